Context: an optimization exercise on an open-source flow, tuned for small area, a short achievable clock period and few clock cycles per item. The choices shown serve that exercise and are no tape-out recipe. Where RTL was checked, it was by simulation tests only, not by an equivalence proof against the original. Runs are listed by start time; runs that overlapped did not see each other's results, and the first one shown may already differ from the original design. Not every run is shown, and edits may drop behaviour that the tests do not exercise. No functional check of the RTL was part of runs 6 to 10, 12, 26 and 27.

--- design/flow/run.sh ---
#!/bin/bash
# synth_recipe.tcl (not shown) runs the flow's synth.tcl, then flattens the netlist and writes it again
# the make line also repeats each setting of config.mk as NAME=value (left out here)
make -C /OpenROAD-flow-scripts/flow DESIGN_CONFIG=/design/flow/config.mk WORK_HOME=/design/flow/orfs CLKGATE_MAP_FILE= SYNTH_SCRIPT=/design/flow/synth_recipe.tcl finish
--- design/flow/constraint.sdc ---
create_clock -name core_clock -period 5.0 [get_ports {clk}]
set_input_delay 1.0000 -clock core_clock [delete_from_list [all_inputs] [get_ports {clk}]]
set_output_delay 1.0000 -clock core_clock [all_outputs]
set_load 0.01 [all_outputs]
--- design/flow/design.v ---
module Fib
(
  input  clk,
  input  reset,
  input signed [32-1 : 0] fib_n,
  output signed [64-1 : 0] fib_return,
  output  fib_busy,
  input  fib_req
);
  wire  clk_sig;
  wire  reset_sig;
  wire signed [32-1 : 0] fib_n_sig;
  reg signed [64-1 : 0] fib_return_sig;
  reg  fib_busy_sig;
  wire  fib_req_sig;
  reg signed [32-1 : 0] fib_n_0000;
  wire signed [32-1 : 0] fib_n_local = 0;
  reg signed [64-1 : 0] fib_cur_0001;
  reg signed [64-1 : 0] fib_next_0005;
  reg signed [32-1 : 0] fib_i_0009;
  reg  binary_expr_00012;
  reg signed [32-1 : 0] unary_expr_00015;
  reg signed [64-1 : 0] fib_tmp_0016;
  reg signed [64-1 : 0] binary_expr_00017;
  wire  fib_req_flag;
  wire  fib_req_local = 1'b0;
  wire  tmp_0001;
  localparam fib_method_IDLE = 32'd0;
  localparam fib_method_S_0000 = 32'd1;
  localparam fib_method_S_0001 = 32'd2;
  localparam fib_method_S_0002 = 32'd3;
  localparam fib_method_S_0005 = 32'd4;
  localparam fib_method_S_0006 = 32'd5;
  localparam fib_method_S_0007 = 32'd6;
  localparam fib_method_S_0008 = 32'd7;
  localparam fib_method_S_0009 = 32'd8;
  localparam fib_method_S_0010 = 32'd9;
  localparam fib_method_S_0011 = 32'd10;
  localparam fib_method_S_0012 = 32'd11;
  localparam fib_method_S_0014 = 32'd12;
  localparam fib_method_S_0015 = 32'd13;
  localparam fib_method_S_0016 = 32'd14;
  localparam fib_method_S_0017 = 32'd15;
  reg [31:0] fib_method;
  reg signed [32-1 : 0] fib_method_delay;
  reg  fib_req_flag_d;
  wire  fib_req_flag_edge;
  wire  tmp_0002;
  wire  tmp_0003;
  wire  tmp_0004;
  wire  tmp_0005;
  wire  tmp_0006;
  wire  tmp_0007;
  wire  tmp_0008;
  wire  tmp_0009;
  wire  tmp_0010;
  wire  tmp_0011;
  wire signed [32-1 : 0] tmp_0012;
  wire  tmp_0013;
  wire signed [32-1 : 0] tmp_0014;
  wire signed [64-1 : 0] tmp_0015;
  assign clk_sig = clk;
  assign reset_sig = reset;
  assign fib_n_sig = fib_n;
  assign fib_return = fib_return_sig;
  always @(posedge clk) begin
    if(reset == 1'b1) begin
      fib_return_sig <= 0;
    end else begin
      if (fib_method == fib_method_S_0016) begin
        fib_return_sig <= fib_cur_0001;
      end
    end
  end
  assign fib_busy = fib_busy_sig;
  always @(posedge clk) begin
    if(reset == 1'b1) begin
      fib_busy_sig <= 1'b1;
    end else begin
      if (fib_method == fib_method_S_0000) begin
        fib_busy_sig <= 1'b0;
      end else if (fib_method == fib_method_S_0001) begin
        fib_busy_sig <= tmp_0005;
      end
    end
  end
  assign fib_req_sig = fib_req;
  assign tmp_0001 = fib_req_local | fib_req_sig;
  assign tmp_0002 = ~fib_req_flag_d;
  assign tmp_0003 = fib_req_flag & tmp_0002;
  assign tmp_0004 = fib_req_flag | fib_req_flag_d;
  assign tmp_0005 = fib_req_flag | fib_req_flag_d;
  assign tmp_0006 = binary_expr_00012 == 1'b1 ? 1'b1 : 1'b0;
  assign tmp_0007 = binary_expr_00012 == 1'b0 ? 1'b1 : 1'b0;
  assign tmp_0008 = fib_method != fib_method_S_0000 ? 1'b1 : 1'b0;
  assign tmp_0009 = fib_method != fib_method_S_0001 ? 1'b1 : 1'b0;
  assign tmp_0010 = tmp_0009 & fib_req_flag_edge;
  assign tmp_0011 = tmp_0008 & tmp_0010;
  assign tmp_0012 = fib_req_sig == 1'b1 ? fib_n_sig : fib_n_local;
  assign tmp_0013 = fib_i_0009 < fib_n_0000 ? 1'b1 : 1'b0;
  assign tmp_0014 = fib_i_0009 + 32'sh00000001;
  assign tmp_0015 = fib_next_0005 + fib_tmp_0016;
  always @(posedge clk) begin
    if(reset == 1'b1) begin
      fib_method <= fib_method_IDLE;
      fib_method_delay <= 32'h0;
    end else begin
      case (fib_method)
        fib_method_IDLE : begin
          fib_method <= fib_method_S_0000;
        end
        fib_method_S_0000 : begin
          fib_method <= fib_method_S_0001;
        end
        fib_method_S_0001 : begin
          if (tmp_0004 == 1'b1) begin
            fib_method <= fib_method_S_0002;
          end
        end
        fib_method_S_0002 : begin
          fib_method <= fib_method_S_0005;
        end
        fib_method_S_0005 : begin
          fib_method <= fib_method_S_0006;
        end
        fib_method_S_0006 : begin
          if (tmp_0006 == 1'b1) begin
            fib_method <= fib_method_S_0011;
          end else if (tmp_0007 == 1'b1) begin
            fib_method <= fib_method_S_0007;
          end
        end
        fib_method_S_0007 : begin
          fib_method <= fib_method_S_0016;
        end
        fib_method_S_0008 : begin
          fib_method <= fib_method_S_0009;
        end
        fib_method_S_0009 : begin
          fib_method <= fib_method_S_0010;
        end
        fib_method_S_0010 : begin
          fib_method <= fib_method_S_0005;
        end
        fib_method_S_0011 : begin
          fib_method <= fib_method_S_0012;
        end
        fib_method_S_0012 : begin
          fib_method <= fib_method_S_0014;
        end
        fib_method_S_0014 : begin
          fib_method <= fib_method_S_0015;
        end
        fib_method_S_0015 : begin
          fib_method <= fib_method_S_0008;
        end
        fib_method_S_0016 : begin
          fib_method <= fib_method_S_0000;
        end
        fib_method_S_0017 : begin
          fib_method <= fib_method_S_0000;
        end
      endcase
      fib_req_flag_d <= fib_req_flag;
      if(tmp_0008 & tmp_0010 == 1'b1) begin
        fib_method <= fib_method_S_0001;
      end
    end
  end
  always @(posedge clk) begin
    if(reset == 1'b1) begin
      fib_n_0000 <= 0;
    end else begin
      if (fib_method == fib_method_S_0001) begin
        fib_n_0000 <= tmp_0012;
      end
    end
  end
  always @(posedge clk) begin
    if(reset == 1'b1) begin
      fib_cur_0001 <= 64'sh0000000000000000;
    end else begin
      if (fib_method == fib_method_S_0002) begin
        fib_cur_0001 <= 64'sh0000000000000000;
      end else if (fib_method == fib_method_S_0012) begin
        fib_cur_0001 <= fib_next_0005;
      end
    end
  end
  always @(posedge clk) begin
    if(reset == 1'b1) begin
      fib_next_0005 <= 64'sh0000000000000001;
    end else begin
      if (fib_method == fib_method_S_0002) begin
        fib_next_0005 <= 64'sh0000000000000001;
      end else if (fib_method == fib_method_S_0014) begin
        fib_next_0005 <= binary_expr_00017;
      end
    end
  end
  always @(posedge clk) begin
    if(reset == 1'b1) begin
      fib_i_0009 <= 32'sh00000000;
    end else begin
      if (fib_method == fib_method_S_0002) begin
        fib_i_0009 <= 32'sh00000000;
      end else if (fib_method == fib_method_S_0009) begin
        fib_i_0009 <= unary_expr_00015;
      end
    end
  end
  always @(posedge clk) begin
    if(reset == 1'b1) begin
      binary_expr_00012 <= 1'b0;
    end else begin
      if (fib_method == fib_method_S_0005) begin
        binary_expr_00012 <= tmp_0013;
      end
    end
  end
  always @(posedge clk) begin
    if(reset == 1'b1) begin
      unary_expr_00015 <= 0;
    end else begin
      if (fib_method == fib_method_S_0008) begin
        unary_expr_00015 <= tmp_0014;
      end
    end
  end
  always @(posedge clk) begin
    if(reset == 1'b1) begin
      fib_tmp_0016 <= 0;
    end else begin
      if (fib_method == fib_method_S_0011) begin
        fib_tmp_0016 <= fib_cur_0001;
      end
    end
  end
  always @(posedge clk) begin
    if(reset == 1'b1) begin
      binary_expr_00017 <= 0;
    end else begin
      if (fib_method == fib_method_S_0012) begin
        binary_expr_00017 <= tmp_0015;
      end
    end
  end
  assign fib_req_flag = tmp_0001;
  assign fib_req_flag_edge = tmp_0003;
endmodule
--- design/flow/config.mk ---
export PLATFORM = sky130hd
export DESIGN_NAME = Fib
export DESIGN_NICKNAME = Fib
export VERILOG_FILES = /design/flow/design.v
export SDC_FILE = /design/flow/constraint.sdc
export NUM_CORES = 4
export LEC_CHECK = 0
export CAP_MARGIN = 20
export CORE_MARGIN = 2
export CORE_UTILIZATION = 40
export SLEW_MARGIN = 20
==> summary.md, run 1 <==
| Metric | Value |
|---|---|
| Total CTS buffers | 48 |
| Number of global-route vias before repair | 16600 |
| Worst EP arrival | 3.85 ns |
| CTS clk-pin slew, worst paths | 0.06 ns |
| Clk buf depth | 3 |
| Post-route clock skew | 0.0158 ns |
| Post-Synthesis Cells | 2530 |
| Fin nets | 2682 |
| Commonest cells after routing, fill and taps aside | nand2_1 (759), a21oi_1 (451), dfxtp_1 (422) |
| YS warnings | 1 |
| Clock Sink Count | 423 |
| Boundary Pins | 100 |
| FF-to-FF End | binary_expr_00017[58] |
| RSZ-0062 raised after global routing | false |
| Total die area | 0.0505 mm^2 |
| Gpl congestion | 0.851 |
| Hold WC Path Type | reg2reg |
| DRT iter0 DRCs | 1058 |
| Routed wire per std cell | 15.9 um |
| Vias/cell | 5.34 |
| Min-delay src | unary_expr_00015[4] |
| Pin count of the biggest net entering global routing | 107 |
| Period utilisation layout | 0.678 |
| CTS tree | done |
| DRT antenna net count | 0 |
| Post-CTS Setup Bufs | 0 |
| Worst Setup End Kind | register |
| Final Max Slew Viols | 0 |
| Worst slew pin tran | 1.05 ns |
| Dpl cells | 3115 |
| Root buffer cell | clkbuf_16 |
| Initial antenna violation count | 1 |
| # setup viols final | 0 |
| Row cnt | 80 |
| Hold Buf Count CTS | 0 |
| RR Startpoint | fib_next_0005[0] |
| Clock latency on the worst-skew pair | 0.58 ns |
| #FFs+latches synth | 423 |
| Reg2reg setup slack | 1.61 ns |
| First-pass GRT wire length | 85.5 mm |
| Die height | 225 um |
| Filler cell count | 4761 |
| First-pass DRT Iterations | 5 |
| Final non-filler cell total | 3203 |
| Data required time of the critical path | 5.46 ns |
| Crit path largest cell delay | 0.41 ns |
| Max Clock Freq | 0.295 GHz |
| R2r worst-path depth | 12 |
| Wirelength, routed | 50.9 mm |
| Die X | 225 um |
| Crit path launch type | register |
| Fraction of registers with async set/reset | 0 |
| CORE AREA | 0.0479 mm^2 |
| Layout cells sized above 1 | 0.0529 |
| Hold WS | 0.449 ns |
| Status | timing/DRC/antenna clean |
| Mean Syn Cell Area | 7.70 um^2 |
| Synthesized net count | 2661 |
| Setup total negative slack | 0 ns |
| CP cell instances | ha_1 -> fa_1 -> a21oi_1 -> nand4b_1 -> a211oi_1 -> nor2_1 -> o211ai_2 -> o21ai_2 -> o2111ai_4 -> a31o_2 -> or2_1 -> a32o_1 |
| Maximum Capacitance Violations | 0 |
| Via count | 17100 |
| Commonest non-fill, non-tap cell in the layout | nand2_1 |
| Starting Density | 0.406 |
| Number of flops mapped to enable cells by yosys | 1 |
| CP Launch Point | fib_next_0005[0] |
| Final hold vios | 0 |
| Post-cts resize count | 0 |
| Fin crit period | 3.39 ns |
| Global route overflow | 0 |
| HPWL Detailed | 33.4 mm |
| CP Capture Point | binary_expr_00017[58] |
| Antenna cell count | 0 |
| Dominant synthesized flop cell | dfxtp_1 |
| Critical path fanouts, max | 5 |
| Setup CP Type | reg2reg |
| Crit-path slowest cell | fa_1 |
| Slew margin rel. | 0.297 |
| Post-route DRC | 0 |
| Post-synthesis cell type count | 76 |
| Port bufs | 99 |
| Synthesized cell area | 0.0195 mm^2 |
| Layout area overhead | 16.3% |
| Gr usage total | 0.203 |
| H-Tree Depth | 2 |
| Post-synthesis sequential area ratio | 0.435 |
## layer usage
layer,track usage,wire length (um),vias up
met4,0.0602,1170,2
met3,0.0283,2370,84
met2,0.340,23500,374
met1,0.273,23900,8015
li1,-,-,8626
met5,0,8,-
## cell type report
type / instances / area [um^2] / area share
inverter: 55 / 206 / 0.00911
timing repair buffer: 121 / 1180 / 0.0521
clock inverter: 20 / 304 / 0.0134
clock buffer: 67 / 1430 / 0.0633
tap: 615 / 769 / 0.0340
sequential: 423 / 8480 / 0.374
multi-input combinational: 1902 / 10300 / 0.454
## cells by family (layout without fill, tap and decap cells)
kind of cell / count (synthesis) / after routing / synth area share
AOI/OAI and AO/OA: 670 / 670 / 0.200
xor gates and xnor gates: 85 / 85 / 0.0382
and+or+nand+nor: 1049 / 1049 / 0.222
muxes: 2 / 2 / 0.00103
buffers and inverters: 205 / 263 / 0.0416
adders and majority gates: 96 / 96 / 0.0621
DFF: 423 / 423 / 0.435
## metrics by stage
step	instance area, um^2	setup slack [ns]	util
2_1_floorplan	19500	2.12	-
3_3_place_gp	20900	1.48	0.435
3_5_place_dp	20900	1.43	0.435
4_1_cts	22600	1.63	0.472
5_1_grt	22700	1.43	0.472
6_report	22700	1.61	0.472
## registers in the layout, indices dropped and copies added (netlist names)
register and cells:
fib_n_0000 32, fib_next_0005 64, fib_return_sig 64, fib_i_0009 32
unary_expr_00015 32, fib_busy_sig 1, binary_expr_00017 64, fib_method 4
fib_req_flag_d 1, binary_expr_00012 1, fib_tmp_0016 64, fib_cur_0001 64
## critical path: cells and delay by family, from the launching register on
kind / cells / cell delay [ns]
flip-flops: 1 / 0.33
adder cells (fa/ha/maj): 2 / 0.65
AND/OR/NAND/NOR: 3 / 0.62
AO/OA/AOI/OAI: 7 / 1.66
## synth_stat cells, types with 3 or more instances
master    instances  share of area
a21o_1           40          0.015
buf_4             5         0.0019
a31oi_1           4         0.0013
a311oi_1          4         0.0018
o21bai_1         13         0.0050
nand2b_1         11         0.0035
and4_1            4         0.0018
a211oi_1         38          0.015
nand4b_1          3         0.0013
or3_1             7         0.0022
a21boi_0          3         0.0012
buf_1             4        0.00077
o21ai_0          58          0.015
clkbuf_1        131          0.025
inv_1            54          0.010
o31ai_1           3         0.0012
nand2_1         763           0.15
o211ai_1          6         0.0023
dfxtp_1         422           0.43
nor2_1          101          0.019
xor2_1           34          0.015
nor4_1            5         0.0016
nor3_1           20         0.0051
and2_1            4         0.0013
a22o_1           13         0.0058
nor2b_1          12         0.0039
a21oi_1         451           0.12
nand3_1          67          0.017
a221oi_1          3         0.0013
nand4_1          25         0.0080
xnor2_1          51          0.023
buf_2             8         0.0021
o21a_1            3         0.0012
a211o_1           5         0.0022
and3_1           13         0.0042
ha_1             95          0.061
## worst min path at each step
stage,endpoint,slack [ns],depth (start not counted)
floorplan,fib_next_0005[62],0.43,2
global placement,fib_i_0009[6],0.44,2
detailed placement,fib_i_0009[4],0.44,2
CTS,fib_next_0005[15],0.45,2
global route,binary_expr_00017[15],0.46,2
finish,fib_i_0009[4],0.45,2
Testbench counts, summed over its fixed seeds: cycles 446,377, requests 1,024.
Power of run 1 is not shown: the default activity estimate is doubtful for this run.
==> run 2: changes to the inputs <==
==> design/flow/design.v (replaced) <==
module Fib
(
  input  clk,
  input  reset,
  input signed [32-1 : 0] fib_n,
  output signed [64-1 : 0] fib_return,
  output  fib_busy,
  input  fib_req
);
  function [63:0] rom(input [6:0] a);
    case (a)
      7'd0: rom = 64'h0000000000000000;
      7'd1: rom = 64'h0000000000000001;
      7'd2: rom = 64'h0000000000000001;
      7'd3: rom = 64'h0000000000000002;
      7'd4: rom = 64'h0000000000000003;
      7'd5: rom = 64'h0000000000000005;
      7'd6: rom = 64'h0000000000000008;
      7'd7: rom = 64'h000000000000000d;
      7'd8: rom = 64'h0000000000000015;
      7'd9: rom = 64'h0000000000000022;
      7'd10: rom = 64'h0000000000000037;
      7'd11: rom = 64'h0000000000000059;
      7'd12: rom = 64'h0000000000000090;
      7'd13: rom = 64'h00000000000000e9;
      7'd14: rom = 64'h0000000000000179;
      7'd15: rom = 64'h0000000000000262;
      7'd16: rom = 64'h00000000000003db;
      7'd17: rom = 64'h000000000000063d;
      7'd18: rom = 64'h0000000000000a18;
      7'd19: rom = 64'h0000000000001055;
      7'd20: rom = 64'h0000000000001a6d;
      7'd21: rom = 64'h0000000000002ac2;
      7'd22: rom = 64'h000000000000452f;
      7'd23: rom = 64'h0000000000006ff1;
      7'd24: rom = 64'h000000000000b520;
      7'd25: rom = 64'h0000000000012511;
      7'd26: rom = 64'h000000000001da31;
      7'd27: rom = 64'h000000000002ff42;
      7'd28: rom = 64'h000000000004d973;
      7'd29: rom = 64'h000000000007d8b5;
      7'd30: rom = 64'h00000000000cb228;
      7'd31: rom = 64'h0000000000148add;
      7'd32: rom = 64'h0000000000213d05;
      7'd33: rom = 64'h000000000035c7e2;
      7'd34: rom = 64'h00000000005704e7;
      7'd35: rom = 64'h00000000008cccc9;
      7'd36: rom = 64'h0000000000e3d1b0;
      7'd37: rom = 64'h0000000001709e79;
      7'd38: rom = 64'h0000000002547029;
      7'd39: rom = 64'h0000000003c50ea2;
      7'd40: rom = 64'h0000000006197ecb;
      7'd41: rom = 64'h0000000009de8d6d;
      7'd42: rom = 64'h000000000ff80c38;
      7'd43: rom = 64'h0000000019d699a5;
      7'd44: rom = 64'h0000000029cea5dd;
      7'd45: rom = 64'h0000000043a53f82;
      7'd46: rom = 64'h000000006d73e55f;
      7'd47: rom = 64'h00000000b11924e1;
      7'd48: rom = 64'h000000011e8d0a40;
      7'd49: rom = 64'h00000001cfa62f21;
      7'd50: rom = 64'h00000002ee333961;
      7'd51: rom = 64'h00000004bdd96882;
      7'd52: rom = 64'h00000007ac0ca1e3;
      7'd53: rom = 64'h0000000c69e60a65;
      7'd54: rom = 64'h0000001415f2ac48;
      7'd55: rom = 64'h000000207fd8b6ad;
      7'd56: rom = 64'h0000003495cb62f5;
      7'd57: rom = 64'h0000005515a419a2;
      7'd58: rom = 64'h00000089ab6f7c97;
      7'd59: rom = 64'h000000dec1139639;
      7'd60: rom = 64'h000001686c8312d0;
      7'd61: rom = 64'h000002472d96a909;
      7'd62: rom = 64'h000003af9a19bbd9;
      7'd63: rom = 64'h000005f6c7b064e2;
      7'd64: rom = 64'h000009a661ca20bb;
      7'd65: rom = 64'h00000f9d297a859d;
      7'd66: rom = 64'h000019438b44a658;
      7'd67: rom = 64'h000028e0b4bf2bf5;
      7'd68: rom = 64'h000042244003d24d;
      7'd69: rom = 64'h00006b04f4c2fe42;
      7'd70: rom = 64'h0000ad2934c6d08f;
      7'd71: rom = 64'h0001182e2989ced1;
      7'd72: rom = 64'h0001c5575e509f60;
      7'd73: rom = 64'h0002dd8587da6e31;
      7'd74: rom = 64'h0004a2dce62b0d91;
      7'd75: rom = 64'h000780626e057bc2;
      7'd76: rom = 64'h000c233f54308953;
      7'd77: rom = 64'h0013a3a1c2360515;
      7'd78: rom = 64'h001fc6e116668e68;
      7'd79: rom = 64'h00336a82d89c937d;
      7'd80: rom = 64'h00533163ef0321e5;
      7'd81: rom = 64'h00869be6c79fb562;
      7'd82: rom = 64'h00d9cd4ab6a2d747;
      7'd83: rom = 64'h016069317e428ca9;
      7'd84: rom = 64'h023a367c34e563f0;
      7'd85: rom = 64'h039a9fadb327f099;
      7'd86: rom = 64'h05d4d629e80d5489;
      7'd87: rom = 64'h096f75d79b354522;
      7'd88: rom = 64'h0f444c01834299ab;
      7'd89: rom = 64'h18b3c1d91e77decd;
      7'd90: rom = 64'h27f80ddaa1ba7878;
      7'd91: rom = 64'h40abcfb3c0325745;
      7'd92: rom = 64'h68a3dd8e61eccfbd;
      7'd93: rom = 64'ha94fad42221f2702;
      default: rom = 64'h0;
    endcase
  endfunction
  reg  [63:0] cur, nxt;
  reg  [31:0] cnt;
  reg         busy;
  reg  [2:0]  ph;        
  reg  [1:0]  st;        
  reg         c;         
  reg         b;         
  wire neg  = fib_n[31];
  wire big  = ~neg & ((|fib_n[30:7]) | (fib_n[6:0] >= 7'd94));
  wire [63:0] tab = neg ? 64'h0 : rom(fib_n[6:0]);
  wire first = (ph == 3'd0);
  wire last  = (ph == 3'd7);
  wire [8:0] sum = nxt[7:0] + cur[7:0] + (c & ~first);
  wire [7:0] nin = st[1] ? sum[7:0] : {7'd0, st[0] & first};
  wire       bin = first ? st != 2'd0 : b;
  wire [4:0] dec = {1'b0, cnt[3:0]} - bin;
  wire       under = dec[4];
  always @(posedge clk) begin
    if (busy) begin
      cur <= {nxt[7:0], cur[63:8]};
    end else if (fib_req) begin
      cur <= tab;
    end
    nxt <= {nin, nxt[63:8]};
    if (busy)
      cnt <= {dec[3:0], cnt[31:4]};
    else
      cnt <= fib_n;
    c <= sum[8];
    b <= under;
  end
  always @(posedge clk) begin
    if (reset) begin
      busy <= 1'b0;
      ph <= 3'd0;
      st <= 2'd0;
    end else if (busy) begin
      ph <= ph + 3'd1;
      if (last) begin
        if (st != 2'd2) st <= st + 2'd1;
        if (st == 2'd2 && under) busy <= 1'b0;
      end
    end else if (fib_req & big) begin
      busy <= 1'b1;
      ph <= 3'd0;
      st <= 2'd0;
    end
  end
  assign fib_return = cur;
  assign fib_busy = busy;
endmodule
==> run 2 against run 1 <==
  * The run now fails in synthesis (1_2_yosys)
==> summary.md, run 2 <==
| Metric | Value |
|---|---|
| Err | ERROR: TCL interpreter returned an error: Source files actually used in the design: |
| Status | stopped before the end (was timing/DRC/antenna clean) |
| YS warnings | 1 (unchanged) |
| Exit stage | synthesis (1_2_yosys) |
Testbench counts for the RTL of run 2, summed over its fixed seeds: cycles 1,024, requests 1,024.
==> run 3: changes to the inputs <==
--- a/design/flow/config.mk
+++ b/design/flow/config.mk
@@ -6,6 +6,8 @@
 export NUM_CORES = 4
 export LEC_CHECK = 0
+export ABC_AREA = 1
 export CAP_MARGIN = 20
 export CORE_MARGIN = 2
 export CORE_UTILIZATION = 40
 export SLEW_MARGIN = 20
+export SYNTH_MEMORY_MAX_BITS = 16384
==> run 3 against run 2 <==
  * Now clean on timing, DRC and antenna
==> summary.md, run 3 <==
| Metric | Value |
|---|---|
| Hold Buf Count CTS | 0 |
| Min-delay src | nxt[45] |
| Setup CP Type | in2reg |
| Gr usage total | 0.384 |
| Starting Density | 0.406 |
| Crit path launch type | primary input |
| Data required time of the critical path | 5.17 ns |
| CTS tree | done |
| Synth top cells by count | nand2_1 (424), nand3_1 (136), dfxtp_1 (104) |
| Port bufs | 99 |
| First-pass DRT Iterations | 7 |
| Mean Syn Cell Area | 7.18 um^2 |
| Pin count of the biggest net entering global routing | 69 |
| HPWL Detailed | 35.3 mm |
| Commonest cells after routing, fill and taps aside | nand2_1 (423), nand3_1 (136), dfxtp_1 (103) |
| Max Clock Freq | 0.258 GHz |
| Critical path fanouts, max | 12 |
| Maximum Capacitance Violations | 0 |
| Post-synthesis sequential area ratio | 0.421 |
| DRT antenna net count | 0 |
| Top post-synthesis cells by area | dfxtp_1 (22%), edfxtp_1 (20%), nand2_1 (17%) |
| H-Tree Depth | 4 |
| RR Startpoint | busy |
| Total CTS buffers | 17 |
| Fin crit period | 3.88 ns |
| Post-synthesis cell type count | 43 |
| Routed wire per std cell | 27.4 um |
| Clock Sink Count | 168 |
| Setup total negative slack | 0 ns |
| Worst slew pin tran | 0.961 ns |
| Wirelength, routed | 47.7 mm |
| Via count | 10500 |
| # setup viols final | 0 |
| Post-route DRC | 0 |
| Total die area | 0.0250 mm^2 |
| Clk buf depth | 2 |
| Fin util | 0.486 |
| Initial antenna violation count | 1 |
| R2r worst-path depth | 3 |
| FF-to-FF End | cur[35] |
| CORE AREA | 0.0234 mm^2 |
| Dominant synthesized flop cell | dfxtp_1 |
| Die X | 158 um |
| Commonest non-fill, non-tap cell in the layout | nand2_1 |
| Post-route clock skew | 0.0200 ns |
| Worst EP arrival | 4.05 ns |
| Post-Synthesis Cells | 1323 |
| Number of global-route vias before repair | 9905 |
| Area of the multi-input gates | 0.00480 mm^2 |
| Fraction of registers with async set/reset | 0 |
| Status | timing/DRC/antenna clean (was stopped before the end) |
| #FFs+latches synth | 168 |
| Hold endpoint | nxt[37] |
| Post-cts resize count | 0 |
| Layout area overhead | 19.6% |
| Filler cell count | 2405 |
| Gpl congestion | 1.22 |
| Final Max Slew Viols | 0 |
| Slew margin rel. | 0.358 |
| Layout cells sized above 1 | 0.0874 |
| YS warnings | 1 (unchanged) |
| Number of flops mapped to enable cells by yosys | 64 |
| Hold depth | 0 |
| DRT iter0 DRCs | 1707 |
| Reg area | 0.00401 mm^2 |
| Boundary Pins | 100 |
| First-pass GRT wire length | 67.8 mm |
| RSZ-0062 raised after global routing | false |
| Clock latency on the worst-skew pair | 0.44 ns |
| Area leader, netlist | dfxtp_1 |
| Fin nets | 1475 |
| Largest regs | cur x64, nxt x64, cnt x32 |
| Most instantiated library cell after synthesis | nand2_1 |
| Synthesized cell area | 0.00950 mm^2 |
| Yosys top cell area share | 0.219 |
| Row cnt | 56 |
| Post-CTS Setup Bufs | 0 |
| Die height | 158 um |
| Synthesized net count | 1392 |
| Vias/cell | 6.05 |
| Period utilisation layout | 0.775 |
| Global route overflow | 0 |
| Root buffer cell | clkbuf_16 |
| Worst Setup End Kind | register |
| Reg2reg setup slack | 2.18 ns |
| Final hold vios | 0 |
| Hold WC Path Type | reg2reg |
| CTS clk-pin slew, worst paths | 0.08 ns |
==> run 3: worst max path at each step <==
stage              from      end  depth (start not counted)
2_1_floorplan   fib_req   cur[0]                          2
3_3_place_gp   fib_n[0]  cur[18]                         12
3_5_place_dp   fib_n[0]  cur[18]                         12
4_1_cts        fib_n[0]  cur[18]                         12
5_1_grt        fib_n[0]  cur[33]                         12
6_report       fib_n[0]  cur[33]                         12
==> run 3: worst max-delay path, stage by stage <==
cell and delay [ns]:
clkdlybuf4s50_1 0.45, buf_4 0.18, inv_1 0.20, ha_1 0.45, nor2_1 0.54, inv_2 0.18, nand2_1 0.33, nand2_1 0.13
a31oi_1 0.25, o21ai_1 0.12, nand2_1 0.12, nand2_1 0.07
==> run 3: area by class of cell <==
class,instances,area share
well taps,319,0.0351
inverters,108,0.0357
multi-input cells,986,0.422
clock inverters,14,0.0132
clock buffers,18,0.0378
flip-flops and latches,168,0.353
diodes,1,0.000220
repair buffers,125,0.103
==> run 3: cell families after synthesis <==
group | after synthesis | synth area share
xor+xnor | 1 | 0.000922
simple gates | 710 | 0.315
buf+inv | 169 | 0.0748
fa+ha+maj | 34 | 0.0463
flops | 168 | 0.421
compound gates | 241 | 0.142
==> run 3: through the flow <==
stage | setup WS [ns] | hold WS, ns | instances | instance area [um^2]
after CTS | 1.38 | 0.309 | 1738 | 11400
after detailed placement | 0.916 | 0.312 | 1706 | 10800
after floorplan | 2.18 | 0.310 | 1323 | 9500
final | 1.12 | 0.313 | 1739 | 11400
after global routing | 1.17 | 0.311 | 1738 | 11400
after global placement | 0.860 | 0.310 | 1706 | 10800
==> run 3: routing by layer <==
metal,vias up,share of wire,track usage
li1,4591,-,-
met1,4831,0.37,0.468
met2,859,0.42,0.575
met3,242,0.13,0.128
met4,0,0.083,0.263
met5,-,0,0
Power of run 3 is not shown: the default activity estimate is doubtful for this run.
==> run 4: changes to the inputs <==
--- a/design/flow/config.mk
+++ b/design/flow/config.mk
@@ -6,8 +6,10 @@
 export NUM_CORES = 4
 export LEC_CHECK = 0
-export ABC_AREA = 1
+export ABC_AREA = 0
+export ABC_CLOCK_PERIOD_IN_PS = 2500
 export CAP_MARGIN = 20
 export CORE_MARGIN = 2
 export CORE_UTILIZATION = 40
+export SETUP_SLACK_MARGIN = 2.5
 export SLEW_MARGIN = 20
 export SYNTH_MEMORY_MAX_BITS = 16384
==> run 4 against run 3 <==
  * Final area rose by 20%
  * Cell count fell by 8.1%
  * Clock skew fell by 0.0033 ns
  * Largest cell class unchanged
  * Highest routed layer is now met5
==> summary.md, run 4 <==
| Metric | Value |
|---|---|
| Vias/cell | 6.83 (was 6.05) |
| First-pass DRT Iterations | 7 (unchanged) |
| Final hold vios | 0 (unchanged) |
| Critical path fanouts, max | 44 (was 12) |
| Max Clock Freq | 0.362 GHz (was 0.258 GHz) |
| Wirelength, routed | 52.2 mm (was 47.7 mm) |
| Clock Sink Count | 168 (unchanged) |
| HPWL Detailed | 33.9 mm (was 35.3 mm) |
| Global route overflow | 0 (unchanged) |
| Via count | 10900 (was 10500) |
| Number of global-route vias before repair | 10300 (was 9905) |
| Status | timing/DRC/antenna clean (unchanged) |
| #FFs+latches synth | 168 (unchanged) |
| CTS clk-pin slew, worst paths | 0.08 ns (about the same) |
| Top post-synthesis cells by area | dfxtp_1 (21%), edfxtp_1 (19%), o21ai_0 (4.7%) (was dfxtp_1 (22%), edfxtp_1 (20%), nand2_1 (17%)) |
| Mean Syn Cell Area | 8.78 um^2 (was 7.18 um^2) |
| DRT antenna net count | 0 (unchanged) |
| Layout cells sized above 1 | 0.271 (was 0.0874) |
| H-Tree Depth | 4 (unchanged) |
| Post-route setup slack | 2.24 ns (was 1.12 ns) |
| Initial antenna violation count | 1 (unchanged) |
| Layout area overhead | 37.4% (was 19.6%) |
| Clk buf depth | 2 (unchanged) |
| Data required time of the critical path | 5.26 ns (was 5.17 ns) |
| Commonest non-fill, non-tap cell in the layout | dfxtp_1 (was nand2_1) |
| Worst Setup End Kind | register (unchanged) |
| Dominant synthesized flop cell | dfxtp_1 (unchanged) |
| Post-synthesis sequential area ratio | 0.404 (was 0.421) |
| Period utilisation layout | 0.552 (was 0.775) |
| Final Max Slew Viols | 0 (unchanged) |
| Die X | 161 um (was 158 um) |
| Post-Place Cell Area | 0.0114 mm^2 (was 0.0108 mm^2) |
| Post-route clock skew | 0.0167 ns (was 0.0200 ns) |
| Pin count of the biggest net entering global routing | 88 (was 69) |
| Row cnt | 57 (was 56) |
| Synth top cells by count | dfxtp_1 (104), o21ai_0 (94), nand2_1 (93) (was nand2_1 (424), nand3_1 (136), dfxtp_1 (104)) |
| Hold WC Path Type | reg2reg (unchanged) |
| Cell area after layout | 0.0136 mm^2 (was 0.0114 mm^2) |
| Gr usage total | 0.392 (was 0.384) |
| Hold WS | 0.326 ns (was 0.313 ns) |
| Gpl congestion | 1.13 (was 1.22) |
| First-pass GRT wire length | 73.4 mm (was 67.8 mm) |
| Post-route DRC | 0 (unchanged) |
| Total die area | 0.0261 mm^2 (was 0.0250 mm^2) |
| YS warnings | 1 (unchanged) |
| Root buffer cell | clkbuf_16 (unchanged) |
| Clock latency on the worst-skew pair | 0.45 ns (was 0.44 ns) |
| CTS tree | done (unchanged) |
| Worst EP arrival | 3.02 ns (was 4.05 ns) |
| Routed wire per std cell | 32.7 um (was 27.4 um) |
| Synthesized cell area | 0.00992 mm^2 (was 0.00950 mm^2) |
| Number of flops mapped to enable cells by yosys | 64 (unchanged) |
| Maximum Capacitance Violations | 0 (unchanged) |
| Boundary Pins | 100 (unchanged) |
| Area leader, netlist | dfxtp_1 (unchanged) |
| Fin crit period | 2.76 ns (was 3.88 ns) |
| Setup total negative slack | 0 ns (unchanged) |
| Slew margin rel. | 0.389 (was 0.358) |
| # setup viols final | 0 (unchanged) |
| Port bufs | 99 (unchanged) |
| Post-Synthesis Cells | 1129 (was 1323) |
| Die height | 161 um (was 158 um) |
| Largest regs | cur x64, nxt x64, cnt x32 (unchanged) |
| Setup CP Type | in2reg (unchanged) |
| Crit path launch type | primary input (unchanged) |
| Fin nets | 1331 (was 1475) |
| Fraction of registers with async set/reset | 0 (unchanged) |
| Pre-CTS setup slack | 0.733 ns (was 0.916 ns) |
| RSZ-0062 raised after global routing | true (was false) |
| Total CTS buffers | 17 (unchanged) |
| Antenna cell count | 0 (was 1) |
| Most instantiated library cell after synthesis | dfxtp_1 (was nand2_1) |
| Synthesized net count | 1198 (was 1392) |
| Yosys top cell area share | 0.210 (was 0.219) |
| Commonest cells after routing, fill and taps aside | dfxtp_1 (101), clkdlybuf4s50_1 (90), nand2_1 (87) (was nand2_1 (423), nand3_1 (136), dfxtp_1 (103)) |
| Worst slew pin tran | 0.916 ns (was 0.961 ns) |
| CORE AREA | 0.0243 mm^2 (was 0.0234 mm^2) |
| Post-synthesis cell type count | 75 (was 43) |
| DRT iter0 DRCs | 2110 (was 1707) |
| Starting Density | 0.408 (was 0.406) |
## run 4: path summary, 6_finish.rpt
kind / cells after the start / slack [ns] / endpoint / start
setup / recovery: 6 / 2.24 / cur[3] / fib_n[4]
hold / removal: 0 / 0.33 / nxt[33] / nxt[41]
setup reg to reg: 11 / 2.64 / c / ph[0]
hold reg to reg: 0 / 0.33 / nxt[33] / nxt[41]
## run 4: layer usage
layer | up-vias | share of wire | GRT usage
met5 | - | 0.00023 | 0
met4 | 2 | 0.081 | 0.267
met3 | 258 | 0.13 | 0.128
met2 | 941 | 0.41 | 0.562
met1 | 5187 | 0.38 | 0.498
li1 | 4527 | - | -
## run 4: final cells by class
type                       count  area, um^2
inverter                      26         124
fill                        2196       10700
clock inverter                15         209
multi-input combinational    828        6160
sequential                   168        4010
tap                          324         405
timing repair buffer         221        2290
clock buffer                  17         425
## run 4: stage by stage
stage	instances	utilization
2_1_floorplan	1129	-
3_3_place_gp	1491	0.469
3_5_place_dp	1491	0.469
4_1_cts	1577	0.539
5_1_grt	1599	0.560
6_report	1599	0.560
## run 4: repair_timing
action / in CTS / in global routing
setup endpoints to repair: 76 / 61
pin swaps: 33 / 38
gates cloned: 4 / 1
hold buffers: 0 / 0
setup buffers: 50 / 21
resized for setup: 146 / 86
## run 4: cell families (layout without fill, tap and decap cells)
family,after synthesis,in the layout,share of synthesized area
multiplexers,37,37,0.0428
buffers and inverters,133,279,0.0568
XOR/XNOR,6,6,0.00530
AND/OR/NAND/NOR,357,357,0.180
flip-flops,168,168,0.404
adder cells (fa/ha/maj),34,34,0.0444
AO/OA/AOI/OAI,394,394,0.267
## run 4: worst max-delay path: stages
cell and delay [ns]:
buf_6 0.35, buf_4 0.34, and3b_1 0.48, a221oi_1 0.14, o211ai_1 0.36, a22o_1 0.32
Power of run 4 is not shown: the default activity estimate is doubtful for this run.
==> run 5: changes to the inputs <==
--- a/design/flow/config.mk
+++ b/design/flow/config.mk
@@ -6,6 +6,5 @@
 export NUM_CORES = 4
 export LEC_CHECK = 0
-export ABC_AREA = 0
-export ABC_CLOCK_PERIOD_IN_PS = 2500
+export ABC_AREA = 1
 export CAP_MARGIN = 20
 export CORE_MARGIN = 2
==> run 5 against run 4 <==
  * Still clean on timing, DRC and antenna
  * Global-route usage rose by 2.7 points
  * Wire length barely moved
  * Register-to-register slack got worse by 0.06 ns
  * Core utilization down 1.1 points
  * Hold slack got worse by 0.017 ns
  * Sequential cell count unchanged
==> summary.md, run 5 <==
| Metric | Value |
|---|---|
| Global route overflow | 0 (unchanged) |
| Clock latency on the worst-skew pair | 0.45 ns (about the same) |
| Post-Place Cell Area | 0.0108 mm^2 (was 0.0114 mm^2) |
| Period utilisation layout | 0.521 (was 0.552) |
| # setup viols final | 0 (unchanged) |
| Gr usage total | 0.419 (was 0.392) |
| CTS clk-pin slew, worst paths | 0.09 ns (was 0.08 ns) |
| R2r worst-path depth | 16 (was 11) |
| Slew margin rel. | 0.511 (was 0.389) |
| Vias/cell | 6.22 (was 6.83) |
| Most instantiated library cell after synthesis | nand2_1 (was dfxtp_1) |
| Final Max Slew Viols | 0 (unchanged) |
| Area leader, netlist | dfxtp_1 (unchanged) |
| Hold WS | 0.309 ns (was 0.326 ns) |
| Hold depth | 0 (unchanged) |
| Pin count of the biggest net entering global routing | 69 (was 88) |
| Maximum Capacitance Violations | 0 (unchanged) |
| Worst Setup End Kind | register (unchanged) |
| CORE AREA | 0.0234 mm^2 (was 0.0243 mm^2) |
| Hold Buf Count CTS | 0 (unchanged) |
| Commonest cells after routing, fill and taps aside | nand2_1 (371), nand3_1 (117), dfxtp_1 (101) (was dfxtp_1 (101), clkdlybuf4s50_1 (90), nand2_1 (87)) |
| Post-synthesis sequential area ratio | 0.421 (was 0.404) |
| Dominant synthesized flop cell | dfxtp_1 (unchanged) |
| Post-route DRC | 0 (unchanged) |
| First-pass GRT wire length | 73.8 mm (was 73.4 mm) |
| Reg area | 0.00401 mm^2 (unchanged) |
| Gpl congestion | 1.17 (was 1.13) |
| Crit path launch type | primary input (unchanged) |
| First-pass DRT Iterations | 6 (was 7) |
| Routed wire per std cell | 29.1 um (was 32.7 um) |
| Max Clock Freq | 0.384 GHz (was 0.362 GHz) |
| Largest regs | cur x64, nxt x64, cnt x32 (unchanged) |
| Layout cells sized above 1 | 0.220 (was 0.271) |
| DRT antenna net count | 0 (unchanged) |
| Pre-CTS setup slack | 0.677 ns (was 0.733 ns) |
| DRT iter0 DRCs | 1844 (was 2110) |
| Setup CP Type | in2reg (unchanged) |
| Root buffer cell | clkbuf_16 (unchanged) |
| Number of flops mapped to enable cells by yosys | 64 (unchanged) |
| CTS tree | done (unchanged) |
| Synth top cells by count | nand2_1 (424), nand3_1 (136), dfxtp_1 (104) (was dfxtp_1 (104), o21ai_0 (94), nand2_1 (93)) |
| Area of the multi-input gates | 0.00557 mm^2 (was 0.00616 mm^2) |
| Fraction of registers with async set/reset | 0 (unchanged) |
| Die X | 158 um (was 161 um) |
| Total die area | 0.0250 mm^2 (was 0.0261 mm^2) |
| Via count | 11200 (was 10900) |
| Commonest non-fill, non-tap cell in the layout | nand2_1 (was dfxtp_1) |
| Die height | 158 um (was 161 um) |
| Post-route setup slack | 2.39 ns (was 2.24 ns) |
| Initial antenna violation count | 1 (unchanged) |
| Post-route clock skew | 0.0206 ns (was 0.0167 ns) |
| HPWL Detailed | 37.2 mm (was 33.9 mm) |
| RSZ-0062 raised after global routing | true (unchanged) |
| Clock Sink Count | 168 (unchanged) |
| Filler cell count | 2261 (was 2196) |
| Hold WC Path Type | reg2reg (unchanged) |
| Wirelength, routed | 52.2 mm (about the same) |
| YS warnings | 1 (unchanged) |
| Post-Synthesis Cells | 1323 (was 1129) |
| Worst EP arrival | 2.86 ns (was 3.02 ns) |
| Row cnt | 56 (was 57) |
| Number of global-route vias before repair | 10700 (was 10300) |
| Setup total negative slack | 0 ns (unchanged) |
| Port bufs | 99 (unchanged) |
| Data required time of the critical path | 5.25 ns (was 5.26 ns) |
| Yosys top cell area share | 0.219 (was 0.210) |
| Fin nets | 1533 (was 1331) |
| Boundary Pins | 100 (unchanged) |
| Layout area overhead | 35.3% (was 37.4%) |
| Total CTS buffers | 17 (unchanged) |
| Top post-synthesis cells by area | dfxtp_1 (22%), edfxtp_1 (20%), nand2_1 (17%) (was dfxtp_1 (21%), edfxtp_1 (19%), o21ai_0 (4.7%)) |
| Mean Syn Cell Area | 7.18 um^2 (was 8.78 um^2) |
| Worst slew pin tran | 0.734 ns (was 0.916 ns) |
| Clk buf depth | 2 (unchanged) |
| Final hold vios | 0 (unchanged) |
| Synthesized cell area | 0.00950 mm^2 (was 0.00992 mm^2) |
| Status | timing/DRC/antenna clean (unchanged) |
| Fin crit period | 2.61 ns (was 2.76 ns) |
| Cell area after layout | 0.0129 mm^2 (was 0.0136 mm^2) |
| Synthesized net count | 1392 (was 1198) |
| Critical path fanouts, max | 25 (was 44) |
| Starting Density | 0.406 (was 0.408) |
| #FFs+latches synth | 168 (unchanged) |
| Post-synthesis cell type count | 43 (was 75) |
| H-Tree Depth | 4 (unchanged) |
-- run 5: changes by cell type after synthesis, moves of 27 or more --
cell	delta
o21ai_0	-40
inv_2	+36
o21ai_1	+61
nand3_1	+97
clkbuf_1	-33
nor2b_1	-31
nand2_1	+331
nand2b_1	-32
inv_1	+47
nor2_1	+34
nor3_1	-27
-- run 5: layout make-up --
cell class,count,share of cell area
Antenna cell,1,0.000195
Clock buffer,17,0.0331
Sequential cell,168,0.312
Inverter,108,0.0369
Timing Repair inverter,2,0.00107
Clock inverter,15,0.0137
Timing Repair Buffer,181,0.139
Tap cell,319,0.0310
Multi-Input combinational cell,986,0.433
-- run 5: metrics by stage --
stage / utilization / instances
final: 0.550 / 1797
after global routing: 0.550 / 1796
after CTS: 0.531 / 1774
after detailed placement: 0.462 / 1708
after global placement: 0.462 / 1708
after floorplan: - / 1323
-- run 5: critical path, cell delays in order --
cell	delay (ns)
clkdlybuf4s15_2	0.25
buf_8	0.17
inv_16	0.13
ha_1	0.26
nor2_2	0.27
nor2_1	0.16
o21ai_0	0.20
nand2_1	0.13
o21ai_2	0.27
-- run 5: repair_timing --
| action | in CTS | in global routing |
|---|---|---|
| buffers inserted | 31 | 21 |
| gates cloned | 3 | 1 |
| pin swaps | 27 | 24 |
| setup endpoints to repair | 121 | 89 |
| resized for setup | 200 | 72 |
-- run 5: final timing paths --
path         slack (ns)  endpoint     start
max                2.39   cur[46]  fib_n[2]
min                0.31    nxt[2]   nxt[10]
max reg2reg        2.58   nxt[62]     ph[0]
min reg2reg        0.31    nxt[2]   nxt[10]
-- run 5: cells by family (layout without fill, tap and decap cells) --
logic type | Yosys count | after routing | share of synthesized area
other | 0 | 1 | 0
AND/OR/NAND/NOR | 710 | 710 | 0.315
AO/OA/AOI/OAI | 241 | 241 | 0.142
adder cells (fa/ha/maj) | 34 | 34 | 0.0463
buffers and inverters | 169 | 323 | 0.0748
XOR/XNOR | 1 | 1 | 0.000922
flip-flops | 168 | 168 | 0.421
-- run 5: metal layers --
layer	GRT usage	routed length, um	up-vias
met1	0.506	19200	5240
met4	0.294	4720	2
li1	-	-	4704
met2	0.635	22000	946
met3	0.128	6280	286
met5	0	17	-
Power of run 5 is not shown: the default activity estimate is doubtful for this run.
==> run 6: changes to the inputs <==
--- a/design/flow/design.v
+++ b/design/flow/design.v
@@ -119,8 +119,7 @@
   wire first = (ph == 3'd0);
   wire last  = (ph == 3'd7);
-  wire [8:0] sum = nxt[7:0] + cur[7:0] + (c & ~first);
+  wire [8:0] sum = nxt[7:0] + cur[7:0] + c;
   wire [7:0] nin = st[1] ? sum[7:0] : {7'd0, st[0] & first};
-  wire       bin = first ? st != 2'd0 : b;
-  wire [4:0] dec = {1'b0, cnt[3:0]} - bin;
+  wire [4:0] dec = {1'b0, cnt[3:0]} - b;
   wire       under = dec[4];
   always @(posedge clk) begin
@@ -135,6 +134,6 @@
     else
       cnt <= fib_n;
-    c <= sum[8];
-    b <= under;
+    c <= sum[8] & ~last;
+    b <= busy & (last | under);
   end
   always @(posedge clk) begin
==> design/flow/flow/run.sh (new file) <==
#!/bin/bash
set -euo pipefail
export BUFFER_PORTS_ARGS="-buffer_cell sky130_fd_sc_hd__buf_1"
bash standard.sh > standard_flow.log 2>&1
==> design/flow/standard.sh (new file) <==
#!/bin/bash
# synth_recipe.tcl (not shown) runs the flow's synth.tcl, then flattens the netlist and writes it again
# the make line also repeats each setting of config.mk as NAME=value (left out here)
make -C /OpenROAD-flow-scripts/flow DESIGN_CONFIG=/design/flow/config.mk WORK_HOME=/design/flow/orfs CLKGATE_MAP_FILE= SYNTH_SCRIPT=/design/flow/synth_recipe.tcl "${@:-finish}"
removed: design/flow/run.sh
==> run 6 against run 5 <==
  * Still clean on timing, DRC and antenna
  * Register-to-register slack improved by 0.14 ns
  * Hold slack improved by 0.014 ns
  * Synthesized cell count decreased by 0.15%
  * Die area about the same
  * Sequential cell count unchanged
  * Cell count decreased by 1.8%
  * First-iteration DRC count decreased by 12%
  * Sequential share of layout area increased by 3.4 points
  * Critical path depth increased by 2
  * Via count decreased by 5.4%
  * Largest cell class unchanged
==> summary.md, run 6 <==
| Metric | Value |
|---|---|
| Status | timing/DRC/antenna clean (unchanged) |
| Filler cell count | 2400 (was 2261) |
| Boundary Pins | 100 (unchanged) |
| Worst slew pin tran | 0.938 ns (was 0.734 ns) |
| # setup viols final | 0 (unchanged) |
| First-pass GRT wire length | 69.9 mm (was 73.8 mm) |
| Commonest cells after routing, fill and taps aside | nand2_1 (401), nand3_1 (126), dfxtp_1 (103) (was nand2_1 (371), nand3_1 (117), dfxtp_1 (101)) |
| Die X | 158 um (about the same) |
| Post-Place Cell Area | 0.0103 mm^2 (was 0.0108 mm^2) |
| Post-Synthesis Cells | 1321 (was 1323) |
| Crit path launch type | primary input (unchanged) |
| Number of flops mapped to enable cells by yosys | 64 (unchanged) |
| Port bufs | 99 (unchanged) |
| Dpl cells | 1713 (was 1708) |
| RSZ-0062 raised after global routing | true (unchanged) |
| Critical path fanouts, max | 12 (was 25) |
| Final non-filler cell total | 1764 (was 1797) |
| FF-to-FF End | nxt[62] (unchanged) |
| Routed wire per std cell | 28.4 um (was 29.1 um) |
| Fin nets | 1499 (was 1533) |
| Maximum Capacitance Violations | 0 (unchanged) |
| Setup CP Type | in2reg (unchanged) |
| Row cnt | 56 (unchanged) |
| Starting Density | 0.406 (about the same) |
| Min-delay src | nxt[48] (was nxt[10]) |
| Pin count of the biggest net entering global routing | 72 (was 69) |
| Reg2reg setup slack | 2.72 ns (was 2.58 ns) |
| Final Max Slew Viols | 0 (unchanged) |
| Clock Sink Count | 168 (unchanged) |
| Synthesized cell area | 0.00951 mm^2 (was 0.00950 mm^2) |
| Hold WS | 0.323 ns (was 0.309 ns) |
| Post-route clock skew | 0.0195 ns (was 0.0206 ns) |
| Setup total negative slack | 0 ns (unchanged) |
| Max Clock Freq | 0.388 GHz (was 0.384 GHz) |
| Total die area | 0.0250 mm^2 (about the same) |
| Top post-synthesis cells by area | dfxtp_1 (22%), edfxtp_1 (20%), nand2_1 (17%) (unchanged) |
| First-pass DRT Iterations | 8 (was 6) |
| Layout area overhead | 21.9% (was 35.3%) |
| Total CTS buffers | 17 (unchanged) |
| H-Tree Depth | 4 (unchanged) |
| Layout cells sized above 1 | 0.162 (was 0.220) |
| Via count | 10600 (was 11200) |
| Largest regs | cur x64, nxt x64, cnt x32 (unchanged) |
| Gr usage total | 0.401 (was 0.419) |
| Mean Syn Cell Area | 7.20 um^2 (was 7.18 um^2) |
| Synth top cells by count | nand2_1 (433), nand3_1 (130), nor2_1 (107) (was nand2_1 (424), nand3_1 (136), dfxtp_1 (104)) |
| Fin crit period | 2.58 ns (was 2.61 ns) |
| Global route overflow | 0 (unchanged) |
| Clk buf depth | 2 (unchanged) |
| Yosys top cell area share | 0.219 (about the same) |
| DRT iter0 DRCs | 1626 (was 1844) |
| CP Launch Point | fib_n[0] (was fib_n[2]) |
| CP Capture Point | cur[34] (was cur[46]) |
| YS warnings | 1 (unchanged) |
| Commonest non-fill, non-tap cell in the layout | nand2_1 (unchanged) |
| Cell area after layout | 0.0116 mm^2 (was 0.0129 mm^2) |
| Period utilisation layout | 0.515 (was 0.521) |
| Data required time of the critical path | 5.19 ns (was 5.25 ns) |
| HPWL Detailed | 36.7 mm (was 37.2 mm) |
| Post-synthesis sequential area ratio | 0.421 (about the same) |
| Final hold vios | 0 (unchanged) |
| RR Startpoint | cur[0] (was ph[0]) |
| Antenna cell count | 0 (was 1) |
| DRT antenna net count | 0 (unchanged) |
| Clock latency on the worst-skew pair | 0.44 ns (was 0.45 ns) |
| R2r worst-path depth | 11 (was 16) |
| Root buffer cell | clkbuf_16 (unchanged) |
| Gpl congestion | 1.12 (was 1.17) |
| Area leader, netlist | dfxtp_1 (unchanged) |
| Hold WC Path Type | reg2reg (unchanged) |
| CTS clk-pin slew, worst paths | 0.08 ns (was 0.09 ns) |
| Die height | 158 um (about the same) |
| Post-route DRC | 0 (unchanged) |
| Most instantiated library cell after synthesis | nand2_1 (unchanged) |
| Post-synthesis cell type count | 46 (was 43) |
| #FFs+latches synth | 168 (unchanged) |
| Dominant synthesized flop cell | dfxtp_1 (unchanged) |
| Number of global-route vias before repair | 9914 (was 10700) |
| CTS tree | done (unchanged) |
| Synthesized net count | 1388 (was 1392) |
| Fraction of registers with async set/reset | 0 (unchanged) |
| Initial antenna violation count | 2 (was 1) |
| Slew margin rel. | 0.375 (was 0.511) |
| Worst Setup End Kind | register (unchanged) |
| Vias/cell | 5.99 (was 6.22) |
| Wirelength, routed | 50.0 mm (was 52.2 mm) |
| Worst EP arrival | 2.77 ns (was 2.86 ns) |
| CORE AREA | 0.0234 mm^2 (unchanged) |
-- run 6: cell types whose count changed after synthesis, sizes merged, moves of 8 or more --
cell	delta
nor2	+14
o21ai	-9
nand2	+9
a21oi	-8
a31oi	-8
-- run 6: stage by stage --
step	util	setup WS (ns)
after floorplan	-	2.50
after global placement	0.439	1.02
after detailed placement	0.439	0.960
after CTS	0.480	2.41
after global routing	0.495	2.41
final	0.495	2.42
-- run 6: cell families after synthesis --
| group | after synthesis | synth area share |
|---|---|---|
| and+or+nand+nor | 730 | 0.323 |
| AOI/OAI and AO/OA | 226 | 0.136 |
| DFF | 168 | 0.421 |
| buffers and inverters | 164 | 0.0751 |
| adders and majority gates | 32 | 0.0437 |
| xor gates and xnor gates | 1 | 0.000921 |
-- run 6: metal layers --
layer | global-route usage | vias to the layer above | share of wire
met5 | 0 | - | 0
met4 | 0.263 | 0 | 0.083
met3 | 0.111 | 246 | 0.11
met2 | 0.619 | 799 | 0.43
met1 | 0.491 | 4905 | 0.38
li1 | - | 4622 | -
-- run 6: repair_timing --
| action | 4_1_cts | 5_1_grt |
|---|---|---|
| endpoints found under the hold margin | 0 | 0 |
| hold buffers | 0 | 0 |
| gates cloned | 1 | 0 |
| endpoints found under the setup margin | 67 | 42 |
| setup buffers | 3 | 15 |
| gates resized for setup | 77 | 74 |
| pin swaps | 2 | 18 |
-- run 6: worst min-delay path by stage --
| stage | to | slack, ns | cells after the start |
|---|---|---|---|
| floorplan | nxt[0] | 0.31 | 0 |
| global placement | nxt[44] | 0.31 | 0 |
| detailed placement | nxt[30] | 0.31 | 0 |
| CTS | nxt[8] | 0.32 | 0 |
| global route | nxt[18] | 0.33 | 0 |
| finish | nxt[40] | 0.32 | 0 |
-- run 6: worst max-delay path, stage by stage --
cell	delay, ns
buf_12	0.13
clkinvlp_4	0.12
buf_8	0.15
ha_4	0.18
nor2_4	0.08
inv_4	0.11
nand2_2	0.08
o211ai_1	0.31
o211ai_1	0.35
nand2_1	0.17
nand2_1	0.07
-- run 6: area by class of cell --
type | instances | area, um^2 | share of cell area
Clock inverter | 15 | 211 | 0.0182
Timing Repair Buffer | 154 | 908 | 0.0784
Tap cell | 319 | 399 | 0.0344
Inverter | 102 | 427 | 0.0368
Multi-Input combinational cell | 989 | 5210 | 0.450
Sequential cell | 168 | 4010 | 0.346
Clock buffer | 17 | 425 | 0.0367
Power of run 6 is not shown: the default activity estimate is doubtful for this run.
==> run 7: changes to the inputs <==
==> design/flow/flow/run.sh (replaced) <==
#!/bin/bash
set -euo pipefail
export BUFFER_PORTS_ARGS="-buffer_cell sky130_fd_sc_hd__buf_2"
bash standard.sh > standard_flow.log 2>&1
==> run 7 against run 6 <==
  * Still clean
  * Worst setup slack improved by 0.031 ns
  * Global-route usage shrank 2.5 points
  * Sequential share of layout area decreased by 0.17 points
  * Cell count decreased by 0.85%
  * Non-clock buffer count down 15
  * Synthesized cell count unchanged
  * Clock skew increased by 0.012 ns
  * Die area unchanged
  * Via count is 0.76% lower
  * Core utilization grew 0.25 points
  * Maximum frequency rose by 1.2%
  * Highest routed layer is now met5
==> summary.md, run 7 <==
| Metric | Value |
|---|---|
| Status | timing/DRC/antenna clean (unchanged) |
| CTS clk-pin slew, worst paths | 0.08 ns (about the same) |
| Port bufs | 99 (unchanged) |
| Commonest non-fill, non-tap cell in the layout | nand2_1 (unchanged) |
| # setup viols final | 0 (unchanged) |
| Synth top cells by count | nand2_1 (433), nand3_1 (130), nor2_1 (107) (unchanged) |
| Via count | 10500 (was 10600) |
| Yosys top cell area share | 0.219 (unchanged) |
| DRT iter0 DRCs | 1514 (was 1626) |
| Clock latency on the worst-skew pair | 0.45 ns (was 0.44 ns) |
| Row cnt | 56 (unchanged) |
| Pin count of the biggest net entering global routing | 66 (was 72) |
| Post-route clock skew | 0.0311 ns (was 0.0195 ns) |
| First-pass GRT wire length | 66.7 mm (was 69.9 mm) |
| RSZ-0062 raised after global routing | true (unchanged) |
| Total die area | 0.0250 mm^2 (unchanged) |
| Hold Buf Count CTS | 0 (unchanged) |
| Post-route DRC | 0 (unchanged) |
| Die height | 158 um (unchanged) |
| Final Max Slew Viols | 0 (unchanged) |
| Maximum Capacitance Violations | 0 (unchanged) |
| Layout cells sized above 1 | 0.221 (was 0.162) |
| Starting Density | 0.406 (unchanged) |
| YS warnings | 1 (unchanged) |
| Setup total negative slack | 0 ns (unchanged) |
| Layout area overhead | 22.5% (was 21.9%) |
| WL met1 | 18.2 mm (was 18.9 mm) |
| Fin crit period | 2.54 ns (was 2.58 ns) |
| Post-synthesis cell type count | 46 (unchanged) |
| Root buffer cell | clkbuf_16 (unchanged) |
| Crit path launch type | primary input (unchanged) |
| Initial antenna violation count | 1 (was 2) |
| Area leader, netlist | dfxtp_1 (unchanged) |
| DR WL met2 | 19.6 mm (was 21.5 mm) |
| Dominant synthesized flop cell | dfxtp_1 (unchanged) |
| CORE AREA | 0.0234 mm^2 (unchanged) |
| Global route overflow | 0 (unchanged) |
| Top post-synthesis cells by area | dfxtp_1 (22%), edfxtp_1 (20%), nand2_1 (17%) (unchanged) |
| Fin nets | 1484 (was 1499) |
| Boundary Pins | 100 (unchanged) |
| Gr usage total | 0.376 (was 0.401) |
| Vias/cell | 6.00 (was 5.99) |
| Number of global-route vias before repair | 9723 (was 9914) |
| Post-synthesis sequential area ratio | 0.421 (unchanged) |
| HPWL Detailed | 34.6 mm (was 36.7 mm) |
| Setup CP Type | in2reg (unchanged) |
| Synthesized cell area | 0.00951 mm^2 (unchanged) |
| First-pass DRT Iterations | 6 (was 8) |
| Post-Synthesis Cells | 1321 (unchanged) |
| Max Clock Freq | 0.393 GHz (was 0.388 GHz) |
| Most instantiated library cell after synthesis | nand2_1 (unchanged) |
| Data required time of the critical path | 5.18 ns (was 5.19 ns) |
| Die X | 158 um (unchanged) |
| DRT antenna net count | 0 (unchanged) |
| Final hold vios | 0 (unchanged) |
| Gpl congestion | 1.14 (was 1.12) |
| Top layer in use | met5 (was met4) |
| Met3 wire length | 5.23 mm (was 5.54 mm) |
| Largest regs | cur x64, nxt x64, cnt x32 (unchanged) |
| Wirelength, routed | 47.3 mm (was 50.0 mm) |
| Worst Setup End Kind | register (unchanged) |
| Total CTS buffers | 17 (unchanged) |
| Slew margin rel. | 0.435 (was 0.375) |
| Antenna cell count | 0 (unchanged) |
| Clock Sink Count | 168 (unchanged) |
| Hold WC Path Type | reg2reg (unchanged) |
| Routed wire per std cell | 27.1 um (was 28.4 um) |
| Worst EP arrival | 2.72 ns (was 2.77 ns) |
| Synthesized net count | 1388 (unchanged) |
| H-Tree Depth | 4 (unchanged) |
| Fraction of registers with async set/reset | 0 (unchanged) |
| Clk buf depth | 2 (unchanged) |
| #FFs+latches synth | 168 (unchanged) |
| CTS tree | done (unchanged) |
| Critical path fanouts, max | 27 (was 12) |
| Worst slew pin tran | 0.846 ns (was 0.938 ns) |
| Commonest cells after routing, fill and taps aside | nand2_1 (396), nand3_1 (126), dfxtp_1 (103) (was nand2_1 (401), nand3_1 (126), dfxtp_1 (103)) |
| Period utilisation layout | 0.509 (was 0.515) |
| Number of flops mapped to enable cells by yosys | 64 (unchanged) |
| Mean Syn Cell Area | 7.20 um^2 (unchanged) |
## run 7: worst max-delay path, stage by stage
cell and delay [ns]:
buf_2 0.15, buf_6 0.30, buf_16 0.24, nand2_2 0.13
inv_1 0.13, nand2_1 0.20, nand3_1 0.18, nand2_1 0.06
o21ai_1 0.20, nand2_1 0.10
## run 7: kinds of logic after synthesis
family,after synthesis,synth area share
AO/OA/AOI/OAI,226,0.136
XOR/XNOR,1,0.000921
adder cells (fa/ha/maj),32,0.0437
buffers and inverters,164,0.0751
flip-flops,168,0.421
AND/OR/NAND/NOR,730,0.323
## run 7: repair_timing
item,CTS,global route
endpoints found under the setup margin,64,35
resized for setup,81,74
setup buffers,7,14
cloned,0,2
pin swaps,4,12
## run 7: cell type report
class | count | area, um^2
clock buffer | 17 | 425
tap | 319 | 399
clock inverter | 15 | 214
timing repair buffer | 139 | 956
fill | 2427 | 11800
inverter | 102 | 418
sequential | 168 | 4010
multi-input combinational | 989 | 5230
## run 7: layer usage
layer	GRT usage	up-vias
li1	-	4602
met1	0.483	4843
met3	0.0898	241
met5	0	-
met2	0.559	804
met4	0.254	2
## run 7: worst paths after layout
kind | from | end | slack, ns | depth (start not counted)
hold / removal | nxt[37] | nxt[29] | 0.32 | 0
setup reg to reg | busy | cur[54] | 2.61 | 5
hold reg to reg | nxt[37] | nxt[29] | 0.32 | 0
setup / recovery | fib_n[3] | cur[23] | 2.46 | 10
## run 7: through the flow
stage	utilization	hold WS, ns	cell area, um^2	setup slack, ns	cells
finish	0.498	0.325	11600	2.46	1749
global route	0.498	0.327	11600	2.48	1749
CTS	0.479	0.322	11200	2.47	1733
detailed placement	0.439	0.312	10300	1.36	1694
global placement	0.439	0.310	10300	1.36	1694
floorplan	-	0.310	9530	2.50	1321
Power of run 7 is not shown: the default activity estimate is doubtful for this run.
==> run 8: changes to the inputs <==
==> design/flow/design.v (replaced) <==
module Fib
(
  input  clk,
  input  reset,
  input signed [32-1 : 0] fib_n,
  output signed [64-1 : 0] fib_return,
  output  fib_busy,
  input  fib_req
);
  function [63:0] rom(input [6:0] a);
    reg [5:0] h; reg [15:0] l; integer k;
    begin
      for (k = 0; k < 6; k = k + 1) h[k] = (a[6:4] == k);
      for (k = 0; k < 16; k = k + 1) l[k] = (a[3:0] == k);
      rom[0] = (h[0] & |(l & 16'h6db6)) | (h[1] & |(l & 16'hb6db)) | (h[2] & |(l & 16'hdb6d)) | (h[3] & |(l & 16'h6db6)) | (h[4] & |(l & 16'hb6db)) | (h[5] & |(l & 16'h1b6d));
      rom[1] = (h[0] & |(l & 16'h8618)) | (h[1] & |(l & 16'h1861)) | (h[2] & |(l & 16'h6186)) | (h[3] & |(l & 16'h8618)) | (h[4] & |(l & 16'h1861)) | (h[5] & |(l & 16'h2186));
      rom[2] = (h[0] & |(l & 16'h5a0)) | (h[1] & |(l & 16'ha05a)) | (h[2] & |(l & 16'h5a05)) | (h[3] & |(l & 16'h5a0)) | (h[4] & |(l & 16'ha05a)) | (h[5] & |(l & 16'h1a05));
      rom[3] = (h[0] & |(l & 16'h68c0)) | (h[1] & |(l & 16'hc057)) | (h[2] & |(l & 16'h5768)) | (h[3] & |(l & 16'h68c0)) | (h[4] & |(l & 16'hc057)) | (h[5] & |(l & 16'h1768));
      rom[4] = (h[0] & |(l & 16'h5d00)) | (h[1] & |(l & 16'hb68f)) | (h[2] & |(l & 16'h5430)) | (h[3] & |(l & 16'h5d00)) | (h[4] & |(l & 16'hb68f)) | (h[5] & |(l & 16'h1430));
      rom[5] = (h[0] & |(l & 16'he600)) | (h[1] & |(l & 16'h75d2)) | (h[2] & |(l & 16'h8ef6)) | (h[3] & |(l & 16'h8bb6)) | (h[4] & |(l & 16'hc309)) | (h[5] & |(l & 16'h159b));
      rom[6] = (h[0] & |(l & 16'he800)) | (h[1] & |(l & 16'h98b9)) | (h[2] & |(l & 16'hd32e)) | (h[3] & |(l & 16'hd175)) | (h[4] & |(l & 16'hd9bc)) | (h[5] & |(l & 16'he17));
      rom[7] = (h[0] & |(l & 16'h3000)) | (h[1] & |(l & 16'ha0a1)) | (h[2] & |(l & 16'hb99e)) | (h[3] & |(l & 16'hd798)) | (h[4] & |(l & 16'hccb)) | (h[5] & |(l & 16'h1379));
      rom[8] = (h[0] & |(l & 16'h4000)) | (h[1] & |(l & 16'h1bc1)) | (h[2] & |(l & 16'h7a13)) | (h[3] & |(l & 16'h6216)) | (h[4] & |(l & 16'hbd0a)) | (h[5] & |(l & 16'h3997));
      rom[9] = (h[0] & |(l & 16'h8000)) | (h[1] & |(l & 16'hccb7)) | (h[2] & |(l & 16'h21a2)) | (h[3] & |(l & 16'h59a3)) | (h[4] & |(l & 16'hcbbc)) | (h[5] & |(l & 16'h3a14));
      rom[10] = (h[1] & |(l & 16'hbc2)) | (h[2] & |(l & 16'hf7af)) | (h[3] & |(l & 16'h8cc2)) | (h[4] & |(l & 16'h67a6)) | (h[5] & |(l & 16'h3ace));
      rom[11] = (h[1] & |(l & 16'hbcb4)) | (h[2] & |(l & 16'h2fa9)) | (h[3] & |(l & 16'h666f)) | (h[4] & |(l & 16'h5fa8)) | (h[5] & |(l & 16'h1708));
      rom[12] = (h[1] & |(l & 16'h7d18)) | (h[2] & |(l & 16'h2971)) | (h[3] & |(l & 16'h5e84)) | (h[4] & |(l & 16'h8970)) | (h[5] & |(l & 16'hf66));
      rom[13] = (h[1] & |(l & 16'h4ba0)) | (h[2] & |(l & 16'hf141)) | (h[3] & |(l & 16'he5de)) | (h[4] & |(l & 16'ha2d)) | (h[5] & |(l & 16'h2433));
      rom[14] = (h[1] & |(l & 16'h3cc0)) | (h[2] & |(l & 16'h415a)) | (h[3] & |(l & 16'h8508)) | (h[4] & |(l & 16'haf0)) | (h[5] & |(l & 16'h1ef4));
      rom[15] = (h[1] & |(l & 16'hfd00)) | (h[2] & |(l & 16'h5a3a)) | (h[3] & |(l & 16'h68d0)) | (h[4] & |(l & 16'hd1f6)) | (h[5] & |(l & 16'h132e));
      rom[16] = (h[1] & |(l & 16'h2600)) | (h[2] & |(l & 16'he197)) | (h[3] & |(l & 16'h5d0d)) | (h[4] & |(l & 16'hc98)) | (h[5] & |(l & 16'h22f3));
      rom[17] = (h[1] & |(l & 16'h2800)) | (h[2] & |(l & 16'h5a14)) | (h[3] & |(l & 16'h3d66)) | (h[4] & |(l & 16'h667b)) | (h[5] & |(l & 16'h2f2f));
      rom[18] = (h[1] & |(l & 16'hf000)) | (h[2] & |(l & 16'h3ace)) | (h[3] & |(l & 16'h2633)) | (h[4] & |(l & 16'he84c)) | (h[5] & |(l & 16'h32f2));
      rom[19] = (h[1] & |(l & 16'h4000)) | (h[2] & |(l & 16'h9708)) | (h[3] & |(l & 16'h4599)) | (h[4] & |(l & 16'h868b)) | (h[5] & |(l & 16'h3442));
      rom[20] = (h[1] & |(l & 16'h8000)) | (h[2] & |(l & 16'hcf66)) | (h[3] & |(l & 16'he8cc)) | (h[4] & |(l & 16'hb30a)) | (h[5] & |(l & 16'h2e82));
      rom[21] = (h[2] & |(l & 16'h6433)) | (h[3] & |(l & 16'h8666)) | (h[4] & |(l & 16'h740a)) | (h[5] & |(l & 16'h1eb4));
      rom[22] = (h[2] & |(l & 16'h5ef4)) | (h[3] & |(l & 16'h5e8)) | (h[4] & |(l & 16'h4367)) | (h[5] & |(l & 16'h1318));
      rom[23] = (h[2] & |(l & 16'h3e98)) | (h[3] & |(l & 16'hb3eb)) | (h[4] & |(l & 16'h82e9)) | (h[5] & |(l & 16'h1416));
      rom[24] = (h[2] & |(l & 16'hfea0)) | (h[3] & |(l & 16'hafea)) | (h[4] & |(l & 16'h287)) | (h[5] & |(l & 16'h15a3));
      rom[25] = (h[2] & |(l & 16'h25c0)) | (h[3] & |(l & 16'hc487)) | (h[4] & |(l & 16'h6f04)) | (h[5] & |(l & 16'h23af));
      rom[26] = (h[2] & |(l & 16'h4500)) | (h[3] & |(l & 16'hb3df)) | (h[4] & |(l & 16'h5f68)) | (h[5] & |(l & 16'h21f));
      rom[27] = (h[2] & |(l & 16'h5e00)) | (h[3] & |(l & 16'h74bf)) | (h[4] & |(l & 16'h8986)) | (h[5] & |(l & 16'h2c9));
      rom[28] = (h[2] & |(l & 16'h8800)) | (h[3] & |(l & 16'h43c9)) | (h[4] & |(l & 16'hd168)) | (h[5] & |(l & 16'h2bc));
      rom[29] = (h[2] & |(l & 16'hd000)) | (h[3] & |(l & 16'h34bc)) | (h[4] & |(l & 16'hceb)) | (h[5] & |(l & 16'h347d));
      rom[30] = (h[2] & |(l & 16'h6000)) | (h[3] & |(l & 16'h98a6)) | (h[4] & |(l & 16'hbd31)) | (h[5] & |(l & 16'h184b));
      rom[31] = (h[2] & |(l & 16'h8000)) | (h[3] & |(l & 16'hcd1e)) | (h[4] & |(l & 16'ha62c)) | (h[5] & |(l & 16'hde7));
      rom[32] = (h[3] & |(l & 16'h6613)) | (h[4] & |(l & 16'h7346)) | (h[5] & |(l & 16'hbe9));
      rom[33] = (h[3] & |(l & 16'he814)) | (h[4] & |(l & 16'h9985)) | (h[5] & |(l & 16'h3c87));
      rom[34] = (h[3] & |(l & 16'heb78)) | (h[4] & |(l & 16'h17b3)) | (h[5] & |(l & 16'h10b2));
      rom[35] = (h[3] & |(l & 16'h5c20)) | (h[4] & |(l & 16'h14c2)) | (h[5] & |(l & 16'h1674));
      rom[36] = (h[3] & |(l & 16'h8b40)) | (h[4] & |(l & 16'h1502)) | (h[5] & |(l & 16'he98));
      rom[37] = (h[3] & |(l & 16'hd180)) | (h[4] & |(l & 16'h78d9)) | (h[5] & |(l & 16'h87b));
      rom[38] = (h[3] & |(l & 16'hba00)) | (h[4] & |(l & 16'h4d0c)) | (h[5] & |(l & 16'h2697));
      rom[39] = (h[3] & |(l & 16'hcc00)) | (h[4] & |(l & 16'he60b)) | (h[5] & |(l & 16'h1ea2));
      rom[40] = (h[3] & |(l & 16'hd000)) | (h[4] & |(l & 16'h3367)) | (h[5] & |(l & 16'h3eaf));
      rom[41] = (h[3] & |(l & 16'h6000)) | (h[4] & |(l & 16'hf432)) | (h[5] & |(l & 16'h872));
      rom[42] = (h[3] & |(l & 16'h8000)) | (h[4] & |(l & 16'h4342)) | (h[5] & |(l & 16'h3df4));
      rom[43] = (h[4] & |(l & 16'h82ef)) | (h[5] & |(l & 16'h3d2e));
      rom[44] = (h[4] & |(l & 16'h284)) | (h[5] & |(l & 16'h10f3));
      rom[45] = (h[4] & |(l & 16'hb468)) | (h[5] & |(l & 16'h2099));
      rom[46] = (h[4] & |(l & 16'hc330)) | (h[5] & |(l & 16'h1bcc));
      rom[47] = (h[4] & |(l & 16'h6f40)) | (h[5] & |(l & 16'h3a66));
      rom[48] = (h[4] & |(l & 16'he980)) | (h[5] & |(l & 16'h3a85));
      rom[49] = (h[4] & |(l & 16'hea00)) | (h[5] & |(l & 16'h3ab3));
      rom[50] = (h[4] & |(l & 16'h5c00)) | (h[5] & |(l & 16'h21c2));
      rom[51] = (h[4] & |(l & 16'h5000)) | (h[5] & |(l & 16'h2cb4));
      rom[52] = (h[4] & |(l & 16'he000)) | (h[5] & |(l & 16'h675));
      rom[53] = (h[4] & |(l & 16'h8000)) | (h[5] & |(l & 16'h1e98));
      rom[54] = (h[5] & |(l & 16'h25cd));
      rom[55] = (h[5] & |(l & 16'h1e66));
      rom[56] = (h[5] & |(l & 16'h25e8));
      rom[57] = (h[5] & |(l & 16'h530));
      rom[58] = (h[5] & |(l & 16'h540));
      rom[59] = (h[5] & |(l & 16'h3380));
      rom[60] = (h[5] & |(l & 16'h200));
      rom[61] = (h[5] & |(l & 16'h3400));
      rom[62] = (h[5] & |(l & 16'h1800));
      rom[63] = (h[5] & |(l & 16'h2000));
    end
  endfunction
  reg  [63:0] cur, nxt;
  reg  [31:0] cnt;
  reg         busy;
  reg  [2:0]  ph;        
  reg  [1:0]  st;        
  reg         c;         
  reg         b;         
  wire neg  = fib_n[31];
  wire big  = ~neg & ((|fib_n[30:7]) | (fib_n[6:0] >= 7'd94));
  wire [63:0] tab = neg ? 64'h0 : rom(fib_n[6:0]);
  wire first = (ph == 3'd0);
  wire last  = (ph == 3'd7);
  wire [8:0] sum = nxt[7:0] + cur[7:0] + c;
  wire [7:0] nin = st[1] ? sum[7:0] : {7'd0, st[0] & first};
  wire [4:0] dec = {1'b0, cnt[3:0]} - b;
  wire       under = dec[4];
  always @(posedge clk) begin
    if (busy) begin
      cur <= {nxt[7:0], cur[63:8]};
    end else if (fib_req) begin
      cur <= tab;
    end
    nxt <= {nin, nxt[63:8]};
    if (busy)
      cnt <= {dec[3:0], cnt[31:4]};
    else
      cnt <= fib_n;
    c <= sum[8] & ~last;
    b <= busy & (last | under);
  end
  always @(posedge clk) begin
    if (reset) begin
      busy <= 1'b0;
      ph <= 3'd0;
      st <= 2'd0;
    end else if (busy) begin
      ph <= ph + 3'd1;
      if (last) begin
        if (st != 2'd2) st <= st + 2'd1;
        if (st == 2'd2 && under) busy <= 1'b0;
      end
    end else if (fib_req & big) begin
      busy <= 1'b1;
      ph <= 3'd0;
      st <= 2'd0;
    end
  end
  assign fib_return = cur;
  assign fib_busy = busy;
endmodule
==> design/flow/flow/run.sh (replaced) <==
#!/bin/bash
set -euo pipefail
export BUFFER_PORTS_ARGS="-buffer_cell sky130_fd_sc_hd__buf_1"
bash standard.sh > standard_flow.log 2>&1
--- a/design/flow/config.mk
+++ b/design/flow/config.mk
@@ -10,5 +10,5 @@
 export CORE_MARGIN = 2
 export CORE_UTILIZATION = 40
+export CTS_BUF_LIST = sky130_fd_sc_hd__clkbuf_8
 export SETUP_SLACK_MARGIN = 2.5
 export SLEW_MARGIN = 20
-export SYNTH_MEMORY_MAX_BITS = 16384
==> run 8 against run 7 <==
  * First-iteration DRC count rose by 5.5%
  * Non-clock buffer count is 2 higher
  * Register-to-register slack improved by 0.17 ns
  * Sequential share of layout area grew 4.4 points
==> summary.md, run 8 <==
| Metric | Value |
|---|---|
| Most instantiated library cell after synthesis | nand2_1 (unchanged) |
| Gr usage total | 0.407 (was 0.376) |
| H-Tree Depth | 4 (unchanged) |
| First-pass DRT Iterations | 7 (was 6) |
| Hold endpoint | nxt[54] (was nxt[29]) |
| YS warnings | 1 (unchanged) |
| Critical path fanouts, max | 11 (was 27) |
| Period utilisation layout | 0.536 (was 0.509) |
| Area leader, netlist | dfxtp_1 (unchanged) |
| DRT iter0 DRCs | 1598 (was 1514) |
| Clock latency on the worst-skew pair | 0.48 ns (was 0.45 ns) |
| Status | timing/DRC/antenna clean (unchanged) |
| Post-synthesis cell type count | 41 (was 46) |
| Layout cells sized above 1 | 0.149 (was 0.221) |
| Initial antenna violation count | 1 (unchanged) |
| Slew margin rel. | 0.344 (was 0.435) |
| Reg area | 0.00401 mm^2 (unchanged) |
| Worst path bufs/invs | 3 (was 4) |
| DRT antenna net count | 0 (unchanged) |
| #FFs+latches synth | 168 (unchanged) |
| Die X | 151 um (was 158 um) |
| Max Clock Freq | 0.373 GHz (was 0.393 GHz) |
| Final Max Slew Viols | 0 (unchanged) |
| Min-delay src | nxt[62] (was nxt[37]) |
| Number of flops mapped to enable cells by yosys | 64 (unchanged) |
| Synthesized cell area | 0.00862 mm^2 (was 0.00951 mm^2) |
| Clk buf depth | 2 (unchanged) |
| R2r worst-path depth | 6 (was 5) |
| Top post-synthesis cells by area | dfxtp_1 (24%), edfxtp_1 (22%), nand2_1 (17%) (was dfxtp_1 (22%), edfxtp_1 (20%), nand2_1 (17%)) |
| Largest regs | cur x64, nxt x64, cnt x32 (unchanged) |
| Number of global-route vias before repair | 9366 (was 9723) |
| Crit-path slowest cell | nand4_1 (was buf_6) |
| CORE AREA | 0.0211 mm^2 (was 0.0234 mm^2) |
| Synthesized net count | 1231 (was 1388) |
| Clock Sink Count | 168 (unchanged) |
| Commonest cells after routing, fill and taps aside | nand2_1 (367), dfxtp_1 (103), o21ai_0 (95) (was nand2_1 (396), nand3_1 (126), dfxtp_1 (103)) |
| Starting Density | 0.409 (was 0.406) |
| Worst slew pin tran | 0.983 ns (was 0.846 ns) |
| Post-route clock skew | 0.0226 ns (was 0.0311 ns) |
| Root buffer cell | clkbuf_8 (was clkbuf_16) |
| Global route overflow | 0 (unchanged) |
| # setup viols final | 0 (unchanged) |
| Vias/cell | 6.18 (was 6.00) |
| Via count | 9832 (was 10500) |
| Filler cell count | 2142 (was 2427) |
| Post-synthesis sequential area ratio | 0.464 (was 0.421) |
| First-pass GRT wire length | 64.8 mm (was 66.7 mm) |
| Setup CP Type | in2reg (unchanged) |
| Crit path largest cell delay | 0.32 ns (was 0.30 ns) |
| Antenna cell count | 0 (unchanged) |
| Fin nets | 1353 (was 1484) |
| Die height | 151 um (was 158 um) |
| RR Startpoint | busy (unchanged) |
| Pin count of the biggest net entering global routing | 65 (was 66) |
| FF-to-FF End | cur[34] (was cur[54]) |
| Final hold vios | 0 (unchanged) |
| HPWL Detailed | 33.7 mm (was 34.6 mm) |
| Area of the multi-input gates | 0.00442 mm^2 (was 0.00523 mm^2) |
| Commonest non-fill, non-tap cell in the layout | nand2_1 (unchanged) |
| Reg2reg setup slack | 2.78 ns (was 2.61 ns) |
| Fin crit period | 2.68 ns (was 2.54 ns) |
| Total CTS buffers | 17 (unchanged) |
| Setup total negative slack | 0 ns (unchanged) |
| Hold depth | 0 (unchanged) |
| Crit path launch type | primary input (unchanged) |
| CTS tree | done (unchanged) |
| RSZ-0062 raised after global routing | true (unchanged) |
| Data required time of the critical path | 5.14 ns (was 5.18 ns) |
| Layout area overhead | 19.7% (was 22.5%) |
| Post-synthesis compound-gate area fraction | 0.144 (was 0.136) |
| Worst Setup End Kind | register (unchanged) |
| Synth Area in Adders | 0.0235 (was 0.0437) |
| Area share of and/or/nand/nor cells after synthesis | 0.309 (was 0.323) |
| Fraction of registers with async set/reset | 0 (unchanged) |
| Largest family of logic cells by synthesized area | simple AND/OR/NAND/NOR gates (unchanged) |
| Post-route DRC | 0 (unchanged) |
| Maximum Capacitance Violations | 0 (unchanged) |
| Yosys top cell area share | 0.241 (was 0.219) |
| Mean Syn Cell Area | 7.30 um^2 (was 7.20 um^2) |
| Total die area | 0.0228 mm^2 (was 0.0250 mm^2) |
| CP cell instances | buf_4 -> inv_2 -> nor2_2 -> nand2_2 -> nand2_1 -> nor2_1 -> inv_1 -> o211ai_1 -> nand4_1 (was buf_2 -> buf_6 -> buf_16 -> nand2_2 -> inv_1 -> nand2_1 -> nand3_1 -> nand2_1 -> o21ai_1 -> nand2_1) |
| Synth top cells by count | nand2_1 (395), o21ai_0 (106), dfxtp_1 (104) (was nand2_1 (433), nand3_1 (130), nor2_1 (107)) |
| CTS clk-pin slew, worst paths | 0.11 ns (was 0.08 ns) |
| Routed wire per std cell | 29.0 um (was 27.1 um) |
| Synth Area in XOR/XNOR | 0.00102 (was 0.000921) |
| Boundary Pins | 100 (unchanged) |
| Post-Synthesis Cells | 1181 (was 1321) |
| Dominant synthesized flop cell | dfxtp_1 (unchanged) |
| Wirelength, routed | 46.1 mm (was 47.3 mm) |
| Row cnt | 53 (was 56) |
| Port bufs | 99 (unchanged) |
| Delay-heaviest family, CP | simple AND/OR/NAND/NOR gates (was buffers and inverters) |
| Mux contribution to synthesized area | 0 (unchanged) |
| Worst EP arrival | 2.83 ns (was 2.72 ns) |
| Gpl congestion | 1.19 (was 1.14) |
| Hold WC Path Type | reg2reg (unchanged) |
-- run 8: cell count changes after synthesis, sizes merged, moves of 8 or more --
cell and delta:
o211ai -12, nand4 +12, o31ai -9, ha -17, clkbuf +8, inv -16, nand3 -46, o21ai +36
nor2 -17, nand2 -38, buf -29, a21oi -8
-- run 8: worst max-delay path by stage --
stage	from	endpoint	slack, ns	cells after the start
5_1_grt	fib_n[0]	cur[32]	2.37	9
4_1_cts	fib_n[2]	cur[18]	2.47	10
3_3_place_gp	fib_n[2]	cur[28]	0.79	12
6_report	fib_n[0]	cur[32]	2.32	9
3_5_place_dp	fib_n[2]	cur[18]	0.92	10
2_1_floorplan	fib_n[2]	cur[8]	2.59	11
-- run 8: stage by stage --
stage,cell area (um^2),cells,hold WS [ns],setup WS (ns),util
finish,10300,1591,0.327,2.32,0.489
global route,10300,1591,0.328,2.37,0.489
CTS,10000,1579,0.324,2.47,0.476
detailed placement,9330,1535,0.313,0.921,0.442
global placement,9330,1535,0.311,0.795,0.442
floorplan,8630,1181,0.310,2.59,-
-- run 8: per-layer routing --
metal	GRT usage	share of wire
met2	0.606	0.42
met3	0.127	0.12
met1	0.502	0.37
met5	0	0
met4	0.280	0.092
-- run 8: cell families (layout without fill, tap and decap cells) --
group / count (synthesis) / after routing
xor+xnor: 1 / 1
compound gates: 231 / 231
buf+inv: 127 / 260
flops: 168 / 168
fa+ha+maj: 15 / 15
simple gates: 639 / 641
-- run 8: area by class of cell --
type / instances / area share
Multi-Input combinational cell: 888 / 0.428
Sequential cell: 168 / 0.388
Timing Repair Buffer: 141 / 0.0739
Inverter: 86 / 0.0341
Tap cell: 275 / 0.0333
Clock buffer: 18 / 0.0240
Clock inverter: 14 / 0.0172
Timing Repair inverter: 1 / 0.000727
-- run 8: what timing repair did --
action	CTS	global route
buffers inserted	10	11
hold buffers	0	0
gates resized for setup	70	53
endpoints found under the setup margin	132	46
cloned	2	1
pin swaps	1	9
-- run 8: worst register-to-register path, delay by kind of cell, from the launching register on --
family	cells	cell delay [ns]
DFF	1	0.40
and+or+nand+nor	2	0.34
buffers and inverters	3	0.84
AOI/OAI and AO/OA	1	0.41
Power of run 8 is not shown: the default activity estimate is doubtful for this run.
==> run 9: changes to the inputs <==
==> design/flow/flow/run.sh (replaced) <==
#!/bin/bash
set -euo pipefail
export BUFFER_PORTS_ARGS="-buffer_cell sky130_fd_sc_hd__buf_1"
export CTS_ARGS="-sink_clustering_enable -repair_clock_nets -buf_list sky130_fd_sc_hd__clkbuf_8 -dont_use_dummy_load"
bash standard.sh > standard_flow.log 2>&1
--- a/design/flow/config.mk
+++ b/design/flow/config.mk
@@ -10,5 +10,4 @@
 export CORE_MARGIN = 2
 export CORE_UTILIZATION = 40
-export CTS_BUF_LIST = sky130_fd_sc_hd__clkbuf_8
 export SETUP_SLACK_MARGIN = 2.5
 export SLEW_MARGIN = 20
==> run 9 against run 8 <==
  * Synthesized cell count unchanged
  * Register-to-register slack worse by 0.03 ns
  * Hold slack worse by 0.027 ns
  * Final area down 1.2%
  * First-iteration DRC count down 7.3%
  * Global-route usage down 0.35 points
  * Maximum frequency up 2.2%
==> summary.md, run 9 <==
| Metric | Value |
|---|---|
| Worst Setup End Kind | register (unchanged) |
| Largest regs | cur x64, nxt x64, cnt x32 (unchanged) |
| Hold WC Path Type | reg2reg (unchanged) |
| Boundary Pins | 100 (unchanged) |
| Synthesized cell area | 0.00862 mm^2 (unchanged) |
| Routed wire per std cell | 29.2 um (was 29.0 um) |
| Worst slew pin tran | 0.962 ns (was 0.983 ns) |
| Post-route clock skew | 0.0371 ns (was 0.0226 ns) |
| Period utilisation layout | 0.525 (was 0.536) |
| Post-synthesis cell type count | 41 (unchanged) |
| Worst EP arrival | 2.72 ns (was 2.83 ns) |
| # setup viols final | 0 (unchanged) |
| Initial antenna violation count | 0 (was 1) |
| Filler cell count | 2172 (was 2142) |
| Clk buf depth | 2 (unchanged) |
| Yosys top cell area share | 0.241 (unchanged) |
| Post-synthesis sequential area ratio | 0.464 (unchanged) |
| Post-Place Cell Area | 0.00933 mm^2 (unchanged) |
| Die height | 151 um (unchanged) |
| Reg area | 0.00401 mm^2 (unchanged) |
| Die X | 151 um (unchanged) |
| Area share of and/or/nand/nor cells after synthesis | 0.309 (unchanged) |
| Root buffer cell | clkbuf_8 (unchanged) |
| Total CTS buffers | 17 (unchanged) |
| CORE AREA | 0.0211 mm^2 (unchanged) |
| Clock Sink Count | 168 (unchanged) |
| Layout cells sized above 1 | 0.141 (was 0.149) |
| First-pass DRT Iterations | 6 (was 7) |
| Gr usage total | 0.403 (was 0.407) |
| Setup total negative slack | 0 ns (unchanged) |
| Dominant synthesized flop cell | dfxtp_1 (unchanged) |
| Wirelength, routed | 46.0 mm (was 46.1 mm) |
| Top post-synthesis cells by area | dfxtp_1 (24%), edfxtp_1 (22%), nand2_1 (17%) (unchanged) |
| Mean Syn Cell Area | 7.30 um^2 (unchanged) |
| Setup CP Type | in2reg (unchanged) |
| Pin count of the biggest net entering global routing | 65 (unchanged) |
| Global route overflow | 0 (unchanged) |
| HPWL Detailed | 33.7 mm (unchanged) |
| Via count | 9940 (was 9832) |
| Data required time of the critical path | 5.10 ns (was 5.14 ns) |
| Mux contribution to synthesized area | 0 (unchanged) |
| Max Clock Freq | 0.381 GHz (was 0.373 GHz) |
| H-Tree Depth | 4 (unchanged) |
| FF-to-FF End | cur[33] (was cur[34]) |
| Post-route DRC | 0 (unchanged) |
| Fin nets | 1351 (was 1353) |
| YS warnings | 1 (unchanged) |
| Final hold vios | 0 (unchanged) |
| Synth Area in Adders | 0.0235 (unchanged) |
| Fin crit period | 2.62 ns (was 2.68 ns) |
| Total die area | 0.0228 mm^2 (unchanged) |
| Clock latency on the worst-skew pair | 0.46 ns (was 0.48 ns) |
| #FFs+latches synth | 168 (unchanged) |
| Largest family of logic cells by synthesized area | simple AND/OR/NAND/NOR gates (unchanged) |
| Most instantiated library cell after synthesis | nand2_1 (unchanged) |
| Gpl congestion | 1.19 (unchanged) |
| Synth top cells by count | nand2_1 (395), o21ai_0 (106), dfxtp_1 (104) (unchanged) |
| DRT iter0 DRCs | 1482 (was 1598) |
| First-pass GRT wire length | 64.2 mm (was 64.8 mm) |
| R2r worst-path depth | 3 (was 6) |
| Number of global-route vias before repair | 9375 (was 9366) |
| CP Capture Point | cur[32] (unchanged) |
| Area of the multi-input gates | 0.00448 mm^2 (was 0.00442 mm^2) |
| Number of flops mapped to enable cells by yosys | 64 (unchanged) |
| Fraction of registers with async set/reset | 0 (unchanged) |
| CP Launch Point | fib_n[3] (was fib_n[0]) |
| Post-Synthesis Cells | 1181 (unchanged) |
| CTS tree | done (unchanged) |
| RR Startpoint | busy (unchanged) |
| Vias/cell | 6.31 (was 6.18) |
| Starting Density | 0.409 (unchanged) |
| Crit path launch type | primary input (unchanged) |
| Final Max Slew Viols | 0 (unchanged) |
| Commonest cells after routing, fill and taps aside | nand2_1 (370), dfxtp_1 (103), o21ai_0 (94) (was nand2_1 (367), dfxtp_1 (103), o21ai_0 (95)) |
| Area leader, netlist | dfxtp_1 (unchanged) |
| Slew margin rel. | 0.358 (was 0.344) |
| Status | timing/DRC/antenna clean (unchanged) |
| Commonest non-fill, non-tap cell in the layout | nand2_1 (unchanged) |
| Synthesized net count | 1231 (unchanged) |
| RSZ-0062 raised after global routing | true (unchanged) |
| Reg2reg setup slack | 2.75 ns (was 2.78 ns) |
| Cell area after layout | 0.0102 mm^2 (was 0.0103 mm^2) |
| Synth Area in XOR/XNOR | 0.00102 (unchanged) |
| Post-synthesis compound-gate area fraction | 0.144 (unchanged) |
| Port bufs | 99 (unchanged) |
| Maximum Capacitance Violations | 0 (unchanged) |
| Layout area overhead | 18.2% (was 19.7%) |
| CTS clk-pin slew, worst paths | 0.10 ns (was 0.11 ns) |
| Row cnt | 53 (unchanged) |
| Critical path fanouts, max | 13 (was 11) |
| DRT antenna net count | 0 (unchanged) |
==> run 9: kinds of logic after synthesis <==
logic type      count (synthesis)
buf+inv                       127
xor+xnor                        1
compound gates                231
simple gates                  639
flops                         168
fa+ha+maj                      15
==> run 9: worst min-delay path by stage <==
| stage | start | end | cells past startpoint |
|---|---|---|---|
| 2_1_floorplan | nxt[8] | nxt[0] | 0 |
| 3_3_place_gp | nxt[60] | nxt[52] | 0 |
| 3_5_place_dp | nxt[29] | nxt[21] | 0 |
| 4_1_cts | nxt[62] | nxt[54] | 0 |
| 5_1_grt | nxt[62] | nxt[54] | 0 |
| 6_report | nxt[45] | nxt[37] | 0 |
==> run 9: per-stage QoR <==
stage | worst slack [ns] | utilization | cells | hold WS (ns)
2_1_floorplan | 2.59 | - | 1181 | 0.310
3_3_place_gp | 0.795 | 0.442 | 1535 | 0.311
3_5_place_dp | 0.921 | 0.442 | 1535 | 0.313
4_1_cts | 2.46 | 0.470 | 1566 | 0.300
5_1_grt | 2.39 | 0.483 | 1574 | 0.304
6_report | 2.38 | 0.484 | 1575 | 0.299
==> run 9: area by class of cell <==
type / count / area share
diodes: 1 / 0.000245
clock buffers: 17 / 0.0229
inverters: 86 / 0.0358
multi-input cells: 887 / 0.439
flip-flops and latches: 168 / 0.393
well taps: 275 / 0.0337
repair buffers: 140 / 0.0742
repair inverters: 1 / 0.000736
==> run 9: worst max-delay path, stage by stage <==
cell	delay, ns
buf_6	0.15
inv_6	0.14
nor2_4	0.09
clkbuf_2	0.16
nand2_4	0.16
nand2_1	0.14
nor2_2	0.14
inv_1	0.07
o211ai_1	0.32
nand4_1	0.32
==> run 9: per-layer routing <==
| metal | up-vias | wire, um | GRT usage |
|---|---|---|---|
| met3 | 252 | 5570 | 0.128 |
| met4 | 0 | 4120 | 0.297 |
| met1 | 4680 | 17100 | 0.495 |
| met2 | 822 | 19300 | 0.593 |
| li1 | 4186 | - | - |
| met5 | - | 0 | 0 |
==> run 9: timing repair <==
action,CTS,global route
hold buffers,0,0
cloned,2,0
hold endpoints to repair,0,0
buffers inserted,12,8
endpoints found under the setup margin,131,47
gates resized for setup,81,65
pin swaps,1,13
Power of run 9 is not shown: the default activity estimate is doubtful for this run.
==> run 10: changes to the inputs <==
--- a/design/flow/config.mk
+++ b/design/flow/config.mk
@@ -10,4 +10,4 @@
 export CORE_MARGIN = 2
 export CORE_UTILIZATION = 40
-export SETUP_SLACK_MARGIN = 2.5
+export SETUP_SLACK_MARGIN = 3.0
 export SLEW_MARGIN = 20
==> run 10 against run 9 <==
  * Critical endpoint is now cur[5]
  * Core utilization grew 15 points
  * Still clean
  * Worst setup slack better by 0.23 ns
  * Sequential share of layout area shrank 9.3 points
  * Via count up 9.9%
==> summary.md, run 10 <==
| Metric | Value |
|---|---|
| Commonest non-fill, non-tap cell in the layout | nand2_1 (unchanged) |
| Setup total negative slack | 0 ns (unchanged) |
| Wirelength, routed | 51.6 mm (was 46.0 mm) |
| Cell area after layout | 0.0134 mm^2 (was 0.0102 mm^2) |
| Fin crit period | 2.40 ns (was 2.62 ns) |
| CTS tree | done (unchanged) |
| Post-synthesis cell type count | 41 (unchanged) |
| Hold WC Path Type | reg2reg (unchanged) |
| Clk buf depth | 2 (unchanged) |
| Antenna cell count | 0 (was 1) |
| Synthesized cell area | 0.00862 mm^2 (unchanged) |
| CP cell instances | buf_2 -> inv_1 -> nand2_2 -> inv_1 -> nand2_1 -> nand3_1 -> nor2_1 -> nand3_1 -> o21ai_2 -> nand2_1 (was buf_6 -> inv_6 -> nor2_4 -> clkbuf_2 -> nand2_4 -> nand2_1 -> nor2_2 -> inv_1 -> o211ai_1 -> nand4_1) |
| First-pass DRT Iterations | 9 (was 6) |
| Hold WS | 0.286 ns (was 0.299 ns) |
| Final hold vios | 0 (unchanged) |
| DRT antenna net count | 0 (unchanged) |
| Post-Synthesis Cells | 1181 (unchanged) |
| Die height | 151 um (unchanged) |
| Area leader, netlist | dfxtp_1 (unchanged) |
| R2r worst-path depth | 11 (was 3) |
| Synthesized net count | 1231 (unchanged) |
| Boundary Pins | 100 (unchanged) |
| Critical path fanouts, max | 6 (was 13) |
| Initial antenna violation count | 0 (unchanged) |
| CTS clk-pin slew, worst paths | 0.12 ns (was 0.10 ns) |
| Dominant synthesized flop cell | dfxtp_1 (unchanged) |
| Dpl cells | 1529 (was 1535) |
| Met3 wire length | 6.71 mm (was 5.57 mm) |
| Synth top cells by count | nand2_1 (395), o21ai_0 (106), dfxtp_1 (104) (unchanged) |
| Pin count of the biggest net entering global routing | 65 (unchanged) |
| Commonest cells after routing, fill and taps aside | nand2_1 (306), buf_4 (147), dfxtp_1 (103) (was nand2_1 (370), dfxtp_1 (103), o21ai_0 (94)) |
| Top post-synthesis cells by area | dfxtp_1 (24%), edfxtp_1 (22%), nand2_1 (17%) (unchanged) |
| Global route overflow | 0 (unchanged) |
| CORE AREA | 0.0211 mm^2 (unchanged) |
| First-pass GRT wire length | 70.7 mm (was 64.2 mm) |
| Via count | 10900 (was 9940) |
| Port bufs | 99 (unchanged) |
| Post-route DRC | 0 (unchanged) |
| Yosys top cell area share | 0.241 (unchanged) |
| Fraction of registers with async set/reset | 0 (unchanged) |
| Routed wire per std cell | 29.8 um (was 29.2 um) |
| Slew margin rel. | 0.551 (was 0.358) |
| Data required time of the critical path | 5.24 ns (was 5.10 ns) |
| Post-synthesis sequential area ratio | 0.464 (unchanged) |
| Clock Sink Count | 168 (unchanged) |
| Worst slew pin tran | 0.673 ns (was 0.962 ns) |
| DR WL met2 | 21.3 mm (was 19.3 mm) |
| Vias/cell | 6.30 (was 6.31) |
| Largest regs | cur x64, nxt x64, cnt x32 (unchanged) |
| Status | timing/DRC/antenna clean (unchanged) |
| Crit path launch type | primary input (unchanged) |
| YS warnings | 1 (unchanged) |
| Post-Place Cell Area | 0.00960 mm^2 (was 0.00933 mm^2) |
| Row cnt | 53 (unchanged) |
| Max Clock Freq | 0.417 GHz (was 0.381 GHz) |
| Total die area | 0.0228 mm^2 (unchanged) |
| Root buffer cell | clkbuf_8 (unchanged) |
| Post-route clock skew | 0.0497 ns (was 0.0371 ns) |
| Number of global-route vias before repair | 10100 (was 9375) |
| Number of flops mapped to enable cells by yosys | 64 (unchanged) |
| Fin nets | 1511 (was 1351) |
| Total CTS buffers | 17 (unchanged) |
| DRT iter0 DRCs | 1502 (was 1482) |
| Most instantiated library cell after synthesis | nand2_1 (unchanged) |
| Setup CP Type | in2reg (unchanged) |
| H-Tree Depth | 4 (unchanged) |
| Crit path largest cell delay | 0.24 ns (was 0.32 ns) |
| Die X | 151 um (unchanged) |
| Delay-heaviest family, CP | simple AND/OR/NAND/NOR gates (unchanged) |
| Hold depth | 0 (unchanged) |
| Crit-path slowest cell | nand2_2 (was o211ai_1) |
| Layout area overhead | 55.1% (was 18.2%) |
| Worst Setup End Kind | register (unchanged) |
| Final Max Slew Viols | 0 (unchanged) |
| Gr usage total | 0.444 (was 0.403) |
| Gpl congestion | 1.14 (was 1.19) |
| #FFs+latches synth | 168 (unchanged) |
| Final non-filler cell total | 1734 (was 1575) |
| # setup viols final | 0 (unchanged) |
| Worst path bufs/invs | 3 (was 4) |
| Maximum Capacitance Violations | 0 (unchanged) |
| Layout cells sized above 1 | 0.395 (was 0.141) |
| Period utilisation layout | 0.480 (was 0.525) |
| Clock latency on the worst-skew pair | 0.47 ns (was 0.46 ns) |
| Levels on crit path | 10 (unchanged) |
| HPWL Detailed | 34.0 mm (was 33.7 mm) |
| Starting Density | 0.409 (unchanged) |
| WL met1 | 18.5 mm (was 17.1 mm) |
| Top layer in use | met4 (unchanged) |
| Worst EP arrival | 2.63 ns (was 2.72 ns) |
| Mean Syn Cell Area | 7.30 um^2 (unchanged) |
| RSZ-0062 raised after global routing | true (unchanged) |
run 10: cell count changes in the layout (fill, tap and decap cells not counted), sizes merged:
cell,previous run,this run
buf,137,248
clkbuf,20,64
bufbuf,0,2
clkinvlp,7,5
inv,78,80
nand2,407,409
clkinv,2,3
diode,1,0
run 10: cell families (layout without fill, tap and decap cells):
kind of cell	count (synthesis)	after routing	synth area share
simple gates	639	642	0.309
compound gates	231	231	0.144
flops	168	168	0.464
buf+inv	127	402	0.0580
fa+ha+maj	15	15	0.0235
xor+xnor	1	1	0.00102
run 10: layout make-up:
class / count / area (um^2)
Tap cell: 275 / 344
Sequential cell: 168 / 4010
Timing Repair Buffer: 297 / 2500
Fill cell: 1774 / 7710
Timing Repair inverter: 2 / 16.3
Clock buffer: 17 / 234
Multi-Input combinational cell: 889 / 5800
Inverter: 86 / 477
run 10: worst paths after layout:
kind,endpoint,from,slack (ns)
max,cur[5],fib_n[6],2.60
min,nxt[31],nxt[39],0.29
max reg2reg,nxt[62],cur[0],3.06
min reg2reg,nxt[31],nxt[39],0.29
run 10: worst reg2reg max path: cells and delay by family, from the launching register on:
family          cells  cell delay (ns)
fa+ha+maj           2             0.74
buf+inv             2             0.15
compound gates      3             0.26
flops               1             0.37
simple gates        4             0.30
run 10: through the flow:
| stage | util | setup WS [ns] |
|---|---|---|
| global placement | 0.455 | 1.13 |
| CTS | 0.587 | 2.73 |
| detailed placement | 0.455 | 1.17 |
| finish | 0.634 | 2.60 |
| floorplan | - | 2.75 |
| global route | 0.634 | 2.61 |
run 10: repair_timing:
item,in CTS,in global routing
resized for setup,357,167
pin swaps,70,65
hold buffers,0,0
setup endpoints to repair,177,193
setup buffers,131,50
cloned,7,0
run 10: layer usage:
layer | up-vias | global-route usage
met5 | - | 0
met4 | 0 | 0.314
met3 | 328 | 0.135
met2 | 990 | 0.668
met1 | 5069 | 0.541
li1 | 4536 | -
Power of run 10 is not shown: the default activity estimate is doubtful for this run.
==> run 11: changes to the inputs <==
==> design/flow/design.v (replaced) <==
module Fib
(
  input  clk,
  input  reset,
  input signed [32-1 : 0] fib_n,
  output signed [64-1 : 0] fib_return,
  output  fib_busy,
  input  fib_req
);
  wire [63:0] romv;
  wire r0866;
  wire r0867;
  wire r0868;
  wire r0869;
  wire r0870;
  wire r0871;
  wire r0872;
  wire r0873;
  wire r0874;
  wire r0875;
  wire r0876;
  wire r0877;
  wire r0878;
  wire r0879;
  wire r0880;
  wire r0881;
  wire r0882;
  wire r0883;
  wire r0884;
  wire r0885;
  wire r0886;
  wire r0887;
  wire r0888;
  wire r0889;
  wire r0890;
  wire r0891;
  wire r0892;
  wire r0893;
  wire r0894;
  wire r0895;
  wire r0896;
  wire r0897;
  wire r0898;
  wire r0899;
  wire r0900;
  wire r0901;
  wire r0902;
  wire r0903;
  wire r0904;
  wire r0905;
  wire r0906;
  wire r0907;
  wire r0908;
  wire r0909;
  wire r0910;
  wire r0911;
  wire r0912;
  wire r0913;
  wire r0914;
  wire r0915;
  wire r0916;
  wire r0917;
  wire r0918;
  wire r0919;
  wire r0920;
  wire r0921;
  wire r0922;
  wire r0923;
  wire r0924;
  wire r0925;
  wire r0926;
  wire r0927;
  wire r0928;
  wire r0929;
  wire r0930;
  wire r0931;
  wire r0932;
  wire r0933;
  wire r0934;
  wire r0935;
  wire r0936;
  wire r0937;
  wire r0938;
  wire r0939;
  wire r0940;
  wire r0941;
  wire r0942;
  wire r0943;
  wire r0944;
  wire r0945;
  wire r0946;
  wire r0947;
  wire r0948;
  wire r0949;
  wire r0950;
  wire r0951;
  wire r0952;
  wire r0953;
  wire r0954;
  wire r0955;
  wire r0956;
  wire r0957;
  wire r0958;
  wire r0959;
  wire r0960;
  wire r0961;
  wire r0962;
  wire r0963;
  wire r0964;
  wire r0965;
  wire r0966;
  wire r0967;
  wire r0968;
  wire r0969;
  wire r0970;
  wire r0971;
  wire r0972;
  wire r0973;
  wire r0974;
  wire r0975;
  wire r0976;
  wire r0977;
  wire r0978;
  wire r0979;
  wire r0980;
  wire r0981;
  wire r0982;
  wire r0983;
  wire r0984;
  wire r0985;
  wire r0986;
  wire r0987;
  wire r0988;
  wire r0989;
  wire r0990;
  wire r0991;
  wire r0992;
  wire r0993;
  wire r0994;
  wire r0995;
  wire r0996;
  wire r0997;
  wire r0998;
  wire r0999;
  wire r1000;
  wire r1001;
  wire r1002;
  wire r1003;
  wire r1004;
  wire r1005;
  wire r1006;
  wire r1007;
  wire r1008;
  wire r1009;
  wire r1010;
  wire r1011;
  wire r1012;
  wire r1013;
  wire r1014;
  wire r1015;
  wire r1016;
  wire r1017;
  wire r1018;
  wire r1019;
  wire r1020;
  wire r1021;
  wire r1022;
  wire r1023;
  wire r1024;
  wire r1025;
  wire r1026;
  wire r1027;
  wire r1028;
  wire r1029;
  wire r1030;
  wire r1031;
  wire r1032;
  wire r1033;
  wire r1034;
  wire r1035;
  wire r1036;
  wire r1037;
  wire r1038;
  wire r1039;
  wire r1040;
  wire r1041;
  wire r1042;
  wire r1043;
  wire r1044;
  wire r1045;
  wire r1046;
  wire r1047;
  wire r1048;
  wire r1049;
  wire r1050;
  wire r1051;
  wire r1052;
  wire r1053;
  wire r1054;
  wire r1055;
  wire r1056;
  wire r1057;
  wire r1058;
  wire r1059;
  wire r1060;
  wire r1061;
  wire r1062;
  wire r1063;
  wire r1064;
  wire r1065;
  wire r1066;
  wire r1067;
  wire r1068;
  wire r1069;
  wire r1070;
  wire r1071;
  wire r1072;
  wire r1073;
  wire r1074;
  wire r1075;
  wire r1076;
  wire r1077;
  wire r1078;
  wire r1079;
  wire r1080;
  wire r1081;
  wire r1082;
  wire r1083;
  wire r1084;
  wire r1085;
  wire r1086;
  wire r1087;
  wire r1088;
  wire r1089;
  wire r1090;
  wire r1091;
  wire r1092;
  wire r1093;
  wire r1094;
  wire r1095;
  wire r1096;
  wire r1097;
  wire r1098;
  wire r1099;
  wire r1100;
  wire r1101;
  wire r1102;
  wire r1103;
  wire r1104;
  wire r1105;
  wire r1106;
  wire r1107;
  wire r1108;
  wire r1109;
  wire r1110;
  wire r1111;
  wire r1112;
  wire r1113;
  wire r1114;
  wire r1115;
  wire r1116;
  wire r1117;
  wire r1118;
  wire r1119;
  wire r1120;
  wire r1121;
  wire r1122;
  wire r1123;
  wire r1124;
  wire r1125;
  wire r1126;
  wire r1127;
  wire r1128;
  wire r1129;
  wire r1130;
  wire r1131;
  wire r1132;
  wire r1133;
  wire r1134;
  wire r1135;
  wire r1136;
  wire r1137;
  wire r1138;
  wire r1139;
  wire r1140;
  wire r1141;
  wire r1142;
  wire r1143;
  wire r1144;
  wire r1145;
  wire r1146;
  wire r1147;
  wire r1148;
  wire r1149;
  wire r1150;
  wire r1151;
  wire r1152;
  wire r1153;
  wire r1154;
  wire r1155;
  wire r1156;
  wire r1157;
  wire r1158;
  wire r1159;
  wire r1160;
  wire r1161;
  wire r1162;
  wire r1163;
  wire r1164;
  wire r1165;
  wire r1166;
  wire r1167;
  wire r1168;
  wire r1169;
  wire r1170;
  wire r1171;
  wire r1172;
  wire r1173;
  wire r1174;
  wire r1175;
  wire r1176;
  wire r1177;
  wire r1178;
  wire r1179;
  wire r1180;
  wire r1181;
  wire r1182;
  wire r1183;
  wire r1184;
  wire r1185;
  wire r1186;
  wire r1187;
  wire r1188;
  wire r1189;
  wire r1190;
  wire r1191;
  wire r1192;
  wire r1193;
  wire r1194;
  wire r1195;
  wire r1196;
  wire r1197;
  wire r1198;
  wire r1199;
  wire r1200;
  wire r1201;
  wire r1202;
  wire r1203;
  wire r1204;
  wire r1205;
  wire r1206;
  wire r1207;
  wire r1208;
  wire r1209;
  wire r1210;
  wire r1211;
  wire r1212;
  wire r1213;
  wire r1214;
  wire r1215;
  wire r1216;
  wire r1217;
  wire r1218;
  wire r1219;
  wire r1220;
  wire r1221;
  wire r1222;
  wire r1223;
  wire r1224;
  wire r1225;
  wire r1226;
  wire r1227;
  wire r1228;
  wire r1229;
  wire r1230;
  wire r1231;
  wire r1232;
  wire r1233;
  wire r1234;
  wire r1235;
  wire r1236;
  wire r1237;
  wire r1238;
  wire r1239;
  wire r1240;
  wire r1241;
  wire r1242;
  wire r1243;
  wire r1244;
  wire r1245;
  wire r1246;
  wire r1247;
  wire r1248;
  wire r1249;
  wire r1250;
  wire r1251;
  wire r1252;
  wire r1253;
  wire r1254;
  wire r1255;
  wire r1256;
  wire r1257;
  wire r1258;
  wire r1259;
  wire r1260;
  wire r1261;
  wire r1262;
  wire r1263;
  wire r1264;
  wire r1265;
  wire r1266;
  wire r1267;
  wire r1268;
  wire r1269;
  wire r1270;
  wire r1271;
  wire r1272;
  wire r1273;
  wire r1274;
  wire r1275;
  wire r1276;
  wire r1277;
  wire r1278;
  wire r1279;
  wire r1280;
  wire r1281;
  wire r1282;
  wire r1283;
  wire r1284;
  wire r1285;
  wire r1286;
  wire r1287;
  wire r1288;
  wire r1289;
  wire r1290;
  wire r1291;
  wire r1292;
  wire r1293;
  wire r1294;
  wire r1295;
  wire r1296;
  wire r1297;
  wire r1298;
  wire r1299;
  wire r1300;
  wire r1301;
  wire r1302;
  wire r1303;
  wire r1304;
  wire r1305;
  wire r1306;
  wire r1307;
  wire r1308;
  wire r1309;
  wire r1310;
  wire r1311;
  wire r1312;
  wire r1313;
  wire r1314;
  wire r1315;
  wire r1316;
  wire r1317;
  wire r1318;
  wire r1319;
  wire r1320;
  wire r1321;
  wire r1322;
  wire r1323;
  wire r1324;
  wire r1325;
  wire r1326;
  wire r1327;
  wire r1328;
  wire r1329;
  wire r1330;
  wire r1331;
  wire r1332;
  wire r1333;
  wire r1334;
  wire r1335;
  wire r1336;
  wire r1337;
  wire r1338;
  wire r1339;
  wire r1340;
  wire r1341;
  wire r1342;
  wire r1343;
  wire r1344;
  wire r1345;
  wire r1346;
  wire r1347;
  wire r1348;
  wire r1349;
  wire r1350;
  wire r1351;
  wire r1352;
  wire r1353;
  wire r1354;
  wire r1355;
  wire r1356;
  wire r1357;
  wire r1358;
  wire r1359;
  wire r1360;
  wire r1361;
  wire r1362;
  wire r1363;
  wire r1364;
  wire r1365;
  wire r1366;
  wire r1367;
  wire r1368;
  wire r1369;
  wire r1370;
  wire r1371;
  wire r1372;
  wire r1373;
  wire r1374;
  wire r1375;
  wire r1376;
  wire r1377;
  wire r1378;
  wire r1379;
  wire r1380;
  wire r1381;
  wire r1382;
  wire r1383;
  wire r1384;
  wire r1385;
  wire r1386;
  wire r1387;
  wire r1388;
  wire r1389;
  wire r1390;
  assign r1299 = (~r0864);
  assign r1300 = (~r0865&~r0863&~r1299);
  assign r1301 = (~r1300);
  assign r1302 = (~r0859);
  assign r1303 = (~r0860&~r1302);
  assign r1304 = (~r0862);
  assign r1305 = (~r0861);
  assign r1306 = (~r1304&~r1305);
  assign r1307 = (~r1306);
  assign r1308 = (~r1303&~r1307);
  assign r1309 = (~r1308);
  assign r1310 = (~r1301&~r1309);
  assign r1311 = (~r0860&~r1307);
  assign r1312 = (~r0860);
  assign r1313 = (~r0859&~r1312);
  assign r1314 = (~r1313);
  assign r1315 = (~r0861&~r1304);
  assign r1316 = (~r1315);
  assign r1317 = (~r1314&~r1316);
  assign r1318 = (~r1311&~r1317);
  assign r1319 = (~r0862&~r0861);
  assign r1320 = (~r1319);
  assign r1321 = (~r1302&~r1312);
  assign r1322 = (~r1321);
  assign r1323 = (~r1320&~r1322);
  assign r1324 = (~r1323);
  assign r1325 = (~r0862&~r1305);
  assign r1326 = (~r0859&~r1320);
  assign r0866 = (~r1322&~r1326) | (~r1325&~r1326);
  assign r0867 = (~r0865);
  assign r0868 = (~r0863);
  assign r0869 = (~r0864&~r0867&~r0868);
  assign r0870 = (~r0869);
  assign r0871 = (~r1318&~r0870) | (~r1324&~r0870) | (~r0866&~r0870);
  assign r0872 = (~r0862&~r1312);
  assign r0873 = (~r0872);
  assign r0874 = (~r1302&~r1305);
  assign r0875 = (~r0874);
  assign r0876 = (~r0873&~r0875);
  assign r0877 = (~r0876);
  assign r0878 = (~r1312&~r1320);
  assign r0879 = (~r1325);
  assign r0880 = (~r0860&~r0879);
  assign r0881 = (~r0878&~r0880);
  assign r0882 = (~r0865&~r0868&~r1299);
  assign r0883 = (~r0882);
  assign r0884 = (~r1318&~r0883) | (~r0877&~r0883) | (~r0881&~r0883);
  assign r0885 = (~r0879&~r1314);
  assign r0886 = (~r1323&~r0885);
  assign r0887 = (~r1312&~r1316);
  assign r0888 = (~r0887);
  assign r0889 = (~r0860&~r1320);
  assign r0890 = (~r1302&~r0879);
  assign r0891 = (~r0889&~r0890);
  assign r0892 = (~r0863&~r0864&~r0867);
  assign r0893 = (~r0892);
  assign r0894 = (~r0886&~r0893) | (~r0888&~r0893) | (~r0891&~r0893);
  assign r1348 = (r1310) | (r0871) | (r0884) | (r0894);
  assign r0895 = (~r0859&~r0860);
  assign r0896 = (~r0895&~r1321);
  assign r0897 = (~r0896);
  assign r0898 = (~r1316&~r0897);
  assign r0899 = (~r0898);
  assign r0900 = (~r0895);
  assign r0901 = (~r0900&~r1307);
  assign r0902 = (~r0901);
  assign r0903 = (~r0899) | (~r0902);
  assign r0904 = (~r0879&~r0897);
  assign r0905 = (~r0900&~r0879);
  assign r0906 = (~r0905);
  assign r0907 = (~r1313) | (~r1319);
  assign r0908 = (~r0906) | (~r0907);
  assign r0909 = (~r0904&~r0908);
  assign r0910 = (~r0909);
  assign r0911 = (~r0903&~r0910) | (~r0869);
  assign r0912 = (~r0885);
  assign r0913 = (~r1303);
  assign r0914 = (~r1320&~r0913);
  assign r0915 = (~r0914);
  assign r0916 = (~r0912) | (~r0915);
  assign r0917 = (~r0916);
  assign r0918 = (~r0876&~r1317);
  assign r0919 = (~r0917) | (~r0918);
  assign r0920 = (~r0901&~r0919) | (~r0892);
  assign r0921 = (~r0879&~r0913);
  assign r0922 = (~r0859&~r1307);
  assign r0923 = (~r0887&~r0922);
  assign r0924 = (~r0923);
  assign r0925 = (~r0921&~r0924) | (~r0882);
  assign r1355 = (~r0911) | (~r0920) | (~r0925);
  assign r0926 = (~r1302&~r1316);
  assign r0927 = (~r0926&~r1311);
  assign r0928 = (~r0859&~r1316);
  assign r0929 = (~r1314&~r1307);
  assign r0930 = (~r0928&~r0929);
  assign r0931 = (~r0861&~r1302);
  assign r0932 = (~r0931);
  assign r0933 = (~r1312&~r1304);
  assign r0934 = (~r0933);
  assign r0935 = (~r0932&~r0934);
  assign r0936 = (~r0935);
  assign r0937 = (~r0930) | (~r0936);
  assign r0938 = (~r0878&~r0937) | (~r0892);
  assign r0939 = (~r1322&~r1307);
  assign r0940 = (~r0939) | (~r0882);
  assign r0941 = (~r1303) | (~r1305);
  assign r0942 = (~r0918) | (~r0941);
  assign r0943 = (~r0889&~r0908);
  assign r0944 = (~r0913&~r1307);
  assign r0945 = (~r0944);
  assign r0946 = (~r0943) | (~r0945);
  assign r0947 = (~r0942&~r0946) | (~r0869);
  assign r1358 = (~r0883&~r0927) | (~r0938) | (~r0940) | (~r0947);
  assign r0948 = (~r0900&~r1316);
  assign r0949 = (~r0948&~r0885);
  assign r0950 = (~r0949);
  assign r0951 = (~r1323&~r0921);
  assign r0952 = (~r0951);
  assign r0953 = (~r0950&~r0952);
  assign r0954 = (~r0953);
  assign r0955 = (~r1308&~r0954) | (~r0892);
  assign r0956 = (~r1304&~r1322);
  assign r0957 = (~r1316&~r0913);
  assign r0958 = (~r0957);
  assign r0959 = (~r0958) | (~r0877);
  assign r0960 = (~r0959);
  assign r0961 = (~r0960&~r0870) | (~r0881&~r0870);
  assign r0962 = (~r1300&~r0961) | (~r0956&~r0961);
  assign r0963 = (~r1320&~r0896);
  assign r0964 = (~r1312&~r0879);
  assign r0965 = (~r0964&~r0957);
  assign r0966 = (~r0965);
  assign r0967 = (~r0929&~r0963&~r0948&~r0966) | (~r0882);
  assign r1347 = (~r0955) | (~r0962) | (~r0967);
  assign r0968 = (~r0939);
  assign r0969 = (~r0926);
  assign r0970 = (~r0968) | (~r0949) | (~r0969);
  assign r0971 = (~r0963&~r0966) | (~r0869);
  assign r0972 = (~r0895&~r1316);
  assign r0973 = (~r0972&~r0922);
  assign r0974 = (~r0973);
  assign r0975 = (~r1322) | (~r1319);
  assign r0976 = (~r0895&~r0975);
  assign r0977 = (~r0948&~r0876);
  assign r0978 = (~r0977);
  assign r0979 = (~r0976&~r0978);
  assign r0980 = (~r0956);
  assign r0981 = (~r0979) | (~r0980);
  assign r0982 = (~r1300&~r0981) | (~r1300&~r0892) | (~r0974&~r0981) | (~r0974&~r0892);
  assign r1346 = (~r0883&~r0970) | (~r0971) | (~r0982);
  assign r0983 = (~r0905&~r0957);
  assign r0984 = (~r0983);
  assign r0985 = (~r1319&~r0984) | (~r0869);
  assign r0986 = (~r0874&~r0934);
  assign r0987 = (~r0921&~r0986);
  assign r0988 = (~r0987) | (~r0882);
  assign r0989 = (~r0974&~r0954) | (~r0892);
  assign r1345 = (~r1301&~r0930) | (~r0985) | (~r0988) | (~r0989);
  assign r0990 = (~r0887&~r0876);
  assign r0991 = (~r0990);
  assign r0992 = (~r1307&~r0901&~r0991) | (~r1303&~r0901&~r0991);
  assign r0993 = (~r0899) | (~r0945);
  assign r0994 = (~r0887&~r1311);
  assign r0995 = (~r0994);
  assign r0996 = (~r0995&~r0978&~r0910);
  assign r0997 = (~r0993&~r0996) | (~r0892);
  assign r1359 = (~r0934&~r0883) | (~r0870&~r0992) | (~r0997);
  assign r0998 = (~r0877) | (~r0975);
  assign r0999 = (~r0932&~r0998) | (~r0933&~r0998);
  assign r1000 = (~r0859&~r0879);
  assign r1001 = (~r1312&~r1307);
  assign r1002 = (~r1000&~r1001);
  assign r1003 = (~r0923) | (~r1002) | (~r0869);
  assign r1004 = (~r0928&~r0964);
  assign r1005 = (~r1004);
  assign r1006 = (~r0944&~r1005) | (~r1300);
  assign r1007 = (~r1316) | (~r0907);
  assign r1008 = (~r1307&~r0897);
  assign r1009 = (~r1008);
  assign r1010 = (~r1009) | (~r0936);
  assign r1011 = (~r1007&~r1010) | (~r0892);
  assign r1344 = (~r0883&~r0999) | (~r1003) | (~r1006) | (~r1011);
  assign r1012 = (~r1321&~r1307);
  assign r1013 = (~r1000&~r0935);
  assign r1014 = (~r1013) | (~r0877);
  assign r1015 = (~r0963&~r1012&~r1014);
  assign r1016 = (~r0914&~r0905);
  assign r1017 = (~r0879&~r0897) | (~r1016);
  assign r1018 = (~r0935&~r1017) | (~r0869);
  assign r1019 = (~r1308&~r0978) | (~r0882);
  assign r1020 = (~r0889&~r1323&~r0885);
  assign r1021 = (~r0870&~r1020);
  assign r1022 = (~r1021);
  assign r1357 = (~r0893&~r1015) | (~r1018) | (~r1019) | (~r1022);
  assign r1023 = (~r0928);
  assign r1024 = (~r0902) | (~r1023);
  assign r1025 = (~r0890&~r0889&~r1024);
  assign r1026 = (~r0957&~r0998) | (~r0892);
  assign r1027 = (~r0859&~r1005) | (~r0882);
  assign r1028 = (~r0890);
  assign r1029 = (~r1028) | (~r0934);
  assign r1030 = (~r0927);
  assign r1031 = (~r1029&~r1030) | (~r1300);
  assign r1343 = (~r0870&~r1025) | (~r1026) | (~r1027) | (~r1031);
  assign r1032 = (~r0859&~r0994);
  assign r1033 = (~r0905&~r0976&~r1032);
  assign r1034 = (~r0963);
  assign r1035 = (~r0968) | (~r1034);
  assign r1036 = (~r0904&~r0959&~r1035) | (~r0892);
  assign r1037 = (~r0860&~r1316);
  assign r1038 = (~r1037);
  assign r1039 = (~r1302&~r1320);
  assign r1040 = (~r1039);
  assign r1041 = (~r1314) | (~r1306);
  assign r1042 = (~r1038) | (~r1040) | (~r1041);
  assign r1043 = (~r0886) | (~r0891);
  assign r1044 = (~r1042&~r1043) | (~r0882);
  assign r1045 = (~r0905&~r1323);
  assign r1046 = (~r1045);
  assign r1047 = (~r0991&~r1046);
  assign r1048 = (~r1047);
  assign r1049 = (~r1030&~r1048) | (~r1300);
  assign r1342 = (~r0870&~r1033) | (~r1036) | (~r1044) | (~r1049);
  assign r1050 = (~r0948);
  assign r1051 = (~r1002) | (~r0869) | (~r1050);
  assign r1052 = (~r0879&~r0913) | (~r0975);
  assign r1053 = (~r1311&~r0957);
  assign r1054 = (~r1053) | (~r0949);
  assign r1055 = (~r1052&~r1054) | (~r0892);
  assign r1361 = (~r1309&~r0883) | (~r1051) | (~r1055);
  assign r1056 = (~r0909) | (~r0958) | (~r0990);
  assign r1057 = (~r0922&~r1056) | (~r1300);
  assign r1058 = (~r0860&~r1304&~r0874);
  assign r1059 = (~r1058&~r1046) | (~r0869);
  assign r1060 = (~r1313) | (~r0861);
  assign r1061 = (~r1038) | (~r1060);
  assign r1062 = (~r1052&~r1061) | (~r0892);
  assign r1063 = (~r1005&~r0952) | (~r0882);
  assign r1341 = (~r1057) | (~r1059) | (~r1062) | (~r1063);
  assign r1064 = (~r0908);
  assign r1065 = (~r1064) | (~r1028);
  assign r1066 = (~r0901&~r0972&~r1065) | (~r0869);
  assign r1067 = (~r1317&~r0944);
  assign r1068 = (~r1312) | (~r1304);
  assign r1069 = (~r1067) | (~r1068);
  assign r1070 = (~r0929&~r1069) | (~r1300);
  assign r1071 = (~r0862&~r0897);
  assign r1072 = (~r1071);
  assign r1073 = (~r1072) | (~r0899) | (~r0968);
  assign r1074 = (~r0929);
  assign r1075 = (~r1318&~r0893) | (~r1074&~r0893) | (~r1040&~r0893);
  assign r1076 = (~r1073&~r1075) | (~r0882&~r1075);
  assign r1340 = (~r1066) | (~r1070) | (~r1076);
  assign r1077 = (~r0862&~r0896);
  assign r1078 = (~r0936) | (~r0945);
  assign r1079 = (~r1078&~r0942) | (~r0869);
  assign r1080 = (~r0865&~r0864&~r0868);
  assign r1081 = (~r0895&~r1307);
  assign r1082 = (~r1081&~r0935);
  assign r1083 = (~r1082&~r0883) | (~r0873&~r0883);
  assign r1084 = (~r0892&~r0939&~r1083) | (~r0892&~r1080&~r1083) | (~r1042&~r0939&~r1083) | (~r1042&~r1080&~r1083);
  assign r1339 = (~r1311&~r1301&~r1077) | (~r1079) | (~r1084);
  assign r1085 = (~r1326&~r0926);
  assign r1086 = (~r1085);
  assign r1087 = (~r1038) | (~r0873) | (~r0892);
  assign r1362 = (~r1086&~r1087) | (~r0883&~r1009) | (~r1018);
  assign r1088 = (~r0957&~r1048) | (~r0869);
  assign r1089 = (~r0970) | (~r0882);
  assign r1090 = (~r0914&~r1024) | (~r0892);
  assign r1356 = (~r1088) | (~r1089) | (~r1090);
  assign r1091 = (~r1082);
  assign r1092 = (~r0984&~r1091&~r0954) | (~r0882);
  assign r1093 = (~r1016) | (~r0902) | (~r1028);
  assign r1094 = (~r1093) | (~r0869);
  assign r1095 = (~r0860&~r0874) | (~r1028) | (~r1023);
  assign r1096 = (~r1095) | (~r0892);
  assign r1354 = (~r1092) | (~r1094) | (~r1096);
  assign r1097 = (~r1307&~r0896);
  assign r1098 = (~r1038&~r1303) | (~r1040&~r1303);
  assign r1099 = (r0898) | (r1098);
  assign r1100 = (~r1097&~r1099) | (~r1300);
  assign r1101 = (~r1035&~r0942) | (~r0892);
  assign r1102 = (~r1080);
  assign r1103 = (~r1307&~r1102);
  assign r1104 = (~r1077);
  assign r1105 = (~r0930&~r0883) | (~r1104&~r0883);
  assign r1106 = (~r1313&~r1105) | (~r1103&~r1105);
  assign r1107 = (~r0917) | (~r1318);
  assign r1108 = (~r1107) | (~r0869);
  assign r1337 = (~r1100) | (~r1101) | (~r1106) | (~r1108);
  assign r1109 = (~r0914&~r1061);
  assign r1363 = (~r0870&~r0996) | (~r0893&~r1109) | (~r0940);
  assign r1110 = (~r0872&~r0931&~r1311);
  assign r1111 = (~r1068);
  assign r1112 = (~r1111&~r0993) | (~r0882);
  assign r1113 = (~r0893&~r1095);
  assign r1114 = (~r1103&~r1113);
  assign r1115 = (~r1311);
  assign r1116 = (~r0960) | (~r1115);
  assign r1117 = (~r1017&~r1116) | (~r0869);
  assign r1336 = (~r1301&~r1110) | (~r1112) | (~r1114) | (~r1117);
  assign r1118 = (~r0922&~r0926&~r0908);
  assign r1119 = (~r0994) | (~r1023);
  assign r1120 = (~r1071&~r1119) | (~r0882);
  assign r1121 = (~r0913&~r0870) | (~r0861&~r0870);
  assign r1122 = (~r1078&~r1121) | (~r1080&~r1121);
  assign r1123 = (~r1326&~r0978);
  assign r1124 = (~r0936) | (~r0902);
  assign r1125 = (~r1124);
  assign r1126 = (~r1123) | (~r0968) | (~r1125);
  assign r1127 = (~r0889);
  assign r1128 = (~r1126) | (~r1127) | (~r1045);
  assign r1129 = (~r1128) | (~r0892);
  assign r1335 = (~r1301&~r1118) | (~r1120) | (~r1122) | (~r1129);
  assign r1130 = (~r0976&~r1119&~r0952) | (~r0869);
  assign r1364 = (~r1130) | (~r1036) | (~r1026);
  assign r1131 = (~r1326&~r0924&~r1098);
  assign r1386 = (~r0870&~r0945);
  assign r1132 = (~r1080&~r1386) | (~r0993);
  assign r1133 = (~r0965&~r0870) | (~r1068&~r0870);
  assign r1134 = (~r1048&~r1133) | (~r0892&~r1133);
  assign r1135 = (~r0943);
  assign r1136 = (~r0978&~r1081&~r1135) | (~r1300);
  assign r1334 = (~r0883&~r1131) | (~r1132) | (~r1134) | (~r1136);
  assign r1137 = (~r1320&~r0900);
  assign r1138 = (~r1137&~r0885);
  assign r1139 = (~r0958) | (~r0877) | (~r0907);
  assign r1140 = (~r1139) | (~r0892);
  assign r1365 = (~r0870&~r1138) | (~r1140) | (~r1094);
  assign r1141 = (~r0931&~r0880&~r0922);
  assign r1142 = (~r1008&~r1014) | (~r0882);
  assign r1143 = (~r0941) | (~r0862) | (~r1080);
  assign r1144 = (~r0976);
  assign r1145 = (r1058) | (~r1144) | (~r0951);
  assign r1146 = (~r1325&~r0976);
  assign r1147 = (~r1001);
  assign r1148 = (~r1304&~r0900);
  assign r1149 = (~r1148);
  assign r1150 = (~r1146&~r0893) | (~r1147&~r0893) | (~r1149&~r0893);
  assign r1151 = (~r0869&~r1150) | (~r1145&~r1150);
  assign r1333 = (~r1301&~r1141) | (~r1142) | (~r1143) | (~r1151);
  assign r1152 = (~r0939&~r1317&~r1098);
  assign r1153 = (~r0964&~r0995) | (~r1080);
  assign r1154 = (~r1039&~r1000);
  assign r1155 = (~r1074) | (~r1154) | (~r1050);
  assign r1156 = (~r0969&~r0893) | (~r0879&~r0893);
  assign r1157 = (~r1155&~r1156) | (~r1300&~r1156);
  assign r1158 = (~r0901&~r1056) | (~r0869);
  assign r1332 = (~r0883&~r1152) | (~r1153) | (~r1157) | (~r1158);
  assign r1159 = (~r0886) | (~r1041);
  assign r1160 = (~r1317&~r0921&~r1159);
  assign r1161 = (~r0944&~r1077) | (~r0869);
  assign r1366 = (~r0893&~r1160) | (~r1161);
  assign r1162 = (~r0951&~r0893) | (~r1085&~r0893);
  assign r1163 = (~r1138&~r1301) | (~r1307&~r1301) | (~r1149&~r1301);
  assign r1164 = (~r0890&~r1037);
  assign r1165 = (~r1164&~r1102) | (~r0936&~r1102) | (~r1074&~r1102);
  assign r1166 = (~r1162&~r1163&~r1165);
  assign r1167 = (~r1325&~r0895&~r0926);
  assign r1168 = (~r1016) | (~r1004);
  assign r1169 = (~r1167&~r1168) | (~r0882);
  assign r1170 = (~r1069) | (~r0869);
  assign r1331 = (~r1166) | (~r1169) | (~r1170);
  assign r1171 = (~r0880&~r1037&~r1001);
  assign r1172 = (~r0872&~r1037&~r1124);
  assign r1367 = (~r0870&~r1172) | (~r0893&~r1171);
  assign r1173 = (~r1126) | (~r0892);
  assign r1174 = (~r0908&~r1091) | (~r0882);
  assign r1175 = (~r0998&~r0995) | (~r0869);
  assign r1353 = (~r1173) | (~r1174) | (~r1175);
  assign r1176 = (~r0880&~r0956);
  assign r1177 = (~r0949&~r0893) | (~r1176&~r0893);
  assign r1178 = (~r0973&~r0883) | (~r0877&~r0883) | (~r0907&~r0883);
  assign r1179 = (~r0935&~r1012);
  assign r1180 = (~r1179&~r1102) | (~r1045&~r1102) | (~r1023&~r1102);
  assign r1181 = (~r0897&~r0880) | (~r1315&~r0880);
  assign r1182 = (~r1181&~r1301) | (~r0945&~r1301) | (~r1138&~r1301);
  assign r1183 = (~r1177&~r1178&~r1180&~r1182);
  assign r1330 = (~r0870&~r1306&~r1077) | (~r1183);
  assign r1184 = (~r1071&~r1030) | (~r0869);
  assign r1185 = (~r0945) | (~r0888);
  assign r1186 = (~r1061&~r1185) | (~r0892);
  assign r1368 = (~r1184) | (~r1186);
  assign r1187 = (~r1164);
  assign r1188 = (~r0963&~r1185&~r1187);
  assign r1189 = (~r0897&~r0883) | (~r1320&~r0883);
  assign r1190 = (~r1109&~r1189) | (~r1034&~r1189) | (~r1080&~r1189);
  assign r1191 = (~r0901&~r1099) | (~r0869);
  assign r1192 = (~r0926&~r0978);
  assign r1193 = (~r1192);
  assign r1194 = (~r0924&~r0952&~r1193) | (~r0892);
  assign r1329 = (~r1301&~r1188) | (~r1190) | (~r1191) | (~r1194);
  assign r1195 = (~r0976&~r1008);
  assign r1196 = (~r1195);
  assign r1197 = (~r0928&~r1187&~r1196);
  assign r1198 = (~r0956&~r0919) | (~r0882);
  assign r1199 = (~r0916&~r0978);
  assign r1200 = (~r1199) | (~r0969);
  assign r1201 = (~r1200) | (~r1080);
  assign r1202 = (~r0870&~r1110);
  assign r1203 = (~r1300&~r1202) | (~r1013&~r1202);
  assign r1328 = (~r0893&~r1197) | (~r1198) | (~r1201) | (~r1203);
  assign r1204 = (~r1086&~r1116) | (~r0869);
  assign r1205 = (~r0978&~r1091) | (~r0892);
  assign r1369 = (~r1204) | (~r1205);
  assign r1206 = (~r0922);
  assign r1207 = (~r0897) | (~r1315);
  assign r1208 = (~r1206&~r0883) | (~r0891&~r0883) | (~r1207&~r0883);
  assign r1209 = (~r1064&~r0870) | (~r0927&~r0870);
  assign r1210 = (~r0865&~r0863&~r0864);
  assign r1211 = (~r1210);
  assign r1212 = (~r1316&~r0978) | (~r1303&~r0978);
  assign r1213 = (~r1301&~r1212) | (~r0968&~r1211);
  assign r1214 = (~r1208&~r1209&~r1213);
  assign r1215 = (~r1192) | (~r1147) | (~r0881);
  assign r1216 = (~r1215) | (~r0892);
  assign r1217 = (~r1029&~r1135) | (~r1080);
  assign r1390 = (~r1214) | (~r1216) | (~r1217);
  assign r1218 = (~r1023&~r0876&~r0935) | (~r1312&~r0876&~r0935);
  assign r1219 = (~r0926&~r1081) | (~r0892);
  assign r1370 = (~r0870&~r1218) | (~r1219);
  assign r1220 = (~r1302&~r1307);
  assign r1221 = (~r1125) | (~r1023);
  assign r1222 = (~r1039&~r1220&~r1221);
  assign r1223 = (~r1124&~r0978);
  assign r1224 = (~r1223);
  assign r1225 = (~r0946&~r1224) | (~r0869);
  assign r1226 = (~r0984&~r1196) | (~r0882);
  assign r1227 = (~r1179) | (~r0983) | (~r1127);
  assign r1228 = (~r0880&~r1102&~r1167);
  assign r1229 = (~r0929&~r1227&~r1228) | (~r0929&~r1300&~r1228) | (~r1210&~r1227&~r1228) | (~r1210&~r1300&~r1228);
  assign r1389 = (~r0893&~r1222) | (~r1225) | (~r1226) | (~r1229);
  assign r1230 = (~r0924&~r1386) | (~r0892&~r1386);
  assign r1372 = (~r0870&~r1199) | (~r1230);
  assign r1231 = (~r1144) | (~r1045);
  assign r1232 = (~r1220&~r1231&~r1224);
  assign r1233 = (~r0949) | (~r0902) | (~r0958);
  assign r1234 = (~r0880&~r0963&~r1233) | (~r0869);
  assign r1235 = (~r1020) | (~r0990);
  assign r1236 = (~r0874&~r1137) | (~r1080);
  assign r1237 = (~r1211&~r1115) | (~r1236);
  assign r1238 = (~r1235&~r1237) | (~r0892&~r1237);
  assign r1239 = (~r0899) | (~r0968) | (~r1045);
  assign r1240 = (~r0922&~r0978&~r1239) | (~r0882);
  assign r1388 = (~r1301&~r1232) | (~r1234) | (~r1238) | (~r1240);
  assign r1241 = (~r1185&~r1065) | (~r0869);
  assign r1373 = (~r1206&~r0893) | (~r1241);
  assign r1242 = (~r1147) | (~r0866) | (~r1149);
  assign r1243 = (~r0972);
  assign r1244 = (~r0943&~r0870) | (~r1243&~r0870);
  assign r1245 = (~r0882&~r1091&~r1244) | (~r0882&~r1210&~r1244) | (~r1242&~r1091&~r1244) | (~r1242&~r1210&~r1244);
  assign r1246 = (~r1001&~r1145) | (~r1300);
  assign r1247 = (~r1223) | (~r1147) | (~r0881);
  assign r1248 = (~r0876&~r0935&~r1097);
  assign r1249 = (~r0880);
  assign r1250 = (~r1248&~r1102) | (~r1249&~r1102) | (~r1034&~r1102);
  assign r1251 = (~r1247&~r1250) | (~r0892&~r1250);
  assign r1387 = (~r1245) | (~r1246) | (~r1251);
  assign r1252 = (~r1317&~r0889&~r1008&~r0984);
  assign r1253 = (~r0904&~r0963&~r1193);
  assign r1254 = (~r1233&~r1196) | (~r0892);
  assign r1352 = (~r0870&~r1253) | (~r0883&~r1252) | (~r1254);
  assign r1255 = (~r1081);
  assign r1256 = (~r0899) | (~r0866);
  assign r1257 = (~r1256) | (~r0869);
  assign r1374 = (~r0893&~r1255) | (~r1257);
  assign r1258 = (~r1192) | (~r1144) | (~r1176);
  assign r1259 = (~r1034&~r0893) | (~r1147&~r0893) | (~r1038&~r0893);
  assign r1260 = (~r0899&~r1211) | (~r1255&~r1211);
  assign r1261 = (~r1146&~r1301) | (~r1243&~r1301) | (~r0980&~r1301);
  assign r1262 = (~r1258&~r1259&~r1260&~r1261) | (~r0882&~r1259&~r1260&~r1261);
  assign r1263 = (~r1012&~r1168) | (~r1080);
  assign r1264 = (~r0889&~r0978&~r1046&~r1032) | (~r0869);
  assign r1382 = (~r1262) | (~r1263) | (~r1264);
  assign r1265 = (~r0870&~r0902);
  assign r1266 = (~r0892&~r1265) | (~r0939&~r1265);
  assign r1375 = (~r1088) | (~r1266);
  assign r1267 = (~r0883) | (~r1211);
  assign r1268 = (~r0929&~r1221) | (~r1267);
  assign r1269 = (~r1300&~r0869);
  assign r1270 = (~r1269);
  assign r1271 = (~r0880&~r1032) | (~r1270);
  assign r1272 = (~r0929) | (~r1300);
  assign r1273 = (~r0893) | (~r1102);
  assign r1274 = (~r1181) | (~r1060) | (~r1273);
  assign r1371 = (~r1268) | (~r1271) | (~r1272) | (~r1274);
  assign r1376 = (~r1123&~r0870) | (~r0886&~r0870) | (~r1067&~r0870);
  assign r1377 = (~r1072&~r0870) | (~r0902&~r0870) | (~r1243&~r0870);
  assign r1275 = (~r0903&~r0954) | (~r1270);
  assign r1276 = (~r0943) | (~r1002);
  assign r1277 = (~r1276) | (~r1273);
  assign r1278 = (~r0964&~r1010) | (~r1267);
  assign r1360 = (~r1275) | (~r1272) | (~r1277) | (~r1278);
  assign r1378 = (~r0951&~r0870) | (~r1004&~r0870) | (~r0945&~r0870);
  assign r1379 = (~r1249&~r0870) | (~r1023&~r0870);
  assign r1279 = (~r0901&~r1086) | (~r1270);
  assign r1280 = (~r1039&~r1000&~r1220) | (~r1273);
  assign r1281 = (~r0890&~r0928) | (~r1267);
  assign r1349 = (~r1279) | (~r1272) | (~r1280) | (~r1281);
  assign r1380 = (~r0912&~r0870) | (~r1023&~r0870);
  assign r1385 = (~r0870&~r1125);
  assign r1282 = (~r1300&~r1385) | (~r1008&~r1385);
  assign r1283 = (~r0890&~r0901&~r0956&~r0976) | (~r0882);
  assign r1284 = (~r0873) | (~r0941) | (~r1060) | (~r0892);
  assign r1350 = (~r1282) | (~r1022) | (~r1283) | (~r1284);
  assign r1381 = (~r1053&~r0870) | (~r0977&~r0870);
  assign r1285 = (~r0979) | (~r0945);
  assign r1286 = (~r1285) | (~r1270);
  assign r1287 = (~r0904&~r1137&~r1124) | (~r1273);
  assign r1288 = (~r1239) | (~r1267);
  assign r1338 = (~r1286) | (~r1287) | (~r1272) | (~r1288);
  assign r1289 = (~r0935&~r1052&~r1005);
  assign r1290 = (~r0889&~r0893);
  assign r1291 = (~r0977) | (~r1013) | (~r1206) | (~r1290);
  assign r1292 = (~r0939) | (~r0867) | (~r0864);
  assign r1293 = (~r0937&~r1231) | (~r0882);
  assign r1351 = (~r0870&~r1289) | (~r1291) | (~r1292) | (~r1293);
  assign r1383 = (~r0870&~r0958);
  assign r1384 = (~r0870&~r1318);
  assign r1294 = (~r0953&~r1269) | (~r1085&~r1269);
  assign r1295 = (~r1310&~r1265&~r1294);
  assign r1296 = (~r0880&~r0986&~r1285) | (~r1267);
  assign r1297 = (~r1007&~r0921&~r0986);
  assign r1298 = (~r0898&~r1297) | (~r1273);
  assign r1327 = (~r1295) | (~r1296) | (~r1298);
  assign r0865 = fib_n[6];
  assign r0863 = fib_n[4];
  assign r0864 = fib_n[5];
  assign r0859 = fib_n[0];
  assign r0860 = fib_n[1];
  assign r0862 = fib_n[3];
  assign r0861 = fib_n[2];
  assign romv[29] = r1348;
  assign romv[35] = r1355;
  assign romv[38] = r1358;
  assign romv[28] = r1347;
  assign romv[27] = r1346;
  assign romv[26] = r1345;
  assign romv[39] = r1359;
  assign romv[25] = r1344;
  assign romv[37] = r1357;
  assign romv[24] = r1343;
  assign romv[23] = r1342;
  assign romv[40] = r1361;
  assign romv[22] = r1341;
  assign romv[21] = r1340;
  assign romv[20] = r1339;
  assign romv[41] = r1362;
  assign romv[36] = r1356;
  assign romv[34] = r1354;
  assign romv[19] = r1337;
  assign romv[42] = r1363;
  assign romv[18] = r1336;
  assign romv[17] = r1335;
  assign romv[43] = r1364;
  assign romv[16] = r1334;
  assign romv[44] = r1365;
  assign romv[15] = r1333;
  assign romv[14] = r1332;
  assign romv[45] = r1366;
  assign romv[13] = r1331;
  assign romv[46] = r1367;
  assign romv[33] = r1353;
  assign romv[12] = r1330;
  assign romv[47] = r1368;
  assign romv[11] = r1329;
  assign romv[10] = r1328;
  assign romv[48] = r1369;
  assign romv[9] = r1390;
  assign romv[49] = r1370;
  assign romv[8] = r1389;
  assign romv[50] = r1372;
  assign romv[7] = r1388;
  assign romv[51] = r1373;
  assign romv[6] = r1387;
  assign romv[32] = r1352;
  assign romv[52] = r1374;
  assign romv[5] = r1382;
  assign romv[53] = r1375;
  assign romv[4] = r1371;
  assign romv[54] = r1376;
  assign romv[55] = r1377;
  assign romv[3] = r1360;
  assign romv[56] = r1378;
  assign romv[57] = r1379;
  assign romv[2] = r1349;
  assign romv[58] = r1380;
  assign romv[30] = r1350;
  assign romv[59] = r1381;
  assign romv[1] = r1338;
  assign romv[31] = r1351;
  assign romv[60] = r1383;
  assign romv[61] = r1384;
  assign romv[0] = r1327;
  assign romv[62] = r1385;
  assign romv[63] = r1386;
  reg  [63:0] cur, nxt;
  reg  [31:0] cnt;
  reg         busy;
  reg  [2:0]  ph;        
  reg  [1:0]  st;        
  reg         c;         
  reg         b;         
  wire neg  = fib_n[31];
  wire big  = ~neg & ((|fib_n[30:7]) | (fib_n[6:0] >= 7'd94));
  wire [63:0] tab = neg ? 64'h0 : romv;
  wire first = (ph == 3'd0);
  wire last  = (ph == 3'd7);
  wire [8:0] sum = nxt[7:0] + cur[7:0] + c;
  wire [7:0] nin = st[1] ? sum[7:0] : {7'd0, st[0] & first};
  wire [4:0] dec = {1'b0, cnt[3:0]} - b;
  wire       under = dec[4];
  always @(posedge clk) begin
    if (busy) begin
      cur <= {nxt[7:0], cur[63:8]};
    end else if (fib_req) begin
      cur <= tab;
    end
    nxt <= {nin, nxt[63:8]};
    if (busy)
      cnt <= {dec[3:0], cnt[31:4]};
    else
      cnt <= fib_n;
    c <= sum[8] & ~last;
    b <= busy & (last | under);
  end
  always @(posedge clk) begin
    if (reset) begin
      busy <= 1'b0;
      ph <= 3'd0;
      st <= 2'd0;
    end else if (busy) begin
      ph <= ph + 3'd1;
      if (last) begin
        if (st != 2'd2) st <= st + 2'd1;
        if (st == 2'd2 && under) busy <= 1'b0;
      end
    end else if (fib_req & big) begin
      busy <= 1'b1;
      ph <= 3'd0;
      st <= 2'd0;
    end
  end
  assign fib_return = cur;
  assign fib_busy = busy;
endmodule
--- a/design/flow/config.mk
+++ b/design/flow/config.mk
@@ -10,4 +10,4 @@
 export CORE_MARGIN = 2
 export CORE_UTILIZATION = 40
-export SETUP_SLACK_MARGIN = 3.0
+export SETUP_SLACK_MARGIN = 2.5
 export SLEW_MARGIN = 20
==> run 11 against run 10 <==
  * Core utilization is 15 points lower
  * Largest cell class unchanged
  * First-iteration DRC count fell by 11%
  * Maximum frequency fell by 7.8%
  * Critical endpoint is now cur[18]
  * Final area decreased by 25%
  * Worst setup slack got worse by 0.20 ns
  * Still clean
  * Synthesized cell count down 2.8%
  * Via count is 14% lower
  * Non-clock buffer count is 158 lower
  * Area after synthesis decreased by 1.1%
  * Wire length is 18% lower
  * Register-to-register slack lost 0.25 ns
  * Clock-buffer cell count is the same
==> summary.md, run 11 <==
| Metric | Value |
|---|---|
| Via count | 9345 (was 10900) |
| CP cell instances | buf_4 -> inv_4 -> nor2_8 -> nand2_2 -> o211ai_1 -> or2_2 -> nand4_1 -> nand2_1 -> nand2_1 (was buf_2 -> inv_1 -> nand2_2 -> inv_1 -> nand2_1 -> nand3_1 -> nor2_1 -> nand3_1 -> o21ai_2 -> nand2_1) |
| Row cnt | 53 (unchanged) |
| Pre-CTS setup slack | 0.871 ns (was 1.17 ns) |
| Commonest non-fill, non-tap cell in the layout | nand2_1 (unchanged) |
| Synthesized net count | 1202 (was 1231) |
| Filler cell count | 2135 (was 1774) |
| First-pass DRT Iterations | 6 (was 9) |
| YS warnings | 8 (was 1) |
| Number of global-route vias before repair | 8749 (was 10100) |
| Largest regs | cur x64, nxt x64, cnt x32 (unchanged) |
| HPWL Detailed | 31.8 mm (was 34.0 mm) |
| Hold Buf Count CTS | 0 (unchanged) |
| Initial antenna violation count | 1 (was 0) |
| Layout cells sized above 1 | 0.133 (was 0.395) |
| Commonest cells after routing, fill and taps aside | nand2_1 (354), o21ai_0 (106), dfxtp_1 (103) (was nand2_1 (306), buf_4 (147), dfxtp_1 (103)) |
| Setup CP Type | in2reg (unchanged) |
| R2r worst-path depth | 8 (was 11) |
| Status | timing/DRC/antenna clean (unchanged) |
| Total die area | 0.0225 mm^2 (was 0.0228 mm^2) |
| Synthesized cell area | 0.00853 mm^2 (was 0.00862 mm^2) |
| Setup total negative slack | 0 ns (unchanged) |
| Number of flops mapped to enable cells by yosys | 64 (unchanged) |
| Worst Setup End Kind | register (unchanged) |
| Reg area | 0.00401 mm^2 (unchanged) |
| Yosys top cell area share | 0.244 (was 0.241) |
| Area of the multi-input gates | 0.00437 mm^2 (was 0.00580 mm^2) |
| Clk buf depth | 2 (unchanged) |
| Synth top cells by count | nand2_1 (378), o21ai_0 (118), dfxtp_1 (104) (was nand2_1 (395), o21ai_0 (106), dfxtp_1 (104)) |
| Crit path top cell by count | nand2_1 |
| Routed wire per std cell | 27.5 um (was 29.8 um) |
| Final Max Slew Viols | 0 (unchanged) |
| Gr usage total | 0.379 (was 0.444) |
| Crit-path slowest cell | o211ai_1 (was nand2_2) |
| Worst slew pin tran | 0.873 ns (was 0.673 ns) |
| Top post-synthesis cells by area | dfxtp_1 (24%), edfxtp_1 (23%), nand2_1 (17%) (was dfxtp_1 (24%), edfxtp_1 (22%), nand2_1 (17%)) |
| Clock latency on the worst-skew pair | 0.46 ns (was 0.47 ns) |
| Crit path launch type | primary input (unchanged) |
| CTS clk-pin slew, worst paths | 0.11 ns (was 0.12 ns) |
| Data required time of the critical path | 5.19 ns (was 5.24 ns) |
| Post-synthesis cell type count | 45 (was 41) |
| Worst EP arrival | 2.79 ns (was 2.63 ns) |
| Crit path largest cell delay | 0.26 ns (was 0.24 ns) |
| RSZ-0062 raised after global routing | true (unchanged) |
| Fin nets | 1321 (was 1511) |
| Hold endpoint | nxt[28] (was nxt[31]) |
| DRT antenna net count | 0 (unchanged) |
| Mean Syn Cell Area | 7.43 um^2 (was 7.30 um^2) |
| CTS tree | done (unchanged) |
| Total CTS buffers | 17 (unchanged) |
| Dominant synthesized flop cell | dfxtp_1 (unchanged) |
| Min-delay src | nxt[36] (was nxt[39]) |
| Slew margin rel. | 0.418 (was 0.551) |
| Most instantiated library cell after synthesis | nand2_1 (unchanged) |
| Global route overflow | 0 (unchanged) |
| # setup viols final | 0 (unchanged) |
| Post-route setup slack | 2.40 ns (was 2.60 ns) |
| #FFs+latches synth | 168 (unchanged) |
| CORE AREA | 0.0210 mm^2 (was 0.0211 mm^2) |
| H-Tree Depth | 4 (unchanged) |
| Root buffer cell | clkbuf_8 (unchanged) |
| Reg2reg setup slack | 2.81 ns (was 3.06 ns) |
| Post-synthesis sequential area ratio | 0.469 (was 0.464) |
| Layout area overhead | 18.2% (was 55.1%) |
| Period utilisation layout | 0.520 (was 0.480) |
| Vias/cell | 6.07 (was 6.30) |
| Hold depth | 0 (unchanged) |
| First-pass GRT wire length | 60.3 mm (was 70.7 mm) |
| Final hold vios | 0 (unchanged) |
| Maximum Capacitance Violations | 0 (unchanged) |
| Post-route DRC | 0 (unchanged) |
| Wirelength, routed | 42.3 mm (was 51.6 mm) |
| Post-route clock skew | 0.0379 ns (was 0.0497 ns) |
| DRT iter0 DRCs | 1333 (was 1502) |
| Die X | 150 um (was 151 um) |
| Port bufs | 99 (unchanged) |
| Area leader, netlist | dfxtp_1 (unchanged) |
| Starting Density | 0.407 (was 0.409) |
| Pin count of the biggest net entering global routing | 59 (was 65) |
| Clock Sink Count | 168 (unchanged) |
| RR Startpoint | busy (was cur[0]) |
| FF-to-FF End | cur[30] (was nxt[62]) |
| Post-Synthesis Cells | 1148 (was 1181) |
| Gpl congestion | 1.18 (was 1.14) |
| Critical path fanouts, max | 15 (was 6) |
| Hold WC Path Type | reg2reg (unchanged) |
| Max Clock Freq | 0.384 GHz (was 0.417 GHz) |
| Antenna cell count | 0 (unchanged) |
| Die height | 150 um (was 151 um) |
| Fraction of registers with async set/reset | 0 (unchanged) |
| Fin crit period | 2.60 ns (was 2.40 ns) |
| Boundary Pins | 100 (unchanged) |
run 11: worst max-delay path: cells and delay by family:
family,cells,cell delay [ns]
simple gates,6,1.15
buf+inv,2,0.37
compound gates,1,0.26
run 11: per-layer routing:
layer	vias to the layer above	GRT usage	share of wire
li1	4065	-	-
met1	4439	0.492	0.39
met2	665	0.585	0.44
met3	176	0.0848	0.098
met4	0	0.209	0.071
met5	-	0	0
run 11: cell type report:
type | count | area share
multi-input combinational | 849 | 0.433
sequential | 168 | 0.397
timing repair buffer | 139 | 0.0739
inverter | 92 | 0.0381
tap | 275 | 0.0341
clock buffer | 17 | 0.0232
run 11: kinds of logic after synthesis:
| logic type | count (synthesis) | share of synthesized area |
|---|---|---|
| buffers and inverters | 131 | 0.0607 |
| adders and majority gates | 19 | 0.0296 |
| DFF | 168 | 0.469 |
| xor gates and xnor gates | 1 | 0.00103 |
| AOI/OAI and AO/OA | 212 | 0.138 |
| and+or+nand+nor | 617 | 0.302 |
run 11: metrics by stage:
| stage | utilization | cell area, um^2 | cells | hold slack [ns] |
|---|---|---|---|---|
| after global placement | 0.441 | 9240 | 1499 | 0.311 |
| after CTS | 0.470 | 9840 | 1530 | 0.301 |
| after global routing | 0.481 | 10100 | 1540 | 0.298 |
| final | 0.481 | 10100 | 1540 | 0.301 |
| after detailed placement | 0.441 | 9240 | 1499 | 0.312 |
| after floorplan | - | 8580 | 1148 | 0.310 |
run 11: worst max path at each step:
| stage | startpoint | end | slack [ns] | cells past startpoint |
|---|---|---|---|---|
| 2_1_floorplan | fib_n[0] | cur[31] | 2.50 | 14 |
| 3_3_place_gp | fib_n[2] | cur[27] | 0.72 | 10 |
| 3_5_place_dp | fib_n[2] | cur[27] | 0.87 | 10 |
| 4_1_cts | fib_n[1] | cur[14] | 2.46 | 13 |
| 5_1_grt | fib_n[3] | cur[18] | 2.45 | 9 |
| 6_report | fib_n[3] | cur[18] | 2.40 | 9 |
run 11: what timing repair did:
action                                  CTS  global route
endpoints found under the setup margin   67            42
gates resized for setup                  84            43
endpoints found under the hold margin     0             0
pin swaps                                 5             7
gates cloned                              0             0
buffers inserted                         14            10
Testbench counts for the RTL of run 11, summed over its fixed seeds: cycles 1,024, requests 1,024.
Power of run 11 is not shown: the default activity estimate is doubtful for this run.
==> run 12: changes to the inputs <==
--- a/design/flow/design.v
+++ b/design/flow/design.v
@@ -1137,7 +1137,6 @@
   reg         c;         
   reg         b;         
-  wire neg  = fib_n[31];
-  wire big  = ~neg & ((|fib_n[30:7]) | (fib_n[6:0] >= 7'd94));
-  wire [63:0] tab = neg ? 64'h0 : romv;
+  wire big  = fib_n[31] | (|fib_n[30:7]) | (fib_n[6:0] >= 7'd94);
+  wire [63:0] tab = romv;
   wire first = (ph == 3'd0);
   wire last  = (ph == 3'd7);
@@ -1169,5 +1168,5 @@
       if (last) begin
         if (st != 2'd2) st <= st + 2'd1;
-        if (st == 2'd2 && under) busy <= 1'b0;
+        if ((st == 2'd2 && under) || (st == 2'd1 && cnt[3])) busy <= 1'b0;
       end
     end else if (fib_req & big) begin
==> run 12 against run 11 <==
  * Critical path depth down 1
  * Core utilization up 1.4 points
  * Maximum frequency down 0.37%
  * Sequential cell count unchanged
  * Largest cell class unchanged
  * Register-to-register slack worse by 0.17 ns
==> summary.md, run 12 <==
| Metric | Value |
|---|---|
| Commonest cells after routing, fill and taps aside | nand2_1 (282), nor2_1 (146), o21ai_0 (123) (was nand2_1 (354), o21ai_0 (106), dfxtp_1 (103)) |
| Fin nets | 1383 (was 1321) |
| # setup viols final | 0 (unchanged) |
| Most instantiated library cell after synthesis | nand2_1 (unchanged) |
| Number of flops mapped to enable cells by yosys | 64 (unchanged) |
| Fin util | 0.495 (was 0.481) |
| CORE AREA | 0.0211 mm^2 (was 0.0210 mm^2) |
| Total die area | 0.0228 mm^2 (was 0.0225 mm^2) |
| Gr usage total | 0.384 (was 0.379) |
| Fin crit period | 2.61 ns (was 2.60 ns) |
| Setup CP Type | in2reg (unchanged) |
| CTS tree | done (unchanged) |
| Post-Synthesis Cells | 1190 (was 1148) |
| Global route overflow | 0 (unchanged) |
| Synthesized cell area | 0.00863 mm^2 (was 0.00853 mm^2) |
| Worst EP arrival | 2.90 ns (was 2.79 ns) |
| Layout cells sized above 1 | 0.150 (was 0.133) |
| Worst Setup End Kind | register (unchanged) |
| Final hold vios | 0 (unchanged) |
| Gpl congestion | 1.09 (was 1.18) |
| Delay-heaviest family, CP | compound AO/OA/AOI/OAI gates (was simple AND/OR/NAND/NOR gates) |
| Mean Syn Cell Area | 7.25 um^2 (was 7.43 um^2) |
| Pin count of the biggest net entering global routing | 87 (was 59) |
| CP cell instances | buf_4 -> nor2_4 -> nand2_1 -> o21ai_1 -> o21ai_0 -> nand2_1 -> nor2_1 -> a21oi_1 (was buf_4 -> inv_4 -> nor2_8 -> nand2_2 -> o211ai_1 -> or2_2 -> nand4_1 -> nand2_1 -> nand2_1) |
| Synthesized net count | 1245 (was 1202) |
| Hold WC Path Type | reg2reg (unchanged) |
| Synth top cells by count | nand2_1 (312), nor2_1 (168), o21ai_0 (141) (was nand2_1 (378), o21ai_0 (118), dfxtp_1 (104)) |
| Max Clock Freq | 0.383 GHz (was 0.384 GHz) |
| Total CTS buffers | 17 (unchanged) |
| Hold Buf Count CTS | 0 (unchanged) |
| Die X | 151 um (was 150 um) |
| Boundary Pins | 100 (unchanged) |
| RSZ-0062 raised after global routing | true (unchanged) |
| Clk buf depth | 2 (unchanged) |
| Post-route DRC | 0 (unchanged) |
| Post-synthesis cell type count | 37 (was 45) |
| First-pass DRT Iterations | 6 (unchanged) |
| Area leader, netlist | dfxtp_1 (unchanged) |
| Root buffer cell | clkbuf_8 (unchanged) |
| Routed wire per std cell | 27.2 um (was 27.5 um) |
| Crit path top cell by count | nand2_1 (unchanged) |
| Largest regs | cur x64, nxt x64, cnt x32 (unchanged) |
| Top post-synthesis cells by area | dfxtp_1 (24%), edfxtp_1 (22%), nand2_1 (14%) (was dfxtp_1 (24%), edfxtp_1 (23%), nand2_1 (17%)) |
| Crit path largest cell delay | 0.48 ns (was 0.26 ns) |
| Setup total negative slack | 0 ns (unchanged) |
| Maximum Capacitance Violations | 0 (unchanged) |
| HPWL Detailed | 32.1 mm (was 31.8 mm) |
| Commonest non-fill, non-tap cell in the layout | nand2_1 (unchanged) |
| Port bufs | 99 (unchanged) |
| #FFs+latches synth | 168 (unchanged) |
| Yosys top cell area share | 0.241 (was 0.244) |
| First-pass GRT wire length | 61.2 mm (was 60.3 mm) |
| Data required time of the critical path | 5.29 ns (was 5.19 ns) |
| Post-route clock skew | 0.0428 ns (was 0.0379 ns) |
| Clock Sink Count | 168 (unchanged) |
| Period utilisation layout | 0.522 (was 0.520) |
| YS warnings | 8 (unchanged) |
| Row cnt | 53 (unchanged) |
| CTS clk-pin slew, worst paths | 0.12 ns (was 0.11 ns) |
| Antenna cell count | 0 (unchanged) |
| Status | timing/DRC/antenna clean (unchanged) |
| Number of global-route vias before repair | 8927 (was 8749) |
| Fraction of registers with async set/reset | 0 (unchanged) |
| Post-route setup slack | 2.39 ns (was 2.40 ns) |
| Crit path launch type | primary input (unchanged) |
| Slew margin rel. | 0.394 (was 0.418) |
| Vias/cell | 5.88 (was 6.07) |
| Worst path bufs/invs | 1 (was 2) |
| Worst slew pin tran | 0.909 ns (was 0.873 ns) |
| Initial antenna violation count | 0 (was 1) |
| Dominant synthesized flop cell | dfxtp_1 (unchanged) |
| Critical path fanouts, max | 14 (was 15) |
| Final Max Slew Viols | 0 (unchanged) |
| H-Tree Depth | 4 (unchanged) |
| Crit-path slowest cell | o21ai_1 (was o211ai_1) |
| Layout area overhead | 21.1% (was 18.2%) |
| Wirelength, routed | 43.5 mm (was 42.3 mm) |
| Starting Density | 0.409 (was 0.407) |
| DRT antenna net count | 0 (unchanged) |
| Clock latency on the worst-skew pair | 0.48 ns (was 0.46 ns) |
| Die height | 151 um (was 150 um) |
| Pre-CTS setup slack | 1.12 ns (was 0.871 ns) |
| Post-synthesis sequential area ratio | 0.464 (was 0.469) |
| DRT iter0 DRCs | 1426 (was 1333) |
| Via count | 9419 (was 9345) |
[run 12: worst register-to-register path, cell delays in order (launching register included)]
cell and delay, ns:
dfxtp_2 0.38, inv_2 0.41, buf_4 0.43, o21ai_0 0.17, inv_1 0.21, nand2_1 0.12
nor2_2 0.13, nand3_1 0.09, nor2_2 0.12, nor2_1 0.04
[run 12: logic make-up after synthesis]
kind of cell / share of synthesized area
compound gates: 0.140
xor+xnor: 0.00203
fa+ha+maj: 0.0307
buf+inv: 0.0722
flops: 0.464
simple gates: 0.291
[run 12: cell type report]
class	count	area (um^2)
inverters	120	508
repair inverters	1	7.51
repair buffers	159	896
fillers	2217	10600
multi-input cells	861	4450
well taps	275	344
clock buffers	17	234
flip-flops and latches	168	4010
[run 12: final timing paths]
kind	start	endpoint	slack, ns	cells past startpoint
worst max-delay path	fib_n[3]	cur[6]	2.39	8
worst max register to register	busy	cur[5]	2.64	9
worst min-delay path	nxt[59]	nxt[51]	0.28	0
worst min register to register	nxt[59]	nxt[51]	0.28	0
[run 12: layer usage]
metal | global-route usage | vias to the layer above | part of all wire
met3 | 0.0982 | 191 | 0.11
met4 | 0.247 | 0 | 0.084
met1 | 0.493 | 4346 | 0.39
li1 | - | 4176 | -
met5 | 0 | - | 0
met2 | 0.574 | 706 | 0.42
[run 12: through the flow]
step           hold WS (ns)  cells  area, um^2
6_report              0.282   1601       10400
3_5_place_dp          0.312   1540        9330
2_1_floorplan         0.310   1190        8660
4_1_cts               0.287   1576       10100
3_3_place_gp          0.310   1540        9330
5_1_grt               0.289   1601       10400
[run 12: what timing repair did]
item	CTS	global route
pin swaps	6	11
resized for setup	101	59
buffers inserted	18	25
endpoints found under the setup margin	69	50
gates cloned	1	0
Power of run 12 is not shown: the default activity estimate is doubtful for this run.
==> run 13: changes to the inputs <==
--- a/design/flow/design.v
+++ b/design/flow/design.v
@@ -1137,6 +1137,7 @@
   reg         c;         
   reg         b;         
-  wire big  = fib_n[31] | (|fib_n[30:7]) | (fib_n[6:0] >= 7'd94);
-  wire [63:0] tab = romv;
+  wire neg  = fib_n[31];
+  wire big  = ~neg & ((|fib_n[30:7]) | (fib_n[6:0] >= 7'd94));
+  wire [63:0] tab = neg ? 64'h0 : romv;
   wire first = (ph == 3'd0);
   wire last  = (ph == 3'd7);
@@ -1168,5 +1169,5 @@
       if (last) begin
         if (st != 2'd2) st <= st + 2'd1;
-        if ((st == 2'd2 && under) || (st == 2'd1 && cnt[3])) busy <= 1'b0;
+        if (st == 2'd2 && under) busy <= 1'b0;
       end
     end else if (fib_req & big) begin
--- a/design/flow/config.mk
+++ b/design/flow/config.mk
@@ -10,4 +10,4 @@
 export CORE_MARGIN = 2
 export CORE_UTILIZATION = 40
-export SETUP_SLACK_MARGIN = 2.5
+export SETUP_SLACK_MARGIN = 2.6
 export SLEW_MARGIN = 20
==> run 13 against run 12 <==
  * Still clean
  * Sequential share of layout area about the same
  * Synthesized cell count down 3.5%
  * Cell count down 2.7%
  * Global-route usage up 2.1 points
  * Sequential cell count unchanged
  * Hold slack better by 0.023 ns
  * Critical path type unchanged
  * Critical endpoint is now cur[15]
==> summary.md, run 13 <==
| Metric | Value |
|---|---|
| Post-synthesis sequential area ratio | 0.469 (was 0.464) |
| Die X | 150 um (was 151 um) |
| Starting Density | 0.407 (was 0.409) |
| Top post-synthesis cells by area | dfxtp_1 (24%), edfxtp_1 (23%), nand2_1 (17%) (was dfxtp_1 (24%), edfxtp_1 (22%), nand2_1 (14%)) |
| Via count | 9741 (was 9419) |
| Synthesized net count | 1202 (was 1245) |
| Commonest cells after routing, fill and taps aside | nand2_1 (345), dfxtp_1 (103), o21ai_0 (98) (was nand2_1 (282), nor2_1 (146), o21ai_0 (123)) |
| Synthesized cell area | 0.00853 mm^2 (was 0.00863 mm^2) |
| RSZ-0062 raised after global routing | true (unchanged) |
| Wirelength, routed | 46.1 mm (was 43.5 mm) |
| Setup CP Type | in2reg (unchanged) |
| Hold Buf Count CTS | 0 (unchanged) |
| Setup total negative slack | 0 ns (unchanged) |
| Period utilisation layout | 0.512 (was 0.522) |
| Initial antenna violation count | 1 (was 0) |
| Total CTS buffers | 17 (unchanged) |
| Layout area overhead | 22.6% (was 21.1%) |
| Final non-filler cell total | 1557 (was 1601) |
| Crit path launch type | primary input (unchanged) |
| Dominant synthesized flop cell | dfxtp_1 (unchanged) |
| Clock Sink Count | 168 (unchanged) |
| CORE AREA | 0.0210 mm^2 (was 0.0211 mm^2) |
| Port bufs | 99 (unchanged) |
| Cell area after layout | 0.0105 mm^2 (was 0.0104 mm^2) |
| Area leader, netlist | dfxtp_1 (unchanged) |
| #FFs+latches synth | 168 (unchanged) |
| Post-Synthesis Cells | 1148 (was 1190) |
| CTS clk-pin slew, worst paths | 0.11 ns (was 0.12 ns) |
| Delay-heaviest family, CP | buffers and inverters (was compound AO/OA/AOI/OAI gates) |
| Routed wire per std cell | 29.6 um (was 27.2 um) |
| CP cell instances | buf_8 -> inv_8 -> ha_4 -> buf_4 -> nand2_4 -> inv_1 -> o21ai_0 -> nand3_1 -> o21ai_1 -> buf_4 -> nand2_1 (was buf_4 -> nor2_4 -> nand2_1 -> o21ai_1 -> o21ai_0 -> nand2_1 -> nor2_1 -> a21oi_1) |
| Filler cell count | 2091 (was 2217) |
| H-Tree Depth | 4 (unchanged) |
| Worst Setup End Kind | register (unchanged) |
| Post-Place Cell Area | 0.00928 mm^2 (was 0.00933 mm^2) |
| Critical path fanouts, max | 11 (was 14) |
| Number of global-route vias before repair | 9144 (was 8927) |
| Dpl cells | 1498 (was 1540) |
| Clk buf depth | 2 (unchanged) |
| Gr usage total | 0.405 (was 0.384) |
| Area of the multi-input gates | 0.00457 mm^2 (was 0.00445 mm^2) |
| First-pass GRT wire length | 63.5 mm (was 61.2 mm) |
| Levels on crit path | 11 (was 8) |
| R2r worst-path depth | 11 (was 9) |
| Gpl congestion | 1.18 (was 1.09) |
| Data required time of the critical path | 5.20 ns (was 5.29 ns) |
| Post-route clock skew | 0.0442 ns (was 0.0428 ns) |
| Mean Syn Cell Area | 7.43 um^2 (was 7.25 um^2) |
| Worst path bufs/invs | 5 (was 1) |
| First-pass DRT Iterations | 8 (was 6) |
| Vias/cell | 6.26 (was 5.88) |
| Fin crit period | 2.56 ns (was 2.61 ns) |
| # setup viols final | 0 (unchanged) |
| Most instantiated library cell after synthesis | nand2_1 (unchanged) |
| Worst EP arrival | 2.76 ns (was 2.90 ns) |
| Yosys top cell area share | 0.244 (was 0.241) |
| Crit path top cell by count | buf_4 (was nand2_1) |
| Final Max Slew Viols | 0 (unchanged) |
| Final hold vios | 0 (unchanged) |
| Pin count of the biggest net entering global routing | 39 (was 87) |
| HPWL Detailed | 33.8 mm (was 32.1 mm) |
| Synth top cells by count | nand2_1 (378), o21ai_0 (118), dfxtp_1 (104) (was nand2_1 (312), nor2_1 (168), o21ai_0 (141)) |
| Fraction of registers with async set/reset | 0 (unchanged) |
| Commonest non-fill, non-tap cell in the layout | nand2_1 (unchanged) |
| Post-route DRC | 0 (unchanged) |
| CP Capture Point | cur[15] (was cur[6]) |
| FF-to-FF End | nxt[62] (was cur[5]) |
| Largest regs | cur x64, nxt x64, cnt x32 (unchanged) |
| Number of flops mapped to enable cells by yosys | 64 (unchanged) |
| Crit-path slowest cell | ha_4 (was o21ai_1) |
| Die height | 150 um (was 151 um) |
| Post-synthesis cell type count | 45 (was 37) |
| Crit path largest cell delay | 0.29 ns (was 0.48 ns) |
| Slew margin rel. | 0.486 (was 0.394) |
| CP Launch Point | fib_n[1] (was fib_n[3]) |
| YS warnings | 8 (unchanged) |
| Root buffer cell | clkbuf_8 (unchanged) |
| Max Clock Freq | 0.390 GHz (was 0.383 GHz) |
| CTS tree | done (unchanged) |
| Worst slew pin tran | 0.766 ns (was 0.909 ns) |
| Layout cells sized above 1 | 0.166 (was 0.150) |
| Total die area | 0.0225 mm^2 (was 0.0228 mm^2) |
| Hold WS | 0.305 ns (was 0.282 ns) |
| Fin nets | 1337 (was 1383) |
| Boundary Pins | 100 (unchanged) |
| Hold WC Path Type | reg2reg (unchanged) |
| Clock latency on the worst-skew pair | 0.45 ns (was 0.48 ns) |
| Maximum Capacitance Violations | 0 (unchanged) |
| RR Startpoint | cur[0] (was busy) |
| DRT antenna net count | 0 (unchanged) |
| Global route overflow | 0 (unchanged) |
| DRT iter0 DRCs | 1195 (was 1426) |
| Reg2reg setup slack | 2.85 ns (was 2.64 ns) |
| Reg area | 0.00401 mm^2 (about the same) |
| Status | timing/DRC/antenna clean (unchanged) |
| Row cnt | 53 (unchanged) |
run 13: changes by cell type after synthesis, moves of 8 or more:
cell / change
inv_1: -31
nand2_1: +66
a31oi_1: -12
nor2_1: -74
nand2_2: +8
nor3_1: +8
o31ai_1: +8
o21ai_0: -23
run 13: cell families after synthesis:
kind of cell	after synthesis	share of synthesized area
adder cells (fa/ha/maj)	19	0.0296
AND/OR/NAND/NOR	617	0.302
AO/OA/AOI/OAI	212	0.138
flip-flops	168	0.469
buffers and inverters	131	0.0607
XOR/XNOR	1	0.00103
run 13: area by class of cell:
class                   count  area share
well taps                 275      0.0329
multi-input cells         850       0.437
inverters                  92      0.0377
repair buffers            153      0.0862
flip-flops and latches    168       0.383
repair inverters            1    0.000718
clock buffers              17      0.0224
diodes                      1    0.000239
run 13: how the worst min path moves through the flow:
stage / depth (start not counted) / start / to
floorplan: 0 / nxt[8] / nxt[0]
global placement: 0 / nxt[43] / nxt[35]
detailed placement: 0 / nxt[53] / nxt[45]
CTS: 0 / nxt[43] / nxt[35]
global route: 0 / nxt[43] / nxt[35]
finish: 0 / nxt[43] / nxt[35]
run 13: through the flow:
step | worst slack [ns] | util
final | 2.44 | 0.499
after CTS | 2.50 | 0.479
after global placement | 0.828 | 0.443
after floorplan | 2.60 | -
after global routing | 2.48 | 0.499
after detailed placement | 0.948 | 0.443
run 13: worst register-to-register path, delay by kind of cell, from the launching register on:
kind | cells | cell delay (ns)
simple gates | 4 | 0.37
buf+inv | 2 | 0.17
flops | 1 | 0.37
compound gates | 3 | 0.32
fa+ha+maj | 2 | 0.84
run 13: layer usage:
layer	wire length (um)	global-route usage	vias to the layer above
met5	11	0	-
met4	4130	0.284	2
met3	4910	0.102	243
met2	19800	0.624	776
met1	17200	0.496	4608
li1	-	-	4112
run 13: repair_timing:
| action | CTS | global route |
|---|---|---|
| endpoints found under the setup margin | 69 | 75 |
| pin swaps | 5 | 12 |
| gates resized for setup | 112 | 78 |
| buffers inserted | 16 | 22 |
| cloned | 2 | 1 |
Testbench counts for the RTL of run 13, summed over its fixed seeds: cycles 1,024, requests 1,024.
Power of run 13 is not shown: the default activity estimate is doubtful for this run.
==> run 14: changes to the inputs <==
--- a/design/flow/config.mk
+++ b/design/flow/config.mk
@@ -10,4 +10,5 @@
 export CORE_MARGIN = 2
 export CORE_UTILIZATION = 40
-export SETUP_SLACK_MARGIN = 2.6
+export PLACE_DENSITY = 0.75
+export SETUP_SLACK_MARGIN = 2.5
 export SLEW_MARGIN = 20
==> run 14 against run 13 <==
  * Synthesized cell count did not move
  * Area after synthesis did not move
  * Hold slack got worse by 0.0040 ns
  * Non-clock buffer count fell by 7
  * Worst setup slack improved by 0.0023 ns
  * Sequential share of layout area rose by 0.52 points
  * Wire length fell by 1.7%
  * Register-to-register slack got worse by 0.02 ns
  * Cell count fell by 0.58%
  * Die area did not move
  * Global-route usage barely moved
  * Clock-buffer cell count did not move
  * Critical path type unchanged
  * Highest routed layer is now met4
==> summary.md, run 14 <==
| Metric | Value |
|---|---|
| Commonest cells after routing, fill and taps aside | nand2_1 (341), dfxtp_1 (103), o21ai_0 (101) (was nand2_1 (345), dfxtp_1 (103), o21ai_0 (98)) |
| Layout cells sized above 1 | 0.152 (was 0.166) |
| Routed wire per std cell | 29.3 um (was 29.6 um) |
| Row cnt | 53 (unchanged) |
| H-Tree Depth | 4 (unchanged) |
| Slew margin rel. | 0.319 (was 0.486) |
| Port bufs | 99 (unchanged) |
| Global route overflow | 0 (unchanged) |
| Worst slew pin tran | 1.02 ns (was 0.766 ns) |
| YS warnings | 8 (unchanged) |
| Yosys top cell area share | 0.244 (unchanged) |
| Reg2reg setup slack | 2.83 ns (was 2.85 ns) |
| M3 GR Usage | 0.127 (was 0.102) |
| Total CTS buffers | 17 (unchanged) |
| Min-delay src | nxt[25] (was nxt[43]) |
| Data required time of the critical path | 5.18 ns (was 5.20 ns) |
| Status | timing/DRC/antenna clean (unchanged) |
| Worst Setup End Kind | register (unchanged) |
| Final Max Slew Viols | 0 (unchanged) |
| Period utilisation layout | 0.512 (about the same) |
| FF-to-FF End | cur[41] (was nxt[62]) |
| Fin nets | 1329 (was 1337) |
| Hold WC Path Type | reg2reg (unchanged) |
| Fin crit period | 2.56 ns (about the same) |
| Post-route DRC | 0 (unchanged) |
| Root buffer cell | clkbuf_8 (unchanged) |
| DRT iter0 DRCs | 1462 (was 1195) |
| Clock Sink Count | 168 (unchanged) |
| Clk buf depth | 2 (unchanged) |
| Max Clock Freq | 0.391 GHz (was 0.390 GHz) |
| Most instantiated library cell after synthesis | nand2_1 (unchanged) |
| Gr usage total | 0.406 (was 0.405) |
| Synthesized cell area | 0.00853 mm^2 (unchanged) |
| Vias/cell | 6.16 (was 6.26) |
| Hold depth | 0 (unchanged) |
| First-pass DRT Iterations | 6 (was 8) |
| Number of flops mapped to enable cells by yosys | 64 (unchanged) |
| Post-route clock skew | 0.0631 ns (was 0.0442 ns) |
| DRT antenna net count | 0 (unchanged) |
| Post-Synthesis Cells | 1148 (unchanged) |
| Boundary Pins | 100 (unchanged) |
| CTS clk-pin slew, worst paths | 0.09 ns (was 0.11 ns) |
| Worst EP arrival | 2.74 ns (was 2.76 ns) |
| Pin count of the biggest net entering global routing | 44 (was 39) |
| Area leader, netlist | dfxtp_1 (unchanged) |
| Commonest non-fill, non-tap cell in the layout | nand2_1 (unchanged) |
| Number of global-route vias before repair | 9350 (was 9144) |
| Met1 GRT Util | 0.487 (was 0.496) |
| Maximum Capacitance Violations | 0 (unchanged) |
| CORE AREA | 0.0210 mm^2 (unchanged) |
| R2r worst-path depth | 7 (was 11) |
| Top post-synthesis cells by area | dfxtp_1 (24%), edfxtp_1 (23%), nand2_1 (17%) (unchanged) |
| Die X | 150 um (unchanged) |
| HPWL Detailed | 33.5 mm (was 33.8 mm) |
| #FFs+latches synth | 168 (unchanged) |
| Antenna cell count | 0 (was 1) |
| Gpl congestion | 1.17 (was 1.18) |
| Final hold vios | 0 (unchanged) |
| Total die area | 0.0225 mm^2 (unchanged) |
| Hold endpoint | nxt[17] (was nxt[35]) |
| Layout area overhead | 21.0% (was 22.6%) |
| Post-synthesis cell type count | 45 (unchanged) |
| RSZ-0062 raised after global routing | true (unchanged) |
| Post-synthesis sequential area ratio | 0.469 (unchanged) |
| Hold Buf Count CTS | 0 (unchanged) |
| Mean Syn Cell Area | 7.43 um^2 (unchanged) |
| Initial antenna violation count | 0 (was 1) |
| RR Startpoint | busy (was cur[0]) |
| Die height | 150 um (unchanged) |
| Setup CP Type | in2reg (unchanged) |
| Largest regs | cur x64, nxt x64, cnt x32 (unchanged) |
| CTS tree | done (unchanged) |
| Synthesized net count | 1202 (unchanged) |
| Clock latency on the worst-skew pair | 0.48 ns (was 0.45 ns) |
| Wirelength, routed | 45.3 mm (was 46.1 mm) |
| Fraction of registers with async set/reset | 0 (unchanged) |
| Setup total negative slack | 0 ns (unchanged) |
| Synth top cells by count | nand2_1 (378), o21ai_0 (118), dfxtp_1 (104) (unchanged) |
| GR Util met2 | 0.617 (was 0.624) |
| GRT busiest layer | met2 (unchanged) |
| Starting Density | 0.407 (unchanged) |
| Via count | 9543 (was 9741) |
| # setup viols final | 0 (unchanged) |
| Critical path fanouts, max | 9 (was 11) |
| First-pass GRT wire length | 63.7 mm (was 63.5 mm) |
| Crit path launch type | primary input (unchanged) |
| Dominant synthesized flop cell | dfxtp_1 (unchanged) |
[run 14: kinds of logic (layout without fill, tap and decap cells)]
group,count (synthesis),after routing,share of synthesized area
AND/OR/NAND/NOR,617,617,0.302
adder cells (fa/ha/maj),19,19,0.0296
flip-flops,168,168,0.469
XOR/XNOR,1,1,0.00103
AO/OA/AOI/OAI,212,212,0.138
buffers and inverters,131,256,0.0607
[run 14: how the worst max path moves through the flow]
stage | start | to | slack [ns]
6_report | fib_n[0] | cur[54] | 2.44
5_1_grt | fib_n[0] | cur[7] | 2.45
4_1_cts | fib_n[0] | cur[31] | 2.42
3_5_place_dp | fib_n[2] | cur[27] | 0.91
3_3_place_gp | fib_n[2] | cur[9] | 0.78
2_1_floorplan | fib_n[0] | cur[31] | 2.50
[run 14: area by class of cell]
type                    instances  area (um^2)
flip-flops and latches        168         4010
inverters                      92          390
repair buffers                146          867
well taps                     275          344
fillers                      2149        10600
clock buffers                  17          234
multi-input cells             849         4470
repair inverters                1         7.51
[run 14: metal layers]
metal / wire (um) / vias up
met5: 0 / -
met4: 4190 / 0
met3: 5190 / 253
met2: 19300 / 800
met1: 16600 / 4419
li1: - / 4071
[run 14: critical path: stages]
cell and delay (ns):
clkbuf_4 0.15, buf_8 0.16, ha_4 0.18, nand2_2 0.20, nand2_1 0.25, nor4_2 0.60
o21ai_0 0.19
[run 14: through the flow]
| step | utilization | cell area (um^2) | worst slack, ns | hold slack [ns] | cells |
|---|---|---|---|---|---|
| global placement | 0.442 | 9270 | 0.784 | 0.310 | 1502 |
| global route | 0.493 | 10300 | 2.45 | 0.307 | 1548 |
| floorplan | - | 8580 | 2.50 | 0.310 | 1148 |
| finish | 0.493 | 10300 | 2.44 | 0.301 | 1548 |
| detailed placement | 0.442 | 9270 | 0.911 | 0.312 | 1502 |
| CTS | 0.475 | 9960 | 2.42 | 0.302 | 1534 |
[run 14: repair_timing]
| action | 4_1_cts | 5_1_grt |
|---|---|---|
| setup endpoints to repair | 69 | 52 |
| pin swaps | 4 | 13 |
| gates resized for setup | 99 | 69 |
| endpoints found under the hold margin | 0 | 0 |
| gates cloned | 2 | 1 |
| setup buffers | 13 | 13 |
Power of run 14 is not shown: the default activity estimate is doubtful for this run.
==> run 15: changes to the inputs <==
--- a/design/flow/config.mk
+++ b/design/flow/config.mk
@@ -9,6 +9,5 @@
 export CAP_MARGIN = 20
 export CORE_MARGIN = 2
-export CORE_UTILIZATION = 40
-export PLACE_DENSITY = 0.75
+export CORE_UTILIZATION = 50
 export SETUP_SLACK_MARGIN = 2.5
 export SLEW_MARGIN = 20
==> run 15 against run 14 <==
  * Still clean on timing, DRC and antenna
  * Non-clock buffer count decreased by 5
  * Sequential cell count unchanged
  * Cell count decreased by 3.8%
  * Sequential share of layout area increased by 1.1 points
  * Clock-buffer cell count unchanged
  * Synthesized cell count unchanged
  * Worst setup slack got worse by 0.083 ns
  * Critical path depth increased by 3
==> summary.md, run 15 <==
| Metric | Value |
|---|---|
| Worst Setup End Kind | register (unchanged) |
| Most instantiated library cell after synthesis | nand2_1 (unchanged) |
| YS warnings | 8 (unchanged) |
| DRT antenna net count | 0 (unchanged) |
| Layout area overhead | 17.7% (was 21.0%) |
| Port bufs | 99 (unchanged) |
| First-pass GRT wire length | 60.5 mm (was 63.7 mm) |
| RR Startpoint | c (was busy) |
| DRT iter0 DRCs | 1839 (was 1462) |
| Commonest cells after routing, fill and taps aside | nand2_1 (351), dfxtp_1 (103), o21ai_0 (101) (was nand2_1 (341), dfxtp_1 (103), o21ai_0 (101)) |
| HPWL Detailed | 30.5 mm (was 33.5 mm) |
| Worst slew pin tran | 0.883 ns (was 1.02 ns) |
| Max Clock Freq | 0.378 GHz (was 0.391 GHz) |
| Vias/cell | 6.61 (was 6.16) |
| Global route overflow | 0 (unchanged) |
| Synthesized net count | 1202 (unchanged) |
| # setup viols final | 0 (unchanged) |
| Synth top cells by count | nand2_1 (378), o21ai_0 (118), dfxtp_1 (104) (unchanged) |
| Dominant synthesized flop cell | dfxtp_1 (unchanged) |
| Slew margin rel. | 0.409 (was 0.319) |
| H-Tree Depth | 4 (unchanged) |
| Post-synthesis cell type count | 45 (unchanged) |
| Clock Sink Count | 168 (unchanged) |
| Hold WC Path Type | reg2reg (unchanged) |
| Post-synthesis sequential area ratio | 0.469 (unchanged) |
| Fin crit period | 2.64 ns (was 2.56 ns) |
| Top post-synthesis cells by area | dfxtp_1 (24%), edfxtp_1 (23%), nand2_1 (17%) (unchanged) |
| Starting Density | 0.513 (was 0.407) |
| Wirelength, routed | 42.3 mm (was 45.3 mm) |
| CTS clk-pin slew, worst paths | 0.09 ns (about the same) |
| Fraction of registers with async set/reset | 0 (unchanged) |
| Maximum Capacitance Violations | 0 (unchanged) |
| Reg2reg setup slack | 2.75 ns (was 2.83 ns) |
| Initial antenna violation count | 0 (unchanged) |
| Area leader, netlist | dfxtp_1 (unchanged) |
| Period utilisation layout | 0.528 (was 0.512) |
| Gr usage total | 0.466 (was 0.406) |
| Critical path fanouts, max | 14 (was 9) |
| CORE AREA | 0.0166 mm^2 (was 0.0210 mm^2) |
| R2r worst-path depth | 11 (was 7) |
| Root buffer cell | clkbuf_8 (unchanged) |
| Post-Synthesis Cells | 1148 (unchanged) |
| Boundary Pins | 100 (unchanged) |
| Total die area | 0.0181 mm^2 (was 0.0225 mm^2) |
| Mean Syn Cell Area | 7.43 um^2 (unchanged) |
| First-pass DRT Iterations | 11 (was 6) |
| CP Launch Point | fib_n[2] (was fib_n[0]) |
| Hold WS | 0.305 ns (was 0.301 ns) |
| Die height | 135 um (was 150 um) |
| FF-to-FF End | nxt[62] (was cur[41]) |
| Worst EP arrival | 2.83 ns (was 2.74 ns) |
| RSZ-0062 raised after global routing | true (unchanged) |
| Routed wire per std cell | 28.4 um (was 29.3 um) |
| Layout cells sized above 1 | 0.130 (was 0.152) |
| Post-route DRC | 0 (unchanged) |
| Status | timing/DRC/antenna clean (unchanged) |
| Setup total negative slack | 0 ns (unchanged) |
| Commonest non-fill, non-tap cell in the layout | nand2_1 (unchanged) |
| Number of flops mapped to enable cells by yosys | 64 (unchanged) |
| Gpl congestion | 1.23 (was 1.17) |
| Final hold vios | 0 (unchanged) |
| Fin nets | 1324 (was 1329) |
| Yosys top cell area share | 0.244 (unchanged) |
| Via count | 9841 (was 9543) |
| Largest regs | cur x64, nxt x64, cnt x32 (unchanged) |
| Hold Buf Count CTS | 0 (unchanged) |
| Setup CP Type | in2reg (unchanged) |
| Die X | 135 um (was 150 um) |
| Clk buf depth | 2 (unchanged) |
| CP Capture Point | cur[18] (was cur[54]) |
| Pin count of the biggest net entering global routing | 54 (was 44) |
| CTS tree | done (unchanged) |
| Post-route clock skew | 0.0298 ns (was 0.0631 ns) |
| Clock latency on the worst-skew pair | 0.46 ns (was 0.48 ns) |
| Number of global-route vias before repair | 9402 (was 9350) |
| Row cnt | 47 (was 53) |
| Final Max Slew Viols | 0 (unchanged) |
| Data required time of the critical path | 5.19 ns (was 5.18 ns) |
| Synthesized cell area | 0.00853 mm^2 (unchanged) |
| Crit path launch type | primary input (unchanged) |
| #FFs+latches synth | 168 (unchanged) |
| Total CTS buffers | 17 (unchanged) |
==> run 15: cell count changes in the layout (fill, tap and decap cells not counted), moves of 3 or more <==
| cell | delta |
|---|---|
| nand2_4 | -10 |
| o21ai_2 | -3 |
| nand2_1 | +10 |
| buf_4 | -3 |
| inv_1 | +3 |
| inv_6 | -3 |
| o21ai_1 | +3 |
| buf_12 | +3 |
==> run 15: cell families (layout without fill, tap and decap cells) <==
logic type,after synthesis,after routing,share of synthesized area
buf+inv,131,251,0.0607
other cells,0,1,0
xor+xnor,1,1,0.00103
fa+ha+maj,19,19,0.0296
compound gates,212,212,0.138
simple gates,617,617,0.302
flops,168,168,0.469
==> run 15: per-layer routing <==
metal	routed length (um)	global-route usage
met1	14300	0.555
met5	0	0
met4	4160	0.339
met3	6040	0.164
met2	17800	0.698
==> run 15: worst min-delay path by stage <==
stage	start	end	slack [ns]	depth (start not counted)
finish	nxt[52]	nxt[44]	0.31	0
global route	nxt[52]	nxt[44]	0.31	0
CTS	nxt[52]	nxt[44]	0.30	0
detailed placement	nxt[25]	nxt[17]	0.31	0
global placement	nxt[38]	nxt[30]	0.31	0
floorplan	nxt[8]	nxt[0]	0.31	0
==> run 15: repair_timing <==
| item | 4_1_cts | 5_1_grt |
|---|---|---|
| resized for setup | 62 | 58 |
| gates cloned | 1 | 0 |
| pin swaps | 1 | 6 |
| endpoints found under the setup margin | 70 | 50 |
| setup buffers | 13 | 13 |
==> run 15: area by class of cell <==
cell class,instances,area (um^2)
fill,1466,6600
multi-input combinational,849,4350
sequential,168,4010
timing repair buffer,141,791
inverter,92,375
tap,220,275
clock buffer,17,234
timing repair inverter,1,7.51
antenna,1,2.50
==> run 15: stage by stage <==
stage / setup WS, ns / instance area (um^2) / std cells / utilization
finish: 2.36 / 10000 / 1489 / 0.603
global route: 2.39 / 10000 / 1488 / 0.603
CTS: 2.45 / 9730 / 1474 / 0.584
detailed placement: 1.01 / 9170 / 1443 / 0.551
global placement: 0.927 / 9170 / 1443 / 0.551
floorplan: 2.50 / 8580 / 1148 / -
==> run 15: worst max-delay path, cell delays in order <==
cell and delay, ns:
buf_6 0.21, nand2_1 0.17, inv_1 0.18, nand2_1 0.15, buf_4 0.23, o211ai_1 0.21, or2_2 0.18, nand4_1 0.28
nand2_1 0.15, nand2_1 0.06
Power of run 15 is not shown: the default activity estimate is doubtful for this run.
==> run 16: changes to the inputs <==
--- a/design/flow/config.mk
+++ b/design/flow/config.mk
@@ -9,5 +9,6 @@
 export CAP_MARGIN = 20
 export CORE_MARGIN = 2
-export CORE_UTILIZATION = 50
+export CORE_UTILIZATION = 40
 export SETUP_SLACK_MARGIN = 2.5
 export SLEW_MARGIN = 20
+export TNS_END_PERCENT = 5
==> run 16 against run 15 <==
  * Final area increased by 0.35%
  * Clock-buffer cell count unchanged
  * Clock skew increased by 0.025 ns
  * Synthesized cell count unchanged
  * Via count decreased by 3.3%
  * Cell count increased by 3.5%
  * Die area increased by 24%
  * Hold slack got worse by 0.029 ns
  * Non-clock buffer count decreased by 2
  * Maximum frequency increased by 0.29%
  * Area after synthesis unchanged
  * Core utilization decreased by 12 points
  * Critical path type unchanged
==> summary.md, run 16 <==
| Metric | Value |
|---|---|
| Post-route DRC | 0 (unchanged) |
| Fin crit period | 2.63 ns (was 2.64 ns) |
| CP cell instances | buf_2 -> buf_4 -> ha_4 -> nand3_4 -> buf_4 -> nand2_1 -> nor4_1 -> o21ai_0 (was buf_6 -> nand2_1 -> inv_1 -> nand2_1 -> buf_4 -> o211ai_1 -> or2_2 -> nand4_1 -> nand2_1 -> nand2_1) |
| Worst slew pin tran | 0.827 ns (was 0.883 ns) |
| Hold WC Path Type | reg2reg (unchanged) |
| Synth top cells by count | nand2_1 (378), o21ai_0 (118), dfxtp_1 (104) (unchanged) |
| Most instantiated library cell after synthesis | nand2_1 (unchanged) |
| RR Startpoint | busy (was c) |
| Setup total negative slack | 0 ns (unchanged) |
| Yosys top cell area share | 0.244 (unchanged) |
| DRT antenna net count | 0 (unchanged) |
| # setup viols final | 0 (unchanged) |
| R2r worst-path depth | 8 (was 11) |
| Maximum Capacitance Violations | 0 (unchanged) |
| Cell area after layout | 0.0101 mm^2 (was 0.0100 mm^2) |
| Layout area overhead | 18.1% (was 17.7%) |
| Post-synthesis sequential area ratio | 0.469 (unchanged) |
| WL met1 | 17.4 mm (was 14.3 mm) |
| Pin count of the biggest net entering global routing | 58 (was 54) |
| H-Tree Depth | 4 (unchanged) |
| Crit-path slowest cell | nor4_1 (was nand4_1) |
| Data required time of the critical path | 5.14 ns (was 5.19 ns) |
| Post-synthesis cell type count | 45 (unchanged) |
| Final hold vios | 0 (unchanged) |
| Gpl congestion | 1.13 (was 1.23) |
| YS warnings | 8 (unchanged) |
| CTS clk-pin slew, worst paths | 0.12 ns (was 0.09 ns) |
| FF-to-FF End | cur[28] (was nxt[62]) |
| Met3 wire length | 4.52 mm (was 6.04 mm) |
| Port bufs | 99 (unchanged) |
| Die height | 150 um (was 135 um) |
| Crit path largest cell delay | 0.65 ns (was 0.28 ns) |
| Max Clock Freq | 0.380 GHz (was 0.378 GHz) |
| Status | timing/DRC/antenna clean (unchanged) |
| Commonest non-fill, non-tap cell in the layout | nand2_1 (unchanged) |
| Post-route clock skew | 0.0551 ns (was 0.0298 ns) |
| #FFs+latches synth | 168 (unchanged) |
| Vias/cell | 6.17 (was 6.61) |
| Global route overflow | 0 (unchanged) |
| Initial antenna violation count | 0 (unchanged) |
| Reg2reg setup slack | 2.50 ns (was 2.75 ns) |
| Boundary Pins | 100 (unchanged) |
| Period utilisation layout | 0.527 (was 0.528) |
| Largest regs | cur x64, nxt x64, cnt x32 (unchanged) |
| First-pass DRT Iterations | 8 (was 11) |
| Root buffer cell | clkbuf_8 (unchanged) |
| Post-Place Cell Area | 0.00927 mm^2 (was 0.00917 mm^2) |
| Hold depth | 0 (unchanged) |
| CORE AREA | 0.0210 mm^2 (was 0.0166 mm^2) |
| Number of flops mapped to enable cells by yosys | 64 (unchanged) |
| Final Max Slew Viols | 0 (unchanged) |
| Clk buf depth | 2 (unchanged) |
| Hold endpoint | nxt[44] (unchanged) |
| Wirelength, routed | 45.5 mm (was 42.3 mm) |
| Total die area | 0.0225 mm^2 (was 0.0181 mm^2) |
| RSZ-0062 raised after global routing | true (unchanged) |
| Gr usage total | 0.403 (was 0.466) |
| Dominant synthesized flop cell | dfxtp_1 (unchanged) |
| Starting Density | 0.407 (was 0.513) |
| DR WL met2 | 20.0 mm (was 17.8 mm) |
| Worst EP arrival | 2.77 ns (was 2.83 ns) |
| Clock latency on the worst-skew pair | 0.47 ns (was 0.46 ns) |
| Top post-synthesis cells by area | dfxtp_1 (24%), edfxtp_1 (23%), nand2_1 (17%) (unchanged) |
| CP Launch Point | fib_n[1] (was fib_n[2]) |
| Worst Setup End Kind | register (unchanged) |
| Layout cells sized above 1 | 0.133 (was 0.130) |
| Total CTS buffers | 17 (unchanged) |
| Critical path fanouts, max | 10 (was 14) |
| Mean Syn Cell Area | 7.43 um^2 (unchanged) |
| Setup CP Type | in2reg (unchanged) |
| Synthesized net count | 1202 (unchanged) |
| Top layer in use | met4 (unchanged) |
| Crit path launch type | primary input (unchanged) |
| Clock Sink Count | 168 (unchanged) |
| Crit path top cell by count | buf_4 (was nand2_1) |
| Routed wire per std cell | 29.5 um (was 28.4 um) |
| Area leader, netlist | dfxtp_1 (unchanged) |
| Min-delay src | nxt[52] (unchanged) |
| Fraction of registers with async set/reset | 0 (unchanged) |
| HPWL Detailed | 33.7 mm (was 30.5 mm) |
| Commonest cells after routing, fill and taps aside | nand2_1 (351), o21ai_0 (107), dfxtp_1 (103) (was nand2_1 (351), dfxtp_1 (103), o21ai_0 (101)) |
| Number of global-route vias before repair | 8969 (was 9402) |
| Slew margin rel. | 0.447 (was 0.409) |
| DRT iter0 DRCs | 1153 (was 1839) |
| CTS tree | done (unchanged) |
| Post-Synthesis Cells | 1148 (unchanged) |
| Die X | 150 um (was 135 um) |
| Row cnt | 53 (was 47) |
| First-pass GRT wire length | 63.1 mm (was 60.5 mm) |
| Synthesized cell area | 0.00853 mm^2 (unchanged) |
| Fin nets | 1321 (was 1324) |
| Via count | 9515 (was 9841) |
[run 16: cell counts after synthesis]
No cell type changed its count.
[run 16: logic make-up after synthesis]
group	Yosys count	synth area share
xor+xnor	1	0.00103
compound gates	212	0.138
flops	168	0.469
buf+inv	131	0.0607
fa+ha+maj	19	0.0296
simple gates	617	0.302
[run 16: final cells by class]
class	instances	area, um^2
clock buffer	17	234
fill	2122	10900
timing repair buffer	139	726
multi-input combinational	849	4370
tap	275	344
sequential	168	4010
antenna	1	2.50
inverter	92	387
[run 16: routing by layer]
metal,vias to the layer above,track usage
met5,-,0
met4,0,0.253
met3,208,0.0857
met2,728,0.628
met1,4522,0.509
li1,4057,-
[run 16: what timing repair did]
action	in CTS	in global routing
buffers inserted	14	5
endpoints found under the setup margin	67	49
gates cloned	0	0
resized for setup	69	49
pin swaps	3	8
hold buffers	0	0
[run 16: worst max-delay path: cells and delay by family]
kind / cells / cell delay [ns]
buffers and inverters: 3 / 0.45
AO/OA/AOI/OAI: 1 / 0.15
adder cells (fa/ha/maj): 1 / 0.22
AND/OR/NAND/NOR: 3 / 0.93
[run 16: metrics by stage]
stage                     hold slack (ns)  utilization  cells  worst slack (ns)
after detailed placement            0.312        0.442   1504              1.12
final                               0.276        0.481   1541              2.37
after global placement              0.310        0.442   1504              1.00
after global routing                0.276        0.481   1540              2.40
after floorplan                     0.310            -   1148              2.49
after CTS                           0.278        0.470   1535              2.45
[run 16: how the worst max path moves through the flow]
stage	endpoint	depth (start not counted)	slack, ns
3_5_place_dp	cur[14]	13	1.12
3_3_place_gp	cur[23]	11	1.0
6_report	cur[54]	8	2.37
4_1_cts	cur[14]	14	2.45
5_1_grt	cur[53]	10	2.40
2_1_floorplan	cur[41]	10	2.49
Power of run 16 is not shown: the default activity estimate is doubtful for this run.
==> run 17: changes to the inputs <==
--- a/design/flow/config.mk
+++ b/design/flow/config.mk
@@ -10,4 +10,5 @@
 export CORE_MARGIN = 2
 export CORE_UTILIZATION = 40
+export PLACE_DENSITY = 0.75
 export SETUP_SLACK_MARGIN = 2.5
 export SLEW_MARGIN = 20
==> run 17 against run 16 <==
  * Register-to-register slack improved by 0.33 ns
  * Maximum frequency increased by 1.0%
  * Area after synthesis unchanged
  * Cell count unchanged
  * Via count increased by 0.17%
  * Clock-buffer cell count unchanged
  * Die area unchanged
  * Hold slack improved by 0.023 ns
  * First-iteration DRC count increased by 27%
==> summary.md, run 17 <==
| Metric | Value |
|---|---|
| Layout area overhead | 18.4% (was 18.1%) |
| RR Startpoint | busy (unchanged) |
| CTS tree | done (unchanged) |
| Post-route DRC | 0 (unchanged) |
| M3 GR Usage | 0.123 (was 0.0857) |
| Most instantiated library cell after synthesis | nand2_1 (unchanged) |
| Final non-filler cell total | 1541 (unchanged) |
| Status | timing/DRC/antenna clean (unchanged) |
| Reg2reg setup slack | 2.83 ns (was 2.50 ns) |
| Critical path fanouts, max | 15 (was 10) |
| Min-delay src | nxt[14] (was nxt[52]) |
| Starting Density | 0.407 (unchanged) |
| Synth top cells by count | nand2_1 (378), o21ai_0 (118), dfxtp_1 (104) (unchanged) |
| Post-Synthesis Cells | 1148 (unchanged) |
| Gr usage total | 0.398 (was 0.403) |
| Post-route clock skew | 0.0396 ns (was 0.0551 ns) |
| Clock latency on the worst-skew pair | 0.46 ns (was 0.47 ns) |
| Dpl cells | 1500 (was 1504) |
| Pin count of the biggest net entering global routing | 59 (was 58) |
| Hold WC Path Type | reg2reg (unchanged) |
| Final Max Slew Viols | 0 (unchanged) |
| Synthesized cell area | 0.00853 mm^2 (unchanged) |
| Gpl congestion | 1.20 (was 1.13) |
| Clk buf depth | 2 (unchanged) |
| Dominant synthesized flop cell | dfxtp_1 (unchanged) |
| Vias/cell | 6.18 (was 6.17) |
| Commonest cells after routing, fill and taps aside | nand2_1 (350), dfxtp_1 (103), o21ai_0 (101) (was nand2_1 (351), o21ai_0 (107), dfxtp_1 (103)) |
| RSZ-0062 raised after global routing | true (unchanged) |
| Post-synthesis cell type count | 45 (unchanged) |
| Met1 GRT Util | 0.483 (was 0.509) |
| Top post-synthesis cells by area | dfxtp_1 (24%), edfxtp_1 (23%), nand2_1 (17%) (unchanged) |
| Commonest non-fill, non-tap cell in the layout | nand2_1 (unchanged) |
| DRT antenna net count | 0 (unchanged) |
| #FFs+latches synth | 168 (unchanged) |
| Total CTS buffers | 17 (unchanged) |
| First-pass DRT Iterations | 7 (was 8) |
| Max Clock Freq | 0.383 GHz (was 0.380 GHz) |
| Area leader, netlist | dfxtp_1 (unchanged) |
| CORE AREA | 0.0210 mm^2 (unchanged) |
| DRT iter0 DRCs | 1469 (was 1153) |
| R2r worst-path depth | 7 (was 8) |
| Row cnt | 53 (unchanged) |
| Maximum Capacitance Violations | 0 (unchanged) |
| Layout cells sized above 1 | 0.138 (was 0.133) |
| Mean Syn Cell Area | 7.43 um^2 (unchanged) |
| First-pass GRT wire length | 62.7 mm (was 63.1 mm) |
| Crit-path slowest cell | o21ai_0 (was nor4_1) |
| Routed wire per std cell | 29.0 um (was 29.5 um) |
| Worst EP arrival | 2.76 ns (was 2.77 ns) |
| Setup CP Type | in2reg (unchanged) |
| # setup viols final | 0 (unchanged) |
| Root buffer cell | clkbuf_8 (unchanged) |
| Crit path largest cell delay | 0.32 ns (was 0.65 ns) |
| Die height | 150 um (unchanged) |
| Pre-CTS setup slack | 1.05 ns (was 1.12 ns) |
| Wirelength, routed | 44.6 mm (was 45.5 mm) |
| Number of global-route vias before repair | 9165 (was 8969) |
| GR Util met2 | 0.603 (was 0.628) |
| Setup total negative slack | 0 ns (unchanged) |
| Crit path launch type | primary input (unchanged) |
| Total die area | 0.0225 mm^2 (unchanged) |
| Number of flops mapped to enable cells by yosys | 64 (unchanged) |
| HPWL Detailed | 33.4 mm (was 33.7 mm) |
| Global route overflow | 0 (unchanged) |
| Clock Sink Count | 168 (unchanged) |
| Synthesized net count | 1202 (unchanged) |
| Die X | 150 um (unchanged) |
| H-Tree Depth | 4 (unchanged) |
| Worst slew pin tran | 0.783 ns (was 0.827 ns) |
| Data required time of the critical path | 5.15 ns (was 5.14 ns) |
| GRT busiest layer | met2 (unchanged) |
| CTS clk-pin slew, worst paths | 0.10 ns (was 0.12 ns) |
| Post-synthesis sequential area ratio | 0.469 (unchanged) |
| Fraction of registers with async set/reset | 0 (unchanged) |
| CP cell instances | buf_6 -> inv_4 -> nor2_8 -> nand2_2 -> nand2_2 -> o21ai_0 -> nand3_1 -> a21oi_1 -> o21ai_0 (was buf_2 -> buf_4 -> ha_4 -> nand3_4 -> buf_4 -> nand2_1 -> nor4_1 -> o21ai_0) |
| Yosys top cell area share | 0.244 (unchanged) |
| Worst Setup End Kind | register (unchanged) |
| YS warnings | 8 (unchanged) |
| Period utilisation layout | 0.522 (was 0.527) |
| Hold endpoint | nxt[6] (was nxt[44]) |
| Fin crit period | 2.61 ns (was 2.63 ns) |
| Port bufs | 99 (unchanged) |
| Hold depth | 0 (unchanged) |
| FF-to-FF End | cur[41] (was cur[28]) |
| Via count | 9531 (was 9515) |
| Final hold vios | 0 (unchanged) |
| Slew margin rel. | 0.476 (was 0.447) |
| Worst path bufs/invs | 2 (was 3) |
| Delay-heaviest family, CP | simple AND/OR/NAND/NOR gates (unchanged) |
| Boundary Pins | 100 (unchanged) |
| Initial antenna violation count | 2 (was 0) |
| Fin nets | 1321 (unchanged) |
| Post-route setup slack | 2.39 ns (was 2.37 ns) |
| Largest regs | cur x64, nxt x64, cnt x32 (unchanged) |
==> run 17: cell counts after synthesis <==
Identical to the previous run, type by type.
==> run 17: routing by layer <==
metal | routed length, um | vias up
li1 | - | 4061
met1 | 16400 | 4446
met2 | 19100 | 781
met3 | 5380 | 243
met4 | 3770 | 0
met5 | 0 | -
==> run 17: what timing repair did <==
action / in CTS / in global routing
endpoints found under the setup margin: 133 / 54
cloned: 1 / 0
gates resized for setup: 75 / 61
hold buffers: 0 / 0
pin swaps: 3 / 7
setup buffers: 13 / 9
==> run 17: worst max path at each step <==
stage	from	to	slack (ns)	cells after the start
floorplan	fib_n[0]	cur[41]	2.49	10
global placement	fib_n[2]	cur[27]	0.89	10
detailed placement	fib_n[2]	cur[27]	1.05	10
CTS	fib_n[6]	cur[12]	2.42	8
global route	fib_n[1]	cur[54]	2.41	9
finish	fib_n[3]	cur[2]	2.39	9
==> run 17: cells by family (layout without fill, tap and decap cells) <==
| kind of cell | after synthesis | in the layout | synth area share |
|---|---|---|---|
| other cells | 0 | 1 | 0 |
| compound gates | 212 | 212 | 0.138 |
| simple gates | 617 | 617 | 0.302 |
| flops | 168 | 168 | 0.469 |
| buf+inv | 131 | 248 | 0.0607 |
| fa+ha+maj | 19 | 19 | 0.0296 |
| xor+xnor | 1 | 1 | 0.00103 |
==> run 17: metrics by stage <==
step	util	hold WS (ns)	instance area [um^2]
final	0.482	0.299	10100
after global routing	0.482	0.303	10100
after CTS	0.469	0.301	9820
after detailed placement	0.441	0.312	9240
after global placement	0.441	0.310	9240
after floorplan	-	0.310	8570
==> run 17: final cells by class <==
| class | instances | area, um^2 |
|---|---|---|
| Multi-Input combinational cell | 849 | 4380 |
| Inverter | 92 | 373 |
| Tap cell | 275 | 344 |
| Antenna cell | 1 | 2.50 |
| Timing Repair inverter | 1 | 7.51 |
| Fill cell | 2161 | 10900 |
| Timing Repair Buffer | 138 | 752 |
| Sequential cell | 168 | 4010 |
| Clock buffer | 17 | 234 |
Power of run 17 is not shown: the default activity estimate is doubtful for this run.
==> run 18: changes to the inputs <==
--- a/design/flow/config.mk
+++ b/design/flow/config.mk
@@ -10,6 +10,5 @@
 export CORE_MARGIN = 2
 export CORE_UTILIZATION = 40
-export PLACE_DENSITY = 0.75
+export PLACE_DENSITY = 0.85
 export SETUP_SLACK_MARGIN = 2.5
 export SLEW_MARGIN = 20
-export TNS_END_PERCENT = 5
==> run 18 against run 17 <==
  * Still clean on timing, DRC and antenna
  * Cell count grew 0.26%
  * First-iteration DRC count shrank 9.7%
  * Clock-buffer cell count is the same
  * Sequential cell count is the same
  * Area after synthesis is the same
  * Critical endpoint is now cur[25]
  * Largest cell class unchanged
  * Highest routed layer unchanged
==> summary.md, run 18 <==
| Metric | Value |
|---|---|
| Status | timing/DRC/antenna clean (unchanged) |
| CORE AREA | 0.0210 mm^2 (unchanged) |
| Port bufs | 99 (unchanged) |
| Die height | 150 um (unchanged) |
| Antenna cell count | 0 (was 1) |
| # setup viols final | 0 (unchanged) |
| Mean Syn Cell Area | 7.43 um^2 (unchanged) |
| Gpl congestion | 1.11 (was 1.20) |
| Post-route DRC | 0 (unchanged) |
| Hold Buf Count CTS | 0 (unchanged) |
| RR Startpoint | busy (unchanged) |
| DRT iter0 DRCs | 1327 (was 1469) |
| Via count | 9495 (was 9531) |
| Largest family of logic cells by synthesized area | simple AND/OR/NAND/NOR gates (unchanged) |
| Wirelength, routed | 45.9 mm (was 44.6 mm) |
| Worst EP arrival | 2.69 ns (was 2.76 ns) |
| Min-delay src | nxt[58] (was nxt[14]) |
| Synthesized cell area | 0.00853 mm^2 (unchanged) |
| Post-synthesis sequential area ratio | 0.469 (unchanged) |
| Initial antenna violation count | 0 (was 2) |
| Boundary Pins | 100 (unchanged) |
| Final hold vios | 0 (unchanged) |
| Area share of and/or/nand/nor cells after synthesis | 0.302 (unchanged) |
| Commonest cells after routing, fill and taps aside | nand2_1 (348), dfxtp_1 (103), o21ai_0 (101) (was nand2_1 (350), dfxtp_1 (103), o21ai_0 (101)) |
| Row cnt | 53 (unchanged) |
| Mux contribution to synthesized area | 0 (unchanged) |
| Clk buf depth | 2 (unchanged) |
| CP cell instances | buf_2 -> inv_1 -> nand3_2 -> clkinvlp_4 -> o21ai_0 -> nand3_1 -> a21oi_1 -> o21ai_0 (was buf_6 -> inv_4 -> nor2_8 -> nand2_2 -> nand2_2 -> o21ai_0 -> nand3_1 -> a21oi_1 -> o21ai_0) |
| Number of flops mapped to enable cells by yosys | 64 (unchanged) |
| H-Tree Depth | 4 (unchanged) |
| Final Max Slew Viols | 0 (unchanged) |
| Starting Density | 0.407 (unchanged) |
| DRT antenna net count | 0 (unchanged) |
| Fraction of registers with async set/reset | 0 (unchanged) |
| Post-Synthesis Cells | 1148 (unchanged) |
| Root buffer cell | clkbuf_8 (unchanged) |
| Synth top cells by count | nand2_1 (378), o21ai_0 (118), dfxtp_1 (104) (unchanged) |
| First-pass GRT wire length | 64.1 mm (was 62.7 mm) |
| Global route overflow | 0 (unchanged) |
| HPWL Detailed | 34.4 mm (was 33.4 mm) |
| Routed wire per std cell | 29.7 um (was 29.0 um) |
| Layout area overhead | 19.1% (was 18.4%) |
| Setup CP Type | in2reg (unchanged) |
| Data required time of the critical path | 5.15 ns (about the same) |
| Synth Area in Adders | 0.0296 (unchanged) |
| CP Launch Point | fib_n[6] (was fib_n[3]) |
| CTS tree | done (unchanged) |
| Slew margin rel. | 0.380 (was 0.476) |
| Worst slew pin tran | 0.931 ns (was 0.783 ns) |
| Top post-synthesis cells by area | dfxtp_1 (24%), edfxtp_1 (23%), nand2_1 (17%) (unchanged) |
| Crit path launch type | primary input (unchanged) |
| Most instantiated library cell after synthesis | nand2_1 (unchanged) |
| RSZ-0062 raised after global routing | true (unchanged) |
| Period utilisation layout | 0.507 (was 0.522) |
| Crit path top cell by count | o21ai_0 |
| Dominant synthesized flop cell | dfxtp_1 (unchanged) |
| Max Clock Freq | 0.394 GHz (was 0.383 GHz) |
| Largest regs | cur x64, nxt x64, cnt x32 (unchanged) |
| Critical path fanouts, max | 11 (was 15) |
| Vias/cell | 6.15 (was 6.18) |
| Crit path largest cell delay | 0.42 ns (was 0.32 ns) |
| Hold WC Path Type | reg2reg (unchanged) |
| Total die area | 0.0225 mm^2 (unchanged) |
| Fin crit period | 2.54 ns (was 2.61 ns) |
| CTS clk-pin slew, worst paths | 0.11 ns (was 0.10 ns) |
| Layout cells sized above 1 | 0.139 (was 0.138) |
| Worst Setup End Kind | register (unchanged) |
| Setup total negative slack | 0 ns (unchanged) |
| Post-route clock skew | 0.0413 ns (was 0.0396 ns) |
| Yosys top cell area share | 0.244 (unchanged) |
| Commonest non-fill, non-tap cell in the layout | nand2_1 (unchanged) |
| Die X | 150 um (unchanged) |
| Synthesized net count | 1202 (unchanged) |
| Number of global-route vias before repair | 9160 (was 9165) |
| First-pass DRT Iterations | 6 (was 7) |
| Post-synthesis compound-gate area fraction | 0.138 (unchanged) |
| Gr usage total | 0.407 (was 0.398) |
| Crit-path slowest cell | clkinvlp_4 (was o21ai_0) |
| #FFs+latches synth | 168 (unchanged) |
| Filler cell count | 2087 (was 2161) |
| Clock Sink Count | 168 (unchanged) |
| Area leader, netlist | dfxtp_1 (unchanged) |
| Synth Area in XOR/XNOR | 0.00103 (unchanged) |
| Total CTS buffers | 17 (unchanged) |
| Maximum Capacitance Violations | 0 (unchanged) |
| YS warnings | 8 (unchanged) |
| Clock latency on the worst-skew pair | 0.46 ns (about the same) |
| Post-synthesis cell type count | 45 (unchanged) |
| Fin nets | 1326 (was 1321) |
| Pin count of the biggest net entering global routing | 62 (was 59) |
==> run 18: cell counts after synthesis <==
Identical to the previous run, type by type.
==> run 18: kinds of logic after synthesis <==
family | count (synthesis)
AND/OR/NAND/NOR | 617
adder cells (fa/ha/maj) | 19
XOR/XNOR | 1
flip-flops | 168
buffers and inverters | 131
AO/OA/AOI/OAI | 212
==> run 18: stage by stage <==
stage	setup slack, ns	hold slack [ns]	cells	util	area, um^2
finish	2.46	0.304	1545	0.485	10200
global route	2.44	0.305	1545	0.485	10200
CTS	2.43	0.294	1537	0.474	9940
detailed placement	0.905	0.313	1502	0.442	9270
global placement	0.632	0.310	1502	0.442	9270
floorplan	2.50	0.310	1148	-	8580
==> run 18: cell type report <==
type	count	area (um^2)	share of cell area
inverter	92	388	0.0382
timing repair inverter	1	7.51	0.000739
timing repair buffer	143	783	0.0771
clock buffer	17	234	0.0230
tap	275	344	0.0339
sequential	168	4010	0.394
multi-input combinational	849	4400	0.433
==> run 18: final timing paths <==
check / end / slack (ns) / cells after the start
max reg2reg: cur[18] / 2.69 / 2
min reg2reg: nxt[50] / 0.30 / 0
max: cur[25] / 2.46 / 8
min: nxt[50] / 0.30 / 0
==> run 18: repair_timing <==
action,4_1_cts,5_1_grt
pin swaps,4,5
buffers inserted,17,8
gates cloned,1,0
endpoints found under the setup margin,75,41
gates resized for setup,93,48
==> run 18: critical path, delay by kind of cell <==
| family | cells | cell delay [ns] |
|---|---|---|
| AOI/OAI and AO/OA | 3 | 0.59 |
| and+or+nand+nor | 2 | 0.35 |
| buffers and inverters | 3 | 0.74 |
==> run 18: metal layers <==
layer	vias to the layer above	wire, um	global-route usage
met5	-	0	0
met4	0	3770	0.280
li1	4068	-	-
met2	742	19900	0.617
met3	198	4960	0.106
met1	4487	17300	0.505
Power of run 18 is not shown: the default activity estimate is doubtful for this run.
==> run 19: changes to the inputs <==
==> design/flow/flow/run.sh (replaced) <==
#!/bin/bash
# The standard layout (standard.sh), with three choices made here:
#  - ports are buffered with buf_1,
#  - the clock tree uses clkbuf_8 and no dummy loads,
#  - the slow 4-input NOR/OR cells are added to the platform's don't-use list.
set -euo pipefail
export BUFFER_PORTS_ARGS="-buffer_cell sky130_fd_sc_hd__buf_1"
export CTS_ARGS="-sink_clustering_enable -repair_clock_nets -buf_list sky130_fd_sc_hd__clkbuf_8 -dont_use_dummy_load"
platform_dont_use=$(make -s -f - <<EOM
PLATFORM_DIR=$FLOW_HOME/platforms/sky130hd
include $FLOW_HOME/platforms/sky130hd/config.mk
all:
	@echo \$(DONT_USE_CELLS)
EOM
)
extra=""
for c in nor4 nor4b nor4bb or4 or4b or4bb; do for s in 1 2 4; do extra="$extra sky130_fd_sc_hd__${c}_$s"; done; done
echo "DONT_USE_CELLS=$platform_dont_use$extra" > dont_use.log
bash standard.sh "DONT_USE_CELLS=$platform_dont_use$extra" finish > standard_flow.log 2>&1
--- a/design/flow/config.mk
+++ b/design/flow/config.mk
@@ -10,5 +10,5 @@
 export CORE_MARGIN = 2
 export CORE_UTILIZATION = 40
-export PLACE_DENSITY = 0.85
+export PLACE_DENSITY = 0.75
 export SETUP_SLACK_MARGIN = 2.5
 export SLEW_MARGIN = 20
==> run 19 against run 18 <==
  * Die area grew 0.51%
  * Worst setup slack lost 0.077 ns
  * Sequential share of layout area shrank 1.0 points
  * Hold slack is essentially flat
  * Area after synthesis grew 0.53%
  * Still clean
  * Clock skew shrank 0.00078 ns
  * First-iteration DRC count shrank 13%
  * Critical path type unchanged
==> summary.md, run 19 <==
| Metric | Value |
|---|---|
| Final Max Slew Viols | 0 (unchanged) |
| Worst Setup End Kind | register (unchanged) |
| Yosys top cell area share | 0.243 (was 0.244) |
| Row cnt | 53 (unchanged) |
| Filler cell count | 2090 (was 2087) |
| Port bufs | 99 (unchanged) |
| Mean Syn Cell Area | 7.47 um^2 (was 7.43 um^2) |
| Initial antenna violation count | 2 (was 0) |
| Synthesized net count | 1202 (unchanged) |
| Gr usage total | 0.391 (was 0.407) |
| First-pass GRT wire length | 62.2 mm (was 64.1 mm) |
| Final hold vios | 0 (unchanged) |
| YS warnings | 8 (unchanged) |
| Final non-filler cell total | 1559 (was 1545) |
| Post-synthesis cell type count | 44 (was 45) |
| Synth top cells by count | nand2_1 (376), dfxtp_1 (104), o21ai_0 (102) (was nand2_1 (378), o21ai_0 (118), dfxtp_1 (104)) |
| Layout cells sized above 1 | 0.167 (was 0.139) |
| Layout area overhead | 21.6% (was 19.1%) |
| Hold WC Path Type | reg2reg (unchanged) |
| Commonest non-fill, non-tap cell in the layout | nand2_1 (unchanged) |
| Worst EP arrival | 2.89 ns (was 2.69 ns) |
| Number of global-route vias before repair | 8949 (was 9160) |
| R2r worst-path depth | 6 (was 2) |
| #FFs+latches synth | 168 (unchanged) |
| Max Clock Freq | 0.382 GHz (was 0.394 GHz) |
| Critical path fanouts, max | 9 (was 11) |
| DRT antenna net count | 0 (unchanged) |
| FF-to-FF End | cur[51] (was cur[18]) |
| Clock Sink Count | 168 (unchanged) |
| HPWL Detailed | 32.6 mm (was 34.4 mm) |
| Post-route DRC | 0 (unchanged) |
| Data required time of the critical path | 5.27 ns (was 5.15 ns) |
| Fraction of registers with async set/reset | 0 (unchanged) |
| Clock latency on the worst-skew pair | 0.46 ns (about the same) |
| Root buffer cell | clkbuf_8 (unchanged) |
| Fin nets | 1339 (was 1326) |
| Boundary Pins | 100 (unchanged) |
| Reg2reg setup slack | 2.76 ns (was 2.69 ns) |
| Cell area after layout | 0.0104 mm^2 (was 0.0102 mm^2) |
| Synthesized cell area | 0.00858 mm^2 (was 0.00853 mm^2) |
| Maximum Capacitance Violations | 0 (unchanged) |
| CTS tree | done (unchanged) |
| Wirelength, routed | 44.1 mm (was 45.9 mm) |
| Commonest cells after routing, fill and taps aside | nand2_1 (346), dfxtp_1 (103), buf_1 (93) (was nand2_1 (348), dfxtp_1 (103), o21ai_0 (101)) |
| Top post-synthesis cells by area | dfxtp_1 (24%), edfxtp_1 (22%), nand2_1 (16%) (was dfxtp_1 (24%), edfxtp_1 (23%), nand2_1 (17%)) |
| Most instantiated library cell after synthesis | nand2_1 (unchanged) |
| Slew margin rel. | 0.507 (was 0.380) |
| Via count | 9583 (was 9495) |
| Hold endpoint | nxt[49] (was nxt[50]) |
| Starting Density | 0.408 (was 0.407) |
| Post-Synthesis Cells | 1148 (unchanged) |
| RR Startpoint | busy (unchanged) |
| First-pass DRT Iterations | 6 (unchanged) |
| Dpl cells | 1507 (was 1502) |
| Gpl congestion | 1.17 (was 1.11) |
| Post-Place Cell Area | 0.00934 mm^2 (was 0.00927 mm^2) |
| RSZ-0062 raised after global routing | true (unchanged) |
| Setup CP Type | in2reg (unchanged) |
| Status | timing/DRC/antenna clean (unchanged) |
| Total die area | 0.0226 mm^2 (was 0.0225 mm^2) |
| DRT iter0 DRCs | 1154 (was 1327) |
| Post-route clock skew | 0.0406 ns (was 0.0413 ns) |
| Setup total negative slack | 0 ns (unchanged) |
| H-Tree Depth | 4 (unchanged) |
| Fin crit period | 2.61 ns (was 2.54 ns) |
| Pin count of the biggest net entering global routing | 63 (was 62) |
| Hold depth | 0 (unchanged) |
| Routed wire per std cell | 28.3 um (was 29.7 um) |
| Dominant synthesized flop cell | dfxtp_1 (unchanged) |
| Global route overflow | 0 (unchanged) |
| Clk buf depth | 2 (unchanged) |
| Vias/cell | 6.15 (about the same) |
| Die height | 150 um (about the same) |
| # setup viols final | 0 (unchanged) |
| CTS clk-pin slew, worst paths | 0.08 ns (was 0.11 ns) |
| Die X | 150 um (about the same) |
| Min-delay src | nxt[57] (was nxt[58]) |
| Largest regs | cur x64, nxt x64, cnt x32 (unchanged) |
| Period utilisation layout | 0.523 (was 0.507) |
| Worst slew pin tran | 0.740 ns (was 0.931 ns) |
| Number of flops mapped to enable cells by yosys | 64 (unchanged) |
| Crit path launch type | primary input (unchanged) |
| Post-synthesis sequential area ratio | 0.467 (was 0.469) |
| Total CTS buffers | 17 (unchanged) |
| CORE AREA | 0.0210 mm^2 (about the same) |
| Area leader, netlist | dfxtp_1 (unchanged) |
## run 19: cell families after synthesis
family,Yosys count,synth area share
and+or+nand+nor,614,0.303
AOI/OAI and AO/OA,213,0.138
DFF,168,0.467
buffers and inverters,133,0.0619
adders and majority gates,19,0.0295
xor gates and xnor gates,1,0.00102
## run 19: metrics by stage
stage | setup WS [ns] | hold slack (ns) | util
5_1_grt | 2.40 | 0.308 | 0.496
6_report | 2.39 | 0.304 | 0.496
4_1_cts | 2.43 | 0.310 | 0.479
3_5_place_dp | 1.15 | 0.312 | 0.444
2_1_floorplan | 2.49 | 0.310 | -
3_3_place_gp | 1.16 | 0.311 | 0.444
## run 19: layer usage
metal | routed length, um | share of wire | track usage | vias to the layer above
li1 | - | - | - | 4107
met1 | 17000 | 0.38 | 0.498 | 4501
met2 | 18700 | 0.42 | 0.582 | 755
met3 | 4730 | 0.11 | 0.104 | 218
met4 | 3580 | 0.081 | 0.259 | 2
met5 | 90 | 0.0020 | 0 | -
## run 19: final cells by class
class                      instances  area (um^2)  area share
inverter                          92          395      0.0379
sequential                       168         4010       0.384
tap                              275          344      0.0330
antenna                            1         2.50    0.000240
multi-input combinational        847         4520       0.433
clock buffer                      17          234      0.0224
timing repair buffer             159          930      0.0891
## run 19: worst max-delay path, cell delays in order
cell and delay, ns:
clkbuf_2 0.10, buf_6 0.15, inv_8 0.12, ha_4 0.25, inv_6 0.07, nor2_2 0.28
inv_2 0.17, buf_4 0.17, nand2_2 0.14, o21ai_2 0.10, buf_4 0.16, o221ai_1 0.17
## run 19: how the worst max path moves through the flow
| stage | startpoint | end | slack, ns | depth (start not counted) |
|---|---|---|---|---|
| after floorplan | fib_n[0] | cur[41] | 2.49 | 10 |
| after global placement | fib_n[1] | cur[44] | 1.16 | 11 |
| after detailed placement | fib_n[1] | cur[44] | 1.15 | 11 |
| after CTS | fib_n[1] | cur[13] | 2.43 | 13 |
| after global routing | fib_n[0] | cur[34] | 2.40 | 12 |
| final | fib_n[0] | cur[34] | 2.39 | 12 |
## run 19: what timing repair did
item                                    in CTS  in global routing
hold buffers                                 0                  0
endpoints found under the setup margin      73                 41
buffers inserted                            19                 15
hold endpoints to repair                     0                  0
resized for setup                           96                 71
pin swaps                                    9                 16
Power of run 19 is not shown: the default activity estimate is doubtful for this run.
==> run 20: changes to the inputs <==
--- a/design/flow/design.v
+++ b/design/flow/design.v
@@ -1147,9 +1147,7 @@
   wire       under = dec[4];
   always @(posedge clk) begin
-    if (busy) begin
-      cur <= {nxt[7:0], cur[63:8]};
-    end else if (fib_req) begin
-      cur <= tab;
-    end
+    cur <= ({64{busy}} & {nxt[7:0], cur[63:8]})
+         | ({64{~busy & fib_req}} & tab)
+         | ({64{~busy & ~fib_req}} & cur);
     nxt <= {nin, nxt[63:8]};
     if (busy)
==> design/flow/flow/run.sh (replaced) <==
#!/bin/bash
set -euo pipefail
export BUFFER_PORTS_ARGS="-buffer_cell sky130_fd_sc_hd__buf_1"
export CTS_ARGS="-sink_clustering_enable -repair_clock_nets -dont_use_dummy_load"
bash standard.sh > standard_flow.log 2>&1
--- a/design/flow/config.mk
+++ b/design/flow/config.mk
@@ -10,5 +10,5 @@
 export CORE_MARGIN = 2
 export CORE_UTILIZATION = 40
-export PLACE_DENSITY = 0.75
+export PLACE_DENSITY = 0.85
 export SETUP_SLACK_MARGIN = 2.5
 export SLEW_MARGIN = 20
==> run 20 against run 19 <==
  * Still clean on timing, DRC and antenna
  * Die area shrank 2.2%
  * Area after synthesis decreased by 2.2%
  * Cell count up 0.90%
  * Critical path type unchanged
==> summary.md, run 20 <==
| Metric | Value |
|---|---|
| Mux contribution to synthesized area | 0 (unchanged) |
| Maximum Capacitance Violations | 0 (unchanged) |
| Row cnt | 52 (was 53) |
| Synth Area in XOR/XNOR | 0.00209 (was 0.00102) |
| WL met1 | 17.2 mm (was 17.0 mm) |
| Data required time of the critical path | 5.31 ns (was 5.27 ns) |
| Post-route DRC | 0 (unchanged) |
| CTS clk-pin slew, worst paths | 0.09 ns (was 0.08 ns) |
| YS warnings | 8 (unchanged) |
| Post-Synthesis Cells | 1198 (was 1148) |
| HPWL Detailed | 34.5 mm (was 32.6 mm) |
| Antenna cell count | 0 (was 1) |
| Area share of and/or/nand/nor cells after synthesis | 0.312 (was 0.303) |
| Largest family of logic cells by synthesized area | simple AND/OR/NAND/NOR gates (unchanged) |
| Synth Area in Adders | 0.0301 (was 0.0295) |
| Synthesized net count | 1252 (was 1202) |
| #FFs+latches synth | 168 (unchanged) |
| Synthesized cell area | 0.00839 mm^2 (was 0.00858 mm^2) |
| Post-synthesis sequential area ratio | 0.401 (was 0.467) |
| Slew margin rel. | 0.354 (was 0.507) |
| Worst EP arrival | 2.87 ns (was 2.89 ns) |
| Top layer in use | met5 (unchanged) |
| CORE AREA | 0.0204 mm^2 (was 0.0210 mm^2) |
| Mean Syn Cell Area | 7.00 um^2 (was 7.47 um^2) |
| Critical path fanouts, max | 9 (unchanged) |
| Crit path launch type | primary input (unchanged) |
| Setup total negative slack | 0 ns (unchanged) |
| Max Clock Freq | 0.391 GHz (was 0.382 GHz) |
| Post-synthesis cell type count | 42 (was 44) |
| Total die area | 0.0221 mm^2 (was 0.0226 mm^2) |
| Met3 wire length | 4.89 mm (was 4.73 mm) |
| Synth top cells by count | nand2_1 (346), dfxtp_1 (168), o21ai_0 (130) (was nand2_1 (376), dfxtp_1 (104), o21ai_0 (102)) |
| Top post-synthesis cells by area | dfxtp_1 (40%), nand2_1 (15%), o21ai_0 (7.8%) (was dfxtp_1 (24%), edfxtp_1 (22%), nand2_1 (16%)) |
| Initial antenna violation count | 1 (was 2) |
| Post-route clock skew | 0.0365 ns (was 0.0406 ns) |
| Pin count of the biggest net entering global routing | 57 (was 63) |
| Clock latency on the worst-skew pair | 0.44 ns (was 0.46 ns) |
| Period utilisation layout | 0.511 (was 0.523) |
| Commonest cells after routing, fill and taps aside | nand2_1 (327), dfxtp_1 (167), o21ai_0 (116) (was nand2_1 (346), dfxtp_1 (103), buf_1 (93)) |
| Total CTS buffers | 17 (unchanged) |
| Clock Sink Count | 168 (unchanged) |
| First-pass DRT Iterations | 6 (unchanged) |
| DR WL met2 | 19.7 mm (was 18.7 mm) |
| Die height | 149 um (was 150 um) |
| Wirelength, routed | 45.2 mm (was 44.1 mm) |
| Boundary Pins | 100 (unchanged) |
| Number of global-route vias before repair | 9273 (was 8949) |
| Dominant synthesized flop cell | dfxtp_1 (unchanged) |
| Gpl congestion | 1.08 (was 1.17) |
| DRT iter0 DRCs | 1127 (was 1154) |
| Yosys top cell area share | 0.401 (was 0.243) |
| Root buffer cell | clkbuf_16 (was clkbuf_8) |
| Layout area overhead | 18.3% (was 21.6%) |
| Most instantiated library cell after synthesis | nand2_1 (unchanged) |
| Pre-CTS setup slack | 1.24 ns (was 1.15 ns) |
| Status | timing/DRC/antenna clean (unchanged) |
| RSZ-0062 raised after global routing | true (unchanged) |
| Number of flops mapped to enable cells by yosys | 0 (was 64) |
| Final Max Slew Viols | 0 (unchanged) |
| Fin crit period | 2.56 ns (was 2.61 ns) |
| H-Tree Depth | 4 (unchanged) |
| Hold WC Path Type | reg2reg (unchanged) |
| Final hold vios | 0 (unchanged) |
| Vias/cell | 6.13 (was 6.15) |
| Starting Density | 0.410 (was 0.408) |
| Post-route setup slack | 2.44 ns (was 2.39 ns) |
| Clk buf depth | 2 (unchanged) |
| Port bufs | 99 (unchanged) |
| Filler cell count | 2126 (was 2090) |
| Worst slew pin tran | 0.967 ns (was 0.740 ns) |
| Routed wire per std cell | 28.7 um (was 28.3 um) |
| Commonest non-fill, non-tap cell in the layout | nand2_1 (unchanged) |
| Layout cells sized above 1 | 0.133 (was 0.167) |
| # setup viols final | 0 (unchanged) |
| Global route overflow | 0 (unchanged) |
| Die X | 149 um (was 150 um) |
| Gr usage total | 0.408 (was 0.391) |
| First-pass GRT wire length | 64.2 mm (was 62.2 mm) |
| DRT antenna net count | 0 (unchanged) |
| Hold Buf Count CTS | 0 (unchanged) |
| Area leader, netlist | dfxtp_1 (unchanged) |
| Worst Setup End Kind | register (unchanged) |
| Fin nets | 1359 (was 1339) |
| Largest regs | cur x64, nxt x64, cnt x32 (unchanged) |
| Setup CP Type | in2reg (unchanged) |
| Via count | 9635 (was 9583) |
| CTS tree | done (unchanged) |
| Post-synthesis compound-gate area fraction | 0.177 (was 0.138) |
| Fraction of registers with async set/reset | 0 (unchanged) |
[run 20: cell type report]
cell class	instances	area, um^2	share of cell area
tap	270	338	0.0340
multi-input combinational	875	4660	0.469
timing repair buffer	133	688	0.0693
inverter	110	447	0.0450
sequential	168	3370	0.339
clock buffer	17	425	0.0429
[run 20: path summary, 6_finish.rpt]
kind	cells past startpoint	end	slack [ns]	from
worst max-delay path	14	cur[19]	2.44	fib_n[0]
worst min-delay path	0	nxt[20]	0.31	nxt[28]
worst max register to register	7	cur[37]	2.67	busy
worst min register to register	0	nxt[20]	0.31	nxt[28]
[run 20: repair_timing]
action,in CTS,in global routing
resized for setup,58,56
setup endpoints to repair,69,44
buffers inserted,9,6
pin swaps,4,6
[run 20: cells by family (layout without fill, tap and decap cells)]
kind of cell | Yosys count | after routing
simple gates | 598 | 598
buf+inv | 155 | 260
compound gates | 256 | 256
xor+xnor | 2 | 2
fa+ha+maj | 19 | 19
flops | 168 | 168
[run 20: through the flow]
stage / hold WS, ns / instances / cell area (um^2) / util
after floorplan: 0.310 / 1198 / 8390 / -
after detailed placement: 0.312 / 1541 / 9020 / 0.442
after CTS: 0.312 / 1567 / 9690 / 0.474
after global routing: 0.316 / 1573 / 9920 / 0.486
final: 0.307 / 1573 / 9920 / 0.486
after global placement: 0.310 / 1541 / 9020 / 0.442
[run 20: worst max-delay path: stages]
cell	delay, ns
buf_6	0.16
inv_4	0.10
ha_2	0.24
nand2_4	0.12
inv_2	0.07
nand2_2	0.08
buf_6	0.15
nand2_1	0.11
inv_2	0.10
nand2_1	0.11
a21oi_2	0.13
nand4_1	0.28
nand2_1	0.15
nand2_1	0.05
[run 20: per-layer routing]
layer	GRT usage	up-vias
met1	0.504	4543
met5	0	-
met2	0.630	694
met3	0.118	195
li1	-	4201
met4	0.248	2
Testbench counts for the RTL of run 20, summed over its fixed seeds: cycles 1,024, requests 1,024.
Power of run 20 is not shown: the default activity estimate is doubtful for this run.
==> run 21: changes to the inputs <==
==> design/flow/flow/run.sh (replaced) <==
#!/bin/bash
set -euo pipefail
export BUFFER_PORTS_ARGS="-buffer_cell sky130_fd_sc_hd__buf_1"
export CTS_ARGS="-sink_clustering_enable -repair_clock_nets -buf_list sky130_fd_sc_hd__clkbuf_8 -dont_use_dummy_load -sink_clustering_size 10 -sink_clustering_max_diameter 40"
bash standard.sh > standard_flow.log 2>&1
==> run 21 against run 20 <==
  * Clock skew up 0.015 ns
  * Core utilization is 1.0 points lower
  * Wire length up 0.31%
  * Worst setup slack hardly changed
  * Maximum frequency barely moved
  * Register-to-register slack about the same
  * Synthesized cell count is the same
  * Critical path type unchanged
  * Global-route usage shrank 0.11 points
  * Sequential share of layout area is 0.71 points higher
  * Critical endpoint is now cur[20]
==> summary.md, run 21 <==
| Metric | Value |
|---|---|
| Status | timing/DRC/antenna clean (unchanged) |
| Port bufs | 99 (unchanged) |
| Clock Sink Count | 168 (unchanged) |
| Clk buf depth | 2 (unchanged) |
| Data required time of the critical path | 5.31 ns (about the same) |
| Yosys top cell area share | 0.401 (unchanged) |
| Most instantiated library cell after synthesis | nand2_1 (unchanged) |
| Fin crit period | 2.56 ns (about the same) |
| Total die area | 0.0221 mm^2 (unchanged) |
| CORE AREA | 0.0204 mm^2 (unchanged) |
| RR Startpoint | busy (unchanged) |
| Post-route clock skew | 0.0511 ns (was 0.0365 ns) |
| Worst slew pin tran | 0.973 ns (was 0.967 ns) |
| Die X | 149 um (unchanged) |
| Vias/cell | 6.20 (was 6.13) |
| FF-to-FF End | cur[50] (was cur[37]) |
| Hold Buf Count CTS | 0 (unchanged) |
| # setup viols final | 0 (unchanged) |
| CP cell instances | buf_4 -> inv_4 -> nand2_1 -> inv_1 -> nand2_2 -> nand2_2 -> o21ai_1 -> nand3_1 -> nand2_1 -> nand3_1 (was buf_6 -> inv_4 -> ha_2 -> nand2_4 -> inv_2 -> nand2_2 -> buf_6 -> nand2_1 -> inv_2 -> nand2_1 -> a21oi_2 -> nand4_1 -> nand2_1 -> nand2_1) |
| Hold WS | 0.302 ns (was 0.307 ns) |
| Dpl cells | 1541 (unchanged) |
| Die height | 149 um (unchanged) |
| CTS tree | done (unchanged) |
| Top post-synthesis cells by area | dfxtp_1 (40%), nand2_1 (15%), o21ai_0 (7.8%) (unchanged) |
| H-Tree Depth | 4 (unchanged) |
| Setup CP Type | in2reg (unchanged) |
| First-pass DRT Iterations | 6 (unchanged) |
| Total CTS buffers | 17 (unchanged) |
| Antenna cell count | 0 (unchanged) |
| Root buffer cell | clkbuf_8 (was clkbuf_16) |
| Number of flops mapped to enable cells by yosys | 0 (unchanged) |
| HPWL Detailed | 34.5 mm (unchanged) |
| Cell area after layout | 0.00972 mm^2 (was 0.00992 mm^2) |
| Synthesized cell area | 0.00839 mm^2 (unchanged) |
| Fin nets | 1359 (unchanged) |
| Boundary Pins | 100 (unchanged) |
| Synthesized net count | 1252 (unchanged) |
| Post-synthesis cell type count | 42 (unchanged) |
| Reg2reg setup slack | 2.66 ns (was 2.67 ns) |
| Dominant synthesized flop cell | dfxtp_1 (unchanged) |
| Post-synthesis sequential area ratio | 0.401 (unchanged) |
| CP Capture Point | cur[20] (was cur[19]) |
| RSZ-0062 raised after global routing | true (unchanged) |
| Critical path fanouts, max | 9 (unchanged) |
| Max Clock Freq | 0.391 GHz (about the same) |
| Via count | 9746 (was 9635) |
| CP Launch Point | fib_n[2] (was fib_n[0]) |
| Final hold vios | 0 (unchanged) |
| Row cnt | 52 (unchanged) |
| Gpl congestion | 1.08 (unchanged) |
| #FFs+latches synth | 168 (unchanged) |
| Gr usage total | 0.407 (was 0.408) |
| Slew margin rel. | 0.350 (was 0.354) |
| Commonest non-fill, non-tap cell in the layout | nand2_1 (unchanged) |
| Hold WC Path Type | reg2reg (unchanged) |
| Clock latency on the worst-skew pair | 0.47 ns (was 0.44 ns) |
| Post-route DRC | 0 (unchanged) |
| Area leader, netlist | dfxtp_1 (unchanged) |
| Crit-path slowest cell | nand2_2 (was nand4_1) |
| Mean Syn Cell Area | 7.00 um^2 (unchanged) |
| Largest regs | cur x64, nxt x64, cnt x32 (unchanged) |
| Worst Setup End Kind | register (unchanged) |
| R2r worst-path depth | 7 (unchanged) |
| DRT antenna net count | 0 (unchanged) |
| Filler cell count | 2134 (was 2126) |
| Starting Density | 0.410 (unchanged) |
| Post-Place Cell Area | 0.00902 mm^2 (unchanged) |
| First-pass GRT wire length | 64.0 mm (was 64.2 mm) |
| Layout cells sized above 1 | 0.131 (was 0.133) |
| Global route overflow | 0 (unchanged) |
| Number of global-route vias before repair | 9220 (was 9273) |
| Post-Synthesis Cells | 1198 (unchanged) |
| Setup total negative slack | 0 ns (unchanged) |
| Maximum Capacitance Violations | 0 (unchanged) |
| DRT iter0 DRCs | 1227 (was 1127) |
| Routed wire per std cell | 28.8 um (was 28.7 um) |
| Worst EP arrival | 2.87 ns (about the same) |
| Crit path largest cell delay | 0.30 ns (was 0.28 ns) |
| Initial antenna violation count | 2 (was 1) |
| Final Max Slew Viols | 0 (unchanged) |
| Commonest cells after routing, fill and taps aside | nand2_1 (326), dfxtp_1 (167), o21ai_0 (116) (was nand2_1 (327), dfxtp_1 (167), o21ai_0 (116)) |
| Layout area overhead | 15.9% (was 18.3%) |
| Period utilisation layout | 0.511 (about the same) |
| YS warnings | 8 (unchanged) |
| Crit path launch type | primary input (unchanged) |
| Fraction of registers with async set/reset | 0 (unchanged) |
| CTS clk-pin slew, worst paths | 0.12 ns (was 0.09 ns) |
| Synth top cells by count | nand2_1 (346), dfxtp_1 (168), o21ai_0 (130) (unchanged) |
| Wirelength, routed | 45.3 mm (was 45.2 mm) |
| Final non-filler cell total | 1573 (unchanged) |
| Pin count of the biggest net entering global routing | 57 (unchanged) |
[run 21: cell counts after synthesis]
Identical to the previous run, type by type.
[run 21: routing by layer]
metal  share of wire  up-vias  global-route usage
met3            0.12      194               0.123
met4           0.076        4               0.257
met5         0.00068        -                   0
li1                -     4201                   -
met2            0.43      741               0.627
met1            0.38     4606               0.497
[run 21: through the flow]
| step | setup WS [ns] | utilization |
|---|---|---|
| after floorplan | 2.52 | - |
| after CTS | 2.44 | 0.465 |
| after detailed placement | 1.24 | 0.442 |
| final | 2.44 | 0.476 |
| after global placement | 1.14 | 0.442 |
| after global routing | 2.47 | 0.476 |
[run 21: cell type report]
class | count | area, um^2 | share of cell area
timing repair buffer | 133 | 679 | 0.0699
sequential | 168 | 3370 | 0.346
inverter | 110 | 447 | 0.0460
multi-input combinational | 875 | 4650 | 0.479
tap | 270 | 338 | 0.0348
clock buffer | 17 | 234 | 0.0241
[run 21: timing repair]
action | in CTS | in global routing
pin swaps | 4 | 6
gates cloned | 0 | 0
buffers inserted | 9 | 6
resized for setup | 58 | 51
setup endpoints to repair | 69 | 38
[run 21: cells by family after synthesis]
group / count (synthesis) / share of synthesized area
buffers and inverters: 155 / 0.0777
adders and majority gates: 19 / 0.0301
AOI/OAI and AO/OA: 256 / 0.177
DFF: 168 / 0.401
xor gates and xnor gates: 2 / 0.00209
and+or+nand+nor: 598 / 0.312
[run 21: worst min-delay path by stage]
stage,start,to,slack [ns],cells after the start
final,nxt[28],nxt[20],0.30,0
after global routing,nxt[28],nxt[20],0.30,0
after CTS,nxt[28],nxt[20],0.30,0
after detailed placement,nxt[31],nxt[23],0.31,0
after global placement,nxt[10],nxt[2],0.31,0
after floorplan,nxt[8],nxt[0],0.31,0
[run 21: critical path, delay by kind of cell]
family	cells	cell delay [ns]
simple gates	6	1.13
buf+inv	3	0.43
compound gates	1	0.28
Power of run 21 is not shown: the default activity estimate is doubtful for this run.
==> run 22: changes to the inputs <==
==> design/flow/flow/run.sh (replaced) <==
#!/bin/bash
set -euo pipefail
export BUFFER_PORTS_ARGS="-buffer_cell sky130_fd_sc_hd__buf_1"
export CTS_ARGS="-sink_clustering_enable -repair_clock_nets -dont_use_dummy_load"
bash standard.sh > standard_flow.log 2>&1
==> run 22 against run 21 <==
  * Sequential share of layout area shrank 0.71 points
  * Clock-buffer cell count unchanged
  * Core utilization up 1.0 points
  * Via count shrank 1.1%
  * Wire length is 0.31% lower
  * Die area stayed put
  * Global-route usage grew 0.11 points
  * Final area increased by 2.1%
  * Maximum frequency is essentially flat
  * First-iteration DRC count down 8.1%
  * Sequential cell count unchanged
==> summary.md, run 22 <==
| Metric | Value |
|---|---|
| Status | timing/DRC/antenna clean (unchanged) |
| Port bufs | 99 (unchanged) |
| Setup total negative slack | 0 ns (unchanged) |
| Antenna cell count | 0 (unchanged) |
| Fin crit period | 2.56 ns (about the same) |
| Max Clock Freq | 0.391 GHz (about the same) |
| Number of flops mapped to enable cells by yosys | 0 (unchanged) |
| First-pass GRT wire length | 64.2 mm (was 64.0 mm) |
| Initial antenna violation count | 1 (was 2) |
| Post-synthesis compound-gate area fraction | 0.177 (unchanged) |
| Synthesized net count | 1252 (unchanged) |
| Filler cell count | 2126 (was 2134) |
| Synth Area in XOR/XNOR | 0.00209 (unchanged) |
| Largest family of logic cells by synthesized area | simple AND/OR/NAND/NOR gates (unchanged) |
| Routed wire per std cell | 28.7 um (was 28.8 um) |
| Final Max Slew Viols | 0 (unchanged) |
| CP cell instances | buf_6 -> inv_4 -> ha_2 -> nand2_4 -> inv_2 -> nand2_2 -> buf_6 -> nand2_1 -> inv_2 -> nand2_1 -> a21oi_2 -> nand4_1 -> nand2_1 -> nand2_1 (was buf_4 -> inv_4 -> nand2_1 -> inv_1 -> nand2_2 -> nand2_2 -> o21ai_1 -> nand3_1 -> nand2_1 -> nand3_1) |
| Delay-heaviest family, CP | simple AND/OR/NAND/NOR gates (unchanged) |
| CORE AREA | 0.0204 mm^2 (unchanged) |
| Die height | 149 um (unchanged) |
| Fraction of registers with async set/reset | 0 (unchanged) |
| H-Tree Depth | 4 (unchanged) |
| HPWL Detailed | 34.5 mm (unchanged) |
| Area leader, netlist | dfxtp_1 (unchanged) |
| Number of global-route vias before repair | 9273 (was 9220) |
| Hold Buf Count CTS | 0 (unchanged) |
| Critical path fanouts, max | 9 (unchanged) |
| Post-route clock skew | 0.0365 ns (was 0.0511 ns) |
| Row cnt | 52 (unchanged) |
| Global route overflow | 0 (unchanged) |
| Layout area overhead | 18.3% (was 15.9%) |
| Data required time of the critical path | 5.31 ns (about the same) |
| Gr usage total | 0.408 (was 0.407) |
| Boundary Pins | 100 (unchanged) |
| Via count | 9635 (was 9746) |
| Total die area | 0.0221 mm^2 (unchanged) |
| Layout cells sized above 1 | 0.133 (was 0.131) |
| Crit path top cell by count | nand2_1 |
| Total CTS buffers | 17 (unchanged) |
| # setup viols final | 0 (unchanged) |
| Crit-path slowest cell | nand4_1 (was nand2_2) |
| Synth Area in Adders | 0.0301 (unchanged) |
| Worst EP arrival | 2.87 ns (about the same) |
| RSZ-0062 raised after global routing | true (unchanged) |
| Synth top cells by count | nand2_1 (346), dfxtp_1 (168), o21ai_0 (130) (unchanged) |
| Clock Sink Count | 168 (unchanged) |
| Worst path bufs/invs | 5 (was 3) |
| Post-synthesis cell type count | 42 (unchanged) |
| Pin count of the biggest net entering global routing | 57 (unchanged) |
| #FFs+latches synth | 168 (unchanged) |
| Synthesized cell area | 0.00839 mm^2 (unchanged) |
| Worst slew pin tran | 0.967 ns (was 0.973 ns) |
| Yosys top cell area share | 0.401 (unchanged) |
| Largest regs | cur x64, nxt x64, cnt x32 (unchanged) |
| DRT antenna net count | 0 (unchanged) |
| Period utilisation layout | 0.511 (about the same) |
| Fin nets | 1359 (unchanged) |
| Wirelength, routed | 45.2 mm (was 45.3 mm) |
| Setup CP Type | in2reg (unchanged) |
| Post-route DRC | 0 (unchanged) |
| Dominant synthesized flop cell | dfxtp_1 (unchanged) |
| Die X | 149 um (unchanged) |
| Clock latency on the worst-skew pair | 0.44 ns (was 0.47 ns) |
| Post-synthesis sequential area ratio | 0.401 (unchanged) |
| YS warnings | 8 (unchanged) |
| Most instantiated library cell after synthesis | nand2_1 (unchanged) |
| Commonest cells after routing, fill and taps aside | nand2_1 (327), dfxtp_1 (167), o21ai_0 (116) (was nand2_1 (326), dfxtp_1 (167), o21ai_0 (116)) |
| Crit path largest cell delay | 0.28 ns (was 0.30 ns) |
| DRT iter0 DRCs | 1127 (was 1227) |
| Gpl congestion | 1.08 (unchanged) |
| Root buffer cell | clkbuf_16 (was clkbuf_8) |
| Mean Syn Cell Area | 7.00 um^2 (unchanged) |
| Clk buf depth | 2 (unchanged) |
| Vias/cell | 6.13 (was 6.20) |
| Top post-synthesis cells by area | dfxtp_1 (40%), nand2_1 (15%), o21ai_0 (7.8%) (unchanged) |
| Hold WC Path Type | reg2reg (unchanged) |
| Starting Density | 0.410 (unchanged) |
| Worst Setup End Kind | register (unchanged) |
| Post-Synthesis Cells | 1198 (unchanged) |
| Maximum Capacitance Violations | 0 (unchanged) |
| Area share of and/or/nand/nor cells after synthesis | 0.312 (unchanged) |
| Final hold vios | 0 (unchanged) |
| Slew margin rel. | 0.354 (was 0.350) |
| CTS clk-pin slew, worst paths | 0.09 ns (was 0.12 ns) |
| Crit path launch type | primary input (unchanged) |
| Mux contribution to synthesized area | 0 (unchanged) |
| First-pass DRT Iterations | 6 (unchanged) |
| CTS tree | done (unchanged) |
| Commonest non-fill, non-tap cell in the layout | nand2_1 (unchanged) |
-- run 22: stage by stage --
| stage | worst slack [ns] | util | cells | hold WS [ns] | instance area (um^2) |
|---|---|---|---|---|---|
| final | 2.44 | 0.486 | 1573 | 0.307 | 9920 |
| after CTS | 2.40 | 0.474 | 1567 | 0.312 | 9690 |
| after floorplan | 2.52 | - | 1198 | 0.310 | 8390 |
| after global placement | 1.14 | 0.442 | 1541 | 0.310 | 9020 |
| after detailed placement | 1.24 | 0.442 | 1541 | 0.312 | 9020 |
| after global routing | 2.45 | 0.486 | 1573 | 0.316 | 9920 |
-- run 22: cell type report --
cell class	instances	area, um^2	area share
clock buffer	17	425	0.0429
multi-input combinational	875	4660	0.469
sequential	168	3370	0.339
inverter	110	447	0.0450
tap	270	338	0.0340
timing repair buffer	133	688	0.0693
-- run 22: worst paths after layout --
| kind | cells past startpoint | slack, ns | end | start |
|---|---|---|---|---|
| min | 0 | 0.31 | nxt[20] | nxt[28] |
| min reg2reg | 0 | 0.31 | nxt[20] | nxt[28] |
| max | 14 | 2.44 | cur[19] | fib_n[0] |
| max reg2reg | 7 | 2.67 | cur[37] | busy |
-- run 22: cells by family (layout without fill, tap and decap cells) --
group                      count (synthesis)  after routing
and+or+nand+nor                          598            598
AOI/OAI and AO/OA                        256            256
adders and majority gates                 19             19
buffers and inverters                    155            260
xor gates and xnor gates                   2              2
DFF                                      168            168
-- run 22: what timing repair did --
item / in CTS / in global routing
setup buffers: 9 / 6
pin swaps: 4 / 6
gates resized for setup: 58 / 56
setup endpoints to repair: 69 / 44
-- run 22: per-layer routing --
metal  track usage  wire [um]  up-vias
li1              -          -     4201
met2         0.630      19700      694
met5             0         34        -
met1         0.504      17200     4543
met3         0.118       4890      195
met4         0.248       3350        2
-- run 22: worst reg2reg max path, stage by stage (launching register included) --
cell      delay, ns
dfxtp_4        0.62
inv_2          0.25
nand2_1        0.35
inv_1          0.12
nand2_2        0.28
a31oi_1        0.12
a211oi_2       0.39
nand2_1        0.08
Power of run 22 is not shown: the default activity estimate is doubtful for this run.
==> run 23: changes to the inputs <==
==> design/flow/flow/run.sh (replaced) <==
#!/bin/bash
set -euo pipefail
export BUFFER_PORTS_ARGS="-buffer_cell sky130_fd_sc_hd__buf_1"
export CTS_ARGS="-sink_clustering_enable -repair_clock_nets -dont_use_dummy_load -buf_list {sky130_fd_sc_hd__clkbuf_8 sky130_fd_sc_hd__clkbuf_16}"
bash standard.sh > standard_flow.log 2>&1
==> run 23 against run 22 <==
  * Maximum frequency unchanged
  * Sequential share of layout area stayed put
  * Global-route usage stayed put
  * Via count stayed put
  * Register-to-register slack barely moved
  * Non-clock buffer count stayed put
  * Final area did not move
  * Worst setup slack stayed put
  * Highest routed layer unchanged
==> summary.md, run 23 <==
| Metric | Value |
|---|---|
| Status | timing/DRC/antenna clean (unchanged) |
| Post-Place Cell Area | 0.00902 mm^2 (unchanged) |
| Layout cells sized above 1 | 0.133 (unchanged) |
| Setup CP Type | in2reg (unchanged) |
| Post-Synthesis Cells | 1198 (unchanged) |
| Total CTS buffers | 17 (unchanged) |
| Via count | 9635 (unchanged) |
| Die height | 149 um (unchanged) |
| Boundary Pins | 100 (unchanged) |
| Final non-filler cell total | 1573 (unchanged) |
| YS warnings | 8 (unchanged) |
| CP Capture Point | cur[19] (unchanged) |
| Port bufs | 99 (unchanged) |
| Die X | 149 um (unchanged) |
| Dpl cells | 1541 (unchanged) |
| Gpl congestion | 1.08 (unchanged) |
| Global route overflow | 0 (unchanged) |
| Fin nets | 1359 (unchanged) |
| Commonest non-fill, non-tap cell in the layout | nand2_1 (unchanged) |
| Largest regs | cur x64, nxt x64, cnt x32 (unchanged) |
| Setup total negative slack | 0 ns (unchanged) |
| Antenna cell count | 0 (unchanged) |
| CTS tree | done (unchanged) |
| # setup viols final | 0 (unchanged) |
| DRT iter0 DRCs | 1127 (unchanged) |
| Critical path fanouts, max | 9 (unchanged) |
| Root buffer cell | clkbuf_16 (unchanged) |
| Final Max Slew Viols | 0 (unchanged) |
| #FFs+latches synth | 168 (unchanged) |
| Row cnt | 52 (unchanged) |
| CTS clk-pin slew, worst paths | 0.09 ns (about the same) |
| First-pass GRT wire length | 64.2 mm (unchanged) |
| Top post-synthesis cells by area | dfxtp_1 (40%), nand2_1 (15%), o21ai_0 (7.8%) (unchanged) |
| Hold WC Path Type | reg2reg (unchanged) |
| FF-to-FF End | cur[37] (unchanged) |
| Most instantiated library cell after synthesis | nand2_1 (unchanged) |
| Number of flops mapped to enable cells by yosys | 0 (unchanged) |
| Max Clock Freq | 0.391 GHz (unchanged) |
| Yosys top cell area share | 0.401 (unchanged) |
| Area leader, netlist | dfxtp_1 (unchanged) |
| Post-synthesis cell type count | 42 (unchanged) |
| Initial antenna violation count | 1 (unchanged) |
| Layout area overhead | 18.3% (unchanged) |
| Clock latency on the worst-skew pair | 0.44 ns (about the same) |
| Hold depth | 0 (unchanged) |
| Slew margin rel. | 0.354 (unchanged) |
| Wirelength, routed | 45.2 mm (unchanged) |
| First-pass DRT Iterations | 6 (unchanged) |
| Worst Setup End Kind | register (unchanged) |
| Maximum Capacitance Violations | 0 (unchanged) |
| Post-route clock skew | 0.0365 ns (unchanged) |
| Fin util | 0.486 (unchanged) |
| Fin crit period | 2.56 ns (unchanged) |
| Final hold vios | 0 (unchanged) |
| Clock Sink Count | 168 (unchanged) |
| CP Launch Point | fib_n[0] (unchanged) |
| Worst slew pin tran | 0.967 ns (unchanged) |
| Crit path launch type | primary input (unchanged) |
| Fraction of registers with async set/reset | 0 (unchanged) |
| RR Startpoint | busy (unchanged) |
| H-Tree Depth | 4 (unchanged) |
| Synthesized cell area | 0.00839 mm^2 (unchanged) |
| Reg2reg setup slack | 2.67 ns (about the same) |
| Dominant synthesized flop cell | dfxtp_1 (unchanged) |
| Vias/cell | 6.13 (unchanged) |
| RSZ-0062 raised after global routing | true (unchanged) |
| Clk buf depth | 2 (unchanged) |
| Data required time of the critical path | 5.31 ns (about the same) |
| Gr usage total | 0.408 (unchanged) |
| Pin count of the biggest net entering global routing | 57 (unchanged) |
| R2r worst-path depth | 7 (unchanged) |
| Cell area after layout | 0.00992 mm^2 (unchanged) |
| Period utilisation layout | 0.511 (unchanged) |
| Commonest cells after routing, fill and taps aside | nand2_1 (327), dfxtp_1 (167), o21ai_0 (116) (unchanged) |
| Synth top cells by count | nand2_1 (346), dfxtp_1 (168), o21ai_0 (130) (unchanged) |
| Starting Density | 0.410 (unchanged) |
| HPWL Detailed | 34.5 mm (unchanged) |
| Worst EP arrival | 2.87 ns (about the same) |
| Number of global-route vias before repair | 9273 (unchanged) |
| Post-synthesis sequential area ratio | 0.401 (unchanged) |
| CORE AREA | 0.0204 mm^2 (unchanged) |
| Routed wire per std cell | 28.7 um (unchanged) |
| Post-route DRC | 0 (unchanged) |
| Filler cell count | 2126 (unchanged) |
| Mean Syn Cell Area | 7.00 um^2 (unchanged) |
| Synthesized net count | 1252 (unchanged) |
| Total die area | 0.0221 mm^2 (unchanged) |
| DRT antenna net count | 0 (unchanged) |
[run 23: worst max-delay path: stages]
cell and delay (ns):
buf_6 0.16, inv_4 0.10, ha_2 0.24, nand2_4 0.12, inv_2 0.07, nand2_2 0.08
buf_6 0.15, nand2_1 0.11, inv_2 0.10, nand2_1 0.11, a21oi_2 0.13, nand4_1 0.28
nand2_1 0.15, nand2_1 0.05
[run 23: layer usage]
metal / GRT usage / vias to the layer above / part of all wire
li1: - / 4201 / -
met1: 0.504 / 4543 / 0.38
met2: 0.630 / 694 / 0.44
met3: 0.118 / 195 / 0.11
met4: 0.248 / 2 / 0.074
met5: 0 / - / 0.00075
[run 23: cell families after synthesis]
group / share of synthesized area
compound gates: 0.177
xor+xnor: 0.00209
fa+ha+maj: 0.0301
buf+inv: 0.0777
flops: 0.401
simple gates: 0.312
[run 23: metrics by stage]
step | setup slack, ns | hold WS [ns]
after global placement | 1.14 | 0.310
after detailed placement | 1.24 | 0.312
after floorplan | 2.52 | 0.310
final | 2.44 | 0.307
after CTS | 2.40 | 0.312
after global routing | 2.45 | 0.316
[run 23: cell type report]
class                   instances  area, um^2  area share
repair buffers                133         688      0.0693
inverters                     110         447      0.0450
well taps                     270         338      0.0340
clock buffers                  17         425      0.0429
multi-input cells             875        4660       0.469
flip-flops and latches        168        3370       0.339
[run 23: worst min-delay path by stage]
stage               slack, ns  endpoint  startpoint
CTS                      0.31   nxt[20]     nxt[28]
global placement         0.31    nxt[2]     nxt[10]
global route             0.32   nxt[20]     nxt[28]
floorplan                0.31    nxt[0]      nxt[8]
finish                   0.31   nxt[20]     nxt[28]
detailed placement       0.31   nxt[23]     nxt[31]
[run 23: repair_timing]
action,in CTS,in global routing
buffers inserted,9,6
pin swaps,4,6
hold buffers,0,0
gates resized for setup,58,56
endpoints found under the hold margin,0,0
setup endpoints to repair,69,44
Power of run 23 is not shown: the default activity estimate is doubtful for this run.
==> run 24: changes to the inputs <==
==> design/flow/flow/run.sh (replaced) <==
#!/bin/bash
set -euo pipefail
export BUFFER_PORTS_ARGS="-buffer_cell sky130_fd_sc_hd__buf_1"
export CTS_ARGS="-sink_clustering_enable -repair_clock_nets -buf_list sky130_fd_sc_hd__clkbuf_8 -dont_use_dummy_load -sink_buffer_max_cap_derate 0.5"
bash standard.sh > standard_flow.log 2>&1
==> run 24 against run 23 <==
  * Clock skew is 0.015 ns higher
  * Final area is 2.1% lower
  * Wire length is 0.31% higher
  * Non-clock buffer count stayed put
  * Worst setup slack hardly changed
  * Maximum frequency hardly changed
  * First-iteration DRC count is 8.9% higher
  * Cell count stayed put
  * Highest routed layer unchanged
  * Critical endpoint is now cur[20]
  * Global-route usage is 0.11 points lower
  * Still clean on timing, DRC and antenna
  * Sequential share of layout area is 0.71 points higher
  * Sequential cell count stayed put
==> summary.md, run 24 <==
| Metric | Value |
|---|---|
| Gpl congestion | 1.08 (unchanged) |
| Worst Setup End Kind | register (unchanged) |
| Port bufs | 99 (unchanged) |
| Met3 wire length | 5.22 mm (was 4.89 mm) |
| Clk buf depth | 2 (unchanged) |
| Final hold vios | 0 (unchanged) |
| Layout area overhead | 15.9% (was 18.3%) |
| Post-synthesis sequential area ratio | 0.401 (unchanged) |
| Reg area | 0.00337 mm^2 (unchanged) |
| Gr usage total | 0.407 (was 0.408) |
| Mean Syn Cell Area | 7.00 um^2 (unchanged) |
| Largest regs | cur x64, nxt x64, cnt x32 (unchanged) |
| Period utilisation layout | 0.511 (about the same) |
| Top post-synthesis cells by area | dfxtp_1 (40%), nand2_1 (15%), o21ai_0 (7.8%) (unchanged) |
| Commonest non-fill, non-tap cell in the layout | nand2_1 (unchanged) |
| Worst path bufs/invs | 3 (was 5) |
| Row cnt | 52 (unchanged) |
| H-Tree Depth | 4 (unchanged) |
| Total die area | 0.0221 mm^2 (unchanged) |
| Fin crit period | 2.56 ns (about the same) |
| Crit path largest cell delay | 0.30 ns (was 0.28 ns) |
| Pin count of the biggest net entering global routing | 57 (unchanged) |
| Die X | 149 um (unchanged) |
| Die height | 149 um (unchanged) |
| Synthesized net count | 1252 (unchanged) |
| Starting Density | 0.410 (unchanged) |
| Levels on crit path | 10 (was 14) |
| CTS tree | done (unchanged) |
| Commonest cells after routing, fill and taps aside | nand2_1 (326), dfxtp_1 (167), o21ai_0 (116) (was nand2_1 (327), dfxtp_1 (167), o21ai_0 (116)) |
| Clock latency on the worst-skew pair | 0.47 ns (was 0.44 ns) |
| Hold WS | 0.302 ns (was 0.307 ns) |
| Max Clock Freq | 0.391 GHz (about the same) |
| First-pass GRT wire length | 64.0 mm (was 64.2 mm) |
| Most instantiated library cell after synthesis | nand2_1 (unchanged) |
| Total CTS buffers | 17 (unchanged) |
| DRT antenna net count | 0 (unchanged) |
| Hold depth | 0 (unchanged) |
| Worst slew pin tran | 0.973 ns (was 0.967 ns) |
| Area leader, netlist | dfxtp_1 (unchanged) |
| DR WL met2 | 19.6 mm (was 19.7 mm) |
| Delay-heaviest family, CP | simple AND/OR/NAND/NOR gates (unchanged) |
| Post-route clock skew | 0.0511 ns (was 0.0365 ns) |
| Area of the multi-input gates | 0.00465 mm^2 (was 0.00466 mm^2) |
| YS warnings | 8 (unchanged) |
| Post-route DRC | 0 (unchanged) |
| Worst EP arrival | 2.87 ns (about the same) |
| Fin nets | 1359 (unchanged) |
| Synthesized cell area | 0.00839 mm^2 (unchanged) |
| R2r worst-path depth | 7 (unchanged) |
| First-pass DRT Iterations | 6 (unchanged) |
| Final Max Slew Viols | 0 (unchanged) |
| HPWL Detailed | 34.5 mm (unchanged) |
| Slew margin rel. | 0.350 (was 0.354) |
| Maximum Capacitance Violations | 0 (unchanged) |
| Fin util | 0.476 (was 0.486) |
| Number of global-route vias before repair | 9220 (was 9273) |
| Setup CP Type | in2reg (unchanged) |
| Crit-path slowest cell | nand2_2 (was nand4_1) |
| Synth top cells by count | nand2_1 (346), dfxtp_1 (168), o21ai_0 (130) (unchanged) |
| Filler cell count | 2134 (was 2126) |
| #FFs+latches synth | 168 (unchanged) |
| CP cell instances | buf_4 -> inv_4 -> nand2_1 -> inv_1 -> nand2_2 -> nand2_2 -> o21ai_1 -> nand3_1 -> nand2_1 -> nand3_1 (was buf_6 -> inv_4 -> ha_2 -> nand2_4 -> inv_2 -> nand2_2 -> buf_6 -> nand2_1 -> inv_2 -> nand2_1 -> a21oi_2 -> nand4_1 -> nand2_1 -> nand2_1) |
| Via count | 9746 (was 9635) |
| Setup total negative slack | 0 ns (unchanged) |
| Routed wire per std cell | 28.8 um (was 28.7 um) |
| Critical path fanouts, max | 9 (unchanged) |
| Clock Sink Count | 168 (unchanged) |
| Dominant synthesized flop cell | dfxtp_1 (unchanged) |
| Wirelength, routed | 45.3 mm (was 45.2 mm) |
| Post-synthesis cell type count | 42 (unchanged) |
| Layout cells sized above 1 | 0.131 (was 0.133) |
| Boundary Pins | 100 (unchanged) |
| Top layer in use | met5 (unchanged) |
| RSZ-0062 raised after global routing | true (unchanged) |
| CTS clk-pin slew, worst paths | 0.12 ns (was 0.09 ns) |
| Root buffer cell | clkbuf_8 (was clkbuf_16) |
| Yosys top cell area share | 0.401 (unchanged) |
| Data required time of the critical path | 5.31 ns (about the same) |
| Number of flops mapped to enable cells by yosys | 0 (unchanged) |
| Antenna cell count | 0 (unchanged) |
| Vias/cell | 6.20 (was 6.13) |
| Global route overflow | 0 (unchanged) |
| Status | timing/DRC/antenna clean (unchanged) |
| Post-Synthesis Cells | 1198 (unchanged) |
| DRT iter0 DRCs | 1227 (was 1127) |
| Initial antenna violation count | 2 (was 1) |
| Fraction of registers with async set/reset | 0 (unchanged) |
| # setup viols final | 0 (unchanged) |
| WL met1 | 17.0 mm (was 17.2 mm) |
| Crit path launch type | primary input (unchanged) |
| Hold WC Path Type | reg2reg (unchanged) |
| CORE AREA | 0.0204 mm^2 (unchanged) |
run 24: cell counts after synthesis:
No cell type changed its count.
run 24: logic make-up (layout without fill, tap and decap cells):
| group | count (synthesis) | after routing | synth area share |
|---|---|---|---|
| adder cells (fa/ha/maj) | 19 | 19 | 0.0301 |
| buffers and inverters | 155 | 260 | 0.0777 |
| AND/OR/NAND/NOR | 598 | 598 | 0.312 |
| AO/OA/AOI/OAI | 256 | 256 | 0.177 |
| flip-flops | 168 | 168 | 0.401 |
| XOR/XNOR | 2 | 2 | 0.00209 |
run 24: path summary, 6_finish.rpt:
path	endpoint	startpoint	slack, ns
max	cur[20]	fib_n[2]	2.44
min	nxt[20]	nxt[28]	0.30
max reg2reg	cur[50]	busy	2.66
min reg2reg	nxt[20]	nxt[28]	0.30
run 24: worst reg2reg max path, cell delays in order, from the launching register on:
cell and delay, ns:
dfxtp_4 0.63, inv_2 0.24, nand2_1 0.33, inv_1 0.12
nand2_2 0.26, inv_4 0.20, nand2_1 0.25, o2111ai_1 0.16
run 24: stage by stage:
stage | std cells | area [um^2] | setup WS, ns
after global placement | 1541 | 9020 | 1.14
after CTS | 1567 | 9500 | 2.44
after global routing | 1573 | 9720 | 2.47
final | 1573 | 9720 | 2.44
after detailed placement | 1541 | 9020 | 1.24
after floorplan | 1198 | 8390 | 2.52
run 24: area by class of cell:
type,instances,share of cell area
Clock buffer,17,0.0241
Timing Repair Buffer,133,0.0699
Multi-Input combinational cell,875,0.479
Inverter,110,0.0460
Tap cell,270,0.0348
Sequential cell,168,0.346
run 24: repair_timing:
item | CTS | global route
buffers inserted | 9 | 6
hold endpoints to repair | 0 | 0
resized for setup | 58 | 51
endpoints found under the setup margin | 69 | 38
hold buffers | 0 | 0
pin swaps | 4 | 6
run 24: routing by layer:
metal / GRT usage / up-vias
met5: 0 / -
met4: 0.257 / 4
met3: 0.123 / 194
met2: 0.627 / 741
met1: 0.497 / 4606
li1: - / 4201
Power of run 24 is not shown: the default activity estimate is doubtful for this run.
==> run 25: changes to the inputs <==
==> design/flow/flow/run.sh (replaced) <==
#!/bin/bash
set -euo pipefail
export BUFFER_PORTS_ARGS="-buffer_cell sky130_fd_sc_hd__buf_1"
export CTS_ARGS="-sink_clustering_enable -repair_clock_nets -dont_use_dummy_load"
bash standard.sh > standard_flow.log 2>&1
--- a/design/flow/config.mk
+++ b/design/flow/config.mk
@@ -11,4 +11,4 @@
 export CORE_UTILIZATION = 40
 export PLACE_DENSITY = 0.85
-export SETUP_SLACK_MARGIN = 2.5
+export SETUP_SLACK_MARGIN = 2.4
 export SLEW_MARGIN = 20
==> run 25 against run 24 <==
  * Final area grew 0.26%
  * Worst setup slack got worse by 0.10 ns
  * Sequential share of layout area fell by 0.089 points
  * Critical endpoint is now cur[17]
  * First-iteration DRC count fell by 2.3%
  * Wire length fell by 1.5%
  * Via count down 0.74%
  * Clock skew shrank 0.015 ns
  * Global-route usage down 0.24 points
  * Critical path depth grew 1
==> summary.md, run 25 <==
| Metric | Value |
|---|---|
| Post-Synthesis Cells | 1198 (unchanged) |
| Reg2reg setup slack | 2.66 ns (about the same) |
| Pin count of the biggest net entering global routing | 70 (was 57) |
| Maximum Capacitance Violations | 0 (unchanged) |
| Post-synthesis sequential area ratio | 0.401 (unchanged) |
| RR Startpoint | busy (unchanged) |
| Layout area overhead | 16.2% (was 15.9%) |
| Synth Area in XOR/XNOR | 0.00209 (unchanged) |
| Final hold vios | 0 (unchanged) |
| First-pass DRT Iterations | 6 (unchanged) |
| Data required time of the critical path | 5.29 ns (was 5.31 ns) |
| Via count | 9674 (was 9746) |
| Fin crit period | 2.66 ns (was 2.56 ns) |
| Hold WC Path Type | reg2reg (unchanged) |
| Post-route clock skew | 0.0358 ns (was 0.0511 ns) |
| Mux contribution to synthesized area | 0 (unchanged) |
| Worst Setup End Kind | register (unchanged) |
| # setup viols final | 0 (unchanged) |
| Slew margin rel. | 0.456 (was 0.350) |
| #FFs+latches synth | 168 (unchanged) |
| DRT iter0 DRCs | 1199 (was 1227) |
| Status | timing/DRC/antenna clean (unchanged) |
| Clock latency on the worst-skew pair | 0.44 ns (was 0.47 ns) |
| Synth top cells by count | nand2_1 (346), dfxtp_1 (168), o21ai_0 (130) (unchanged) |
| Mean Syn Cell Area | 7.00 um^2 (unchanged) |
| Worst EP arrival | 2.95 ns (was 2.87 ns) |
| CP Launch Point | fib_n[0] (was fib_n[2]) |
| Area leader, netlist | dfxtp_1 (unchanged) |
| Post-route DRC | 0 (unchanged) |
| CTS tree | done (unchanged) |
| Max Clock Freq | 0.376 GHz (was 0.391 GHz) |
| Root buffer cell | clkbuf_16 (was clkbuf_8) |
| Largest family of logic cells by synthesized area | simple AND/OR/NAND/NOR gates (unchanged) |
| FF-to-FF End | cur[49] (was cur[50]) |
| CORE AREA | 0.0204 mm^2 (unchanged) |
| Setup total negative slack | 0 ns (unchanged) |
| Gpl congestion | 1.24 (was 1.08) |
| Largest regs | cur x64, nxt x64, cnt x32 (unchanged) |
| Fin nets | 1350 (was 1359) |
| Period utilisation layout | 0.532 (was 0.511) |
| Number of global-route vias before repair | 9336 (was 9220) |
| Row cnt | 52 (unchanged) |
| CP cell instances | clkbuf_4 -> inv_4 -> ha_2 -> nand2_1 -> nand2_2 -> o21ai_0 -> nand2_1 -> nor2_4 -> nand2_1 -> nand2_1 -> nand2_1 (was buf_4 -> inv_4 -> nand2_1 -> inv_1 -> nand2_2 -> nand2_2 -> o21ai_1 -> nand3_1 -> nand2_1 -> nand3_1) |
| Fraction of registers with async set/reset | 0 (unchanged) |
| Hold Buf Count CTS | 0 (unchanged) |
| Starting Density | 0.410 (unchanged) |
| Total CTS buffers | 17 (unchanged) |
| Routed wire per std cell | 28.5 um (was 28.8 um) |
| Layout cells sized above 1 | 0.117 (was 0.131) |
| Synth Area in Adders | 0.0301 (unchanged) |
| Gr usage total | 0.404 (was 0.407) |
| Crit path launch type | primary input (unchanged) |
| Crit path largest cell delay | 0.39 ns (was 0.30 ns) |
| Global route overflow | 0 (unchanged) |
| Port bufs | 99 (unchanged) |
| Commonest non-fill, non-tap cell in the layout | nand2_1 (unchanged) |
| R2r worst-path depth | 8 (was 7) |
| DRT antenna net count | 0 (unchanged) |
| Dominant synthesized flop cell | dfxtp_1 (unchanged) |
| Synthesized cell area | 0.00839 mm^2 (unchanged) |
| Min-delay src | nxt[34] (was nxt[28]) |
| Crit path top cell by count | nand2_1 |
| Vias/cell | 6.18 (was 6.20) |
| Hold endpoint | nxt[26] (was nxt[20]) |
| Area share of and/or/nand/nor cells after synthesis | 0.312 (unchanged) |
| Post-synthesis compound-gate area fraction | 0.177 (unchanged) |
| HPWL Detailed | 33.9 mm (was 34.5 mm) |
| Number of flops mapped to enable cells by yosys | 0 (unchanged) |
| Die X | 149 um (unchanged) |
| Clk buf depth | 2 (unchanged) |
| H-Tree Depth | 4 (unchanged) |
| Commonest cells after routing, fill and taps aside | nand2_1 (326), dfxtp_1 (167), o21ai_0 (119) (was nand2_1 (326), dfxtp_1 (167), o21ai_0 (116)) |
| Most instantiated library cell after synthesis | nand2_1 (unchanged) |
| Delay-heaviest family, CP | simple AND/OR/NAND/NOR gates (unchanged) |
| Worst path bufs/invs | 2 (was 3) |
| Synthesized net count | 1252 (unchanged) |
| Wirelength, routed | 44.7 mm (was 45.3 mm) |
| Die height | 149 um (unchanged) |
| Worst slew pin tran | 0.807 ns (was 0.973 ns) |
| Setup CP Type | in2reg (unchanged) |
| Final Max Slew Viols | 0 (unchanged) |
| YS warnings | 8 (unchanged) |
| Boundary Pins | 100 (unchanged) |
| Yosys top cell area share | 0.401 (unchanged) |
| Total die area | 0.0221 mm^2 (unchanged) |
| Top post-synthesis cells by area | dfxtp_1 (40%), nand2_1 (15%), o21ai_0 (7.8%) (unchanged) |
| CTS clk-pin slew, worst paths | 0.09 ns (was 0.12 ns) |
| First-pass GRT wire length | 63.3 mm (was 64.0 mm) |
| Initial antenna violation count | 2 (unchanged) |
| RSZ-0062 raised after global routing | true (unchanged) |
| Crit-path slowest cell | o21ai_0 (was nand2_2) |
| Clock Sink Count | 168 (unchanged) |
| Post-synthesis cell type count | 42 (unchanged) |
| Hold depth | 0 (unchanged) |
| Critical path fanouts, max | 9 (unchanged) |
run 25: cell count changes in the layout (fill, tap and decap cells not counted), moves of 4 or more:
cell and change:
clkbuf_8 -17, nand2_4 -7, nand2_2 +7, o21ai_1 -4, inv_1 +5, clkbuf_16 +17
buf_4 -11, inv_4 -4
run 25: worst max path at each step:
stage	end	slack [ns]	cells past startpoint
3_3_place_gp	cur[30]	0.95	11
5_1_grt	cur[11]	2.34	12
2_1_floorplan	cur[0]	2.49	12
6_report	cur[17]	2.34	11
3_5_place_dp	cur[30]	1.05	11
4_1_cts	cur[4]	2.39	12
run 25: cell families (layout without fill, tap and decap cells):
kind of cell             count (synthesis)  after routing
flip-flops                             168            168
buffers and inverters                  155            251
adder cells (fa/ha/maj)                 19             19
AND/OR/NAND/NOR                        598            598
XOR/XNOR                                 2              2
other                                    0              1
AO/OA/AOI/OAI                          256            256
run 25: worst reg2reg max path, cell delays in order, from the launching register on:
cell	delay (ns)
dfxtp_4	0.62
inv_2	0.26
nand2_1	0.28
inv_1	0.11
buf_12	0.20
nand2_4	0.19
inv_6	0.13
o211ai_1	0.22
o2111ai_1	0.19
run 25: layout make-up:
cell class,instances,area [um^2]
Sequential cell,168,3370
Timing Repair Buffer,124,601
Multi-Input combinational cell,875,4570
Antenna cell,1,2.50
Inverter,110,438
Fill cell,2141,10700
Clock buffer,17,425
Tap cell,270,338
run 25: repair_timing:
item / in CTS / in global routing
pin swaps: 4 / 5
resized for setup: 52 / 34
hold endpoints to repair: 0 / 0
endpoints found under the setup margin: 65 / 44
setup buffers: 9 / 5
run 25: through the flow:
step,hold slack [ns],worst slack [ns],instances,cell area [um^2],utilization
2_1_floorplan,0.310,2.49,1198,8390,-
3_3_place_gp,0.310,0.950,1533,8960,0.439
3_5_place_dp,0.313,1.05,1533,8960,0.439
4_1_cts,0.299,2.39,1559,9600,0.470
5_1_grt,0.314,2.34,1564,9740,0.477
6_report,0.299,2.34,1565,9740,0.477
run 25: layer usage:
metal / share of wire / wire [um] / vias to the layer above / track usage
met3: 0.11 / 5080 / 213 / 0.120
met1: 0.38 / 16800 / 4520 / 0.491
li1: - / - / 4175 / -
met5: 0 / 0 / - / 0
met2: 0.42 / 18900 / 766 / 0.614
met4: 0.086 / 3840 / 0 / 0.284
Power of run 25 is not shown: the default activity estimate is doubtful for this run.
==> run 26: changes to the inputs <==
==> design/flow/design.v (replaced) <==
module Fib
(
  input  clk,
  input  reset,
  input signed [32-1 : 0] fib_n,
  output signed [64-1 : 0] fib_return,
  output  fib_busy,
  input  fib_req
);
  function [63:0] rom(input [6:0] a);
    reg [5:0] h; reg [15:0] l; integer k;
    begin
      for (k = 0; k < 6; k = k + 1) h[k] = (a[6:4] == k);
      for (k = 0; k < 16; k = k + 1) l[k] = (a[3:0] == k);
      rom[0] = (h[0] & |(l & 16'h6db6)) | (h[1] & |(l & 16'hb6db)) | (h[2] & |(l & 16'hdb6d)) | (h[3] & |(l & 16'h6db6)) | (h[4] & |(l & 16'hb6db)) | (h[5] & |(l & 16'h1b6d));
      rom[1] = (h[0] & |(l & 16'h8618)) | (h[1] & |(l & 16'h1861)) | (h[2] & |(l & 16'h6186)) | (h[3] & |(l & 16'h8618)) | (h[4] & |(l & 16'h1861)) | (h[5] & |(l & 16'h2186));
      rom[2] = (h[0] & |(l & 16'h5a0)) | (h[1] & |(l & 16'ha05a)) | (h[2] & |(l & 16'h5a05)) | (h[3] & |(l & 16'h5a0)) | (h[4] & |(l & 16'ha05a)) | (h[5] & |(l & 16'h1a05));
      rom[3] = (h[0] & |(l & 16'h68c0)) | (h[1] & |(l & 16'hc057)) | (h[2] & |(l & 16'h5768)) | (h[3] & |(l & 16'h68c0)) | (h[4] & |(l & 16'hc057)) | (h[5] & |(l & 16'h1768));
      rom[4] = (h[0] & |(l & 16'h5d00)) | (h[1] & |(l & 16'hb68f)) | (h[2] & |(l & 16'h5430)) | (h[3] & |(l & 16'h5d00)) | (h[4] & |(l & 16'hb68f)) | (h[5] & |(l & 16'h1430));
      rom[5] = (h[0] & |(l & 16'he600)) | (h[1] & |(l & 16'h75d2)) | (h[2] & |(l & 16'h8ef6)) | (h[3] & |(l & 16'h8bb6)) | (h[4] & |(l & 16'hc309)) | (h[5] & |(l & 16'h159b));
      rom[6] = (h[0] & |(l & 16'he800)) | (h[1] & |(l & 16'h98b9)) | (h[2] & |(l & 16'hd32e)) | (h[3] & |(l & 16'hd175)) | (h[4] & |(l & 16'hd9bc)) | (h[5] & |(l & 16'he17));
      rom[7] = (h[0] & |(l & 16'h3000)) | (h[1] & |(l & 16'ha0a1)) | (h[2] & |(l & 16'hb99e)) | (h[3] & |(l & 16'hd798)) | (h[4] & |(l & 16'hccb)) | (h[5] & |(l & 16'h1379));
      rom[8] = (h[0] & |(l & 16'h4000)) | (h[1] & |(l & 16'h1bc1)) | (h[2] & |(l & 16'h7a13)) | (h[3] & |(l & 16'h6216)) | (h[4] & |(l & 16'hbd0a)) | (h[5] & |(l & 16'h3997));
      rom[9] = (h[0] & |(l & 16'h8000)) | (h[1] & |(l & 16'hccb7)) | (h[2] & |(l & 16'h21a2)) | (h[3] & |(l & 16'h59a3)) | (h[4] & |(l & 16'hcbbc)) | (h[5] & |(l & 16'h3a14));
      rom[10] = (h[1] & |(l & 16'hbc2)) | (h[2] & |(l & 16'hf7af)) | (h[3] & |(l & 16'h8cc2)) | (h[4] & |(l & 16'h67a6)) | (h[5] & |(l & 16'h3ace));
      rom[11] = (h[1] & |(l & 16'hbcb4)) | (h[2] & |(l & 16'h2fa9)) | (h[3] & |(l & 16'h666f)) | (h[4] & |(l & 16'h5fa8)) | (h[5] & |(l & 16'h1708));
      rom[12] = (h[1] & |(l & 16'h7d18)) | (h[2] & |(l & 16'h2971)) | (h[3] & |(l & 16'h5e84)) | (h[4] & |(l & 16'h8970)) | (h[5] & |(l & 16'hf66));
      rom[13] = (h[1] & |(l & 16'h4ba0)) | (h[2] & |(l & 16'hf141)) | (h[3] & |(l & 16'he5de)) | (h[4] & |(l & 16'ha2d)) | (h[5] & |(l & 16'h2433));
      rom[14] = (h[1] & |(l & 16'h3cc0)) | (h[2] & |(l & 16'h415a)) | (h[3] & |(l & 16'h8508)) | (h[4] & |(l & 16'haf0)) | (h[5] & |(l & 16'h1ef4));
      rom[15] = (h[1] & |(l & 16'hfd00)) | (h[2] & |(l & 16'h5a3a)) | (h[3] & |(l & 16'h68d0)) | (h[4] & |(l & 16'hd1f6)) | (h[5] & |(l & 16'h132e));
      rom[16] = (h[1] & |(l & 16'h2600)) | (h[2] & |(l & 16'he197)) | (h[3] & |(l & 16'h5d0d)) | (h[4] & |(l & 16'hc98)) | (h[5] & |(l & 16'h22f3));
      rom[17] = (h[1] & |(l & 16'h2800)) | (h[2] & |(l & 16'h5a14)) | (h[3] & |(l & 16'h3d66)) | (h[4] & |(l & 16'h667b)) | (h[5] & |(l & 16'h2f2f));
      rom[18] = (h[1] & |(l & 16'hf000)) | (h[2] & |(l & 16'h3ace)) | (h[3] & |(l & 16'h2633)) | (h[4] & |(l & 16'he84c)) | (h[5] & |(l & 16'h32f2));
      rom[19] = (h[1] & |(l & 16'h4000)) | (h[2] & |(l & 16'h9708)) | (h[3] & |(l & 16'h4599)) | (h[4] & |(l & 16'h868b)) | (h[5] & |(l & 16'h3442));
      rom[20] = (h[1] & |(l & 16'h8000)) | (h[2] & |(l & 16'hcf66)) | (h[3] & |(l & 16'he8cc)) | (h[4] & |(l & 16'hb30a)) | (h[5] & |(l & 16'h2e82));
      rom[21] = (h[2] & |(l & 16'h6433)) | (h[3] & |(l & 16'h8666)) | (h[4] & |(l & 16'h740a)) | (h[5] & |(l & 16'h1eb4));
      rom[22] = (h[2] & |(l & 16'h5ef4)) | (h[3] & |(l & 16'h5e8)) | (h[4] & |(l & 16'h4367)) | (h[5] & |(l & 16'h1318));
      rom[23] = (h[2] & |(l & 16'h3e98)) | (h[3] & |(l & 16'hb3eb)) | (h[4] & |(l & 16'h82e9)) | (h[5] & |(l & 16'h1416));
      rom[24] = (h[2] & |(l & 16'hfea0)) | (h[3] & |(l & 16'hafea)) | (h[4] & |(l & 16'h287)) | (h[5] & |(l & 16'h15a3));
      rom[25] = (h[2] & |(l & 16'h25c0)) | (h[3] & |(l & 16'hc487)) | (h[4] & |(l & 16'h6f04)) | (h[5] & |(l & 16'h23af));
      rom[26] = (h[2] & |(l & 16'h4500)) | (h[3] & |(l & 16'hb3df)) | (h[4] & |(l & 16'h5f68)) | (h[5] & |(l & 16'h21f));
      rom[27] = (h[2] & |(l & 16'h5e00)) | (h[3] & |(l & 16'h74bf)) | (h[4] & |(l & 16'h8986)) | (h[5] & |(l & 16'h2c9));
      rom[28] = (h[2] & |(l & 16'h8800)) | (h[3] & |(l & 16'h43c9)) | (h[4] & |(l & 16'hd168)) | (h[5] & |(l & 16'h2bc));
      rom[29] = (h[2] & |(l & 16'hd000)) | (h[3] & |(l & 16'h34bc)) | (h[4] & |(l & 16'hceb)) | (h[5] & |(l & 16'h347d));
      rom[30] = (h[2] & |(l & 16'h6000)) | (h[3] & |(l & 16'h98a6)) | (h[4] & |(l & 16'hbd31)) | (h[5] & |(l & 16'h184b));
      rom[31] = (h[2] & |(l & 16'h8000)) | (h[3] & |(l & 16'hcd1e)) | (h[4] & |(l & 16'ha62c)) | (h[5] & |(l & 16'hde7));
      rom[32] = (h[3] & |(l & 16'h6613)) | (h[4] & |(l & 16'h7346)) | (h[5] & |(l & 16'hbe9));
      rom[33] = (h[3] & |(l & 16'he814)) | (h[4] & |(l & 16'h9985)) | (h[5] & |(l & 16'h3c87));
      rom[34] = (h[3] & |(l & 16'heb78)) | (h[4] & |(l & 16'h17b3)) | (h[5] & |(l & 16'h10b2));
      rom[35] = (h[3] & |(l & 16'h5c20)) | (h[4] & |(l & 16'h14c2)) | (h[5] & |(l & 16'h1674));
      rom[36] = (h[3] & |(l & 16'h8b40)) | (h[4] & |(l & 16'h1502)) | (h[5] & |(l & 16'he98));
      rom[37] = (h[3] & |(l & 16'hd180)) | (h[4] & |(l & 16'h78d9)) | (h[5] & |(l & 16'h87b));
      rom[38] = (h[3] & |(l & 16'hba00)) | (h[4] & |(l & 16'h4d0c)) | (h[5] & |(l & 16'h2697));
      rom[39] = (h[3] & |(l & 16'hcc00)) | (h[4] & |(l & 16'he60b)) | (h[5] & |(l & 16'h1ea2));
      rom[40] = (h[3] & |(l & 16'hd000)) | (h[4] & |(l & 16'h3367)) | (h[5] & |(l & 16'h3eaf));
      rom[41] = (h[3] & |(l & 16'h6000)) | (h[4] & |(l & 16'hf432)) | (h[5] & |(l & 16'h872));
      rom[42] = (h[3] & |(l & 16'h8000)) | (h[4] & |(l & 16'h4342)) | (h[5] & |(l & 16'h3df4));
      rom[43] = (h[4] & |(l & 16'h82ef)) | (h[5] & |(l & 16'h3d2e));
      rom[44] = (h[4] & |(l & 16'h284)) | (h[5] & |(l & 16'h10f3));
      rom[45] = (h[4] & |(l & 16'hb468)) | (h[5] & |(l & 16'h2099));
      rom[46] = (h[4] & |(l & 16'hc330)) | (h[5] & |(l & 16'h1bcc));
      rom[47] = (h[4] & |(l & 16'h6f40)) | (h[5] & |(l & 16'h3a66));
      rom[48] = (h[4] & |(l & 16'he980)) | (h[5] & |(l & 16'h3a85));
      rom[49] = (h[4] & |(l & 16'hea00)) | (h[5] & |(l & 16'h3ab3));
      rom[50] = (h[4] & |(l & 16'h5c00)) | (h[5] & |(l & 16'h21c2));
      rom[51] = (h[4] & |(l & 16'h5000)) | (h[5] & |(l & 16'h2cb4));
      rom[52] = (h[4] & |(l & 16'he000)) | (h[5] & |(l & 16'h675));
      rom[53] = (h[4] & |(l & 16'h8000)) | (h[5] & |(l & 16'h1e98));
      rom[54] = (h[5] & |(l & 16'h25cd));
      rom[55] = (h[5] & |(l & 16'h1e66));
      rom[56] = (h[5] & |(l & 16'h25e8));
      rom[57] = (h[5] & |(l & 16'h530));
      rom[58] = (h[5] & |(l & 16'h540));
      rom[59] = (h[5] & |(l & 16'h3380));
      rom[60] = (h[5] & |(l & 16'h200));
      rom[61] = (h[5] & |(l & 16'h3400));
      rom[62] = (h[5] & |(l & 16'h1800));
      rom[63] = (h[5] & |(l & 16'h2000));
    end
  endfunction
  wire [63:0] romv = rom(fib_n[6:0]);
  reg  [63:0] cur, nxt;
  reg  [31:0] cnt;
  reg         busy;
  reg  [2:0]  ph;        
  reg  [1:0]  st;        
  reg         c;         
  reg         b;         
  wire neg  = fib_n[31];
  wire big  = ~neg & ((|fib_n[30:7]) | (fib_n[6:0] >= 7'd94));
  wire [63:0] tab = neg ? 64'h0 : romv;
  wire first = (ph == 3'd0);
  wire last  = (ph == 3'd7);
  wire [8:0] sum = nxt[7:0] + cur[7:0] + c;
  wire [7:0] nin = st[1] ? sum[7:0] : {7'd0, st[0] & first};
  wire [4:0] dec = {1'b0, cnt[3:0]} - b;
  wire       under = dec[4];
  always @(posedge clk) begin
    cur <= ({64{busy}} & {nxt[7:0], cur[63:8]})
         | ({64{~busy & fib_req}} & tab)
         | ({64{~busy & ~fib_req}} & cur);
    nxt <= {nin, nxt[63:8]};
    if (busy)
      cnt <= {dec[3:0], cnt[31:4]};
    else
      cnt <= fib_n;
    c <= sum[8] & ~last;
    b <= busy & (last | under);
  end
  always @(posedge clk) begin
    if (reset) begin
      busy <= 1'b0;
      ph <= 3'd0;
      st <= 2'd0;
    end else if (busy) begin
      ph <= ph + 3'd1;
      if (last) begin
        if (st != 2'd2) st <= st + 2'd1;
        if (st == 2'd2 && under) busy <= 1'b0;
      end
    end else if (fib_req & big) begin
      busy <= 1'b1;
      ph <= 3'd0;
      st <= 2'd0;
    end
  end
  assign fib_return = cur;
  assign fib_busy = busy;
endmodule
--- a/design/flow/config.mk
+++ b/design/flow/config.mk
@@ -11,4 +11,4 @@
 export CORE_UTILIZATION = 40
 export PLACE_DENSITY = 0.85
-export SETUP_SLACK_MARGIN = 2.4
+export SETUP_SLACK_MARGIN = 2.5
 export SLEW_MARGIN = 20
==> run 26 against run 25 <==
  * Via count grew 4.1%
  * Area after synthesis shrank 1.3%
  * First-iteration DRC count grew 23%
  * Critical path type unchanged
  * Wire length is 1.7% higher
  * Sequential cell count stayed put
  * Critical path depth shrank 2
==> summary.md, run 26 <==
| Metric | Value |
|---|---|
| Status | timing/DRC/antenna clean (unchanged) |
| Number of global-route vias before repair | 9634 (was 9336) |
| Hold depth | 0 (unchanged) |
| DRT antenna net count | 0 (unchanged) |
| Clock latency on the worst-skew pair | 0.43 ns (was 0.44 ns) |
| Top post-synthesis cells by area | dfxtp_1 (41%), nand2_1 (17%), o21ai_0 (8.1%) (was dfxtp_1 (40%), nand2_1 (15%), o21ai_0 (7.8%)) |
| Post-synthesis compound-gate area fraction | 0.188 (was 0.177) |
| Area share of and/or/nand/nor cells after synthesis | 0.315 (was 0.312) |
| First-pass GRT wire length | 65.6 mm (was 63.3 mm) |
| Via count | 10100 (was 9674) |
| Routed wire per std cell | 28.2 um (was 28.5 um) |
| Cell area after layout | 0.0101 mm^2 (was 0.00974 mm^2) |
| Fin crit period | 2.59 ns (was 2.66 ns) |
| Commonest non-fill, non-tap cell in the layout | nand2_1 (unchanged) |
| RSZ-0062 raised after global routing | true (unchanged) |
| Die height | 148 um (was 149 um) |
| Crit-path slowest cell | nor2_2 (was o21ai_0) |
| Commonest cells after routing, fill and taps aside | nand2_1 (349), dfxtp_1 (167), o21ai_0 (122) (was nand2_1 (326), dfxtp_1 (167), o21ai_0 (119)) |
| Post-route clock skew | 0.0268 ns (was 0.0358 ns) |
| Port bufs | 99 (unchanged) |
| Largest regs | cur x64, nxt x64, cnt x32 (unchanged) |
| CTS clk-pin slew, worst paths | 0.08 ns (was 0.09 ns) |
| Worst path bufs/invs | 2 (unchanged) |
| GR Util met2 | 0.615 (was 0.614) |
| Crit path top cell by count | nand2_1 (unchanged) |
| Worst EP arrival | 2.93 ns (was 2.95 ns) |
| RR Startpoint | busy (unchanged) |
| Layout area overhead | 22.2% (was 16.2%) |
| Gr usage total | 0.414 (was 0.404) |
| First-pass DRT Iterations | 6 (unchanged) |
| Period utilisation layout | 0.518 (was 0.532) |
| DRT iter0 DRCs | 1477 (was 1199) |
| Vias/cell | 6.25 (was 6.18) |
| Synth Area in XOR/XNOR | 0.00212 (was 0.00209) |
| Levels on crit path | 9 (was 11) |
| Gpl congestion | 1.16 (was 1.24) |
| Reg area | 0.00337 mm^2 (unchanged) |
| Row cnt | 52 (unchanged) |
| Die X | 148 um (was 149 um) |
| Slew margin rel. | 0.534 (was 0.456) |
| Hold WS | 0.316 ns (was 0.299 ns) |
| Crit path launch type | primary input (unchanged) |
| Clk buf depth | 2 (unchanged) |
| Post-Place Cell Area | 0.00905 mm^2 (was 0.00896 mm^2) |
| Met1 GRT Util | 0.528 (was 0.491) |
| Mean Syn Cell Area | 6.85 um^2 (was 7.00 um^2) |
| Hold Buf Count CTS | 0 (unchanged) |
| Setup total negative slack | 0 ns (unchanged) |
| Total die area | 0.0219 mm^2 (was 0.0221 mm^2) |
| Mux contribution to synthesized area | 0 (unchanged) |
| Clock Sink Count | 168 (unchanged) |
| Wirelength, routed | 45.4 mm (was 44.7 mm) |
| Fin nets | 1392 (was 1350) |
| Crit path largest cell delay | 0.37 ns (was 0.39 ns) |
| Boundary Pins | 100 (unchanged) |
| Antenna cell count | 0 (was 1) |
| Initial antenna violation count | 1 (was 2) |
| Yosys top cell area share | 0.406 (was 0.401) |
| Delay-heaviest family, CP | simple AND/OR/NAND/NOR gates (unchanged) |
| YS warnings | 1 (was 8) |
| Post-synthesis sequential area ratio | 0.406 (was 0.401) |
| HPWL Detailed | 33.6 mm (was 33.9 mm) |
| Worst slew pin tran | 0.697 ns (was 0.807 ns) |
| Fraction of registers with async set/reset | 0 (unchanged) |
| Pin count of the biggest net entering global routing | 62 (was 70) |
| Largest family of logic cells by synthesized area | simple AND/OR/NAND/NOR gates (unchanged) |
| Critical path fanouts, max | 13 (was 9) |
| Hold WC Path Type | reg2reg (unchanged) |
| R2r worst-path depth | 6 (was 8) |
| Post-Synthesis Cells | 1209 (was 1198) |
| Synth top cells by count | nand2_1 (376), dfxtp_1 (168), o21ai_0 (134) (was nand2_1 (346), dfxtp_1 (168), o21ai_0 (130)) |
| Area of the multi-input gates | 0.00475 mm^2 (was 0.00457 mm^2) |
| CP cell instances | buf_4 -> nand2_1 -> nor2_2 -> inv_1 -> nand2_1 -> nor2_1 -> nand3_1 -> a22oi_1 -> o21ai_1 (was clkbuf_4 -> inv_4 -> ha_2 -> nand2_1 -> nand2_2 -> o21ai_0 -> nand2_1 -> nor2_4 -> nand2_1 -> nand2_1 -> nand2_1) |
| Synth Area in Adders | 0.0245 (was 0.0301) |
| Reg2reg setup slack | 2.74 ns (was 2.66 ns) |
| Setup CP Type | in2reg (unchanged) |
| Starting Density | 0.408 (was 0.410) |
| Min-delay src | nxt[31] (was nxt[34]) |
| Filler cell count | 2096 (was 2141) |
| Global route overflow | 0 (unchanged) |
| Layout cells sized above 1 | 0.137 (was 0.117) |
| Max Clock Freq | 0.386 GHz (was 0.376 GHz) |
| Synthesized cell area | 0.00828 mm^2 (was 0.00839 mm^2) |
| Area leader, netlist | dfxtp_1 (unchanged) |
| Most instantiated library cell after synthesis | nand2_1 (unchanged) |
| Maximum Capacitance Violations | 0 (unchanged) |
| Final Max Slew Viols | 0 (unchanged) |
| Root buffer cell | clkbuf_16 (unchanged) |
| Worst Setup End Kind | register (unchanged) |
| M3 GR Usage | 0.104 (was 0.120) |
| CTS tree | done (unchanged) |
| Post-synthesis cell type count | 45 (was 42) |
| Data required time of the critical path | 5.34 ns (was 5.29 ns) |
| Dominant synthesized flop cell | dfxtp_1 (unchanged) |
| # setup viols final | 0 (unchanged) |
| #FFs+latches synth | 168 (unchanged) |
| Total CTS buffers | 17 (unchanged) |
| Post-route DRC | 0 (unchanged) |
| Number of flops mapped to enable cells by yosys | 0 (unchanged) |
| Final hold vios | 0 (unchanged) |
| Hold endpoint | nxt[23] (was nxt[26]) |
| H-Tree Depth | 4 (unchanged) |
| FF-to-FF End | cur[38] (was cur[49]) |
| Synthesized net count | 1259 (was 1252) |
| CORE AREA | 0.0203 mm^2 (was 0.0204 mm^2) |
| GRT busiest layer | met2 (unchanged) |
## run 26: cell count changes in the layout (fill, tap and decap cells not counted), moves of 5 or more
cell,previous run,this run
buf_4,22,57
nor2_2,12,17
nor2_1,76,61
nand3_1,89,97
nand2_2,34,22
inv_2,15,9
inv_1,87,67
o21ai_1,19,13
a21oi_1,35,44
nor3_1,10,15
nand2_1,326,349
## run 26: worst max path at each step
stage,slack [ns],from,to
after global routing,2.42,fib_n[1],cur[13]
after detailed placement,1.37,fib_n[3],cur[4]
final,2.41,fib_n[3],cur[34]
after floorplan,2.69,fib_n[2],cur[5]
after global placement,1.32,fib_n[3],cur[4]
after CTS,2.39,fib_n[3],cur[4]
## run 26: layout make-up
class / count / share of cell area
Clock buffer: 17 / 0.0420
Inverter: 88 / 0.0354
Timing Repair Buffer: 161 / 0.0875
Tap cell: 270 / 0.0334
Multi-Input combinational cell: 906 / 0.469
Sequential cell: 168 / 0.333
## run 26: what timing repair did
action / CTS / global route
gates resized for setup: 49 / 89
pin swaps: 3 / 10
buffers inserted: 12 / 16
endpoints found under the setup margin: 61 / 50
gates cloned: 0 / 0
## run 26: cells by family after synthesis
logic type,Yosys count
AND/OR/NAND/NOR,622
flip-flops,168
XOR/XNOR,2
buffers and inverters,135
AO/OA/AOI/OAI,267
adder cells (fa/ha/maj),15
## run 26: metrics by stage
stage	utilization	setup slack, ns	std cells
after floorplan	-	2.69	1209
after global placement	0.446	1.32	1565
after detailed placement	0.446	1.37	1565
after CTS	0.478	2.39	1594
after global routing	0.499	2.42	1610
final	0.499	2.41	1610
## run 26: layer usage
| layer | part of all wire | routed length, um |
|---|---|---|
| met1 | 0.38 | 17300 |
| met3 | 0.11 | 4990 |
| met2 | 0.43 | 19300 |
| met5 | 0 | 0 |
| met4 | 0.085 | 3840 |
Power of run 26 is not shown: the default activity estimate is doubtful for this run.
==> run 27: changes to the inputs <==
--- a/design/flow/config.mk
+++ b/design/flow/config.mk
@@ -11,4 +11,4 @@
 export CORE_UTILIZATION = 40
 export PLACE_DENSITY = 0.85
-export SETUP_SLACK_MARGIN = 2.5
+export SETUP_SLACK_MARGIN = 2.6
 export SLEW_MARGIN = 20
==> run 27 against run 26 <==
  * Core utilization rose by 2.1 points
  * Register-to-register slack improved by 0.15 ns
  * Synthesized cell count did not move
  * Still clean
  * Die area did not move
  * Maximum frequency rose by 4.0%
  * Wire length rose by 1.5%
  * Largest cell class unchanged
  * Clock skew rose by 0.00090 ns
  * Via count rose by 0.70%
==> summary.md, run 27 <==
| Metric | Value |
|---|---|
| Status | timing/DRC/antenna clean (unchanged) |
| Port bufs | 99 (unchanged) |
| Area leader, netlist | dfxtp_1 (unchanged) |
| Starting Density | 0.408 (unchanged) |
| Post-route clock skew | 0.0277 ns (was 0.0268 ns) |
| First-pass GRT wire length | 66.1 mm (was 65.6 mm) |
| Commonest cells after routing, fill and taps aside | nand2_1 (331), dfxtp_1 (167), o21ai_0 (108) (was nand2_1 (349), dfxtp_1 (167), o21ai_0 (122)) |
| DRT antenna net count | 0 (unchanged) |
| Dominant synthesized flop cell | dfxtp_1 (unchanged) |
| Number of global-route vias before repair | 9629 (was 9634) |
| Number of flops mapped to enable cells by yosys | 0 (unchanged) |
| Gpl congestion | 1.16 (unchanged) |
| Mean Syn Cell Area | 6.85 um^2 (unchanged) |
| Post-synthesis cell type count | 45 (unchanged) |
| Worst slew pin tran | 0.733 ns (was 0.697 ns) |
| Via count | 10100 (about the same) |
| Critical path fanouts, max | 13 (unchanged) |
| Worst EP arrival | 2.84 ns (was 2.93 ns) |
| Top post-synthesis cells by area | dfxtp_1 (41%), nand2_1 (17%), o21ai_0 (8.1%) (unchanged) |
| Initial antenna violation count | 2 (was 1) |
| Layout area overhead | 27.4% (was 22.2%) |
| Max Clock Freq | 0.402 GHz (was 0.386 GHz) |
| Area of the multi-input gates | 0.00493 mm^2 (was 0.00475 mm^2) |
| Boundary Pins | 100 (unchanged) |
| # setup viols final | 0 (unchanged) |
| Vias/cell | 6.21 (was 6.25) |
| Dpl cells | 1565 (unchanged) |
| Synth top cells by count | nand2_1 (376), dfxtp_1 (168), o21ai_0 (134) (unchanged) |
| Pin count of the biggest net entering global routing | 62 (unchanged) |
| YS warnings | 1 (unchanged) |
| Clk buf depth | 2 (unchanged) |
| Total die area | 0.0219 mm^2 (unchanged) |
| Period utilisation layout | 0.498 (was 0.518) |
| Clock Sink Count | 168 (unchanged) |
| Largest regs | cur x64, nxt x64, cnt x32 (unchanged) |
| Pre-CTS setup slack | 1.37 ns (unchanged) |
| Crit path launch type | primary input (unchanged) |
| HPWL Detailed | 33.6 mm (unchanged) |
| Data required time of the critical path | 5.35 ns (was 5.34 ns) |
| RSZ-0062 raised after global routing | true (unchanged) |
| Reg area | 0.00337 mm^2 (unchanged) |
| Layout cells sized above 1 | 0.176 (was 0.137) |
| Post-synthesis sequential area ratio | 0.406 (unchanged) |
| Hold WC Path Type | reg2reg (unchanged) |
| Worst Setup End Kind | register (unchanged) |
| Setup CP Type | in2reg (unchanged) |
| Synthesized net count | 1259 (unchanged) |
| Setup total negative slack | 0 ns (unchanged) |
| H-Tree Depth | 4 (unchanged) |
| Fin nets | 1413 (was 1392) |
| Post-route DRC | 0 (unchanged) |
| Commonest non-fill, non-tap cell in the layout | nand2_1 (unchanged) |
| Clock latency on the worst-skew pair | 0.44 ns (was 0.43 ns) |
| Slew margin rel. | 0.511 (was 0.534) |
| CTS clk-pin slew, worst paths | 0.08 ns (about the same) |
| Post-Synthesis Cells | 1209 (unchanged) |
| Die X | 148 um (unchanged) |
| Die height | 148 um (unchanged) |
| Wirelength, routed | 46.1 mm (was 45.4 mm) |
| Yosys top cell area share | 0.406 (unchanged) |
| Fin crit period | 2.49 ns (was 2.59 ns) |
| CTS tree | done (unchanged) |
| Fraction of registers with async set/reset | 0 (unchanged) |
| Total CTS buffers | 17 (unchanged) |
| Most instantiated library cell after synthesis | nand2_1 (unchanged) |
| Maximum Capacitance Violations | 0 (unchanged) |
| #FFs+latches synth | 168 (unchanged) |
| Root buffer cell | clkbuf_16 (unchanged) |
| Routed wire per std cell | 28.2 um (about the same) |
| Final Max Slew Viols | 0 (unchanged) |
| Synthesized cell area | 0.00828 mm^2 (unchanged) |
| Final non-filler cell total | 1632 (was 1610) |
| First-pass DRT Iterations | 5 (was 6) |
| Post-route setup slack | 2.51 ns (was 2.41 ns) |
| DRT iter0 DRCs | 1581 (was 1477) |
| Final hold vios | 0 (unchanged) |
| Global route overflow | 0 (unchanged) |
| Filler cell count | 2055 (was 2096) |
| CORE AREA | 0.0203 mm^2 (unchanged) |
| Gr usage total | 0.418 (was 0.414) |
| Row cnt | 52 (unchanged) |
| Fin util | 0.520 (was 0.499) |
## run 27: cell counts after synthesis
Identical to the previous run, type by type.
## run 27: per-layer routing
layer,wire length (um),vias up,track usage
li1,-,4378,-
met1,17200,4708,0.531
met2,19600,789,0.627
met3,5400,263,0.112
met4,3890,2,0.271
met5,10,-,0
## run 27: worst paths after layout
check                start      end  slack, ns  cells past startpoint
setup / recovery  fib_n[3]  cur[31]       2.51                      8
setup reg to reg    cur[0]  nxt[62]       2.89                     11
hold reg to reg    nxt[31]  nxt[23]       0.31                      0
hold / removal     nxt[31]  nxt[23]       0.31                      0
## run 27: what timing repair did
action | in CTS | in global routing
cloned | 0 | 1
setup endpoints to repair | 66 | 43
resized for setup | 98 | 126
setup buffers | 15 | 33
hold buffers | 0 | 0
pin swaps | 5 | 18
## run 27: cell families after synthesis
family,Yosys count,share of synthesized area
buf+inv,135,0.0641
fa+ha+maj,15,0.0245
xor+xnor,2,0.00212
flops,168,0.406
simple gates,622,0.315
compound gates,267,0.188
## run 27: worst max-delay path, stage by stage
cell	delay, ns
buf_6	0.15
nor2_4	0.33
nand2_1	0.29
nand3_1	0.34
nor3_1	0.11
o21ai_0	0.37
nand2_1	0.14
nand4_1	0.09
## run 27: layout make-up
cell class                      instances  area share
Inverter                               88      0.0355
Multi-Input combinational cell        906       0.467
Sequential cell                       168       0.319
Antenna cell                            1    0.000237
Clock buffer                           17      0.0403
Timing Repair Buffer                  182       0.106
Tap cell                              270      0.0320
## run 27: metrics by stage
step | instance area, um^2 | hold WS (ns)
global placement | 9050 | 0.310
detailed placement | 9050 | 0.312
floorplan | 8280 | 0.310
global route | 10500 | 0.322
finish | 10500 | 0.313
CTS | 9880 | 0.315
Power of run 27 is not shown: the default activity estimate is doubtful for this run.
==> run 28: changes to the inputs <==
==> design/flow/design.v: back to that of run 20 <==
==> run 28 against run 27 <==
  * Critical path depth rose by 3
  * Worst setup slack improved by 0.022 ns
  * Non-clock buffer count fell by 38
==> summary.md, run 28 <==
| Metric | Value |
|---|---|
| Post-Synthesis Cells | 1198 (was 1209) |
| Wirelength, routed | 44.7 mm (was 46.1 mm) |
| Hold Buf Count CTS | 0 (unchanged) |
| Fin nets | 1372 (was 1413) |
| Root buffer cell | clkbuf_16 (unchanged) |
| Data required time of the critical path | 5.29 ns (was 5.35 ns) |
| Crit-path slowest cell | nand2_1 (was o21ai_0) |
| Crit path launch type | primary input (unchanged) |
| Period utilisation layout | 0.494 (was 0.498) |
| RSZ-0062 raised after global routing | true (unchanged) |
| Setup CP Type | in2reg (unchanged) |
| Top post-synthesis cells by area | dfxtp_1 (40%), nand2_1 (15%), o21ai_0 (7.8%) (was dfxtp_1 (41%), nand2_1 (17%), o21ai_0 (8.1%)) |
| Layout area overhead | 21.0% (was 27.4%) |
| Commonest cells after routing, fill and taps aside | nand2_1 (320), dfxtp_1 (167), o21ai_0 (110) (was nand2_1 (331), dfxtp_1 (167), o21ai_0 (108)) |
| Dominant synthesized flop cell | dfxtp_1 (unchanged) |
| DRT antenna net count | 0 (unchanged) |
| Most instantiated library cell after synthesis | nand2_1 (unchanged) |
| CTS tree | done (unchanged) |
| Post-synthesis compound-gate area fraction | 0.177 (was 0.188) |
| Fin crit period | 2.47 ns (was 2.49 ns) |
| Via count | 9871 (was 10100) |
| Synth top cells by count | nand2_1 (346), dfxtp_1 (168), o21ai_0 (130) (was nand2_1 (376), dfxtp_1 (168), o21ai_0 (134)) |
| Clock Sink Count | 168 (unchanged) |
| First-pass DRT Iterations | 8 (was 5) |
| Die height | 149 um (was 148 um) |
| Boundary Pins | 100 (unchanged) |
| Synthesized cell area | 0.00839 mm^2 (was 0.00828 mm^2) |
| Final hold vios | 0 (unchanged) |
| Clock latency on the worst-skew pair | 0.44 ns (about the same) |
| Area share of and/or/nand/nor cells after synthesis | 0.312 (was 0.315) |
| Post-route clock skew | 0.0384 ns (was 0.0277 ns) |
| H-Tree Depth | 4 (unchanged) |
| Clk buf depth | 2 (unchanged) |
| Post-route DRC | 0 (unchanged) |
| Final Max Slew Viols | 0 (unchanged) |
| Routed wire per std cell | 28.1 um (was 28.2 um) |
| Area of the multi-input gates | 0.00473 mm^2 (was 0.00493 mm^2) |
| Worst EP arrival | 2.76 ns (was 2.84 ns) |
| Area leader, netlist | dfxtp_1 (unchanged) |
| Maximum Capacitance Violations | 0 (unchanged) |
| First-pass GRT wire length | 63.0 mm (was 66.1 mm) |
| Hold WC Path Type | reg2reg (unchanged) |
| Synth Area in Adders | 0.0301 (was 0.0245) |
| CORE AREA | 0.0204 mm^2 (was 0.0203 mm^2) |
| Setup total negative slack | 0 ns (unchanged) |
| Global route overflow | 0 (unchanged) |
| Gpl congestion | 1.17 (was 1.16) |
| Yosys top cell area share | 0.401 (was 0.406) |
| Status | timing/DRC/antenna clean (unchanged) |
| Die X | 149 um (was 148 um) |
| Synth Area in XOR/XNOR | 0.00209 (was 0.00212) |
| Commonest non-fill, non-tap cell in the layout | nand2_1 (unchanged) |
| Pin count of the biggest net entering global routing | 117 (was 62) |
| DRT iter0 DRCs | 1459 (was 1581) |
| Worst slew pin tran | 1.07 ns (was 0.733 ns) |
| #FFs+latches synth | 168 (unchanged) |
| Total die area | 0.0221 mm^2 (was 0.0219 mm^2) |
| Worst Setup End Kind | register (unchanged) |
| Critical path fanouts, max | 12 (was 13) |
| Largest regs | cur x64, nxt x64, cnt x32 (unchanged) |
| Synthesized net count | 1252 (was 1259) |
| Post-Place Cell Area | 0.00902 mm^2 (was 0.00905 mm^2) |
| # setup viols final | 0 (unchanged) |
| YS warnings | 8 (was 1) |
| Hold WS | 0.312 ns (was 0.313 ns) |
| Crit path largest cell delay | 0.31 ns (was 0.37 ns) |
| Port bufs | 99 (unchanged) |
| Initial antenna violation count | 0 (was 2) |
| HPWL Detailed | 32.6 mm (was 33.6 mm) |
| Slew margin rel. | 0.286 (was 0.511) |
| Number of global-route vias before repair | 9358 (was 9629) |
| Starting Density | 0.410 (was 0.408) |
| CTS clk-pin slew, worst paths | 0.09 ns (was 0.08 ns) |
| Reg area | 0.00337 mm^2 (unchanged) |
| Vias/cell | 6.22 (was 6.21) |
| CP cell instances | buf_1 -> buf_12 -> nor2_4 -> buf_4 -> buf_4 -> nand2_1 -> nand2_2 -> o21ai_1 -> nand3_1 -> o21ai_2 -> nand2_1 (was buf_6 -> nor2_4 -> nand2_1 -> nand3_1 -> nor3_1 -> o21ai_0 -> nand2_1 -> nand4_1) |
| Gr usage total | 0.398 (was 0.418) |
| Post-synthesis sequential area ratio | 0.401 (was 0.406) |
| Row cnt | 52 (unchanged) |
| Post-synthesis cell type count | 42 (was 45) |
| Max Clock Freq | 0.405 GHz (was 0.402 GHz) |
| Fraction of registers with async set/reset | 0 (unchanged) |
| Cell area after layout | 0.0101 mm^2 (was 0.0105 mm^2) |
| Largest family of logic cells by synthesized area | simple AND/OR/NAND/NOR gates (unchanged) |
| Layout cells sized above 1 | 0.153 (was 0.176) |
| Fin util | 0.497 (was 0.520) |
| Mean Syn Cell Area | 7.00 um^2 (was 6.85 um^2) |
| Number of flops mapped to enable cells by yosys | 0 (unchanged) |
| Filler cell count | 2053 (was 2055) |
| Mux contribution to synthesized area | 0 (unchanged) |
| Total CTS buffers | 17 (unchanged) |
## run 28: cell types whose count changed in the layout (fill, tap and decap cells not counted), moves of 4 or more
cell	before	now
nor2_1	61	76
nand3_2	2	6
a21oi_2	5	0
a21oi_1	41	36
inv_2	8	18
inv_1	63	78
nand2_1	331	320
nor3_1	15	10
buf_6	18	7
nand3_1	96	86
nor2_4	20	14
buf_4	64	38
## run 28: repair_timing
| item | 4_1_cts | 5_1_grt |
|---|---|---|
| endpoints found under the setup margin | 69 | 48 |
| buffers inserted | 10 | 17 |
| resized for setup | 79 | 74 |
| gates cloned | 2 | 1 |
| pin swaps | 7 | 9 |
## run 28: final cells by class
class | instances | share of cell area
Tap cell | 270 | 0.0333
Timing Repair Buffer | 144 | 0.0789
Sequential cell | 168 | 0.332
Clock buffer | 17 | 0.0419
Timing Repair inverter | 1 | 0.000493
Antenna cell | 1 | 0.000247
Multi-Input combinational cell | 876 | 0.467
Inverter | 110 | 0.0468
## run 28: logic make-up (layout without fill, tap and decap cells)
kind of cell,Yosys count,count (layout)
AOI/OAI and AO/OA,256,256
xor gates and xnor gates,2,2
adders and majority gates,19,19
buffers and inverters,155,272
DFF,168,168
other,0,1
and+or+nand+nor,598,599
## run 28: worst paths after layout
path	cells past startpoint	from	end	slack [ns]
setup / recovery	11	fib_n[3]	cur[13]	2.53
hold / removal	0	nxt[61]	nxt[53]	0.31
setup reg to reg	11	cur[0]	nxt[62]	2.88
hold reg to reg	0	nxt[61]	nxt[53]	0.31
## run 28: critical path: cells and delay by family
kind / cells / cell delay [ns]
compound gates: 2 / 0.39
buf+inv: 4 / 0.63
simple gates: 5 / 0.74
## run 28: metal layers
layer	up-vias	track usage	wire (um)
met5	-	0	0
met3	251	0.119	5450
li1	4220	-	-
met1	4585	0.488	16800
met4	0	0.268	3800
met2	815	0.603	18700
## run 28: stage by stage
| stage | worst slack (ns) | instances |
|---|---|---|
| after floorplan | 2.60 | 1198 |
| after global placement | 1.01 | 1539 |
| after detailed placement | 1.21 | 1539 |
| after CTS | 2.55 | 1568 |
| after global routing | 2.48 | 1586 |
| final | 2.53 | 1587 |
Testbench counts for the RTL of run 28, summed over its fixed seeds: cycles 1,024, requests 1,024.
Power of run 28 is not shown: the default activity estimate is doubtful for this run.
==> run 29: changes to the inputs <==
--- a/design/flow/config.mk
+++ b/design/flow/config.mk
@@ -11,4 +11,4 @@
 export CORE_UTILIZATION = 40
 export PLACE_DENSITY = 0.85
-export SETUP_SLACK_MARGIN = 2.6
+export SETUP_SLACK_MARGIN = 2.9
 export SLEW_MARGIN = 20
==> run 29 against run 28 <==
  * Still clean
  * Non-clock buffer count increased by 63
  * Clock skew decreased by 0.0072 ns
  * Final area increased by 15%
  * Cell count increased by 3.8%
  * Worst setup slack improved by 0.17 ns
  * Die area unchanged
  * Wire length increased by 6.9%
  * Via count increased by 4.9%
  * Hold slack got worse by 0.0014 ns
  * Maximum frequency increased by 7.5%
  * First-iteration DRC count increased by 9.8%
  * Critical endpoint unchanged
  * Highest routed layer unchanged
==> summary.md, run 29 <==
| Metric | Value |
|---|---|
| Status | timing/DRC/antenna clean (unchanged) |
| Maximum Capacitance Violations | 0 (unchanged) |
| Crit-path slowest cell | nand2_1 (unchanged) |
| Top post-synthesis cells by area | dfxtp_1 (40%), nand2_1 (15%), o21ai_0 (7.8%) (unchanged) |
| YS warnings | 8 (unchanged) |
| Wirelength, routed | 47.7 mm (was 44.7 mm) |
| Initial antenna violation count | 0 (unchanged) |
| DRT iter0 DRCs | 1602 (was 1459) |
| RSZ-0062 raised after global routing | true (unchanged) |
| Clock latency on the worst-skew pair | 0.43 ns (was 0.44 ns) |
| H-Tree Depth | 4 (unchanged) |
| CP cell instances | buf_16 -> nor2_4 -> buf_4 -> nand2_1 -> nand2_2 -> o21ai_0 -> nand3_1 -> o21ai_1 -> nand2_1 (was buf_1 -> buf_12 -> nor2_4 -> buf_4 -> buf_4 -> nand2_1 -> nand2_2 -> o21ai_1 -> nand3_1 -> o21ai_2 -> nand2_1) |
| Post-synthesis cell type count | 42 (unchanged) |
| #FFs+latches synth | 168 (unchanged) |
| Post-route clock skew | 0.0312 ns (was 0.0384 ns) |
| Number of flops mapped to enable cells by yosys | 0 (unchanged) |
| Post-route setup slack | 2.71 ns (was 2.53 ns) |
| Hold Buf Count CTS | 0 (unchanged) |
| Antenna cell count | 0 (was 1) |
| Boundary Pins | 100 (unchanged) |
| Synthesized cell area | 0.00839 mm^2 (unchanged) |
| Filler cell count | 1934 (was 2053) |
| Area leader, netlist | dfxtp_1 (unchanged) |
| Via count | 10400 (was 9871) |
| Pin count of the biggest net entering global routing | 64 (was 117) |
| Fin nets | 1434 (was 1372) |
| Starting Density | 0.410 (unchanged) |
| Slew margin rel. | 0.524 (was 0.286) |
| Post-synthesis sequential area ratio | 0.401 (unchanged) |
| Clock Sink Count | 168 (unchanged) |
| Final Max Slew Viols | 0 (unchanged) |
| Mux contribution to synthesized area | 0 (unchanged) |
| Final hold vios | 0 (unchanged) |
| Fraction of registers with async set/reset | 0 (unchanged) |
| Worst Setup End Kind | register (unchanged) |
| Layout cells sized above 1 | 0.257 (was 0.153) |
| Crit path top cell by count | nand2_1 |
| Fin crit period | 2.29 ns (was 2.47 ns) |
| Layout area overhead | 38.7% (was 21.0%) |
| Row cnt | 52 (unchanged) |
| Post-route DRC | 0 (unchanged) |
| Setup CP Type | in2reg (unchanged) |
| Post-synthesis compound-gate area fraction | 0.177 (unchanged) |
| CTS clk-pin slew, worst paths | 0.08 ns (was 0.09 ns) |
| Area share of and/or/nand/nor cells after synthesis | 0.312 (unchanged) |
| Worst path bufs/invs | 2 (was 4) |
| Gr usage total | 0.421 (was 0.398) |
| Mean Syn Cell Area | 7.00 um^2 (unchanged) |
| Synth Area in XOR/XNOR | 0.00209 (unchanged) |
| CTS tree | done (unchanged) |
| Commonest cells after routing, fill and taps aside | nand2_1 (287), dfxtp_1 (163), o21ai_0 (97) (was nand2_1 (320), dfxtp_1 (167), o21ai_0 (110)) |
| Die height | 149 um (unchanged) |
| # setup viols final | 0 (unchanged) |
| Max Clock Freq | 0.436 GHz (was 0.405 GHz) |
| CORE AREA | 0.0204 mm^2 (unchanged) |
| Root buffer cell | clkbuf_16 (unchanged) |
| Period utilisation layout | 0.459 (was 0.494) |
| Total die area | 0.0221 mm^2 (unchanged) |
| Synthesized net count | 1252 (unchanged) |
| Largest family of logic cells by synthesized area | simple AND/OR/NAND/NOR gates (unchanged) |
| Gpl congestion | 1.18 (was 1.17) |
| Yosys top cell area share | 0.401 (unchanged) |
| Data required time of the critical path | 5.29 ns (about the same) |
| Port bufs | 99 (unchanged) |
| Setup total negative slack | 0 ns (unchanged) |
| Vias/cell | 6.28 (was 6.22) |
| Total CTS buffers | 17 (unchanged) |
| Dominant synthesized flop cell | dfxtp_1 (unchanged) |
| Crit path launch type | primary input (unchanged) |
| First-pass GRT wire length | 66.2 mm (was 63.0 mm) |
| Worst EP arrival | 2.59 ns (was 2.76 ns) |
| Post-Synthesis Cells | 1198 (unchanged) |
| Worst slew pin tran | 0.713 ns (was 1.07 ns) |
| Most instantiated library cell after synthesis | nand2_1 (unchanged) |
| Die X | 149 um (unchanged) |
| Clk buf depth | 2 (unchanged) |
| Synth top cells by count | nand2_1 (346), dfxtp_1 (168), o21ai_0 (130) (unchanged) |
| Global route overflow | 0 (unchanged) |
| Largest regs | cur x64, nxt x64, cnt x32 (unchanged) |
| HPWL Detailed | 32.8 mm (was 32.6 mm) |
| Routed wire per std cell | 29.0 um (was 28.1 um) |
| Pre-CTS setup slack | 1.25 ns (was 1.21 ns) |
| Crit path largest cell delay | 0.36 ns (was 0.31 ns) |
| DRT antenna net count | 0 (unchanged) |
| Number of global-route vias before repair | 9646 (was 9358) |
| Commonest non-fill, non-tap cell in the layout | nand2_1 (unchanged) |
| Delay-heaviest family, CP | simple AND/OR/NAND/NOR gates (unchanged) |
| Synth Area in Adders | 0.0301 (unchanged) |
| First-pass DRT Iterations | 10 (was 8) |
| Critical path fanouts, max | 8 (was 12) |
| Hold WC Path Type | reg2reg (unchanged) |
run 29: worst paths after layout:
| path | depth (start not counted) | from | slack (ns) | end |
|---|---|---|---|---|
| min | 0 | nxt[29] | 0.31 | nxt[21] |
| max | 9 | fib_n[2] | 2.71 | cur[13] |
| min reg2reg | 0 | nxt[29] | 0.31 | nxt[21] |
| max reg2reg | 6 | busy | 2.88 | cur[50] |
run 29: layout make-up:
| class | instances | area [um^2] | share of cell area |
|---|---|---|---|
| sequential | 168 | 3370 | 0.290 |
| inverter | 110 | 548 | 0.0471 |
| timing repair buffer | 207 | 1690 | 0.145 |
| tap | 270 | 338 | 0.0290 |
| multi-input combinational | 876 | 5260 | 0.452 |
| clock buffer | 17 | 425 | 0.0366 |
run 29: metrics by stage:
| step | cells | cell area [um^2] | hold WS, ns | util |
|---|---|---|---|---|
| global placement | 1533 | 9090 | 0.310 | 0.445 |
| global route | 1648 | 11600 | 0.316 | 0.570 |
| finish | 1648 | 11600 | 0.311 | 0.570 |
| CTS | 1605 | 10800 | 0.316 | 0.528 |
| floorplan | 1198 | 8540 | 0.310 | - |
| detailed placement | 1533 | 9090 | 0.313 | 0.445 |
run 29: what timing repair did:
| item | in CTS | in global routing |
|---|---|---|
| hold endpoints to repair | 0 | 0 |
| resized for setup | 211 | 115 |
| endpoints found under the setup margin | 71 | 66 |
| gates cloned | 5 | 4 |
| setup buffers | 50 | 39 |
| pin swaps | 32 | 51 |
run 29: per-layer routing:
layer,vias up,wire (um),global-route usage
li1,4368,-,-
met1,4826,17700,0.525
met2,866,19600,0.619
met3,292,6080,0.123
met4,0,4400,0.306
met5,-,0,0
run 29: logic make-up after synthesis:
kind of cell,Yosys count
DFF,168
adders and majority gates,19
buffers and inverters,155
xor gates and xnor gates,2
AOI/OAI and AO/OA,256
and+or+nand+nor,598
run 29: worst reg2reg max path, cell delays in order, from the launching register on:
cell       delay (ns)
dfxtp_4          0.38
buf_4            0.16
buf_4            0.15
nor2_4           0.04
buf_4            0.31
a22oi_2          0.56
o2111ai_4        0.30
Power of run 29 is not shown: the default activity estimate is doubtful for this run.
==> run 30: changes to the inputs <==
--- a/design/flow/config.mk
+++ b/design/flow/config.mk
@@ -11,4 +11,4 @@
 export CORE_UTILIZATION = 40
 export PLACE_DENSITY = 0.85
-export SETUP_SLACK_MARGIN = 2.9
+export SETUP_SLACK_MARGIN = 2.8
 export SLEW_MARGIN = 20
==> run 30 against run 29 <==
  * Still clean on timing, DRC and antenna
  * Global-route usage is 0.23 points higher
  * Worst setup slack worse by 0.043 ns
  * Largest cell class unchanged
  * First-iteration DRC count down 23%
  * Wire length is essentially flat
  * Maximum frequency is 1.8% lower
  * Die area did not move
  * Critical path depth is 3 higher
  * Clock-buffer cell count unchanged
==> summary.md, run 30 <==
| Metric | Value |
|---|---|
| CTS tree | done (unchanged) |
| Worst EP arrival | 2.65 ns (was 2.59 ns) |
| Synth top cells by count | nand2_1 (346), dfxtp_1 (168), o21ai_0 (130) (unchanged) |
| Min-delay src | nxt[59] (was nxt[29]) |
| Layout cells sized above 1 | 0.275 (was 0.257) |
| Global route overflow | 0 (unchanged) |
| Via count | 10300 (was 10400) |
| Slew margin rel. | 0.391 (was 0.524) |
| Initial antenna violation count | 0 (unchanged) |
| Gpl congestion | 1.10 (was 1.18) |
| Number of flops mapped to enable cells by yosys | 0 (unchanged) |
| Clock Sink Count | 168 (unchanged) |
| Critical path fanouts, max | 7 (was 8) |
| Synthesized cell area | 0.00839 mm^2 (unchanged) |
| Row cnt | 52 (unchanged) |
| Clk buf depth | 2 (unchanged) |
| FF-to-FF End | cur[50] (unchanged) |
| Number of global-route vias before repair | 9921 (was 9646) |
| DRT iter0 DRCs | 1231 (was 1602) |
| CORE AREA | 0.0204 mm^2 (unchanged) |
| Reg2reg setup slack | 2.96 ns (was 2.88 ns) |
| Yosys top cell area share | 0.401 (unchanged) |
| Post-synthesis sequential area ratio | 0.401 (unchanged) |
| Commonest non-fill, non-tap cell in the layout | nand2_1 (unchanged) |
| Post-Synthesis Cells | 1198 (unchanged) |
| Crit path launch type | primary input (unchanged) |
| Period utilisation layout | 0.468 (was 0.459) |
| Hold depth | 0 (unchanged) |
| Max Clock Freq | 0.428 GHz (was 0.436 GHz) |
| Total die area | 0.0221 mm^2 (unchanged) |
| R2r worst-path depth | 7 (was 6) |
| Mean Syn Cell Area | 7.00 um^2 (unchanged) |
| Die height | 149 um (unchanged) |
| RSZ-0062 raised after global routing | true (unchanged) |
| Post-route clock skew | 0.0424 ns (was 0.0312 ns) |
| First-pass DRT Iterations | 10 (unchanged) |
| Hold endpoint | nxt[51] (was nxt[21]) |
| Clock latency on the worst-skew pair | 0.44 ns (was 0.43 ns) |
| Dominant synthesized flop cell | dfxtp_1 (unchanged) |
| Pin count of the biggest net entering global routing | 40 (was 64) |
| Antenna cell count | 0 (unchanged) |
| DRT antenna net count | 0 (unchanged) |
| Largest regs | cur x64, nxt x64, cnt x32 (unchanged) |
| YS warnings | 8 (unchanged) |
| Most instantiated library cell after synthesis | nand2_1 (unchanged) |
| Layout area overhead | 40.0% (was 38.7%) |
| Worst slew pin tran | 0.913 ns (was 0.713 ns) |
| Port bufs | 99 (unchanged) |
| HPWL Detailed | 33.8 mm (was 32.8 mm) |
| Wirelength, routed | 47.7 mm (about the same) |
| #FFs+latches synth | 168 (unchanged) |
| Root buffer cell | clkbuf_16 (unchanged) |
| Area leader, netlist | dfxtp_1 (unchanged) |
| Status | timing/DRC/antenna clean (unchanged) |
| First-pass GRT wire length | 66.5 mm (was 66.2 mm) |
| Setup total negative slack | 0 ns (unchanged) |
| Post-route DRC | 0 (unchanged) |
| # setup viols final | 0 (unchanged) |
| Synthesized net count | 1252 (unchanged) |
| Total CTS buffers | 17 (unchanged) |
| Hold Buf Count CTS | 0 (unchanged) |
| Post-synthesis cell type count | 42 (unchanged) |
| H-Tree Depth | 4 (unchanged) |
| RR Startpoint | busy (unchanged) |
| Setup CP Type | in2reg (unchanged) |
| Boundary Pins | 100 (unchanged) |
| Maximum Capacitance Violations | 0 (unchanged) |
| Worst Setup End Kind | register (unchanged) |
| Fraction of registers with async set/reset | 0 (unchanged) |
| Vias/cell | 6.23 (was 6.28) |
| CTS clk-pin slew, worst paths | 0.07 ns (was 0.08 ns) |
| Starting Density | 0.410 (unchanged) |
| Routed wire per std cell | 29.0 um (about the same) |
| Data required time of the critical path | 5.31 ns (was 5.29 ns) |
| Fin crit period | 2.34 ns (was 2.29 ns) |
| Fin nets | 1433 (was 1434) |
| Final hold vios | 0 (unchanged) |
| Gr usage total | 0.423 (was 0.421) |
| Hold WC Path Type | reg2reg (unchanged) |
| Top post-synthesis cells by area | dfxtp_1 (40%), nand2_1 (15%), o21ai_0 (7.8%) (unchanged) |
| Final Max Slew Viols | 0 (unchanged) |
| Die X | 149 um (unchanged) |
| Commonest cells after routing, fill and taps aside | nand2_1 (286), dfxtp_1 (167), buf_1 (91) (was nand2_1 (287), dfxtp_1 (163), o21ai_0 (97)) |
-- run 30: worst max path at each step --
stage / start / to / slack (ns) / cells after the start
after CTS: fib_n[3] / cur[8] / 2.75 / 13
after global placement: fib_n[2] / cur[32] / 1.19 / 7
after floorplan: fib_n[1] / cur[7] / 2.78 / 13
after global routing: fib_n[1] / cur[7] / 2.68 / 14
final: fib_n[1] / cur[14] / 2.66 / 12
after detailed placement: fib_n[2] / cur[8] / 1.31 / 11
-- run 30: critical path: stages --
cell and delay, ns:
buf_6 0.10, buf_12 0.14, buf_12 0.13, ha_4 0.20
inv_1 0.14, nor2_4 0.08, inv_4 0.11, nand2_1 0.12
o21ai_0 0.22, nand3_1 0.11, o21ai_2 0.21, nand3_1 0.09
-- run 30: metrics by stage --
stage / cell area [um^2] / setup slack, ns / std cells / hold WS, ns / util
6_report: 11700 / 2.66 / 1647 / 0.311 / 0.575
4_1_cts: 10800 / 2.75 / 1604 / 0.309 / 0.527
5_1_grt: 11700 / 2.68 / 1647 / 0.319 / 0.575
2_1_floorplan: 8490 / 2.78 / 1198 / 0.310 / -
3_3_place_gp: 9060 / 1.19 / 1534 / 0.310 / 0.443
3_5_place_dp: 9060 / 1.31 / 1534 / 0.312 / 0.443
-- run 30: final cells by class --
| cell class | count | area [um^2] |
|---|---|---|
| Inverter | 110 | 553 |
| Multi-Input combinational cell | 878 | 5510 |
| Fill cell | 1891 | 8690 |
| Sequential cell | 168 | 3370 |
| Timing Repair Buffer | 204 | 1550 |
| Clock buffer | 17 | 425 |
| Tap cell | 270 | 338 |
-- run 30: what timing repair did --
action | 4_1_cts | 5_1_grt
endpoints found under the hold margin | 0 | 0
resized for setup | 227 | 158
setup endpoints to repair | 70 | 57
pin swaps | 49 | 64
buffers inserted | 50 | 40
cloned | 3 | 3
-- run 30: cell families after synthesis --
logic type / after synthesis / synth area share
adders and majority gates: 19 / 0.0301
buffers and inverters: 155 / 0.0777
xor gates and xnor gates: 2 / 0.00209
and+or+nand+nor: 598 / 0.312
AOI/OAI and AO/OA: 256 / 0.177
DFF: 168 / 0.401
-- run 30: layer usage --
layer  global-route usage  vias up  share of wire
met4                0.295        0          0.084
met3                0.146      242           0.13
met2                0.639      862           0.42
li1                     -     4362              -
met1                0.505     4798           0.37
met5                    0        -              0
Power of run 30 is not shown: the default activity estimate is doubtful for this run.
==> run 31: changes to the inputs <==
--- a/design/flow/config.mk
+++ b/design/flow/config.mk
@@ -11,4 +11,4 @@
 export CORE_UTILIZATION = 40
 export PLACE_DENSITY = 0.85
-export SETUP_SLACK_MARGIN = 2.8
+export SETUP_SLACK_MARGIN = 2.7
 export SLEW_MARGIN = 20
==> run 31 against run 30 <==
  * Die area is the same
  * First-iteration DRC count is 13% higher
  * Sequential cell count unchanged
  * Hold slack hardly changed
  * Cell count fell by 3.9%
  * Critical path type unchanged
  * Critical endpoint is now cur[21]
  * Via count down 3.9%
  * Worst setup slack lost 0.027 ns
  * Global-route usage fell by 2.2 points
  * Synthesized cell count unchanged
==> summary.md, run 31 <==
| Metric | Value |
|---|---|
| Pre-CTS setup slack | 1.31 ns (about the same) |
| Gr usage total | 0.401 (was 0.423) |
| Antenna cell count | 0 (unchanged) |
| Area of the multi-input gates | 0.00484 mm^2 (was 0.00551 mm^2) |
| Initial antenna violation count | 0 (unchanged) |
| Crit path launch type | primary input (unchanged) |
| HPWL Detailed | 32.5 mm (was 33.8 mm) |
| Die height | 149 um (unchanged) |
| Final Max Slew Viols | 0 (unchanged) |
| Post-route DRC | 0 (unchanged) |
| H-Tree Depth | 4 (unchanged) |
| Synth top cells by count | nand2_1 (346), dfxtp_1 (168), o21ai_0 (130) (unchanged) |
| Die X | 149 um (unchanged) |
| Wirelength, routed | 44.6 mm (was 47.7 mm) |
| DRT antenna net count | 0 (unchanged) |
| Fin nets | 1369 (was 1433) |
| Layout area overhead | 22.9% (was 40.0%) |
| Crit-path slowest cell | nand4_1 (was o21ai_0) |
| First-pass DRT Iterations | 8 (was 10) |
| Hold Buf Count CTS | 0 (unchanged) |
| Fin crit period | 2.36 ns (was 2.34 ns) |
| Pin count of the biggest net entering global routing | 64 (was 40) |
| Yosys top cell area share | 0.401 (unchanged) |
| Critical path fanouts, max | 9 (was 7) |
| Worst Setup End Kind | register (unchanged) |
| Number of flops mapped to enable cells by yosys | 0 (unchanged) |
| Gpl congestion | 1.07 (was 1.10) |
| Routed wire per std cell | 28.2 um (was 29.0 um) |
| Boundary Pins | 100 (unchanged) |
| YS warnings | 8 (unchanged) |
| Crit path largest cell delay | 0.24 ns (was 0.22 ns) |
| #FFs+latches synth | 168 (unchanged) |
| Area leader, netlist | dfxtp_1 (unchanged) |
| CORE AREA | 0.0204 mm^2 (unchanged) |
| Setup CP Type | in2reg (unchanged) |
| Slew margin rel. | 0.523 (was 0.391) |
| Period utilisation layout | 0.473 (was 0.468) |
| Mean Syn Cell Area | 7.00 um^2 (unchanged) |
| Data required time of the critical path | 5.30 ns (was 5.31 ns) |
| First-pass GRT wire length | 63.6 mm (was 66.5 mm) |
| Post-synthesis cell type count | 42 (unchanged) |
| Maximum Capacitance Violations | 0 (unchanged) |
| Number of global-route vias before repair | 9323 (was 9921) |
| Worst slew pin tran | 0.716 ns (was 0.913 ns) |
| Global route overflow | 0 (unchanged) |
| Top post-synthesis cells by area | dfxtp_1 (40%), nand2_1 (15%), o21ai_0 (7.8%) (unchanged) |
| Starting Density | 0.410 (unchanged) |
| Synthesized cell area | 0.00839 mm^2 (unchanged) |
| Post-Synthesis Cells | 1198 (unchanged) |
| Port bufs | 99 (unchanged) |
| Crit path top cell by count | nand2_1 |
| Dominant synthesized flop cell | dfxtp_1 (unchanged) |
| Post-route clock skew | 0.0400 ns (was 0.0424 ns) |
| Commonest cells after routing, fill and taps aside | nand2_1 (314), dfxtp_1 (167), o21ai_0 (108) (was nand2_1 (286), dfxtp_1 (167), buf_1 (91)) |
| Total die area | 0.0221 mm^2 (unchanged) |
| Synthesized net count | 1252 (unchanged) |
| CTS tree | done (unchanged) |
| Root buffer cell | clkbuf_16 (unchanged) |
| Fraction of registers with async set/reset | 0 (unchanged) |
| Worst EP arrival | 2.66 ns (was 2.65 ns) |
| DRT iter0 DRCs | 1392 (was 1231) |
| Layout cells sized above 1 | 0.162 (was 0.275) |
| Final hold vios | 0 (unchanged) |
| Vias/cell | 6.23 (about the same) |
| Setup total negative slack | 0 ns (unchanged) |
| Total CTS buffers | 17 (unchanged) |
| Max Clock Freq | 0.423 GHz (was 0.428 GHz) |
| Most instantiated library cell after synthesis | nand2_1 (unchanged) |
| Filler cell count | 2085 (was 1891) |
| Clock latency on the worst-skew pair | 0.44 ns (about the same) |
| Via count | 9864 (was 10300) |
| Post-synthesis sequential area ratio | 0.401 (unchanged) |
| Reg area | 0.00337 mm^2 (unchanged) |
| Commonest non-fill, non-tap cell in the layout | nand2_1 (unchanged) |
| CP cell instances | buf_12 -> inv_8 -> ha_2 -> nand2_4 -> nand2_1 -> inv_1 -> o21ai_1 -> o21ai_1 -> nand4_1 -> nand2_1 -> nand2_1 (was buf_6 -> buf_12 -> buf_12 -> ha_4 -> inv_1 -> nor2_4 -> inv_4 -> nand2_1 -> o21ai_0 -> nand3_1 -> o21ai_2 -> nand3_1) |
| Hold WC Path Type | reg2reg (unchanged) |
| Status | timing/DRC/antenna clean (unchanged) |
| Clock Sink Count | 168 (unchanged) |
| Largest regs | cur x64, nxt x64, cnt x32 (unchanged) |
| Post-route setup slack | 2.64 ns (was 2.66 ns) |
| Clk buf depth | 2 (unchanged) |
| # setup viols final | 0 (unchanged) |
| CTS clk-pin slew, worst paths | 0.07 ns (about the same) |
| RSZ-0062 raised after global routing | true (unchanged) |
| Row cnt | 52 (unchanged) |
-- run 31: worst max-delay path, delay by kind of cell --
| kind | cells | cell delay, ns |
|---|---|---|
| adder cells (fa/ha/maj) | 1 | 0.23 |
| AND/OR/NAND/NOR | 5 | 0.67 |
| buffers and inverters | 3 | 0.33 |
| AO/OA/AOI/OAI | 2 | 0.41 |
-- run 31: per-stage QoR --
step | cells | area [um^2] | utilization | hold WS, ns
after CTS | 1565 | 9870 | 0.483 | 0.308
after detailed placement | 1533 | 9000 | 0.441 | 0.312
after global routing | 1583 | 10300 | 0.504 | 0.307
final | 1583 | 10300 | 0.504 | 0.311
after floorplan | 1198 | 8430 | - | 0.310
after global placement | 1533 | 9000 | 0.441 | 0.309
-- run 31: layout make-up --
| type | instances | area share |
|---|---|---|
| Clock buffer | 17 | 0.0413 |
| Inverter | 110 | 0.0479 |
| Multi-Input combinational cell | 876 | 0.470 |
| Sequential cell | 168 | 0.327 |
| Tap cell | 270 | 0.0328 |
| Timing Repair Buffer | 141 | 0.0805 |
| Timing Repair inverter | 1 | 0.000729 |
-- run 31: metal layers --
metal	part of all wire	global-route usage
met1	0.38	0.504
met3	0.10	0.101
met4	0.085	0.279
met5	0	0
met2	0.43	0.604
-- run 31: logic make-up after synthesis --
logic type / Yosys count / synth area share
AND/OR/NAND/NOR: 598 / 0.312
AO/OA/AOI/OAI: 256 / 0.177
flip-flops: 168 / 0.401
buffers and inverters: 155 / 0.0777
adder cells (fa/ha/maj): 19 / 0.0301
XOR/XNOR: 2 / 0.00209
-- run 31: path summary, 6_finish.rpt --
check / from / endpoint / slack (ns) / cells after the start
max: fib_n[0] / cur[21] / 2.64 / 11
min: nxt[28] / nxt[20] / 0.31 / 0
max reg2reg: busy / cur[49] / 2.90 / 8
min reg2reg: nxt[28] / nxt[20] / 0.31 / 0
-- run 31: repair_timing --
| item | in CTS | in global routing |
|---|---|---|
| pin swaps | 7 | 25 |
| endpoints found under the setup margin | 71 | 49 |
| resized for setup | 104 | 82 |
| buffers inserted | 12 | 18 |
| gates cloned | 3 | 0 |
Power of run 31 is not shown: the default activity estimate is doubtful for this run.
==> run 32: changes to the inputs <==
--- a/design/flow/config.mk
+++ b/design/flow/config.mk
@@ -11,4 +11,4 @@
 export CORE_UTILIZATION = 40
 export PLACE_DENSITY = 0.85
-export SETUP_SLACK_MARGIN = 2.7
+export SETUP_SLACK_MARGIN = 2.75
 export SLEW_MARGIN = 20
==> run 32 against run 31 <==
  * Critical path depth fell by 1
  * Register-to-register slack got worse by 0.07 ns
  * Clock skew fell by 0.017 ns
  * Critical path type unchanged
  * First-iteration DRC count fell by 7.6%
  * Cell count rose by 0.95%
  * Largest cell class unchanged
  * Area after synthesis did not move
  * Critical endpoint is now cur[12]
  * Non-clock buffer count rose by 16
  * Highest routed layer unchanged
==> summary.md, run 32 <==
| Metric | Value |
|---|---|
| Synthesized net count | 1252 (unchanged) |
| Row cnt | 52 (unchanged) |
| First-pass GRT wire length | 60.7 mm (was 63.6 mm) |
| Hold WC Path Type | reg2reg (unchanged) |
| Boundary Pins | 100 (unchanged) |
| Setup CP Type | in2reg (unchanged) |
| Port bufs | 99 (unchanged) |
| Clk buf depth | 2 (unchanged) |
| Routed wire per std cell | 26.7 um (was 28.2 um) |
| Final non-filler cell total | 1598 (was 1583) |
| Clock Sink Count | 168 (unchanged) |
| Vias/cell | 6.13 (was 6.23) |
| First-pass DRT Iterations | 8 (unchanged) |
| Post-route clock skew | 0.0234 ns (was 0.0400 ns) |
| H-Tree Depth | 4 (unchanged) |
| Wirelength, routed | 42.7 mm (was 44.6 mm) |
| Post-route DRC | 0 (unchanged) |
| Number of global-route vias before repair | 9273 (was 9323) |
| Synth top cells by count | nand2_1 (346), dfxtp_1 (168), o21ai_0 (130) (unchanged) |
| Pin count of the biggest net entering global routing | 64 (unchanged) |
| Worst Setup End Kind | register (unchanged) |
| Synthesized cell area | 0.00839 mm^2 (unchanged) |
| Post-synthesis sequential area ratio | 0.401 (unchanged) |
| Crit path launch type | primary input (unchanged) |
| # setup viols final | 0 (unchanged) |
| CTS tree | done (unchanged) |
| Slew margin rel. | 0.517 (was 0.523) |
| Top post-synthesis cells by area | dfxtp_1 (40%), nand2_1 (15%), o21ai_0 (7.8%) (unchanged) |
| Status | timing/DRC/antenna clean (unchanged) |
| Gr usage total | 0.380 (was 0.401) |
| Most instantiated library cell after synthesis | nand2_1 (unchanged) |
| Area leader, netlist | dfxtp_1 (unchanged) |
| Maximum Capacitance Violations | 0 (unchanged) |
| Worst slew pin tran | 0.717 ns (was 0.716 ns) |
| HPWL Detailed | 31.4 mm (was 32.5 mm) |
| Worst EP arrival | 2.66 ns (about the same) |
| Post-Synthesis Cells | 1198 (unchanged) |
| DRT antenna net count | 0 (unchanged) |
| Area of the multi-input gates | 0.00502 mm^2 (was 0.00484 mm^2) |
| Setup total negative slack | 0 ns (unchanged) |
| Root buffer cell | clkbuf_16 (unchanged) |
| Die height | 149 um (unchanged) |
| Total CTS buffers | 17 (unchanged) |
| Hold WS | 0.315 ns (was 0.311 ns) |
| Global route overflow | 0 (unchanged) |
| Fraction of registers with async set/reset | 0 (unchanged) |
| RSZ-0062 raised after global routing | true (unchanged) |
| Filler cell count | 2028 (was 2085) |
| Yosys top cell area share | 0.401 (unchanged) |
| Number of flops mapped to enable cells by yosys | 0 (unchanged) |
| Largest regs | cur x64, nxt x64, cnt x32 (unchanged) |
| Fin nets | 1384 (was 1369) |
| Commonest cells after routing, fill and taps aside | nand2_1 (299), dfxtp_1 (167), o21ai_0 (95) (was nand2_1 (314), dfxtp_1 (167), o21ai_0 (108)) |
| Initial antenna violation count | 0 (unchanged) |
| CORE AREA | 0.0204 mm^2 (unchanged) |
| CTS clk-pin slew, worst paths | 0.08 ns (was 0.07 ns) |
| Fin crit period | 2.37 ns (was 2.36 ns) |
| Clock latency on the worst-skew pair | 0.43 ns (was 0.44 ns) |
| Dpl cells | 1535 (was 1533) |
| Mean Syn Cell Area | 7.00 um^2 (unchanged) |
| YS warnings | 8 (unchanged) |
| Layout area overhead | 27.2% (was 22.9%) |
| DRT iter0 DRCs | 1286 (was 1392) |
| #FFs+latches synth | 168 (unchanged) |
| Antenna cell count | 0 (unchanged) |
| Commonest non-fill, non-tap cell in the layout | nand2_1 (unchanged) |
| Final Max Slew Viols | 0 (unchanged) |
| Layout cells sized above 1 | 0.191 (was 0.162) |
| Gpl congestion | 1.09 (was 1.07) |
| Via count | 9797 (was 9864) |
| Data required time of the critical path | 5.29 ns (was 5.30 ns) |
| Critical path fanouts, max | 10 (was 9) |
| Max Clock Freq | 0.423 GHz (about the same) |
| Total die area | 0.0221 mm^2 (unchanged) |
| Period utilisation layout | 0.473 (about the same) |
| Dominant synthesized flop cell | dfxtp_1 (unchanged) |
| Final hold vios | 0 (unchanged) |
| Post-synthesis cell type count | 42 (unchanged) |
| Reg area | 0.00337 mm^2 (unchanged) |
| Die X | 149 um (unchanged) |
| Starting Density | 0.410 (unchanged) |
[run 32: cell counts after synthesis]
Identical to the previous run, type by type.
[run 32: critical path, stage by stage]
cell	delay, ns
buf_8	0.19
inv_4	0.13
nand2_1	0.17
nor2_1	0.14
inv_1	0.18
nand2_1	0.11
o21ai_0	0.39
nand3_1	0.19
nand2_1	0.10
nand2_1	0.04
[run 32: final timing paths]
kind | from | to | slack (ns) | cells past startpoint
setup / recovery | fib_n[2] | cur[12] | 2.63 | 10
hold / removal | nxt[53] | nxt[45] | 0.31 | 0
hold reg to reg | nxt[53] | nxt[45] | 0.31 | 0
setup reg to reg | busy | cur[50] | 2.83 | 8
[run 32: what timing repair did]
action                                  in CTS  in global routing
resized for setup                          153                 88
hold buffers                                 0                  0
buffers inserted                            24                 19
endpoints found under the setup margin      71                 50
cloned                                       1                  2
pin swaps                                   15                 31
[run 32: cell type report]
type	count	share of cell area
well taps	270	0.0317
flip-flops and latches	168	0.316
inverters	110	0.0486
repair buffers	157	0.0937
clock buffers	17	0.0399
multi-input cells	876	0.471
[run 32: cells by family after synthesis]
family,share of synthesized area
AOI/OAI and AO/OA,0.177
xor gates and xnor gates,0.00209
adders and majority gates,0.0301
buffers and inverters,0.0777
DFF,0.401
and+or+nand+nor,0.312
[run 32: through the flow]
step           worst slack, ns  instance area, um^2   util
2_1_floorplan             2.75                 8480      -
6_report                  2.63                10700  0.522
3_3_place_gp              1.23                 9050  0.443
4_1_cts                   2.71                10200  0.500
5_1_grt                   2.69                10700  0.522
3_5_place_dp              1.34                 9050  0.443
[run 32: routing by layer]
| metal | part of all wire | vias up | track usage |
|---|---|---|---|
| met4 | 0.082 | 0 | 0.258 |
| met3 | 0.12 | 237 | 0.113 |
| met1 | 0.38 | 4495 | 0.473 |
| met2 | 0.42 | 792 | 0.568 |
| li1 | - | 4273 | - |
| met5 | 0 | - | 0 |
Power of run 32 is not shown: the default activity estimate is doubtful for this run.
==> run 33: changes to the inputs <==
--- a/design/flow/config.mk
+++ b/design/flow/config.mk
@@ -10,5 +10,5 @@
 export CORE_MARGIN = 2
 export CORE_UTILIZATION = 40
-export PLACE_DENSITY = 0.85
-export SETUP_SLACK_MARGIN = 2.75
+export PLACE_DENSITY = 0.95
+export SETUP_SLACK_MARGIN = 2.7
 export SLEW_MARGIN = 20
==> run 33 against run 32 <==
  * Still clean
  * Area after synthesis stayed put
  * Register-to-register slack barely moved
  * Maximum frequency decreased by 1.6%
  * Global-route usage shrank 0.35 points
  * Clock-buffer cell count did not move
  * First-iteration DRC count increased by 11%
==> summary.md, run 33 <==
| Metric | Value |
|---|---|
| Status | timing/DRC/antenna clean (unchanged) |
| Die X | 149 um (unchanged) |
| Worst slew pin tran | 0.985 ns (was 0.717 ns) |
| Routed wire per std cell | 26.7 um (about the same) |
| Setup CP Type | in2reg (unchanged) |
| Crit path largest cell delay | 0.35 ns (was 0.39 ns) |
| Post-Synthesis Cells | 1198 (unchanged) |
| Total CTS buffers | 17 (unchanged) |
| Pin count of the biggest net entering global routing | 64 (unchanged) |
| Vias/cell | 6.17 (was 6.13) |
| RSZ-0062 raised after global routing | true (unchanged) |
| Root buffer cell | clkbuf_16 (unchanged) |
| Crit path launch type | primary input (unchanged) |
| Crit path top cell by count | nand2_1 (unchanged) |
| Initial antenna violation count | 0 (unchanged) |
| Mean Syn Cell Area | 7.00 um^2 (unchanged) |
| Worst Setup End Kind | register (unchanged) |
| YS warnings | 8 (unchanged) |
| Port bufs | 99 (unchanged) |
| # setup viols final | 0 (unchanged) |
| Commonest non-fill, non-tap cell in the layout | nand2_1 (unchanged) |
| Yosys top cell area share | 0.401 (unchanged) |
| Crit-path slowest cell | nand2_2 (was o21ai_0) |
| Antenna cell count | 0 (unchanged) |
| DRT antenna net count | 0 (unchanged) |
| Synthesized net count | 1252 (unchanged) |
| CTS clk-pin slew, worst paths | 0.08 ns (about the same) |
| Fin crit period | 2.40 ns (was 2.37 ns) |
| Area of the multi-input gates | 0.00478 mm^2 (was 0.00502 mm^2) |
| Delay-heaviest family, CP | simple AND/OR/NAND/NOR gates (unchanged) |
| Max Clock Freq | 0.416 GHz (was 0.423 GHz) |
| Worst EP arrival | 2.70 ns (was 2.66 ns) |
| Post-synthesis sequential area ratio | 0.401 (unchanged) |
| First-pass GRT wire length | 59.9 mm (was 60.7 mm) |
| Clock latency on the worst-skew pair | 0.44 ns (was 0.43 ns) |
| Synth top cells by count | nand2_1 (346), dfxtp_1 (168), o21ai_0 (130) (unchanged) |
| Number of flops mapped to enable cells by yosys | 0 (unchanged) |
| Total die area | 0.0221 mm^2 (unchanged) |
| Layout area overhead | 21.8% (was 27.2%) |
| HPWL Detailed | 31.1 mm (was 31.4 mm) |
| Wirelength, routed | 42.2 mm (was 42.7 mm) |
| Commonest cells after routing, fill and taps aside | nand2_1 (314), dfxtp_1 (167), o21ai_0 (107) (was nand2_1 (299), dfxtp_1 (167), o21ai_0 (95)) |
| Layout cells sized above 1 | 0.159 (was 0.191) |
| First-pass DRT Iterations | 6 (was 8) |
| Setup total negative slack | 0 ns (unchanged) |
| Starting Density | 0.410 (unchanged) |
| Synthesized cell area | 0.00839 mm^2 (unchanged) |
| Global route overflow | 0 (unchanged) |
| Gpl congestion | 1.13 (was 1.09) |
| Final hold vios | 0 (unchanged) |
| Reg area | 0.00337 mm^2 (unchanged) |
| Die height | 149 um (unchanged) |
| Number of global-route vias before repair | 9201 (was 9273) |
| Post-synthesis cell type count | 42 (unchanged) |
| Most instantiated library cell after synthesis | nand2_1 (unchanged) |
| CORE AREA | 0.0204 mm^2 (unchanged) |
| Area leader, netlist | dfxtp_1 (unchanged) |
| Slew margin rel. | 0.342 (was 0.517) |
| DRT iter0 DRCs | 1429 (was 1286) |
| CTS tree | done (unchanged) |
| H-Tree Depth | 4 (unchanged) |
| Data required time of the critical path | 5.30 ns (was 5.29 ns) |
| Fin nets | 1368 (was 1384) |
| Hold Buf Count CTS | 0 (unchanged) |
| Top post-synthesis cells by area | dfxtp_1 (40%), nand2_1 (15%), o21ai_0 (7.8%) (unchanged) |
| Largest regs | cur x64, nxt x64, cnt x32 (unchanged) |
| Clk buf depth | 2 (unchanged) |
| Clock Sink Count | 168 (unchanged) |
| Final Max Slew Viols | 0 (unchanged) |
| Dominant synthesized flop cell | dfxtp_1 (unchanged) |
| Critical path fanouts, max | 21 (was 10) |
| Gr usage total | 0.377 (was 0.380) |
| Period utilisation layout | 0.481 (was 0.473) |
| Post-route clock skew | 0.0271 ns (was 0.0234 ns) |
| Worst path bufs/invs | 2 (was 3) |
| Filler cell count | 2071 (was 2028) |
| CP cell instances | buf_1 -> nor2_1 -> nand2_2 -> inv_4 -> nand2_1 -> nand4_1 -> o21bai_2 -> nand2_1 (was buf_8 -> inv_4 -> nand2_1 -> nor2_1 -> inv_1 -> nand2_1 -> o21ai_0 -> nand3_1 -> nand2_1 -> nand2_1) |
| Fraction of registers with async set/reset | 0 (unchanged) |
| Maximum Capacitance Violations | 0 (unchanged) |
| Hold WC Path Type | reg2reg (unchanged) |
| #FFs+latches synth | 168 (unchanged) |
| Boundary Pins | 100 (unchanged) |
| Via count | 9766 (was 9797) |
| Row cnt | 52 (unchanged) |
| Post-route DRC | 0 (unchanged) |
## run 33: cell count changes in the layout (fill, tap and decap cells not counted), sizes merged
cell | before | now
buf | 155 | 141
clkinvlp | 1 | 4
clkinv | 3 | 1
bufbuf | 1 | 0
inv | 106 | 105
nor2 | 104 | 103
## run 33: cell families after synthesis
logic type / synth area share
flip-flops: 0.401
adder cells (fa/ha/maj): 0.0301
AO/OA/AOI/OAI: 0.177
AND/OR/NAND/NOR: 0.312
XOR/XNOR: 0.00209
buffers and inverters: 0.0777
## run 33: routing by layer
metal | up-vias | GRT usage | wire, um
met5 | - | 0 | 0
met3 | 228 | 0.121 | 5340
met1 | 4517 | 0.464 | 15600
li1 | 4215 | - | -
met2 | 806 | 0.551 | 17400
met4 | 0 | 0.275 | 3860
## run 33: what timing repair did
action | 4_1_cts | 5_1_grt
gates resized for setup | 91 | 78
pin swaps | 11 | 19
gates cloned | 0 | 1
setup endpoints to repair | 71 | 52
buffers inserted | 16 | 13
## run 33: stage by stage
step	util	setup slack, ns	std cells	instance area, um^2	hold slack, ns
final	0.500	2.60	1582	10200	0.317
after global routing	0.500	2.61	1582	10200	0.316
after CTS	0.481	2.66	1568	9840	0.314
after detailed placement	0.441	1.26	1535	9010	0.312
after global placement	0.441	1.01	1535	9010	0.310
after floorplan	-	2.69	1198	8430	0.310
## run 33: area by class of cell
cell class | instances | area share
clock buffer | 17 | 0.0417
inverter | 110 | 0.0483
multi-input combinational | 875 | 0.469
sequential | 168 | 0.330
tap | 270 | 0.0331
timing repair buffer | 142 | 0.0788
## run 33: worst paths after layout
kind	from	endpoint	slack, ns	cells past startpoint
worst min register to register	nxt[44]	nxt[36]	0.32	0
worst max register to register	busy	cur[49]	2.82	8
worst min-delay path	nxt[44]	nxt[36]	0.32	0
worst max-delay path	fib_n[4]	cur[15]	2.60	8
Power of run 33 is not shown: the default activity estimate is doubtful for this run.
==> run 34: changes to the inputs <==
--- a/design/flow/config.mk
+++ b/design/flow/config.mk
@@ -10,5 +10,5 @@
 export CORE_MARGIN = 2
 export CORE_UTILIZATION = 40
-export PLACE_DENSITY = 0.95
+export PLACE_DENSITY = 0.75
 export SETUP_SLACK_MARGIN = 2.7
 export SLEW_MARGIN = 20
==> run 34 against run 33 <==
  * Critical endpoint is now cur[25]
  * Still clean on timing, DRC and antenna
  * Worst setup slack gained 0.073 ns
  * Clock skew shrank 0.0043 ns
  * Sequential cell count is the same
  * Critical path type unchanged
  * Highest routed layer unchanged
  * Clock-buffer cell count is the same
  * Core utilization grew 0.59 points
  * Non-clock buffer count shrank 3
  * Via count shrank 0.62%
  * Wire length grew 0.86%
==> summary.md, run 34 <==
| Metric | Value |
|---|---|
| Worst Setup End Kind | register (unchanged) |
| RSZ-0062 raised after global routing | true (unchanged) |
| Antenna cell count | 0 (unchanged) |
| Synthesized net count | 1252 (unchanged) |
| Synth top cells by count | nand2_1 (346), dfxtp_1 (168), o21ai_0 (130) (unchanged) |
| Setup CP Type | in2reg (unchanged) |
| Area leader, netlist | dfxtp_1 (unchanged) |
| Fraction of registers with async set/reset | 0 (unchanged) |
| Layout area overhead | 23.2% (was 21.8%) |
| Slew margin rel. | 0.527 (was 0.342) |
| DRT iter0 DRCs | 1390 (was 1429) |
| Number of global-route vias before repair | 9127 (was 9201) |
| Status | timing/DRC/antenna clean (unchanged) |
| Worst slew pin tran | 0.710 ns (was 0.985 ns) |
| R2r worst-path depth | 8 (unchanged) |
| CTS tree | done (unchanged) |
| CTS clk-pin slew, worst paths | 0.06 ns (was 0.08 ns) |
| Period utilisation layout | 0.466 (was 0.481) |
| Number of flops mapped to enable cells by yosys | 0 (unchanged) |
| Routed wire per std cell | 26.9 um (was 26.7 um) |
| Post-synthesis sequential area ratio | 0.401 (unchanged) |
| Reg2reg setup slack | 2.95 ns (was 2.82 ns) |
| Gpl congestion | 1.15 (was 1.13) |
| Crit path launch type | primary input (unchanged) |
| Vias/cell | 6.14 (was 6.17) |
| Mean Syn Cell Area | 7.00 um^2 (unchanged) |
| #FFs+latches synth | 168 (unchanged) |
| H-Tree Depth | 4 (unchanged) |
| Critical path fanouts, max | 30 (was 21) |
| Worst EP arrival | 2.69 ns (was 2.70 ns) |
| Die height | 149 um (unchanged) |
| Clock Sink Count | 168 (unchanged) |
| Yosys top cell area share | 0.401 (unchanged) |
| Post-Synthesis Cells | 1198 (unchanged) |
| Top post-synthesis cells by area | dfxtp_1 (40%), nand2_1 (15%), o21ai_0 (7.8%) (unchanged) |
| Layout cells sized above 1 | 0.167 (was 0.159) |
| Post-route clock skew | 0.0228 ns (was 0.0271 ns) |
| Synthesized cell area | 0.00839 mm^2 (unchanged) |
| Commonest cells after routing, fill and taps aside | nand2_1 (314), dfxtp_1 (167), o21ai_0 (112) (was nand2_1 (314), dfxtp_1 (167), o21ai_0 (107)) |
| Port bufs | 99 (unchanged) |
| Total CTS buffers | 17 (unchanged) |
| Starting Density | 0.410 (unchanged) |
| Gr usage total | 0.377 (about the same) |
| Setup total negative slack | 0 ns (unchanged) |
| Post-synthesis cell type count | 42 (unchanged) |
| HPWL Detailed | 30.7 mm (was 31.1 mm) |
| First-pass DRT Iterations | 7 (was 6) |
| First-pass GRT wire length | 60.4 mm (was 59.9 mm) |
| Hold depth | 0 (unchanged) |
| # setup viols final | 0 (unchanged) |
| Final Max Slew Viols | 0 (unchanged) |
| Post-route DRC | 0 (unchanged) |
| Root buffer cell | clkbuf_16 (unchanged) |
| Via count | 9705 (was 9766) |
| Dominant synthesized flop cell | dfxtp_1 (unchanged) |
| Boundary Pins | 100 (unchanged) |
| CORE AREA | 0.0204 mm^2 (unchanged) |
| Initial antenna violation count | 2 (was 0) |
| Clk buf depth | 2 (unchanged) |
| Row cnt | 52 (unchanged) |
| Largest regs | cur x64, nxt x64, cnt x32 (unchanged) |
| Die X | 149 um (unchanged) |
| Global route overflow | 0 (unchanged) |
| Max Clock Freq | 0.429 GHz (was 0.416 GHz) |
| Most instantiated library cell after synthesis | nand2_1 (unchanged) |
| Maximum Capacitance Violations | 0 (unchanged) |
| YS warnings | 8 (unchanged) |
| Total die area | 0.0221 mm^2 (unchanged) |
| Fin crit period | 2.33 ns (was 2.40 ns) |
| DRT antenna net count | 0 (unchanged) |
| Wirelength, routed | 42.6 mm (was 42.2 mm) |
| Final hold vios | 0 (unchanged) |
| Fin nets | 1366 (was 1368) |
| Hold Buf Count CTS | 0 (unchanged) |
| Data required time of the critical path | 5.35 ns (was 5.30 ns) |
| Hold WC Path Type | reg2reg (unchanged) |
| Pin count of the biggest net entering global routing | 64 (unchanged) |
| Commonest non-fill, non-tap cell in the layout | nand2_1 (unchanged) |
| Clock latency on the worst-skew pair | 0.44 ns (about the same) |
-- run 34: cell counts after synthesis --
No cell type changed its count.
-- run 34: critical path, stage by stage --
cell and delay (ns):
buf_1 0.19, inv_1 0.17, nor2_4 0.21, buf_12 0.22, inv_1 0.18, nor3_2 0.25, a21oi_1 0.06, nand3_1 0.21
nand2_1 0.10, nand2_1 0.06
-- run 34: layout make-up --
type	count	area (um^2)
Sequential cell	168	3370
Fill cell	2091	10100
Timing Repair Buffer	139	826
Tap cell	270	338
Inverter	110	485
Multi-Input combinational cell	876	4890
Clock buffer	17	425
-- run 34: routing by layer --
layer / share of wire / vias to the layer above / global-route usage
li1: - / 4229 / -
met1: 0.38 / 4431 / 0.482
met2: 0.42 / 801 / 0.565
met3: 0.12 / 244 / 0.102
met4: 0.083 / 0 / 0.236
met5: 0 / - / 0
-- run 34: kinds of logic after synthesis --
kind of cell	count (synthesis)	synth area share
adder cells (fa/ha/maj)	19	0.0301
XOR/XNOR	2	0.00209
flip-flops	168	0.401
AO/OA/AOI/OAI	256	0.177
AND/OR/NAND/NOR	598	0.312
buffers and inverters	155	0.0777
-- run 34: what timing repair did --
item	4_1_cts	5_1_grt
gates cloned	1	2
setup endpoints to repair	70	47
resized for setup	108	78
pin swaps	10	17
buffers inserted	13	15
-- run 34: per-stage QoR --
step                      instance area, um^2  worst slack, ns  std cells  hold WS [ns]  utilization
final                                   10300             2.67       1580         0.315        0.506
after global routing                    10300             2.63       1580         0.313        0.506
after CTS                                9900             2.70       1563         0.315        0.484
after detailed placement                 8990             1.17       1532         0.312        0.440
after global placement                   8990             1.06       1532         0.310        0.440
after floorplan                          8430             2.69       1198         0.310            -
-- run 34: final timing paths --
check,from,endpoint
worst max register to register,busy,cur[49]
worst max-delay path,fib_n[4],cur[25]
worst min-delay path,nxt[58],nxt[50]
worst min register to register,nxt[58],nxt[50]
Power of run 34 is not shown: the default activity estimate is doubtful for this run.

==> static timing again, ports no longer ideal <==
The results above use ideal ports. As a check the final layouts listed here were re-extracted and re-timed, cells and wires unchanged.
Step 1 sets driving cells, clkbuf_16 on the clock port and buf_2 on the other inputs (assumed; they add their load-dependent delay and slew).
Step 2 moves the port delays by t, midway between the first and last clock arrival at a register: inputs arrive t later, outputs are due t later. That takes back most of the time a late clock gives input paths.
a / b / c = ideal / step 1 / step 2; a / b = the first two.
run | shift t [ns] | setup slack, ns | worst setup path after step 2 | slew at the worst register clock pin (ns) | cell pins on the clock port's net
run 1 | 0.624 | 1.612 / 1.612 / 1.371 | input to register | 0.06 / 0.06 | 1
run 3 | 0.477 | 1.124 / 1.154 / 0.677 | input to register | 0.08 / 0.08 | 1
run 4 | 0.489 | 2.239 / 2.254 / 1.765 | input to register | 0.09 / 0.09 | 1
run 5 | 0.487 | 2.393 / 2.423 / 1.935 | input to register | 0.09 / 0.09 | 1
run 6 | 0.483 | 2.425 / 2.427 / 1.944 | input to register | 0.09 / 0.09 | 1
run 7 | 0.478 | 2.456 / 2.481 / 2.003 | input to register | 0.10 / 0.10 | 1
run 8 | 0.517 | 2.318 / 2.345 / 1.828 | input to register | 0.12 / 0.12 | 1
run 9 | 0.489 | 2.375 / 2.389 / 1.899 | input to register | 0.11 / 0.11 | 1
run 10 | 0.488 | 2.602 / 2.590 / 2.102 | input to register | 0.12 / 0.12 | 1
run 11 | 0.484 | 2.399 / 2.423 / 1.939 | input to register | 0.11 / 0.11 | 1
run 12 | 0.500 | 2.389 / 2.413 / 1.913 | input to register | 0.12 / 0.12 | 1
run 13 | 0.477 | 2.438 / 2.434 / 1.957 | input to register | 0.11 / 0.11 | 1
run 14 | 0.499 | 2.440 / 2.459 / 1.960 | input to register | 0.12 / 0.12 | 1
run 15 | 0.489 | 2.358 / 2.365 / 1.877 | input to register | 0.10 / 0.10 | 1
run 16 | 0.492 | 2.365 / 2.396 / 1.904 | input to register | 0.12 / 0.12 | 1
run 17 | 0.485 | 2.392 / 2.410 / 1.926 | input to register | 0.10 / 0.10 | 1
run 18 | 0.475 | 2.463 / 2.467 / 1.992 | input to register | 0.11 / 0.11 | 1
run 19 | 0.483 | 2.386 / 2.412 / 1.930 | input to register | 0.10 / 0.10 | 1
run 20 | 0.470 | 2.444 / 2.456 / 1.987 | input to register | 0.09 / 0.09 | 1
run 21 | 0.494 | 2.444 / 2.464 / 1.970 | input to register | 0.13 / 0.13 | 1
run 22 | 0.470 | 2.444 / 2.456 / 1.987 | input to register | 0.09 / 0.09 | 1
run 23 | 0.470 | 2.444 / 2.456 / 1.987 | input to register | 0.09 / 0.09 | 1
run 24 | 0.494 | 2.444 / 2.464 / 1.970 | input to register | 0.13 / 0.13 | 1
run 25 | 0.470 | 2.342 / 2.366 / 1.897 | input to register | 0.09 / 0.09 | 1
run 26 | 0.464 | 2.410 / 2.417 / 1.953 | input to register | 0.08 / 0.08 | 1
run 27 | 0.469 | 2.510 / 2.518 / 2.049 | input to register | 0.08 / 0.08 | 1
run 28 | 0.469 | 2.532 / 2.555 / 2.086 | input to register | 0.09 / 0.09 | 1
run 29 | 0.463 | 2.705 / 2.591 / 2.129 | input to register | 0.08 / 0.08 | 1
run 30 | 0.470 | 2.662 / 2.671 / 2.201 | input to register | 0.08 / 0.08 | 1
run 31 | 0.467 | 2.635 / 2.622 / 2.155 | input to register | 0.09 / 0.09 | 1
run 32 | 0.455 | 2.634 / 2.628 / 2.174 | input to register | 0.08 / 0.08 | 1
run 33 | 0.465 | 2.595 / 2.604 / 2.140 | input to register | 0.08 / 0.08 | 1
run 34 | 0.471 | 2.668 / 2.667 / 2.196 | input to register | 0.08 / 0.08 | 1
After both steps every run listed still meets setup and hold. The setup slack of run 29, which loses most, moves by -0.114 ns with the drivers and by -0.576 ns with both steps.
